What follows belongs to an exercise in optimizing a design on an open flow for small area, a short achievable clock period and few clock cycles; a production flow would make more cautious choices. RTL that was checked went through simulation tests only; none was proved equivalent to the original. Order is by start time. A run may have started before the one above it ended, and the first run may already hold edits. Some runs may be left out. An edit can pass the tests and still lose a function that they never use. For runs 1, 3 to 9, 21, 24, 25, 29, 42, 44, 49 and 50, only the layout was checked, not whether the RTL still works. No activity file was given, so power comes from the tool's default toggle rates.

$ cat flow/design.v
`timescale 1ns / 1ps
module process(
	input clk,				 
	input rst,				 
	input [23:0] in_pix,	 
	output reg [5:0] row, col, 	 
	output reg out_we, 			 
	output reg [23:0] out_pix,	 
	output reg mirror_done,		 
	output reg gray_done,		 
	output reg filter_done);	 
parameter S0 = 5'b00000;  
parameter S1 = 5'b00001;  
parameter S2 = 5'b00010;  
parameter S3 = 5'b00011;  
parameter S4 = 5'b00100;  
parameter S5 = 5'b00101;  
parameter S6 = 5'b00110;  
parameter S7 = 5'b00111;  
parameter S8 = 5'b01000;  
parameter S9 = 5'b01001;  
parameter S10 = 5'b01010; 
parameter S11 = 5'b01011; 
parameter S12 = 5'b01100; 
parameter S13 = 5'b01101; 
parameter S14 = 5'b01110; 
parameter S15 = 5'b01111; 
parameter S16 = 5'b10000; 
parameter S17 = 5'b10001; 
parameter S18 = 5'b10010; 
reg [5:0] state, next_state;
reg [23:0] val1, val2;
reg [7:0] R, G, B, max, min;
reg [8:0] sum_mm;
reg [7:0] memorare_pixeli[0:64];
reg [7:0] element_filtru;
reg signed [12:0] sum_G;
reg [5:0] linie, coloana;
reg [7:0]  termen;
reg        termen_centru;
reg signed [12:0] t_G;
integer i;
wire [7:0] clamp_G = sum_G[12] ? 8'd0 : (|sum_G[11:8]) ? 8'd255 : sum_G[7:0];
always @(*) begin
	termen = 8'd0;
	termen_centru = 1'b0;
	case (state)
		S8:  if (linie != 0 && coloana != 0)  termen = memorare_pixeli[64];
		S9:  if (linie != 0)                  termen = memorare_pixeli[0];
		S10: if (linie != 0 && coloana != 63) termen = in_pix[15:8];
		S11: if (coloana != 0)                termen = memorare_pixeli[63];
		S12: begin termen = element_filtru; termen_centru = 1'b1; end
		S13: if (coloana != 63)               termen = in_pix[15:8];
		S14: if (linie != 63 && coloana != 0) termen = memorare_pixeli[62];
		S15: if (linie != 63)                 termen = in_pix[15:8];
		S16: if (linie != 63 && coloana != 63) termen = in_pix[15:8];
		default: termen = 8'd0;
	endcase
	if (termen_centru)
		t_G = 13'sd9 * $signed({5'b0, termen});
	else
		t_G = -$signed({5'b0, termen});
end
always @(posedge clk) begin
	if (rst) begin
		state <= S0;
	end else begin
		state <= next_state;
		case(state)
			S0: begin
				row <= 6'b000000;
				col <= 6'b000000;
			end
			S1: begin
				val1 <= in_pix;
				row <= 63 - row;
			end
			S2: begin
				val2 <= in_pix;
				row <= 63 - row;
			end
			S3: begin
				if(row == 31) begin
					row <= 0;
					col <= col+1;
				end else begin
					row <= row+1;
				end
			end
			S4: begin
				row <= 6'b000000;
				col <= 6'b000000;
			end
			S5: begin
				if(row == 63) begin
					row <= 0;
					col <= col+1;
				end else begin
					row <= row+1;
				end
			end
			S6: begin
				row <= 6'b000000;
				col <= 6'b000000;
			end
			S7: begin
				element_filtru <= in_pix[15:8];
				linie <= row;
				coloana <= col;
				sum_G <= 0;
				row <= row - 1;
				col <= col - 1;
			end
			S8: begin
				col <= col + 1;
			end
			S9: begin
				col <= col + 1;
			end
			S10: begin
				col <= col - 2;
				row <= row + 1;
			end
			S11: begin
				col <= col + 1;
			end
			S12: begin
				col <= col + 1;
			end
			S13: begin
				row <= row + 1;
				col <= col - 2;
			end
			S14: begin
				col <= col + 1;
			end
			S15: begin
				col <= col + 1;
			end
			S16: begin
				row <= linie;
				col <= coloana;
			end
			S17: begin
				for (i = 64; i > 0; i = i - 1)
					memorare_pixeli[i] <= memorare_pixeli[i-1];
				memorare_pixeli[0] <= element_filtru;
				if(row == 63) begin
					row <= 0;
					col <= col+1;
				end else begin
					row <= row+1;
				end
			end
			default: ;
		endcase
		if (state >= S8 && state <= S16) begin
			sum_G <= sum_G + t_G;
		end
	end
end
always @(*) begin
	mirror_done = 0;
	gray_done = 0;
	filter_done = 0;
	out_we = 0;
	out_pix = 0;
	next_state = state;
	R = in_pix[23:16];
	G = in_pix[15:8];
	B = in_pix[7:0];
	max = 0;
	min = 0;
	sum_mm = 0;
	case(state)
		S0: next_state = S1;
		S1: next_state = S2;
		S2: begin
			out_we = 1;
			out_pix = val1;
			next_state = S3;
		end
		S3: begin
			out_we = 1;
			out_pix = val2;
			if(col == 63 && row == 31)
				next_state = S4;
			else
				next_state = S1;
		end
		S4: begin
			mirror_done = 1;
			next_state = S5;
		end
		S5: begin
			if (R > B && R > G) begin
				max = R;
				if (G < B)
					min = G;
				else
					min = B;
			end else if (G > R && G > B) begin
				max = G;
				if (R < B)
					min = R;
				else
					min = B;
			end else begin
				max = B;
				if (R < G)
					min = R;
				else
					min = G;
			end
			sum_mm = max + min;
			out_we = 1;
			out_pix = {8'b0, sum_mm[8:1], 8'b0};
			if(col == 63 && row == 63)
				next_state = S6;
			else
				next_state = S5;
		end
		S6: begin
			gray_done = 1;
			next_state = S7;
		end
		S7:  next_state = S8;
		S8:  next_state = S9;
		S9:  next_state = S10;
		S10: next_state = S11;
		S11: next_state = S12;
		S12: next_state = S13;
		S13: next_state = S14;
		S14: next_state = S15;
		S15: next_state = S16;
		S16: next_state = S17;
		S17: begin
			out_we = 1;
			out_pix = {8'b0, clamp_G, 8'b0};
			if(col == 63 && row == 63)
				next_state = S18;
			else
				next_state = S7;
		end
		S18: begin
			filter_done = 1;
			next_state = S0;
		end
		default: next_state = S0;
	endcase
end
endmodule
$ cat flow/run.sh
#!/bin/bash
# synth_recipe.tcl (not shown) runs the flow's synth.tcl, then flattens the netlist and writes it again
# the make line also repeats each setting of config.mk as NAME=value (left out here)
make -C /OpenROAD-flow-scripts/flow DESIGN_CONFIG=/design/flow/config.mk WORK_HOME=/design/flow/orfs CLKGATE_MAP_FILE= SYNTH_SCRIPT=/design/flow/synth_recipe.tcl finish
$ cat flow/config.mk
export PLATFORM = sky130hd
export DESIGN_NAME = process
export DESIGN_NICKNAME = process
export VERILOG_FILES = /design/flow/design.v
export SDC_FILE = /design/flow/constraint.sdc
export NUM_CORES = 4
export LEC_CHECK = 0
export CAP_MARGIN = 20
export CORE_MARGIN = 2
export CORE_UTILIZATION = 45
export PLACE_DENSITY = 0.6
export SLEW_MARGIN = 20
$ cat flow/constraint.sdc
create_clock -name core_clock -period 7.0 [get_ports {clk}]
set_input_delay 1.4000 -clock core_clock [delete_from_list [all_inputs] [get_ports {clk}]]
set_output_delay 1.4000 -clock core_clock [all_outputs]
set_load 0.01 [all_outputs]
==> impl_metrics.toml, run 1 <==
[timing]
tightest_slew_ns = 1.086
finalClockSkew_ns = 0.03573
period_share_pct = 97.24
slew_violations = 0
hold_slack_ns = 0.3988
grt_setup_unrepaired = "yes"
fmax_mhz = 146.9
hold_viol_final = 0
period_needed_ns = 6.807
slew_headroom_pct = 27.44
setup_viol = 0

[worst_setup_path]
crit_path_end_kind = "primary output"
cp_cell_sequence = "clkdlybuf4s50_1 > inv_1 > ha_1 > a21oi_2 > a21oi_1 > or3_4 > nor3_4 > buf_6 > mux2i_1 > o21ai_0 > ha_1 > buf_4 > nand2_1 > o41a_1 > and4_1 > or3_4 > dlygate4sd2_1"
worstRegToRegCells = 18
cpMaxStageDelayCell = "clkdlybuf4s50_1"
cp-start-kind = "input port"
critPathRequiredTime_ns = 5.60
crit_buf_inv = 5
cp_max_fo = 5
critPathKind = "input port to primary output"
cp_data_arrival_time_ns = 5.41
critPathMaxStageDelay_ns = 0.51
crit_cells = 17
critPathTopFamily = "simple AND/OR/NAND/NOR gates"

[global_routing]
gr-usage-met2_pct = 20.42
overflow = 0
antenna_found_initial = 0
grt_pass1_wl_mm = 60.92
grt_use_total_pct = 14.74
met1_usage_pct = 23.51
grt_pass1_vias = 10810
grt_max_degree = 158
grt.busiest_layer = "met1"
grt_util_met3_pct = 3.137

[place]
place_hpwl_mm = 23.11
io_buffer_count = 65
detailed_place.area_um2 = 24890
gp_congestion = 0.8318

[power]
max-vdd-ir-drop_mv = 0.2076
p_clk_share_pct = 40.3
power.switching_w = 0.001583
powerDensity_nw_per_um2 = 282.1
power_frac_comb_pct = 6.1
seqPwrFrac_pct = 53.6
leakagePower_nw = 9.117
power_w = 0.007585
internal_power_w = 0.006002
swShare_pct = 20.87

[synthesis]
synth_top_family_by_area = "compound AO/OA/AOI/OAI gates"
yosysSeqAreaShare_pct = 81.19
syn_inst = 1239
synth_area_um2 = 22790
yosysWarnings = 2
synth_fa_ha_area_share_pct = 3.700
ys.flop_type = "edfxtp_1"
synth.largest_area_cell = "edfxtp_1"
yosys-mux-area-fraction_pct = 0.4391
yosysUniqueCellTypes = 81
synth_top_cells_by_area = "edfxtp_1 81%, ha_1 3.3%, a21oi_1 1.0%"
syn_nets = 1330
synthArstFlopShare_pct = 0
synthSimpleGateAreaFrac_pct = 4.962
synth_top_area_share_pct = 80.76
synth-seq-cells = 618
synth_compound_area_share_pct = 6.911
syn_area_per_cell_um2 = 18.40
synth_enable_flop_cells = 613
synth_xor_xnor_area_share_pct = 1.608

[clock_tree]
clock_latency_ns = 0.62
cts_buffers = 59
ctsLongestPathBuffers = 3
cts_root_buf = "clkbuf_16"
clk_pin_slew_ns = 0.06
htree_levels = 2
clock_sink_count = 618
tritoncts = "built"

[route]
wl_mm = 38.52
wl_per_cell_um = 17.89
via_per_inst = 5.143
drc = 0
detail-route-antenna-nets = 0
first_pass_iters = 6
drt-initial-drc-count = 885
vias = 11070

[die]
initial_core_util_pct = 45.53
die_y_um = 229.1
die_w_um = 229.1
coreArea_um2 = 50070
ios = 66
die_area_um2 = 52470
num_rows = 82

[run]
max-cap-violations = 0

[cells_and_area]
area_delta_synth_final_pct = 17.94
n_antenna_cell = 0
final_cell_area_um2 = 26880
layout-drive-gt1-share_pct = 15.40
final_net_count = 1524
fillers = 4001

[status]
outcome = "finished clean"

[hold_path]
hp-class = "register to register"
hold_path_depth = 0
Yosys cell counts (6+ instances only):
cell and instances:
nor2b_1 11, a222oi_1 7, o22ai_1 8, a22oi_1 11
o21ai_0 41, inv_1 39, a21o_1 13, a21oi_1 46
mux2i_1 10, clkbuf_1 18, xnor2_1 21, nand4_1 10
or3_1 6, nor2_1 60, o221ai_1 6, xor2_1 19
a22o_1 22, nand3_1 19, edfxtp_1 613, nor3_1 21
a31oi_1 6, nand2_1 61, ha_1 61
worst paths after layout:
| kind | startpoint | endpoint | slack [ns] |
|---|---|---|---|
| hold reg to reg | memorare_pixeli[29][2]$_DFFE_PP_ | memorare_pixeli[30][2]$_DFFE_PP_ | 0.40 |
| hold / removal | memorare_pixeli[29][2]$_DFFE_PP_ | memorare_pixeli[30][2]$_DFFE_PP_ | 0.40 |
| setup reg to reg | state[3]$_SDFF_PP0_ | sum_G[12]$_SDFFCE_PN0P_ | 0.71 |
| setup / recovery | in_pix[11] | out_pix[12] | 0.19 |
timing repair:
action,4_1_cts,5_1_grt
gates resized for setup,14,19
endpoints found under the setup margin,6,5
hold buffers,0,0
setup buffers,1,4
pin swaps,5,6
logic make-up (layout without fill, tap and decap cells):
| family | count (synthesis) | count (layout) |
|---|---|---|
| AOI/OAI and AO/OA | 218 | 218 |
| xor gates and xnor gates | 41 | 41 |
| adders and majority gates | 65 | 65 |
| buffers and inverters | 66 | 308 |
| DFF | 618 | 618 |
| muxes | 10 | 10 |
| and+or+nand+nor | 221 | 221 |
final cells by class:
| cell class | count | area [um2] | share of cell area (%) |
|---|---|---|---|
| flip-flops and latches | 618 | 18510 | 68.84 |
| clock inverters | 44 | 384.1 | 1.429 |
| repair buffers | 158 | 1385 | 5.152 |
| well taps | 672 | 840.8 | 3.128 |
| inverters | 41 | 153.9 | 0.5725 |
| multi-input cells | 555 | 4113 | 15.30 |
| clock buffers | 65 | 1499 | 5.576 |
routing by layer:
layer	part of all wire, %	wire length [um]
met1	52	19980
met2	42	16250
met3	4.2	1630
met4	1.7	657
met5	0	0
flip-flops by register name, summed over array words and instances (netlist names):
signal and count:
memorare_pixeli 520, val1 24, val2 24, sum_G 13, element_filtru 8, col 6
coloana 6, linie 6, row 6, state 5
power by group through the flow:
stage / Combinational, W / Clock [W] / Sequential (W)
after global placement: 0.000437 / 0 / 0.00414
after detailed placement: 0.000439 / 0 / 0.00414
after floorplan: 0.000236 / 0 / 0.00413
final: 0.000464 / 0.00306 / 0.00406
after CTS: 0.000447 / 0.00317 / 0.00406
after global routing: 0.000510 / 0.00331 / 0.00407
cell usage in the layout (no fill, tap or decap), drive strengths merged, types with 22 or more instances in the layout:
master,count
a21oi,48
a22o,22
buf,95
clkbuf,65
clkdlybuf4s50,58
clkinv,37
edfxtp,613
ha,61
inv,40
nand2,61
nor2,62
nor3,22
o21ai,45
xnor2,22
per-stage QoR:
stage	worst slack [ns]	std cells	util, %	setup TNS [ns]
after detailed placement	-0.3642	2039	49.72	-1.420
after CTS	0.03683	2149	53.52	0
after floorplan	-2.631	1239	-	-1368.26
after global routing	-0.04600	2153	53.69	-0.09269
after global placement	-0.3871	2039	49.72	-1.488
final	0.1933	2153	53.69	0
==> run 2: changes to the inputs <==
==> flow/design.v (replaced) <==
`timescale 1ns / 1ps
module process(
	input clk,
	input rst,
	input [23:0] in_pix,
	output reg [5:0] row, col,
	output reg out_we,
	output reg [23:0] out_pix,
	output reg mirror_done,
	output reg gray_done,
	output reg filter_done);
localparam PM = 2'd0, PG = 2'd1, PF = 2'd2;
reg [1:0]  phase, nphase;
reg [1:0]  sub, nsub;
reg [12:0] cnt, ncnt;
reg [23:0] P;
reg signed [12:0] T1, Tpre;
reg [9:0]  Hreg;
reg [7:0]  G1, G2;
wire [6:0] s = cnt[12:6];
wire [5:0] i = cnt[5:0];
always @(*) begin
	nphase = phase; nsub = sub; ncnt = cnt;
	case (phase)
	PM: begin
		if (sub == 2'd2) begin
			nsub = 2'd0;
			ncnt = cnt + 13'd1;
			if (cnt[10:0] == 11'd2047) begin nphase = PG; ncnt = 13'd0; end
		end else
			nsub = sub + 2'd1;
	end
	PG: begin
		nsub = sub + 2'd1;
		if (sub == 2'd3) begin
			ncnt = cnt + 13'd1;
			if (cnt[10:0] == 11'd2047) begin nphase = PF; ncnt = 13'd0; end
		end
	end
	default: begin
		if (sub == 2'd0)
			nsub = 2'd1;
		else if (sub == 2'd1) begin
			if (s == 7'd65 && i == 6'd1) begin
				nphase = PM; nsub = 2'd0; ncnt = 13'd0;
			end else if (i == 6'd1 && s != 7'd0) begin
				nsub = 2'd2;
			end else begin
				nsub = 2'd0; ncnt = cnt + 13'd1;
			end
		end else begin
			nsub = 2'd0; ncnt = cnt + 13'd1;
		end
	end
	endcase
end
reg [5:0] nrow, ncol;
reg nwe, nmd, ngd, nfd;
wire [6:0]  nsw = ncnt[12:6];
wire [5:0]  ni  = ncnt[5:0];
wire [12:0] wpos = ncnt - 13'd66;
always @(*) begin
	nrow = 6'd0; ncol = 6'd0; nwe = 1'b0; nmd = 1'b0; ngd = 1'b0; nfd = 1'b0;
	case (nphase)
	PM: begin
		nrow = (nsub == 2'd1) ? ~{1'b0, ncnt[10:6]} : {1'b0, ncnt[10:6]};
		ncol = ncnt[5:0];
		nwe = (nsub != 2'd0);
		nmd = (nsub == 2'd2) && (ncnt[10:0] == 11'd2047);
	end
	PG: begin
		nrow = ncnt[10:5];
		ncol = {ncnt[4:0], nsub[0]};
		nwe = nsub[1];
		ngd = (nsub == 2'd3) && (ncnt[10:0] == 11'd2047);
	end
	default: begin
		case (nsub)
		2'd0: begin
			if (nsw <= 7'd63) begin
				nrow = nsw[5:0];
				ncol = nsw[0] ? ~ni : ni;
				nwe = 1'b1;
			end else if (nsw == 7'd64 && ni == 6'd0) begin
				nrow = 6'd63; ncol = 6'd63; nwe = 1'b1;
			end
		end
		2'd1: begin
			nrow = wpos[11:6];
			ncol = wpos[6] ? wpos[5:0] : ~wpos[5:0];
			nwe = (ncnt >= 13'd66) && (ncnt <= 13'd4161);
			nfd = (nsw == 7'd65) && (ni == 6'd1);
		end
		default: begin
			if (nsw == 7'd64) begin nrow = 6'd63; ncol = 6'd63; end
			else begin nrow = nsw[5:0]; ncol = nsw[0] ? 6'd63 : 6'd0; end
		end
		endcase
	end
	endcase
end
always @(posedge clk) begin
	if (rst) begin
		phase <= PM; sub <= 2'd0; cnt <= 13'd0;
		row <= 6'd0; col <= 6'd0; out_we <= 1'b0;
		mirror_done <= 1'b0; gray_done <= 1'b0; filter_done <= 1'b0;
	end else begin
		phase <= nphase; sub <= nsub; cnt <= ncnt;
		row <= nrow; col <= ncol; out_we <= nwe;
		mirror_done <= nmd; gray_done <= ngd; filter_done <= nfd;
	end
end
wire [7:0] pr = P[23:16], pg = P[15:8], pb = P[7:0];
wire [7:0] mx1 = (pr > pg) ? pr : pg;
wire [7:0] mn1 = (pr > pg) ? pg : pr;
wire [7:0] mx  = (pb > mx1) ? pb : mx1;
wire [7:0] mn  = (pb < mn1) ? pb : mn1;
wire [8:0] gsum = {1'b0, mx} + {1'b0, mn};
wire signed [12:0] pT = P[22:10];
wire [9:0] pH = P[9:0];
wire signed [12:0] tpre_n = $signed({1'b0, G1, 3'b000}) + $signed({5'b0, G1})
                          - $signed({5'b0, G2}) - $signed({3'b0, pH});
wire [7:0] gm = (i == 6'd0) ? 8'd0 : pg;
wire signed [12:0] Tn = Tpre - $signed({5'b0, gm});
wire [9:0] Hn = {2'b0, G1} + {2'b0, G2} + {2'b0, gm};
wire signed [12:0] fd = T1 - $signed({3'b0, Hreg});
wire [7:0] fcl = fd[12] ? 8'd0 : (|fd[11:8]) ? 8'd255 : fd[7:0];
always @(posedge clk) begin
	case (phase)
	PM: out_pix <= in_pix;
	PG: begin
		P <= in_pix;
		if (sub == 2'd1 || sub == 2'd2) out_pix <= {8'd0, gsum[8:1], 8'd0};
	end
	default: begin
		case (sub)
		2'd0: begin
			out_pix <= {8'd0, fcl, 8'd0};
			T1 <= pT;
			Tpre <= tpre_n;
			P <= (s <= 7'd63) ? in_pix : 24'd0;
		end
		2'd1: begin
			out_pix <= {1'b0, Tn, Hn};
			Hreg <= Hn;
			G2 <= (i == 6'd0) ? 8'd0 : G1;
			G1 <= pg;
			P <= (s == 7'd0) ? 24'd0 : (i == 6'd0) ? {1'b0, Tn, Hn} : in_pix;
		end
		default: P <= in_pix;
		endcase
	end
	endcase
end
endmodule
==> run 2 against run 1 <==
Critical endpoint is now out_pix[13]$_DFFE_PP_. Power decreased by 74%. Global-route usage increased by 11 points. Sequential power decreased by 79%. Setup slack improved by 0.65 ns. Via count decreased by 25%. Count of clock-buffer cells in the layout decreased by 42. Die area decreased by 55%. Clock skew decreased by 0.028 ns. Synthesized area decreased by 56%. Clock power decreased by about 70%.
==> impl_metrics.toml, run 2 <==
[synthesis]
synth_xor_xnor_area_share_pct = 5.251
synth_enable_flop_cells = 100
synth_compound_area_share_pct = 21.09
yosysSeqAreaShare_pct = 36.52
ys.flop_type = "edfxtp_1"
synth_top_cells_by_area = "edfxtp_1 30%, ha_1 10%, dfxtp_1 6.6%"
yosysMostFrequentCell = "edfxtp_1"
synth_top_family_by_area = "compound AO/OA/AOI/OAI gates"
synth_common_cells = "100 x edfxtp_1, 94 x inv_1, 86 x nand2_1, 84 x nor2_1, 83 x ha_1"
synth-seq-cells = 133
syn_area_per_cell_um2 = 9.562
synth.largest_area_cell = "edfxtp_1"
yosysUniqueCellTypes = 81
yosys-mux-area-fraction_pct = 1.534
syn_inst = 1049
yosysWarnings = 1
synth_fa_ha_area_share_pct = 15.74
synthArstFlopShare_pct = 0
synth_area_um2 = 10030
syn_nets = 1185
synth_top_area_share_pct = 29.94
synthSimpleGateAreaFrac_pct = 14.16

[clock_tree]
clock_sink_count = 133
ctsLongestPathBuffers = 2
cts_hold_buf = 0
ctsResizeCount = 0
tritoncts = "built"
cts_buffers = 17
post_cts_buffers = 0
cts_root_buf = "clkbuf_16"
clk_pin_slew_ns = 0.06
clock_latency_ns = 0.43
htree_levels = 4

[run]
max-cap-violations = 0

[die]
num_rows = 54
coreArea_um2 = 21820
die_area_um2 = 23500
initial_core_util_pct = 45.96
die_y_um = 153.3
ios = 66
die_w_um = 153.3

[global_routing]
grt_max_degree = 42
overflow = 0
grt_use_total_pct = 26.24
antenna_found_initial = 0
grt_pass1_vias = 7891
grt_pass1_wl_mm = 46.79

[cells_and_area]
final_common_cell = "edfxtp_1"
final_core_util_pct = 53.18
final_net_count = 1244
layout-drive-gt1-share_pct = 7.583
n_antenna_cell = 0
area_delta_synth_final_pct = 15.70
reg_top3 = "P x24, out_pix x24"
layout_common_cells = "100 x edfxtp_1, 94 x inv_1, 86 x nand2_1"

[power]
powerDensity_nw_per_um2 = 173.1
max-vdd-ir-drop_mv = 0.1670
leakagePower_nw = 4.676

[place]
io_buffer_count = 65
gp_congestion = 0.9580
place_hpwl_mm = 22.59
dp_slack_ns = 0.9614

[timing]
slew_headroom_pct = 43.88
period_needed_ns = 6.154
fin_ws_ns = 0.8464
hold_viol_final = 0
fmax_mhz = 162.5
tightest_slew_ns = 0.8354
slew_violations = 0
finalClockSkew_ns = 0.007261
setup_viol = 0
grt_setup_unrepaired = "no"
finalSetupTns_ns = 0
period_share_pct = 87.91

[worst_setup_path]
cpMaxStageDelayCell = "a21o_1"
critPathKind = "register to register"
cp-start-kind = "register"
crit_path_end_kind = "register"
critPathMaxStageDelay_ns = 0.57
cp_max_fo = 18
cp_data_arrival_time_ns = 6.32
critPathRequiredTime_ns = 7.17
crit_buf_inv = 2
critPathTopFamily = "compound AO/OA/AOI/OAI gates"
critPathMostFrequentCell = "a21oi_1"

[route]
via_per_inst = 5.941
first_pass_iters = 5
vias = 8324
detail-route-antenna-nets = 0
drc = 0
wl_per_cell_um = 21.50
drt-initial-drc-count = 937
wl_mm = 30.12

[hold_path]
hp-class = "register to register"

[status]
outcome = "finished clean"
run 2: changes by cell type in the layout (fill, tap and decap cells not counted), moves of 22 or more:
cell,previous run,this run
fa_1,3,27
ha_1,61,83
nand2_1,61,86
buf_4,90,18
nor2_1,58,83
dfxtp_1,5,33
inv_1,39,94
edfxtp_1,613,100
clkbuf_16,59,19
a21oi_1,41,75
run 2: cell type report:
cell class              count  area, um2
clock buffers              23      520.5
fillers                  2043      10220
well taps                 280      350.3
inverters                  95      356.6
multi-input cells         777       5814
clock inverters             9      87.58
repair buffers             84      813.3
flip-flops and latches    133       3664
run 2: path summary, 6_finish.rpt:
kind	startpoint	to	slack (ns)	depth (start not counted)
hold / removal	P[21]$_DFFE_PN_	T1[11]$_DFFE_PP_	0.53	0
hold reg to reg	P[21]$_DFFE_PN_	T1[11]$_DFFE_PP_	0.53	0
setup / recovery	P[13]$_DFFE_PN_	out_pix[13]$_DFFE_PP_	0.85	26
setup reg to reg	P[13]$_DFFE_PN_	out_pix[13]$_DFFE_PP_	0.85	26
run 2: power by group:
| part | switching [W] | internal [W] | total [W] | leakage [nW] |
|---|---|---|---|---|
| clock network | 0.000369 | 0.000562 | 0.000931 | 0.305 |
| logic | 0.000124 | 0.0000890 | 0.000213 | 3.16 |
| registers | 0.00000479 | 0.000860 | 0.000864 | 1.21 |
run 2: metrics by stage:
stage	power, W	hold WS (ns)	instances	cell area, um2
floorplan	0.001001	0.4739	1049	10030
global placement	0.001090	0.5007	1368	10970
detailed placement	0.001089	0.5120	1368	10970
CTS	0.002012	0.5264	1400	11580
global route	0.002068	0.5384	1401	11610
finish	0.002009	0.5290	1401	11610
run 2: cell families after synthesis:
| family | Yosys count |
|---|---|
| AO/OA/AOI/OAI | 304 |
| buffers and inverters | 139 |
| flip-flops | 133 |
| XOR/XNOR | 58 |
| adder cells (fa/ha/maj) | 110 |
| AND/OR/NAND/NOR | 290 |
| multiplexers | 15 |
run 2: per-layer routing:
metal / vias up / share of wire, % / global-route usage [%]
met1: 3985 / 48 / 40.60
met2: 358 / 41 / 35.95
met4: 0 / 1.8 / 7.099
li1: 3942 / - / -
met5: - / 0 / 0
met3: 39 / 9.6 / 6.691
Testbench counts for the RTL of run 2, summed over its fixed seeds: cycles 363,584.
==> run 3: changes to the inputs <==
--- a/flow/design.v
+++ b/flow/design.v
@@ -16,5 +16,3 @@
 reg [23:0] P;
-reg signed [12:0] T1, Tpre;
-reg [9:0]  Hreg;
-reg [7:0]  G1, G2;
+reg [7:0]  G0, G1, G2, D;
 wire [6:0] s = cnt[12:6];
@@ -120,9 +118,8 @@
 wire [9:0] pH = P[9:0];
-wire signed [12:0] tpre_n = $signed({1'b0, G1, 3'b000}) + $signed({5'b0, G1})
-                          - $signed({5'b0, G2}) - $signed({3'b0, pH});
-wire [7:0] gm = (i == 6'd0) ? 8'd0 : pg;
-wire signed [12:0] Tn = Tpre - $signed({5'b0, gm});
-wire [9:0] Hn = {2'b0, G1} + {2'b0, G2} + {2'b0, gm};
-wire signed [12:0] fd = T1 - $signed({3'b0, Hreg});
-wire [7:0] fcl = fd[12] ? 8'd0 : (|fd[11:8]) ? 8'd255 : fd[7:0];
+wire [7:0] g0m = (i == 6'd0) ? 8'd0 : G0;
+wire [9:0] Hn = {2'b0, g0m} + {2'b0, G1} + {2'b0, G2};
+wire signed [12:0] Tn = $signed({1'b0, G1, 3'b000}) + $signed({4'b0, G1, 1'b0})
+                      - $signed({3'b0, Hn}) - $signed({3'b0, pH});
+wire signed [12:0] Dn = pT - $signed({3'b0, Hn});
+wire [7:0] Dcl = Dn[12] ? 8'd0 : (|Dn[11:8]) ? 8'd255 : Dn[7:0];
 always @(posedge clk) begin
@@ -137,6 +134,6 @@
 		2'd0: begin
-			out_pix <= {8'd0, fcl, 8'd0};
-			T1 <= pT;
-			Tpre <= tpre_n;
-			P <= (s <= 7'd63) ? in_pix : 24'd0;
+			out_pix <= {8'd0, D, 8'd0};
+			G0 <= (s <= 7'd63) ? in_pix[15:8] : 8'd0;
+			G1 <= G0;
+			G2 <= (i == 6'd1) ? 8'd0 : G1;
 		end
@@ -144,5 +141,3 @@
 			out_pix <= {1'b0, Tn, Hn};
-			Hreg <= Hn;
-			G2 <= (i == 6'd0) ? 8'd0 : G1;
-			G1 <= pg;
+			D <= Dcl;
 			P <= (s == 7'd0) ? 24'd0 : (i == 6'd0) ? {1'b0, Tn, Hn} : in_pix;
==> run 3 against run 2 <==
Clock skew is 0.00089 ns higher. Maximum frequency down 1.5%. Final cell count is 3.4% higher. Non-clock buffer count decreased by 3.
==> impl_metrics.toml, run 3 <==
[route]
via_per_inst = 5.981
wl_met3_mm = 1.742
detail-route-antenna-nets = 0
drt-initial-drc-count = 766
routed.top_layer = "met4"
first_pass_iters = 5
vias = 8661
wl_per_cell_um = 21.35
wl_mm = 30.91
wirelength_met1_mm = 13.13
drc = 0
wl_met2_mm = 14.75

[global_routing]
overflow = 0
grt_max_degree = 35
grt_use_total_pct = 27.80
grt_pass1_wl_mm = 47.30
grt_pass1_vias = 8201
antenna_found_initial = 0

[hold_path]
min_from = "G0[2]$_SDFFCE_PN0P_"
hp-class = "register to register"
hold_end = "G1[2]$_DFFE_PP_"
hold_path_depth = 0

[die]
die_y_um = 151.2
die_area_um2 = 22850
coreArea_um2 = 21150
ios = 66
initial_core_util_pct = 46.07
die_w_um = 151.2
num_rows = 53

[synthesis]
yosysSeqAreaShare_pct = 31.43
yosysWarnings = 1
synth_common_cells = "105 x inv_1, 105 x nand2_1, 98 x a21oi_1, 98 x nor2_1, 80 x edfxtp_1"
synth_enable_flop_cells = 80
yosysUniqueCellTypes = 95
syn_area_per_cell_um2 = 8.804
synth_area_um2 = 9746
syn_inst = 1107
synth-seq-cells = 113
synthArstFlopShare_pct = 0
ys.flop_type = "edfxtp_1"
synth_top_cells_by_area = "edfxtp_1 25%, ha_1 9.5%, dfxtp_1 6.8%"
synth.largest_area_cell = "edfxtp_1"
synth_top_area_share_pct = 24.65
syn_nets = 1234

[worst_setup_path]
critPathMostFrequentCell = "fa_1"
crit_path_end_kind = "register"
r2r-start = "cnt[5]$_SDFF_PP0_"
critPathKind = "register to register"
rrSetupSlack_ns = 0.75
cp_max_fo = 13
worstRegToRegCells = 24
critPathRequiredTime_ns = 7.14
cp-start-kind = "register"
cp_data_arrival_time_ns = 6.38
cpMaxStageDelayCell = "fa_1"
cp_cell_sequence = "nor4_2 > buf_4 > nand2_1 > and2_1 > fa_1 > ha_1 > fa_1 > a21o_1 > a21oi_1 > xnor2_1 > inv_1 > fa_1 > inv_1 > fa_1 > inv_1 > ha_1 > o21ai_0 > a21boi_0 > o21ai_0 > nand2b_1 > a21o_1 > a21oi_1 > o31ai_1 > o21ai_0"
critPathTopFamily = "adder cells"
critPathMaxStageDelay_ns = 0.51
crit_buf_inv = 4
r2r_end = "P[22]$_DFFE_PP_"

[cells_and_area]
layout-drive-gt1-share_pct = 7.758
final_cell_area_um2 = 11260
final_net_count = 1287
layout_common_cells = "105 x inv_1, 105 x nand2_1, 98 x a21oi_1"
n_antenna_cell = 0
instances_no_fill = 1448
final_core_util_pct = 53.21
area_delta_synth_final_pct = 15.51
reg_top3 = "P x24, out_pix x24, cnt x13"

[clock_tree]
ctsResizeCount = 0
post_cts_buffers = 0
clock_sink_count = 113
cts_root_buf = "clkbuf_16"
htree_levels = 4
clock_latency_ns = 0.43
tritoncts = "built"
clk_pin_slew_ns = 0.06
cts_buffers = 17
cts_hold_buf = 0
ctsLongestPathBuffers = 2

[power]
powerDensity_nw_per_um2 = 182.0
max-vdd-ir-drop_mv = 0.1730
leakagePower_nw = 4.666

[timing]
finalClockSkew_ns = 0.008149
setup_viol = 0
slew_violations = 0
tightest_slew_ns = 1.063
fin_ws_ns = 0.7545
slew_headroom_pct = 28.62
finalSetupTns_ns = 0
grt_setup_unrepaired = "no"
fmax_mhz = 160.1
period_needed_ns = 6.246
hold_viol_final = 0
period_share_pct = 89.22

[place]
place_hpwl_mm = 23.91
io_buffer_count = 65
dp.cells = 1416
gp_congestion = 0.9606
detailed_place.area_um2 = 10660
dp_slack_ns = 0.7206

[run]
max-cap-violations = 0

[status]
outcome = "finished clean"
run 3: metrics by stage:
step,total power (W),hold WS [ns]
2_1_floorplan,0.001025,0.4174
3_3_place_gp,0.001160,0.4294
4_1_cts,0.002052,0.4406
3_5_place_dp,0.001160,0.4265
6_report,0.002049,0.4402
5_1_grt,0.002121,0.4655
run 3: how the worst max path moves through the flow:
stage / from / to / slack, ns / cells after the start
after floorplan: cnt[5]$_SDFF_PP0_ / P[20]$_DFFE_PP_ / 1.25 / 25
after global placement: cnt[5]$_SDFF_PP0_ / P[22]$_DFFE_PP_ / 0.77 / 24
after detailed placement: cnt[5]$_SDFF_PP0_ / P[22]$_DFFE_PP_ / 0.72 / 24
after CTS: cnt[5]$_SDFF_PP0_ / P[22]$_DFFE_PP_ / 0.68 / 24
after global routing: cnt[5]$_SDFF_PP0_ / P[22]$_DFFE_PP_ / 0.31 / 24
final: cnt[5]$_SDFF_PP0_ / P[22]$_DFFE_PP_ / 0.75 / 24
run 3: cells by family (layout without fill, tap and decap cells):
family,after synthesis,in the layout,share of synthesized area (%)
xor+xnor,45,45,4.686
flops,113,113,31.43
simple gates,351,351,17.76
mux,28,28,2.953
fa+ha+maj,102,102,15.15
buf+inv,152,218,6.111
compound gates,316,316,21.92
run 3: cell type report:
class	count	area, um2
Fill cell	1976	9897
Inverter	105	394.1
Tap cell	275	344.1
Sequential cell	113	3063
Timing Repair Buffer	81	770.7
Clock buffer	17	425.4
Multi-Input combinational cell	842	6090
Clock inverter	15	170.2
run 3: where the power goes:
part	total [W]	leakage (nW)	internal [W]	switching, W
Sequential	0.000740	1.03	0.000733	0.00000712
Combinational	0.000411	3.35	0.000169	0.000242
Clock	0.000897	0.291	0.000534	0.000363
Total	0.00205	4.67	0.00144	0.000612
run 3: worst reg2reg max path, delay by kind of cell, from the launching register on:
kind / cells / cell delay [ns]
adders and majority gates: 6 / 2.31
DFF: 1 / 0.40
AOI/OAI and AO/OA: 9 / 1.62
buffers and inverters: 4 / 0.51
xor gates and xnor gates: 1 / 0.22
and+or+nand+nor: 4 / 0.88
run 3: per-layer routing:
metal  up-vias  GRT usage (%)
met5         -              0
met4         0          11.40
met3        70          3.494
met2       331          47.25
met1      4131          35.89
li1       4129              -
==> run 4: changes to the inputs <==
--- a/flow/config.mk
+++ b/flow/config.mk
@@ -7,2 +7,3 @@
 export LEC_CHECK = 0
+export ABC_CLOCK_PERIOD_IN_PS = 2500
 export CAP_MARGIN = 20
@@ -11,2 +12,3 @@
 export PLACE_DENSITY = 0.6
+export SETUP_SLACK_MARGIN = 4.3
 export SLEW_MARGIN = 20
==> run 4 against run 3 <==
Sequential share of layout area decreased by 6.7 points. Highest routed layer unchanged. Critical endpoint is now D[3]$_SDFFCE_PP0P_. Power up 16%. Die area is the same.
==> impl_metrics.toml, run 4 <==
[synthesis]
syn_area_per_cell_um2 = 8.804
synthArstFlopShare_pct = 0
synth_top_area_share_pct = 24.65
synth_top_cells_by_area = "edfxtp_1 25%, ha_1 9.5%, dfxtp_1 6.8%"
yosysWarnings = 1
synth.largest_area_cell = "edfxtp_1"
syn_inst = 1107
ys.flop_type = "edfxtp_1"
yosysUniqueCellTypes = 95
synth-seq-cells = 113
synth_common_cells = "105 x inv_1, 105 x nand2_1, 98 x a21oi_1, 98 x nor2_1, 80 x edfxtp_1"
syn_nets = 1234
synth_area_um2 = 9746
synth_enable_flop_cells = 80
yosysSeqAreaShare_pct = 31.43

[worst_setup_path]
critPathKind = "register to register"
crit_path_end_kind = "register"
critPathTopFamily = "buffers and inverters"
cp-start-kind = "register"
cp_data_arrival_time_ns = 5.57
critPathMaxStageDelay_ns = 0.58
cpMaxStageDelayCell = "fa_2"
rrSetupSlack_ns = 1.59
crit_buf_inv = 15
cp_max_fo = 8
critPathRequiredTime_ns = 7.16
critPathMostFrequentCell = "buf_6"

[global_routing]
grt_max_degree = 35
grt_pass1_wl_mm = 55.98
overflow = 0
grt_use_total_pct = 32.65
grt_pass1_vias = 9685
antenna_found_initial = 0

[route]
drt-initial-drc-count = 1010
drc = 0
vias = 10180
detail-route-antenna-nets = 0
wl_per_cell_um = 23.83
wl_mm = 38.97
via_per_inst = 6.223
first_pass_iters = 5

[timing]
grt_setup_unrepaired = "yes"
period_share_pct = 77.34
period_needed_ns = 5.414
finalSetupTns_ns = 0
setup_viol = 0
hold_viol_final = 0
finalClockSkew_ns = 0.01078
slew_violations = 0
slew_headroom_pct = 34.52
fmax_mhz = 184.7
tightest_slew_ns = 0.9811

[status]
outcome = "finished clean"

[die]
ios = 66
num_rows = 53
die_w_um = 151.2
coreArea_um2 = 21150
initial_core_util_pct = 46.07
die_y_um = 151.2
die_area_um2 = 22850

[clock_tree]
htree_levels = 4
cts_root_buf = "clkbuf_16"
clock_latency_ns = 0.43
cts_hold_buf = 0
ctsLongestPathBuffers = 2
clk_pin_slew_ns = 0.06
clock_sink_count = 113
cts_buffers = 17
tritoncts = "built"

[power]
leakagePower_nw = 6.314
max-vdd-ir-drop_mv = 0.1727
powerDensity_nw_per_um2 = 156.4

[cells_and_area]
final_core_util_pct = 71.54
reg_top3 = "P x24, out_pix x24, cnt x13"
final_common_cell = "buf_4"
final_net_count = 1474
area_delta_synth_final_pct = 55.28
layout-drive-gt1-share_pct = 41.10
n_antenna_cell = 0
layout_common_cells = "137 x buf_4, 89 x nand2_1, 83 x nor2_1"

[place]
io_buffer_count = 65
gp_congestion = 0.9351
place_hpwl_mm = 24.62

[hold_path]
hp-class = "register to register"

[run]
max-cap-violations = 0
-- run 4: area by class of cell --
class                      instances  area [um2]
multi-input combinational        842        8078
fill                            1452        6021
sequential                       113        3098
timing repair buffer             268        2571
clock buffer                      27       600.6
inverter                         105       411.6
tap                              275       344.1
clock inverter                     5       30.03
-- run 4: cells by family after synthesis --
group / count (synthesis) / synth area share (%)
AOI/OAI and AO/OA: 316 / 21.92
and+or+nand+nor: 351 / 17.76
muxes: 28 / 2.953
buffers and inverters: 152 / 6.111
xor gates and xnor gates: 45 / 4.686
DFF: 113 / 31.43
adders and majority gates: 102 / 15.15
-- run 4: worst register-to-register path: cells and delay by family, from the launching register on --
family | cells | cell delay, ns
xor+xnor | 1 | 0.17
buf+inv | 15 | 1.73
simple gates | 3 | 0.49
fa+ha+maj | 3 | 1.05
compound gates | 8 | 1.34
flops | 1 | 0.35
-- run 4: final timing paths --
check / from / depth (start not counted) / to
min: G0[3]$_SDFFCE_PN0P_ / 0 / G1[3]$_DFFE_PP_
max reg2reg: cnt[4]$_SDFF_PP0_ / 30 / D[3]$_SDFFCE_PP0P_
max: cnt[4]$_SDFF_PP0_ / 30 / D[3]$_SDFFCE_PP0P_
min reg2reg: G0[3]$_SDFFCE_PN0P_ / 0 / G1[3]$_DFFE_PP_
-- run 4: power by group --
group          switching, W  leakage (nW)  total [W]  internal [W]
sequential       0.00000703          1.04   0.000739      0.000731
clock              0.000334         0.308   0.000923      0.000588
combinational      0.000371          4.97   0.000706      0.000336
total              0.000712          6.31    0.00237       0.00166
-- run 4: metal layers --
metal / routed length, um / global-route usage (%)
met2: 18500 / 53.84
met3: 3022 / 5.361
met1: 14630 / 40.26
met4: 2823 / 19.49
met5: 0 / 0
-- run 4: metrics by stage --
step / instance area, um2 / hold WS, ns / instances / total power [W] / worst slack, ns
6_report: 15130 / 0.4341 / 1635 / 0.002367 / 1.586
5_1_grt: 15130 / 0.4553 / 1635 / 0.002436 / 1.367
4_1_cts: 13860 / 0.4362 / 1575 / 0.002266 / 1.701
3_5_place_dp: 11010 / 0.4251 / 1409 / 0.001192 / 1.177
3_3_place_gp: 11010 / 0.4225 / 1409 / 0.001193 / 1.204
2_1_floorplan: 10220 / 0.4174 / 1107 / 0.001057 / 1.926
-- run 4: repair_timing --
action / 4_1_cts / 5_1_grt
pin swaps: 111 / 117
resized for setup: 264 / 181
endpoints found under the setup margin: 106 / 111
buffers inserted: 133 / 60
cloned: 1 / 0
==> run 5: changes to the inputs <==
--- a/flow/config.mk
+++ b/flow/config.mk
@@ -12,3 +12,2 @@
 export PLACE_DENSITY = 0.6
-export SETUP_SLACK_MARGIN = 4.3
 export SLEW_MARGIN = 20
==> run 5 against run 4 <==
Die area unchanged. Sequential share of layout area up 6.7 points. Largest cell class unchanged. Critical endpoint is now P[22]$_DFFE_PP_. Cell area down 26%. Routed wire length down 21%. Synthesized cell count unchanged. Worst hold slack better by 0.0061 ns.
==> impl_metrics.toml, run 5 <==
[synthesis]
synth_area_um2 = 9746
yosysUniqueCellTypes = 95
ys.flop_type = "edfxtp_1"
synth-seq-cells = 113
yosysWarnings = 1
synth.largest_area_cell = "edfxtp_1"
synth_common_cells = "105 x inv_1, 105 x nand2_1, 98 x a21oi_1, 98 x nor2_1, 80 x edfxtp_1"
syn_inst = 1107
syn_area_per_cell_um2 = 8.804
yosysSeqAreaShare_pct = 31.43
synth_enable_flop_cells = 80
synth_top_area_share_pct = 24.65
synth_top_cells_by_area = "edfxtp_1 25%, ha_1 9.5%, dfxtp_1 6.8%"
synthArstFlopShare_pct = 0
syn_nets = 1234

[clock_tree]
post_cts_buffers = 0
tritoncts = "built"
ctsResizeCount = 0
clock_latency_ns = 0.43
clock_sink_count = 113
clk_pin_slew_ns = 0.06
cts_hold_buf = 0
cts_root_buf = "clkbuf_16"
htree_levels = 4
ctsLongestPathBuffers = 2
cts_buffers = 17

[worst_setup_path]
cp_data_arrival_time_ns = 6.38
cpMaxStageDelayCell = "fa_1"
crit_buf_inv = 4
critPathMostFrequentCell = "fa_1"
critPathKind = "register to register"
critPathTopFamily = "adder cells"
critPathRequiredTime_ns = 7.14
cp-start-kind = "register"
critPathMaxStageDelay_ns = 0.51
r2r-start = "cnt[5]$_SDFF_PP0_"
cp_cell_sequence = "nor4_2 > buf_4 > nand2_1 > and2_1 > fa_1 > ha_1 > fa_1 > a21o_1 > a21oi_1 > xnor2_1 > inv_1 > fa_1 > inv_1 > fa_1 > inv_1 > ha_1 > o21ai_0 > a21boi_0 > o21ai_0 > nand2b_1 > a21o_1 > a21oi_1 > o31ai_1 > o21ai_0"
cp_max_fo = 13
critPathLaunch = "cnt[5]$_SDFF_PP0_"
crit_path_end_kind = "register"

[route]
via_per_inst = 5.981
detail-route-antenna-nets = 0
wl_mm = 30.91
wl_per_cell_um = 21.35
drc = 0
vias = 8661
drt-initial-drc-count = 766
first_pass_iters = 5

[cells_and_area]
n_antenna_cell = 0
layout-drive-gt1-share_pct = 7.758
layout_common_cells = "105 x inv_1, 105 x nand2_1, 98 x a21oi_1"
area_delta_synth_final_pct = 15.51
final_net_count = 1287
reg_top3 = "P x24, out_pix x24, cnt x13"

[die]
die_area_um2 = 22850
num_rows = 53
coreArea_um2 = 21150
die_y_um = 151.2
initial_core_util_pct = 46.07
die_w_um = 151.2
ios = 66

[timing]
tightest_slew_ns = 1.063
grt_setup_unrepaired = "no"
finalSetupTns_ns = 0
period_needed_ns = 6.246
slew_violations = 0
setup_viol = 0
hold_viol_final = 0
period_share_pct = 89.22
slew_headroom_pct = 28.62
finalClockSkew_ns = 0.008149
hold_slack_ns = 0.4402
fmax_mhz = 160.1

[place]
place_hpwl_mm = 23.91
gp_congestion = 0.9606
io_buffer_count = 65

[global_routing]
antenna_found_initial = 0
grt_use_total_pct = 27.80
overflow = 0
grt_pass1_vias = 8201
grt_pass1_wl_mm = 47.30
grt_max_degree = 35

[hold_path]
hp-class = "register to register"
min_from = "G0[2]$_SDFFCE_PN0P_"

[power]
powerDensity_nw_per_um2 = 182.0
max-vdd-ir-drop_mv = 0.1730
leakagePower_nw = 4.666

[status]
outcome = "finished clean"

[run]
max-cap-violations = 0
-- run 5: cell counts after synthesis --
No cell type changed its count.
-- run 5: path summary, 6_finish.rpt --
| check | slack, ns | cells after the start | end |
|---|---|---|---|
| setup / recovery | 0.75 | 24 | P[22]$_DFFE_PP_ |
| hold / removal | 0.44 | 0 | G1[2]$_DFFE_PP_ |
| setup reg to reg | 0.75 | 24 | P[22]$_DFFE_PP_ |
| hold reg to reg | 0.44 | 0 | G1[2]$_DFFE_PP_ |
-- run 5: layout make-up --
type,count,area (um2)
fill,1976,9897
multi-input combinational,842,6090
sequential,113,3063
timing repair buffer,81,770.7
clock buffer,17,425.4
inverter,105,394.1
tap,275,344.1
clock inverter,15,170.2
-- run 5: layer usage --
metal  vias up  track usage, %  routed length (um)
met3        70           3.494                1742
li1       4129               -                   -
met1      4131           35.89               13130
met4         0           11.40                1291
met2       331           47.25               14750
met5         -               0                   0
-- run 5: logic make-up after synthesis --
kind of cell / Yosys count / share of synthesized area [%]
fa+ha+maj: 102 / 15.15
compound gates: 316 / 21.92
simple gates: 351 / 17.76
mux: 28 / 2.953
xor+xnor: 45 / 4.686
buf+inv: 152 / 6.111
flops: 113 / 31.43
-- run 5: metrics by stage --
| step | utilization (%) | setup WS (ns) | instances | cell area [um2] | power, W |
|---|---|---|---|---|---|
| 3_5_place_dp | 50.40 | 0.7206 | 1416 | 10660 | 0.001160 |
| 2_1_floorplan | - | 1.246 | 1107 | 9746 | 0.001025 |
| 3_3_place_gp | 50.40 | 0.7689 | 1416 | 10660 | 0.001160 |
| 6_report | 53.21 | 0.7545 | 1448 | 11260 | 0.002049 |
| 4_1_cts | 53.21 | 0.6827 | 1448 | 11260 | 0.002052 |
| 5_1_grt | 53.21 | 0.3093 | 1448 | 11260 | 0.002121 |
-- run 5: power breakdown --
part | switching [W] | total, W | internal [W]
registers | 0.00000712 | 0.000740 | 0.000733
clock network | 0.000363 | 0.000897 | 0.000534
logic | 0.000242 | 0.000411 | 0.000169
total | 0.000612 | 0.00205 | 0.00144
-- run 5: worst reg2reg max path: stages (launching register included) --
cell      delay, ns
dfxtp_1        0.40
nor4_2         0.26
buf_4          0.23
nand2_1        0.24
and2_1         0.26
fa_1           0.37
ha_1           0.22
fa_1           0.41
a21o_1         0.18
a21oi_1        0.23
xnor2_1        0.22
inv_1          0.18
fa_1           0.51
inv_1          0.06
fa_1           0.49
inv_1          0.04
ha_1           0.31
o21ai_0        0.13
a21boi_0       0.25
o21ai_0        0.11
nand2b_1       0.12
a21o_1         0.12
a21oi_1        0.09
o31ai_1        0.30
o21ai_0        0.21
==> run 6: changes to the inputs <==
==> flow/design.v (replaced) <==
`timescale 1ns / 1ps
module process(
	input clk,
	input rst,
	input [23:0] in_pix,
	output reg [5:0] row, col,
	output reg out_we,
	output reg [23:0] out_pix,
	output reg mirror_done,
	output reg gray_done,
	output reg filter_done);
localparam PM = 2'd0, PG = 2'd1, PF = 2'd2;
reg [1:0]  phase, nphase;
reg [1:0]  sub, nsub;
reg [12:0] cnt, ncnt;
wire [6:0]  s = cnt[12:6];
wire [5:0]  i = cnt[5:0];
wire [12:0] cinc = cnt + 13'd1;
wire [6:0]  s1 = cinc[12:6];
wire [5:0]  i1 = cinc[5:0];
wire [12:0] wpos = cnt - 13'd66;
wire        last11 = (cnt[10:0] == 11'd2047);
reg [5:0] nrow, ncol;
reg nwe, nmd, ngd, nfd;
reg f_i0, f_i1, f_s0, f_ra;
always @(*) begin
	nphase = phase; nsub = sub; ncnt = cnt;
	nrow = row; ncol = col;
	nwe = 1'b0; nmd = 1'b0; ngd = 1'b0; nfd = 1'b0;
	case (phase)
	PM: begin
		case (sub)
		2'd0: begin
			nsub = 2'd1; nrow = ~{1'b0, cnt[10:6]}; ncol = cnt[5:0]; nwe = 1'b1;
		end
		2'd1: begin
			nsub = 2'd2; nrow = {1'b0, cnt[10:6]}; ncol = cnt[5:0]; nwe = 1'b1;
			nmd = last11;
		end
		default: begin
			nsub = 2'd0;
			if (last11) begin
				nphase = PG; ncnt = 13'd0; nrow = 6'd0; ncol = 6'd0;
			end else begin
				ncnt = cinc; nrow = {1'b0, cinc[10:6]}; ncol = cinc[5:0];
			end
		end
		endcase
	end
	PG: begin
		nsub = sub + 2'd1;
		case (sub)
		2'd0: begin nrow = cnt[10:5]; ncol = {cnt[4:0], 1'b1}; end
		2'd1: begin ncol = {cnt[4:0], 1'b0}; nwe = 1'b1; end
		2'd2: begin ncol = {cnt[4:0], 1'b1}; nwe = 1'b1; ngd = last11; end
		default: begin
			if (last11) begin
				nphase = PF; ncnt = 13'd0; nrow = 6'd0; ncol = 6'd0; nwe = 1'b1;
			end else begin
				ncnt = cinc; nrow = cinc[10:5]; ncol = {cinc[4:0], 1'b0};
			end
		end
		endcase
	end
	default: begin
		case (sub)
		2'd0: begin
			nsub = 2'd1;
			nrow = wpos[11:6];
			ncol = wpos[6] ? wpos[5:0] : ~wpos[5:0];
			nwe = (cnt >= 13'd66) && (cnt <= 13'd4161);
			nfd = (cnt == 13'd4161);
		end
		2'd1: begin
			if (cnt == 13'd4161) begin
				nphase = PM; nsub = 2'd0; ncnt = 13'd0; nrow = 6'd0; ncol = 6'd0;
			end else if (i == 6'd1 && s != 7'd0 && s <= 7'd64) begin
				nsub = 2'd2;
				if (s == 7'd64) begin nrow = 6'd63; ncol = 6'd63; end
				else begin nrow = s[5:0]; ncol = {6{s[0]}}; end
			end else begin
				nsub = 2'd0; ncnt = cinc;
				if (s1 <= 7'd63) begin
					nrow = s1[5:0]; ncol = s1[0] ? ~i1 : i1; nwe = 1'b1;
				end else if (s1 == 7'd64 && i1 == 6'd0) begin
					nrow = 6'd63; ncol = 6'd63; nwe = 1'b1;
				end
			end
		end
		default: begin
			nsub = 2'd0; ncnt = cinc;
			nrow = s[5:0]; ncol = s[0] ? 6'd61 : 6'd2;
			nwe = (s <= 7'd63);
		end
		endcase
	end
	endcase
end
always @(posedge clk) begin
	if (rst) begin
		phase <= PM; sub <= 2'd0; cnt <= 13'd0;
		f_i0 <= 1'b1; f_i1 <= 1'b0; f_s0 <= 1'b1; f_ra <= 1'b1;
		row <= 6'd0; col <= 6'd0; out_we <= 1'b0;
		mirror_done <= 1'b0; gray_done <= 1'b0; filter_done <= 1'b0;
	end else begin
		phase <= nphase; sub <= nsub; cnt <= ncnt;
		f_i0 <= (ncnt[5:0] == 6'd0); f_i1 <= (ncnt[5:0] == 6'd1);
		f_s0 <= (ncnt[12:6] == 7'd0); f_ra <= ~ncnt[12];
		row <= nrow; col <= ncol; out_we <= nwe;
		mirror_done <= nmd; gray_done <= ngd; filter_done <= nfd;
	end
end
reg [23:0] P;
reg [7:0]  G0, G1;
reg [8:0]  E;
reg signed [12:0] K, J;
wire [7:0] ir = in_pix[23:16], ig = in_pix[15:8], ib = in_pix[7:0];
wire rg = ir > ig, rb = ir > ib, gb = ig > ib;
wire [7:0] imax = rg ? (rb ? ir : ib) : (gb ? ig : ib);
wire [7:0] imin = rg ? (gb ? ib : ig) : (rb ? ib : ir);
wire [8:0] gsum = {1'b0, P[15:8]} + {1'b0, P[7:0]};
wire signed [12:0] pT = P[22:10];
wire [9:0] pH = P[9:0];
wire first = f_i0;
wire [7:0] g0a = f_i1 ? 8'd0 : G0;
wire signed [12:0] Dn = J - $signed({5'b0, g0a});
wire [7:0] Dcl = Dn[12] ? 8'd0 : (|Dn[11:8]) ? 8'd255 : Dn[7:0];
wire [7:0] g0b = first ? 8'd0 : G0;
wire [7:0] g1b = first ? 8'd0 : G1;
wire [9:0] Hn = {1'b0, E} + {2'b0, g0b};
wire signed [12:0] Tn = K - $signed({5'b0, g0b});
always @(posedge clk) begin
	case (phase)
	PM: begin
		out_pix <= in_pix;
	end
	PG: begin
		P <= {8'd0, imax, imin};
		out_pix <= {8'd0, gsum[8:1], 8'd0};
	end
	default: begin
		case (sub)
		2'd0: begin
			out_pix <= {8'd0, Dcl, 8'd0};
			K <= K - $signed({3'b0, pH});
			J <= pT - $signed({4'b0, E});
			G1 <= G0;
			G0 <= f_ra ? in_pix[15:8] : 8'd0;
		end
		2'd1: begin
			out_pix <= {1'b0, Tn, Hn};
			E <= {1'b0, G0} + {1'b0, g1b};
			K <= $signed({2'b0, G0, 3'b000}) + $signed({5'b0, G0}) - $signed({5'b0, g1b});
			P <= f_s0 ? 24'd0 : first ? {1'b0, Tn, Hn} : in_pix;
		end
		default: P <= in_pix;
		endcase
	end
	endcase
end
endmodule
--- a/flow/config.mk
+++ b/flow/config.mk
@@ -7,3 +7,2 @@
 export LEC_CHECK = 0
-export ABC_CLOCK_PERIOD_IN_PS = 2500
 export CAP_MARGIN = 20
==> run 6 against run 5 <==
Still clean. Clock power is 5.6% higher. Critical endpoint is now P[15]$_DFFE_PP_. Worst hold slack better by 0.032 ns. Combinational power is 17% higher. Sequential share of layout area grew 0.62 points. Critical path type is now input port to register. Routed wire length increased by 22%. Cell area rose by 18%. Largest power group unchanged. Non-clock buffer count decreased by 2.
==> impl_metrics.toml, run 6 <==
[synthesis]
yosysWarnings = 1
synth.largest_area_cell = "edfxtp_1"
synth-seq-cells = 135
synth_area_um2 = 11710
ys.flop_type = "edfxtp_1"
syn_area_per_cell_um2 = 8.538
synth_enable_flop_cells = 98
synth_top_cells_by_area = "edfxtp_1 25%, ha_1 12%, dfxtp_1 6.3%"
synth_common_cells = "141 x nor2_1, 109 x ha_1, 106 x inv_1, 104 x nand2_1, 98 x edfxtp_1"
synth_top_area_share_pct = 25.14
yosysMostFrequentCell = "nor2_1"
synthArstFlopShare_pct = 0
yosysSeqAreaShare_pct = 31.47
yosysUniqueCellTypes = 86
syn_inst = 1371
syn_nets = 1519

[hold_path]
hp-class = "register to register"

[worst_setup_path]
crit_buf_inv = 2
cp-start-kind = "input port"
cp_cell_sequence = "clkdlybuf4s50_1 > inv_1 > ha_1 > a21o_1 > a21oi_1 > a21oi_1 > a211oi_1 > or3_1 > nand2_1 > o21ai_0 > a21oi_1"
critPathTopFamily = "compound AO/OA/AOI/OAI gates"
critPathMaxStageDelay_ns = 0.71
crit_path_end_kind = "register"
critPathMostFrequentCell = "a21oi_1"
cp_max_fo = 9
cpMaxStageDelayCell = "clkdlybuf4s50_1"
critPathRequiredTime_ns = 7.16
critPathKind = "input port to register"
cp_data_arrival_time_ns = 4.34

[timing]
finalSetupTns_ns = 0
finalClockSkew_ns = 0.01053
grt_setup_unrepaired = "no"
hold_slack_ns = 0.4724
tightest_slew_ns = 1.071
period_needed_ns = 4.185
period_share_pct = 59.78
slew_violations = 0
fmax_mhz = 239.0
setup_viol = 0
fin_ws_ns = 2.815
hold_viol_final = 0
slew_headroom_pct = 28.45

[route]
wl_mm = 37.84
vias = 10610
first_pass_iters = 6
detail-route-antenna-nets = 0
drt-initial-drc-count = 1143
drc = 0
via_per_inst = 6.055
wl_per_cell_um = 21.60

[power]
powerDensity_nw_per_um2 = 175.0
leakagePower_nw = 5.112
seqPwrFrac_pct = 38.4
max-vdd-ir-drop_mv = 0.1360
p_clk_share_pct = 40.9
swShare_pct = 29.58
internal_power_w = 0.001631
power.switching_w = 0.0006852
power_frac_comb_pct = 20.7

[die]
die_w_um = 165.3
die_area_um2 = 27320
initial_core_util_pct = 45.44
ios = 66
die_y_um = 165.3
num_rows = 59
coreArea_um2 = 25760

[global_routing]
grt_max_degree = 45
antenna_found_initial = 0
overflow = 0
grt_use_total_pct = 28.25
grt_pass1_vias = 10140
grt_pass1_wl_mm = 58.59

[cells_and_area]
final_common_cell = "nor2_1"
final_net_count = 1552
seq_area_um2 = 3684
largest_register = "out_pix"
layout-drive-gt1-share_pct = 5.434
largest_reg_flops = 24
area_delta_synth_final_pct = 13.06
instances_no_fill = 1752
multi_input_area_um2 = 7371
reg_top3 = "out_pix x24, P x23"
n_antenna_cell = 0
layout_common_cells = "140 x nor2_1, 109 x ha_1, 106 x inv_1"
fillers = 2423
final_core_util_pct = 51.37

[place]
dp_slack_ns = 2.496
gp_congestion = 0.9280
dp.cells = 1720
io_buffer_count = 65
place_hpwl_mm = 27.96

[clock_tree]
cts_hold_buf = 0
tritoncts = "built"
post_cts_buffers = 0
ctsResizeCount = 0
clock_latency_ns = 0.43
clock_sink_count = 135
cts_buffers = 17
cts_root_buf = "clkbuf_16"
ctsLongestPathBuffers = 2
htree_levels = 4
clk_pin_slew_ns = 0.06

[run]
max-cap-violations = 0

[status]
outcome = "finished clean"
==> run 6: cell types whose count changed after synthesis, sizes merged, moves of 16 or more <==
cell    delta
clkbuf    +24
o21ai     +39
xnor2     +26
edfxtp    +18
nor2      +43
nand2b    +25
xor2      +16
o22ai     +28
ha        +35
==> run 6: area by class of cell <==
class                           instances  area share [%]
Multi-Input combinational cell       1063           55.69
Sequential cell                       135           27.83
Timing Repair Buffer                   79           5.710
Clock buffer                           17           3.214
Tap cell                              335           3.167
Inverter                              108           3.063
Clock inverter                         15           1.324
==> run 6: worst reg2reg max path: cells and delay by family (launching register included) <==
family	cells	cell delay (ns)
XOR/XNOR	1	0.53
flip-flops	1	0.30
AO/OA/AOI/OAI	5	1.13
AND/OR/NAND/NOR	3	0.55
adder cells (fa/ha/maj)	2	0.61
buffers and inverters	2	0.26
==> run 6: kinds of logic (layout without fill, tap and decap cells) <==
group           after synthesis  in the layout  share of synthesized area [%]
xor+xnor                     83             83                          6.274
simple gates                440            440                          18.49
buf+inv                     173            219                          5.697
compound gates              399            399                          22.44
fa+ha+maj                   122            122                          13.87
flops                       135            135                          31.47
mux                          19             19                          1.764
==> run 6: metal layers <==
metal	share of wire [%]	global-route usage (%)
met2	47	46.53
met3	6.4	4.171
met1	42	36.74
met4	4.8	12.81
met5	0	0
==> run 6: power by group through the flow <==
| stage | registers (W) | logic (W) | clock network [W] |
|---|---|---|---|
| 2_1_floorplan | 0.000910 | 0.000310 | 0 |
| 3_3_place_gp | 0.000908 | 0.000467 | 0 |
| 3_5_place_dp | 0.000908 | 0.000471 | 0 |
| 6_report | 0.000891 | 0.000479 | 0.000947 |
| 5_1_grt | 0.000893 | 0.000526 | 0.000995 |
| 4_1_cts | 0.000891 | 0.000474 | 0.000956 |
==> run 6: final timing paths <==
check,start,to,slack (ns),depth (start not counted)
max,in_pix[11],P[15]$_DFFE_PP_,2.82,11
min,col[1]$_SDFFE_PP0P_,col[1]$_SDFFE_PP0P_,0.47,2
max reg2reg,f_i0$_SDFF_PP1_,P[22]$_SDFFCE_PP0P_,3.34,13
min reg2reg,col[1]$_SDFFE_PP0P_,col[1]$_SDFFE_PP0P_,0.47,2
==> run 6: stage by stage <==
stage               total power [W]  area, um2
global placement           0.001375      12630
global route               0.002413      13240
detailed placement         0.001379      12630
finish                     0.002317      13240
CTS                        0.002321      13240
floorplan                  0.001220      11710
==> run 7: changes to the inputs <==
--- a/flow/design.v
+++ b/flow/design.v
@@ -116,7 +116,7 @@
 reg signed [12:0] K, J;
-wire [7:0] ir = in_pix[23:16], ig = in_pix[15:8], ib = in_pix[7:0];
-wire rg = ir > ig, rb = ir > ib, gb = ig > ib;
-wire [7:0] imax = rg ? (rb ? ir : ib) : (gb ? ig : ib);
-wire [7:0] imin = rg ? (gb ? ib : ig) : (rb ? ib : ir);
-wire [8:0] gsum = {1'b0, P[15:8]} + {1'b0, P[7:0]};
+reg rg, rb, gb;
+wire [7:0] pr = P[23:16], pg = P[15:8], pb = P[7:0];
+wire [7:0] pmax = rg ? (rb ? pr : pb) : (gb ? pg : pb);
+wire [7:0] pmin = rg ? (gb ? pb : pg) : (rb ? pb : pr);
+wire [8:0] gsum = {1'b0, pmax} + {1'b0, pmin};
 wire signed [12:0] pT = P[22:10];
@@ -124,7 +124,5 @@
 wire first = f_i0;
-wire [7:0] g0a = f_i1 ? 8'd0 : G0;
-wire signed [12:0] Dn = J - $signed({5'b0, g0a});
+wire signed [12:0] Dn = J - $signed({3'b0, out_pix[9:0]});
 wire [7:0] Dcl = Dn[12] ? 8'd0 : (|Dn[11:8]) ? 8'd255 : Dn[7:0];
 wire [7:0] g0b = first ? 8'd0 : G0;
-wire [7:0] g1b = first ? 8'd0 : G1;
 wire [9:0] Hn = {1'b0, E} + {2'b0, g0b};
@@ -137,3 +135,6 @@
 	PG: begin
-		P <= {8'd0, imax, imin};
+		P <= in_pix;
+		rg <= in_pix[23:16] > in_pix[15:8];
+		rb <= in_pix[23:16] > in_pix[7:0];
+		gb <= in_pix[15:8] > in_pix[7:0];
 		out_pix <= {8'd0, gsum[8:1], 8'd0};
@@ -145,4 +146,4 @@
 			K <= K - $signed({3'b0, pH});
-			J <= pT - $signed({4'b0, E});
-			G1 <= G0;
+			J <= pT;
+			G1 <= first ? 8'd0 : G0;
 			G0 <= f_ra ? in_pix[15:8] : 8'd0;
@@ -151,4 +152,4 @@
 			out_pix <= {1'b0, Tn, Hn};
-			E <= {1'b0, G0} + {1'b0, g1b};
-			K <= $signed({2'b0, G0, 3'b000}) + $signed({5'b0, G0}) - $signed({5'b0, g1b});
+			E <= {1'b0, G0} + {1'b0, G1};
+			K <= $signed({2'b0, G0, 3'b000}) + $signed({5'b0, G0}) - $signed({5'b0, G1});
 			P <= f_s0 ? 24'd0 : first ? {1'b0, Tn, Hn} : in_pix;
==> run 7 against run 6 <==
Sequential share of layout area rose by 0.68 points. Routed wire length shrank 0.66%. Global-route usage down 0.061 points. Sequential power is 3.3% higher. Maximum frequency grew 6.7%. Cell area increased by 0.26%. Sequential cell count is 3 higher.
==> impl_metrics.toml, run 7 <==
[status]
outcome = "finished clean"

[worst_setup_path]
cp_data_arrival_time_ns = 4.25
cp-start-kind = "register"
cp_cell_sequence = "ha_1 > nand4_1 > o31ai_1 > nand4_1 > a2111oi_4 > o21ai_1 > and3_1 > a41o_1"
critPathLaunch = "cnt[0]$_SDFF_PP0_"
cpMaxStageDelayCell = "a2111oi_4"
critPathMaxStageDelay_ns = 0.81
r2r-start = "cnt[0]$_SDFF_PP0_"
critPathMostFrequentCell = "nand4_1"
crit_path_end_kind = "register"
critPathTopFamily = "compound AO/OA/AOI/OAI gates"
critPathRequiredTime_ns = 7.33
cp_max_fo = 15
crit_buf_inv = 0
critPathKind = "register to register"

[timing]
period_share_pct = 56.01
finalSetupTns_ns = 0
slew_headroom_pct = 36.76
tightest_slew_ns = 0.9486
finalClockSkew_ns = 0.01859
period_needed_ns = 3.921
hold_viol_final = 0
grt_setup_unrepaired = "no"
slew_violations = 0
fmax_mhz = 255.1
setup_viol = 0

[cells_and_area]
final_net_count = 1525
layout-drive-gt1-share_pct = 5.575
reg_top3 = "P x24, out_pix x24"
final_common_cell = "inv_1"
fillers = 2480
layout_common_cells = "109 x inv_1, 108 x a21oi_1, 107 x nand2_1"
area_delta_synth_final_pct = 12.93
n_antenna_cell = 0
final_cell_area_um2 = 13270

[clock_tree]
tritoncts = "built"
clock_sink_count = 138
cts_hold_buf = 0
clk_pin_slew_ns = 0.08
clock_latency_ns = 0.44
ctsResizeCount = 0
cts_buffers = 17
post_cts_buffers = 0
cts_root_buf = "clkbuf_16"
ctsLongestPathBuffers = 2
htree_levels = 4

[die]
ios = 66
die_w_um = 165.6
die_y_um = 165.6
coreArea_um2 = 25840
initial_core_util_pct = 45.48
die_area_um2 = 27420
num_rows = 59

[place]
io_buffer_count = 65
place_hpwl_mm = 27.93
detailed_place.area_um2 = 12670
gp_congestion = 0.9500

[synthesis]
yosysUniqueCellTypes = 84
synth.largest_area_cell = "edfxtp_1"
synth_common_cells = "109 x inv_1, 108 x a21oi_1, 107 x nand2_1, 102 x edfxtp_1, 102 x nor2_1"
synth_top_cells_by_area = "edfxtp_1 26%, ha_1 11%, dfxtp_1 6.1%"
yosysWarnings = 1
synth-seq-cells = 138
yosysSeqAreaShare_pct = 32.20
synth_area_um2 = 11750
syn_area_per_cell_um2 = 8.652
synth_enable_flop_cells = 102
ys.flop_type = "edfxtp_1"
synth_top_area_share_pct = 26.07
synthArstFlopShare_pct = 0
syn_nets = 1497
yosysMostFrequentCell = "inv_1"
syn_inst = 1358

[power]
leakagePower_nw = 5.329
powerDensity_nw_per_um2 = 171.7
max-vdd-ir-drop_mv = 0.1286

[hold_path]
hp-class = "register to register"
min_from = "row[5]$_SDFFE_PP0P_"

[route]
first_pass_iters = 7
drt-initial-drc-count = 1170
detail-route-antenna-nets = 0
vias = 10590
drc = 0
wl_mm = 37.59
via_per_inst = 6.104
wl_per_cell_um = 21.68

[global_routing]
grt_max_degree = 41
grt_pass1_wl_mm = 58.08
grt_use_total_pct = 28.19
overflow = 0
antenna_found_initial = 1
grt_pass1_vias = 10120

[run]
max-cap-violations = 0
## run 7: area by class of cell
type	count	area, um2	share of cell area, %
clock buffer	18	429.2	3.234
clock inverter	14	172.7	1.301
multi-input combinational	1032	7243	54.59
sequential	138	3784	28.51
tap	335	419.2	3.159
inverter	114	427.9	3.225
timing repair buffer	83	793.3	5.978
## run 7: worst reg2reg max path: stages, from the launching register on
cell and delay [ns]:
dfxtp_1 0.68, ha_1 0.46, nand4_1 0.48, o31ai_1 0.53
nand4_1 0.21, a2111oi_4 0.81, o21ai_1 0.22, and3_1 0.23
a41o_1 0.20
## run 7: layer usage
layer / track usage (%) / up-vias / part of all wire (%)
met5: 0 / - / 0
met4: 8.268 / 0 / 2.3
met3: 6.643 / 72 / 8.3
met2: 44.25 / 441 / 45
met1: 38.68 / 5015 / 44
li1: - / 5057 / -
## run 7: final timing paths
path	to	slack [ns]	cells after the start
hold reg to reg	row[5]$_SDFFE_PP0P_	0.46	2
setup / recovery	row[4]$_SDFFE_PP0P_	3.08	8
setup reg to reg	row[4]$_SDFFE_PP0P_	3.08	8
hold / removal	row[5]$_SDFFE_PP0P_	0.46	2
## run 7: cell families (layout without fill, tap and decap cells)
| group | count (synthesis) | count (layout) | share of synthesized area (%) |
|---|---|---|---|
| compound gates | 427 | 427 | 24.79 |
| simple gates | 395 | 395 | 16.51 |
| buf+inv | 188 | 229 | 6.197 |
| flops | 138 | 138 | 32.20 |
| fa+ha+maj | 113 | 113 | 12.80 |
| xor+xnor | 72 | 72 | 5.367 |
| mux | 25 | 25 | 2.140 |
## run 7: through the flow
step	instances	total power, W	utilization (%)	setup slack [ns]	hold slack, ns
floorplan	1358	0.001180	-	3.954	0.4414
global placement	1700	0.001322	48.94	3.333	0.4694
detailed placement	1702	0.001324	49.03	3.225	0.4536
CTS	1734	0.002276	51.36	3.206	0.4741
global route	1734	0.002357	51.36	2.855	0.4907
finish	1734	0.002278	51.36	3.079	0.4646
## run 7: where the power goes
| group | total (W) | internal [W] | leakage (nW) | switching (W) |
|---|---|---|---|---|
| Sequential | 0.000920 | 0.000898 | 1.25 | 0.0000223 |
| Combinational | 0.000398 | 0.000158 | 3.80 | 0.000240 |
| Clock | 0.000961 | 0.000562 | 0.281 | 0.000398 |
==> run 8: changes to the inputs <==
--- a/flow/config.mk
+++ b/flow/config.mk
@@ -9,4 +9,4 @@
 export CORE_MARGIN = 2
-export CORE_UTILIZATION = 45
-export PLACE_DENSITY = 0.6
+export CORE_UTILIZATION = 65
+export PLACE_DENSITY = 0.75
 export SLEW_MARGIN = 20
==> run 8 against run 7 <==
Sequential cell count is the same. Sequential power is essentially flat. Count of clock-buffer cells in the layout is the same. First-iteration DRC count grew 15%. Final cell count shrank 6.5%. Highest routed layer unchanged. Critical endpoint unchanged. Synthesized area is the same. Setup slack gained 0.060 ns. Critical path type unchanged.
==> impl_metrics.toml, run 8 <==
[status]
outcome = "finished clean"

[cells_and_area]
area_delta_synth_final_pct = 11.32
instances_no_fill = 1621
final_net_count = 1518
layout-drive-gt1-share_pct = 5.172
final_core_util_pct = 73.32
reg_top3 = "P x24, out_pix x24"
n_antenna_cell = 0
layout_common_cells = "108 x inv_1, 108 x a21oi_1, 107 x nand2_1"

[power]
powerDensity_nw_per_um2 = 171.8
leakagePower_nw = 5.301
max-vdd-ir-drop_mv = 0.1789

[global_routing]
met1_usage_pct = 51.93
grt_util_met3_pct = 8.001
grt_pass1_wl_mm = 56.44
gr-usage-met2_pct = 57.03
antenna_found_initial = 0
grt_max_degree = 41
grt.busiest_layer = "met2"
overflow = 0
grt_pass1_vias = 10110
grt_use_total_pct = 38.05

[timing]
fmax_mhz = 259.0
period_needed_ns = 3.861
grt_setup_unrepaired = "no"
setup_viol = 0
tightest_slew_ns = 1.075
finalClockSkew_ns = 0.007648
slew_violations = 0
period_share_pct = 55.16
hold_viol_final = 0
slew_headroom_pct = 28.00
finalSetupTns_ns = 0

[worst_setup_path]
critPathKind = "register to register"
cp_max_fo = 15
rrSetupSlack_ns = 3.14
cp-start-kind = "register"
cp_data_arrival_time_ns = 4.18
critPathRequiredTime_ns = 7.32
crit_path_end_kind = "register"

[clock_tree]
ctsLongestPathBuffers = 2
clk_pin_slew_ns = 0.06
clock_latency_ns = 0.42
ctsResizeCount = 0
cts_hold_buf = 0
cts_buffers = 17
clock_sink_count = 138
post_cts_buffers = 0
htree_levels = 4
cts_root_buf = "clkbuf_16"
tritoncts = "built"

[synthesis]
syn_inst = 1358
synth_enable_flop_cells = 102
synth_top_area_share_pct = 26.07
synth_area_um2 = 11750
ys.flop_type = "edfxtp_1"
yosysMostFrequentCell = "inv_1"
synth_common_cells = "109 x inv_1, 108 x a21oi_1, 107 x nand2_1, 102 x edfxtp_1, 102 x nor2_1"
synth_top_cells_by_area = "edfxtp_1 26%, ha_1 11%, dfxtp_1 6.1%"
synthArstFlopShare_pct = 0
synth.largest_area_cell = "edfxtp_1"
yosysUniqueCellTypes = 84
yosysSeqAreaShare_pct = 32.20
synth-seq-cells = 138
syn_nets = 1497
syn_area_per_cell_um2 = 8.652
yosysWarnings = 1

[die]
die_y_um = 138.5
ios = 66
die_w_um = 138.5
num_rows = 49
initial_core_util_pct = 65.86
die_area_um2 = 19170
coreArea_um2 = 17840

[place]
dp.cells = 1589
io_buffer_count = 65
place_hpwl_mm = 27.26
gp_congestion = 0.9732

[route]
wl_per_cell_um = 22.93
drc = 0
detail-route-antenna-nets = 0
wl_mm = 37.17
via_per_inst = 6.780
vias = 10990
drt-initial-drc-count = 1346
first_pass_iters = 8

[hold_path]
hp-class = "register to register"

[run]
max-cap-violations = 0
[run 8: power breakdown]
part	internal (W)	leakage, nW	switching (W)
Sequential	0.000898	1.25	0.0000238
Clock	0.000563	0.289	0.000369
Combinational	0.000157	3.76	0.000238
[run 8: cells by family after synthesis]
group / share of synthesized area, %
flops: 32.20
buf+inv: 6.197
mux: 2.140
fa+ha+maj: 12.80
simple gates: 16.51
xor+xnor: 5.367
compound gates: 24.79
[run 8: path summary, 6_finish.rpt]
path | end | cells past startpoint | start
max | row[4]$_SDFFE_PP0P_ | 8 | cnt[0]$_SDFF_PP0_
min | row[5]$_SDFFE_PP0P_ | 2 | row[5]$_SDFFE_PP0P_
max reg2reg | row[4]$_SDFFE_PP0P_ | 8 | cnt[0]$_SDFF_PP0_
min reg2reg | row[5]$_SDFFE_PP0P_ | 2 | row[5]$_SDFFE_PP0P_
[run 8: cell type report]
| cell class | count | area, um2 |
|---|---|---|
| multi-input cells | 1032 | 7248 |
| fillers | 1357 | 4761 |
| flip-flops and latches | 138 | 3784 |
| repair buffers | 76 | 733.2 |
| clock buffers | 18 | 429.2 |
| inverters | 114 | 427.9 |
| well taps | 229 | 286.5 |
| clock inverters | 14 | 171.4 |
[run 8: worst max-delay path: stages, from the launching register on]
cell and delay, ns:
dfxtp_1 0.66, ha_1 0.45, nand4_1 0.45, o31ai_1 0.54
nand4_1 0.21, a2111oi_4 0.77, o21ai_1 0.24, and3_1 0.23
a41o_1 0.20
[run 8: stage by stage]
stage	total power (W)	cell area (um2)	hold slack [ns]	setup slack, ns
after floorplan	0.001180	11750	0.4414	3.954
after global placement	0.001308	12470	0.4827	3.492
after detailed placement	0.001314	12470	0.4866	3.325
after CTS	0.002229	13080	0.4958	3.315
after global routing	0.002313	13080	0.5150	2.985
final	0.002248	13080	0.4841	3.139
[run 8: routing by layer]
metal / part of all wire (%) / vias to the layer above
met5: 0 / -
met4: 5.5 / 0
met3: 11 / 149
met2: 43 / 707
met1: 40 / 5110
li1: - / 5025
==> run 9: changes to the inputs <==
--- a/flow/design.v
+++ b/flow/design.v
@@ -18,4 +18,2 @@
 wire [12:0] cinc = cnt + 13'd1;
-wire [6:0]  s1 = cinc[12:6];
-wire [5:0]  i1 = cinc[5:0];
 wire [12:0] wpos = cnt - 13'd66;
@@ -24,3 +22,4 @@
 reg nwe, nmd, ngd, nfd;
-reg f_i0, f_i1, f_s0, f_ra;
+reg f_i0, f_s0, f_ra;
+reg nf_i0, nf_s0, nf_ra;
 always @(*) begin
@@ -29,2 +28,3 @@
 	nwe = 1'b0; nmd = 1'b0; ngd = 1'b0; nfd = 1'b0;
+	nf_i0 = f_i0; nf_s0 = f_s0; nf_ra = f_ra;
 	case (phase)
@@ -37,3 +37,3 @@
 			nsub = 2'd2; nrow = {1'b0, cnt[10:6]}; ncol = cnt[5:0]; nwe = 1'b1;
-			nmd = last11;
+			nmd = last11; ncnt = cinc;
 		end
@@ -41,6 +41,6 @@
 			nsub = 2'd0;
-			if (last11) begin
+			if (cnt[11]) begin
 				nphase = PG; ncnt = 13'd0; nrow = 6'd0; ncol = 6'd0;
 			end else begin
-				ncnt = cinc; nrow = {1'b0, cinc[10:6]}; ncol = cinc[5:0];
+				nrow = {1'b0, cnt[10:6]}; ncol = cnt[5:0];
 			end
@@ -54,8 +54,9 @@
 		2'd1: begin ncol = {cnt[4:0], 1'b0}; nwe = 1'b1; end
-		2'd2: begin ncol = {cnt[4:0], 1'b1}; nwe = 1'b1; ngd = last11; end
+		2'd2: begin ncol = {cnt[4:0], 1'b1}; nwe = 1'b1; ngd = last11; ncnt = cinc; end
 		default: begin
-			if (last11) begin
+			if (cnt[11]) begin
 				nphase = PF; ncnt = 13'd0; nrow = 6'd0; ncol = 6'd0; nwe = 1'b1;
+				nf_i0 = 1'b1; nf_s0 = 1'b1; nf_ra = 1'b1;
 			end else begin
-				ncnt = cinc; nrow = cinc[10:5]; ncol = {cinc[4:0], 1'b0};
+				nrow = cnt[10:5]; ncol = {cnt[4:0], 1'b0};
 			end
@@ -67,3 +68,3 @@
 		2'd0: begin
-			nsub = 2'd1;
+			nsub = 2'd1; ncnt = cinc;
 			nrow = wpos[11:6];
@@ -74,5 +75,5 @@
 		2'd1: begin
-			if (cnt == 13'd4161) begin
+			if (cnt == 13'd4162) begin
 				nphase = PM; nsub = 2'd0; ncnt = 13'd0; nrow = 6'd0; ncol = 6'd0;
-			end else if (i == 6'd1 && s != 7'd0 && s <= 7'd64) begin
+			end else if (i == 6'd2 && s != 7'd0 && s <= 7'd64) begin
 				nsub = 2'd2;
@@ -81,8 +82,9 @@
 			end else begin
-				nsub = 2'd0; ncnt = cinc;
-				if (s1 <= 7'd63) begin
-					nrow = s1[5:0]; ncol = s1[0] ? ~i1 : i1; nwe = 1'b1;
-				end else if (s1 == 7'd64 && i1 == 6'd0) begin
+				nsub = 2'd0;
+				if (s <= 7'd63) begin
+					nrow = s[5:0]; ncol = s[0] ? ~i : i; nwe = 1'b1;
+				end else if (s == 7'd64 && i == 6'd0) begin
 					nrow = 6'd63; ncol = 6'd63; nwe = 1'b1;
 				end
+				nf_i0 = (i == 6'd0); nf_s0 = (s == 7'd0); nf_ra = ~cnt[12];
 			end
@@ -90,5 +92,6 @@
 		default: begin
-			nsub = 2'd0; ncnt = cinc;
-			nrow = s[5:0]; ncol = s[0] ? 6'd61 : 6'd2;
+			nsub = 2'd0;
+			nrow = s[5:0]; ncol = s[0] ? ~i : i;
 			nwe = (s <= 7'd63);
+			nf_i0 = 1'b0; nf_s0 = 1'b0; nf_ra = ~cnt[12];
 		end
@@ -101,3 +104,3 @@
 		phase <= PM; sub <= 2'd0; cnt <= 13'd0;
-		f_i0 <= 1'b1; f_i1 <= 1'b0; f_s0 <= 1'b1; f_ra <= 1'b1;
+		f_i0 <= 1'b1; f_s0 <= 1'b1; f_ra <= 1'b1;
 		row <= 6'd0; col <= 6'd0; out_we <= 1'b0;
@@ -106,4 +109,3 @@
 		phase <= nphase; sub <= nsub; cnt <= ncnt;
-		f_i0 <= (ncnt[5:0] == 6'd0); f_i1 <= (ncnt[5:0] == 6'd1);
-		f_s0 <= (ncnt[12:6] == 7'd0); f_ra <= ~ncnt[12];
+		f_i0 <= nf_i0; f_s0 <= nf_s0; f_ra <= nf_ra;
 		row <= nrow; col <= ncol; out_we <= nwe;
@@ -129,14 +131,17 @@
 wire signed [12:0] Tn = K - $signed({5'b0, g0b});
+wire fA = (phase == PF) && (sub == 2'd0);
+wire fB = (phase == PF) && (sub == 2'd1);
+always @(posedge clk) begin
+	P <= !fB ? in_pix : f_s0 ? 24'd0 : first ? {1'b0, Tn, Hn} : in_pix;
+	rg <= in_pix[23:16] > in_pix[15:8];
+	rb <= in_pix[23:16] > in_pix[7:0];
+	gb <= in_pix[15:8] > in_pix[7:0];
+	E <= {1'b0, G0} + {1'b0, G1};
+	K <= fA ? K - $signed({3'b0, pH})
+	        : $signed({2'b0, G0, 3'b000}) + $signed({5'b0, G0}) - $signed({5'b0, G1});
+end
 always @(posedge clk) begin
 	case (phase)
-	PM: begin
-		out_pix <= in_pix;
-	end
-	PG: begin
-		P <= in_pix;
-		rg <= in_pix[23:16] > in_pix[15:8];
-		rb <= in_pix[23:16] > in_pix[7:0];
-		gb <= in_pix[15:8] > in_pix[7:0];
-		out_pix <= {8'd0, gsum[8:1], 8'd0};
-	end
+	PM: out_pix <= in_pix;
+	PG: out_pix <= {8'd0, gsum[8:1], 8'd0};
 	default: begin
@@ -145,3 +150,2 @@
 			out_pix <= {8'd0, Dcl, 8'd0};
-			K <= K - $signed({3'b0, pH});
 			J <= pT;
@@ -150,9 +154,4 @@
 		end
-		2'd1: begin
-			out_pix <= {1'b0, Tn, Hn};
-			E <= {1'b0, G0} + {1'b0, G1};
-			K <= $signed({2'b0, G0, 3'b000}) + $signed({5'b0, G0}) - $signed({5'b0, G1});
-			P <= f_s0 ? 24'd0 : first ? {1'b0, Tn, Hn} : in_pix;
-		end
-		default: P <= in_pix;
+		2'd1: out_pix <= {1'b0, Tn, Hn};
+		default: ;
 		endcase
--- a/flow/config.mk
+++ b/flow/config.mk
@@ -9,4 +9,4 @@
 export CORE_MARGIN = 2
-export CORE_UTILIZATION = 65
-export PLACE_DENSITY = 0.75
+export CORE_UTILIZATION = 45
+export PLACE_DENSITY = 0.6
 export SLEW_MARGIN = 20
==> run 9 against run 8 <==
Still clean on timing, DRC and antenna. Sequential cell count is the same. Global-route usage shrank 11 points. Non-clock buffer count shrank 2. Critical path depth grew 3. Critical path type unchanged. Critical endpoint is now out_pix[15]$_DFFE_PP_. Largest power group unchanged. Highest routed layer unchanged.
==> impl_metrics.toml, run 9 <==
[status]
outcome = "finished clean"

[cells_and_area]
layout_common_cells = "103 x inv_1, 103 x ha_1, 100 x o21ai_0"
layout-drive-gt1-share_pct = 4.514
area_delta_synth_final_pct = 14.12
instances_no_fill = 1571
final_cell_area_um2 = 11930
reg_top3 = "P x24, out_pix x24"
final_net_count = 1413
final_core_util_pct = 52.53

[route]
first_pass_iters = 5
vias = 9445
via_per_inst = 6.012
wl_per_cell_um = 20.42
drc = 0
wl_mm = 32.08
drt-initial-drc-count = 1025
detail-route-antenna-nets = 0

[synthesis]
syn_area_per_cell_um2 = 8.457
synth-seq-cells = 138
synthArstFlopShare_pct = 0
yosysSeqAreaShare_pct = 31.51
synth_enable_flop_cells = 53
synth_top_area_share_pct = 16.28
synth_common_cells = "103 x ha_1, 103 x inv_1, 100 x o21ai_0, 95 x nand2_1, 93 x nor2_1"
synth_area_um2 = 10450
syn_nets = 1377
syn_inst = 1236
synth_top_cells_by_area = "dfxtp_1 16%, edfxtp_1 15%, ha_1 12%"
yosysWarnings = 1
yosysUniqueCellTypes = 75
ys.flop_type = "dfxtp_1"
synth.largest_area_cell = "dfxtp_1"

[worst_setup_path]
critPathLaunch = "rg$_DFF_P_"
critPathRequiredTime_ns = 7.17
cpMaxStageDelayCell = "dfxtp_1"
critPathKind = "register to register"
r2r_end = "out_pix[15]$_DFFE_PP_"
cp-start-kind = "register"
cp_max_fo = 25
crit_buf_inv = 1
critPathMostFrequentCell = "a21oi_1"
cp_cell_sequence = "inv_1 > o22ai_1 > a211oi_1 > fa_1 > a21o_1 > a31o_2 > a21oi_1 > nand2b_1 > a21oi_1 > a221oi_1 > o21ai_0"
critPathTopFamily = "compound AO/OA/AOI/OAI gates"
rrSetupSlack_ns = 3.52
worstRegToRegCells = 11
critPathMaxStageDelay_ns = 0.90
cp_data_arrival_time_ns = 3.65
crit_cells = 11
r2r-start = "rg$_DFF_P_"
crit_path_end_kind = "register"
worstSetupEndpoint = "out_pix[15]$_DFFE_PP_"

[place]
dp.cells = 1538
detailed_place.area_um2 = 11310
place_hpwl_mm = 24.21
io_buffer_count = 65
dp_slack_ns = 3.569
gp_congestion = 0.9633

[timing]
finalClockSkew_ns = 0.01334
grt_setup_unrepaired = "no"
tightest_slew_ns = 1.020
finalSetupTns_ns = 0
fin_ws_ns = 3.520
slew_violations = 0
slew_headroom_pct = 31.89
period_needed_ns = 3.480
setup_viol = 0
hold_viol_final = 0
period_share_pct = 49.72
hold_slack_ns = 0.4970
fmax_mhz = 287.3

[global_routing]
grt_max_degree = 36
grt_pass1_vias = 8982
overflow = 0
antenna_found_initial = 0
grt_use_total_pct = 26.61
grt_pass1_wl_mm = 50.07

[power]
internal_power_w = 0.001611
power_w = 0.002265
p_clk_share_pct = 43.1
max-vdd-ir-drop_mv = 0.1500
power.switching_w = 0.0006539
swShare_pct = 28.87
leakagePower_nw = 4.957
seqPwrFrac_pct = 39.5
powerDensity_nw_per_um2 = 189.9
power_frac_comb_pct = 17.4

[clock_tree]
cts_buffers = 17
cts_hold_buf = 0
clock_sink_count = 138
ctsResizeCount = 0
post_cts_buffers = 0
clk_pin_slew_ns = 0.06
tritoncts = "built"
htree_levels = 4
clock_latency_ns = 0.44
cts_root_buf = "clkbuf_16"
ctsLongestPathBuffers = 2

[die]
coreArea_um2 = 22710
ios = 66
initial_core_util_pct = 46.03
num_rows = 55
die_area_um2 = 24460
die_y_um = 156.4
die_w_um = 156.4

[hold_path]
hp-class = "register to register"

[run]
max-cap-violations = 0
[run 9: cell types whose count changed after synthesis, sizes merged, moves of 9 or more]
cell and change:
o31ai -22, nor2 -10, dfxtp +49, nand2 -12
xnor2 -19, a21o -11, nor2b +9, edfxtp -49
clkbuf -13, a21oi -17, nor3 -9, o21ai +17
[run 9: cell type report]
cell class / count / area [um2]
Fill cell: 2145 / 10780
Clock buffer: 18 / 439.2
Clock inverter: 14 / 181.4
Antenna cell: 1 / 2.502
Timing Repair Buffer: 74 / 718.2
Inverter: 104 / 390.4
Sequential cell: 138 / 3293
Tap cell: 285 / 356.6
Multi-Input combinational cell: 937 / 6548
[run 9: kinds of logic (layout without fill, tap and decap cells)]
| family | count (synthesis) | after routing | share of synthesized area [%] |
|---|---|---|---|
| AND/OR/NAND/NOR | 349 | 349 | 16.29 |
| adder cells (fa/ha/maj) | 115 | 115 | 14.63 |
| buffers and inverters | 161 | 210 | 5.877 |
| other | 0 | 1 | 0 |
| AO/OA/AOI/OAI | 391 | 391 | 24.47 |
| multiplexers | 27 | 27 | 2.621 |
| flip-flops | 138 | 138 | 31.51 |
| XOR/XNOR | 55 | 55 | 4.609 |
[run 9: metal layers]
metal	vias up	wire length (um)	GRT usage (%)
met5	-	0	0
met3	58	2439	4.985
li1	4570	-	-
met4	0	931	10.40
met2	370	14330	41.58
met1	4447	14370	36.44
[run 9: power groups by stage]
stage          registers, W  clock network (W)  logic, W
6_report           0.000894           0.000976  0.000394
5_1_grt            0.000898            0.00102  0.000432
4_1_cts            0.000894           0.000983  0.000390
3_5_place_dp       0.000911                  0  0.000386
3_3_place_gp       0.000911                  0  0.000385
2_1_floorplan      0.000895                  0  0.000272
[run 9: worst reg2reg max path, cell delays in order (launching register included)]
cell	delay [ns]
dfxtp_1	0.90
inv_1	0.34
o22ai_1	0.20
a211oi_1	0.15
fa_1	0.47
a21o_1	0.21
a31o_2	0.23
a21oi_1	0.17
nand2b_1	0.15
a21oi_1	0.07
a221oi_1	0.21
o21ai_0	0.12
[run 9: how the worst min path moves through the flow]
stage / startpoint / depth (start not counted) / to
global route: P[12]$_DFF_P_ / 0 / J[2]$_DFFE_PP_
CTS: row[5]$_SDFFE_PP0P_ / 2 / row[5]$_SDFFE_PP0P_
finish: row[5]$_SDFFE_PP0P_ / 2 / row[5]$_SDFFE_PP0P_
global placement: P[15]$_DFF_P_ / 0 / J[5]$_DFFE_PP_
detailed placement: P[15]$_DFF_P_ / 0 / J[5]$_DFFE_PP_
floorplan: P[20]$_DFF_P_ / 0 / J[10]$_DFFE_PP_
==> run 10: changes to the inputs <==
--- a/flow/design.v
+++ b/flow/design.v
@@ -24,2 +24,3 @@
 reg nf_i0, nf_s0, nf_ra;
+reg f_byp, nf_byp;
 always @(*) begin
@@ -28,3 +29,3 @@
 	nwe = 1'b0; nmd = 1'b0; ngd = 1'b0; nfd = 1'b0;
-	nf_i0 = f_i0; nf_s0 = f_s0; nf_ra = f_ra;
+	nf_i0 = f_i0; nf_s0 = f_s0; nf_ra = f_ra; nf_byp = 1'b0;
 	case (phase)
@@ -68,3 +69,3 @@
 		2'd0: begin
-			nsub = 2'd1; ncnt = cinc;
+			nsub = 2'd1; ncnt = cinc; nf_byp = f_i0;
 			nrow = wpos[11:6];
@@ -88,3 +89,3 @@
 				end
-				nf_i0 = (i == 6'd0); nf_s0 = (s == 7'd0); nf_ra = ~cnt[12];
+				nf_i0 = (i == 6'd0); nf_s0 = (cnt <= 13'd64); nf_ra = ~cnt[12];
 			end
@@ -104,3 +105,3 @@
 		phase <= PM; sub <= 2'd0; cnt <= 13'd0;
-		f_i0 <= 1'b1; f_s0 <= 1'b1; f_ra <= 1'b1;
+		f_i0 <= 1'b1; f_s0 <= 1'b1; f_ra <= 1'b1; f_byp <= 1'b0;
 		row <= 6'd0; col <= 6'd0; out_we <= 1'b0;
@@ -109,3 +110,3 @@
 		phase <= nphase; sub <= nsub; cnt <= ncnt;
-		f_i0 <= nf_i0; f_s0 <= nf_s0; f_ra <= nf_ra;
+		f_i0 <= nf_i0; f_s0 <= nf_s0; f_ra <= nf_ra; f_byp <= nf_byp;
 		row <= nrow; col <= ncol; out_we <= nwe;
@@ -128,5 +129,6 @@
 wire [7:0] Dcl = Dn[12] ? 8'd0 : (|Dn[11:8]) ? 8'd255 : Dn[7:0];
-wire [7:0] g0b = first ? 8'd0 : G0;
-wire [9:0] Hn = {1'b0, E} + {2'b0, g0b};
-wire signed [12:0] Tn = K - $signed({5'b0, g0b});
+wire [9:0] Hs = {1'b0, E} + {2'b0, G0};
+wire signed [12:0] Ts = K - $signed({5'b0, G0});
+wire [9:0] Hn = first ? {1'b0, E} : Hs;
+wire signed [12:0] Tn = first ? K : Ts;
 wire fA = (phase == PF) && (sub == 2'd0);
@@ -134,3 +136,3 @@
 always @(posedge clk) begin
-	P <= !fB ? in_pix : f_s0 ? 24'd0 : first ? {1'b0, Tn, Hn} : in_pix;
+	P <= f_byp ? {1'b0, Tn, Hn} : in_pix;
 	rg <= in_pix[23:16] > in_pix[15:8];
@@ -139,3 +141,3 @@
 	E <= {1'b0, G0} + {1'b0, G1};
-	K <= fA ? K - $signed({3'b0, pH})
+	K <= fA ? K - $signed({3'b0, f_s0 ? 10'd0 : pH})
 	        : $signed({2'b0, G0, 3'b000}) + $signed({5'b0, G0}) - $signed({5'b0, G1});
--- a/flow/config.mk
+++ b/flow/config.mk
@@ -11,2 +11,3 @@
 export PLACE_DENSITY = 0.6
+export SETUP_SLACK_MARGIN = 3.9
 export SLEW_MARGIN = 20
==> run 10 against run 9 <==
Synthesized area down 1.3%. Count of clock-buffer cells in the layout down 1. Maximum frequency up 17%. Critical endpoint is now out_pix[8]$_DFFE_PP_. Critical path depth unchanged. Highest routed layer unchanged. Combinational power down 6.6%. Largest cell class unchanged. First-iteration DRC count down 27%. Routed wire length down 5.2%. Final cell count down 1.2%.
==> impl_metrics.toml, run 10 <==
[global_routing]
grt_max_degree = 45
antenna_found_initial = 0
grt_pass1_wl_mm = 47.02
grt_pass1_vias = 8281
grt_use_total_pct = 25.25
overflow = 0

[cells_and_area]
reg_top3 = "P x24, out_pix x24"
layout-drive-gt1-share_pct = 6.788
multi_input_area_um2 = 6451
layout_common_cells = "113 x a21oi_1, 104 x nor2_1, 101 x ha_1"
final_common_cell = "a21oi_1"
fillers = 2125
seq_area_um2 = 3324
area_delta_synth_final_pct = 15.11
instances_no_fill = 1552
n_antenna_cell = 0
final_net_count = 1394

[worst_setup_path]
cpMaxStageDelayCell = "or4b_1"
worstRegToRegCells = 11
cp_cell_sequence = "inv_1 > ha_2 > fa_2 > nor2b_1 > o31ai_2 > a2bb2oi_2 > or4b_1 > a31oi_4 > o211ai_4 > o21ai_1 > o221ai_1"
critPathTopFamily = "compound AO/OA/AOI/OAI gates"
crit_buf_inv = 1
crit_path_end_kind = "register"
cp-start-kind = "register"
critPathKind = "register to register"
cp_data_arrival_time_ns = 3.11
critPathRequiredTime_ns = 7.14
crit_cells = 11
cp_max_fo = 8
critPathMaxStageDelay_ns = 0.54

[status]
outcome = "finished clean"

[timing]
fmax_mhz = 335.9
hold_viol_final = 0
slew_violations = 0
tightest_slew_ns = 0.9269
grt_setup_unrepaired = "yes"
hold_slack_ns = 0.4903
period_share_pct = 42.53
period_needed_ns = 2.977
setup_viol = 0
finalSetupTns_ns = 0
finalClockSkew_ns = 0.01105
slew_headroom_pct = 37.92

[synthesis]
synth_area_um2 = 10320
synthSimpleGateAreaFrac_pct = 16.09
synth_top_cells_by_area = "dfxtp_1 17%, edfxtp_1 15%, ha_1 12%"
syn_inst = 1212
synth_top_area_share_pct = 16.68
yosysWarnings = 1
synth_compound_area_share_pct = 23.78
synth.largest_area_cell = "dfxtp_1"
synthArstFlopShare_pct = 0
synth_common_cells = "113 x a21oi_1, 105 x nor2_1, 102 x ha_1, 96 x inv_1, 86 x dfxtp_1"
synth_enable_flop_cells = 53
yosysMostFrequentCell = "a21oi_1"
syn_nets = 1352
yosysSeqAreaShare_pct = 32.10
yosys-mux-area-fraction_pct = 2.655
synth_fa_ha_area_share_pct = 14.69
yosysUniqueCellTypes = 79
syn_area_per_cell_um2 = 8.515
ys.flop_type = "dfxtp_1"
synth_xor_xnor_area_share_pct = 4.753
synth_top_family_by_area = "compound AO/OA/AOI/OAI gates"
synth-seq-cells = 139

[route]
wl_mm = 30.42
vias = 9124
wl_met3_mm = 1.579
detail-route-antenna-nets = 0
wirelength_met1_mm = 14.40
routed.top_layer = "met4"
wl_per_cell_um = 19.60
first_pass_iters = 5
wl_met2_mm = 13.79
drt-initial-drc-count = 746
drc = 0
via_per_inst = 5.879

[place]
dp.cells = 1510
io_buffer_count = 65
place_hpwl_mm = 22.80
gp_congestion = 0.8910

[clock_tree]
htree_levels = 4
ctsLongestPathBuffers = 2
clock_latency_ns = 0.43
clk_pin_slew_ns = 0.07
tritoncts = "built"
cts_root_buf = "clkbuf_16"
cts_hold_buf = 0
cts_buffers = 17
clock_sink_count = 139

[hold_path]
hp-class = "register to register"
hold_path_depth = 2

[power]
power.switching_w = 0.0006460
powerDensity_nw_per_um2 = 183.3
internal_power_w = 0.001532
swShare_pct = 29.67
max-vdd-ir-drop_mv = 0.1043
p_clk_share_pct = 42.0
seqPwrFrac_pct = 41.1
power_frac_comb_pct = 16.9
leakagePower_nw = 4.871

[run]
max-cap-violations = 0

[die]
die_w_um = 155.4
num_rows = 55
ios = 66
coreArea_um2 = 22570
die_area_um2 = 24160
initial_core_util_pct = 45.72
die_y_um = 155.4
run 10: cell types whose count changed after synthesis, sizes merged, moves of 8 or more:
| cell | before | now |
|---|---|---|
| a21oi | 91 | 114 |
| nand2 | 95 | 77 |
| nand2b | 24 | 32 |
| nor2b | 27 | 36 |
| nor2 | 93 | 105 |
| o211a | 8 | 0 |
| o21ai | 100 | 86 |
run 10: through the flow:
stage          instance area [um2]  worst slack (ns)  util (%)  total power (W)
2_1_floorplan                10320             4.002         -         0.001151
3_3_place_gp                 11160             3.599     49.43         0.001266
3_5_place_dp                 11160             3.540     49.43         0.001267
4_1_cts                      11750             3.874     52.07         0.002176
5_1_grt                      11880             3.761     52.63         0.002261
6_report                     11880             4.023     52.63         0.002178
run 10: logic make-up (layout without fill, tap and decap cells):
kind of cell,Yosys count,after routing
AOI/OAI and AO/OA,377,377
and+or+nand+nor,340,340
buffers and inverters,159,214
DFF,139,139
adders and majority gates,114,114
xor gates and xnor gates,56,56
muxes,27,27
run 10: worst reg2reg max path: stages, from the launching register on:
cell	delay, ns
edfxtp_1	0.37
inv_1	0.10
ha_2	0.22
fa_2	0.23
nor2b_1	0.07
o31ai_2	0.32
a2bb2oi_2	0.15
or4b_1	0.54
a31oi_4	0.22
o211ai_4	0.15
o21ai_1	0.17
o221ai_1	0.16
run 10: final timing paths:
| path | start | end | slack [ns] |
|---|---|---|---|
| setup / recovery | J[0]$_DFFE_PP_ | out_pix[8]$_DFFE_PP_ | 4.02 |
| hold / removal | col[3]$_SDFFE_PP0N_ | col[3]$_SDFFE_PP0N_ | 0.49 |
| hold reg to reg | col[3]$_SDFFE_PP0N_ | col[3]$_SDFFE_PP0N_ | 0.49 |
| setup reg to reg | J[0]$_DFFE_PP_ | out_pix[8]$_DFFE_PP_ | 4.02 |
run 10: cell type report:
cell class	instances	share of cell area (%)
multi-input cells	914	54.31
clock buffers	17	3.581
inverters	97	3.065
repair buffers	85	6.762
well taps	285	3.002
clock inverters	15	1.296
flip-flops and latches	139	27.99
run 10: what timing repair did:
action	CTS	global route
setup endpoints to repair	11	14
resized for setup	5	13
pin swaps	0	3
setup buffers	0	10
gates cloned	0	0
run 10: metal layers:
layer / GRT usage, % / vias up
met5: 0 / -
met4: 7.208 / 0
met3: 3.900 / 39
met2: 39.59 / 285
met1: 36.12 / 4343
li1: - / 4457
run 10: power groups by stage:
stage	sequential, W	combinational, W	clock [W]
floorplan	0.000898	0.000253	0
global placement	0.000917	0.000350	0
detailed placement	0.000917	0.000350	0
CTS	0.000900	0.000352	0.000924
global route	0.000898	0.000406	0.000956
finish	0.000896	0.000368	0.000914
Testbench counts for the RTL of run 10, summed over its fixed seeds: cycles 363,584.
==> run 11: changes to the inputs <==
--- a/flow/config.mk
+++ b/flow/config.mk
@@ -11,3 +11,2 @@
 export PLACE_DENSITY = 0.6
-export SETUP_SLACK_MARGIN = 3.9
 export SLEW_MARGIN = 20
==> run 11 against run 10 <==
Count of clock-buffer cells in the layout unchanged. Clock power about the same. Combinational power decreased by 3%. Die area unchanged. Via count decreased by 1.3%. Cell area decreased by 1.2%.
==> impl_metrics.toml, run 11 <==
[synthesis]
synth-seq-cells = 139
synth_enable_flop_cells = 53
synthArstFlopShare_pct = 0
synth_area_um2 = 10320
synth_top_area_share_pct = 16.68
yosysSeqAreaShare_pct = 32.10
yosysMostFrequentCell = "a21oi_1"
yosysWarnings = 1
synth.largest_area_cell = "dfxtp_1"
syn_inst = 1212
syn_nets = 1352
synth_top_cells_by_area = "dfxtp_1 17%, edfxtp_1 15%, ha_1 12%"
syn_area_per_cell_um2 = 8.515
synth_common_cells = "113 x a21oi_1, 105 x nor2_1, 102 x ha_1, 96 x inv_1, 86 x dfxtp_1"
yosysUniqueCellTypes = 79
ys.flop_type = "dfxtp_1"

[cells_and_area]
final_common_cell = "a21oi_1"
layout_common_cells = "113 x a21oi_1, 104 x nor2_1, 102 x ha_1"
instances_no_fill = 1542
reg_top3 = "P x24, out_pix x24"
layout-drive-gt1-share_pct = 5.171
fillers = 2135
final_net_count = 1384
n_antenna_cell = 0
final_core_util_pct = 52.00
area_delta_synth_final_pct = 13.72

[route]
first_pass_iters = 6
drc = 0
vias = 9003
wl_per_cell_um = 19.58
drt-initial-drc-count = 729
detail-route-antenna-nets = 0
wl_mm = 30.20
via_per_inst = 5.839

[global_routing]
antenna_found_initial = 0
grt_pass1_vias = 8267
grt_pass1_wl_mm = 46.99
overflow = 0
gr-usage-met2_pct = 39.53
grt.busiest_layer = "met2"
grt_max_degree = 45
grt_use_total_pct = 25.24
met1_usage_pct = 36.14
grt_util_met3_pct = 3.900

[clock_tree]
ctsResizeCount = 0
htree_levels = 4
tritoncts = "built"
cts_buffers = 17
clock_sink_count = 139
cts_root_buf = "clkbuf_16"
post_cts_buffers = 0
ctsLongestPathBuffers = 2
cts_hold_buf = 0
clock_latency_ns = 0.43
clk_pin_slew_ns = 0.07

[power]
powerDensity_nw_per_um2 = 184.9
max-vdd-ir-drop_mv = 0.1049
leakagePower_nw = 4.805

[timing]
fmax_mhz = 285.6
hold_viol_final = 0
finalSetupTns_ns = 0
tightest_slew_ns = 1.005
setup_viol = 0
finalClockSkew_ns = 0.01098
slew_headroom_pct = 32.93
grt_setup_unrepaired = "no"
period_share_pct = 50.02
slew_violations = 0
period_needed_ns = 3.501
fin_ws_ns = 3.499

[worst_setup_path]
cp-start-kind = "register"
cp_max_fo = 31
critPathRequiredTime_ns = 7.16
crit_path_end_kind = "register"
rrSetupSlack_ns = 3.50
critPathKind = "register to register"
cp_data_arrival_time_ns = 3.66

[place]
dp.cells = 1510
dp_slack_ns = 3.540
io_buffer_count = 65
gp_congestion = 0.8910
place_hpwl_mm = 22.80

[die]
die_w_um = 155.4
die_y_um = 155.4
num_rows = 55
initial_core_util_pct = 45.72
coreArea_um2 = 22570
ios = 66
die_area_um2 = 24160

[status]
outcome = "finished clean"

[hold_path]
hp-class = "register to register"

[run]
max-cap-violations = 0
run 11: cell counts after synthesis:
Identical to the previous run, type by type.
run 11: final cells by class:
type | instances | area [um2] | area share (%)
timing repair buffer | 75 | 725.7 | 6.183
multi-input combinational | 914 | 6397 | 54.51
clock buffer | 17 | 425.4 | 3.625
sequential | 139 | 3313 | 28.23
inverter | 97 | 364.1 | 3.102
clock inverter | 15 | 153.9 | 1.311
tap | 285 | 356.6 | 3.038
run 11: final timing paths:
| path | from | to | cells past startpoint |
|---|---|---|---|
| max reg2reg | rg$_DFF_P_ | out_pix[15]$_DFFE_PP_ | 12 |
| max | rg$_DFF_P_ | out_pix[15]$_DFFE_PP_ | 12 |
| min | col[3]$_SDFFE_PP0N_ | col[3]$_SDFFE_PP0N_ | 2 |
| min reg2reg | col[3]$_SDFFE_PP0N_ | col[3]$_SDFFE_PP0N_ | 2 |
run 11: kinds of logic after synthesis:
| group | synth area share [%] |
|---|---|
| buf+inv | 5.929 |
| compound gates | 23.78 |
| flops | 32.10 |
| mux | 2.655 |
| xor+xnor | 4.753 |
| simple gates | 16.09 |
| fa+ha+maj | 14.69 |
run 11: critical path: stages, from the launching register on:
cell,delay [ns]
dfxtp_1,0.98
xor2_1,0.24
mux2i_1,0.21
a211oi_1,0.09
fa_1,0.46
a21o_1,0.18
a21oi_1,0.21
nor2b_1,0.08
o21a_1,0.19
o21a_1,0.16
o21ai_0,0.16
a311o_1,0.19
o211ai_1,0.08
run 11: power by group:
| part | total, W | switching [W] | internal [W] |
|---|---|---|---|
| Combinational | 0.000356 | 0.000191 | 0.000164 |
| Clock | 0.000915 | 0.000413 | 0.000502 |
| Sequential | 0.000900 | 0.0000386 | 0.000861 |
| Total | 0.00217 | 0.000643 | 0.00153 |
run 11: per-layer routing:
layer | vias up | wire, um | share of wire (%)
met1 | 4274 | 14320 | 47
met4 | 0 | 519 | 1.7
met3 | 35 | 1631 | 5.4
met2 | 261 | 13730 | 45
li1 | 4433 | - | -
met5 | - | 0 | 0
run 11: stage by stage:
stage / hold WS, ns / total power (W) / area (um2)
3_3_place_gp: 0.4819 / 0.001266 / 11160
5_1_grt: 0.5082 / 0.002253 / 11740
2_1_floorplan: 0.4222 / 0.001151 / 10320
4_1_cts: 0.4933 / 0.002175 / 11740
6_report: 0.4897 / 0.002170 / 11740
3_5_place_dp: 0.4844 / 0.001267 / 11160
==> run 12: changes to the inputs <==
--- a/flow/design.v
+++ b/flow/design.v
@@ -119,7 +119,10 @@
 reg signed [12:0] K, J;
-reg rg, rb, gb;
+reg mxr, mxg, mxb, mnr, mng, mnb;
 wire [7:0] pr = P[23:16], pg = P[15:8], pb = P[7:0];
-wire [7:0] pmax = rg ? (rb ? pr : pb) : (gb ? pg : pb);
-wire [7:0] pmin = rg ? (gb ? pb : pg) : (rb ? pb : pr);
+wire [7:0] pmax = ({8{mxr}} & pr) | ({8{mxg}} & pg) | ({8{mxb}} & pb);
+wire [7:0] pmin = ({8{mnr}} & pr) | ({8{mng}} & pg) | ({8{mnb}} & pb);
 wire [8:0] gsum = {1'b0, pmax} + {1'b0, pmin};
+wire irg = in_pix[23:16] > in_pix[15:8];
+wire irb = in_pix[23:16] > in_pix[7:0];
+wire igb = in_pix[15:8] > in_pix[7:0];
 wire signed [12:0] pT = P[22:10];
@@ -137,5 +140,8 @@
 	P <= f_byp ? {1'b0, Tn, Hn} : in_pix;
-	rg <= in_pix[23:16] > in_pix[15:8];
-	rb <= in_pix[23:16] > in_pix[7:0];
-	gb <= in_pix[15:8] > in_pix[7:0];
+	mxr <= irg & irb;
+	mxg <= ~(irg & irb) & igb;
+	mxb <= ~(irg & irb) & ~igb;
+	mnb <= irb & igb;
+	mng <= ~(irb & igb) & irg;
+	mnr <= ~(irb & igb) & ~irg;
 	E <= {1'b0, G0} + {1'b0, G1};
--- a/flow/config.mk
+++ b/flow/config.mk
@@ -11,2 +11,3 @@
 export PLACE_DENSITY = 0.6
+export SETUP_SLACK_MARGIN = 4.4
 export SLEW_MARGIN = 20
==> run 12 against run 11 <==
Still clean. First-iteration DRC count grew 15%. Sequential share of layout area decreased by 1.1 points. Via count up 1.7%. Final cell count is 2.4% higher. Synthesized cell count rose by 0.25%. Sequential power grew 2%. Maximum frequency is 22% higher. Cell area is 6.3% higher.
==> impl_metrics.toml, run 12 <==
[die]
coreArea_um2 = 22500
ios = 66
num_rows = 55
die_area_um2 = 24020
initial_core_util_pct = 45.59
die_w_um = 155.0
die_y_um = 155.0

[route]
vias = 9152
wl_per_cell_um = 19.87
detail-route-antenna-nets = 0
wl_mm = 31.38
drc = 0
via_per_inst = 5.796
drt-initial-drc-count = 839
first_pass_iters = 5

[global_routing]
grt_use_total_pct = 26.06
grt_util_met3_pct = 3.872
antenna_found_initial = 0
met1_usage_pct = 35.60
grt.busiest_layer = "met2"
gr-usage-met2_pct = 41.14
grt_max_degree = 46
grt_pass1_vias = 8741
overflow = 0
grt_pass1_wl_mm = 48.40

[worst_setup_path]
critPathMaxStageDelay_ns = 0.44
cp-start-kind = "register"
cp_data_arrival_time_ns = 3.05
critPathTopFamily = "simple AND/OR/NAND/NOR gates"
critPathKind = "register to register"
cp_max_fo = 8
crit_buf_inv = 0
crit_path_end_kind = "register"
cpMaxStageDelayCell = "or4b_1"
cp_cell_sequence = "ha_4 > fa_2 > nor2b_4 > o2111ai_2 > nand4b_1 > nand3_1 > a21oi_2 > a21bo_4 > o21ai_4 > or4b_1"
critPathRequiredTime_ns = 7.17

[place]
io_buffer_count = 65
dp_slack_ns = 3.540
place_hpwl_mm = 22.87
detailed_place.area_um2 = 11140
gp_congestion = 0.8937

[cells_and_area]
n_antenna_cell = 0
fillers = 2067
layout-drive-gt1-share_pct = 17.54
area_delta_synth_final_pct = 21.62
layout_common_cells = "111 x nor2_1, 90 x inv_1, 86 x ha_1"
final_net_count = 1421
reg_top3 = "P x24, out_pix x24"
final_cell_area_um2 = 12480
final_common_cell = "nor2_1"

[timing]
setup_viol = 0
tightest_slew_ns = 0.6902
slew_violations = 0
fmax_mhz = 347.1
slew_headroom_pct = 53.94
grt_setup_unrepaired = "yes"
period_needed_ns = 2.881
period_share_pct = 41.16
hold_slack_ns = 0.4911
hold_viol_final = 0
finalSetupTns_ns = 0
fin_ws_ns = 4.119
finalClockSkew_ns = 0.01306

[power]
p_clk_share_pct = 43.6
max-vdd-ir-drop_mv = 0.1475
powerDensity_nw_per_um2 = 177.4
leakagePower_nw = 5.297
internal_power_w = 0.001595
swShare_pct = 27.93
power.switching_w = 0.0006181
seqPwrFrac_pct = 41.3
power_frac_comb_pct = 15.1

[synthesis]
synth_top_area_share_pct = 17.37
syn_nets = 1355
synthArstFlopShare_pct = 0
yosysMostFrequentCell = "nor2_1"
syn_area_per_cell_um2 = 8.444
synth.largest_area_cell = "dfxtp_1"
synth_area_um2 = 10260
synth_common_cells = "117 x nor2_1, 105 x inv_1, 102 x ha_1, 101 x o21ai_0, 97 x a21oi_1"
yosysUniqueCellTypes = 82
synth_enable_flop_cells = 53
yosysSeqAreaShare_pct = 32.88
ys.flop_type = "dfxtp_1"
syn_inst = 1215
synth-seq-cells = 142
synth_top_cells_by_area = "dfxtp_1 17%, edfxtp_1 16%, ha_1 12%"
yosysWarnings = 1

[clock_tree]
cts_buffers = 17
htree_levels = 4
cts_root_buf = "clkbuf_16"
tritoncts = "built"
clock_sink_count = 142
clock_latency_ns = 0.44
clk_pin_slew_ns = 0.06
ctsLongestPathBuffers = 2

[status]
outcome = "finished clean"

[run]
max-cap-violations = 0

[hold_path]
hp-class = "register to register"
run 12: cell count changes after synthesis, sizes merged, moves of 8 or more:
| cell | change |
|---|---|
| nor2 | +12 |
| nor2b | -15 |
| inv | +9 |
| a222oi | +14 |
| buf | -8 |
| o21ai | +22 |
| a211oi | -21 |
| mux2i | -14 |
| a21oi | -16 |
| nand2 | +11 |
run 12: metrics by stage:
step,util [%],instances,total power (W)
floorplan,-,1215,0.001143
global placement,49.52,1512,0.001250
detailed placement,49.52,1512,0.001253
CTS,53.52,1560,0.002211
global route,55.45,1579,0.002299
finish,55.45,1579,0.002213
run 12: power by group through the flow:
| stage | combinational [W] | sequential (W) | clock (W) |
|---|---|---|---|
| after global placement | 0.000317 | 0.000933 | 0 |
| final | 0.000335 | 0.000914 | 0.000965 |
| after CTS | 0.000322 | 0.000914 | 0.000975 |
| after global routing | 0.000370 | 0.000917 | 0.00101 |
| after floorplan | 0.000227 | 0.000916 | 0 |
| after detailed placement | 0.000320 | 0.000933 | 0 |
run 12: metal layers:
metal  share of wire, %  vias to the layer above
li1                   -                     4473
met1                 45                     4300
met2                 45                      321
met3                6.3                       58
met4                3.8                        0
met5                  0                        -
run 12: layout make-up:
class / instances / area [um2] / area share (%)
Inverter: 105 / 421.7 / 3.379
Clock buffer: 18 / 429.2 / 3.439
Multi-Input combinational cell: 907 / 6820 / 54.66
Clock inverter: 14 / 183.9 / 1.474
Sequential cell: 142 / 3385 / 27.12
Tap cell: 285 / 356.6 / 2.858
Timing Repair Buffer: 108 / 882.1 / 7.069
run 12: what timing repair did:
action | in CTS | in global routing
resized for setup | 152 | 112
pin swaps | 22 | 45
hold buffers | 0 | 0
gates cloned | 0 | 0
endpoints found under the setup margin | 156 | 76
buffers inserted | 16 | 19
run 12: path summary, 6_finish.rpt:
| check | slack, ns | from | to | depth (start not counted) |
|---|---|---|---|---|
| worst max-delay path | 4.12 | out_pix[0]$_DFFE_PN_ | out_pix[14]$_DFFE_PN_ | 10 |
| worst min-delay path | 0.49 | P[22]$_DFF_P_ | J[12]$_DFFE_PP_ | 0 |
| worst max register to register | 4.12 | out_pix[0]$_DFFE_PN_ | out_pix[14]$_DFFE_PN_ | 10 |
| worst min register to register | 0.49 | P[22]$_DFF_P_ | J[12]$_DFFE_PP_ | 0 |
run 12: logic make-up (layout without fill, tap and decap cells):
group	after synthesis	after routing	synth area share, %
mux	14	14	1.415
compound gates	359	359	22.57
buf+inv	166	245	6.305
flops	142	142	32.88
xor+xnor	55	55	4.695
simple gates	365	365	17.35
fa+ha+maj	114	114	14.78
Testbench counts for the RTL of run 12, summed over its fixed seeds: cycles 363,584.
==> run 13: changes to the inputs <==
--- a/flow/config.mk
+++ b/flow/config.mk
@@ -11,3 +11,3 @@
 export PLACE_DENSITY = 0.6
-export SETUP_SLACK_MARGIN = 4.4
+export SETUP_SLACK_MARGIN = 4.1
 export SLEW_MARGIN = 20
==> run 13 against run 12 <==
Setup slack lost 0.062 ns. Still clean. Die area is the same. Final cell count down 1.8%. Count of clock-buffer cells in the layout unchanged. Critical path type unchanged. Largest power group is now registers. Synthesized area unchanged.
==> impl_metrics.toml, run 13 <==
[synthesis]
synth_common_cells = "117 x nor2_1, 105 x inv_1, 102 x ha_1, 101 x o21ai_0, 97 x a21oi_1"
yosysWarnings = 1
yosys-mux-area-fraction_pct = 1.415
yosysUniqueCellTypes = 82
yosysMostFrequentCell = "nor2_1"
syn_inst = 1215
ys.flop_type = "dfxtp_1"
synth_enable_flop_cells = 53
synthArstFlopShare_pct = 0
synth_top_cells_by_area = "dfxtp_1 17%, edfxtp_1 16%, ha_1 12%"
yosysSeqAreaShare_pct = 32.88
syn_nets = 1355
synth_fa_ha_area_share_pct = 14.78
syn_area_per_cell_um2 = 8.444
synth_top_area_share_pct = 17.37
synth-seq-cells = 142
synth.largest_area_cell = "dfxtp_1"
synth_top_family_by_area = "compound AO/OA/AOI/OAI gates"
synthSimpleGateAreaFrac_pct = 17.35
synth_area_um2 = 10260
synth_xor_xnor_area_share_pct = 4.695
synth_compound_area_share_pct = 22.57

[cells_and_area]
final_net_count = 1393
fillers = 2105
layout_common_cells = "116 x nor2_1, 101 x inv_1, 98 x ha_1"
final_common_cell = "nor2_1"
area_delta_synth_final_pct = 15.34
multi_input_area_um2 = 6381
seq_area_um2 = 3382
layout-drive-gt1-share_pct = 8.610
final_core_util_pct = 52.59
reg_top3 = "P x24, out_pix x24"
n_antenna_cell = 0

[global_routing]
grt_util_met3_pct = 3.788
met1_usage_pct = 35.21
grt_pass1_wl_mm = 47.32
antenna_found_initial = 0
grt_pass1_vias = 8478
grt.busiest_layer = "met2"
grt_use_total_pct = 25.48
grt_max_degree = 46
overflow = 0
gr-usage-met2_pct = 40.11

[timing]
finalSetupTns_ns = 0
period_needed_ns = 2.943
hold_viol_final = 0
period_share_pct = 42.04
slew_violations = 0
grt_setup_unrepaired = "yes"
finalClockSkew_ns = 0.01215
slew_headroom_pct = 35.10
fmax_mhz = 339.8
setup_viol = 0
tightest_slew_ns = 0.9722

[route]
wl_per_cell_um = 19.58
drt-initial-drc-count = 850
vias = 9065
detail-route-antenna-nets = 0
via_per_inst = 5.845
first_pass_iters = 9
wl_mm = 30.37
drc = 0

[worst_setup_path]
crit_path_end_kind = "register"
r2r-start = "out_pix[2]$_DFFE_PN_"
cp_data_arrival_time_ns = 3.11
cp-start-kind = "register"
cp_max_fo = 8
critPathKind = "register to register"
rrSetupSlack_ns = 4.06
r2r_end = "out_pix[14]$_DFFE_PN_"
critPathRequiredTime_ns = 7.17
worstRegToRegCells = 10

[hold_path]
hold_end = "J[5]$_DFFE_PP_"
min_from = "P[15]$_DFF_P_"
hp-class = "register to register"
hold_path_depth = 0

[clock_tree]
clk_pin_slew_ns = 0.06
cts_hold_buf = 0
clock_latency_ns = 0.43
cts_buffers = 17
ctsLongestPathBuffers = 2
cts_root_buf = "clkbuf_16"
clock_sink_count = 142
htree_levels = 4
tritoncts = "built"

[run]
max-cap-violations = 0

[status]
outcome = "finished clean"

[die]
coreArea_um2 = 22500
ios = 66
initial_core_util_pct = 45.59
die_y_um = 155.0
num_rows = 55
die_w_um = 155.0
die_area_um2 = 24020

[place]
place_hpwl_mm = 22.83
io_buffer_count = 65
gp_congestion = 0.9047

[power]
max-vdd-ir-drop_mv = 0.1534
powerDensity_nw_per_um2 = 178.7
power_w = 0.002115
leakagePower_nw = 5.057
[run 13: cell count changes in the layout (fill, tap and decap cells not counted), moves of 7 or more]
cell             before  now
a21oi_1              80   92
a21oi_2              15    6
buf_4                39   15
buf_6                 7    0
clkbuf_2             11    3
clkdlybuf4s50_1       1   49
dlygate4sd2_1        40    2
dlymetal6s2s_1        1   10
ha_1                 86   98
ha_4                 14    2
inv_1                90  101
inv_2                11    4
o21ai_0              82   93
o21ai_2              11    4
[run 13: layer usage]
layer	wire length, um	share of wire (%)
met3	1739	5.7
met5	0	0
met4	940	3.1
met1	14070	46
met2	13620	45
[run 13: critical path: stages (launching register included)]
cell	delay (ns)
edfxtp_1	0.42
inv_1	0.08
ha_1	0.25
nor2b_2	0.18
o2111ai_2	0.19
nand4b_1	0.20
a211o_1	0.30
a21oi_1	0.16
a21bo_4	0.28
o21ai_2	0.18
or4b_1	0.45
[run 13: through the flow]
step / instances / setup slack [ns] / cell area, um2 / hold WS, ns
3_5_place_dp: 1513 / 3.434 / 11080 / 0.4551
5_1_grt: 1551 / 3.945 / 11830 / 0.4922
2_1_floorplan: 1215 / 4.224 / 10260 / 0.4287
3_3_place_gp: 1513 / 3.495 / 11080 / 0.4510
6_report: 1551 / 4.057 / 11830 / 0.4718
4_1_cts: 1548 / 4.096 / 11690 / 0.4729
[run 13: worst max path at each step]
| stage | slack (ns) | startpoint | endpoint |
|---|---|---|---|
| after global placement | 3.50 | in_pix[9] | mxr$_DFF_P_ |
| final | 4.06 | out_pix[2]$_DFFE_PN_ | out_pix[14]$_DFFE_PN_ |
| after global routing | 3.95 | out_pix[4]$_DFFE_PN_ | out_pix[14]$_DFFE_PN_ |
| after floorplan | 4.22 | in_pix[9] | mxr$_DFF_P_ |
| after CTS | 4.10 | sub[1]$_SDFF_PP0_ | out_pix[3]$_DFFE_PN_ |
| after detailed placement | 3.43 | in_pix[9] | mxr$_DFF_P_ |
[run 13: repair_timing]
| item | CTS | global route |
|---|---|---|
| pin swaps | 5 | 5 |
| setup endpoints to repair | 17 | 30 |
| endpoints found under the hold margin | 0 | 0 |
| cloned | 0 | 0 |
| gates resized for setup | 20 | 51 |
| setup buffers | 3 | 3 |
[run 13: final cells by class]
| cell class | instances | area share [%] |
|---|---|---|
| clock inverters | 14 | 1.015 |
| clock buffers | 18 | 3.627 |
| inverters | 105 | 3.331 |
| multi-input cells | 907 | 53.92 |
| repair buffers | 80 | 6.513 |
| well taps | 285 | 3.013 |
| flip-flops and latches | 142 | 28.58 |
[run 13: power breakdown]
group	internal [W]	switching, W
Clock	0.000488	0.000374
Combinational	0.000150	0.000186
Sequential	0.000882	0.0000346
==> run 14: changes to the inputs <==
--- a/flow/design.v
+++ b/flow/design.v
@@ -18,4 +18,10 @@
 wire [12:0] cinc = cnt + 13'd1;
-wire [12:0] wpos = cnt - 13'd66;
 wire        last11 = (cnt[10:0] == 11'd2047);
+wire        dirA  = cnt[6] ^ cnt[12];
+wire [5:0]  a_row = cnt[11:6] ^ {6{cnt[12]}};
+wire [5:0]  a_col = cnt[5:0] ^ {6{dirA}};
+wire [13:0] wpx   = {1'b0, cnt} - 14'd66;
+wire [5:0]  w_row = wpx[11:6];
+wire [5:0]  w_col = wpx[5:0] ^ {6{~wpx[6]}};
+wire        w_ok  = (wpx[13:12] == 2'b00);
 reg [5:0] nrow, ncol;
@@ -27,3 +33,3 @@
 	nphase = phase; nsub = sub; ncnt = cnt;
-	nrow = row; ncol = col;
+	nrow = a_row; ncol = a_col;
 	nwe = 1'b0; nmd = 1'b0; ngd = 1'b0; nfd = 1'b0;
@@ -32,35 +38,19 @@
 	PM: begin
-		case (sub)
-		2'd0: begin
-			nsub = 2'd1; nrow = ~{1'b0, cnt[10:6]}; ncol = cnt[5:0]; nwe = 1'b1;
-		end
-		2'd1: begin
-			nsub = 2'd2; nrow = {1'b0, cnt[10:6]}; ncol = cnt[5:0]; nwe = 1'b1;
-			nmd = last11; ncnt = cinc;
-		end
-		default: begin
-			nsub = 2'd0;
-			if (cnt[11]) begin
-				nphase = PG; ncnt = 13'd0; nrow = 6'd0; ncol = 6'd0;
-			end else begin
-				nrow = {1'b0, cnt[10:6]}; ncol = cnt[5:0];
-			end
-		end
-		endcase
+		nrow = {sub == 2'd0, cnt[10:6] ^ {5{sub == 2'd0}}};
+		ncol = cnt[5:0];
+		nwe = (sub != 2'd2);
+		nsub = (sub == 2'd2) ? 2'd0 : sub + 2'd1;
+		if (sub == 2'd1) begin nmd = last11; ncnt = cinc; end
+		if (sub == 2'd2 && cnt[11]) begin nphase = PG; ncnt = 13'd0; end
 	end
 	PG: begin
+		nrow = cnt[10:5];
+		ncol = {cnt[4:0], ~sub[0]};
+		nwe = sub[0] ^ sub[1];
 		nsub = sub + 2'd1;
-		case (sub)
-		2'd0: begin nrow = cnt[10:5]; ncol = {cnt[4:0], 1'b1}; end
-		2'd1: begin ncol = {cnt[4:0], 1'b0}; nwe = 1'b1; end
-		2'd2: begin ncol = {cnt[4:0], 1'b1}; nwe = 1'b1; ngd = last11; ncnt = cinc; end
-		default: begin
-			if (cnt[11]) begin
-				nphase = PF; ncnt = 13'd0; nrow = 6'd0; ncol = 6'd0; nwe = 1'b1;
-				nf_i0 = 1'b1; nf_s0 = 1'b1; nf_ra = 1'b1;
-			end else begin
-				nrow = cnt[10:5]; ncol = {cnt[4:0], 1'b0};
-			end
+		if (sub == 2'd2) begin ngd = last11; ncnt = cinc; end
+		if (sub == 2'd3 && cnt[11]) begin
+			nphase = PF; ncnt = 13'd0;
+			nf_i0 = 1'b1; nf_s0 = 1'b1; nf_ra = 1'b1;
 		end
-		endcase
 	end
@@ -70,5 +60,3 @@
 			nsub = 2'd1; ncnt = cinc; nf_byp = f_i0;
-			nrow = wpos[11:6];
-			ncol = wpos[6] ? wpos[5:0] : ~wpos[5:0];
-			nwe = (cnt >= 13'd66) && (cnt <= 13'd4161);
+			nrow = w_row; ncol = w_col; nwe = w_ok;
 			nfd = (cnt == 13'd4161);
@@ -78,13 +66,7 @@
 				nphase = PM; nsub = 2'd0; ncnt = 13'd0; nrow = 6'd0; ncol = 6'd0;
-			end else if (i == 6'd2 && s != 7'd0 && s <= 7'd64) begin
-				nsub = 2'd2;
-				if (s == 7'd64) begin nrow = 6'd63; ncol = 6'd63; end
-				else begin nrow = s[5:0]; ncol = {6{s[0]}}; end
+			end else if (i == 6'd2 && s != 7'd0 && !(cnt[12] && cnt[11:6] != 6'd0)) begin
+				nsub = 2'd2; ncol = {6{dirA}};
 			end else begin
 				nsub = 2'd0;
-				if (s <= 7'd63) begin
-					nrow = s[5:0]; ncol = s[0] ? ~i : i; nwe = 1'b1;
-				end else if (s == 7'd64 && i == 6'd0) begin
-					nrow = 6'd63; ncol = 6'd63; nwe = 1'b1;
-				end
+				nwe = ~cnt[12] | (cnt == 13'd4096);
 				nf_i0 = (i == 6'd0); nf_s0 = (cnt <= 13'd64); nf_ra = ~cnt[12];
@@ -94,4 +76,3 @@
 			nsub = 2'd0;
-			nrow = s[5:0]; ncol = s[0] ? ~i : i;
-			nwe = (s <= 7'd63);
+			nwe = ~cnt[12];
 			nf_i0 = 1'b0; nf_s0 = 1'b0; nf_ra = ~cnt[12];
==> run 14 against run 13 <==
Count of clock-buffer cells in the layout is 1 higher. Final cell count is 3.3% lower. Global-route usage decreased by 0.85 points. Via count down 6.7%. Routed wire length is 5.5% lower. Setup slack worse by 0.10 ns.
==> impl_metrics.toml, run 14 <==
[power]
internal_power_w = 0.001526
p_clk_share_pct = 41.9
seqPwrFrac_pct = 43.5
power.switching_w = 0.0005791
leakagePower_nw = 4.980
max-vdd-ir-drop_mv = 0.1730
power_frac_comb_pct = 14.6
swShare_pct = 27.51
powerDensity_nw_per_um2 = 179.3

[clock_tree]
htree_levels = 4
tritoncts = "built"
clock_sink_count = 142
ctsLongestPathBuffers = 2
cts_root_buf = "clkbuf_16"
clock_latency_ns = 0.44
clk_pin_slew_ns = 0.06
cts_buffers = 17
cts_hold_buf = 0

[cells_and_area]
fillers = 2108
final_common_cell = "nor2_1"
multi_input_area_um2 = 6255
reg_top3 = "P x24, out_pix x24"
layout-drive-gt1-share_pct = 9.426
seq_area_um2 = 3376
area_delta_synth_final_pct = 16.85
n_antenna_cell = 0
final_net_count = 1349
layout_common_cells = "104 x nor2_1, 100 x ha_1, 97 x a21oi_1"

[route]
drt-initial-drc-count = 615
vias = 8460
drc = 0
first_pass_iters = 8
wl_mm = 28.69
wl_per_cell_um = 19.13
detail-route-antenna-nets = 0
via_per_inst = 5.640

[timing]
hold_viol_final = 0
finalClockSkew_ns = 0.009990
fmax_mhz = 328.4
hold_slack_ns = 0.4892
finalSetupTns_ns = 0
slew_headroom_pct = 28.92
period_share_pct = 43.50
setup_viol = 0
tightest_slew_ns = 1.066
slew_violations = 0
grt_setup_unrepaired = "yes"
period_needed_ns = 3.045

[global_routing]
grt_use_total_pct = 24.63
grt_pass1_vias = 8034
antenna_found_initial = 0
overflow = 0
grt_max_degree = 47
grt_pass1_wl_mm = 45.17

[hold_path]
hp-class = "register to register"

[synthesis]
synth-seq-cells = 142
syn_nets = 1296
synth_enable_flop_cells = 53
synth_area_um2 = 10050
yosysUniqueCellTypes = 71
yosys-mux-area-fraction_pct = 2.565
synth_common_cells = "104 x ha_1, 104 x nor2_1, 100 x a21oi_1, 100 x inv_1, 89 x dfxtp_1"
synthArstFlopShare_pct = 0
synthSimpleGateAreaFrac_pct = 16.43
syn_inst = 1154
ys.flop_type = "dfxtp_1"
synth_top_cells_by_area = "dfxtp_1 18%, edfxtp_1 16%, ha_1 13%"
yosysSeqAreaShare_pct = 33.57
synth_top_family_by_area = "compound AO/OA/AOI/OAI gates"
synth.largest_area_cell = "dfxtp_1"
syn_area_per_cell_um2 = 8.709
synth_xor_xnor_area_share_pct = 6.101
synth_top_area_share_pct = 17.73
synth_fa_ha_area_share_pct = 15.34
yosysWarnings = 1
synth_compound_area_share_pct = 20.03

[worst_setup_path]
cpMaxStageDelayCell = "or4b_4"
cp_data_arrival_time_ns = 3.33
critPathRequiredTime_ns = 7.29
crit_path_end_kind = "register"
critPathMaxStageDelay_ns = 0.59
crit_buf_inv = 0
cp_cell_sequence = "ha_4 > fa_2 > nor2b_2 > o31a_1 > o31ai_4 > a211oi_2 > nor3_1 > or4b_4 > a31oi_1 > a221o_1"
cp-start-kind = "register"
critPathKind = "register to register"
cp_max_fo = 8
critPathTopFamily = "compound AO/OA/AOI/OAI gates"

[die]
die_w_um = 153.4
die_y_um = 153.4
ios = 66
num_rows = 54
initial_core_util_pct = 45.91
coreArea_um2 = 21890
die_area_um2 = 23540

[place]
gp_congestion = 0.8870
place_hpwl_mm = 21.61
io_buffer_count = 65

[status]
outcome = "finished clean"

[run]
max-cap-violations = 0
-- run 14: cell types whose count changed after synthesis, sizes merged, moves of 5 or more --
cell / before / now
nand2: 88 / 73
or3: 6 / 12
a31oi: 14 / 9
clkbuf: 49 / 42
o21ai: 108 / 77
nor2: 117 / 104
inv: 105 / 100
and3: 16 / 8
nor2b: 21 / 26
mux2i: 10 / 19
xnor2: 37 / 44
xor2: 18 / 26
-- run 14: routing by layer --
metal / vias up / track usage (%) / wire, um
met1: 3988 / 34.80 / 13670
met3: 40 / 3.771 / 1374
met2: 234 / 38.86 / 12940
met4: 0 / 7.689 / 710
met5: - / 0 / 0
li1: 4198 / - / -
-- run 14: final cells by class --
cell class | instances | area share (%)
clock buffers | 19 | 3.772
clock inverters | 13 | 0.9590
inverters | 101 | 3.229
well taps | 280 | 2.983
flip-flops and latches | 142 | 28.75
repair buffers | 90 | 7.043
multi-input cells | 855 | 53.27
-- run 14: repair_timing --
| item | in CTS | in global routing |
|---|---|---|
| endpoints found under the setup margin | 23 | 44 |
| resized for setup | 26 | 46 |
| setup buffers | 5 | 12 |
| pin swaps | 11 | 16 |
-- run 14: path summary, 6_finish.rpt --
| check | end | slack (ns) | start | cells past startpoint |
|---|---|---|---|---|
| max | out_pix[9]$_DFFE_PN_ | 3.95 | out_pix[0]$_DFFE_PN_ | 10 |
| min | J[0]$_DFFE_PP_ | 0.49 | P[10]$_DFF_P_ | 0 |
| max reg2reg | out_pix[9]$_DFFE_PN_ | 3.95 | out_pix[0]$_DFFE_PN_ | 10 |
| min reg2reg | J[0]$_DFFE_PP_ | 0.49 | P[10]$_DFF_P_ | 0 |
-- run 14: logic make-up after synthesis --
group,count (synthesis)
compound gates,309
simple gates,335
buf+inv,157
flops,142
fa+ha+maj,116
mux,25
xor+xnor,70
-- run 14: power by group through the flow --
| stage | sequential, W | clock, W | combinational (W) |
|---|---|---|---|
| global route | 0.000918 | 0.000932 | 0.000343 |
| CTS | 0.000915 | 0.000899 | 0.000298 |
| finish | 0.000915 | 0.000882 | 0.000308 |
| floorplan | 0.000918 | 0 | 0.000203 |
| detailed placement | 0.000933 | 0 | 0.000293 |
| global placement | 0.000933 | 0 | 0.000294 |
-- run 14: through the flow --
step                std cells  instance area (um2)  power (W)  util (%)  setup WS, ns
floorplan                1154                10060   0.001122         -         4.029
global placement         1451                10900   0.001226     49.77         3.336
detailed placement       1451                10900   0.001225     49.77         3.334
CTS                      1488                11530   0.002111     52.67         3.934
global route             1500                11740   0.002192     53.64         3.859
finish                   1500                11740   0.002105     53.64         3.955
Testbench counts for the RTL of run 14, summed over its fixed seeds: cycles 363,584.
==> run 15: changes to the inputs <==
--- a/flow/config.mk
+++ b/flow/config.mk
@@ -10,2 +10,3 @@
 export CORE_UTILIZATION = 45
+export CTS_BUF_LIST = sky130_fd_sc_hd__clkbuf_8
 export PLACE_DENSITY = 0.6
==> run 15 against run 14 <==
Sequential share of layout area hardly changed. Largest power group unchanged. Clock skew is 0.0051 ns higher. Sequential cell count stayed put. Synthesized area stayed put. Non-clock buffer count is 12 higher. Highest routed layer unchanged. Via count hardly changed. Setup slack worse by 0.0028 ns. Worst hold slack worse by 0.0064 ns.
==> impl_metrics.toml, run 15 <==
[status]
outcome = "finished clean"

[place]
gp_congestion = 0.8870
place_hpwl_mm = 21.61
io_buffer_count = 65
dp_slack_ns = 3.334
detailed_place.area_um2 = 10900

[die]
die_area_um2 = 23540
die_w_um = 153.4
die_y_um = 153.4
initial_core_util_pct = 45.91
num_rows = 54
coreArea_um2 = 21890
ios = 66

[worst_setup_path]
critPathKind = "register to register"
cp_max_fo = 7
cp-start-kind = "register"
critPathRequiredTime_ns = 7.32
critPathMaxStageDelay_ns = 0.56
rrSetupSlack_ns = 3.95
worstRegToRegCells = 11
cp_cell_sequence = "ha_4 > fa_2 > nor2b_2 > o31a_1 > o31ai_4 > a211oi_2 > nor3_1 > or4b_4 > buf_4 > a31oi_4 > a221o_1"
r2r_end = "out_pix[9]$_DFFE_PN_"
cp_data_arrival_time_ns = 3.36
crit_path_end_kind = "register"
cpMaxStageDelayCell = "or4b_4"
r2r-start = "out_pix[0]$_DFFE_PN_"

[synthesis]
synth_enable_flop_cells = 53
syn_nets = 1296
synthArstFlopShare_pct = 0
syn_inst = 1154
synth_common_cells = "104 x ha_1, 104 x nor2_1, 100 x a21oi_1, 100 x inv_1, 89 x dfxtp_1"
ys.flop_type = "dfxtp_1"
synth_top_area_share_pct = 17.73
synth_area_um2 = 10050
yosysWarnings = 1
yosysUniqueCellTypes = 71
synth-seq-cells = 142
synth.largest_area_cell = "dfxtp_1"
yosysSeqAreaShare_pct = 33.57
syn_area_per_cell_um2 = 8.709
synth_top_cells_by_area = "dfxtp_1 18%, edfxtp_1 16%, ha_1 13%"

[power]
max-vdd-ir-drop_mv = 0.1187
leakagePower_nw = 4.981
power_w = 0.001869
powerDensity_nw_per_um2 = 159.0

[timing]
fmax_mhz = 328.1
hold_slack_ns = 0.4828
grt_setup_unrepaired = "yes"
tightest_slew_ns = 1.066
setup_viol = 0
finalClockSkew_ns = 0.01511
finalSetupTns_ns = 0
fin_ws_ns = 3.952
hold_viol_final = 0
slew_violations = 0
period_needed_ns = 3.048
period_share_pct = 43.54
slew_headroom_pct = 28.93

[global_routing]
grt_pass1_vias = 8009
gr-usage-met2_pct = 39.07
grt_max_degree = 47
overflow = 0
met1_usage_pct = 34.91
grt_util_met3_pct = 3.969
grt.busiest_layer = "met2"
grt_pass1_wl_mm = 45.31
grt_use_total_pct = 24.61
antenna_found_initial = 0

[cells_and_area]
reg_top3 = "P x24, out_pix x24"
layout_common_cells = "103 x nor2_1, 101 x ha_1, 97 x a21oi_1"
final_common_cell = "nor2_1"
fillers = 2110
final_net_count = 1361
layout-drive-gt1-share_pct = 10.80
area_delta_synth_final_pct = 16.96
n_antenna_cell = 0
final_cell_area_um2 = 11750

[run]
max-cap-violations = 0

[route]
via_per_inst = 5.592
first_pass_iters = 6
detail-route-antenna-nets = 0
wl_mm = 28.76
drc = 0
drt-initial-drc-count = 660
wl_per_cell_um = 19.02
vias = 8455

[clock_tree]
clk_pin_slew_ns = 0.09
tritoncts = "built"
clock_latency_ns = 0.47
ctsLongestPathBuffers = 2
cts_root_buf = "clkbuf_8"
clock_sink_count = 142
htree_levels = 4
cts_buffers = 17

[hold_path]
hp-class = "register to register"
hold_end = "J[0]$_DFFE_PP_"
min_from = "P[10]$_DFF_P_"
hold_path_depth = 0
run 15: changes by cell type in the layout (fill, tap and decap cells not counted), sizes merged:
cell,change
inv,+1
buf,+12
dlymetal6s2s,+1
dlygate4sd2,+1
clkbuf,-3
run 15: repair_timing:
item	4_1_cts	5_1_grt
setup endpoints to repair	24	45
cloned	0	0
hold buffers	0	0
pin swaps	15	23
buffers inserted	6	23
gates resized for setup	32	53
run 15: where the power goes:
| group | switching [W] | internal (W) | leakage, nW |
|---|---|---|---|
| Clock | 0.000351 | 0.000290 | 0.191 |
| Combinational | 0.000167 | 0.000148 | 3.54 |
| Sequential | 0.0000327 | 0.000881 | 1.25 |
| Total | 0.000551 | 0.00132 | 4.98 |
run 15: layer usage:
metal  wire length [um]  vias up
met5                  0        -
met4                590        0
met3               1362       31
met2              13100      216
met1              13710     3990
li1                   -     4218
run 15: metrics by stage:
stage	utilization [%]	std cells
after floorplan	-	1154
after global placement	49.77	1451
after detailed placement	49.77	1451
after CTS	51.98	1489
after global routing	53.69	1512
final	53.69	1512
run 15: logic make-up (layout without fill, tap and decap cells):
group | after synthesis | count (layout) | synth area share (%)
AOI/OAI and AO/OA | 309 | 309 | 20.03
xor gates and xnor gates | 70 | 70 | 6.101
adders and majority gates | 116 | 116 | 15.34
buffers and inverters | 157 | 235 | 5.964
DFF | 142 | 142 | 33.57
muxes | 25 | 25 | 2.565
and+or+nand+nor | 335 | 335 | 16.43
run 15: how the worst max path moves through the flow:
stage          slack (ns)                  from                     to  cells after the start
4_1_cts              3.93        J[0]$_DFFE_PP_  out_pix[14]$_DFFE_PN_                     11
2_1_floorplan        4.03  out_pix[0]$_DFFE_PN_  out_pix[14]$_DFFE_PN_                     11
6_report             3.95  out_pix[0]$_DFFE_PN_   out_pix[9]$_DFFE_PN_                     11
5_1_grt              3.85  out_pix[1]$_DFFE_PN_  out_pix[14]$_DFFE_PN_                     10
3_5_place_dp         3.33             in_pix[1]            mxb$_DFF_P_                     11
3_3_place_gp         3.34             in_pix[1]            mxb$_DFF_P_                     11
run 15: critical path, delay by kind of cell (launching register included):
family                     cells  cell delay, ns
DFF                            1            0.45
buffers and inverters          1            0.18
AOI/OAI and AO/OA              5            0.90
adders and majority gates      2            0.59
and+or+nand+nor                3            0.77
run 15: final cells by class:
class	instances	area [um2]	share of cell area, %
inverter	101	379.1	3.225
timing repair buffer	102	935.9	7.963
multi-input combinational	855	6349	54.01
sequential	142	3376	28.72
clock buffer	18	247.7	2.108
clock inverter	14	116.4	0.9900
tap	280	350.3	2.981
==> run 16: changes to the inputs <==
==> flow/flow/run.sh (new file) <==
#!/bin/bash
# The standard layout (standard.sh, standard synthesis unchanged),
# except that the port buffers are sky130_fd_sc_hd__buf_1 cells.
# make's full output goes to make.log in the work folder; ORFS keeps each
# step's own log under orfs/logs.
set -euo pipefail
bash standard.sh "BUFFER_PORTS_ARGS=-buffer_cell sky130_fd_sc_hd__buf_1" finish > make.log 2>&1
==> flow/standard.sh (new file) <==
#!/bin/bash
# synth_recipe.tcl (not shown) runs the flow's synth.tcl, then flattens the netlist and writes it again
# the make line also repeats each setting of config.mk as NAME=value (left out here)
make -C /OpenROAD-flow-scripts/flow DESIGN_CONFIG=/design/flow/config.mk WORK_HOME=/design/flow/orfs CLKGATE_MAP_FILE= SYNTH_SCRIPT=/design/flow/synth_recipe.tcl "${@:-finish}"
--- a/flow/config.mk
+++ b/flow/config.mk
@@ -10,3 +10,2 @@
 export CORE_UTILIZATION = 45
-export CTS_BUF_LIST = sky130_fd_sc_hd__clkbuf_8
 export PLACE_DENSITY = 0.6
removed: flow/run.sh
==> run 16 against run 15 <==
Synthesized area unchanged. Maximum frequency increased by 1.1%. Worst hold slack got worse by 0.0037 ns. Critical path depth unchanged. Setup slack improved by 0.032 ns. Cell area decreased by 3.4%. Die area unchanged. Critical path type unchanged. Critical endpoint is now out_pix[14]$_DFFE_PN_.
==> impl_metrics.toml, run 16 <==
[die]
num_rows = 54
coreArea_um2 = 21890
die_y_um = 153.4
die_w_um = 153.4
ios = 66
die_area_um2 = 23540
initial_core_util_pct = 45.91

[timing]
hold_slack_ns = 0.4791
period_needed_ns = 3.016
finalClockSkew_ns = 0.01045
fmax_mhz = 331.6
slew_violations = 0
period_share_pct = 43.08
hold_viol_final = 0
grt_setup_unrepaired = "yes"
setup_viol = 0
slew_headroom_pct = 42.44
tightest_slew_ns = 0.8634
finalSetupTns_ns = 0

[synthesis]
yosysUniqueCellTypes = 71
syn_inst = 1154
synth_enable_flop_cells = 53
synthArstFlopShare_pct = 0
synth_common_cells = "104 x ha_1, 104 x nor2_1, 100 x a21oi_1, 100 x inv_1, 89 x dfxtp_1"
synth_area_um2 = 10050
synth_top_cells_by_area = "dfxtp_1 18%, edfxtp_1 16%, ha_1 13%"
ys.flop_type = "dfxtp_1"
yosysWarnings = 1
syn_nets = 1296
synth.largest_area_cell = "dfxtp_1"
synth-seq-cells = 142
syn_area_per_cell_um2 = 8.709
synth_top_area_share_pct = 17.73
yosysSeqAreaShare_pct = 33.57

[worst_setup_path]
critPathMaxStageDelay_ns = 0.53
cp_data_arrival_time_ns = 3.19
cpMaxStageDelayCell = "or4_1"
worstSetupEndpoint = "out_pix[14]$_DFFE_PN_"
critPathKind = "register to register"
cp_max_fo = 4
crit_path_end_kind = "register"
critPathLaunch = "J[0]$_DFFE_PP_"
worstRegToRegCells = 11
cp_cell_sequence = "inv_1 > ha_2 > fa_2 > nor2b_2 > o31a_1 > o31ai_4 > a21oi_1 > or2_1 > a221oi_4 > a31oi_1 > or4_1"
rrSetupSlack_ns = 3.98
critPathRequiredTime_ns = 7.17
crit_cells = 11
r2r_end = "out_pix[14]$_DFFE_PN_"
r2r-start = "J[0]$_DFFE_PP_"
cp-start-kind = "register"
crit_buf_inv = 1
critPathTopFamily = "compound AO/OA/AOI/OAI gates"

[route]
wl_per_cell_um = 19.22
via_per_inst = 5.697
routed.top_layer = "met4"
wl_met2_mm = 13.09
wl_mm = 28.72
first_pass_iters = 5
wirelength_met1_mm = 13.70
detail-route-antenna-nets = 0
drt-initial-drc-count = 767
drc = 0
wl_met3_mm = 1.269
vias = 8511

[global_routing]
grt_pass1_wl_mm = 45.26
grt_pass1_vias = 8127
grt_max_degree = 47
grt_use_total_pct = 24.53
antenna_found_initial = 0
overflow = 0

[cells_and_area]
multi_input_area_um2 = 6231
final_common_cell = "nor2_1"
reg_top3 = "P x24, out_pix x24"
final_net_count = 1343
seq_area_um2 = 3373
n_antenna_cell = 0
area_delta_synth_final_pct = 13.03
fillers = 2081
layout-drive-gt1-share_pct = 8.567
layout_common_cells = "104 x nor2_1, 102 x ha_1, 96 x inv_1, 96 x a21oi_1, 89 x dfxtp_1"

[clock_tree]
clk_pin_slew_ns = 0.07
clock_sink_count = 142
cts_buffers = 17
cts_hold_buf = 0
cts_root_buf = "clkbuf_16"
ctsLongestPathBuffers = 2
clock_latency_ns = 0.43
tritoncts = "built"
htree_levels = 4

[power]
seqPwrFrac_pct = 41.6
leakagePower_nw = 4.766
power_frac_comb_pct = 12.9
power.switching_w = 0.0005835
internal_power_w = 0.001618
power_w = 0.002201
max-vdd-ir-drop_mv = 0.1600
p_clk_share_pct = 45.6
powerDensity_nw_per_um2 = 193.8
swShare_pct = 26.51

[status]
outcome = "finished clean"

[run]
max-cap-violations = 0

[place]
place_hpwl_mm = 21.61
gp_congestion = 0.9179
io_buffer_count = 65

[hold_path]
hp-class = "register to register"
## run 16: how the worst min path moves through the flow
stage / startpoint / endpoint / cells after the start
CTS: P[10]$_DFF_P_ / J[0]$_DFFE_PP_ / 0
global route: P[10]$_DFF_P_ / J[0]$_DFFE_PP_ / 0
floorplan: P[20]$_DFF_P_ / J[10]$_DFFE_PP_ / 0
finish: P[10]$_DFF_P_ / J[0]$_DFFE_PP_ / 0
detailed placement: P[10]$_DFF_P_ / J[0]$_DFFE_PP_ / 0
global placement: P[10]$_DFF_P_ / J[0]$_DFFE_PP_ / 0
## run 16: stage by stage
step	worst slack (ns)	utilization, %	std cells	area (um2)
4_1_cts	4.031	51.23	1488	11220
2_1_floorplan	4.029	-	1154	10060
3_3_place_gp	3.759	47.95	1452	10500
6_report	3.984	51.89	1494	11360
5_1_grt	3.849	51.89	1494	11360
3_5_place_dp	3.700	47.95	1452	10500
## run 16: cells by family (layout without fill, tap and decap cells)
| group | Yosys count | in the layout | synth area share (%) |
|---|---|---|---|
| simple gates | 335 | 335 | 16.43 |
| compound gates | 309 | 309 | 20.03 |
| buf+inv | 157 | 217 | 5.964 |
| flops | 142 | 142 | 33.57 |
| fa+ha+maj | 116 | 116 | 15.34 |
| xor+xnor | 70 | 70 | 6.101 |
| mux | 25 | 25 | 2.565 |
## run 16: power by group through the flow
stage	registers [W]	clock network, W	logic (W)
2_1_floorplan	0.000918	0	0.000203
3_3_place_gp	0.000931	0	0.000270
4_1_cts	0.000913	0.00101	0.000276
3_5_place_dp	0.000931	0	0.000270
6_report	0.000915	0.00100	0.000283
5_1_grt	0.000916	0.00105	0.000318
## run 16: layer usage
metal / vias to the layer above / GRT usage (%)
met5: - / 0
li1: 4190 / -
met1: 4045 / 34.37
met2: 233 / 39.48
met3: 43 / 3.005
met4: 0 / 8.038
## run 16: repair_timing
action                     in CTS  in global routing
resized for setup              12                 34
setup endpoints to repair      15                 40
pin swaps                       3                  6
setup buffers                   4                  6
## run 16: area by class of cell
cell class	instances	area share, %
clock buffers	18	3.965
multi-input cells	855	54.85
inverters	101	3.337
well taps	280	3.084
clock inverters	14	1.652
repair buffers	84	3.414
flip-flops and latches	142	29.70
==> run 17: changes to the inputs <==
==> flow/flow/run.sh (replaced) <==
#!/bin/bash
# The standard layout (standard.sh, standard synthesis unchanged),
# except that the port buffers are sky130_fd_sc_hd__buf_2 cells.
# make's full output goes to make.log in the work folder; ORFS keeps each
# step's own log under orfs/logs.
set -euo pipefail
bash standard.sh "BUFFER_PORTS_ARGS=-buffer_cell sky130_fd_sc_hd__buf_2" finish > make.log 2>&1
==> run 17 against run 16 <==
Count of clock-buffer cells in the layout increased by 6. Sequential share of layout area grew 0.14 points. Highest routed layer unchanged. Synthesized area stayed put. Critical path depth unchanged. Utilization down 0.23 points. Worst hold slack lost 0.012 ns. First-iteration DRC count shrank 6.4%. Register-to-register slack gained 0.02 ns. Still clean. Global-route usage decreased by 0.28 points. Cell area is 0.44% lower. Sequential power hardly changed. Maximum frequency up 0.78%.
==> impl_metrics.toml, run 17 <==
[cells_and_area]
fillers = 2111
layout_common_cells = "104 x nor2_1, 102 x ha_1, 99 x a21oi_1"
reg_top3 = "P x24, out_pix x24"
area_delta_synth_final_pct = 12.54
final_core_util_pct = 51.66
final_net_count = 1339
layout-drive-gt1-share_pct = 12.23
n_antenna_cell = 0
final_common_cell = "nor2_1"

[global_routing]
gr-usage-met2_pct = 38.67
antenna_found_initial = 0
grt_util_met3_pct = 4.225
met1_usage_pct = 33.52
grt_pass1_wl_mm = 44.80
grt_pass1_vias = 8146
grt.busiest_layer = "met2"
grt_max_degree = 47
overflow = 0
grt_use_total_pct = 24.25

[route]
vias = 8579
via_per_inst = 5.758
detail-route-antenna-nets = 0
first_pass_iters = 6
wl_per_cell_um = 19.15
drt-initial-drc-count = 718
wl_mm = 28.53
drc = 0

[timing]
slew_violations = 0
period_share_pct = 42.75
slew_headroom_pct = 44.20
tightest_slew_ns = 0.8349
hold_viol_final = 0
grt_setup_unrepaired = "yes"
setup_viol = 0
period_needed_ns = 2.993
finalClockSkew_ns = 0.01076
finalSetupTns_ns = 0
fmax_mhz = 334.2

[power]
p_comb_w = 0.000288
internal_power_w = 0.001594
power_leader = "the clock network"
max-vdd-ir-drop_mv = 0.1535
power.switching_w = 0.0005637
power_sequential_w = 0.000915
powerDensity_nw_per_um2 = 190.8
p_clk_share_pct = 44.3
power_frac_comb_pct = 13.3
leakagePower_nw = 4.914
swShare_pct = 26.13
clock_power_w = 0.000955
seqPwrFrac_pct = 42.4

[run]
max-cap-violations = 0

[clock_tree]
tritoncts = "built"
clock_latency_ns = 0.43
cts_buffers = 17
clock_sink_count = 142
htree_levels = 4
cts_root_buf = "clkbuf_16"
clk_pin_slew_ns = 0.06
ctsLongestPathBuffers = 2

[synthesis]
yosysSeqAreaShare_pct = 33.57
synth_enable_flop_cells = 53
synth_top_area_share_pct = 17.73
synth_area_um2 = 10050
syn_area_per_cell_um2 = 8.709
synth_top_cells_by_area = "dfxtp_1 18%, edfxtp_1 16%, ha_1 13%"
synth-seq-cells = 142
synthArstFlopShare_pct = 0
synth.largest_area_cell = "dfxtp_1"
synth_common_cells = "104 x ha_1, 104 x nor2_1, 100 x a21oi_1, 100 x inv_1, 89 x dfxtp_1"
yosysWarnings = 1
syn_nets = 1296
ys.flop_type = "dfxtp_1"
yosysUniqueCellTypes = 71
syn_inst = 1154

[worst_setup_path]
crit_buf_inv = 1
rrSetupSlack_ns = 4.01
cp-start-kind = "register"
critPathTopFamily = "compound AO/OA/AOI/OAI gates"
cp_data_arrival_time_ns = 3.15
cp_max_fo = 3
worstSetupEndpoint = "out_pix[14]$_DFFE_PN_"
crit_path_end_kind = "register"
cpMaxStageDelayCell = "or4_1"
crit_cells = 11
critPathLaunch = "J[0]$_DFFE_PP_"
critPathKind = "register to register"
r2r_end = "out_pix[14]$_DFFE_PN_"
worstRegToRegCells = 11
critPathMaxStageDelay_ns = 0.50
critPathRequiredTime_ns = 7.16
r2r-start = "J[0]$_DFFE_PP_"
cp_cell_sequence = "inv_1 > ha_2 > fa_2 > nor2b_1 > o31a_1 > o31ai_4 > a21oi_1 > or2_1 > a221oi_4 > a31oi_1 > or4_1"

[die]
ios = 66
coreArea_um2 = 21890
num_rows = 54
die_area_um2 = 23540
die_w_um = 153.4
initial_core_util_pct = 45.91
die_y_um = 153.4

[place]
gp_congestion = 0.9197
place_hpwl_mm = 21.54
io_buffer_count = 65

[hold_path]
hp-class = "register to register"

[status]
outcome = "finished clean"
-- run 17: cell counts after synthesis --
No cell type changed its count.
-- run 17: layout make-up --
type	count	area, um2	share of cell area, %
Inverter	101	379.1	3.352
Clock buffer	24	514.2	4.547
Timing Repair Buffer	80	437.9	3.872
Tap cell	280	350.3	3.098
Sequential cell	142	3374	29.84
Multi-Input combinational cell	855	6153	54.41
Clock inverter	8	100.1	0.8851
-- run 17: timing repair --
action                                 in CTS  in global routing
setup buffers                               3                  5
endpoints found under the hold margin       0                  0
gates resized for setup                     5                 22
setup endpoints to repair                  11                 36
hold buffers                                0                  0
pin swaps                                   5                 13
-- run 17: metrics by stage --
| step | setup WS (ns) | std cells | power, W | hold WS, ns | instance area, um2 |
|---|---|---|---|---|---|
| 2_1_floorplan | 4.029 | 1154 | 0.001122 | 0.4293 | 10060 |
| 3_3_place_gp | 3.839 | 1450 | 0.001206 | 0.4507 | 10560 |
| 3_5_place_dp | 3.825 | 1450 | 0.001206 | 0.4537 | 10560 |
| 4_1_cts | 3.965 | 1485 | 0.002161 | 0.4600 | 11210 |
| 5_1_grt | 3.857 | 1490 | 0.002239 | 0.4893 | 11310 |
| 6_report | 4.007 | 1490 | 0.002157 | 0.4675 | 11310 |
-- run 17: cell families (layout without fill, tap and decap cells) --
group,after synthesis,count (layout),share of synthesized area (%)
xor gates and xnor gates,70,70,6.101
AOI/OAI and AO/OA,309,309,20.03
DFF,142,142,33.57
adders and majority gates,116,116,15.34
muxes,25,25,2.565
buffers and inverters,157,213,5.964
and+or+nand+nor,335,335,16.43
-- run 17: layer usage --
layer | vias up | share of wire [%]
met2 | 269 | 45
li1 | 4186 | -
met4 | 0 | 2.6
met3 | 46 | 6.0
met5 | - | 0
met1 | 4078 | 46
-- run 17: worst min path at each step --
stage	from	end	cells past startpoint
2_1_floorplan	P[20]$_DFF_P_	J[10]$_DFFE_PP_	0
3_3_place_gp	P[10]$_DFF_P_	J[0]$_DFFE_PP_	0
3_5_place_dp	P[10]$_DFF_P_	J[0]$_DFFE_PP_	0
4_1_cts	P[10]$_DFF_P_	J[0]$_DFFE_PP_	0
5_1_grt	P[10]$_DFF_P_	J[0]$_DFFE_PP_	0
6_report	P[10]$_DFF_P_	J[0]$_DFFE_PP_	0
-- run 17: worst register-to-register path, stage by stage (launching register included) --
cell and delay, ns:
edfxtp_1 0.36, inv_1 0.07, ha_2 0.19, fa_2 0.21, nor2b_1 0.06, o31a_1 0.28
o31ai_4 0.27, a21oi_1 0.10, or2_1 0.27, a221oi_4 0.29, a31oi_1 0.13, or4_1 0.50
==> run 18: changes to the inputs <==
--- a/flow/config.mk
+++ b/flow/config.mk
@@ -11,3 +11,3 @@
 export PLACE_DENSITY = 0.6
-export SETUP_SLACK_MARGIN = 4.1
+export SETUP_SLACK_MARGIN = 4.3
 export SLEW_MARGIN = 20
==> run 18 against run 17 <==
Count of clock-buffer cells in the layout increased by 1. Largest power group unchanged. Sequential share of layout area decreased by 1.2 points. Worst hold slack improved by 0.029 ns. Highest routed layer unchanged. Clock skew increased by 0.0019 ns. First-iteration DRC count increased by 5.7%. Maximum frequency increased by 0.43%. Setup slack improved by 0.013 ns.
==> impl_metrics.toml, run 18 <==
[route]
first_pass_iters = 6
wl_mm = 29.31
detail-route-antenna-nets = 0
drc = 0
drt-initial-drc-count = 759
vias = 8639
wl_per_cell_um = 19.47
via_per_inst = 5.740

[worst_setup_path]
crit_path_end_kind = "register"
cp_cell_sequence = "inv_1 > ha_2 > fa_2 > nor2b_2 > o31a_1 > o31ai_4 > a21oi_1 > or2_1 > a221oi_4 > buf_4 > buf_6 > a31oi_2 > a221o_1"
cp-start-kind = "register"
critPathKind = "register to register"
critPathRequiredTime_ns = 7.17
cpMaxStageDelayCell = "edfxtp_1"
cp_data_arrival_time_ns = 3.15
cp_max_fo = 6
critPathMaxStageDelay_ns = 0.35
rrSetupSlack_ns = 4.02

[die]
coreArea_um2 = 21890
initial_core_util_pct = 45.91
num_rows = 54
ios = 66
die_area_um2 = 23540
die_w_um = 153.4
die_y_um = 153.4

[synthesis]
synth-seq-cells = 142
synth.largest_area_cell = "dfxtp_1"
synth_compound_area_share_pct = 20.03
synth_xor_xnor_area_share_pct = 6.101
synth_top_family_by_area = "compound AO/OA/AOI/OAI gates"
syn_nets = 1296
synth_top_cells_by_area = "dfxtp_1 18%, edfxtp_1 16%, ha_1 13%"
yosysWarnings = 1
synthSimpleGateAreaFrac_pct = 16.43
synth_fa_ha_area_share_pct = 15.34
synth_common_cells = "104 x ha_1, 104 x nor2_1, 100 x a21oi_1, 100 x inv_1, 89 x dfxtp_1"
synth_enable_flop_cells = 53
synthArstFlopShare_pct = 0
synth_area_um2 = 10050
synth_top_area_share_pct = 17.73
yosysSeqAreaShare_pct = 33.57
yosys-mux-area-fraction_pct = 2.565
syn_area_per_cell_um2 = 8.709
syn_inst = 1154
yosysUniqueCellTypes = 71
ys.flop_type = "dfxtp_1"

[cells_and_area]
final_common_cell = "nor2_1"
layout_common_cells = "102 x nor2_1, 95 x ha_1, 94 x inv_1"
layout-drive-gt1-share_pct = 17.96
n_antenna_cell = 0
area_delta_synth_final_pct = 17.55
reg_top3 = "P x24, out_pix x24"
final_net_count = 1354
final_core_util_pct = 53.97

[global_routing]
grt_pass1_vias = 8096
antenna_found_initial = 0
grt_use_total_pct = 24.56
grt_pass1_wl_mm = 45.25
grt_max_degree = 47
overflow = 0

[timing]
finalClockSkew_ns = 0.01271
setup_viol = 0
grt_setup_unrepaired = "yes"
finalSetupTns_ns = 0
fmax_mhz = 335.6
slew_violations = 0
slew_headroom_pct = 42.51
tightest_slew_ns = 0.8594
period_needed_ns = 2.980
period_share_pct = 42.57
hold_viol_final = 0

[clock_tree]
htree_levels = 4
clock_latency_ns = 0.43
clk_pin_slew_ns = 0.06
cts_root_buf = "clkbuf_16"
ctsLongestPathBuffers = 2
cts_buffers = 17
clock_sink_count = 142
tritoncts = "built"

[hold_path]
hp-class = "register to register"

[place]
place_hpwl_mm = 21.57
io_buffer_count = 65
gp_congestion = 0.9205

[run]
max-cap-violations = 0

[status]
outcome = "finished clean"

[power]
powerDensity_nw_per_um2 = 183.6
leakagePower_nw = 5.065
max-vdd-ir-drop_mv = 0.1723
[run 18: changes by cell type in the layout (fill, tap and decap cells not counted), moves of 6 or more]
cell and delta:
a21oi_1 -8, o21ai_2 +6, buf_4 +12, o21ai_0 -9
ha_1 -7, a21oi_2 +8
[run 18: worst paths after layout]
| kind | from | endpoint | cells after the start |
|---|---|---|---|
| max | J[0]$_DFFE_PP_ | out_pix[9]$_DFFE_PN_ | 13 |
| min | P[15]$_DFF_P_ | J[5]$_DFFE_PP_ | 0 |
| max reg2reg | J[0]$_DFFE_PP_ | out_pix[9]$_DFFE_PN_ | 13 |
| min reg2reg | P[15]$_DFF_P_ | J[5]$_DFFE_PP_ | 0 |
[run 18: cell families after synthesis]
group                      count (synthesis)
muxes                                     25
AOI/OAI and AO/OA                        309
adders and majority gates                116
buffers and inverters                    157
xor gates and xnor gates                  70
and+or+nand+nor                          335
DFF                                      142
[run 18: final cells by class]
cell class / instances / area [um2]
Sequential cell: 142 / 3381
Tap cell: 280 / 350.3
Multi-Input combinational cell: 855 / 6492
Clock inverter: 7 / 68.82
Clock buffer: 25 / 538.0
Inverter: 101 / 394.1
Fill cell: 2094 / 10080
Timing Repair Buffer: 95 / 589.3
[run 18: layer usage]
| layer | routed length, um | global-route usage [%] | vias up |
|---|---|---|---|
| li1 | - | - | 4224 |
| met1 | 13720 | 34.55 | 4137 |
| met2 | 13740 | 39.75 | 251 |
| met3 | 1410 | 4.054 | 27 |
| met4 | 436 | 5.636 | 0 |
| met5 | 0 | 0 | - |
[run 18: report_power, final]
group          leakage (nW)  total, W  switching, W  internal (W)
registers              1.26  0.000915     0.0000326      0.000882
logic                  3.51  0.000312      0.000176      0.000136
clock network         0.301  0.000942      0.000372      0.000571
[run 18: stage by stage]
stage	setup slack, ns	cells	cell area [um2]	power [W]	hold slack [ns]
6_report	4.020	1505	11810	0.002169	0.4963
3_5_place_dp	3.865	1450	10630	0.001211	0.4700
3_3_place_gp	3.940	1450	10630	0.001211	0.4769
4_1_cts	4.012	1491	11430	0.002158	0.4816
2_1_floorplan	4.051	1154	10130	0.001125	0.4293
5_1_grt	3.915	1505	11810	0.002246	0.5006
[run 18: what timing repair did]
action / CTS / global route
gates resized for setup: 39 / 73
hold buffers: 0 / 0
endpoints found under the hold margin: 0 / 0
buffers inserted: 9 / 14
endpoints found under the setup margin: 40 / 54
cloned: 0 / 0
pin swaps: 13 / 36
[run 18: worst max-delay path: cells and delay by family (launching register included)]
kind	cells	cell delay, ns
compound gates	6	1.32
flops	1	0.35
simple gates	2	0.31
buf+inv	3	0.34
fa+ha+maj	2	0.40
==> run 19: changes to the inputs <==
==> flow/design.v: back to that of run 12 <==
--- a/flow/config.mk
+++ b/flow/config.mk
@@ -11,3 +11,3 @@
 export PLACE_DENSITY = 0.6
-export SETUP_SLACK_MARGIN = 4.3
+export SETUP_SLACK_MARGIN = 4.1
 export SLEW_MARGIN = 20
==> run 19 against run 18 <==
First-iteration DRC count increased by 11%. Count of clock-buffer cells in the layout decreased by 7. Sequential cell count unchanged. Global-route usage increased by 0.88 points. Final cell count increased by 3.1%. Largest power group is now registers. Setup slack improved by 0.12 ns. Synthesized area increased by 2.1%. Clock skew decreased by 0.0014 ns.
==> impl_metrics.toml, run 19 <==
[status]
outcome = "finished clean"

[worst_setup_path]
r2r-start = "out_pix[0]$_DFFE_PN_"
cpMaxStageDelayCell = "or4b_4"
critPathKind = "register to register"
cp_cell_sequence = "ha_2 > fa_2 > nor2b_4 > o2111ai_2 > nand4b_1 > nand3_1 > a21oi_2 > a21bo_4 > o21ai_2 > or4b_4"
rrSetupSlack_ns = 4.14
crit_cells = 10
crit_buf_inv = 0
cp_data_arrival_time_ns = 3.03
critPathTopFamily = "simple AND/OR/NAND/NOR gates"
critPathMaxStageDelay_ns = 0.46
worstRegToRegCells = 10
critPathRequiredTime_ns = 7.16
r2r_end = "out_pix[14]$_DFFE_PN_"
crit_path_end_kind = "register"
cp_max_fo = 6
cp-start-kind = "register"

[die]
ios = 66
die_w_um = 155.0
coreArea_um2 = 22500
die_area_um2 = 24020
num_rows = 55
die_y_um = 155.0
initial_core_util_pct = 45.59

[clock_tree]
ctsLongestPathBuffers = 2
clock_latency_ns = 0.43
cts_buffers = 17
cts_hold_buf = 0
htree_levels = 4
cts_root_buf = "clkbuf_16"
tritoncts = "built"
clock_sink_count = 142
clk_pin_slew_ns = 0.06

[global_routing]
grt_pass1_vias = 8520
grt_pass1_wl_mm = 47.56
grt_use_total_pct = 25.44
grt_max_degree = 46
antenna_found_initial = 0
overflow = 0

[timing]
slew_violations = 0
fmax_mhz = 349.1
hold_viol_final = 0
finalClockSkew_ns = 0.01129
period_share_pct = 40.92
hold_slack_ns = 0.4903
period_needed_ns = 2.864
finalSetupTns_ns = 0
grt_setup_unrepaired = "yes"
slew_headroom_pct = 28.55
setup_viol = 0
tightest_slew_ns = 1.070

[synthesis]
synth_common_cells = "117 x nor2_1, 105 x inv_1, 102 x ha_1, 101 x o21ai_0, 97 x a21oi_1"
ys.flop_type = "dfxtp_1"
synth_enable_flop_cells = 53
synth_top_cells_by_area = "dfxtp_1 17%, edfxtp_1 16%, ha_1 12%"
synthArstFlopShare_pct = 0
syn_nets = 1355
yosysUniqueCellTypes = 82
yosysSeqAreaShare_pct = 32.88
synth-seq-cells = 142
yosysMostFrequentCell = "nor2_1"
syn_inst = 1215
syn_area_per_cell_um2 = 8.444
synth.largest_area_cell = "dfxtp_1"
synth_top_area_share_pct = 17.37
synth_area_um2 = 10260
yosysWarnings = 1

[cells_and_area]
final_common_cell = "nor2_1"
n_antenna_cell = 0
fillers = 2130
final_cell_area_um2 = 11520
reg_top3 = "P x24, out_pix x24"
layout-drive-gt1-share_pct = 13.10
area_delta_synth_final_pct = 12.26
layout_common_cells = "116 x nor2_1, 101 x inv_1, 97 x o21ai_0"
final_core_util_pct = 51.18
instances_no_fill = 1552
final_net_count = 1394

[run]
max-cap-violations = 0

[power]
powerDensity_nw_per_um2 = 181.8
max-vdd-ir-drop_mv = 0.1426
leakagePower_nw = 4.979

[route]
drc = 0
via_per_inst = 5.805
detail-route-antenna-nets = 0
first_pass_iters = 6
drt-initial-drc-count = 845
wl_per_cell_um = 19.57
vias = 9009
wl_mm = 30.38

[place]
place_hpwl_mm = 22.77
detailed_place.area_um2 = 10740
dp.cells = 1511
gp_congestion = 0.9258
io_buffer_count = 65

[hold_path]
min_from = "P[15]$_DFF_P_"
hp-class = "register to register"
hold_end = "J[5]$_DFFE_PP_"
hold_path_depth = 0
run 19: worst max path at each step:
stage	start	endpoint	slack (ns)
2_1_floorplan	in_pix[9]	mxr$_DFF_P_	4.22
3_3_place_gp	in_pix[9]	mxr$_DFF_P_	3.97
3_5_place_dp	in_pix[1]	mng$_DFF_P_	3.93
4_1_cts	G0[0]$_SDFFCE_PN0P_	out_pix[14]$_DFFE_PN_	4.08
5_1_grt	out_pix[0]$_DFFE_PN_	out_pix[14]$_DFFE_PN_	4.02
6_report	out_pix[0]$_DFFE_PN_	out_pix[14]$_DFFE_PN_	4.14
run 19: area by class of cell:
cell class | instances | area, um2 | area share [%]
Clock buffer | 18 | 429.2 | 3.726
Clock inverter | 14 | 117.6 | 1.021
Inverter | 105 | 394.1 | 3.422
Multi-Input combinational cell | 907 | 6392 | 55.50
Sequential cell | 142 | 3374 | 29.30
Tap cell | 285 | 356.6 | 3.096
Timing Repair Buffer | 81 | 452.9 | 3.933
run 19: worst register-to-register path: stages (launching register included):
cell,delay (ns)
edfxtp_1,0.40
ha_2,0.21
fa_2,0.41
nor2b_4,0.15
o2111ai_2,0.15
nand4b_1,0.18
nand3_1,0.11
a21oi_2,0.15
a21bo_4,0.26
o21ai_2,0.12
or4b_4,0.46
run 19: power by group:
part / internal, W / switching (W)
Clock: 0.000487 / 0.000375
Sequential: 0.000881 / 0.0000344
Combinational: 0.000133 / 0.000183
Total: 0.00150 / 0.000593
run 19: what timing repair did:
| item | in CTS | in global routing |
|---|---|---|
| resized for setup | 2 | 35 |
| pin swaps | 1 | 11 |
| buffers inserted | 0 | 8 |
| endpoints found under the setup margin | 26 | 25 |
run 19: metal layers:
metal / vias up / wire length [um] / GRT usage [%]
met5: - / 0 / 0
met4: 0 / 1041 / 10.63
met3: 49 / 2000 / 4.401
met2: 315 / 13530 / 39.62
met1: 4214 / 13810 / 35.00
li1: 4431 / - / -
run 19: cell families (layout without fill, tap and decap cells):
kind of cell,after synthesis,in the layout,share of synthesized area (%)
buffers and inverters,166,218,6.305
xor gates and xnor gates,55,55,4.695
AOI/OAI and AO/OA,359,359,22.57
muxes,14,14,1.415
DFF,142,142,32.88
and+or+nand+nor,365,365,17.35
adders and majority gates,114,114,14.78
run 19: per-stage QoR:
step / worst slack [ns] / power (W)
floorplan: 4.224 / 0.001135
global placement: 3.973 / 0.001223
detailed placement: 3.932 / 0.001223
CTS: 4.083 / 0.002083
global route: 4.018 / 0.002174
finish: 4.136 / 0.002094
Testbench counts for the RTL of run 19, summed over its fixed seeds: cycles 363,584.
==> run 20: changes to the inputs <==
--- a/flow/config.mk
+++ b/flow/config.mk
@@ -11,3 +11,3 @@
 export PLACE_DENSITY = 0.6
-export SETUP_SLACK_MARGIN = 4.1
+export SETUP_SLACK_MARGIN = 4.3
 export SLEW_MARGIN = 20
==> run 20 against run 19 <==
Final cell count is 1.8% higher. Largest power group is now the clock network. Utilization is 2.6 points higher. Clock skew is 0.00084 ns lower. Critical path type unchanged. Power is 5.0% higher. Clock power is 13% higher.
==> impl_metrics.toml, run 20 <==
[worst_setup_path]
rrSetupSlack_ns = 4.13
critPathRequiredTime_ns = 7.17
critPathKind = "register to register"
worstRegToRegCells = 9
r2r-start = "P[17]$_DFF_P_"
r2r_end = "out_pix[14]$_DFFE_PN_"
crit_path_end_kind = "register"
cp_data_arrival_time_ns = 3.03
cp-start-kind = "register"
cp_max_fo = 3

[die]
die_y_um = 155.0
ios = 66
coreArea_um2 = 22500
die_w_um = 155.0
num_rows = 55
initial_core_util_pct = 45.59
die_area_um2 = 24020

[synthesis]
syn_nets = 1355
synth_area_um2 = 10260
syn_area_per_cell_um2 = 8.444
yosysMostFrequentCell = "nor2_1"
synth-seq-cells = 142
synth_top_cells_by_area = "dfxtp_1 17%, edfxtp_1 16%, ha_1 12%"
yosysWarnings = 1
synth.largest_area_cell = "dfxtp_1"
synthArstFlopShare_pct = 0
synth_enable_flop_cells = 53
syn_inst = 1215
ys.flop_type = "dfxtp_1"
synth_top_area_share_pct = 17.37
yosysSeqAreaShare_pct = 32.88
yosysUniqueCellTypes = 82
synth_common_cells = "117 x nor2_1, 105 x inv_1, 102 x ha_1, 101 x o21ai_0, 97 x a21oi_1"

[route]
wl_met3_mm = 1.730
wl_mm = 31.06
wl_per_cell_um = 19.66
routed.top_layer = "met4"
first_pass_iters = 6
vias = 9186
drt-initial-drc-count = 785
via_per_inst = 5.814
drc = 0
detail-route-antenna-nets = 0
wirelength_met1_mm = 14.17
wl_met2_mm = 14.43

[cells_and_area]
seq_area_um2 = 3386
reg_top3 = "P x24, out_pix x24"
n_antenna_cell = 0
final_common_cell = "nor2_1"
final_net_count = 1422
fillers = 2082
layout_common_cells = "113 x nor2_1, 92 x inv_1, 91 x ha_1"
area_delta_synth_final_pct = 17.94
layout-drive-gt1-share_pct = 19.61
multi_input_area_um2 = 6676

[global_routing]
grt_pass1_vias = 8505
gr-usage-met2_pct = 41.71
grt.busiest_layer = "met2"
grt_pass1_wl_mm = 47.29
grt_max_degree = 46
grt_use_total_pct = 25.50
overflow = 0
grt_util_met3_pct = 3.816
antenna_found_initial = 0
met1_usage_pct = 35.30

[timing]
period_needed_ns = 2.869
slew_violations = 0
tightest_slew_ns = 0.6909
fmax_mhz = 348.6
grt_setup_unrepaired = "yes"
hold_slack_ns = 0.4752
finalSetupTns_ns = 0
finalClockSkew_ns = 0.01044
slew_headroom_pct = 53.94
hold_viol_final = 0
setup_viol = 0
period_share_pct = 40.98

[status]
outcome = "finished clean"

[place]
gp_congestion = 0.9203
place_hpwl_mm = 22.85
io_buffer_count = 65

[power]
leakagePower_nw = 5.201
p_clk_share_pct = 44.2
swShare_pct = 28.01
power.switching_w = 0.0006161
powerDensity_nw_per_um2 = 181.8
seqPwrFrac_pct = 41.7
power_frac_comb_pct = 14.2
max-vdd-ir-drop_mv = 0.1444
internal_power_w = 0.001583

[clock_tree]
tritoncts = "built"
ctsLongestPathBuffers = 2
clk_pin_slew_ns = 0.07
cts_buffers = 17
clock_sink_count = 142
cts_root_buf = "clkbuf_16"
clock_latency_ns = 0.43
htree_levels = 4
cts_hold_buf = 0

[hold_path]
hp-class = "register to register"
min_from = "P[12]$_DFF_P_"
hold_path_depth = 0
hold_end = "J[2]$_DFFE_PP_"

[run]
max-cap-violations = 0
[run 20: cell counts after synthesis]
No cell type changed its count.
[run 20: per-stage QoR]
step	instance area [um2]	worst slack [ns]	total power, W	utilization [%]	instances
2_1_floorplan	10290	4.302	0.001138	-	1215
3_3_place_gp	10790	3.632	0.001224	47.93	1513
3_5_place_dp	10790	3.775	0.001227	47.93	1513
4_1_cts	11610	4.125	0.002198	51.58	1557
5_1_grt	12100	4.013	0.002290	53.77	1580
6_report	12100	4.131	0.002199	53.77	1580
[run 20: power groups by stage]
| stage | clock (W) | sequential [W] | combinational (W) |
|---|---|---|---|
| after detailed placement | 0 | 0.000933 | 0.000294 |
| after global placement | 0 | 0.000933 | 0.000291 |
| final | 0.000971 | 0.000917 | 0.000312 |
| after global routing | 0.00102 | 0.000919 | 0.000347 |
| after floorplan | 0 | 0.000916 | 0.000222 |
| after CTS | 0.000982 | 0.000915 | 0.000301 |
[run 20: critical path, cell delays in order, from the launching register on]
cell and delay (ns):
dfxtp_1 0.38, a222oi_1 0.54, inv_1 0.11, ha_1 0.32, nand3_1 0.07, o22a_1 0.20, a21oi_2 0.16, a21oi_1 0.11
and4b_1 0.20, or4b_1 0.51
[run 20: repair_timing]
item                                   in CTS  in global routing
setup endpoints to repair                  24                 43
resized for setup                          37                 78
pin swaps                                   8                 30
endpoints found under the hold margin       0                  0
buffers inserted                           12                 23
[run 20: cells by family (layout without fill, tap and decap cells)]
kind of cell | Yosys count | after routing | share of synthesized area (%)
xor gates and xnor gates | 55 | 55 | 4.695
buffers and inverters | 166 | 246 | 6.305
adders and majority gates | 114 | 114 | 14.78
AOI/OAI and AO/OA | 359 | 359 | 22.57
DFF | 142 | 142 | 32.88
muxes | 14 | 14 | 1.415
and+or+nand+nor | 365 | 365 | 17.35
[run 20: worst max path at each step]
| stage | from | to | cells after the start |
|---|---|---|---|
| floorplan | out_pix[0]$_DFFE_PN_ | out_pix[14]$_DFFE_PN_ | 10 |
| global placement | out_pix[0]$_DFFE_PN_ | out_pix[15]$_DFFE_PN_ | 10 |
| detailed placement | out_pix[0]$_DFFE_PN_ | out_pix[15]$_DFFE_PN_ | 10 |
| CTS | mnr$_DFF_P_ | out_pix[15]$_DFFE_PN_ | 10 |
| global route | P[17]$_DFF_P_ | out_pix[14]$_DFFE_PN_ | 9 |
| finish | P[17]$_DFF_P_ | out_pix[14]$_DFFE_PN_ | 9 |
[run 20: layout make-up]
cell class	instances	share of cell area, %
multi-input combinational	907	55.18
sequential	142	27.98
timing repair buffer	109	5.480
clock buffer	19	3.578
inverter	105	3.361
tap	285	2.947
clock inverter	13	1.479
==> run 21: changes to the inputs <==
--- a/flow/design.v
+++ b/flow/design.v
@@ -130,4 +130,4 @@
 wire first = f_i0;
-wire signed [12:0] Dn = J - $signed({3'b0, out_pix[9:0]});
-wire [7:0] Dcl = Dn[12] ? 8'd0 : (|Dn[11:8]) ? 8'd255 : Dn[7:0];
+wire [7:0] Dcl = J[12] ? 8'd0 : (|J[11:8]) ? 8'd255 : J[7:0];
+wire [7:0] g0b = first ? 8'd0 : G0;
 wire [9:0] Hs = {1'b0, E} + {2'b0, G0};
@@ -162,3 +162,6 @@
 		end
-		2'd1: out_pix <= {1'b0, Tn, Hn};
+		2'd1: begin
+			out_pix <= {1'b0, Tn, Hn};
+			J <= J - $signed({4'b0, E}) - $signed({5'b0, g0b});
+		end
 		default: ;
--- a/flow/config.mk
+++ b/flow/config.mk
@@ -11,3 +11,3 @@
 export PLACE_DENSITY = 0.6
-export SETUP_SLACK_MARGIN = 4.3
+export SETUP_SLACK_MARGIN = 4.1
 export SLEW_MARGIN = 20
==> run 21 against run 20 <==
Sequential power barely moved. Sequential share of layout area is 0.99 points lower. Highest routed layer unchanged. Die area is 5.7% higher.
==> impl_metrics.toml, run 21 <==
[clock_tree]
clk_pin_slew_ns = 0.07
ctsLongestPathBuffers = 2
clock_latency_ns = 0.44
htree_levels = 4
cts_root_buf = "clkbuf_16"
tritoncts = "built"
cts_buffers = 17
clock_sink_count = 142

[global_routing]
grt_max_degree = 49
grt_use_total_pct = 27.12
grt_pass1_vias = 9187
antenna_found_initial = 1
overflow = 0
grt_pass1_wl_mm = 53.59

[timing]
slew_violations = 0
grt_setup_unrepaired = "yes"
tightest_slew_ns = 0.9334
hold_viol_final = 0
fmax_mhz = 337.8
slew_headroom_pct = 37.69
period_needed_ns = 2.960
finalClockSkew_ns = 0.01710
hold_slack_ns = 0.4642
period_share_pct = 42.29
setup_viol = 0
finalSetupTns_ns = 0

[route]
drt-initial-drc-count = 1112
via_per_inst = 5.977
wl_mm = 34.91
wl_per_cell_um = 21.03
vias = 9921
drc = 0
first_pass_iters = 7
detail-route-antenna-nets = 0

[synthesis]
synth_top_area_share_pct = 16.40
synthArstFlopShare_pct = 0
synth.largest_area_cell = "dfxtp_1"
synth-seq-cells = 142
yosysWarnings = 1
synth_common_cells = "108 x nor2_1, 107 x inv_1, 106 x ha_1, 98 x o21ai_0, 96 x nand2_1"
yosysMostFrequentCell = "nor2_1"
yosysUniqueCellTypes = 83
synth_top_cells_by_area = "dfxtp_1 16%, edfxtp_1 15%, ha_1 12%"
syn_inst = 1269
synth_enable_flop_cells = 53
syn_nets = 1420
synth_area_um2 = 10860
syn_area_per_cell_um2 = 8.560
ys.flop_type = "dfxtp_1"
yosysSeqAreaShare_pct = 31.05

[worst_setup_path]
cp_data_arrival_time_ns = 3.26
r2r_end = "K[10]$_DFF_P_"
worstRegToRegCells = 12
crit_path_end_kind = "register"
cp-start-kind = "register"
critPathLaunch = "G0[1]$_SDFFCE_PN0P_"
critPathKind = "register to register"
worstSetupEndpoint = "K[10]$_DFF_P_"
r2r-start = "G0[1]$_SDFFCE_PN0P_"
critPathRequiredTime_ns = 7.30
cp_max_fo = 5
rrSetupSlack_ns = 4.04

[die]
coreArea_um2 = 23610
num_rows = 56
ios = 66
die_w_um = 159.4
initial_core_util_pct = 46.00
die_area_um2 = 25400
die_y_um = 159.4

[power]
power_frac_comb_pct = 15.9
power_sequential_w = 0.000918
swShare_pct = 30.98
p_comb_w = 0.000345
powerDensity_nw_per_um2 = 173.2
power.switching_w = 0.0006725
seqPwrFrac_pct = 42.3
clock_power_w = 0.000908
leakagePower_nw = 5.374
max-vdd-ir-drop_mv = 0.1347
p_clk_share_pct = 41.8
power_leader = "registers"
internal_power_w = 0.001498

[hold_path]
hp-class = "register to register"
min_from = "f_byp$_SDFF_PP0_"

[cells_and_area]
fillers = 2260
layout_common_cells = "106 x nor2_1, 101 x inv_1, 93 x o21ai_0, 93 x ha_1, 91 x nand2_1"
final_net_count = 1479
reg_top3 = "P x24, out_pix x24"
n_antenna_cell = 0
layout-drive-gt1-share_pct = 17.15
area_delta_synth_final_pct = 15.34
final_common_cell = "nor2_1"

[run]
max-cap-violations = 0

[status]
outcome = "finished clean"

[place]
gp_congestion = 0.9417
place_hpwl_mm = 25.33
io_buffer_count = 65
-- run 21: cell types whose count changed after synthesis, moves of 5 or more --
cell,delta
nor2_1,-9
a31oi_1,+8
nand2_1,+8
o211ai_1,+8
a21oi_1,-7
fa_1,+7
a311oi_1,+6
mux2_2,+6
buf_2,-5
nand2b_1,-5
o21ai_1,+5
-- run 21: worst max-delay path: stages (launching register included) --
cell      delay, ns
edfxtp_1       0.40
buf_4          0.13
inv_2          0.05
fa_1           0.53
inv_1          0.07
ha_4           0.26
nand2_1        0.05
o21ai_1        0.10
or4_4          0.45
a31oi_4        0.24
o21ai_1        0.13
xnor2_1        0.29
mux2i_1        0.12
-- run 21: logic make-up after synthesis --
family | after synthesis | share of synthesized area, %
fa+ha+maj | 125 | 15.71
buf+inv | 172 | 6.243
flops | 142 | 31.05
compound gates | 386 | 23.72
mux | 23 | 2.258
simple gates | 364 | 16.42
xor+xnor | 57 | 4.596
-- run 21: worst min-delay path by stage --
| stage | endpoint | slack [ns] | cells past startpoint |
|---|---|---|---|
| floorplan | sub[0]$_SDFF_PP0_ | 0.47 | 1 |
| global placement | P[13]$_DFF_P_ | 0.44 | 1 |
| detailed placement | P[13]$_DFF_P_ | 0.45 | 1 |
| CTS | P[13]$_DFF_P_ | 0.46 | 1 |
| global route | P[13]$_DFF_P_ | 0.49 | 1 |
| finish | P[13]$_DFF_P_ | 0.46 | 1 |
-- run 21: area by class of cell --
cell class,instances,area (um2),share of cell area (%)
clock buffers,17,425.4,3.395
well taps,319,399.1,3.186
inverters,110,416.7,3.325
flip-flops and latches,142,3382,26.99
repair buffers,101,618.1,4.933
clock inverters,15,140.1,1.118
repair inverters,1,5.005,0.03994
multi-input cells,955,7143,57.01
-- run 21: through the flow --
stage	utilization [%]	area, um2	worst slack [ns]	cells	power (W)
floorplan	-	10870	4.106	1269	0.001156
global placement	48.28	11400	3.677	1601	0.001254
detailed placement	48.32	11410	3.623	1602	0.001256
CTS	51.65	12200	4.025	1650	0.002157
global route	53.06	12530	3.933	1660	0.002251
finish	53.06	12530	4.040	1660	0.002171
-- run 21: timing repair --
item,CTS,global route
cloned,1,0
setup buffers,15,10
pin swaps,6,26
gates resized for setup,26,53
setup endpoints to repair,44,40
hold buffers,0,0
-- run 21: per-layer routing --
metal	vias up	routed length (um)	GRT usage, %	part of all wire, %
met4	0	580	6.777	1.7
met5	-	0	0	0
met2	421	14750	39.33	42
met1	4757	16440	41.10	47
li1	4705	-	-	-
met3	38	3136	5.288	9.0
==> run 22: changes to the inputs <==
--- a/flow/design.v
+++ b/flow/design.v
@@ -130,4 +130,4 @@
 wire first = f_i0;
-wire [7:0] Dcl = J[12] ? 8'd0 : (|J[11:8]) ? 8'd255 : J[7:0];
-wire [7:0] g0b = first ? 8'd0 : G0;
+wire signed [12:0] Dn = J - $signed({3'b0, out_pix[9:0]});
+wire [7:0] Dcl = Dn[12] ? 8'd0 : (|Dn[11:8]) ? 8'd255 : Dn[7:0];
 wire [9:0] Hs = {1'b0, E} + {2'b0, G0};
@@ -162,6 +162,3 @@
 		end
-		2'd1: begin
-			out_pix <= {1'b0, Tn, Hn};
-			J <= J - $signed({4'b0, E}) - $signed({5'b0, g0b});
-		end
+		2'd1: out_pix <= {1'b0, Tn, Hn};
 		default: ;
--- a/flow/config.mk
+++ b/flow/config.mk
@@ -9,4 +9,4 @@
 export CORE_MARGIN = 2
-export CORE_UTILIZATION = 45
-export PLACE_DENSITY = 0.6
+export CORE_UTILIZATION = 50
+export PLACE_DENSITY = 0.75
 export SETUP_SLACK_MARGIN = 4.1
==> run 22 against run 21 <==
Still clean. Count of clock-buffer cells in the layout grew 2. Cell area shrank 7.6%. Sequential cell count is the same. Critical endpoint is now out_pix[14]$_DFFE_PN_. Largest power group is now the clock network. Highest routed layer unchanged.
==> impl_metrics.toml, run 22 <==
[status]
outcome = "finished clean"

[synthesis]
synth_enable_flop_cells = 53
synth_area_um2 = 10260
yosysUniqueCellTypes = 82
ys.flop_type = "dfxtp_1"
synth-seq-cells = 142
syn_inst = 1215
synth_common_cells = "117 x nor2_1, 105 x inv_1, 102 x ha_1, 101 x o21ai_0, 97 x a21oi_1"
yosysWarnings = 1
yosysSeqAreaShare_pct = 32.88
synth.largest_area_cell = "dfxtp_1"
syn_nets = 1355
syn_area_per_cell_um2 = 8.444
yosysMostFrequentCell = "nor2_1"
synth_top_cells_by_area = "dfxtp_1 17%, edfxtp_1 16%, ha_1 12%"
synthArstFlopShare_pct = 0
synth_top_area_share_pct = 17.37

[run]
max-cap-violations = 0

[clock_tree]
clk_pin_slew_ns = 0.06
htree_levels = 4
clock_latency_ns = 0.43
tritoncts = "built"
ctsLongestPathBuffers = 2
clock_sink_count = 142
cts_root_buf = "clkbuf_16"
cts_buffers = 17

[die]
num_rows = 52
ios = 66
coreArea_um2 = 20170
die_y_um = 147.2
die_area_um2 = 21680
initial_core_util_pct = 50.87
die_w_um = 147.2

[worst_setup_path]
cp-start-kind = "register"
critPathKind = "register to register"
critPathRequiredTime_ns = 7.17
crit_path_end_kind = "register"
cpMaxStageDelayCell = "or4b_4"
critPathMaxStageDelay_ns = 0.48
cp_data_arrival_time_ns = 3.10
cp_cell_sequence = "ha_4 > fa_2 > nor2b_4 > o2111ai_2 > nand4b_1 > buf_4 > a21oi_1 > xor2_1 > nor3_4 > o21ai_2 > or4b_4"
cp_max_fo = 8

[route]
first_pass_iters = 8
wl_mm = 29.81
drt-initial-drc-count = 1268
drc = 0
wl_per_cell_um = 19.39
vias = 9326
via_per_inst = 6.068
detail-route-antenna-nets = 0

[timing]
fin_ws_ns = 4.065
period_share_pct = 41.93
hold_slack_ns = 0.4811
setup_viol = 0
slew_violations = 0
finalSetupTns_ns = 0
grt_setup_unrepaired = "yes"
tightest_slew_ns = 1.052
fmax_mhz = 340.7
finalClockSkew_ns = 0.009218
period_needed_ns = 2.935
hold_viol_final = 0
slew_headroom_pct = 29.78

[place]
detailed_place.area_um2 = 10720
gp_congestion = 0.9242
io_buffer_count = 65
place_hpwl_mm = 21.94
dp_slack_ns = 3.926

[cells_and_area]
layout-drive-gt1-share_pct = 13.34
layout_common_cells = "116 x nor2_1, 100 x inv_1, 97 x ha_1"
reg_top3 = "P x24, out_pix x24"
final_core_util_pct = 57.41
final_common_cell = "nor2_1"
fillers = 1790
area_delta_synth_final_pct = 12.87
final_cell_area_um2 = 11580
n_antenna_cell = 0
final_net_count = 1394

[power]
leakagePower_nw = 5.015
powerDensity_nw_per_um2 = 190.2
max-vdd-ir-drop_mv = 0.1444

[global_routing]
grt_pass1_wl_mm = 47.07
grt_max_degree = 46
overflow = 0
antenna_found_initial = 0
grt_pass1_vias = 8574
grt_use_total_pct = 27.71

[hold_path]
hp-class = "register to register"
## run 22: cell count changes in the layout (fill, tap and decap cells not counted), moves of 6 or more
cell	previous run	this run
buf_4	31	15
nor2_1	106	116
o211ai_1	13	5
a211oi_2	7	0
a21oi_1	85	92
ha_4	10	4
mux2_2	10	4
o21ai_1	12	6
## run 22: metal layers
layer | wire length (um) | GRT usage (%)
met2 | 13350 | 43.06
met5 | 0 | 0
met1 | 12710 | 37.89
met4 | 1160 | 11.59
met3 | 2590 | 5.404
## run 22: metrics by stage
step,total power (W),instances
4_1_cts,0.002187,1531
3_5_place_dp,0.001220,1495
2_1_floorplan,0.001135,1215
6_report,0.002202,1537
3_3_place_gp,0.001215,1495
5_1_grt,0.002276,1537
## run 22: worst paths after layout
path | slack, ns | cells after the start | startpoint | endpoint
setup / recovery | 4.06 | 11 | out_pix[0]$_DFFE_PN_ | out_pix[14]$_DFFE_PN_
hold / removal | 0.48 | 0 | P[12]$_DFF_P_ | J[2]$_DFFE_PP_
setup reg to reg | 4.06 | 11 | out_pix[0]$_DFFE_PN_ | out_pix[14]$_DFFE_PN_
hold reg to reg | 0.48 | 0 | P[12]$_DFF_P_ | J[2]$_DFFE_PP_
## run 22: cell type report
class / count / area, um2 / area share [%]
Clock buffer: 19 / 432.9 / 3.739
Clock inverter: 13 / 188.9 / 1.632
Inverter: 105 / 397.9 / 3.436
Multi-Input combinational cell: 907 / 6389 / 55.17
Sequential cell: 142 / 3381 / 29.19
Tap cell: 270 / 337.8 / 2.917
Timing Repair Buffer: 81 / 452.9 / 3.911
## run 22: worst max-delay path, delay by kind of cell, from the launching register on
family	cells	cell delay, ns
adder cells (fa/ha/maj)	2	0.62
AND/OR/NAND/NOR	4	0.90
buffers and inverters	1	0.13
XOR/XNOR	1	0.25
flip-flops	1	0.44
AO/OA/AOI/OAI	3	0.34
## run 22: power breakdown
part	total [W]	switching (W)	internal, W
combinational	0.000318	0.000185	0.000133
sequential	0.000917	0.0000351	0.000882
clock	0.000967	0.000370	0.000597
## run 22: timing repair
item / CTS / global route
endpoints found under the setup margin: 33 / 20
hold buffers: 0 / 0
setup buffers: 4 / 5
gates resized for setup: 17 / 28
cloned: 0 / 0
pin swaps: 6 / 6
## run 22: kinds of logic after synthesis
logic type / count (synthesis) / synth area share [%]
simple gates: 365 / 17.35
mux: 14 / 1.415
xor+xnor: 55 / 4.695
buf+inv: 166 / 6.305
flops: 142 / 32.88
compound gates: 359 / 22.57
fa+ha+maj: 114 / 14.78
Testbench counts for the RTL of run 22, summed over its fixed seeds: cycles 363,584.
==> run 23: changes to the inputs <==
--- a/flow/config.mk
+++ b/flow/config.mk
@@ -9,4 +9,6 @@
 export CORE_MARGIN = 2
-export CORE_UTILIZATION = 50
-export PLACE_DENSITY = 0.75
+export CORE_UTILIZATION = 45
+export CTS_CLUSTER_DIAMETER = 150
+export CTS_CLUSTER_SIZE = 36
+export PLACE_DENSITY = 0.6
 export SETUP_SLACK_MARGIN = 4.1
==> run 23 against run 22 <==
Clock power shrank 11%. Still clean on timing, DRC and antenna. Critical path type unchanged. Largest power group is now registers. Non-clock buffer count is the same. Critical endpoint unchanged. Register-to-register slack gained 0.07 ns. Routed wire length grew 1.9%. Sequential cell count is the same. Largest cell class unchanged. Critical path depth shrank 1. Die area grew 11%. Sequential share of layout area grew 0.10 points. First-iteration DRC count shrank 33%. Maximum frequency grew 2.5%.
==> impl_metrics.toml, run 23 <==
[synthesis]
ys.flop_type = "dfxtp_1"
synth_xor_xnor_area_share_pct = 4.695
synth_top_area_share_pct = 17.37
yosysSeqAreaShare_pct = 32.88
synthSimpleGateAreaFrac_pct = 17.35
synth_top_family_by_area = "compound AO/OA/AOI/OAI gates"
synth-seq-cells = 142
syn_area_per_cell_um2 = 8.444
yosysUniqueCellTypes = 82
synth_common_cells = "117 x nor2_1, 105 x inv_1, 102 x ha_1, 101 x o21ai_0, 97 x a21oi_1"
yosysWarnings = 1
synth_top_cells_by_area = "dfxtp_1 17%, edfxtp_1 16%, ha_1 12%"
syn_nets = 1355
yosysMostFrequentCell = "nor2_1"
synth_fa_ha_area_share_pct = 14.78
synth.largest_area_cell = "dfxtp_1"
synthArstFlopShare_pct = 0
yosys-mux-area-fraction_pct = 1.415
syn_inst = 1215
synth_compound_area_share_pct = 22.57
synth_area_um2 = 10260
synth_enable_flop_cells = 53

[die]
die_w_um = 155.0
die_y_um = 155.0
num_rows = 55
die_area_um2 = 24020
initial_core_util_pct = 45.59
coreArea_um2 = 22500
ios = 66

[run]
max-cap-violations = 0

[place]
place_hpwl_mm = 22.77
io_buffer_count = 65
dp_slack_ns = 3.932
gp_congestion = 0.9258
detailed_place.area_um2 = 10740

[cells_and_area]
area_delta_synth_final_pct = 12.26
final_common_cell = "nor2_1"
final_net_count = 1394
layout-drive-gt1-share_pct = 13.10
final_cell_area_um2 = 11520
layout_common_cells = "116 x nor2_1, 101 x inv_1, 97 x o21ai_0"
reg_top3 = "P x24, out_pix x24"
n_antenna_cell = 0
final_core_util_pct = 51.18

[global_routing]
grt_pass1_vias = 8520
grt_use_total_pct = 25.44
grt_max_degree = 46
antenna_found_initial = 0
grt_pass1_wl_mm = 47.56
overflow = 0

[route]
wl_mm = 30.38
detail-route-antenna-nets = 0
vias = 9009
wl_per_cell_um = 19.57
drt-initial-drc-count = 845
drc = 0
first_pass_iters = 6
via_per_inst = 5.805

[worst_setup_path]
critPathRequiredTime_ns = 7.16
critPathKind = "register to register"
cp_max_fo = 6
cp-start-kind = "register"
cp_data_arrival_time_ns = 3.03
crit_path_end_kind = "register"

[timing]
tightest_slew_ns = 1.070
finalClockSkew_ns = 0.01129
setup_viol = 0
fmax_mhz = 349.1
period_share_pct = 40.92
fin_ws_ns = 4.136
slew_violations = 0
grt_setup_unrepaired = "yes"
hold_viol_final = 0
slew_headroom_pct = 28.55
finalSetupTns_ns = 0
period_needed_ns = 2.864

[power]
powerDensity_nw_per_um2 = 181.8
power_w = 0.002094
leakagePower_nw = 4.979
max-vdd-ir-drop_mv = 0.1426

[clock_tree]
clock_sink_count = 142
tritoncts = "built"
cts_hold_buf = 0
htree_levels = 4
ctsLongestPathBuffers = 2
clock_latency_ns = 0.43
cts_buffers = 17
clk_pin_slew_ns = 0.06
cts_root_buf = "clkbuf_16"

[status]
outcome = "finished clean"

[hold_path]
hp-class = "register to register"
[run 23: per-layer routing]
| layer | GRT usage (%) | share of wire, % | routed length, um |
|---|---|---|---|
| met5 | 0 | 0 | 0 |
| met4 | 10.63 | 3.4 | 1041 |
| met3 | 4.401 | 6.6 | 2000 |
| met2 | 39.62 | 45 | 13530 |
| met1 | 35.00 | 45 | 13810 |
[run 23: final cells by class]
type / instances / area [um2]
Fill cell: 2130 / 10990
Inverter: 105 / 394.1
Clock buffer: 18 / 429.2
Sequential cell: 142 / 3374
Timing Repair Buffer: 81 / 452.9
Multi-Input combinational cell: 907 / 6392
Tap cell: 285 / 356.6
Clock inverter: 14 / 117.6
[run 23: repair_timing]
item	CTS	global route
resized for setup	2	35
pin swaps	1	11
gates cloned	0	0
buffers inserted	0	8
endpoints found under the setup margin	26	25
[run 23: cell families after synthesis]
family          Yosys count
compound gates          359
simple gates            365
buf+inv                 166
flops                   142
fa+ha+maj               114
mux                      14
xor+xnor                 55
[run 23: stage by stage]
stage               std cells  hold slack [ns]
detailed placement       1511           0.4639
finish                   1552           0.4903
CTS                      1543           0.4775
floorplan                1215           0.4287
global route             1552           0.4943
global placement         1511           0.4597
[run 23: where the power goes]
part | switching, W | internal [W]
sequential | 0.0000344 | 0.000881
combinational | 0.000183 | 0.000133
clock | 0.000375 | 0.000487
total | 0.000593 | 0.00150
[run 23: worst max-delay path, stage by stage (launching register included)]
cell and delay [ns]:
edfxtp_1 0.40, ha_2 0.21, fa_2 0.41, nor2b_4 0.15
o2111ai_2 0.15, nand4b_1 0.18, nand3_1 0.11, a21oi_2 0.15
a21bo_4 0.26, o21ai_2 0.12, or4b_4 0.46
[run 23: path summary, 6_finish.rpt]
check	start	cells after the start	endpoint	slack, ns
max	out_pix[0]$_DFFE_PN_	10	out_pix[14]$_DFFE_PN_	4.14
max reg2reg	out_pix[0]$_DFFE_PN_	10	out_pix[14]$_DFFE_PN_	4.14
min	P[15]$_DFF_P_	0	J[5]$_DFFE_PP_	0.49
min reg2reg	P[15]$_DFF_P_	0	J[5]$_DFFE_PP_	0.49
==> run 24: changes to the inputs <==
--- a/flow/design.v
+++ b/flow/design.v
@@ -136,3 +136,2 @@
 wire signed [12:0] Tn = first ? K : Ts;
-wire fA = (phase == PF) && (sub == 2'd0);
 wire fB = (phase == PF) && (sub == 2'd1);
@@ -147,4 +146,4 @@
 	E <= {1'b0, G0} + {1'b0, G1};
-	K <= fA ? K - $signed({3'b0, f_s0 ? 10'd0 : pH})
-	        : $signed({2'b0, G0, 3'b000}) + $signed({5'b0, G0}) - $signed({5'b0, G1});
+	K <= $signed({2'b0, G0, 3'b000}) + $signed({5'b0, G0}) - $signed({5'b0, G1})
+	     - $signed({3'b0, f_s0 ? 10'd0 : pH});
 end
--- a/flow/config.mk
+++ b/flow/config.mk
@@ -10,4 +10,2 @@
 export CORE_UTILIZATION = 45
-export CTS_CLUSTER_DIAMETER = 150
-export CTS_CLUSTER_SIZE = 36
 export PLACE_DENSITY = 0.6
==> run 24 against run 23 <==
Highest routed layer unchanged. Sequential cell count unchanged. Synthesized cell count shrank 7.1%. Routed wire length shrank 4.1%. Clock skew decreased by 0.00085 ns. Worst hold slack got worse by 0.014 ns. Combinational power fell by 3%. Global-route usage is 0.50 points lower. Synthesized area shrank 3.9%. First-iteration DRC count fell by 13%. Critical endpoint is now K[11]$_DFF_P_. Clock power up 11%. Die area is 3.8% lower. Cell area decreased by 0.83%.
==> impl_metrics.toml, run 24 <==
[die]
initial_core_util_pct = 45.47
coreArea_um2 = 21690
die_area_um2 = 23120
ios = 66
die_y_um = 152.0
die_w_um = 152.0
num_rows = 54

[synthesis]
yosysWarnings = 1
synth.largest_area_cell = "dfxtp_1"
synth_common_cells = "104 x inv_1, 100 x a21oi_1, 97 x nor2_1, 94 x ha_1, 89 x dfxtp_1"
synth_top_area_share_pct = 18.07
yosysUniqueCellTypes = 76
ys.flop_type = "dfxtp_1"
synthArstFlopShare_pct = 0
synth_enable_flop_cells = 53
yosysMostFrequentCell = "inv_1"
synth_top_cells_by_area = "dfxtp_1 18%, edfxtp_1 16%, ha_1 12%"
synth-seq-cells = 142
syn_area_per_cell_um2 = 8.735
yosysSeqAreaShare_pct = 34.20
syn_inst = 1129
synth_area_um2 = 9862
syn_nets = 1269

[timing]
slew_headroom_pct = 44.43
slew_violations = 0
setup_viol = 0
period_needed_ns = 2.956
finalSetupTns_ns = 0
hold_viol_final = 0
finalClockSkew_ns = 0.01043
grt_setup_unrepaired = "yes"
period_share_pct = 42.22
tightest_slew_ns = 0.8324
fmax_mhz = 338.3
fin_ws_ns = 4.044

[clock_tree]
tritoncts = "built"
clk_pin_slew_ns = 0.07
cts_root_buf = "clkbuf_16"
cts_hold_buf = 0
ctsLongestPathBuffers = 2
cts_buffers = 17
htree_levels = 4
clock_sink_count = 142
clock_latency_ns = 0.43

[route]
drt-initial-drc-count = 739
detail-route-antenna-nets = 0
vias = 8528
wl_per_cell_um = 19.66
drc = 0
wl_mm = 29.14
via_per_inst = 5.754
first_pass_iters = 8

[hold_path]
hp-class = "register to register"

[global_routing]
overflow = 0
grt_pass1_wl_mm = 45.48
antenna_found_initial = 0
grt_max_degree = 46
grt_use_total_pct = 24.94
grt_pass1_vias = 8034

[cells_and_area]
reg_top3 = "P x24, out_pix x24"
area_delta_synth_final_pct = 15.82
final_net_count = 1329
layout-drive-gt1-share_pct = 16.39
layout_common_cells = "102 x inv_1, 96 x nor2_1, 93 x ha_1"
final_core_util_pct = 52.67
final_cell_area_um2 = 11420
final_common_cell = "inv_1"
n_antenna_cell = 0

[worst_setup_path]
critPathKind = "register to register"
crit_path_end_kind = "register"
critPathTopFamily = "adder cells"
cpMaxStageDelayCell = "fa_1"
cp_cell_sequence = "inv_2 > fa_1 > inv_1 > fa_1 > ha_1 > a21o_1 > a21oi_2 > o21bai_1 > a21oi_2 > o21ai_2 > a21oi_2 > o21bai_1 > xnor2_1"
cp_data_arrival_time_ns = 3.27
critPathMaxStageDelay_ns = 0.54
cp-start-kind = "register"
critPathRequiredTime_ns = 7.32
cp_max_fo = 2
crit_buf_inv = 2
critPathMostFrequentCell = "a21oi_2"

[run]
max-cap-violations = 0

[place]
detailed_place.area_um2 = 10390
io_buffer_count = 65
place_hpwl_mm = 21.40
gp_congestion = 0.8749
dp_slack_ns = 3.728

[power]
powerDensity_nw_per_um2 = 191.1
max-vdd-ir-drop_mv = 0.1758
leakagePower_nw = 4.973
power_w = 0.002183

[status]
outcome = "finished clean"
-- run 24: where the power goes --
group	total [W]	switching (W)	internal, W
sequential	0.000918	0.0000355	0.000882
combinational	0.000306	0.000178	0.000128
clock	0.000959	0.000411	0.000547
-- run 24: cell type report --
cell class | count | area (um2)
Multi-Input combinational cell | 822 | 6030
Tap cell | 280 | 350.3
Fill cell | 2014 | 10270
Timing Repair Buffer | 102 | 630.6
Clock inverter | 15 | 195.2
Sequential cell | 142 | 3401
Inverter | 104 | 390.4
Clock buffer | 17 | 425.4
-- run 24: layer usage --
| layer | global-route usage [%] | vias up | share of wire [%] |
|---|---|---|---|
| li1 | - | 4168 | - |
| met1 | 35.35 | 4034 | 46 |
| met2 | 40.03 | 292 | 46 |
| met3 | 3.537 | 34 | 5.7 |
| met4 | 6.809 | 0 | 1.6 |
| met5 | 0 | - | 0 |
-- run 24: metrics by stage --
step	std cells	hold slack [ns]
floorplan	1129	0.4087
global placement	1425	0.4500
detailed placement	1425	0.4605
CTS	1474	0.4759
global route	1482	0.4953
finish	1482	0.4763
-- run 24: worst register-to-register path, cell delays in order, from the launching register on --
cell and delay, ns:
edfxtp_1 0.38, inv_2 0.07, fa_1 0.54, inv_1 0.05
fa_1 0.49, ha_1 0.31, a21o_1 0.17, a21oi_2 0.14
o21bai_1 0.08, a21oi_2 0.17, o21ai_2 0.10, a21oi_2 0.13
o21bai_1 0.08, xnor2_1 0.13
-- run 24: final timing paths --
kind | startpoint | endpoint | slack [ns] | cells past startpoint
worst min register to register | P[10]$_DFF_P_ | J[0]$_DFFE_PP_ | 0.48 | 0
worst max-delay path | G0[0]$_SDFFCE_PN0P_ | K[11]$_DFF_P_ | 4.04 | 13
worst max register to register | G0[0]$_SDFFCE_PN0P_ | K[11]$_DFF_P_ | 4.04 | 13
worst min-delay path | P[10]$_DFF_P_ | J[0]$_DFFE_PP_ | 0.48 | 0
-- run 24: repair_timing --
action,4_1_cts,5_1_grt
setup buffers,17,8
setup endpoints to repair,30,43
pin swaps,17,22
gates cloned,0,0
gates resized for setup,25,41
-- run 24: kinds of logic (layout without fill, tap and decap cells) --
kind of cell | Yosys count | in the layout | synth area share (%)
AO/OA/AOI/OAI | 328 | 328 | 21.92
XOR/XNOR | 45 | 45 | 3.996
adder cells (fa/ha/maj) | 114 | 114 | 15.99
buffers and inverters | 165 | 238 | 6.534
flip-flops | 142 | 142 | 34.20
multiplexers | 15 | 15 | 1.535
AND/OR/NAND/NOR | 320 | 320 | 15.82
==> run 25: changes to the inputs <==
--- a/flow/design.v
+++ b/flow/design.v
@@ -18,4 +18,10 @@
 wire [12:0] cinc = cnt + 13'd1;
-wire [12:0] wpos = cnt - 13'd66;
 wire        last11 = (cnt[10:0] == 11'd2047);
+wire        dirA  = cnt[6] ^ cnt[12];
+wire [5:0]  a_row = cnt[11:6] ^ {6{cnt[12]}};
+wire [5:0]  a_col = cnt[5:0] ^ {6{dirA}};
+wire [13:0] wpx   = {1'b0, cnt} - 14'd66;
+wire [5:0]  w_row = wpx[11:6];
+wire [5:0]  w_col = wpx[5:0] ^ {6{~wpx[6]}};
+wire        w_ok  = (wpx[13:12] == 2'b00);
 reg [5:0] nrow, ncol;
@@ -27,3 +33,3 @@
 	nphase = phase; nsub = sub; ncnt = cnt;
-	nrow = row; ncol = col;
+	nrow = a_row; ncol = a_col;
 	nwe = 1'b0; nmd = 1'b0; ngd = 1'b0; nfd = 1'b0;
@@ -32,35 +38,19 @@
 	PM: begin
-		case (sub)
-		2'd0: begin
-			nsub = 2'd1; nrow = ~{1'b0, cnt[10:6]}; ncol = cnt[5:0]; nwe = 1'b1;
-		end
-		2'd1: begin
-			nsub = 2'd2; nrow = {1'b0, cnt[10:6]}; ncol = cnt[5:0]; nwe = 1'b1;
-			nmd = last11; ncnt = cinc;
-		end
-		default: begin
-			nsub = 2'd0;
-			if (cnt[11]) begin
-				nphase = PG; ncnt = 13'd0; nrow = 6'd0; ncol = 6'd0;
-			end else begin
-				nrow = {1'b0, cnt[10:6]}; ncol = cnt[5:0];
-			end
-		end
-		endcase
+		nrow = {sub == 2'd0, cnt[10:6] ^ {5{sub == 2'd0}}};
+		ncol = cnt[5:0];
+		nwe = (sub != 2'd2);
+		nsub = (sub == 2'd2) ? 2'd0 : sub + 2'd1;
+		if (sub == 2'd1) begin nmd = last11; ncnt = cinc; end
+		if (sub == 2'd2 && cnt[11]) begin nphase = PG; ncnt = 13'd0; end
 	end
 	PG: begin
+		nrow = cnt[10:5];
+		ncol = {cnt[4:0], ~sub[0]};
+		nwe = sub[0] ^ sub[1];
 		nsub = sub + 2'd1;
-		case (sub)
-		2'd0: begin nrow = cnt[10:5]; ncol = {cnt[4:0], 1'b1}; end
-		2'd1: begin ncol = {cnt[4:0], 1'b0}; nwe = 1'b1; end
-		2'd2: begin ncol = {cnt[4:0], 1'b1}; nwe = 1'b1; ngd = last11; ncnt = cinc; end
-		default: begin
-			if (cnt[11]) begin
-				nphase = PF; ncnt = 13'd0; nrow = 6'd0; ncol = 6'd0; nwe = 1'b1;
-				nf_i0 = 1'b1; nf_s0 = 1'b1; nf_ra = 1'b1;
-			end else begin
-				nrow = cnt[10:5]; ncol = {cnt[4:0], 1'b0};
-			end
+		if (sub == 2'd2) begin ngd = last11; ncnt = cinc; end
+		if (sub == 2'd3 && cnt[11]) begin
+			nphase = PF; ncnt = 13'd0;
+			nf_i0 = 1'b1; nf_s0 = 1'b1; nf_ra = 1'b1;
 		end
-		endcase
 	end
@@ -70,5 +60,3 @@
 			nsub = 2'd1; ncnt = cinc; nf_byp = f_i0;
-			nrow = wpos[11:6];
-			ncol = wpos[6] ? wpos[5:0] : ~wpos[5:0];
-			nwe = (cnt >= 13'd66) && (cnt <= 13'd4161);
+			nrow = w_row; ncol = w_col; nwe = w_ok;
 			nfd = (cnt == 13'd4161);
@@ -78,13 +66,7 @@
 				nphase = PM; nsub = 2'd0; ncnt = 13'd0; nrow = 6'd0; ncol = 6'd0;
-			end else if (i == 6'd2 && s != 7'd0 && s <= 7'd64) begin
-				nsub = 2'd2;
-				if (s == 7'd64) begin nrow = 6'd63; ncol = 6'd63; end
-				else begin nrow = s[5:0]; ncol = {6{s[0]}}; end
+			end else if (i == 6'd2 && s != 7'd0 && !(cnt[12] && cnt[11:6] != 6'd0)) begin
+				nsub = 2'd2; ncol = {6{dirA}};
 			end else begin
 				nsub = 2'd0;
-				if (s <= 7'd63) begin
-					nrow = s[5:0]; ncol = s[0] ? ~i : i; nwe = 1'b1;
-				end else if (s == 7'd64 && i == 6'd0) begin
-					nrow = 6'd63; ncol = 6'd63; nwe = 1'b1;
-				end
+				nwe = ~cnt[12] | (cnt == 13'd4096);
 				nf_i0 = (i == 6'd0); nf_s0 = (cnt <= 13'd64); nf_ra = ~cnt[12];
@@ -94,4 +76,3 @@
 			nsub = 2'd0;
-			nrow = s[5:0]; ncol = s[0] ? ~i : i;
-			nwe = (s <= 7'd63);
+			nwe = ~cnt[12];
 			nf_i0 = 1'b0; nf_s0 = 1'b0; nf_ra = ~cnt[12];
@@ -136,3 +117,2 @@
 wire signed [12:0] Tn = first ? K : Ts;
-wire fB = (phase == PF) && (sub == 2'd1);
 always @(posedge clk) begin
==> run 25 against run 24 <==
Utilization grew 0.43 points. Synthesized area decreased by 2.0%. Routed wire length is 7.5% lower. Register-to-register slack worse by 0.13 ns. Combinational power increased by 4%. Largest power group unchanged. Highest routed layer unchanged.
==> impl_metrics.toml, run 25 <==
[timing]
period_needed_ns = 3.083
slew_headroom_pct = 36.62
period_share_pct = 44.05
setup_viol = 0
hold_slack_ns = 0.4639
fmax_mhz = 324.3
slew_violations = 0
finalClockSkew_ns = 0.008687
tightest_slew_ns = 0.9495
finalSetupTns_ns = 0
grt_setup_unrepaired = "yes"
hold_viol_final = 0

[synthesis]
synthArstFlopShare_pct = 0
syn_nets = 1211
syn_area_per_cell_um2 = 9.033
yosysUniqueCellTypes = 67
synth_top_area_share_pct = 18.43
yosysWarnings = 1
synth_area_um2 = 9666
synth_common_cells = "103 x inv_1, 95 x ha_1, 90 x nor2_1, 89 x dfxtp_1, 73 x nand2_1"
synth_top_cells_by_area = "dfxtp_1 18%, edfxtp_1 16%, ha_1 12%"
synth.largest_area_cell = "dfxtp_1"
synth-seq-cells = 142
synth_enable_flop_cells = 53
ys.flop_type = "dfxtp_1"
yosysSeqAreaShare_pct = 34.90
yosysMostFrequentCell = "inv_1"
syn_inst = 1070

[die]
ios = 66
coreArea_um2 = 21020
num_rows = 53
die_w_um = 150.6
die_y_um = 150.6
die_area_um2 = 22670
initial_core_util_pct = 45.98

[worst_setup_path]
cpMaxStageDelayCell = "fa_1"
cp_cell_sequence = "inv_2 > fa_1 > inv_1 > fa_1 > ha_1 > a21o_1 > a21oi_2 > o21bai_1 > a2111o_1 > a31oi_1 > o21bai_1 > xnor2_1"
worstRegToRegCells = 12
r2r-start = "G0[0]$_SDFFCE_PN0P_"
critPathMaxStageDelay_ns = 0.55
cp_max_fo = 2
rrSetupSlack_ns = 3.92
r2r_end = "K[11]$_DFF_P_"
critPathRequiredTime_ns = 7.31
cp-start-kind = "register"
crit_path_end_kind = "register"
critPathKind = "register to register"
cp_data_arrival_time_ns = 3.39

[cells_and_area]
final_core_util_pct = 53.10
final_common_cell = "inv_1"
instances_no_fill = 1421
final_net_count = 1274
n_antenna_cell = 0
reg_top3 = "P x24, out_pix x24"
area_delta_synth_final_pct = 15.48
layout_common_cells = "100 x inv_1, 92 x ha_1, 90 x nor2_1"
final_cell_area_um2 = 11160
layout-drive-gt1-share_pct = 15.97

[power]
max-vdd-ir-drop_mv = 0.1605
leakagePower_nw = 4.902
powerDensity_nw_per_um2 = 195.4

[route]
first_pass_iters = 7
drt-initial-drc-count = 607
vias = 8027
drc = 0
via_per_inst = 5.649
detail-route-antenna-nets = 0
wl_per_cell_um = 18.96
wl_mm = 26.94

[clock_tree]
clock_latency_ns = 0.42
ctsLongestPathBuffers = 2
clock_sink_count = 142
tritoncts = "built"
clk_pin_slew_ns = 0.06
cts_buffers = 17
htree_levels = 4
cts_root_buf = "clkbuf_16"
cts_hold_buf = 0

[place]
place_hpwl_mm = 20.19
io_buffer_count = 65
gp_congestion = 0.8733
dp.cells = 1370
detailed_place.area_um2 = 10210

[hold_path]
hp-class = "register to register"
min_from = "P[13]$_DFF_P_"
hold_end = "J[3]$_DFFE_PP_"
hold_path_depth = 0

[global_routing]
grt_pass1_wl_mm = 42.03
grt_pass1_vias = 7636
grt_max_degree = 45
antenna_found_initial = 0
grt_use_total_pct = 24.39
overflow = 0

[status]
outcome = "finished clean"

[run]
max-cap-violations = 0
## run 25: worst max path at each step
stage / depth (start not counted) / to / start / slack (ns)
4_1_cts: 12 / K[11]$_DFF_P_ / G0[0]$_SDFFCE_PN0P_ / 3.92
3_5_place_dp: 12 / K[11]$_DFF_P_ / f_s0$_SDFFE_PP1P_ / 3.77
2_1_floorplan: 12 / K[11]$_DFF_P_ / G0[0]$_SDFFCE_PN0P_ / 4.01
6_report: 12 / K[11]$_DFF_P_ / G0[0]$_SDFFCE_PN0P_ / 3.92
3_3_place_gp: 12 / K[11]$_DFF_P_ / f_s0$_SDFFE_PP1P_ / 3.81
5_1_grt: 12 / K[11]$_DFF_P_ / G0[0]$_SDFFCE_PN0P_ / 3.78
## run 25: stage by stage
step	power, W	setup WS [ns]
final	0.002181	3.917
after CTS	0.002180	3.919
after global placement	0.001234	3.806
after detailed placement	0.001238	3.768
after global routing	0.002262	3.779
after floorplan	0.001144	4.010
## run 25: final cells by class
class / instances / area [um2]
clock buffer: 18 / 429.2
clock inverter: 14 / 182.7
fill: 1926 / 9859
inverter: 103 / 386.6
multi-input combinational: 779 / 5909
sequential: 142 / 3386
tap: 275 / 344.1
timing repair buffer: 90 / 524.3
## run 25: critical path, delay by kind of cell, from the launching register on
family | cells | cell delay (ns)
fa+ha+maj | 3 | 1.30
xor+xnor | 1 | 0.12
compound gates | 6 | 1.05
buf+inv | 2 | 0.12
flops | 1 | 0.38
## run 25: timing repair
| action | 4_1_cts | 5_1_grt |
|---|---|---|
| pin swaps | 5 | 20 |
| resized for setup | 22 | 34 |
| hold endpoints to repair | 0 | 0 |
| buffers inserted | 10 | 9 |
| setup endpoints to repair | 34 | 37 |
## run 25: logic make-up (layout without fill, tap and decap cells)
family                   after synthesis  after routing  synth area share [%]
flip-flops                           142            142                 34.90
multiplexers                          24             24                 2.524
buffers and inverters                149            225                 5.968
AO/OA/AOI/OAI                        264            264                 18.24
XOR/XNOR                              65             65                 5.890
AND/OR/NAND/NOR                      311            311                 16.04
adder cells (fa/ha/maj)              115            115                 16.44
## run 25: report_power, final
part / switching (W) / internal, W / leakage (nW) / total (W)
combinational: 0.000181 / 0.000138 / 3.35 / 0.000319
clock: 0.000373 / 0.000568 / 0.295 / 0.000941
sequential: 0.0000380 / 0.000883 / 1.26 / 0.000921
## run 25: layer usage
layer	global-route usage [%]	routed length [um]
met1	34.22	12490
met2	38.68	12070
met3	4.242	1706
met4	6.792	676
met5	0	0
==> run 26: changes to the inputs <==
==> flow/design.v: back to that of run 12 <==
--- a/flow/config.mk
+++ b/flow/config.mk
@@ -13 +13,2 @@
 export SLEW_MARGIN = 20
+export TNS_END_PERCENT = 5
==> run 26 against run 25 <==
Critical path depth is 2 lower. Sequential share of layout area down 0.93 points. Largest power group is now registers. Synthesized cell count grew 14%. Critical endpoint is now out_pix[14]$_DFFE_PN_.
==> impl_metrics.toml, run 26 <==
[route]
first_pass_iters = 7
vias = 8959
via_per_inst = 5.773
wl_per_cell_um = 19.55
wl_mm = 30.34
detail-route-antenna-nets = 0
drt-initial-drc-count = 829
drc = 0

[clock_tree]
clock_latency_ns = 0.43
tritoncts = "built"
cts_hold_buf = 0
ctsLongestPathBuffers = 2
cts_buffers = 17
clock_sink_count = 142
clk_pin_slew_ns = 0.06
cts_root_buf = "clkbuf_16"
htree_levels = 4

[worst_setup_path]
critPathMaxStageDelay_ns = 0.46
cp-start-kind = "register"
cp_cell_sequence = "ha_2 > fa_2 > nor2b_4 > o2111ai_2 > nand4b_1 > nand3_1 > a21oi_2 > a21bo_4 > o21ai_2 > or4b_4"
cp_data_arrival_time_ns = 3.04
r2r-start = "out_pix[0]$_DFFE_PN_"
cp_max_fo = 6
crit_path_end_kind = "register"
critPathRequiredTime_ns = 7.16
cpMaxStageDelayCell = "or4b_4"
critPathLaunch = "out_pix[0]$_DFFE_PN_"
critPathKind = "register to register"

[synthesis]
yosysSeqAreaShare_pct = 32.88
yosysWarnings = 1
synth_enable_flop_cells = 53
synth.largest_area_cell = "dfxtp_1"
synth_common_cells = "117 x nor2_1, 105 x inv_1, 102 x ha_1, 101 x o21ai_0, 97 x a21oi_1"
yosysMostFrequentCell = "nor2_1"
synth_area_um2 = 10260
synth_top_area_share_pct = 17.37
synth-seq-cells = 142
synth_top_cells_by_area = "dfxtp_1 17%, edfxtp_1 16%, ha_1 12%"
syn_inst = 1215
ys.flop_type = "dfxtp_1"
syn_nets = 1355
yosysUniqueCellTypes = 82
syn_area_per_cell_um2 = 8.444
synthArstFlopShare_pct = 0

[cells_and_area]
final_cell_area_um2 = 11480
layout_common_cells = "116 x nor2_1, 102 x inv_1, 98 x ha_1"
final_net_count = 1394
n_antenna_cell = 0
fillers = 2137
area_delta_synth_final_pct = 11.88
layout-drive-gt1-share_pct = 12.63
final_common_cell = "nor2_1"
reg_top3 = "P x24, out_pix x24"
final_core_util_pct = 51.01

[timing]
finalSetupTns_ns = 0
hold_viol_final = 0
finalClockSkew_ns = 0.01185
slew_violations = 0
fmax_mhz = 347.3
period_needed_ns = 2.879
setup_viol = 0
tightest_slew_ns = 1.078
hold_slack_ns = 0.4860
slew_headroom_pct = 28.03
period_share_pct = 41.13
grt_setup_unrepaired = "yes"

[hold_path]
hp-class = "register to register"
min_from = "P[15]$_DFF_P_"

[die]
ios = 66
die_w_um = 155.0
die_y_um = 155.0
die_area_um2 = 24020
coreArea_um2 = 22500
initial_core_util_pct = 45.59
num_rows = 55

[run]
max-cap-violations = 0

[place]
detailed_place.area_um2 = 10740
io_buffer_count = 65
place_hpwl_mm = 22.77
gp_congestion = 0.9258

[power]
leakagePower_nw = 4.979
powerDensity_nw_per_um2 = 181.8
max-vdd-ir-drop_mv = 0.1418

[global_routing]
antenna_found_initial = 0
grt_pass1_vias = 8520
grt_pass1_wl_mm = 47.56
overflow = 0
grt_max_degree = 46
grt_use_total_pct = 25.44

[status]
outcome = "finished clean"
## run 26: changes by cell type in the layout (fill, tap and decap cells not counted), moves of 7 or more
| cell | change |
|---|---|
| nand3_1 | +8 |
| mux2i_1 | -9 |
| nor2_1 | +26 |
| nand4_1 | -8 |
| nand2b_1 | +9 |
| buf_4 | -7 |
| nand2_1 | +17 |
| a21oi_1 | +35 |
| dfxtp_1 | +7 |
| o21ai_0 | +41 |
## run 26: cells by family after synthesis
group / count (synthesis) / share of synthesized area (%)
adders and majority gates: 114 / 14.78
and+or+nand+nor: 365 / 17.35
buffers and inverters: 166 / 6.305
DFF: 142 / 32.88
muxes: 14 / 1.415
xor gates and xnor gates: 55 / 4.695
AOI/OAI and AO/OA: 359 / 22.57
## run 26: metal layers
metal,vias to the layer above,GRT usage [%],routed length [um]
li1,4426,-,-
met1,4187,35.00,13880
met2,298,39.62,13640
met3,48,4.401,1822
met4,0,10.63,1004
met5,-,0,0
## run 26: report_power, final
group          total (W)  internal, W  switching (W)
clock network   0.000862     0.000487       0.000375
logic           0.000310     0.000130       0.000180
registers       0.000916     0.000881      0.0000343
## run 26: worst paths after layout
kind | end | slack [ns] | cells after the start
setup / recovery | out_pix[14]$_DFFE_PN_ | 4.12 | 10
hold / removal | J[5]$_DFFE_PP_ | 0.49 | 0
setup reg to reg | out_pix[14]$_DFFE_PN_ | 4.12 | 10
hold reg to reg | J[5]$_DFFE_PP_ | 0.49 | 0
## run 26: repair_timing
action,4_1_cts,5_1_grt
endpoints found under the setup margin,26,25
pin swaps,1,8
buffers inserted,0,8
resized for setup,2,29
## run 26: metrics by stage
| step | cells | power [W] | setup WS, ns |
|---|---|---|---|
| floorplan | 1215 | 0.001135 | 4.224 |
| detailed placement | 1511 | 0.001223 | 3.932 |
| global placement | 1511 | 0.001223 | 3.973 |
| CTS | 1543 | 0.002083 | 4.083 |
| global route | 1552 | 0.002169 | 3.929 |
| finish | 1552 | 0.002087 | 4.121 |
## run 26: layout make-up
| type | count | area [um2] | area share [%] |
|---|---|---|---|
| multi-input cells | 907 | 6354 | 55.35 |
| flip-flops and latches | 142 | 3374 | 29.40 |
| repair buffers | 81 | 452.9 | 3.946 |
| clock buffers | 18 | 429.2 | 3.739 |
| inverters | 105 | 394.1 | 3.434 |
| well taps | 285 | 356.6 | 3.107 |
| clock inverters | 14 | 117.6 | 1.025 |
## run 26: critical path: cells and delay by family, from the launching register on
family,cells,cell delay [ns]
AO/OA/AOI/OAI,4,0.70
adder cells (fa/ha/maj),2,0.62
AND/OR/NAND/NOR,4,0.90
flip-flops,1,0.40
Testbench counts for the RTL of run 26, summed over its fixed seeds: cycles 363,584.
==> run 27: changes to the inputs <==
--- a/flow/config.mk
+++ b/flow/config.mk
@@ -7,3 +7,3 @@
 export LEC_CHECK = 0
-export CAP_MARGIN = 20
+export CAP_MARGIN = 0
 export CORE_MARGIN = 2
@@ -12,3 +12,2 @@
 export SETUP_SLACK_MARGIN = 4.1
-export SLEW_MARGIN = 20
-export TNS_END_PERCENT = 5
+export SLEW_MARGIN = 0
==> run 27 against run 26 <==
Cell area grew 0.48%. Sequential power hardly changed. Synthesized area did not move. Clock skew is essentially flat. Register-to-register slack improved by 0.03 ns. Still clean. Critical path depth did not move. Combinational power grew 2%. Routed wire length about the same. Sequential cell count is the same. Utilization rose by 0.24 points. Synthesized cell count is the same.
==> impl_metrics.toml, run 27 <==
[clock_tree]
tritoncts = "built"
clock_sink_count = 142
ctsLongestPathBuffers = 2
cts_root_buf = "clkbuf_16"
cts_buffers = 17
clk_pin_slew_ns = 0.06
clock_latency_ns = 0.43
htree_levels = 4

[die]
coreArea_um2 = 22500
initial_core_util_pct = 45.59
die_y_um = 155.0
die_w_um = 155.0
ios = 66
die_area_um2 = 24020
num_rows = 55

[global_routing]
grt.busiest_layer = "met2"
grt_use_total_pct = 25.44
gr-usage-met2_pct = 39.62
antenna_found_initial = 0
grt_max_degree = 46
grt_util_met3_pct = 4.401
met1_usage_pct = 35.00
grt_pass1_vias = 8520
grt_pass1_wl_mm = 47.56
overflow = 0

[cells_and_area]
layout-drive-gt1-share_pct = 13.26
seq_area_um2 = 3374
reg_top3 = "P x24, out_pix x24"
final_net_count = 1394
n_antenna_cell = 0
area_delta_synth_final_pct = 12.42
final_common_cell = "nor2_1"
multi_input_area_um2 = 6416
final_core_util_pct = 51.25
layout_common_cells = "116 x nor2_1, 101 x inv_1, 97 x o21ai_0"
fillers = 2131

[route]
wl_per_cell_um = 19.56
wl_mm = 30.36
detail-route-antenna-nets = 0
drt-initial-drc-count = 791
via_per_inst = 5.762
first_pass_iters = 8
vias = 8943
drc = 0

[synthesis]
yosysSeqAreaShare_pct = 32.88
synth-seq-cells = 142
syn_inst = 1215
yosysUniqueCellTypes = 82
ys.flop_type = "dfxtp_1"
syn_area_per_cell_um2 = 8.444
synth.largest_area_cell = "dfxtp_1"
synthArstFlopShare_pct = 0
yosysMostFrequentCell = "nor2_1"
yosysWarnings = 1
synth_enable_flop_cells = 53
synth_top_area_share_pct = 17.37
syn_nets = 1355
synth_common_cells = "117 x nor2_1, 105 x inv_1, 102 x ha_1, 101 x o21ai_0, 97 x a21oi_1"
synth_area_um2 = 10260
synth_top_cells_by_area = "dfxtp_1 17%, edfxtp_1 16%, ha_1 12%"

[timing]
fmax_mhz = 350.5
grt_setup_unrepaired = "yes"
hold_viol_final = 0
slew_violations = 0
period_needed_ns = 2.853
finalClockSkew_ns = 0.01158
tightest_slew_ns = 1.070
period_share_pct = 40.75
hold_slack_ns = 0.4874
finalSetupTns_ns = 0
setup_viol = 0
slew_headroom_pct = 28.48

[worst_setup_path]
cpMaxStageDelayCell = "or4b_4"
cp_max_fo = 6
crit_path_end_kind = "register"
cp-start-kind = "register"
cp_cell_sequence = "ha_2 > fa_2 > nor2b_4 > o2111ai_2 > nand4b_1 > nand3_1 > a21oi_2 > a21bo_4 > o21ai_2 > or4b_4"
cp_data_arrival_time_ns = 3.02
critPathKind = "register to register"
critPathTopFamily = "simple AND/OR/NAND/NOR gates"
critPathMaxStageDelay_ns = 0.46
crit_buf_inv = 0
critPathRequiredTime_ns = 7.17

[place]
place_hpwl_mm = 22.77
io_buffer_count = 65
gp_congestion = 0.9258

[power]
leakagePower_nw = 4.981
powerDensity_nw_per_um2 = 181.8
max-vdd-ir-drop_mv = 0.1441

[hold_path]
hp-class = "register to register"

[status]
outcome = "finished clean"

[run]
max-cap-violations = 0
==> run 27: path summary, 6_finish.rpt <==
kind / cells past startpoint / endpoint / from / slack [ns]
max: 10 / out_pix[14]$_DFFE_PN_ / out_pix[0]$_DFFE_PN_ / 4.15
min: 0 / J[5]$_DFFE_PP_ / P[15]$_DFF_P_ / 0.49
max reg2reg: 10 / out_pix[14]$_DFFE_PN_ / out_pix[0]$_DFFE_PN_ / 4.15
min reg2reg: 0 / J[5]$_DFFE_PP_ / P[15]$_DFF_P_ / 0.49
==> run 27: logic make-up (layout without fill, tap and decap cells) <==
logic type      count (synthesis)  count (layout)  synth area share, %
flops                         142             142                32.88
mux                            14              14                1.415
simple gates                  365             365                17.35
compound gates                359             359                22.57
xor+xnor                       55              55                4.695
fa+ha+maj                     114             114                14.78
buf+inv                       166             218                6.305
==> run 27: where the power goes <==
group	switching (W)	total, W	internal (W)
Clock	0.000378	0.000865	0.000486
Sequential	0.0000343	0.000916	0.000881
Combinational	0.000183	0.000316	0.000133
Total	0.000595	0.00210	0.00150
==> run 27: final cells by class <==
cell class / count / share of cell area [%]
multi-input cells: 907 / 55.63
clock inverters: 14 / 1.020
inverters: 105 / 3.417
well taps: 285 / 3.092
clock buffers: 18 / 3.721
flip-flops and latches: 142 / 29.26
repair buffers: 81 / 3.862
==> run 27: metal layers <==
layer  vias up  routed length (um)
li1       4427                   -
met1      4180               13890
met2       286               13480
met3        50                1902
met4         0                1088
met5         -                   0
==> run 27: what timing repair did <==
item                       CTS  global route
buffers inserted             0             9
pin swaps                    1             9
setup endpoints to repair   26            49
hold buffers                 0             0
resized for setup            2            39
==> run 27: worst register-to-register path, stage by stage (launching register included) <==
cell,delay [ns]
edfxtp_1,0.40
ha_2,0.21
fa_2,0.41
nor2b_4,0.15
o2111ai_2,0.13
nand4b_1,0.17
nand3_1,0.11
a21oi_2,0.14
a21bo_4,0.25
o21ai_2,0.15
or4b_4,0.47
==> run 27: through the flow <==
step	worst slack, ns	std cells	instance area [um2]	total power (W)
global placement	3.973	1511	10740	0.001223
floorplan	4.224	1215	10260	0.001135
CTS	4.083	1543	11290	0.002083
detailed placement	3.932	1511	10740	0.001223
finish	4.147	1552	11530	0.002097
global route	4.037	1552	11530	0.002175
==> run 28: changes to the inputs <==
--- a/flow/config.mk
+++ b/flow/config.mk
@@ -7,3 +7,3 @@
 export LEC_CHECK = 0
-export CAP_MARGIN = 0
+export CAP_MARGIN = 20
 export CORE_MARGIN = 2
@@ -11,3 +11,3 @@
 export PLACE_DENSITY = 0.6
-export SETUP_SLACK_MARGIN = 4.1
-export SLEW_MARGIN = 0
+export SETUP_SLACK_MARGIN = 4.0
+export SLEW_MARGIN = 20
==> run 28 against run 27 <==
Synthesized area unchanged. First-iteration DRC count up 9.7%. Final cell count down 0.26%. Utilization down 0.65 points. Combinational power down 4%. Setup slack worse by 0.024 ns. Clock skew up 0.00071 ns. Sequential power about the same. Critical path type unchanged. Global-route usage unchanged. Count of clock-buffer cells in the layout unchanged. Still clean on timing, DRC and antenna.
==> impl_metrics.toml, run 28 <==
[die]
coreArea_um2 = 22500
die_y_um = 155.0
die_w_um = 155.0
num_rows = 55
initial_core_util_pct = 45.59
ios = 66
die_area_um2 = 24020

[cells_and_area]
layout-drive-gt1-share_pct = 11.72
instances_no_fill = 1548
final_cell_area_um2 = 11390
layout_common_cells = "116 x nor2_1, 102 x inv_1, 101 x ha_1"
final_net_count = 1390
n_antenna_cell = 0
fillers = 2143
area_delta_synth_final_pct = 10.99
final_common_cell = "nor2_1"
reg_top3 = "P x24, out_pix x24"

[worst_setup_path]
cp-start-kind = "register"
crit_path_end_kind = "register"
cp_max_fo = 8
critPathRequiredTime_ns = 7.16
critPathKind = "register to register"
cp_data_arrival_time_ns = 3.04

[synthesis]
synth_compound_area_share_pct = 22.57
synth_top_family_by_area = "compound AO/OA/AOI/OAI gates"
synth_enable_flop_cells = 53
syn_nets = 1355
synthSimpleGateAreaFrac_pct = 17.35
synth.largest_area_cell = "dfxtp_1"
ys.flop_type = "dfxtp_1"
syn_area_per_cell_um2 = 8.444
yosys-mux-area-fraction_pct = 1.415
yosysWarnings = 1
synth_fa_ha_area_share_pct = 14.78
yosysUniqueCellTypes = 82
synth_area_um2 = 10260
synth_common_cells = "117 x nor2_1, 105 x inv_1, 102 x ha_1, 101 x o21ai_0, 97 x a21oi_1"
yosysMostFrequentCell = "nor2_1"
synth_top_area_share_pct = 17.37
synthArstFlopShare_pct = 0
syn_inst = 1215
synth_xor_xnor_area_share_pct = 4.695
yosysSeqAreaShare_pct = 32.88
synth-seq-cells = 142
synth_top_cells_by_area = "dfxtp_1 17%, edfxtp_1 16%, ha_1 12%"

[clock_tree]
ctsLongestPathBuffers = 2
clock_sink_count = 142
htree_levels = 4
cts_root_buf = "clkbuf_16"
clk_pin_slew_ns = 0.06
cts_hold_buf = 0
cts_buffers = 17
tritoncts = "built"
clock_latency_ns = 0.43

[global_routing]
grt_use_total_pct = 25.44
antenna_found_initial = 0
grt_max_degree = 46
grt_pass1_wl_mm = 47.55
overflow = 0
grt_pass1_vias = 8521

[route]
drt-initial-drc-count = 868
wl_per_cell_um = 19.58
via_per_inst = 5.782
wl_mm = 30.31
drc = 0
first_pass_iters = 7
detail-route-antenna-nets = 0
vias = 8950

[status]
outcome = "finished clean"

[place]
place_hpwl_mm = 22.77
io_buffer_count = 65
dp.cells = 1511
gp_congestion = 0.9258
detailed_place.area_um2 = 10740

[timing]
hold_slack_ns = 0.4843
slew_violations = 0
slew_headroom_pct = 27.61
grt_setup_unrepaired = "no"
finalClockSkew_ns = 0.01229
period_needed_ns = 2.877
hold_viol_final = 0
period_share_pct = 41.10
finalSetupTns_ns = 0
tightest_slew_ns = 1.084
setup_viol = 0
fmax_mhz = 347.6

[power]
powerDensity_nw_per_um2 = 182.9
power_w = 0.002082
leakagePower_nw = 4.955
max-vdd-ir-drop_mv = 0.1434

[run]
max-cap-violations = 0

[hold_path]
hp-class = "register to register"
run 28: cell count changes in the layout (fill, tap and decap cells not counted), sizes merged:
cell | before | now
buf | 81 | 77
run 28: logic make-up (layout without fill, tap and decap cells):
| kind of cell | after synthesis | count (layout) |
|---|---|---|
| simple gates | 365 | 365 |
| compound gates | 359 | 359 |
| buf+inv | 166 | 214 |
| flops | 142 | 142 |
| fa+ha+maj | 114 | 114 |
| xor+xnor | 55 | 55 |
| mux | 14 | 14 |
run 28: per-layer routing:
layer	GRT usage [%]	routed length [um]	up-vias
met2	39.60	13510	300
li1	-	-	4418
met4	10.63	1054	0
met1	35.02	13940	4182
met3	4.401	1802	50
met5	0	0	-
run 28: layout make-up:
cell class	instances	area, um2	area share, %
multi-input cells	907	6292	55.26
repair buffers	77	422.9	3.714
flip-flops and latches	142	3374	29.63
clock buffers	18	429.2	3.769
well taps	285	356.6	3.132
clock inverters	14	117.6	1.033
inverters	105	394.1	3.461
run 28: final timing paths:
path	from	endpoint	slack, ns	cells past startpoint
max	out_pix[0]$_DFFE_PN_	out_pix[14]$_DFFE_PN_	4.12	10
min	P[15]$_DFF_P_	J[5]$_DFFE_PP_	0.48	0
max reg2reg	out_pix[0]$_DFFE_PN_	out_pix[14]$_DFFE_PN_	4.12	10
min reg2reg	P[15]$_DFF_P_	J[5]$_DFFE_PP_	0.48	0
run 28: power by group:
part           switching, W  internal (W)
sequential        0.0000341      0.000881
combinational      0.000177      0.000127
clock              0.000377      0.000486
run 28: critical path, stage by stage, from the launching register on:
cell and delay, ns:
edfxtp_1 0.39, ha_1 0.23, fa_2 0.36, nor2b_2 0.18, o2111ai_2 0.14, nand4b_1 0.18, nand3_1 0.10, a21oi_1 0.14
a21bo_2 0.28, o21ai_1 0.17, or4b_1 0.46
run 28: per-stage QoR:
step | setup WS, ns | utilization (%)
after detailed placement | 3.932 | 47.75
after global placement | 3.973 | 47.75
final | 4.123 | 50.60
after CTS | 4.065 | 50.18
after global routing | 3.931 | 50.60
after floorplan | 4.224 | -
run 28: what timing repair did:
| item | 4_1_cts | 5_1_grt |
|---|---|---|
| hold endpoints to repair | 0 | 0 |
| setup buffers | 0 | 4 |
| gates resized for setup | 0 | 19 |
| setup endpoints to repair | 0 | 19 |
==> run 29: changes to the inputs <==
--- a/flow/design.v
+++ b/flow/design.v
@@ -118,3 +118,4 @@
 reg [8:0]  E;
-reg signed [12:0] K, J;
+reg signed [12:0] K;
+reg [9:0]  J;
 reg mxr, mxg, mxb, mnr, mng, mnb;
@@ -130,4 +131,5 @@
 wire first = f_i0;
-wire signed [12:0] Dn = J - $signed({3'b0, out_pix[9:0]});
-wire [7:0] Dcl = Dn[12] ? 8'd0 : (|Dn[11:8]) ? 8'd255 : Dn[7:0];
+wire [9:0] Jn = pT[12] ? 10'd0 : (|pT[11:10]) ? 10'h3ff : pT[9:0];
+wire [10:0] Dn = {1'b0, J} - {1'b0, out_pix[9:0]};
+wire [7:0] Dcl = Dn[10] ? 8'd0 : (|Dn[9:8]) ? 8'd255 : Dn[7:0];
 wire [9:0] Hs = {1'b0, E} + {2'b0, G0};
@@ -158,3 +160,3 @@
 			out_pix <= {8'd0, Dcl, 8'd0};
-			J <= pT;
+			J <= Jn;
 			G1 <= first ? 8'd0 : G0;
--- a/flow/config.mk
+++ b/flow/config.mk
@@ -11,3 +11,3 @@
 export PLACE_DENSITY = 0.6
-export SETUP_SLACK_MARGIN = 4.0
+export SETUP_SLACK_MARGIN = 4.1
 export SLEW_MARGIN = 20
==> run 29 against run 28 <==
Largest cell class unchanged. Highest routed layer unchanged. Cell area up 3.3%. Global-route usage up 1.1 points. Final cell count up 1.3%. Critical endpoint is now out_pix[22]$_DFFE_PN_.
==> impl_metrics.toml, run 29 <==
[synthesis]
synth.largest_area_cell = "dfxtp_1"
yosys-mux-area-fraction_pct = 2.268
syn_inst = 1224
synth_top_family_by_area = "compound AO/OA/AOI/OAI gates"
synth_top_area_share_pct = 17.18
synthSimpleGateAreaFrac_pct = 17.62
synth_top_cells_by_area = "dfxtp_1 17%, edfxtp_1 14%, ha_1 12%"
synthArstFlopShare_pct = 0
yosysUniqueCellTypes = 78
synth_compound_area_share_pct = 23.18
synth_common_cells = "143 x nor2_1, 102 x ha_1, 102 x inv_1, 89 x dfxtp_1, 84 x a21oi_1"
yosysWarnings = 1
synth_area_um2 = 10370
syn_nets = 1364
synth_xor_xnor_area_share_pct = 4.223
synth_fa_ha_area_share_pct = 14.62
ys.flop_type = "dfxtp_1"
yosysSeqAreaShare_pct = 31.66
yosysMostFrequentCell = "nor2_1"
syn_area_per_cell_um2 = 8.472
synth_enable_flop_cells = 50
synth-seq-cells = 139

[clock_tree]
htree_levels = 4
tritoncts = "built"
clock_latency_ns = 0.43
ctsLongestPathBuffers = 2
cts_hold_buf = 0
clock_sink_count = 139
cts_root_buf = "clkbuf_16"
cts_buffers = 17
clk_pin_slew_ns = 0.07

[global_routing]
grt_pass1_vias = 8939
grt_pass1_wl_mm = 49.74
overflow = 0
grt_max_degree = 46
grt_use_total_pct = 26.50
antenna_found_initial = 0

[worst_setup_path]
critPathRequiredTime_ns = 7.16
critPathKind = "register to register"
crit_path_end_kind = "register"
cp-start-kind = "register"
cp_data_arrival_time_ns = 2.98
cp_max_fo = 6
rrSetupSlack_ns = 4.18

[timing]
period_needed_ns = 2.816
slew_violations = 0
grt_setup_unrepaired = "yes"
slew_headroom_pct = 49.50
fmax_mhz = 355.1
finalClockSkew_ns = 0.009477
hold_viol_final = 0
tightest_slew_ns = 0.7575
finalSetupTns_ns = 0
period_share_pct = 40.23
setup_viol = 0

[power]
max-vdd-ir-drop_mv = 0.1421
power.switching_w = 0.0006321
seqPwrFrac_pct = 40.8
internal_power_w = 0.001561
swShare_pct = 28.82
powerDensity_nw_per_um2 = 186.5
leakagePower_nw = 5.170
p_clk_share_pct = 44.3
power_frac_comb_pct = 14.9

[hold_path]
hp-class = "register to register"

[place]
io_buffer_count = 65
detailed_place.area_um2 = 10870
dp.cells = 1520
place_hpwl_mm = 23.29
gp_congestion = 0.9061

[cells_and_area]
instances_no_fill = 1568
final_cell_area_um2 = 11760
area_delta_synth_final_pct = 13.38
layout-drive-gt1-share_pct = 14.42
fillers = 2152
layout_common_cells = "141 x nor2_1, 99 x ha_1, 96 x inv_1"
final_common_cell = "nor2_1"
n_antenna_cell = 0
final_net_count = 1410
reg_top3 = "P x24, out_pix x24"

[die]
die_area_um2 = 24280
num_rows = 55
die_w_um = 155.8
ios = 66
die_y_um = 155.8
coreArea_um2 = 22640
initial_core_util_pct = 45.80

[route]
first_pass_iters = 8
wl_per_cell_um = 20.25
via_per_inst = 5.923
drt-initial-drc-count = 1002
vias = 9287
detail-route-antenna-nets = 0
wl_mm = 31.75
drc = 0

[run]
max-cap-violations = 0

[status]
outcome = "finished clean"
run 29: cell families (layout without fill, tap and decap cells):
family                   count (synthesis)  count (layout)
XOR/XNOR                                50              50
flip-flops                             139             139
AO/OA/AOI/OAI                          352             352
buffers and inverters                  170             229
AND/OR/NAND/NOR                        376             376
multiplexers                            23              23
adder cells (fa/ha/maj)                114             114
run 29: what timing repair did:
| item | CTS | global route |
|---|---|---|
| buffers inserted | 5 | 11 |
| gates resized for setup | 10 | 24 |
| setup endpoints to repair | 21 | 21 |
| pin swaps | 2 | 4 |
run 29: power by group through the flow:
| stage | Combinational (W) | Sequential [W] | Clock [W] |
|---|---|---|---|
| 2_1_floorplan | 0.000238 | 0.000896 | 0 |
| 4_1_cts | 0.000322 | 0.000893 | 0.000978 |
| 6_report | 0.000328 | 0.000895 | 0.000971 |
| 3_5_place_dp | 0.000317 | 0.000911 | 0 |
| 5_1_grt | 0.000365 | 0.000896 | 0.00101 |
| 3_3_place_gp | 0.000313 | 0.000911 | 0 |
run 29: per-stage QoR:
step	hold WS [ns]	worst slack [ns]	util [%]	power (W)
after floorplan	0.4725	4.134	-	0.001134
after global placement	0.4789	3.885	48.03	0.001224
after detailed placement	0.4846	3.825	48.03	0.001227
after CTS	0.4967	4.045	51.11	0.002193
after global routing	0.5284	4.072	51.93	0.002274
final	0.4941	4.184	51.93	0.002193
run 29: final timing paths:
kind / start / cells after the start / to
worst min-delay path: col[0]$_SDFFE_PP0N_ / 2 / col[0]$_SDFFE_PP0N_
worst min register to register: col[0]$_SDFFE_PP0N_ / 2 / col[0]$_SDFFE_PP0N_
worst max-delay path: G0[6]$_SDFFCE_PN0P_ / 8 / out_pix[22]$_DFFE_PN_
worst max register to register: G0[6]$_SDFFCE_PN0P_ / 8 / out_pix[22]$_DFFE_PN_
run 29: metal layers:
layer,share of wire (%),wire length (um),track usage [%]
met1,46,14450,36.51
met2,45,14310,42.01
met3,6.1,1939,4.000
met4,3.3,1044,10.18
met5,0,0,0
run 29: critical path: stages (launching register included):
cell and delay [ns]:
edfxtp_1 0.54, inv_2 0.16, ha_1 0.35, or2_2 0.28, a211oi_1 0.40, a21oi_2 0.10, buf_4 0.19, and3_1 0.17
or3_1 0.36
run 29: final cells by class:
type | instances | area, um2 | area share, %
Multi-Input combinational cell | 915 | 6564 | 55.83
Sequential cell | 139 | 3284 | 27.93
Timing Repair Buffer | 94 | 543.0 | 4.619
Clock buffer | 18 | 450.4 | 3.831
Inverter | 103 | 386.6 | 3.288
Tap cell | 285 | 356.6 | 3.033
Clock inverter | 14 | 172.7 | 1.469
==> run 30: changes to the inputs <==
--- a/flow/design.v
+++ b/flow/design.v
@@ -18,4 +18,10 @@
 wire [12:0] cinc = cnt + 13'd1;
-wire [12:0] wpos = cnt - 13'd66;
 wire        last11 = (cnt[10:0] == 11'd2047);
+wire        dirA  = cnt[6] ^ cnt[12];
+wire [5:0]  a_row = cnt[11:6] ^ {6{cnt[12]}};
+wire [5:0]  a_col = cnt[5:0] ^ {6{dirA}};
+wire [13:0] wpx   = {1'b0, cnt} - 14'd66;
+wire [5:0]  w_row = wpx[11:6];
+wire [5:0]  w_col = wpx[5:0] ^ {6{~wpx[6]}};
+wire        w_ok  = (wpx[13:12] == 2'b00);
 reg [5:0] nrow, ncol;
@@ -27,3 +33,3 @@
 	nphase = phase; nsub = sub; ncnt = cnt;
-	nrow = row; ncol = col;
+	nrow = a_row; ncol = a_col;
 	nwe = 1'b0; nmd = 1'b0; ngd = 1'b0; nfd = 1'b0;
@@ -32,35 +38,19 @@
 	PM: begin
-		case (sub)
-		2'd0: begin
-			nsub = 2'd1; nrow = ~{1'b0, cnt[10:6]}; ncol = cnt[5:0]; nwe = 1'b1;
-		end
-		2'd1: begin
-			nsub = 2'd2; nrow = {1'b0, cnt[10:6]}; ncol = cnt[5:0]; nwe = 1'b1;
-			nmd = last11; ncnt = cinc;
-		end
-		default: begin
-			nsub = 2'd0;
-			if (cnt[11]) begin
-				nphase = PG; ncnt = 13'd0; nrow = 6'd0; ncol = 6'd0;
-			end else begin
-				nrow = {1'b0, cnt[10:6]}; ncol = cnt[5:0];
-			end
-		end
-		endcase
+		nrow = {sub == 2'd0, cnt[10:6] ^ {5{sub == 2'd0}}};
+		ncol = cnt[5:0];
+		nwe = (sub != 2'd2);
+		nsub = (sub == 2'd2) ? 2'd0 : sub + 2'd1;
+		if (sub == 2'd1) begin nmd = last11; ncnt = cinc; end
+		if (sub == 2'd2 && cnt[11]) begin nphase = PG; ncnt = 13'd0; end
 	end
 	PG: begin
+		nrow = cnt[10:5];
+		ncol = {cnt[4:0], ~sub[0]};
+		nwe = sub[0] ^ sub[1];
 		nsub = sub + 2'd1;
-		case (sub)
-		2'd0: begin nrow = cnt[10:5]; ncol = {cnt[4:0], 1'b1}; end
-		2'd1: begin ncol = {cnt[4:0], 1'b0}; nwe = 1'b1; end
-		2'd2: begin ncol = {cnt[4:0], 1'b1}; nwe = 1'b1; ngd = last11; ncnt = cinc; end
-		default: begin
-			if (cnt[11]) begin
-				nphase = PF; ncnt = 13'd0; nrow = 6'd0; ncol = 6'd0; nwe = 1'b1;
-				nf_i0 = 1'b1; nf_s0 = 1'b1; nf_ra = 1'b1;
-			end else begin
-				nrow = cnt[10:5]; ncol = {cnt[4:0], 1'b0};
-			end
+		if (sub == 2'd2) begin ngd = last11; ncnt = cinc; end
+		if (sub == 2'd3 && cnt[11]) begin
+			nphase = PF; ncnt = 13'd0;
+			nf_i0 = 1'b1; nf_s0 = 1'b1; nf_ra = 1'b1;
 		end
-		endcase
 	end
@@ -70,5 +60,3 @@
 			nsub = 2'd1; ncnt = cinc; nf_byp = f_i0;
-			nrow = wpos[11:6];
-			ncol = wpos[6] ? wpos[5:0] : ~wpos[5:0];
-			nwe = (cnt >= 13'd66) && (cnt <= 13'd4161);
+			nrow = w_row; ncol = w_col; nwe = w_ok;
 			nfd = (cnt == 13'd4161);
@@ -78,13 +66,7 @@
 				nphase = PM; nsub = 2'd0; ncnt = 13'd0; nrow = 6'd0; ncol = 6'd0;
-			end else if (i == 6'd2 && s != 7'd0 && s <= 7'd64) begin
-				nsub = 2'd2;
-				if (s == 7'd64) begin nrow = 6'd63; ncol = 6'd63; end
-				else begin nrow = s[5:0]; ncol = {6{s[0]}}; end
+			end else if (i == 6'd2 && s != 7'd0 && !(cnt[12] && cnt[11:6] != 6'd0)) begin
+				nsub = 2'd2; ncol = {6{dirA}};
 			end else begin
 				nsub = 2'd0;
-				if (s <= 7'd63) begin
-					nrow = s[5:0]; ncol = s[0] ? ~i : i; nwe = 1'b1;
-				end else if (s == 7'd64 && i == 6'd0) begin
-					nrow = 6'd63; ncol = 6'd63; nwe = 1'b1;
-				end
+				nwe = ~cnt[12] | (cnt == 13'd4096);
 				nf_i0 = (i == 6'd0); nf_s0 = (cnt <= 13'd64); nf_ra = ~cnt[12];
@@ -94,4 +76,3 @@
 			nsub = 2'd0;
-			nrow = s[5:0]; ncol = s[0] ? ~i : i;
-			nwe = (s <= 7'd63);
+			nwe = ~cnt[12];
 			nf_i0 = 1'b0; nf_s0 = 1'b0; nf_ra = ~cnt[12];
@@ -139,3 +120,2 @@
 wire fA = (phase == PF) && (sub == 2'd0);
-wire fB = (phase == PF) && (sub == 2'd1);
 always @(posedge clk) begin
==> run 30 against run 29 <==
Maximum frequency is 4.0% lower. Synthesized area is 1.6% lower. Register-to-register slack worse by 0.12 ns. First-iteration DRC count is 10% lower. Combinational power is 5% lower. Die area is 1.6% lower. Sequential power hardly changed. Routed wire length is 4.7% lower. Power is 5.5% lower. Clock skew is 0.0019 ns lower. Worst hold slack better by 0.087 ns. Clock power is 11% lower. Critical endpoint is now out_pix[6]$_DFFE_PN_. Highest routed layer unchanged.
==> impl_metrics.toml, run 30 <==
[status]
outcome = "finished clean"

[timing]
finalSetupTns_ns = 0
slew_violations = 0
finalClockSkew_ns = 0.007613
period_share_pct = 41.89
hold_viol_final = 0
period_needed_ns = 2.932
slew_headroom_pct = 42.58
fmax_mhz = 341.0
grt_setup_unrepaired = "yes"
setup_viol = 0
tightest_slew_ns = 0.8551

[synthesis]
syn_area_per_cell_um2 = 8.714
yosysSeqAreaShare_pct = 32.18
synth_xor_xnor_area_share_pct = 6.254
synthSimpleGateAreaFrac_pct = 16.28
synth_compound_area_share_pct = 21.26
syn_nets = 1313
synth-seq-cells = 139
synth_area_um2 = 10200
synth_top_area_share_pct = 17.46
synth_top_family_by_area = "compound AO/OA/AOI/OAI gates"
synth_fa_ha_area_share_pct = 15.11
yosys-mux-area-fraction_pct = 2.085
synth_top_cells_by_area = "dfxtp_1 17%, edfxtp_1 15%, ha_1 13%"
syn_inst = 1171
yosysWarnings = 1
yosysMostFrequentCell = "nor2_1"
yosysUniqueCellTypes = 77
synth_enable_flop_cells = 50
synthArstFlopShare_pct = 0
ys.flop_type = "dfxtp_1"
synth_common_cells = "126 x nor2_1, 104 x ha_1, 98 x inv_1, 89 x dfxtp_1, 85 x a21oi_1"
synth.largest_area_cell = "dfxtp_1"

[worst_setup_path]
worstRegToRegCells = 10
rrSetupSlack_ns = 4.07
crit_path_end_kind = "register"
worstSetupEndpoint = "out_pix[6]$_DFFE_PN_"
cp-start-kind = "register"
cp_max_fo = 4
cp_data_arrival_time_ns = 3.04
r2r_end = "out_pix[6]$_DFFE_PN_"
critPathRequiredTime_ns = 7.11
r2r-start = "G0[0]$_SDFFCE_PN0P_"
critPathKind = "register to register"
critPathLaunch = "G0[0]$_SDFFCE_PN0P_"

[place]
place_hpwl_mm = 22.74
io_buffer_count = 65
gp_congestion = 0.9132
detailed_place.area_um2 = 10640

[cells_and_area]
fillers = 2179
final_core_util_pct = 50.72
layout_common_cells = "125 x nor2_1, 103 x ha_1, 90 x inv_1"
final_net_count = 1364
area_delta_synth_final_pct = 11.51
final_common_cell = "nor2_1"
reg_top3 = "P x24, out_pix x24"
layout-drive-gt1-share_pct = 13.60
final_cell_area_um2 = 11380
n_antenna_cell = 0

[route]
detail-route-antenna-nets = 0
drt-initial-drc-count = 902
drc = 0
via_per_inst = 5.843
wl_mm = 30.26
wl_per_cell_um = 19.91
vias = 8881
first_pass_iters = 5

[global_routing]
overflow = 0
grt_max_degree = 39
grt_pass1_wl_mm = 46.66
antenna_found_initial = 0
grt_use_total_pct = 25.33
grt_pass1_vias = 8257

[run]
max-cap-violations = 0

[hold_path]
hp-class = "register to register"
hold_path_depth = 2

[clock_tree]
cts_root_buf = "clkbuf_16"
tritoncts = "built"
clk_pin_slew_ns = 0.06
clock_sink_count = 139
cts_hold_buf = 0
post_cts_buffers = 6
htree_levels = 4
cts_buffers = 17
ctsLongestPathBuffers = 2
clock_latency_ns = 0.43
ctsResizeCount = 10

[power]
max-vdd-ir-drop_mv = 0.1472
leakagePower_nw = 4.900
powerDensity_nw_per_um2 = 182.2

[die]
num_rows = 55
initial_core_util_pct = 45.48
coreArea_um2 = 22430
die_y_um = 154.6
ios = 66
die_area_um2 = 23900
die_w_um = 154.6
[run 30: cell types whose count changed after synthesis, moves of 8 or more]
| cell | delta |
|---|---|
| xnor2_1 | +21 |
| nor2_1 | -17 |
| clkbuf_1 | -14 |
| o21ai_0 | -12 |
| a221oi_1 | -8 |
| nand2_1 | +8 |
[run 30: worst min path at each step]
stage                             start  slack [ns]       endpoint
finish              G1[0]$_SDFFCE_PP0P_        0.58   E[0]$_DFF_P_
global route              K[12]$_DFF_P_        0.63  K[12]$_DFF_P_
CTS                 G1[0]$_SDFFCE_PP0P_        0.58   E[0]$_DFF_P_
detailed placement  G1[0]$_SDFFCE_PP0P_        0.57   E[0]$_DFF_P_
global placement          K[12]$_DFF_P_        0.57  K[12]$_DFF_P_
floorplan                  E[8]$_DFF_P_        0.50   P[9]$_DFF_P_
[run 30: cell type report]
class / instances / area (um2) / share of cell area [%]
Inverter: 101 / 382.9 / 3.365
Timing Repair Buffer: 86 / 483.0 / 4.245
Tap cell: 285 / 356.6 / 3.134
Sequential cell: 139 / 3287 / 28.89
Multi-Input combinational cell: 876 / 6312 / 55.48
Timing Repair inverter: 1 / 7.507 / 0.06598
Clock inverter: 15 / 123.9 / 1.089
Clock buffer: 17 / 425.4 / 3.739
[run 30: report_power, final]
group	switching [W]	leakage [nW]	internal [W]	total [W]
logic	0.000178	3.41	0.000134	0.000312
clock network	0.000375	0.272	0.000488	0.000863
registers	0.0000353	1.22	0.000863	0.000898
[run 30: stage by stage]
step | std cells | worst slack (ns) | power, W | hold WS [ns]
floorplan | 1171 | 4.285 | 0.001126 | 0.4989
global placement | 1475 | 3.544 | 0.001210 | 0.5665
detailed placement | 1475 | 3.479 | 0.001214 | 0.5682
CTS | 1514 | 4.109 | 0.002076 | 0.5794
global route | 1520 | 3.993 | 0.002155 | 0.6324
finish | 1520 | 4.068 | 0.002073 | 0.5812
[run 30: worst max-delay path, stage by stage, from the launching register on]
cell	delay [ns]
edfxtp_1	0.44
buf_4	0.14
ha_1	0.15
inv_1	0.06
fa_1	0.39
nor2b_1	0.17
o21ai_0	0.12
a21boi_1	0.25
o311ai_1	0.17
a31oi_1	0.46
o22ai_1	0.28
[run 30: kinds of logic after synthesis]
family	count (synthesis)
xor+xnor	72
simple gates	344
fa+ha+maj	116
compound gates	326
flops	139
buf+inv	156
mux	18
[run 30: layer usage]
metal / global-route usage, % / vias up / part of all wire [%]
met4: 9.303 / 0 / 2.9
met2: 40.52 / 314 / 45
met5: 0 / - / 0
met1: 34.74 / 4223 / 46
li1: - / 4298 / -
met3: 3.951 / 46 / 6.3
Testbench counts for the RTL of run 30, summed over its fixed seeds: cycles 363,584.
==> run 31: changes to the inputs <==
--- a/flow/config.mk
+++ b/flow/config.mk
@@ -11,3 +11,3 @@
 export PLACE_DENSITY = 0.6
-export SETUP_SLACK_MARGIN = 4.1
+export SETUP_SLACK_MARGIN = 4.2
 export SLEW_MARGIN = 20
==> run 31 against run 30 <==
Still clean. Power is 0.45% higher. Synthesized cell count did not move. Clock power up 0.6%. Sequential cell count did not move. Utilization increased by 0.51 points. Routed wire length is 1.1% higher. Cell area grew 1.0%. Clock skew up 0.0026 ns. Register-to-register slack gained 0.15 ns. Synthesized area unchanged. Worst hold slack about the same. Final cell count increased by 0.33%.
==> impl_metrics.toml, run 31 <==
[cells_and_area]
instances_no_fill = 1525
final_common_cell = "nor2_1"
area_delta_synth_final_pct = 12.63
final_net_count = 1369
layout_common_cells = "125 x nor2_1, 101 x ha_1, 88 x inv_1"
reg_top3 = "P x24, out_pix x24"
layout-drive-gt1-share_pct = 15.40
fillers = 2171
n_antenna_cell = 0

[timing]
hold_viol_final = 0
fmax_mhz = 359.4
finalSetupTns_ns = 0
fin_ws_ns = 4.217
slew_violations = 0
finalClockSkew_ns = 0.01023
setup_viol = 0
grt_setup_unrepaired = "yes"
slew_headroom_pct = 42.50
tightest_slew_ns = 0.8563
period_needed_ns = 2.783
period_share_pct = 39.75

[synthesis]
synthArstFlopShare_pct = 0
syn_inst = 1171
synth_area_um2 = 10200
yosysSeqAreaShare_pct = 32.18
synth_enable_flop_cells = 50
synth_common_cells = "126 x nor2_1, 104 x ha_1, 98 x inv_1, 89 x dfxtp_1, 85 x a21oi_1"
yosysUniqueCellTypes = 77
ys.flop_type = "dfxtp_1"
synth.largest_area_cell = "dfxtp_1"
yosysMostFrequentCell = "nor2_1"
synth_top_area_share_pct = 17.46
synth-seq-cells = 139
syn_nets = 1313
yosysWarnings = 1
syn_area_per_cell_um2 = 8.714
synth_top_cells_by_area = "dfxtp_1 17%, edfxtp_1 15%, ha_1 13%"

[worst_setup_path]
critPathRequiredTime_ns = 7.31
critPathKind = "register to register"
crit_path_end_kind = "register"
cp_max_fo = 3
cp-start-kind = "register"
critPathLaunch = "G0[1]$_SDFFCE_PN0P_"
cp_data_arrival_time_ns = 3.09
r2r-start = "G0[1]$_SDFFCE_PN0P_"

[global_routing]
overflow = 0
grt_pass1_vias = 8225
grt_pass1_wl_mm = 46.69
grt_max_degree = 39
grt_use_total_pct = 25.35
antenna_found_initial = 0

[clock_tree]
clock_latency_ns = 0.44
cts_root_buf = "clkbuf_16"
htree_levels = 4
clock_sink_count = 139
cts_hold_buf = 0
cts_buffers = 17
clk_pin_slew_ns = 0.07
tritoncts = "built"
ctsLongestPathBuffers = 2

[place]
dp_slack_ns = 3.479
gp_congestion = 0.9132
io_buffer_count = 65
place_hpwl_mm = 22.74
dp.cells = 1475

[route]
detail-route-antenna-nets = 0
first_pass_iters = 7
via_per_inst = 5.919
vias = 9027
drc = 0
drt-initial-drc-count = 842
wl_mm = 30.61
wl_per_cell_um = 20.07

[power]
leakagePower_nw = 4.942
powerDensity_nw_per_um2 = 181.2
max-vdd-ir-drop_mv = 0.1502

[die]
die_y_um = 154.6
die_w_um = 154.6
num_rows = 55
initial_core_util_pct = 45.48
die_area_um2 = 23900
ios = 66
coreArea_um2 = 22430

[status]
outcome = "finished clean"

[run]
max-cap-violations = 0

[hold_path]
hp-class = "register to register"
min_from = "G1[0]$_SDFFCE_PP0P_"
-- run 31: cell counts after synthesis --
No cell type changed its count.
-- run 31: worst paths after layout --
check / depth (start not counted) / end / slack [ns]
worst max-delay path: 11 / K[11]$_DFF_P_ / 4.22
worst min-delay path: 2 / E[0]$_DFF_P_ / 0.58
worst min register to register: 2 / E[0]$_DFF_P_ / 0.58
worst max register to register: 11 / K[11]$_DFF_P_ / 4.22
-- run 31: worst max-delay path: stages, from the launching register on --
cell and delay (ns):
edfxtp_1 0.46, buf_4 0.18, ha_1 0.29, ha_2 0.20
fa_2 0.42, a211oi_4 0.30, o21ai_2 0.09, a21o_1 0.16
a21o_1 0.18, a31oi_2 0.18, xnor2_1 0.13, mux2i_1 0.08
-- run 31: cell families (layout without fill, tap and decap cells) --
group,count (synthesis),in the layout,share of synthesized area [%]
AO/OA/AOI/OAI,326,326,21.26
XOR/XNOR,72,72,6.254
adder cells (fa/ha/maj),116,116,15.11
buffers and inverters,156,225,6.830
flip-flops,139,139,32.18
multiplexers,18,18,2.085
AND/OR/NAND/NOR,344,344,16.28
-- run 31: cell type report --
type | instances | area, um2 | share of cell area [%]
multi-input combinational | 876 | 6374 | 55.46
timing repair buffer | 91 | 524.3 | 4.562
timing repair inverter | 1 | 7.507 | 0.06532
tap | 285 | 356.6 | 3.103
inverter | 101 | 387.9 | 3.375
clock inverter | 15 | 123.9 | 1.078
sequential | 139 | 3293 | 28.66
clock buffer | 17 | 425.4 | 3.702
-- run 31: power by group --
group          internal, W  total [W]  switching (W)
registers         0.000864   0.000900      0.0000356
logic             0.000135   0.000314       0.000179
clock network     0.000488   0.000868       0.000381
total              0.00149    0.00208       0.000596
-- run 31: metal layers --
metal  up-vias  wire length (um)  part of all wire (%)  track usage, %
met4         0               877                   2.9           9.039
met1      4296             13810                    45           35.09
met2       359             13880                    45           40.39
met5         -                 0                     0               0
met3        54              2037                   6.7           3.811
li1       4318                 -                     -               -
-- run 31: timing repair --
action,CTS,global route
setup endpoints to repair,27,40
hold endpoints to repair,0,0
gates cloned,1,0
buffers inserted,8,9
resized for setup,17,46
pin swaps,4,15
-- run 31: metrics by stage --
stage	total power [W]	hold slack (ns)	area (um2)	utilization, %
floorplan	0.001126	0.4989	10200	-
detailed placement	0.001214	0.5682	10640	47.41
CTS	0.002076	0.5794	11290	50.31
global route	0.002157	0.6324	11490	51.23
finish	0.002082	0.5811	11490	51.23
global placement	0.001210	0.5665	10640	47.41
==> run 32: changes to the inputs <==
--- a/flow/config.mk
+++ b/flow/config.mk
@@ -11,3 +11,3 @@
 export PLACE_DENSITY = 0.6
-export SETUP_SLACK_MARGIN = 4.2
+export SETUP_SLACK_MARGIN = 4.3
 export SLEW_MARGIN = 20
==> run 32 against run 31 <==
Combinational power grew 4%. Critical path type unchanged. Sequential power is essentially flat. Routed wire length grew 0.85%. Critical path depth grew 2. Clock power grew 5.3%. Power grew 2.7%. Largest cell class unchanged. Via count shrank 0.17%. Count of clock-buffer cells in the layout is the same. Maximum frequency grew 1.8%.
==> impl_metrics.toml, run 32 <==
[clock_tree]
ctsLongestPathBuffers = 2
cts_buffers = 17
tritoncts = "built"
clock_latency_ns = 0.43
clk_pin_slew_ns = 0.07
cts_hold_buf = 0
cts_root_buf = "clkbuf_16"
clock_sink_count = 139
htree_levels = 4

[worst_setup_path]
cpMaxStageDelayCell = "fa_1"
cp_max_fo = 5
critPathRequiredTime_ns = 7.30
critPathKind = "register to register"
crit_path_end_kind = "register"
critPathTopFamily = "compound AO/OA/AOI/OAI gates"
crit_buf_inv = 4
rrSetupSlack_ns = 4.27
cp_cell_sequence = "buf_6 > clkinvlp_4 > buf_12 > fa_1 > inv_2 > ha_4 > a211oi_4 > o21ai_2 > a21o_1 > a21o_1 > a31oi_2 > xnor2_1 > mux2i_1"
cp-start-kind = "register"
critPathMaxStageDelay_ns = 0.53
cp_data_arrival_time_ns = 3.03
critPathMostFrequentCell = "a21o_1"

[power]
power_w = 0.002138
powerDensity_nw_per_um2 = 179.0
max-vdd-ir-drop_mv = 0.1484
leakagePower_nw = 5.055

[timing]
fmax_mhz = 365.9
hold_viol_final = 0
tightest_slew_ns = 0.8878
slew_headroom_pct = 40.39
slew_violations = 0
period_share_pct = 39.04
finalSetupTns_ns = 0
grt_setup_unrepaired = "yes"
period_needed_ns = 2.733
setup_viol = 0
fin_ws_ns = 4.267
finalClockSkew_ns = 0.01292

[die]
num_rows = 55
die_w_um = 154.6
coreArea_um2 = 22430
die_area_um2 = 23900
die_y_um = 154.6
initial_core_util_pct = 45.48
ios = 66

[route]
wl_mm = 30.87
detail-route-antenna-nets = 0
via_per_inst = 5.852
first_pass_iters = 5
wl_per_cell_um = 20.04
vias = 9012
drt-initial-drc-count = 846
drc = 0

[cells_and_area]
instances_no_fill = 1540
final_common_cell = "nor2_1"
area_delta_synth_final_pct = 17.07
n_antenna_cell = 0
reg_top3 = "P x24, out_pix x24"
layout_common_cells = "124 x nor2_1, 93 x ha_1, 86 x inv_1"
fillers = 2029
layout-drive-gt1-share_pct = 19.92
final_net_count = 1384

[synthesis]
synthArstFlopShare_pct = 0
yosysMostFrequentCell = "nor2_1"
yosysUniqueCellTypes = 77
syn_nets = 1313
yosysSeqAreaShare_pct = 32.18
synth_enable_flop_cells = 50
synth_compound_area_share_pct = 21.26
synth_xor_xnor_area_share_pct = 6.254
synth_top_cells_by_area = "dfxtp_1 17%, edfxtp_1 15%, ha_1 13%"
synth_area_um2 = 10200
syn_inst = 1171
synth.largest_area_cell = "dfxtp_1"
syn_area_per_cell_um2 = 8.714
synth-seq-cells = 139
synth_top_area_share_pct = 17.46
ys.flop_type = "dfxtp_1"
yosys-mux-area-fraction_pct = 2.085
yosysWarnings = 1
synth_common_cells = "126 x nor2_1, 104 x ha_1, 98 x inv_1, 89 x dfxtp_1, 85 x a21oi_1"
synthSimpleGateAreaFrac_pct = 16.28
synth_fa_ha_area_share_pct = 15.11
synth_top_family_by_area = "compound AO/OA/AOI/OAI gates"

[global_routing]
antenna_found_initial = 0
overflow = 0
grt_pass1_vias = 8298
grt_max_degree = 46
grt_pass1_wl_mm = 47.18
grt_use_total_pct = 25.58

[place]
place_hpwl_mm = 22.47
gp_congestion = 0.8944
dp.cells = 1475
io_buffer_count = 65
dp_slack_ns = 3.449

[hold_path]
hp-class = "register to register"

[run]
max-cap-violations = 0

[status]
outcome = "finished clean"
==> run 32: path summary, 6_finish.rpt <==
| kind | start | depth (start not counted) | to |
|---|---|---|---|
| max | G0[1]$_SDFFCE_PN0P_ | 13 | K[11]$_DFF_P_ |
| min reg2reg | phase[0]$_SDFFE_PP0P_ | 2 | phase[0]$_SDFFE_PP0P_ |
| min | phase[0]$_SDFFE_PP0P_ | 2 | phase[0]$_SDFFE_PP0P_ |
| max reg2reg | G0[1]$_SDFFCE_PN0P_ | 13 | K[11]$_DFF_P_ |
==> run 32: cell families after synthesis <==
| kind of cell | Yosys count |
|---|---|
| AND/OR/NAND/NOR | 344 |
| buffers and inverters | 156 |
| flip-flops | 139 |
| adder cells (fa/ha/maj) | 116 |
| AO/OA/AOI/OAI | 326 |
| XOR/XNOR | 72 |
| multiplexers | 18 |
==> run 32: area by class of cell <==
class / instances / area (um2) / share of cell area, %
repair inverters: 1 / 7.507 / 0.06285
clock buffers: 17 / 425.4 / 3.561
multi-input cells: 876 / 6646 / 55.64
clock inverters: 15 / 155.1 / 1.299
flip-flops and latches: 139 / 3301 / 27.63
inverters: 101 / 389.1 / 3.258
repair buffers: 106 / 664.4 / 5.562
well taps: 285 / 356.6 / 2.985
==> run 32: stage by stage <==
| step | utilization [%] | hold WS, ns | cell area (um2) |
|---|---|---|---|
| after floorplan | - | 0.4989 | 10210 |
| after detailed placement | 47.43 | 0.5338 | 10640 |
| after CTS | 51.41 | 0.5428 | 11530 |
| final | 53.25 | 0.5460 | 11950 |
| after global routing | 53.25 | 0.6003 | 11950 |
| after global placement | 47.43 | 0.5267 | 10640 |
==> run 32: power breakdown <==
part	total [W]	switching, W	internal (W)
registers	0.000899	0.0000352	0.000864
clock network	0.000914	0.000411	0.000503
logic	0.000325	0.000183	0.000142
total	0.00214	0.000629	0.00151
==> run 32: worst reg2reg max path, stage by stage (launching register included) <==
cell and delay, ns:
edfxtp_1 0.38, buf_6 0.12, clkinvlp_4 0.11, buf_12 0.15, fa_1 0.53, inv_2 0.05
ha_4 0.18, a211oi_4 0.20, o21ai_2 0.10, a21o_1 0.18, a21o_1 0.18, a31oi_2 0.19
xnor2_1 0.13, mux2i_1 0.08
==> run 32: routing by layer <==
layer | share of wire (%) | GRT usage [%] | wire length (um)
met2 | 45 | 40.54 | 13950
met5 | 0 | 0 | 0
met1 | 47 | 36.21 | 14380
met3 | 5.6 | 2.998 | 1730
met4 | 2.6 | 8.907 | 811
==> run 32: repair_timing <==
action / in CTS / in global routing
endpoints found under the setup margin: 52 / 55
gates resized for setup: 44 / 84
pin swaps: 12 / 38
cloned: 1 / 0
buffers inserted: 20 / 12
==> run 33: changes to the inputs <==
--- a/flow/design.v
+++ b/flow/design.v
@@ -106,5 +106,24 @@
 wire [8:0] gsum = {1'b0, pmax} + {1'b0, pmin};
-wire irg = in_pix[23:16] > in_pix[15:8];
-wire irb = in_pix[23:16] > in_pix[7:0];
-wire igb = in_pix[15:8] > in_pix[7:0];
+function gt8(input [7:0] x, input [7:0] y);
+	reg [7:0] gg, ee;
+	reg [3:0] g1, e1;
+	reg [1:0] g2, e2;
+	integer k;
+	begin
+		gg = x & ~y;
+		ee = ~(x ^ y);
+		for (k = 0; k < 4; k = k + 1) begin
+			g1[k] = gg[2*k+1] | (ee[2*k+1] & gg[2*k]);
+			e1[k] = ee[2*k+1] & ee[2*k];
+		end
+		for (k = 0; k < 2; k = k + 1) begin
+			g2[k] = g1[2*k+1] | (e1[2*k+1] & g1[2*k]);
+			e2[k] = e1[2*k+1] & e1[2*k];
+		end
+		gt8 = g2[1] | (e2[1] & g2[0]);
+	end
+endfunction
+wire irg = gt8(in_pix[23:16], in_pix[15:8]);
+wire irb = gt8(in_pix[23:16], in_pix[7:0]);
+wire igb = gt8(in_pix[15:8], in_pix[7:0]);
 wire signed [12:0] pT = P[22:10];
--- a/flow/config.mk
+++ b/flow/config.mk
@@ -11,3 +11,3 @@
 export PLACE_DENSITY = 0.6
-export SETUP_SLACK_MARGIN = 4.3
+export SETUP_SLACK_MARGIN = 4.2
 export SLEW_MARGIN = 20
==> run 33 against run 32 <==
Global-route usage grew 0.85 points. Worst hold slack gained 0.063 ns. Power grew 0.64%. Setup slack lost 0.088 ns. Sequential share of layout area grew 0.16 points. Sequential cell count is the same. Clock skew shrank 0.00062 ns. Die area grew 2.2%. Maximum frequency shrank 3.1%. Critical endpoint is now out_pix[8]$_DFFE_PP_.
==> impl_metrics.toml, run 33 <==
[cells_and_area]
fillers = 2141
final_net_count = 1417
instances_no_fill = 1576
final_cell_area_um2 = 11830
n_antenna_cell = 0
reg_top3 = "P x24, out_pix x24"
final_common_cell = "nor2_1"
area_delta_synth_final_pct = 13.37
layout-drive-gt1-share_pct = 14.72
layout_common_cells = "128 x nor2_1, 95 x ha_1, 86 x dfxtp_1"

[place]
io_buffer_count = 65
place_hpwl_mm = 23.33
dp.cells = 1520
gp_congestion = 0.9128
detailed_place.area_um2 = 10920

[worst_setup_path]
crit_path_end_kind = "register"
cp-start-kind = "register"
cp_max_fo = 4
critPathKind = "register to register"
critPathRequiredTime_ns = 7.15
worstRegToRegCells = 9
cp_data_arrival_time_ns = 2.97

[timing]
period_share_pct = 40.29
grt_setup_unrepaired = "yes"
slew_violations = 0
hold_slack_ns = 0.6087
slew_headroom_pct = 31.70
tightest_slew_ns = 1.021
finalClockSkew_ns = 0.01230
hold_viol_final = 0
setup_viol = 0
fmax_mhz = 354.6
finalSetupTns_ns = 0
period_needed_ns = 2.820

[clock_tree]
cts_root_buf = "clkbuf_16"
clock_sink_count = 139
cts_buffers = 17
htree_levels = 4
ctsLongestPathBuffers = 2
tritoncts = "built"
clk_pin_slew_ns = 0.07
clock_latency_ns = 0.44
cts_hold_buf = 0

[route]
drt-initial-drc-count = 930
drc = 0
detail-route-antenna-nets = 0
vias = 9351
first_pass_iters = 6
via_per_inst = 5.933
wl_mm = 31.89
wl_per_cell_um = 20.23

[hold_path]
hold_path_depth = 2
hp-class = "register to register"

[status]
outcome = "finished clean"

[die]
die_y_um = 156.3
ios = 66
num_rows = 55
die_w_um = 156.3
die_area_um2 = 24410
coreArea_um2 = 22710
initial_core_util_pct = 45.93

[synthesis]
syn_inst = 1225
yosysSeqAreaShare_pct = 31.47
synth_area_um2 = 10430
syn_nets = 1364
synth.largest_area_cell = "dfxtp_1"
synth_enable_flop_cells = 50
synth_top_cells_by_area = "dfxtp_1 17%, edfxtp_1 14%, ha_1 12%"
synth_common_cells = "130 x nor2_1, 101 x ha_1, 93 x inv_1, 89 x dfxtp_1"
syn_area_per_cell_um2 = 8.515
ys.flop_type = "dfxtp_1"
synth-seq-cells = 139
yosysWarnings = 1
synth_top_area_share_pct = 17.08
synthArstFlopShare_pct = 0
yosysUniqueCellTypes = 83
yosysMostFrequentCell = "nor2_1"

[global_routing]
grt_pass1_vias = 8672
grt_max_degree = 45
overflow = 0
antenna_found_initial = 0
grt_pass1_wl_mm = 49.18
grt_use_total_pct = 26.43

[power]
leakagePower_nw = 4.989
powerDensity_nw_per_um2 = 181.9
max-vdd-ir-drop_mv = 0.1273
power_w = 0.002152

[run]
max-cap-violations = 0
[run 33: final cells by class]
cell class	count	area (um2)	area share, %
clock buffer	17	425.4	3.597
clock inverter	15	175.2	1.481
inverter	93	361.6	3.058
multi-input combinational	929	6650	56.23
sequential	139	3287	27.79
tap	285	356.6	3.015
timing repair buffer	97	565.5	4.782
timing repair inverter	1	5.005	0.04232
[run 33: timing repair]
| action | CTS | global route |
|---|---|---|
| resized for setup | 14 | 30 |
| setup endpoints to repair | 47 | 21 |
| pin swaps | 0 | 12 |
| buffers inserted | 7 | 16 |
| gates cloned | 1 | 0 |
[run 33: path summary, 6_finish.rpt]
kind              slack (ns)                    to           startpoint
setup reg to reg        4.18  out_pix[8]$_DFFE_PP_  G0[0]$_SDFFCE_PN0P_
hold reg to reg         0.61          E[0]$_DFF_P_  G1[0]$_SDFFCE_PP0P_
setup / recovery        4.18  out_pix[8]$_DFFE_PP_  G0[0]$_SDFFCE_PN0P_
hold / removal          0.61          E[0]$_DFF_P_  G1[0]$_SDFFCE_PP0P_
[run 33: per-stage QoR]
stage / utilization, % / setup WS (ns)
2_1_floorplan: - / 4.209
3_3_place_gp: 48.06 / 3.766
3_5_place_dp: 48.08 / 3.583
4_1_cts: 51.12 / 4.211
5_1_grt: 52.08 / 4.117
6_report: 52.08 / 4.180
[run 33: cells by family after synthesis]
| kind of cell | Yosys count | synth area share (%) |
|---|---|---|
| adder cells (fa/ha/maj) | 113 | 14.42 |
| AO/OA/AOI/OAI | 341 | 22.08 |
| flip-flops | 139 | 31.47 |
| AND/OR/NAND/NOR | 383 | 17.97 |
| buffers and inverters | 157 | 5.925 |
| multiplexers | 29 | 2.843 |
| XOR/XNOR | 63 | 5.290 |
[run 33: power by group]
part	internal, W	switching (W)	total (W)	leakage (nW)
Clock	0.000510	0.000420	0.000930	0.288
Sequential	0.000863	0.0000406	0.000904	1.23
Combinational	0.000137	0.000181	0.000318	3.47
[run 33: worst max-delay path: stages (launching register included)]
cell and delay [ns]:
edfxtp_1 0.50, ha_2 0.25, inv_2 0.06, fa_2 0.20
nor2b_2 0.06, o31a_1 0.25, o21a_1 0.21, o41a_1 0.52
mux2i_2 0.30, o2111ai_2 0.20
[run 33: routing by layer]
| metal | global-route usage (%) | wire length, um | part of all wire, % |
|---|---|---|---|
| met1 | 39.06 | 15440 | 48 |
| met2 | 39.29 | 13400 | 42 |
| met3 | 3.489 | 2041 | 6.4 |
| met4 | 9.611 | 1009 | 3.2 |
| met5 | 0 | 0 | 0 |
Testbench counts for the RTL of run 33, summed over its fixed seeds: cycles 363,584.
==> run 34: changes to the inputs <==
--- a/flow/design.v
+++ b/flow/design.v
@@ -106,24 +106,5 @@
 wire [8:0] gsum = {1'b0, pmax} + {1'b0, pmin};
-function gt8(input [7:0] x, input [7:0] y);
-	reg [7:0] gg, ee;
-	reg [3:0] g1, e1;
-	reg [1:0] g2, e2;
-	integer k;
-	begin
-		gg = x & ~y;
-		ee = ~(x ^ y);
-		for (k = 0; k < 4; k = k + 1) begin
-			g1[k] = gg[2*k+1] | (ee[2*k+1] & gg[2*k]);
-			e1[k] = ee[2*k+1] & ee[2*k];
-		end
-		for (k = 0; k < 2; k = k + 1) begin
-			g2[k] = g1[2*k+1] | (e1[2*k+1] & g1[2*k]);
-			e2[k] = e1[2*k+1] & e1[2*k];
-		end
-		gt8 = g2[1] | (e2[1] & g2[0]);
-	end
-endfunction
-wire irg = gt8(in_pix[23:16], in_pix[15:8]);
-wire irb = gt8(in_pix[23:16], in_pix[7:0]);
-wire igb = gt8(in_pix[15:8], in_pix[7:0]);
+wire irg = in_pix[23:16] > in_pix[15:8];
+wire irb = in_pix[23:16] > in_pix[7:0];
+wire igb = in_pix[15:8] > in_pix[7:0];
 wire signed [12:0] pT = P[22:10];
--- a/flow/config.mk
+++ b/flow/config.mk
@@ -7,2 +7,3 @@
 export LEC_CHECK = 0
+export ABC_AREA = 1
 export CAP_MARGIN = 20
==> run 34 against run 33 <==
Still clean on timing, DRC and antenna. Maximum frequency grew 9.6%. Synthesized cell count grew 23%. Routed wire length grew 3.7%. Via count grew 8.4%. Critical path depth grew 1. Setup slack gained 0.25 ns. Sequential share of layout area shrank 0.18 points. Worst hold slack lost 0.015 ns. Combinational power grew 81%.
==> impl_metrics.toml, run 34 <==
[status]
outcome = "finished clean"

[power]
internal_power_w = 0.001698
p_clk_share_pct = 39.3
power.switching_w = 0.0007921
leakagePower_nw = 5.726
powerDensity_nw_per_um2 = 209.4
power_w = 0.002491
max-vdd-ir-drop_mv = 0.1236
power_frac_comb_pct = 23.1
swShare_pct = 31.80
seqPwrFrac_pct = 37.6

[die]
coreArea_um2 = 23400
die_y_um = 158.1
ios = 66
num_rows = 56
initial_core_util_pct = 45.68
die_area_um2 = 25010
die_w_um = 158.1

[synthesis]
synth-seq-cells = 139
yosysWarnings = 1
synth_common_cells = "391 x nand2_1, 192 x inv_1, 131 x nand3_1, 104 x ha_1, 101 x a21oi_1"
syn_nets = 1646
ys.flop_type = "dfxtp_1"
synthArstFlopShare_pct = 0
syn_area_per_cell_um2 = 7.108
yosysMostFrequentCell = "nand2_1"
synth_top_area_share_pct = 16.67
yosysSeqAreaShare_pct = 30.71
synth_top_cells_by_area = "dfxtp_1 17%, edfxtp_1 14%, nand2_1 14%"
synth.largest_area_cell = "dfxtp_1"
synth_enable_flop_cells = 50
yosysUniqueCellTypes = 53
synth_area_um2 = 10690
syn_inst = 1504

[place]
detailed_place.area_um2 = 11200
io_buffer_count = 65
dp_slack_ns = 3.819
dp.cells = 1848
gp_congestion = 0.9696
place_hpwl_mm = 25.98

[route]
wl_mm = 33.06
drt-initial-drc-count = 868
via_per_inst = 5.374
vias = 10140
drc = 0
first_pass_iters = 5
detail-route-antenna-nets = 0
wl_per_cell_um = 17.53

[hold_path]
hp-class = "register to register"

[global_routing]
grt_util_met3_pct = 3.942
grt_pass1_wl_mm = 50.79
grt.busiest_layer = "met2"
grt_pass1_vias = 9216
grt_max_degree = 34
overflow = 0
antenna_found_initial = 0
gr-usage-met2_pct = 41.93
grt_use_total_pct = 26.79
met1_usage_pct = 38.21

[worst_setup_path]
critPathKind = "register to register"
crit_path_end_kind = "register"
cp-start-kind = "register"
cp_data_arrival_time_ns = 2.82
cp_max_fo = 4
critPathRequiredTime_ns = 7.25

[clock_tree]
cts_root_buf = "clkbuf_16"
clock_sink_count = 139
clk_pin_slew_ns = 0.07
tritoncts = "built"
htree_levels = 4
ctsLongestPathBuffers = 2
cts_buffers = 17
clock_latency_ns = 0.44

[timing]
hold_slack_ns = 0.5940
fin_ws_ns = 4.427
slew_headroom_pct = 49.67
slew_violations = 0
hold_viol_final = 0
fmax_mhz = 388.7
period_share_pct = 36.75
finalSetupTns_ns = 0
tightest_slew_ns = 0.7541
finalClockSkew_ns = 0.01263
setup_viol = 0
period_needed_ns = 2.573
grt_setup_unrepaired = "no"

[cells_and_area]
fillers = 2371
reg_top3 = "P x24, out_pix x24"
area_delta_synth_final_pct = 11.28
layout_common_cells = "391 x nand2_1, 190 x inv_1, 131 x nand3_1"
layout-drive-gt1-share_pct = 10.21
instances_no_fill = 1886
final_net_count = 1696
final_common_cell = "nand2_1"
n_antenna_cell = 0
final_core_util_pct = 50.83
final_cell_area_um2 = 11900

[run]
max-cap-violations = 0
## run 34: power by group through the flow
| stage | sequential (W) | combinational, W | clock, W |
|---|---|---|---|
| 2_1_floorplan | 0.000938 | 0.000413 | 0 |
| 3_3_place_gp | 0.000954 | 0.000563 | 0 |
| 3_5_place_dp | 0.000954 | 0.000564 | 0 |
| 4_1_cts | 0.000937 | 0.000569 | 0.000988 |
| 5_1_grt | 0.000945 | 0.000644 | 0.00103 |
| 6_report | 0.000937 | 0.000575 | 0.000978 |
## run 34: kinds of logic (layout without fill, tap and decap cells)
family	Yosys count	in the layout	synth area share, %
and+or+nand+nor	709	709	29.11
xor gates and xnor gates	41	41	3.359
muxes	1	1	0.09364
buffers and inverters	249	312	9.422
adders and majority gates	116	116	14.42
AOI/OAI and AO/OA	249	249	12.89
DFF	139	139	30.71
## run 34: final cells by class
cell class | instances | area (um2) | area share [%]
sequential | 139 | 3284 | 27.61
clock inverter | 12 | 170.2 | 1.430
tap | 319 | 399.1 | 3.355
clock buffer | 20 | 456.7 | 3.839
timing repair buffer | 73 | 385.4 | 3.239
timing repair inverter | 1 | 7.507 | 0.06310
multi-input combinational | 1116 | 6412 | 53.90
inverter | 206 | 780.7 | 6.563
## run 34: layer usage
layer / wire length, um / share of wire, % / up-vias
met3: 2267 / 6.9 / 42
met1: 15300 / 46 / 4663
met4: 673 / 2.0 / 0
li1: - / - / 5071
met2: 14820 / 45 / 360
met5: 0 / 0 / -
## run 34: repair_timing
| action | CTS | global route |
|---|---|---|
| pin swaps | 0 | 0 |
| resized for setup | 4 | 6 |
| gates cloned | 1 | 0 |
| setup buffers | 1 | 4 |
| endpoints found under the hold margin | 0 | 0 |
| hold buffers | 0 | 0 |
| endpoints found under the setup margin | 34 | 36 |
## run 34: worst max-delay path: stages, from the launching register on
cell	delay (ns)
edfxtp_1	0.51
ha_1	0.27
fa_1	0.41
inv_1	0.08
nand3_1	0.06
nand2_1	0.14
nand4_1	0.17
nand2_1	0.13
xor2_1	0.23
inv_1	0.13
o21ai_0	0.26
## run 34: worst paths after layout
| path | start | to | slack (ns) | depth (start not counted) |
|---|---|---|---|---|
| worst min-delay path | P[18]$_DFF_P_ | J[8]$_SDFFCE_PP0P_ | 0.59 | 2 |
| worst max register to register | G0[0]$_SDFFCE_PN0P_ | out_pix[18]$_DFFE_PN_ | 4.43 | 10 |
| worst min register to register | P[18]$_DFF_P_ | J[8]$_SDFFCE_PP0P_ | 0.59 | 2 |
| worst max-delay path | G0[0]$_SDFFCE_PN0P_ | out_pix[18]$_DFFE_PN_ | 4.43 | 10 |
Testbench counts for the RTL of run 34, summed over its fixed seeds: cycles 363,584.
==> run 35: changes to the inputs <==
--- a/flow/config.mk
+++ b/flow/config.mk
@@ -12,3 +12,3 @@
 export PLACE_DENSITY = 0.6
-export SETUP_SLACK_MARGIN = 4.2
+export SETUP_SLACK_MARGIN = 4.0
 export SLEW_MARGIN = 20
==> run 35 against run 34 <==
Die area stayed put. Critical path depth shrank 4. Synthesized area is the same. Critical endpoint is now out_pix[0]$_DFFE_PN_. Critical path type unchanged. Count of clock-buffer cells in the layout did not move. Via count unchanged.
==> impl_metrics.toml, run 35 <==
[cells_and_area]
n_antenna_cell = 0
layout-drive-gt1-share_pct = 9.725
fillers = 2373
instances_no_fill = 1882
final_net_count = 1692
reg_top3 = "P x24, out_pix x24"
area_delta_synth_final_pct = 10.91
layout_common_cells = "391 x nand2_1, 191 x inv_1, 131 x nand3_1"
final_common_cell = "nand2_1"

[timing]
period_share_pct = 39.99
finalClockSkew_ns = 0.01011
fmax_mhz = 357.2
setup_viol = 0
grt_setup_unrepaired = "no"
hold_viol_final = 0
period_needed_ns = 2.799
finalSetupTns_ns = 0
tightest_slew_ns = 0.7751
slew_violations = 0
slew_headroom_pct = 48.27

[die]
die_y_um = 158.1
die_area_um2 = 25010
coreArea_um2 = 23400
ios = 66
die_w_um = 158.1
num_rows = 56
initial_core_util_pct = 45.68

[synthesis]
yosysWarnings = 1
ys.flop_type = "dfxtp_1"
synth_common_cells = "391 x nand2_1, 192 x inv_1, 131 x nand3_1, 104 x ha_1, 101 x a21oi_1"
yosysMostFrequentCell = "nand2_1"
yosysUniqueCellTypes = 53
syn_inst = 1504
synth_top_area_share_pct = 16.67
synth.largest_area_cell = "dfxtp_1"
synth-seq-cells = 139
syn_nets = 1646
yosysSeqAreaShare_pct = 30.71
syn_area_per_cell_um2 = 7.108
synthArstFlopShare_pct = 0
synth_enable_flop_cells = 50
synth_top_cells_by_area = "dfxtp_1 17%, edfxtp_1 14%, nand2_1 14%"
synth_area_um2 = 10690

[route]
via_per_inst = 5.386
wl_mm = 33.20
drt-initial-drc-count = 862
vias = 10140
first_pass_iters = 5
wl_per_cell_um = 17.64
detail-route-antenna-nets = 0
drc = 0

[clock_tree]
clock_sink_count = 139
ctsLongestPathBuffers = 2
cts_root_buf = "clkbuf_16"
clk_pin_slew_ns = 0.06
htree_levels = 4
clock_latency_ns = 0.44
tritoncts = "built"
cts_buffers = 17

[global_routing]
grt_pass1_vias = 9216
overflow = 0
grt_pass1_wl_mm = 50.70
antenna_found_initial = 0
grt_max_degree = 34
grt_use_total_pct = 26.74

[power]
power_leader = "the clock network"
max-vdd-ir-drop_mv = 0.1233
seqPwrFrac_pct = 37.6
powerDensity_nw_per_um2 = 210.3
power_sequential_w = 0.000938
p_comb_w = 0.000576
clock_power_w = 0.000980
swShare_pct = 31.91
power.switching_w = 0.0007957
p_clk_share_pct = 39.3
power_frac_comb_pct = 23.1
leakagePower_nw = 5.718
internal_power_w = 0.001698

[worst_setup_path]
crit_path_end_kind = "register"
rrSetupSlack_ns = 4.20
cpMaxStageDelayCell = "nor2_1"
critPathRequiredTime_ns = 7.09
cp-start-kind = "register"
crit_buf_inv = 3
critPathMaxStageDelay_ns = 0.55
cp_data_arrival_time_ns = 2.89
critPathKind = "register to register"
cp_max_fo = 14
critPathTopFamily = "buffers and inverters"
cp_cell_sequence = "inv_1 > ha_1 > inv_2 > nand2_1 > nor2_1 > clkinvlp_4"

[place]
dp.cells = 1848
place_hpwl_mm = 25.98
gp_congestion = 0.9696
io_buffer_count = 65

[status]
outcome = "finished clean"

[run]
max-cap-violations = 0

[hold_path]
hp-class = "register to register"
## run 35: cell count changes in the layout (fill, tap and decap cells not counted)
cell,before,now
inv_1,190,191
nor2_1,96,97
o21ai_1,8,6
ha_1,103,104
buf_4,8,4
dfxtp_2,1,0
ha_2,1,0
o21ai_0,88,90
nor2_2,6,5
clkinvlp_4,6,5
dfxtp_1,88,89
## run 35: kinds of logic (layout without fill, tap and decap cells)
group | count (synthesis) | count (layout) | synth area share [%]
XOR/XNOR | 41 | 41 | 3.359
AO/OA/AOI/OAI | 249 | 249 | 12.89
adder cells (fa/ha/maj) | 116 | 116 | 14.42
multiplexers | 1 | 1 | 0.09364
buffers and inverters | 249 | 308 | 9.422
AND/OR/NAND/NOR | 709 | 709 | 29.11
flip-flops | 139 | 139 | 30.71
## run 35: per-layer routing
layer | track usage, % | routed length (um) | vias up
met2 | 41.80 | 14800 | 353
met3 | 4.106 | 2211 | 40
met5 | 0 | 0 | -
li1 | - | - | 5060
met4 | 7.894 | 676 | 0
met1 | 38.09 | 15510 | 4683
## run 35: timing repair
item | 4_1_cts | 5_1_grt
resized for setup | 2 | 2
buffers inserted | 0 | 1
cloned | 0 | 1
endpoints found under the setup margin | 10 | 26
hold buffers | 0 | 0
## run 35: area by class of cell
cell class / instances / area, um2 / share of cell area, %
Multi-Input combinational cell: 1116 / 6407 / 54.04
Sequential cell: 139 / 3283 / 27.69
Inverter: 206 / 777.0 / 6.553
Clock buffer: 20 / 456.7 / 3.852
Tap cell: 319 / 399.1 / 3.366
Timing Repair Buffer: 69 / 355.3 / 2.997
Clock inverter: 12 / 170.2 / 1.435
Timing Repair inverter: 1 / 7.507 / 0.06332
## run 35: through the flow
step	instance area (um2)	worst slack, ns	hold WS [ns]	util (%)	power [W]
after floorplan	10690	4.485	0.4740	-	0.001351
after global placement	11200	4.002	0.5797	47.87	0.001517
after detailed placement	11200	3.819	0.5961	47.87	0.001518
after CTS	11840	3.978	0.5944	50.58	0.002494
after global routing	11860	4.004	0.6105	50.66	0.002616
final	11860	4.201	0.6007	50.66	0.002493
## run 35: worst min-delay path, delay by kind of cell, from the launching register on
family | cells | cell delay [ns]
AOI/OAI and AO/OA | 1 | 0.06
DFF | 1 | 0.33
buffers and inverters | 1 | 0.06
## run 35: worst paths after layout
check / cells after the start / start / to
min: 2 / P[18]$_DFF_P_ / J[8]$_SDFFCE_PP0P_
max: 6 / sub[0]$_SDFF_PP0_ / out_pix[0]$_DFFE_PN_
min reg2reg: 2 / P[18]$_DFF_P_ / J[8]$_SDFFCE_PP0P_
max reg2reg: 6 / sub[0]$_SDFF_PP0_ / out_pix[0]$_DFFE_PN_
==> run 36: changes to the inputs <==
--- a/flow/design.v
+++ b/flow/design.v
@@ -106,5 +106,24 @@
 wire [8:0] gsum = {1'b0, pmax} + {1'b0, pmin};
-wire irg = in_pix[23:16] > in_pix[15:8];
-wire irb = in_pix[23:16] > in_pix[7:0];
-wire igb = in_pix[15:8] > in_pix[7:0];
+function gt8(input [7:0] x, input [7:0] y);
+	reg [7:0] gg, ee;
+	reg [3:0] g1, e1;
+	reg [1:0] g2, e2;
+	integer k;
+	begin
+		gg = x & ~y;
+		ee = ~(x ^ y);
+		for (k = 0; k < 4; k = k + 1) begin
+			g1[k] = gg[2*k+1] | (ee[2*k+1] & gg[2*k]);
+			e1[k] = ee[2*k+1] & ee[2*k];
+		end
+		for (k = 0; k < 2; k = k + 1) begin
+			g2[k] = g1[2*k+1] | (e1[2*k+1] & g1[2*k]);
+			e2[k] = e1[2*k+1] & e1[2*k];
+		end
+		gt8 = g2[1] | (e2[1] & g2[0]);
+	end
+endfunction
+wire irg = gt8(in_pix[23:16], in_pix[15:8]);
+wire irb = gt8(in_pix[23:16], in_pix[7:0]);
+wire igb = gt8(in_pix[15:8], in_pix[7:0]);
 wire signed [12:0] pT = P[22:10];
--- a/flow/config.mk
+++ b/flow/config.mk
@@ -12,3 +12,3 @@
 export PLACE_DENSITY = 0.6
-export SETUP_SLACK_MARGIN = 4.0
+export SETUP_SLACK_MARGIN = 4.2
 export SLEW_MARGIN = 20
==> run 36 against run 35 <==
Die area decreased by 1.6%. Count of clock-buffer cells in the layout is 2 lower. Worst hold slack got worse by 0.038 ns. Cell area down 1.5%. Critical path type unchanged. Critical endpoint is now K[9]$_DFF_P_. Largest cell class unchanged. Largest power group unchanged.
==> impl_metrics.toml, run 36 <==
[die]
die_w_um = 156.9
num_rows = 55
die_area_um2 = 24610
ios = 66
die_y_um = 156.9
initial_core_util_pct = 46.17
coreArea_um2 = 22780

[global_routing]
antenna_found_initial = 0
grt_pass1_vias = 9110
overflow = 0
grt_use_total_pct = 26.84
grt_pass1_wl_mm = 50.13
grt_max_degree = 34

[timing]
setup_viol = 0
fmax_mhz = 381.3
hold_viol_final = 0
finalSetupTns_ns = 0
grt_setup_unrepaired = "no"
period_share_pct = 37.46
tightest_slew_ns = 0.9087
hold_slack_ns = 0.5626
period_needed_ns = 2.622
slew_violations = 0
slew_headroom_pct = 39.34
finalClockSkew_ns = 0.01337

[cells_and_area]
layout_common_cells = "398 x nand2_1, 188 x inv_1, 131 x nand3_1"
n_antenna_cell = 0
reg_top3 = "P x24, out_pix x24"
final_cell_area_um2 = 11670
final_common_cell = "nand2_1"
layout-drive-gt1-share_pct = 9.929
final_net_count = 1668
area_delta_synth_final_pct = 11.01
final_core_util_pct = 51.25

[power]
powerDensity_nw_per_um2 = 181.5
leakagePower_nw = 5.744
p_clk_share_pct = 43.0
power_frac_comb_pct = 14.8
internal_power_w = 0.001494
power.switching_w = 0.0006253
max-vdd-ir-drop_mv = 0.1433
swShare_pct = 29.51
seqPwrFrac_pct = 42.2

[synthesis]
synth_area_um2 = 10520
synth-seq-cells = 139
yosysUniqueCellTypes = 54
syn_inst = 1478
ys.flop_type = "dfxtp_1"
syn_nets = 1617
synth_top_cells_by_area = "dfxtp_1 17%, edfxtp_1 14%, nand2_1 14%"
synthArstFlopShare_pct = 0
yosysSeqAreaShare_pct = 31.22
yosysMostFrequentCell = "nand2_1"
synth_common_cells = "399 x nand2_1, 189 x inv_1, 131 x nand3_1, 101 x ha_1, 99 x a21oi_1"
synth.largest_area_cell = "dfxtp_1"
synth_enable_flop_cells = 50
syn_area_per_cell_um2 = 7.115
yosysWarnings = 1
synth_top_area_share_pct = 16.94

[clock_tree]
cts_buffers = 17
ctsLongestPathBuffers = 2
cts_hold_buf = 0
htree_levels = 4
clock_latency_ns = 0.43
clock_sink_count = 139
clk_pin_slew_ns = 0.06
tritoncts = "built"
cts_root_buf = "clkbuf_16"

[place]
gp_congestion = 0.9759
place_hpwl_mm = 25.84
detailed_place.area_um2 = 11080
io_buffer_count = 65

[run]
max-cap-violations = 0

[route]
wl_per_cell_um = 17.57
wl_mm = 32.57
drc = 0
vias = 9816
detail-route-antenna-nets = 0
via_per_inst = 5.294
drt-initial-drc-count = 940
first_pass_iters = 5

[worst_setup_path]
rrSetupSlack_ns = 4.38
cp_max_fo = 6
critPathKind = "register to register"
crit_path_end_kind = "register"
cp_data_arrival_time_ns = 2.94
critPathRequiredTime_ns = 7.31
cp-start-kind = "register"

[hold_path]
hp-class = "register to register"

[status]
outcome = "finished clean"
-- run 36: layer usage --
layer | vias up | track usage [%] | wire (um)
li1 | 4947 | - | -
met1 | 4504 | 36.91 | 15170
met2 | 311 | 42.86 | 14540
met3 | 54 | 4.237 | 1910
met4 | 0 | 9.174 | 947
met5 | - | 0 | 0
-- run 36: cells by family after synthesis --
group / Yosys count / share of synthesized area [%]
AOI/OAI and AO/OA: 235 / 12.47
xor gates and xnor gates: 40 / 3.331
adders and majority gates: 113 / 14.30
buffers and inverters: 241 / 9.018
DFF: 139 / 31.22
and+or+nand+nor: 710 / 29.66
-- run 36: stage by stage --
step                instances  power, W  setup WS, ns
finish                   1854  0.002119         4.378
global route             1854  0.002205         4.202
CTS                      1854  0.002126         4.220
detailed placement       1823  0.001220         4.232
global placement         1823  0.001222         4.281
floorplan                1478  0.001115         4.606
-- run 36: cell type report --
cell class | count | area [um2]
Tap cell | 313 | 391.6
Timing Repair Buffer | 70 | 362.8
Fill cell | 2268 | 11100
Sequential cell | 139 | 3283
Multi-Input combinational cell | 1098 | 6287
Clock inverter | 13 | 132.6
Clock buffer | 18 | 450.4
Inverter | 203 | 765.7
-- run 36: repair_timing --
action,4_1_cts,5_1_grt
hold endpoints to repair,0,0
buffers inserted,0,0
resized for setup,0,3
setup endpoints to repair,0,17
-- run 36: path summary, 6_finish.rpt --
check | depth (start not counted) | start | to
setup reg to reg | 10 | G0[1]$_SDFFCE_PN0P_ | K[9]$_DFF_P_
setup / recovery | 10 | G0[1]$_SDFFCE_PN0P_ | K[9]$_DFF_P_
hold / removal | 2 | f_s0$_SDFFE_PP1P_ | f_s0$_SDFFE_PP1P_
hold reg to reg | 2 | f_s0$_SDFFE_PP1P_ | f_s0$_SDFFE_PP1P_
-- run 36: power groups by stage --
| stage | clock network [W] | logic, W | registers (W) |
|---|---|---|---|
| global route | 0.000955 | 0.000352 | 0.000897 |
| detailed placement | 0 | 0.000307 | 0.000912 |
| floorplan | 0 | 0.000218 | 0.000897 |
| global placement | 0 | 0.000310 | 0.000912 |
| finish | 0.000911 | 0.000314 | 0.000895 |
| CTS | 0.000922 | 0.000310 | 0.000894 |
-- run 36: worst max-delay path, cell delays in order (launching register included) --
cell	delay, ns
edfxtp_1	0.48
inv_1	0.23
fa_1	0.58
inv_1	0.04
ha_1	0.35
a21oi_1	0.20
nand2_1	0.12
a21oi_1	0.23
o21bai_1	0.12
nor2_1	0.10
o22ai_1	0.08
Testbench counts for the RTL of run 36, summed over its fixed seeds: cycles 363,584.
==> run 37: changes to the inputs <==
--- a/flow/design.v
+++ b/flow/design.v
@@ -106,24 +106,5 @@
 wire [8:0] gsum = {1'b0, pmax} + {1'b0, pmin};
-function gt8(input [7:0] x, input [7:0] y);
-	reg [7:0] gg, ee;
-	reg [3:0] g1, e1;
-	reg [1:0] g2, e2;
-	integer k;
-	begin
-		gg = x & ~y;
-		ee = ~(x ^ y);
-		for (k = 0; k < 4; k = k + 1) begin
-			g1[k] = gg[2*k+1] | (ee[2*k+1] & gg[2*k]);
-			e1[k] = ee[2*k+1] & ee[2*k];
-		end
-		for (k = 0; k < 2; k = k + 1) begin
-			g2[k] = g1[2*k+1] | (e1[2*k+1] & g1[2*k]);
-			e2[k] = e1[2*k+1] & e1[2*k];
-		end
-		gt8 = g2[1] | (e2[1] & g2[0]);
-	end
-endfunction
-wire irg = gt8(in_pix[23:16], in_pix[15:8]);
-wire irb = gt8(in_pix[23:16], in_pix[7:0]);
-wire igb = gt8(in_pix[15:8], in_pix[7:0]);
+wire irg = in_pix[23:16] > in_pix[15:8];
+wire irb = in_pix[23:16] > in_pix[7:0];
+wire igb = in_pix[15:8] > in_pix[7:0];
 wire signed [12:0] pT = P[22:10];
--- a/flow/config.mk
+++ b/flow/config.mk
@@ -12,3 +12,3 @@
 export PLACE_DENSITY = 0.6
-export SETUP_SLACK_MARGIN = 4.2
+export SETUP_SLACK_MARGIN = 4.4
 export SLEW_MARGIN = 20
==> run 37 against run 36 <==
Routed wire length grew 2.2%. Worst hold slack better by 0.035 ns. Critical path depth up 1. Synthesized area increased by 1.7%. Critical endpoint is now out_pix[6]$_DFFE_PN_.
==> impl_metrics.toml, run 37 <==
[status]
outcome = "finished clean"

[timing]
tightest_slew_ns = 0.7553
fmax_mhz = 395.4
slew_headroom_pct = 49.59
grt_setup_unrepaired = "yes"
hold_viol_final = 0
period_needed_ns = 2.529
period_share_pct = 36.13
finalSetupTns_ns = 0
slew_violations = 0
finalClockSkew_ns = 0.01065
setup_viol = 0

[worst_setup_path]
r2r_end = "out_pix[6]$_DFFE_PN_"
critPathRequiredTime_ns = 7.17
critPathKind = "register to register"
critPathLaunch = "G0[0]$_SDFFCE_PN0P_"
cp_data_arrival_time_ns = 2.69
worstSetupEndpoint = "out_pix[6]$_DFFE_PN_"
r2r-start = "G0[0]$_SDFFCE_PN0P_"
cp-start-kind = "register"
cp_max_fo = 4
crit_path_end_kind = "register"
worstRegToRegCells = 11
rrSetupSlack_ns = 4.47

[route]
drt-initial-drc-count = 791
via_per_inst = 5.349
vias = 10150
first_pass_iters = 8
drc = 0
detail-route-antenna-nets = 0
wl_per_cell_um = 17.54
wl_mm = 33.29

[cells_and_area]
layout_common_cells = "390 x nand2_1, 183 x inv_1, 130 x nand3_1"
reg_top3 = "P x24, out_pix x24"
layout-drive-gt1-share_pct = 12.03
final_common_cell = "nand2_1"
instances_no_fill = 1898
n_antenna_cell = 0
area_delta_synth_final_pct = 12.58
final_net_count = 1708

[synthesis]
yosysMostFrequentCell = "nand2_1"
synth_enable_flop_cells = 50
syn_inst = 1504
synth.largest_area_cell = "dfxtp_1"
ys.flop_type = "dfxtp_1"
synth-seq-cells = 139
syn_area_per_cell_um2 = 7.108
yosysSeqAreaShare_pct = 30.71
synth_top_area_share_pct = 16.67
synthArstFlopShare_pct = 0
synth_common_cells = "391 x nand2_1, 192 x inv_1, 131 x nand3_1, 104 x ha_1, 101 x a21oi_1"
synth_top_cells_by_area = "dfxtp_1 17%, edfxtp_1 14%, nand2_1 14%"
syn_nets = 1646
synth_area_um2 = 10690
yosysUniqueCellTypes = 53
yosysWarnings = 1

[clock_tree]
ctsLongestPathBuffers = 2
cts_hold_buf = 0
tritoncts = "built"
cts_buffers = 17
clock_latency_ns = 0.44
cts_root_buf = "clkbuf_16"
htree_levels = 4
clock_sink_count = 139
clk_pin_slew_ns = 0.06

[global_routing]
met1_usage_pct = 38.31
grt.busiest_layer = "met2"
overflow = 0
grt_max_degree = 34
gr-usage-met2_pct = 42.05
grt_pass1_wl_mm = 50.85
grt_util_met3_pct = 3.942
grt_use_total_pct = 26.83
grt_pass1_vias = 9215
antenna_found_initial = 0

[power]
powerDensity_nw_per_um2 = 207.7
power_w = 0.002500
max-vdd-ir-drop_mv = 0.1234
leakagePower_nw = 5.772

[run]
max-cap-violations = 0

[die]
die_area_um2 = 25010
initial_core_util_pct = 45.68
coreArea_um2 = 23400
die_w_um = 158.1
die_y_um = 158.1
num_rows = 56
ios = 66

[place]
io_buffer_count = 65
place_hpwl_mm = 25.98
gp_congestion = 0.9696
dp.cells = 1848

[hold_path]
hp-class = "register to register"
## run 37: layer usage
metal	part of all wire, %	wire length [um]
met5	0	0
met4	2.2	719
met3	6.0	1984
met2	45	14890
met1	47	15690
## run 37: kinds of logic after synthesis
kind of cell	Yosys count	share of synthesized area [%]
compound gates	249	12.89
xor+xnor	41	3.359
fa+ha+maj	116	14.42
buf+inv	249	9.422
flops	139	30.71
mux	1	0.09364
simple gates	709	29.11
## run 37: stage by stage
step	utilization [%]	worst slack, ns	hold WS [ns]	cell area, um2
6_report	51.43	4.471	0.5976	12040
4_1_cts	50.80	4.429	0.5944	11890
3_3_place_gp	47.87	4.002	0.5797	11200
3_5_place_dp	47.87	3.819	0.5961	11200
2_1_floorplan	-	4.485	0.4740	10690
5_1_grt	51.43	4.314	0.6118	12040
## run 37: power by group
part / leakage (nW) / internal [W] / switching, W
sequential: 1.23 / 0.000888 / 0.0000501
clock: 0.299 / 0.000612 / 0.000366
combinational: 4.24 / 0.000204 / 0.000380
total: 5.77 / 0.00170 / 0.000796
## run 37: repair_timing
| item | 4_1_cts | 5_1_grt |
|---|---|---|
| pin swaps | 0 | 5 |
| endpoints found under the hold margin | 0 | 0 |
| endpoints found under the setup margin | 68 | 29 |
| setup buffers | 4 | 13 |
| cloned | 1 | 0 |
| gates resized for setup | 10 | 25 |
## run 37: worst min-delay path by stage
stage	startpoint	to	slack [ns]	cells past startpoint
CTS	P[18]$_DFF_P_	J[8]$_SDFFCE_PP0P_	0.59	2
global placement	G1[0]$_SDFFCE_PP0P_	E[0]$_DFF_P_	0.58	2
floorplan	f_s0$_SDFFE_PP1P_	f_s0$_SDFFE_PP1P_	0.47	2
finish	P[18]$_DFF_P_	J[8]$_SDFFCE_PP0P_	0.60	2
detailed placement	P[18]$_DFF_P_	J[8]$_SDFFCE_PP0P_	0.60	2
global route	P[18]$_DFF_P_	J[8]$_SDFFCE_PP0P_	0.61	2
## run 37: critical path, stage by stage (launching register included)
cell and delay [ns]:
edfxtp_1 0.44, buf_4 0.14, ha_1 0.18, inv_1 0.06
fa_1 0.40, nand3b_1 0.17, nand2_1 0.11, nand3_1 0.13
a21oi_1 0.15, nand3b_1 0.14, nand3_1 0.09, o21ai_0 0.23
## run 37: layout make-up
type	instances	area [um2]
Sequential cell	139	3284
Fill cell	2379	11370
Inverter	206	787.0
Multi-Input combinational cell	1116	6455
Clock inverter	12	170.2
Clock buffer	20	456.7
Timing Repair inverter	1	7.507
Tap cell	319	399.1
Timing Repair Buffer	85	475.5
Testbench counts for the RTL of run 37, summed over its fixed seeds: cycles 363,584.
==> run 38: changes to the inputs <==
--- a/flow/config.mk
+++ b/flow/config.mk
@@ -12,3 +12,3 @@
 export PLACE_DENSITY = 0.6
-export SETUP_SLACK_MARGIN = 4.4
+export SETUP_SLACK_MARGIN = 4.8
 export SLEW_MARGIN = 20
==> run 38 against run 37 <==
Clock power grew 1%. Utilization grew 8.1 points. Power grew 5.8%. Via count grew 5.1%. Register-to-register slack gained 0.14 ns. Critical path depth shrank 10. Sequential share of layout area shrank 3.4 points. Non-clock buffer count grew 53. Die area is the same. Combinational power grew 21%. Largest cell class unchanged. Highest routed layer unchanged.
==> impl_metrics.toml, run 38 <==
[status]
outcome = "finished clean"

[synthesis]
synth-seq-cells = 139
synthArstFlopShare_pct = 0
syn_nets = 1646
yosysUniqueCellTypes = 53
syn_area_per_cell_um2 = 7.108
syn_inst = 1504
yosysWarnings = 1
synth_area_um2 = 10690
synth.largest_area_cell = "dfxtp_1"
synth_enable_flop_cells = 50
synth_top_cells_by_area = "dfxtp_1 17%, edfxtp_1 14%, nand2_1 14%"
yosysSeqAreaShare_pct = 30.71
ys.flop_type = "dfxtp_1"
synth_top_area_share_pct = 16.67
synth_common_cells = "391 x nand2_1, 192 x inv_1, 131 x nand3_1, 104 x ha_1, 101 x a21oi_1"
yosysMostFrequentCell = "nand2_1"

[die]
initial_core_util_pct = 45.68
num_rows = 56
ios = 66
coreArea_um2 = 23400
die_w_um = 158.1
die_y_um = 158.1
die_area_um2 = 25010

[route]
wl_per_cell_um = 18.40
vias = 10670
drc = 0
wl_mm = 35.89
via_per_inst = 5.471
drt-initial-drc-count = 973
first_pass_iters = 6
detail-route-antenna-nets = 0

[clock_tree]
ctsLongestPathBuffers = 2
cts_buffers = 17
htree_levels = 4
clock_latency_ns = 0.44
cts_root_buf = "clkbuf_16"
cts_hold_buf = 0
tritoncts = "built"
clk_pin_slew_ns = 0.06
clock_sink_count = 139

[worst_setup_path]
critPathMaxStageDelay_ns = 0.42
cp_data_arrival_time_ns = 1.02
r2r_end = "P[12]$_DFF_P_"
critPathRequiredTime_ns = 5.60
critPathKind = "register to primary output"
cp-start-kind = "register"
crit_buf_inv = 1
cpMaxStageDelayCell = "edfxtp_1"
critPathTopFamily = "flip-flops"
cp_max_fo = 2
cp_cell_sequence = "buf_2"
worstRegToRegCells = 12
crit_path_end_kind = "primary output"
rrSetupSlack_ns = 4.61
r2r-start = "G0[0]$_SDFFCE_PN0P_"

[hold_path]
hold_end = "cnt[1]$_SDFFE_PP0P_"
hold_path_depth = 2
hp-class = "register to register"
min_from = "cnt[1]$_SDFFE_PP0P_"

[global_routing]
grt_max_degree = 34
antenna_found_initial = 0
grt_use_total_pct = 28.42
overflow = 0
grt_pass1_wl_mm = 53.70
grt_pass1_vias = 9850

[cells_and_area]
reg_top3 = "P x24, out_pix x24"
layout_common_cells = "353 x nand2_1, 152 x inv_1, 105 x nand3_1"
layout-drive-gt1-share_pct = 27.57
final_common_cell = "nand2_1"
final_net_count = 1761
area_delta_synth_final_pct = 30.35
n_antenna_cell = 0

[timing]
slew_violations = 0
setup_viol = 0
finalSetupTns_ns = 0
period_share_pct = 34.61
tightest_slew_ns = 0.9795
fmax_mhz = 412.7
period_needed_ns = 2.423
fin_ws_ns = 4.577
finalClockSkew_ns = 0.01143
grt_setup_unrepaired = "yes"
slew_headroom_pct = 34.63
hold_viol_final = 0

[run]
max-cap-violations = 0

[place]
dp_slack_ns = 4.064
gp_congestion = 0.9918
place_hpwl_mm = 26.38
io_buffer_count = 65

[power]
power_w = 0.002645
max-vdd-ir-drop_mv = 0.1648
powerDensity_nw_per_um2 = 189.8
leakagePower_nw = 6.234
-- run 38: cell counts after synthesis --
Identical to the previous run, type by type.
-- run 38: worst max-delay path by stage --
stage | startpoint | end | slack [ns] | cells after the start
6_report | out_pix[9]$_DFFE_PN_ | out_pix[9] | 4.58 | 1
5_1_grt | G0[0]$_SDFFCE_PN0P_ | P[12]$_DFF_P_ | 4.56 | 12
4_1_cts | out_pix[1]$_DFFE_PN_ | out_pix[1] | 4.54 | 1
3_5_place_dp | sub[0]$_SDFF_PP0_ | col[4]$_SDFF_PP0_ | 4.06 | 9
3_3_place_gp | sub[0]$_SDFF_PP0_ | col[4]$_SDFF_PP0_ | 4.16 | 9
2_1_floorplan | in_pix[1] | mnr$_DFF_P_ | 4.61 | 10
-- run 38: layout make-up --
cell class	count	area [um2]
clock buffer	19	432.9
multi-input combinational	1116	7541
tap	319	399.1
sequential	139	3326
fill	2170	9468
timing repair inverter	1	7.507
timing repair buffer	138	1160
inverter	206	877.1
clock inverter	13	191.4
-- run 38: metrics by stage --
| stage | utilization (%) | std cells | hold slack [ns] | cell area (um2) |
|---|---|---|---|---|
| final | 59.54 | 1951 | 0.5639 | 13930 |
| after global routing | 59.54 | 1951 | 0.5987 | 13930 |
| after CTS | 55.12 | 1926 | 0.5785 | 12900 |
| after detailed placement | 49.08 | 1849 | 0.5645 | 11480 |
| after global placement | 49.08 | 1849 | 0.5610 | 11480 |
| after floorplan | - | 1504 | 0.4740 | 10960 |
-- run 38: metal layers --
layer	GRT usage (%)	wire (um)	vias up
li1	-	-	5217
met3	4.407	2177	65
met1	39.16	16040	5016
met5	0	0	-
met4	11.11	1174	0
met2	44.74	16490	375
-- run 38: what timing repair did --
action / in CTS / in global routing
cloned: 1 / 0
pin swaps: 41 / 81
setup buffers: 44 / 25
gates resized for setup: 131 / 227
setup endpoints to repair: 154 / 124
-- run 38: cell families after synthesis --
logic type | count (synthesis) | synth area share, %
buffers and inverters | 249 | 9.422
xor gates and xnor gates | 41 | 3.359
muxes | 1 | 0.09364
DFF | 139 | 30.71
and+or+nand+nor | 709 | 29.11
AOI/OAI and AO/OA | 249 | 12.89
adders and majority gates | 116 | 14.42
-- run 38: power by group --
part / switching (W) / total (W) / internal (W)
clock: 0.000391 / 0.000991 / 0.000600
combinational: 0.000429 / 0.000708 / 0.000279
sequential: 0.0000550 / 0.000946 / 0.000891
==> run 39: changes to the inputs <==
--- a/flow/design.v
+++ b/flow/design.v
@@ -106,5 +106,24 @@
 wire [8:0] gsum = {1'b0, pmax} + {1'b0, pmin};
-wire irg = in_pix[23:16] > in_pix[15:8];
-wire irb = in_pix[23:16] > in_pix[7:0];
-wire igb = in_pix[15:8] > in_pix[7:0];
+function gt8(input [7:0] x, input [7:0] y);
+	reg [7:0] gg, ee;
+	reg [3:0] g1, e1;
+	reg [1:0] g2, e2;
+	integer k;
+	begin
+		gg = x & ~y;
+		ee = ~(x ^ y);
+		for (k = 0; k < 4; k = k + 1) begin
+			g1[k] = gg[2*k+1] | (ee[2*k+1] & gg[2*k]);
+			e1[k] = ee[2*k+1] & ee[2*k];
+		end
+		for (k = 0; k < 2; k = k + 1) begin
+			g2[k] = g1[2*k+1] | (e1[2*k+1] & g1[2*k]);
+			e2[k] = e1[2*k+1] & e1[2*k];
+		end
+		gt8 = g2[1] | (e2[1] & g2[0]);
+	end
+endfunction
+wire irg = gt8(in_pix[23:16], in_pix[15:8]);
+wire irb = gt8(in_pix[23:16], in_pix[7:0]);
+wire igb = gt8(in_pix[15:8], in_pix[7:0]);
 wire signed [12:0] pT = P[22:10];
--- a/flow/config.mk
+++ b/flow/config.mk
@@ -12,3 +12,3 @@
 export PLACE_DENSITY = 0.6
-export SETUP_SLACK_MARGIN = 4.8
+export SETUP_SLACK_MARGIN = 4.6
 export SLEW_MARGIN = 20
==> run 39 against run 38 <==
Still clean on timing, DRC and antenna. Count of clock-buffer cells in the layout shrank 1. Die area shrank 1.6%. Global-route usage shrank 1.1 points. Critical endpoint is now out_pix[1].
==> impl_metrics.toml, run 39 <==
[status]
outcome = "finished clean"

[timing]
finalSetupTns_ns = 0
grt_setup_unrepaired = "yes"
finalClockSkew_ns = 0.009284
hold_viol_final = 0
tightest_slew_ns = 0.8849
period_needed_ns = 2.451
slew_violations = 0
slew_headroom_pct = 40.94
fmax_mhz = 408.0
period_share_pct = 35.02
fin_ws_ns = 4.549
setup_viol = 0

[clock_tree]
clock_latency_ns = 0.43
htree_levels = 4
cts_buffers = 17
ctsLongestPathBuffers = 2
clock_sink_count = 139
cts_root_buf = "clkbuf_16"
clk_pin_slew_ns = 0.06
tritoncts = "built"

[synthesis]
syn_area_per_cell_um2 = 7.115
yosys-mux-area-fraction_pct = 0
ys.flop_type = "dfxtp_1"
yosysUniqueCellTypes = 54
synth_common_cells = "399 x nand2_1, 189 x inv_1, 131 x nand3_1, 101 x ha_1, 99 x a21oi_1"
yosysMostFrequentCell = "nand2_1"
synth_area_um2 = 10520
synth_enable_flop_cells = 50
synthSimpleGateAreaFrac_pct = 29.66
synth_compound_area_share_pct = 12.47
synth_xor_xnor_area_share_pct = 3.331
synthArstFlopShare_pct = 0
synth_top_cells_by_area = "dfxtp_1 17%, edfxtp_1 14%, nand2_1 14%"
synth-seq-cells = 139
yosysSeqAreaShare_pct = 31.22
syn_inst = 1478
synth_top_family_by_area = "simple AND/OR/NAND/NOR gates"
synth_top_area_share_pct = 16.94
synth_fa_ha_area_share_pct = 14.30
synth.largest_area_cell = "dfxtp_1"
yosysWarnings = 1
syn_nets = 1617

[worst_setup_path]
crit_cells = 1
critPathKind = "register to primary output"
rrSetupSlack_ns = 4.63
critPathRequiredTime_ns = 5.60
r2r-start = "G0[0]$_SDFFCE_PN0P_"
critPathMaxStageDelay_ns = 0.45
cpMaxStageDelayCell = "edfxtp_1"
cp_cell_sequence = "buf_2"
cp-start-kind = "register"
crit_buf_inv = 1
r2r_end = "out_pix[14]$_DFFE_PP_"
critPathTopFamily = "flip-flops"
worstSetupEndpoint = "out_pix[1]"
worstRegToRegCells = 8
crit_path_end_kind = "primary output"
cp_max_fo = 2
critPathLaunch = "out_pix[1]$_DFFE_PP_"
cp_data_arrival_time_ns = 1.05

[die]
die_y_um = 156.9
coreArea_um2 = 22780
initial_core_util_pct = 46.17
die_area_um2 = 24610
num_rows = 55
die_w_um = 156.9
ios = 66

[global_routing]
grt_use_total_pct = 27.30
grt_pass1_wl_mm = 50.85
grt_max_degree = 34
antenna_found_initial = 0
grt_pass1_vias = 9163
overflow = 0

[place]
io_buffer_count = 65
dp_slack_ns = 4.232
place_hpwl_mm = 25.84
detailed_place.area_um2 = 11080
gp_congestion = 0.9759

[power]
max-vdd-ir-drop_mv = 0.1433
leakagePower_nw = 5.864
powerDensity_nw_per_um2 = 176.2
power_w = 0.002126

[cells_and_area]
final_net_count = 1693
multi_input_area_um2 = 6474
final_common_cell = "nand2_1"
seq_area_um2 = 3286
reg_top3 = "P x24, out_pix x24"
fillers = 2239
final_cell_area_um2 = 12070
area_delta_synth_final_pct = 14.73
n_antenna_cell = 0
layout-drive-gt1-share_pct = 14.18
layout_common_cells = "392 x nand2_1, 180 x inv_1, 128 x nand3_1"

[route]
drt-initial-drc-count = 988
wl_mm = 33.33
vias = 10020
drc = 0
wl_per_cell_um = 17.74
first_pass_iters = 6
detail-route-antenna-nets = 0
via_per_inst = 5.331

[run]
max-cap-violations = 0

[hold_path]
hp-class = "register to register"
[run 39: cell count changes in the layout (fill, tap and decap cells not counted), sizes merged, moves of 5 or more]
cell,before,now
a21oi,106,101
nand2,401,409
clkinvlp,9,3
nand4,33,20
xnor2,15,10
buf,137,94
o21ai,97,85
[run 39: how the worst min path moves through the flow]
| stage | from | to | slack (ns) | cells after the start |
|---|---|---|---|---|
| 6_report | f_s0$_SDFFE_PP1P_ | f_s0$_SDFFE_PP1P_ | 0.56 | 2 |
| 5_1_grt | f_s0$_SDFFE_PP1P_ | f_s0$_SDFFE_PP1P_ | 0.59 | 2 |
| 4_1_cts | f_s0$_SDFFE_PP1P_ | f_s0$_SDFFE_PP1P_ | 0.57 | 2 |
| 3_5_place_dp | f_s0$_SDFFE_PP1P_ | f_s0$_SDFFE_PP1P_ | 0.55 | 2 |
| 3_3_place_gp | f_s0$_SDFFE_PP1P_ | f_s0$_SDFFE_PP1P_ | 0.55 | 2 |
| 2_1_floorplan | f_s0$_SDFFE_PP1P_ | f_s0$_SDFFE_PP1P_ | 0.48 | 2 |
[run 39: kinds of logic (layout without fill, tap and decap cells)]
kind of cell             Yosys count  in the layout
adder cells (fa/ha/maj)          113            113
AO/OA/AOI/OAI                    235            235
flip-flops                       139            139
XOR/XNOR                          40             40
AND/OR/NAND/NOR                  710            710
buffers and inverters            241            329
[run 39: stage by stage]
stage | cells | hold WS, ns | util [%]
2_1_floorplan | 1478 | 0.4802 | -
3_3_place_gp | 1823 | 0.5487 | 48.66
3_5_place_dp | 1823 | 0.5520 | 48.66
4_1_cts | 1866 | 0.5669 | 51.91
5_1_grt | 1879 | 0.5855 | 52.97
6_report | 1879 | 0.5593 | 52.97
[run 39: cell type report]
cell class                 count  share of cell area (%)
clock inverter                13                   1.099
timing repair inverter         1                 0.04148
tap                          313                   3.246
multi-input combinational   1098                   53.66
sequential                   139                   27.23
clock buffer                  18                   3.733
timing repair buffer          94                   4.604
inverter                     203                   6.388
[run 39: power by group]
part	leakage, nW	internal [W]	switching (W)
combinational	4.37	0.000117	0.000202
clock	0.287	0.000519	0.000393
sequential	1.21	0.000862	0.0000328
total	5.86	0.00150	0.000628
[run 39: repair_timing]
action / CTS / global route
gates resized for setup: 28 / 37
setup buffers: 11 / 13
endpoints found under the setup margin: 48 / 48
cloned: 1 / 0
pin swaps: 5 / 14
hold buffers: 0 / 0
hold endpoints to repair: 0 / 0
[run 39: metal layers]
metal  track usage (%)  part of all wire, %  up-vias
li1                  -                    -     5007
met1             37.65                   46     4580
met2             43.78                   45      359
met3             4.154                  6.1       71
met4             8.869                  3.2        0
met5                 0                    0        -
Testbench counts for the RTL of run 39, summed over its fixed seeds: cycles 363,584.
==> run 40: changes to the inputs <==
--- a/flow/design.v
+++ b/flow/design.v
@@ -106,24 +106,5 @@
 wire [8:0] gsum = {1'b0, pmax} + {1'b0, pmin};
-function gt8(input [7:0] x, input [7:0] y);
-	reg [7:0] gg, ee;
-	reg [3:0] g1, e1;
-	reg [1:0] g2, e2;
-	integer k;
-	begin
-		gg = x & ~y;
-		ee = ~(x ^ y);
-		for (k = 0; k < 4; k = k + 1) begin
-			g1[k] = gg[2*k+1] | (ee[2*k+1] & gg[2*k]);
-			e1[k] = ee[2*k+1] & ee[2*k];
-		end
-		for (k = 0; k < 2; k = k + 1) begin
-			g2[k] = g1[2*k+1] | (e1[2*k+1] & g1[2*k]);
-			e2[k] = e1[2*k+1] & e1[2*k];
-		end
-		gt8 = g2[1] | (e2[1] & g2[0]);
-	end
-endfunction
-wire irg = gt8(in_pix[23:16], in_pix[15:8]);
-wire irb = gt8(in_pix[23:16], in_pix[7:0]);
-wire igb = gt8(in_pix[15:8], in_pix[7:0]);
+wire irg = in_pix[23:16] > in_pix[15:8];
+wire irb = in_pix[23:16] > in_pix[7:0];
+wire igb = in_pix[15:8] > in_pix[7:0];
 wire signed [12:0] pT = P[22:10];
==> run 40 against run 39 <==
Power increased by 17%. Cell area is 2.9% higher. Highest routed layer unchanged. Setup slack improved by 0.020 ns. Clock power is 3.1% higher. Sequential power up 5.1%. Critical path depth unchanged. Die area is 1.6% higher. Final cell count rose by 1.4%. Count of clock-buffer cells in the layout is 2 higher. Clock skew barely moved.
==> impl_metrics.toml, run 40 <==
[status]
outcome = "finished clean"

[route]
wl_per_cell_um = 17.38
drc = 0
vias = 10360
drt-initial-drc-count = 934
detail-route-antenna-nets = 0
first_pass_iters = 5
via_per_inst = 5.440
wl_mm = 33.12

[worst_setup_path]
cp_max_fo = 2
critPathRequiredTime_ns = 5.60
critPathMaxStageDelay_ns = 0.44
cp_data_arrival_time_ns = 1.03
cpMaxStageDelayCell = "edfxtp_1"
r2r_end = "K[8]$_DFF_P_"
cp_cell_sequence = "buf_2"
critPathKind = "register to primary output"
worstRegToRegCells = 11
rrSetupSlack_ns = 4.64
cp-start-kind = "register"
crit_buf_inv = 1
r2r-start = "G0[0]$_SDFFCE_PN0P_"
critPathTopFamily = "flip-flops"
crit_path_end_kind = "primary output"

[global_routing]
grt_max_degree = 34
antenna_found_initial = 0
overflow = 0
grt_use_total_pct = 27.25
grt_pass1_wl_mm = 51.95
grt_pass1_vias = 9712

[synthesis]
synth-seq-cells = 139
synthArstFlopShare_pct = 0
yosysMostFrequentCell = "nand2_1"
synth_top_cells_by_area = "dfxtp_1 17%, edfxtp_1 14%, nand2_1 14%"
synth_common_cells = "391 x nand2_1, 192 x inv_1, 131 x nand3_1, 104 x ha_1, 101 x a21oi_1"
yosysUniqueCellTypes = 53
synth_top_area_share_pct = 16.67
synth_area_um2 = 10690
synth.largest_area_cell = "dfxtp_1"
yosysSeqAreaShare_pct = 30.71
syn_nets = 1646
yosysWarnings = 1
ys.flop_type = "dfxtp_1"
syn_inst = 1504
synth_enable_flop_cells = 50
syn_area_per_cell_um2 = 7.108

[hold_path]
hold_path_depth = 3
min_from = "K[11]$_DFF_P_"
hold_end = "K[11]$_DFF_P_"
hp-class = "register to register"

[timing]
finalClockSkew_ns = 0.009613
finalSetupTns_ns = 0
hold_viol_final = 0
slew_headroom_pct = 48.63
slew_violations = 0
hold_slack_ns = 0.6026
setup_viol = 0
fin_ws_ns = 4.569
fmax_mhz = 411.4
period_share_pct = 34.72
period_needed_ns = 2.431
tightest_slew_ns = 0.7697
grt_setup_unrepaired = "yes"

[clock_tree]
ctsLongestPathBuffers = 2
cts_buffers = 17
tritoncts = "built"
clk_pin_slew_ns = 0.06
cts_root_buf = "clkbuf_16"
clock_latency_ns = 0.43
htree_levels = 4
clock_sink_count = 139

[die]
num_rows = 56
coreArea_um2 = 23400
ios = 66
die_area_um2 = 25010
die_y_um = 158.1
die_w_um = 158.1
initial_core_util_pct = 45.68

[cells_and_area]
n_antenna_cell = 0
layout_common_cells = "388 x nand2_1, 166 x inv_1, 129 x nand3_1"
final_core_util_pct = 53.03
area_delta_synth_final_pct = 16.08
final_common_cell = "nand2_1"
reg_top3 = "P x24, out_pix x24"
final_net_count = 1715
layout-drive-gt1-share_pct = 16.08

[run]
max-cap-violations = 0

[place]
place_hpwl_mm = 25.91
dp_slack_ns = 4.000
io_buffer_count = 65
gp_congestion = 0.9551

[power]
max-vdd-ir-drop_mv = 0.1479
powerDensity_nw_per_um2 = 200.2
leakagePower_nw = 5.800
==> run 40: cell families after synthesis <==
family / share of synthesized area (%)
simple gates: 29.11
mux: 0.09364
fa+ha+maj: 14.42
compound gates: 12.89
xor+xnor: 3.359
buf+inv: 9.422
flops: 30.71
==> run 40: power by group <==
group	internal [W]	switching [W]	leakage, nW
Clock	0.000565	0.000375	0.286
Sequential	0.000889	0.0000518	1.23
Combinational	0.000218	0.000386	4.28
Total	0.00167	0.000813	5.80
==> run 40: metal layers <==
metal	share of wire (%)	up-vias	global-route usage (%)	wire length [um]
met5	0	-	0	0
met2	46	395	44.97	15270
li1	-	5115	-	-
met1	45	4819	37.42	14820
met4	1.6	0	6.221	546
met3	7.5	35	4.517	2476
==> run 40: how the worst max path moves through the flow <==
stage | endpoint | slack, ns | from | cells after the start
5_1_grt | K[8]$_DFF_P_ | 4.52 | G0[0]$_SDFFCE_PN0P_ | 11
6_report | out_pix[6] | 4.57 | out_pix[6]$_DFFE_PN_ | 1
3_5_place_dp | K[4]$_DFF_P_ | 4.00 | sub[0]$_SDFF_PP0_ | 8
3_3_place_gp | K[4]$_DFF_P_ | 4.12 | sub[0]$_SDFF_PP0_ | 8
4_1_cts | out_pix[6] | 4.57 | out_pix[6]$_DFFE_PN_ | 1
2_1_floorplan | mxb$_DFF_P_ | 4.60 | in_pix[3] | 9
==> run 40: area by class of cell <==
type	count	area (um2)
Tap cell	319	399.1
Timing Repair Buffer	92	548.0
Multi-Input combinational cell	1116	6761
Timing Repair inverter	1	7.507
Clock buffer	20	436.7
Sequential cell	139	3293
Inverter	206	800.8
Fill cell	2304	10990
Clock inverter	12	162.7
==> run 40: worst register-to-register path: stages, from the launching register on <==
cell,delay (ns)
edfxtp_1,0.41
buf_4,0.16
inv_2,0.05
fa_1,0.52
inv_1,0.06
ha_4,0.24
a21oi_2,0.16
nand2_1,0.11
a211o_1,0.31
nand2_1,0.08
nand2_1,0.05
o21ai_0,0.14
==> run 40: through the flow <==
stage          power (W)  cell area (um2)  instances
3_3_place_gp    0.001523            11320       1848
4_1_cts         0.002466            12070       1892
5_1_grt         0.002611            12410       1905
2_1_floorplan   0.001357            10810       1504
6_report        0.002484            12410       1905
3_5_place_dp    0.001526            11320       1848
==> run 40: what timing repair did <==
item | in CTS | in global routing
gates resized for setup | 25 | 61
pin swaps | 4 | 8
hold buffers | 0 | 0
gates cloned | 1 | 0
endpoints found under the setup margin | 85 | 50
setup buffers | 11 | 13
Testbench counts for the RTL of run 40, summed over its fixed seeds: cycles 363,584.
==> run 41: changes to the inputs <==
--- a/flow/design.v
+++ b/flow/design.v
@@ -106,5 +106,24 @@
 wire [8:0] gsum = {1'b0, pmax} + {1'b0, pmin};
-wire irg = in_pix[23:16] > in_pix[15:8];
-wire irb = in_pix[23:16] > in_pix[7:0];
-wire igb = in_pix[15:8] > in_pix[7:0];
+function gt8(input [7:0] x, input [7:0] y);
+	reg [7:0] gg, ee;
+	reg [3:0] g1, e1;
+	reg [1:0] g2, e2;
+	integer k;
+	begin
+		gg = x & ~y;
+		ee = ~(x ^ y);
+		for (k = 0; k < 4; k = k + 1) begin
+			g1[k] = gg[2*k+1] | (ee[2*k+1] & gg[2*k]);
+			e1[k] = ee[2*k+1] & ee[2*k];
+		end
+		for (k = 0; k < 2; k = k + 1) begin
+			g2[k] = g1[2*k+1] | (e1[2*k+1] & g1[2*k]);
+			e2[k] = e1[2*k+1] & e1[2*k];
+		end
+		gt8 = g2[1] | (e2[1] & g2[0]);
+	end
+endfunction
+wire irg = gt8(in_pix[23:16], in_pix[15:8]);
+wire irb = gt8(in_pix[23:16], in_pix[7:0]);
+wire igb = gt8(in_pix[15:8], in_pix[7:0]);
 wire signed [12:0] pT = P[22:10];
--- a/flow/config.mk
+++ b/flow/config.mk
@@ -12,3 +12,3 @@
 export PLACE_DENSITY = 0.6
-export SETUP_SLACK_MARGIN = 4.6
+export SETUP_SLACK_MARGIN = 4.7
 export SLEW_MARGIN = 20
==> run 41 against run 40 <==
Non-clock buffer count increased by 23. Die area down 1.6%. Synthesized area decreased by 1.6%. First-iteration DRC count decreased by 21%. Power fell by 14%. Worst hold slack lost 0.061 ns. Critical path type unchanged. Largest cell class unchanged. Largest power group is now the clock network.
==> impl_metrics.toml, run 41 <==
[worst_setup_path]
critPathTopFamily = "flip-flops"
crit_buf_inv = 1
critPathMaxStageDelay_ns = 0.43
cp_data_arrival_time_ns = 1.03
cp-start-kind = "register"
critPathKind = "register to primary output"
cp_max_fo = 2
cpMaxStageDelayCell = "edfxtp_1"
cp_cell_sequence = "buf_2"
rrSetupSlack_ns = 4.71
critPathRequiredTime_ns = 5.60
crit_path_end_kind = "primary output"

[clock_tree]
cts_hold_buf = 0
clk_pin_slew_ns = 0.07
htree_levels = 4
clock_latency_ns = 0.43
clock_sink_count = 139
cts_buffers = 17
tritoncts = "built"
ctsLongestPathBuffers = 2
cts_root_buf = "clkbuf_16"

[die]
die_area_um2 = 24610
die_y_um = 156.9
coreArea_um2 = 22780
ios = 66
initial_core_util_pct = 46.17
die_w_um = 156.9
num_rows = 55

[synthesis]
yosysWarnings = 1
synth_enable_flop_cells = 50
ys.flop_type = "dfxtp_1"
synth-seq-cells = 139
synthArstFlopShare_pct = 0
yosysMostFrequentCell = "nand2_1"
synth_common_cells = "399 x nand2_1, 189 x inv_1, 131 x nand3_1, 101 x ha_1, 99 x a21oi_1"
syn_nets = 1617
syn_inst = 1478
yosysUniqueCellTypes = 54
synth_area_um2 = 10520
syn_area_per_cell_um2 = 7.115
synth.largest_area_cell = "dfxtp_1"
yosysSeqAreaShare_pct = 31.22
synth_top_area_share_pct = 16.94
synth_top_cells_by_area = "dfxtp_1 17%, edfxtp_1 14%, nand2_1 14%"

[timing]
finalSetupTns_ns = 0
grt_setup_unrepaired = "yes"
tightest_slew_ns = 0.6953
fin_ws_ns = 4.569
period_share_pct = 34.72
setup_viol = 0
period_needed_ns = 2.431
fmax_mhz = 411.4
slew_headroom_pct = 53.47
slew_violations = 0
hold_viol_final = 0
finalClockSkew_ns = 0.009409

[power]
leakagePower_nw = 5.988
max-vdd-ir-drop_mv = 0.1273
powerDensity_nw_per_um2 = 171.3

[cells_and_area]
fillers = 2261
reg_top3 = "P x24, out_pix x24"
final_net_count = 1714
seq_area_um2 = 3299
layout-drive-gt1-share_pct = 17.95
final_core_util_pct = 54.98
multi_input_area_um2 = 6703
final_common_cell = "nand2_1"
layout_common_cells = "390 x nand2_1, 174 x inv_1, 124 x nand3_1"
final_cell_area_um2 = 12520
area_delta_synth_final_pct = 19.08

[place]
place_hpwl_mm = 25.07
detailed_place.area_um2 = 11150
gp_congestion = 0.9763
io_buffer_count = 65
dp_slack_ns = 4.249

[route]
drc = 0
via_per_inst = 5.301
drt-initial-drc-count = 737
vias = 10080
first_pass_iters = 6
detail-route-antenna-nets = 0
wl_mm = 33.15
wl_per_cell_um = 17.43

[global_routing]
grt_pass1_wl_mm = 50.84
antenna_found_initial = 1
grt_pass1_vias = 9449
met1_usage_pct = 37.23
grt.busiest_layer = "met2"
overflow = 0
grt_use_total_pct = 27.17
grt_util_met3_pct = 3.462
gr-usage-met2_pct = 44.05
grt_max_degree = 34

[hold_path]
hp-class = "register to register"

[run]
max-cap-violations = 0

[status]
outcome = "finished clean"
[run 41: cell types whose count changed after synthesis, moves of 4 or more]
cell      before  now
nand4_1       33   20
o21ai_0       90   75
nand2_1      391  399
xnor2_1       15   10
clkbuf_2       4    0
xor2_1        26   30
buf_4          8    3
[run 41: layout make-up]
type	instances	area share, %
repair buffers	115	5.935
multi-input cells	1098	53.52
clock inverters	14	1.219
well taps	313	3.127
clock buffers	18	3.427
diodes	1	0.01998
flip-flops and latches	139	26.35
inverters	203	6.364
repair inverters	1	0.03996
[run 41: final timing paths]
kind                             start                 to  cells after the start
setup reg to reg   G0[0]$_SDFFCE_PN0P_       K[8]$_DFF_P_                     11
hold reg to reg      f_s0$_SDFFE_PP1P_  f_s0$_SDFFE_PP1P_                      2
hold / removal       f_s0$_SDFFE_PP1P_  f_s0$_SDFFE_PP1P_                      2
setup / recovery  out_pix[5]$_DFFE_PP_         out_pix[5]                      1
[run 41: per-layer routing]
metal / vias up / share of wire, % / routed length, um
met5: - / 0 / 0
li1: 5060 / - / -
met4: 0 / 2.3 / 758
met1: 4670 / 45 / 14990
met2: 306 / 46 / 15400
met3: 46 / 6.0 / 1999
[run 41: timing repair]
| item | CTS | global route |
|---|---|---|
| gates resized for setup | 50 | 71 |
| endpoints found under the setup margin | 109 | 69 |
| setup buffers | 20 | 24 |
| gates cloned | 1 | 0 |
| pin swaps | 12 | 22 |
[run 41: logic make-up after synthesis]
family          share of synthesized area [%]
simple gates                            29.66
xor+xnor                                3.331
buf+inv                                 9.018
fa+ha+maj                               14.30
compound gates                          12.47
flops                                   31.22
[run 41: stage by stage]
step / total power, W / std cells / hold WS [ns]
2_1_floorplan: 0.001118 / 1478 / 0.4802
3_3_place_gp: 0.001223 / 1824 / 0.5516
3_5_place_dp: 0.001222 / 1824 / 0.5466
4_1_cts: 0.002142 / 1877 / 0.5619
5_1_grt: 0.002228 / 1902 / 0.5742
6_report: 0.002145 / 1902 / 0.5415
[run 41: power breakdown]
group          internal (W)  switching (W)
logic              0.000126       0.000206
clock network      0.000506       0.000413
registers          0.000863      0.0000317
total               0.00150       0.000650
Testbench counts for the RTL of run 41, summed over its fixed seeds: cycles 363,584.
==> run 42: changes to the inputs <==
==> flow/design.v: back to that of run 29 <==
--- a/flow/config.mk
+++ b/flow/config.mk
@@ -12,3 +12,3 @@
 export PLACE_DENSITY = 0.6
-export SETUP_SLACK_MARGIN = 4.7
+export SETUP_SLACK_MARGIN = 4.6
 export SLEW_MARGIN = 20
==> run 42 against run 41 <==
Routed wire length rose by 9.9%. Synthesized area rose by 5.5%. Clock power rose by 1%. Highest routed layer unchanged. Still clean. Critical endpoint is now out_pix[21]. Combinational power rose by 28%. Utilization fell by 1.5 points.
==> impl_metrics.toml, run 42 <==
[worst_setup_path]
worstRegToRegCells = 12
critPathMaxStageDelay_ns = 0.46
r2r-start = "G0[6]$_SDFFCE_PN0P_"
cp-start-kind = "register"
cp_data_arrival_time_ns = 1.05
cpMaxStageDelayCell = "edfxtp_1"
r2r_end = "K[11]$_DFF_P_"
cp_cell_sequence = "buf_6"
critPathRequiredTime_ns = 5.60
crit_path_end_kind = "primary output"
cp_max_fo = 1
critPathKind = "register to primary output"
crit_buf_inv = 1
rrSetupSlack_ns = 4.70
critPathTopFamily = "flip-flops"

[clock_tree]
cts_buffers = 17
clock_sink_count = 139
clk_pin_slew_ns = 0.07
tritoncts = "built"
clock_latency_ns = 0.44
cts_root_buf = "clkbuf_16"
htree_levels = 4
cts_hold_buf = 0
ctsLongestPathBuffers = 2

[synthesis]
syn_area_per_cell_um2 = 6.753
synth_area_um2 = 11090
syn_inst = 1643
synth_top_cells_by_area = "dfxtp_1 16%, nand2_1 16%, edfxtp_1 14%"
yosysMostFrequentCell = "nand2_1"
yosysSeqAreaShare_pct = 29.59
yosysWarnings = 1
yosysUniqueCellTypes = 46
synth-seq-cells = 139
synth_top_area_share_pct = 16.06
synth.largest_area_cell = "dfxtp_1"
synth_enable_flop_cells = 50
synthArstFlopShare_pct = 0
synth_common_cells = "462 x nand2_1, 215 x inv_1, 143 x nor2_1, 139 x nand3_1, 109 x o21ai_0"
syn_nets = 1783
ys.flop_type = "dfxtp_1"

[cells_and_area]
area_delta_synth_final_pct = 16.98
layout_common_cells = "458 x nand2_1, 195 x inv_1, 134 x nor2_1"
final_common_cell = "nand2_1"
fillers = 2425
reg_top3 = "P x24, out_pix x24"
n_antenna_cell = 0
multi_input_area_um2 = 7107
layout-drive-gt1-share_pct = 15.15
final_net_count = 1856
seq_area_um2 = 3288

[timing]
period_needed_ns = 2.448
hold_viol_final = 0
finalSetupTns_ns = 0
fin_ws_ns = 4.552
hold_slack_ns = 0.5142
slew_headroom_pct = 29.38
finalClockSkew_ns = 0.01555
tightest_slew_ns = 1.058
fmax_mhz = 408.6
grt_setup_unrepaired = "yes"
slew_violations = 0
setup_viol = 0
period_share_pct = 34.97

[route]
drc = 0
detail-route-antenna-nets = 0
wl_per_cell_um = 17.74
via_per_inst = 5.434
first_pass_iters = 6
wl_mm = 36.42
drt-initial-drc-count = 1156
vias = 11160

[die]
num_rows = 57
die_w_um = 161.0
die_y_um = 161.0
ios = 66
coreArea_um2 = 24250
initial_core_util_pct = 45.75
die_area_um2 = 25930

[place]
io_buffer_count = 65
dp_slack_ns = 3.933
place_hpwl_mm = 27.09
gp_congestion = 0.9498

[global_routing]
antenna_found_initial = 0
grt_use_total_pct = 28.11
overflow = 0
grt_pass1_wl_mm = 56.88
grt_max_degree = 32
grt_pass1_vias = 10480

[hold_path]
hold_path_depth = 4
min_from = "row[1]$_SDFFE_PP0P_"
hp-class = "register to register"
hold_end = "row[1]$_SDFFE_PP0P_"

[status]
outcome = "finished clean"

[power]
powerDensity_nw_per_um2 = 174.1
max-vdd-ir-drop_mv = 0.1557
leakagePower_nw = 6.272

[run]
max-cap-violations = 0
## run 42: cell types whose count changed in the layout (fill, tap and decap cells not counted), moves of 7 or more
cell,previous run,this run
o21ai_0,65,86
dfxtp_2,13,4
nand3b_1,12,3
dfxtp_1,76,85
xor2_1,30,18
nand3_1,124,133
nor2_1,93,134
inv_1,174,195
buf_4,46,35
o211ai_1,4,11
nand2_1,390,458
o21ai_1,13,22
nand4_1,20,27
## run 42: cells by family after synthesis
| group | count (synthesis) | synth area share [%] |
|---|---|---|
| buffers and inverters | 278 | 10.13 |
| xor gates and xnor gates | 32 | 2.526 |
| DFF | 139 | 29.59 |
| and+or+nand+nor | 813 | 30.90 |
| AOI/OAI and AO/OA | 267 | 13.18 |
| adders and majority gates | 114 | 13.67 |
## run 42: repair_timing
item | 4_1_cts | 5_1_grt
resized for setup | 34 | 96
pin swaps | 3 | 24
endpoints found under the setup margin | 89 | 65
gates cloned | 2 | 0
setup buffers | 16 | 15
## run 42: layer usage
layer	track usage, %	wire length, um
met1	39.36	16690
met4	10.67	1259
met3	3.826	2352
met2	44.25	16120
met5	0	0
## run 42: worst max path at each step
stage | start | endpoint | slack, ns | cells after the start
floorplan | in_pix[9] | mxb$_DFF_P_ | 4.53 | 11
global placement | sub[0]$_SDFF_PP0_ | f_s0$_SDFFE_PP1P_ | 4.00 | 10
detailed placement | sub[1]$_SDFF_PP0_ | f_s0$_SDFFE_PP1P_ | 3.93 | 11
CTS | out_pix[21]$_DFFE_PN_ | out_pix[21] | 4.54 | 1
global route | out_pix[21]$_DFFE_PN_ | out_pix[21] | 4.51 | 1
finish | out_pix[21]$_DFFE_PN_ | out_pix[21] | 4.55 | 1
## run 42: where the power goes
| group | switching [W] | internal (W) | leakage, nW |
|---|---|---|---|
| Combinational | 0.000265 | 0.000161 | 4.75 |
| Sequential | 0.0000387 | 0.000865 | 1.22 |
| Clock | 0.000443 | 0.000488 | 0.300 |
## run 42: layout make-up
type                    instances  share of cell area [%]
clock inverters                15                   1.494
flip-flops and latches        139                   25.33
repair inverters                2                 0.09640
well taps                     324                   3.123
repair buffers                101                   4.897
inverters                     229                   7.018
clock buffers                  17                   3.278
multi-input cells            1226                   54.76
## run 42: per-stage QoR
step                utilization, %  area, um2  total power, W  std cells
CTS                          51.62      12520        0.002247       2038
finish                       53.52      12980        0.002259       2053
global placement             48.14      11670        0.001310       1988
floorplan                        -      11170        0.001196       1643
detailed placement           48.14      11670        0.001312       1988
global route                 53.52      12980        0.002357       2053
==> run 43: changes to the inputs <==
==> flow/design.v: back to that of run 33 <==
--- a/flow/config.mk
+++ b/flow/config.mk
@@ -12,3 +12,3 @@
 export PLACE_DENSITY = 0.6
-export SETUP_SLACK_MARGIN = 4.6
+export SETUP_SLACK_MARGIN = 4.5
 export SLEW_MARGIN = 20
==> run 43 against run 42 <==
Clock skew is 0.0056 ns lower. Largest power group unchanged. Global-route usage shrank 0.97 points. Final cell count shrank 9.1%. Count of clock-buffer cells in the layout is 1 higher. Critical endpoint is now out_pix[1]. Non-clock buffer count is 20 lower. Routed wire length fell by 9.3%. Highest routed layer unchanged. Synthesized area down 5.2%. Sequential share of layout area rose by 2.4 points. Register-to-register slack lost 0.10 ns. Utilization shrank 1.4 points. First-iteration DRC count decreased by 19%. Die area decreased by 5.1%.
==> impl_metrics.toml, run 43 <==
[synthesis]
synth_top_area_share_pct = 16.94
yosysWarnings = 1
synth_common_cells = "399 x nand2_1, 189 x inv_1, 131 x nand3_1, 101 x ha_1, 99 x a21oi_1"
yosysUniqueCellTypes = 54
synth-seq-cells = 139
syn_inst = 1478
synth_area_um2 = 10520
ys.flop_type = "dfxtp_1"
yosysMostFrequentCell = "nand2_1"
synthArstFlopShare_pct = 0
syn_nets = 1617
synth_enable_flop_cells = 50
syn_area_per_cell_um2 = 7.115
synth_top_cells_by_area = "dfxtp_1 17%, edfxtp_1 14%, nand2_1 14%"
yosysSeqAreaShare_pct = 31.22
synth.largest_area_cell = "dfxtp_1"

[die]
initial_core_util_pct = 46.17
coreArea_um2 = 22780
die_w_um = 156.9
ios = 66
die_y_um = 156.9
die_area_um2 = 24610
num_rows = 55

[clock_tree]
clk_pin_slew_ns = 0.06
cts_root_buf = "clkbuf_16"
cts_buffers = 17
htree_levels = 4
clock_sink_count = 139
tritoncts = "built"
ctsLongestPathBuffers = 2
clock_latency_ns = 0.43
cts_hold_buf = 0

[worst_setup_path]
cp_max_fo = 2
crit_cells = 1
crit_buf_inv = 1
worstRegToRegCells = 8
critPathMaxStageDelay_ns = 0.45
critPathRequiredTime_ns = 5.60
crit_path_end_kind = "primary output"
cp-start-kind = "register"
cpMaxStageDelayCell = "edfxtp_1"
critPathTopFamily = "flip-flops"
cp_data_arrival_time_ns = 1.04
critPathKind = "register to primary output"
cp_cell_sequence = "buf_2"

[cells_and_area]
final_core_util_pct = 52.09
area_delta_synth_final_pct = 12.83
multi_input_area_um2 = 6389
seq_area_um2 = 3286
layout_common_cells = "396 x nand2_1, 181 x inv_1, 129 x nand3_1"
layout-drive-gt1-share_pct = 12.62
n_antenna_cell = 0
fillers = 2252
reg_top3 = "P x24, out_pix x24"
final_net_count = 1680
final_common_cell = "nand2_1"

[route]
vias = 9957
via_per_inst = 5.336
detail-route-antenna-nets = 0
wl_per_cell_um = 17.70
first_pass_iters = 7
drt-initial-drc-count = 942
drc = 0
wl_mm = 33.02

[timing]
finalSetupTns_ns = 0
slew_headroom_pct = 43.36
hold_slack_ns = 0.5604
hold_viol_final = 0
grt_setup_unrepaired = "yes"
slew_violations = 0
setup_viol = 0
tightest_slew_ns = 0.8486
period_share_pct = 34.90
period_needed_ns = 2.443
finalClockSkew_ns = 0.009989
fmax_mhz = 409.3

[global_routing]
grt_use_total_pct = 27.15
grt_pass1_vias = 9146
grt_max_degree = 34
overflow = 0
grt_pass1_wl_mm = 50.56
antenna_found_initial = 0

[status]
outcome = "finished clean"

[place]
io_buffer_count = 65
gp_congestion = 0.9759
place_hpwl_mm = 25.84

[run]
max-cap-violations = 0

[power]
max-vdd-ir-drop_mv = 0.1427
powerDensity_nw_per_um2 = 178.9
leakagePower_nw = 5.797

[hold_path]
hold_path_depth = 2
hp-class = "register to register"
## run 43: final cells by class
class                   count  area share (%)
multi-input cells        1098           53.84
flip-flops and latches    139           27.69
inverters                 203           6.454
clock buffers              18           3.796
repair buffers             81           3.754
well taps                 313           3.301
clock inverters            13           1.118
repair inverters            1         0.04218
## run 43: kinds of logic after synthesis
family,count (synthesis),synth area share [%]
flops,139,31.22
buf+inv,241,9.018
xor+xnor,40,3.331
compound gates,235,12.47
fa+ha+maj,113,14.30
simple gates,710,29.66
## run 43: path summary, 6_finish.rpt
kind                             start                     to  slack [ns]
hold reg to reg      f_s0$_SDFFE_PP1P_      f_s0$_SDFFE_PP1P_        0.56
setup reg to reg   G0[0]$_SDFFCE_PN0P_  out_pix[14]$_DFFE_PP_        4.60
setup / recovery  out_pix[1]$_DFFE_PP_             out_pix[1]        4.56
hold / removal       f_s0$_SDFFE_PP1P_      f_s0$_SDFFE_PP1P_        0.56
## run 43: where the power goes
group	leakage, nW	switching, W	internal [W]
sequential	1.21	0.0000327	0.000862
clock	0.287	0.000394	0.000519
combinational	4.30	0.000202	0.000115
total	5.80	0.000628	0.00149
## run 43: metrics by stage
stage               cells  setup slack (ns)  power (W)  area, um2
global placement     1823             4.281   0.001222      11080
CTS                  1859             4.505   0.002127      11720
global route         1866             4.484   0.002207      11870
detailed placement   1823             4.232   0.001220      11080
finish               1866             4.557   0.002123      11870
floorplan            1478             4.606   0.001115      10520
## run 43: worst reg2reg max path, delay by kind of cell (launching register included)
kind | cells | cell delay [ns]
AOI/OAI and AO/OA | 2 | 0.42
xor gates and xnor gates | 1 | 0.13
adders and majority gates | 2 | 0.68
DFF | 1 | 0.53
and+or+nand+nor | 3 | 0.41
## run 43: metal layers
layer | vias up | part of all wire [%] | global-route usage, %
li1 | 4977 | - | -
met1 | 4556 | 46 | 37.43
met2 | 366 | 45 | 43.48
met3 | 58 | 6.4 | 4.154
met4 | 0 | 2.9 | 8.956
met5 | - | 0 | 0
## run 43: timing repair
item,4_1_cts,5_1_grt
pin swaps,1,4
gates cloned,1,0
resized for setup,9,32
setup endpoints to repair,33,36
setup buffers,4,7
Testbench counts for the RTL of run 43, summed over its fixed seeds: cycles 363,584.
==> run 44: changes to the inputs <==
--- a/flow/design.v
+++ b/flow/design.v
@@ -138,3 +138,2 @@
 wire signed [12:0] Tn = first ? K : Ts;
-wire fA = (phase == PF) && (sub == 2'd0);
 always @(posedge clk) begin
@@ -148,4 +147,4 @@
 	E <= {1'b0, G0} + {1'b0, G1};
-	K <= fA ? K - $signed({3'b0, f_s0 ? 10'd0 : pH})
-	        : $signed({2'b0, G0, 3'b000}) + $signed({5'b0, G0}) - $signed({5'b0, G1});
+	K <= $signed({2'b0, G0, 3'b000}) + $signed({5'b0, G0}) - $signed({5'b0, G1})
+	     - $signed({3'b0, f_s0 ? 10'd0 : pH});
 end
==> run 44 against run 43 <==
Power up 0.76%. Synthesized area down 2.2%. Sequential power about the same. Clock power is 3.0% higher. Combinational power decreased by 3%. Global-route usage is 0.23 points lower. Highest routed layer unchanged. Cell area fell by 0.39%. Synthesized cell count decreased by 2.9%. Sequential share of layout area is 0.18 points higher. Worst hold slack better by 0.0063 ns. Largest cell class unchanged. Critical path depth up 9.
==> impl_metrics.toml, run 44 <==
[place]
gp_congestion = 0.8843
place_hpwl_mm = 23.51
dp.cells = 1745
io_buffer_count = 65
dp_slack_ns = 3.989

[cells_and_area]
layout-drive-gt1-share_pct = 14.88
final_net_count = 1644
n_antenna_cell = 0
reg_top3 = "P x24, out_pix x24"
instances_no_fill = 1804
fillers = 2201
area_delta_synth_final_pct = 14.93
layout_common_cells = "370 x nand2_1, 188 x inv_1, 127 x nand3_1"
final_common_cell = "nand2_1"

[synthesis]
yosys-mux-area-fraction_pct = 0
synthSimpleGateAreaFrac_pct = 28.95
synth_common_cells = "374 x nand2_1, 200 x inv_1, 130 x nand3_1, 101 x nor2_1, 92 x ha_1"
synth-seq-cells = 139
yosysSeqAreaShare_pct = 31.93
yosysMostFrequentCell = "nand2_1"
synth.largest_area_cell = "dfxtp_1"
synth_top_cells_by_area = "dfxtp_1 17%, edfxtp_1 15%, nand2_1 14%"
synth_top_area_share_pct = 17.33
yosysWarnings = 1
synth_compound_area_share_pct = 10.77
synth_enable_flop_cells = 50
synth_fa_ha_area_share_pct = 15.09
syn_inst = 1435
syn_nets = 1573
syn_area_per_cell_um2 = 7.166
synth_xor_xnor_area_share_pct = 3.322
synth_top_family_by_area = "simple AND/OR/NAND/NOR gates"
synth_area_um2 = 10280
ys.flop_type = "dfxtp_1"
synthArstFlopShare_pct = 0
yosysUniqueCellTypes = 47

[route]
first_pass_iters = 5
wl_mm = 31.71
wl_met3_mm = 2.117
wl_met2_mm = 14.41
vias = 9765
via_per_inst = 5.413
drt-initial-drc-count = 769
wirelength_met1_mm = 14.08
routed.top_layer = "met4"
drc = 0
wl_per_cell_um = 17.58
detail-route-antenna-nets = 0

[clock_tree]
tritoncts = "built"
cts_root_buf = "clkbuf_16"
clk_pin_slew_ns = 0.06
htree_levels = 4
clock_sink_count = 139
cts_buffers = 17
ctsLongestPathBuffers = 2
clock_latency_ns = 0.44

[worst_setup_path]
cp_data_arrival_time_ns = 3.02
cpMaxStageDelayCell = "fa_1"
r2r_end = "K[10]$_DFF_P_"
worstRegToRegCells = 10
rrSetupSlack_ns = 4.34
cp_max_fo = 3
cp_cell_sequence = "inv_2 > fa_1 > inv_1 > fa_1 > inv_1 > fa_2 > o21ai_2 > nand4_1 > o211ai_1 > xor2_1"
crit_buf_inv = 3
critPathKind = "register to register"
critPathMaxStageDelay_ns = 0.53
r2r-start = "G0[0]$_SDFFCE_PN0P_"
critPathRequiredTime_ns = 7.37
cp-start-kind = "register"
crit_path_end_kind = "register"
critPathTopFamily = "adder cells"

[die]
die_y_um = 155.2
die_area_um2 = 24080
die_w_um = 155.2
initial_core_util_pct = 45.70
coreArea_um2 = 22500
num_rows = 55
ios = 66

[global_routing]
grt_util_met3_pct = 3.593
gr-usage-met2_pct = 43.83
grt.busiest_layer = "met2"
antenna_found_initial = 0
met1_usage_pct = 36.45
overflow = 0
grt_pass1_vias = 9310
grt_pass1_wl_mm = 49.99
grt_use_total_pct = 26.92
grt_max_degree = 39

[timing]
setup_viol = 0
hold_viol_final = 0
grt_setup_unrepaired = "yes"
period_needed_ns = 2.655
tightest_slew_ns = 0.7378
slew_headroom_pct = 50.75
slew_violations = 0
period_share_pct = 37.93
finalSetupTns_ns = 0
finalClockSkew_ns = 0.01049
hold_slack_ns = 0.5667
fmax_mhz = 376.6
fin_ws_ns = 4.345

[power]
swShare_pct = 28.26
internal_power_w = 0.001535
p_clk_share_pct = 43.9
leakagePower_nw = 5.761
powerDensity_nw_per_um2 = 181.0
seqPwrFrac_pct = 41.8
power_frac_comb_pct = 14.3
power.switching_w = 0.0006045
max-vdd-ir-drop_mv = 0.1531

[hold_path]
hold_end = "P[13]$_DFF_P_"
hp-class = "register to register"
min_from = "K[3]$_DFF_P_"
hold_path_depth = 2

[run]
max-cap-violations = 0

[status]
outcome = "finished clean"
run 44: how the worst max path moves through the flow:
stage / start / depth (start not counted) / endpoint / slack (ns)
floorplan: G0[1]$_SDFFCE_PN0P_ / 11 / K[9]$_DFF_P_ / 4.42
detailed placement: f_s0$_SDFFE_PP1P_ / 11 / K[12]$_DFF_P_ / 3.99
global placement: f_s0$_SDFFE_PP1P_ / 11 / K[12]$_DFF_P_ / 4.03
finish: G0[0]$_SDFFCE_PN0P_ / 10 / K[10]$_DFF_P_ / 4.34
CTS: G0[0]$_SDFFCE_PN0P_ / 10 / K[10]$_DFF_P_ / 4.35
global route: G0[1]$_SDFFCE_PN0P_ / 11 / K[9]$_DFF_P_ / 4.24
run 44: layout make-up:
type	instances	area, um2	area share, %
Sequential cell	139	3294	27.87
Clock inverter	14	171.4	1.450
Inverter	215	817.0	6.913
Clock buffer	18	429.2	3.631
Tap cell	285	356.6	3.017
Timing Repair inverter	2	12.51	0.1059
Timing Repair Buffer	95	554.3	4.690
Multi-Input combinational cell	1036	6183	52.32
run 44: power groups by stage:
| stage | Sequential [W] | Combinational, W | Clock [W] |
|---|---|---|---|
| 4_1_cts | 0.000894 | 0.000300 | 0.000942 |
| 5_1_grt | 0.000897 | 0.000347 | 0.000981 |
| 6_report | 0.000894 | 0.000305 | 0.000939 |
| 2_1_floorplan | 0.000897 | 0.000220 | 0 |
| 3_5_place_dp | 0.000911 | 0.000297 | 0 |
| 3_3_place_gp | 0.000911 | 0.000296 | 0 |
run 44: through the flow:
step	power (W)	area [um2]	utilization, %
3_5_place_dp	0.001208	10860	48.27
6_report	0.002139	11820	52.52
5_1_grt	0.002225	11820	52.52
2_1_floorplan	0.001117	10370	-
3_3_place_gp	0.001207	10860	48.27
4_1_cts	0.002136	11660	51.84
run 44: cell families (layout without fill, tap and decap cells):
group                      count (synthesis)  after routing
and+or+nand+nor                          685            685
buffers and inverters                    260            344
AOI/OAI and AO/OA                        200            200
DFF                                      139            139
adders and majority gates                112            112
xor gates and xnor gates                  39             39
run 44: what timing repair did:
action                     4_1_cts  5_1_grt
gates cloned                     2        0
hold buffers                     0        0
buffers inserted                16        9
setup endpoints to repair       42       49
gates resized for setup         28       32
pin swaps                       14       10
run 44: worst reg2reg max path, delay by kind of cell, from the launching register on:
kind                     cells  cell delay (ns)
adder cells (fa/ha/maj)      3             1.42
buffers and inverters        3             0.19
flip-flops                   1             0.39
AO/OA/AOI/OAI                2             0.31
XOR/XNOR                     1             0.18
AND/OR/NAND/NOR              1             0.10
==> run 45: changes to the inputs <==
--- a/flow/design.v
+++ b/flow/design.v
@@ -138,2 +138,3 @@
 wire signed [12:0] Tn = first ? K : Ts;
+wire fA = (phase == PF) && (sub == 2'd0);
 always @(posedge clk) begin
@@ -147,4 +148,4 @@
 	E <= {1'b0, G0} + {1'b0, G1};
-	K <= $signed({2'b0, G0, 3'b000}) + $signed({5'b0, G0}) - $signed({5'b0, G1})
-	     - $signed({3'b0, f_s0 ? 10'd0 : pH});
+	K <= fA ? K - $signed({3'b0, f_s0 ? 10'd0 : pH})
+	        : $signed({2'b0, G0, 3'b000}) + $signed({5'b0, G0}) - $signed({5'b0, G1});
 end
--- a/flow/config.mk
+++ b/flow/config.mk
@@ -10,3 +10,3 @@
 export CORE_MARGIN = 2
-export CORE_UTILIZATION = 45
+export CORE_UTILIZATION = 35
 export PLACE_DENSITY = 0.6
==> run 45 against run 44 <==
Still clean on timing, DRC and antenna. Final cell count up 7.9%. Via count grew 2.5%. Power is 4.8% higher. Worst hold slack better by 0.021 ns. Global-route usage decreased by 5.7 points. Count of clock-buffer cells in the layout down 1. Sequential cell count unchanged. Critical path depth fell by 9. Maximum frequency up 8.5%. Routed wire length increased by 3.5%. Synthesized area grew 2.3%. Sequential share of layout area decreased by 0.70 points. Critical endpoint is now out_pix[0].
==> impl_metrics.toml, run 45 <==
[status]
outcome = "finished clean"

[clock_tree]
clock_sink_count = 139
clock_latency_ns = 0.44
clk_pin_slew_ns = 0.06
cts_hold_buf = 0
ctsLongestPathBuffers = 2
cts_buffers = 17
cts_root_buf = "clkbuf_16"
tritoncts = "built"
htree_levels = 4

[timing]
grt_setup_unrepaired = "yes"
finalSetupTns_ns = 0
hold_slack_ns = 0.5873
tightest_slew_ns = 0.8213
slew_headroom_pct = 45.19
slew_violations = 0
fmax_mhz = 408.6
period_needed_ns = 2.447
period_share_pct = 34.96
finalClockSkew_ns = 0.009053
setup_viol = 0
hold_viol_final = 0

[synthesis]
synth_common_cells = "399 x nand2_1, 189 x inv_1, 131 x nand3_1, 101 x ha_1, 99 x a21oi_1"
synth_enable_flop_cells = 50
synth-seq-cells = 139
synth.largest_area_cell = "dfxtp_1"
synthArstFlopShare_pct = 0
syn_inst = 1478
yosysSeqAreaShare_pct = 31.22
syn_area_per_cell_um2 = 7.115
ys.flop_type = "dfxtp_1"
synth_area_um2 = 10520
syn_nets = 1617
synth_top_cells_by_area = "dfxtp_1 17%, edfxtp_1 14%, nand2_1 14%"
yosysUniqueCellTypes = 54
yosysMostFrequentCell = "nand2_1"
synth_top_area_share_pct = 16.94
yosysWarnings = 1

[cells_and_area]
layout_common_cells = "397 x nand2_1, 180 x inv_1, 128 x nand3_1"
n_antenna_cell = 0
fillers = 3165
area_delta_synth_final_pct = 14.93
final_net_count = 1682
reg_top3 = "P x24, out_pix x24"
final_core_util_pct = 40.78
layout-drive-gt1-share_pct = 12.60
final_common_cell = "nand2_1"

[power]
powerDensity_nw_per_um2 = 185.4
leakagePower_nw = 5.832
power_w = 0.002241
max-vdd-ir-drop_mv = 0.1845

[worst_setup_path]
cp_cell_sequence = "buf_2"
critPathTopFamily = "flip-flops"
crit_buf_inv = 1
critPathMaxStageDelay_ns = 0.44
cp_max_fo = 2
cpMaxStageDelayCell = "edfxtp_1"
crit_path_end_kind = "primary output"
cp-start-kind = "register"
cp_data_arrival_time_ns = 1.05
critPathKind = "register to primary output"
critPathRequiredTime_ns = 5.60

[route]
drt-initial-drc-count = 851
vias = 10010
wl_per_cell_um = 16.86
via_per_inst = 5.142
drc = 0
wl_mm = 32.81
first_pass_iters = 6
detail-route-antenna-nets = 0

[global_routing]
antenna_found_initial = 0
grt_pass1_wl_mm = 50.98
grt_pass1_vias = 9373
grt_max_degree = 33
grt_use_total_pct = 21.17
overflow = 0

[place]
gp_congestion = 0.9232
place_hpwl_mm = 25.81
io_buffer_count = 65

[die]
die_area_um2 = 31450
ios = 66
coreArea_um2 = 29640
die_y_um = 177.3
initial_core_util_pct = 35.48
num_rows = 63
die_w_um = 177.3

[hold_path]
hp-class = "register to register"

[run]
max-cap-violations = 0
run 45: changes by cell type after synthesis, sizes merged, moves of 5 or more:
cell,before,now
inv,210,199
nor3,7,13
nand4,35,20
a21oi,88,101
nand2,382,409
a21o,0,5
ha,92,101
buf,22,17
fa,20,12
o21ai,67,85
run 45: repair_timing:
item                                    4_1_cts  5_1_grt
gates resized for setup                       7       35
cloned                                        0        1
pin swaps                                     0        4
endpoints found under the setup margin       36       28
setup buffers                                 4        8
run 45: worst min-delay path, delay by kind of cell, from the launching register on:
family         cells  cell delay [ns]
AO/OA/AOI/OAI      2             0.15
flip-flops         1             0.40
run 45: worst paths after layout:
path                            slack, ns                 start  cells after the start                 to
worst min register to register       0.59     f_s0$_SDFFE_PP1P_                      2  f_s0$_SDFFE_PP1P_
worst max register to register       4.63   G0[1]$_SDFFCE_PN0P_                     10       K[9]$_DFF_P_
worst max-delay path                 4.55  out_pix[0]$_DFFE_PP_                      1         out_pix[0]
worst min-delay path                 0.59     f_s0$_SDFFE_PP1P_                      2  f_s0$_SDFFE_PP1P_
run 45: logic make-up after synthesis:
| kind of cell | Yosys count | synth area share (%) |
|---|---|---|
| flops | 139 | 31.22 |
| compound gates | 235 | 12.47 |
| buf+inv | 241 | 9.018 |
| fa+ha+maj | 113 | 14.30 |
| xor+xnor | 40 | 3.331 |
| simple gates | 710 | 29.66 |
run 45: power by group:
| part | total, W | switching, W | internal (W) |
|---|---|---|---|
| registers | 0.000895 | 0.0000329 | 0.000862 |
| clock network | 0.00103 | 0.000389 | 0.000640 |
| logic | 0.000317 | 0.000201 | 0.000117 |
run 45: cell type report:
class                   count  area [um2]  area share (%)
repair inverters            1       5.005         0.04141
multi-input cells        1098        6411           53.04
repair buffers             83       464.2           3.841
clock buffers              17       425.4           3.520
inverters                 203       769.5           6.366
clock inverters            15       239.0           1.977
well taps                 390       488.0           4.037
flip-flops and latches    139        3284           27.17
run 45: metal layers:
metal	vias to the layer above	global-route usage, %	part of all wire (%)
met5	-	0	0
met4	0	8.811	3.3
met3	57	2.935	4.6
met2	310	33.69	46
met1	4645	28.81	47
li1	4995	-	-
run 45: through the flow:
step,setup WS [ns],cell area (um2),cells
2_1_floorplan,4.606,10520,1478
3_3_place_gp,4.291,11190,1901
3_5_place_dp,4.268,11190,1901
4_1_cts,4.508,11900,1937
5_1_grt,4.471,12090,1946
6_report,4.553,12090,1946
Testbench counts for the RTL of run 45, summed over its fixed seeds: cycles 363,584.
==> run 46: changes to the inputs <==
--- a/flow/config.mk
+++ b/flow/config.mk
@@ -10,4 +10,4 @@
 export CORE_MARGIN = 2
-export CORE_UTILIZATION = 35
-export PLACE_DENSITY = 0.6
+export CORE_UTILIZATION = 45
+export PLACE_DENSITY = 0.7
 export SETUP_SLACK_MARGIN = 4.5
==> run 46 against run 45 <==
Critical path depth up 8. Synthesized area unchanged. Combinational power fell by 3%. Count of clock-buffer cells in the layout grew 1. Power down 3.3%. Synthesized cell count did not move. Utilization grew 11 points. First-iteration DRC count decreased by 0.24%. Register-to-register slack worse by 0.14 ns. Worst hold slack worse by 0.028 ns.
==> impl_metrics.toml, run 46 <==
[status]
outcome = "finished clean"

[route]
first_pass_iters = 8
vias = 10090
via_per_inst = 5.407
drt-initial-drc-count = 849
drc = 0
wl_per_cell_um = 16.62
wl_mm = 31.04
detail-route-antenna-nets = 0

[cells_and_area]
reg_top3 = "P x24, out_pix x24"
final_cell_area_um2 = 11900
final_net_count = 1680
area_delta_synth_final_pct = 13.18
layout_common_cells = "396 x nand2_1, 180 x inv_1, 131 x nand3_1"
n_antenna_cell = 0
final_common_cell = "nand2_1"
layout-drive-gt1-share_pct = 12.36

[die]
ios = 66
initial_core_util_pct = 46.17
die_y_um = 156.9
die_area_um2 = 24610
num_rows = 55
coreArea_um2 = 22780
die_w_um = 156.9

[synthesis]
yosysMostFrequentCell = "nand2_1"
yosysWarnings = 1
yosysUniqueCellTypes = 54
synth-seq-cells = 139
synth_area_um2 = 10520
synth_top_area_share_pct = 16.94
synth_common_cells = "399 x nand2_1, 189 x inv_1, 131 x nand3_1, 101 x ha_1, 99 x a21oi_1"
synth_top_cells_by_area = "dfxtp_1 17%, edfxtp_1 14%, nand2_1 14%"
synth_enable_flop_cells = 50
ys.flop_type = "dfxtp_1"
yosysSeqAreaShare_pct = 31.22
syn_inst = 1478
syn_area_per_cell_um2 = 7.115
synthArstFlopShare_pct = 0
syn_nets = 1617
synth.largest_area_cell = "dfxtp_1"

[worst_setup_path]
worstSetupEndpoint = "out_pix[14]$_DFFE_PP_"
critPathKind = "register to register"
r2r_end = "out_pix[14]$_DFFE_PP_"
rrSetupSlack_ns = 4.49
cp-start-kind = "register"
critPathLaunch = "G0[0]$_SDFFCE_PN0P_"
crit_path_end_kind = "register"
worstRegToRegCells = 9
cp_data_arrival_time_ns = 2.67
cp_max_fo = 4
r2r-start = "G0[0]$_SDFFCE_PN0P_"
critPathRequiredTime_ns = 7.16

[timing]
hold_viol_final = 0
period_needed_ns = 2.512
period_share_pct = 35.89
slew_headroom_pct = 41.42
fmax_mhz = 398.1
finalSetupTns_ns = 0
grt_setup_unrepaired = "yes"
setup_viol = 0
tightest_slew_ns = 0.8778
finalClockSkew_ns = 0.006448
slew_violations = 0

[place]
detailed_place.area_um2 = 11080
io_buffer_count = 65
place_hpwl_mm = 24.05
gp_congestion = 0.9509

[power]
swShare_pct = 27.42
max-vdd-ir-drop_mv = 0.1461
power_frac_comb_pct = 14.3
power_w = 0.002167
leakagePower_nw = 5.783
power.switching_w = 0.0005942
p_clk_share_pct = 44.4
powerDensity_nw_per_um2 = 182.0
seqPwrFrac_pct = 41.3
internal_power_w = 0.001573

[clock_tree]
clock_sink_count = 139
clock_latency_ns = 0.42
tritoncts = "built"
cts_buffers = 17
ctsLongestPathBuffers = 2
htree_levels = 4
cts_root_buf = "clkbuf_16"
cts_hold_buf = 0
clk_pin_slew_ns = 0.06

[global_routing]
grt_pass1_wl_mm = 48.61
grt_max_degree = 33
antenna_found_initial = 0
overflow = 0
grt_pass1_vias = 9264
grt_use_total_pct = 25.48

[run]
max-cap-violations = 0

[hold_path]
hp-class = "register to register"
min_from = "E[8]$_DFF_P_"
-- run 46: cell types whose count changed in the layout (fill, tap and decap cells not counted), moves of 3 or more --
| cell | previous run | this run |
|---|---|---|
| nand3_1 | 128 | 131 |
| o21ai_0 | 69 | 72 |
| o21ai_1 | 13 | 9 |
| ha_4 | 4 | 1 |
-- run 46: final cells by class --
cell class,instances,area [um2]
timing repair buffer,81,445.4
multi-input combinational,1098,6381
clock buffer,18,429.2
sequential,139,3284
inverter,203,769.5
timing repair inverter,1,5.005
tap,313,391.6
fill,2174,10880
clock inverter,14,196.4
-- run 46: how the worst min path moves through the flow --
stage | to | slack, ns | cells after the start
3_3_place_gp | P[9]$_DFF_P_ | 0.52 | 2
3_5_place_dp | P[9]$_DFF_P_ | 0.54 | 2
2_1_floorplan | f_s0$_SDFFE_PP1P_ | 0.48 | 2
4_1_cts | P[9]$_DFF_P_ | 0.55 | 2
5_1_grt | P[9]$_DFF_P_ | 0.57 | 2
6_report | P[9]$_DFF_P_ | 0.56 | 2
-- run 46: cell families after synthesis --
| group | synth area share (%) |
|---|---|
| fa+ha+maj | 14.30 |
| compound gates | 12.47 |
| buf+inv | 9.018 |
| xor+xnor | 3.331 |
| simple gates | 29.66 |
| flops | 31.22 |
-- run 46: what timing repair did --
item	CTS	global route
endpoints found under the hold margin	0	0
gates resized for setup	13	23
pin swaps	0	1
buffers inserted	7	4
gates cloned	0	1
setup endpoints to repair	75	24
-- run 46: through the flow --
stage	util, %	worst slack, ns	hold WS [ns]	cells
CTS	51.76	4.460	0.5544	1862
floorplan	-	4.606	0.4802	1478
global route	52.25	4.428	0.5720	1867
detailed placement	48.66	3.843	0.5440	1823
global placement	48.66	3.952	0.5178	1823
finish	52.25	4.488	0.5589	1867
-- run 46: power groups by stage --
stage	clock, W	combinational, W	sequential (W)
after floorplan	0	0.000218	0.000897
after global placement	0	0.000297	0.000911
after detailed placement	0	0.000299	0.000912
after CTS	0.000968	0.000302	0.000894
after global routing	0.000999	0.000351	0.000898
final	0.000963	0.000309	0.000895
-- run 46: routing by layer --
metal / global-route usage (%) / part of all wire (%) / vias to the layer above
li1: - / - / 4992
met1: 35.03 / 45 / 4612
met2: 40.31 / 45 / 422
met3: 3.711 / 7.2 / 68
met4: 10.05 / 3.3 / 0
met5: 0 / 0 / -
-- run 46: worst max-delay path, cell delays in order, from the launching register on --
cell and delay [ns]:
edfxtp_1 0.46, buf_4 0.17, ha_1 0.22, fa_2 0.40, nand3b_1 0.17, nand2_1 0.12
xnor2_1 0.13, o21ai_1 0.16, a21oi_1 0.27, nand3_1 0.14
==> run 47: changes to the inputs <==
--- a/flow/config.mk
+++ b/flow/config.mk
@@ -11,4 +11,5 @@
 export CORE_UTILIZATION = 45
-export PLACE_DENSITY = 0.7
+export PLACE_DENSITY = 0.6
 export SETUP_SLACK_MARGIN = 4.5
 export SLEW_MARGIN = 20
+export TNS_END_PERCENT = 30
==> run 47 against run 46 <==
Via count is 1.1% lower. Non-clock buffer count is 1 higher. Count of clock-buffer cells in the layout stayed put. Global-route usage is 1.5 points higher. Clock skew is 0.0045 ns higher. Power is 2.0% lower. Largest cell class unchanged. Critical endpoint is now out_pix[1].
==> impl_metrics.toml, run 47 <==
[synthesis]
syn_inst = 1478
synthSimpleGateAreaFrac_pct = 29.66
ys.flop_type = "dfxtp_1"
synth_enable_flop_cells = 50
synth_top_area_share_pct = 16.94
synth_common_cells = "399 x nand2_1, 189 x inv_1, 131 x nand3_1, 101 x ha_1, 99 x a21oi_1"
synth-seq-cells = 139
synth_top_cells_by_area = "dfxtp_1 17%, edfxtp_1 14%, nand2_1 14%"
synth_compound_area_share_pct = 12.47
yosysWarnings = 1
yosysMostFrequentCell = "nand2_1"
synthArstFlopShare_pct = 0
synth.largest_area_cell = "dfxtp_1"
synth_fa_ha_area_share_pct = 14.30
syn_nets = 1617
yosys-mux-area-fraction_pct = 0
synth_xor_xnor_area_share_pct = 3.331
yosysSeqAreaShare_pct = 31.22
synth_area_um2 = 10520
synth_top_family_by_area = "simple AND/OR/NAND/NOR gates"
syn_area_per_cell_um2 = 7.115
yosysUniqueCellTypes = 54

[power]
power.switching_w = 0.0006293
seqPwrFrac_pct = 42.1
internal_power_w = 0.001495
power_frac_comb_pct = 14.9
powerDensity_nw_per_um2 = 178.8
max-vdd-ir-drop_mv = 0.1436
leakagePower_nw = 5.800
p_clk_share_pct = 43.0
swShare_pct = 29.63

[cells_and_area]
final_core_util_pct = 52.13
layout-drive-gt1-share_pct = 12.61
final_common_cell = "nand2_1"
area_delta_synth_final_pct = 12.92
reg_top3 = "P x24, out_pix x24"
final_net_count = 1681
layout_common_cells = "396 x nand2_1, 180 x inv_1, 131 x nand3_1"
n_antenna_cell = 0
fillers = 2247

[timing]
fmax_mhz = 400.5
finalClockSkew_ns = 0.01092
setup_viol = 0
grt_setup_unrepaired = "yes"
slew_headroom_pct = 42.22
period_share_pct = 35.67
slew_violations = 0
finalSetupTns_ns = 0
hold_viol_final = 0
tightest_slew_ns = 0.8657
period_needed_ns = 2.497

[die]
initial_core_util_pct = 46.17
die_y_um = 156.9
ios = 66
die_area_um2 = 24610
coreArea_um2 = 22780
num_rows = 55
die_w_um = 156.9

[worst_setup_path]
critPathMaxStageDelay_ns = 0.48
cpMaxStageDelayCell = "edfxtp_1"
critPathRequiredTime_ns = 5.60
cp_cell_sequence = "buf_2"
crit_buf_inv = 1
critPathTopFamily = "flip-flops"
cp_max_fo = 3
worstRegToRegCells = 10
cp-start-kind = "register"
critPathKind = "register to primary output"
crit_cells = 1
cp_data_arrival_time_ns = 1.10
crit_path_end_kind = "primary output"

[route]
wl_per_cell_um = 17.64
drt-initial-drc-count = 983
vias = 9981
wl_mm = 32.94
detail-route-antenna-nets = 0
via_per_inst = 5.346
first_pass_iters = 5
drc = 0

[clock_tree]
clock_sink_count = 139
htree_levels = 4
ctsLongestPathBuffers = 2
cts_hold_buf = 0
cts_buffers = 17
clk_pin_slew_ns = 0.06
clock_latency_ns = 0.43
cts_root_buf = "clkbuf_16"
tritoncts = "built"

[global_routing]
grt_pass1_wl_mm = 50.29
antenna_found_initial = 0
overflow = 0
grt_pass1_vias = 9125
grt_use_total_pct = 26.95
grt_max_degree = 34

[status]
outcome = "finished clean"

[place]
io_buffer_count = 65
place_hpwl_mm = 25.84
gp_congestion = 0.9759

[hold_path]
hp-class = "register to register"
hold_path_depth = 2

[run]
max-cap-violations = 0
run 47: worst paths after layout:
check,startpoint,endpoint,slack (ns)
min reg2reg,f_s0$_SDFFE_PP1P_,f_s0$_SDFFE_PP1P_,0.57
max,out_pix[1]$_DFFE_PP_,out_pix[1],4.50
min,f_s0$_SDFFE_PP1P_,f_s0$_SDFFE_PP1P_,0.57
max reg2reg,G0[0]$_SDFFCE_PN0P_,out_pix[8]$_DFFE_PP_,4.62
run 47: cells by family (layout without fill, tap and decap cells):
group                      count (synthesis)  after routing
xor gates and xnor gates                  40             40
buffers and inverters                    241            317
and+or+nand+nor                          710            710
DFF                                      139            139
adders and majority gates                113            113
AOI/OAI and AO/OA                        235            235
run 47: per-layer routing:
metal	GRT usage (%)	vias up	wire [um]
met5	0	-	0
met4	9.000	0	936
met3	4.265	57	2006
met2	43.13	356	14860
met1	37.07	4582	15140
li1	-	4986	-
run 47: stage by stage:
step / setup WS [ns] / hold WS, ns / std cells / power (W) / area, um2
3_5_place_dp: 4.232 / 0.5520 / 1823 / 0.001220 / 11080
3_3_place_gp: 4.281 / 0.5487 / 1823 / 0.001222 / 11080
5_1_grt: 4.464 / 0.5855 / 1867 / 0.002207 / 11880
6_report: 4.503 / 0.5662 / 1867 / 0.002124 / 11880
4_1_cts: 4.388 / 0.5669 / 1855 / 0.002126 / 11680
2_1_floorplan: 4.606 / 0.4802 / 1478 / 0.001115 / 10520
run 47: power groups by stage:
| stage | Clock [W] | Sequential [W] | Combinational (W) |
|---|---|---|---|
| floorplan | 0 | 0.000897 | 0.000218 |
| CTS | 0.000922 | 0.000894 | 0.000310 |
| detailed placement | 0 | 0.000912 | 0.000307 |
| global route | 0.000955 | 0.000897 | 0.000354 |
| global placement | 0 | 0.000912 | 0.000310 |
| finish | 0.000913 | 0.000895 | 0.000316 |
run 47: final cells by class:
cell class / count / area, um2 / area share [%]
clock buffer: 18 / 450.4 / 3.793
clock inverter: 13 / 132.6 / 1.117
inverter: 203 / 768.2 / 6.469
multi-input combinational: 1098 / 6389 / 53.80
sequential: 139 / 3286 / 27.67
tap: 313 / 391.6 / 3.298
timing repair buffer: 82 / 452.9 / 3.814
timing repair inverter: 1 / 5.005 / 0.04215
run 47: repair_timing:
action | CTS | global route
pin swaps | 0 | 4
setup endpoints to repair | 33 | 45
setup buffers | 0 | 12
cloned | 1 | 0
resized for setup | 2 | 39
==> run 48: changes to the inputs <==
--- a/flow/config.mk
+++ b/flow/config.mk
@@ -14,2 +14,2 @@
 export SLEW_MARGIN = 20
-export TNS_END_PERCENT = 30
+export TNS_END_PERCENT = 60
==> run 48 against run 47 <==
Via count fell by 0.26%. Final cell count shrank 0.16%. Die area unchanged. Largest power group unchanged. Still clean on timing, DRC and antenna. Count of clock-buffer cells in the layout did not move. Power about the same.
==> impl_metrics.toml, run 48 <==
[status]
outcome = "finished clean"

[run]
max-cap-violations = 0

[cells_and_area]
layout-drive-gt1-share_pct = 12.38
layout_common_cells = "396 x nand2_1, 181 x inv_1, 131 x nand3_1"
seq_area_um2 = 3286
multi_input_area_um2 = 6379
final_cell_area_um2 = 11840
reg_top3 = "P x24, out_pix x24"
area_delta_synth_final_pct = 12.61
fillers = 2256
instances_no_fill = 1864
n_antenna_cell = 0
final_common_cell = "nand2_1"
final_net_count = 1678

[synthesis]
synthArstFlopShare_pct = 0
yosysWarnings = 1
synth_area_um2 = 10520
synth_enable_flop_cells = 50
synth_fa_ha_area_share_pct = 14.30
ys.flop_type = "dfxtp_1"
synth_common_cells = "399 x nand2_1, 189 x inv_1, 131 x nand3_1, 101 x ha_1, 99 x a21oi_1"
yosysSeqAreaShare_pct = 31.22
synth_top_family_by_area = "simple AND/OR/NAND/NOR gates"
synth-seq-cells = 139
syn_area_per_cell_um2 = 7.115
synth_compound_area_share_pct = 12.47
yosysUniqueCellTypes = 54
synthSimpleGateAreaFrac_pct = 29.66
synth.largest_area_cell = "dfxtp_1"
yosysMostFrequentCell = "nand2_1"
synth_xor_xnor_area_share_pct = 3.331
yosys-mux-area-fraction_pct = 0
syn_nets = 1617
syn_inst = 1478
synth_top_area_share_pct = 16.94
synth_top_cells_by_area = "dfxtp_1 17%, edfxtp_1 14%, nand2_1 14%"

[die]
ios = 66
num_rows = 55
die_area_um2 = 24610
coreArea_um2 = 22780
die_w_um = 156.9
initial_core_util_pct = 46.17
die_y_um = 156.9

[power]
max-vdd-ir-drop_mv = 0.1425
powerDensity_nw_per_um2 = 179.3
leakagePower_nw = 5.786
power_w = 0.002124

[worst_setup_path]
cp_data_arrival_time_ns = 1.10
critPathMaxStageDelay_ns = 0.49
cpMaxStageDelayCell = "edfxtp_1"
r2r_end = "out_pix[8]$_DFFE_PP_"
worstRegToRegCells = 10
rrSetupSlack_ns = 4.53
crit_path_end_kind = "primary output"
critPathTopFamily = "flip-flops"
critPathRequiredTime_ns = 5.60
crit_buf_inv = 1
critPathKind = "register to primary output"
cp-start-kind = "register"
cp_max_fo = 3
critPathLaunch = "out_pix[1]$_DFFE_PP_"
r2r-start = "G0[0]$_SDFFCE_PN0P_"
cp_cell_sequence = "buf_2"

[hold_path]
min_from = "f_s0$_SDFFE_PP1P_"
hold_path_depth = 2
hp-class = "register to register"
hold_end = "f_s0$_SDFFE_PP1P_"

[timing]
hold_viol_final = 0
grt_setup_unrepaired = "yes"
setup_viol = 0
fmax_mhz = 399.3
finalClockSkew_ns = 0.01055
period_share_pct = 35.78
period_needed_ns = 2.505
slew_violations = 0
hold_slack_ns = 0.5602
slew_headroom_pct = 42.73
finalSetupTns_ns = 0
tightest_slew_ns = 0.8581

[clock_tree]
clock_latency_ns = 0.43
htree_levels = 4
cts_hold_buf = 0
cts_buffers = 17
clock_sink_count = 139
ctsLongestPathBuffers = 2
tritoncts = "built"
cts_root_buf = "clkbuf_16"
clk_pin_slew_ns = 0.07

[route]
vias = 9955
drc = 0
via_per_inst = 5.341
drt-initial-drc-count = 993
wl_per_cell_um = 17.71
wl_mm = 33.02
detail-route-antenna-nets = 0
first_pass_iters = 6

[place]
io_buffer_count = 65
place_hpwl_mm = 25.84
detailed_place.area_um2 = 11080
gp_congestion = 0.9759
dp.cells = 1823

[global_routing]
antenna_found_initial = 0
gr-usage-met2_pct = 43.38
met1_usage_pct = 37.26
grt_use_total_pct = 27.09
grt_max_degree = 34
overflow = 0
grt_util_met3_pct = 4.182
grt_pass1_wl_mm = 50.47
grt_pass1_vias = 9142
grt.busiest_layer = "met2"
[run 48: cell counts after synthesis]
Identical to the previous run, type by type.
[run 48: cell type report]
type                            instances  share of cell area [%]
Sequential cell                       139                   27.74
Timing Repair inverter                  1                 0.04226
Clock inverter                         13                   1.120
Multi-Input combinational cell       1098                   53.86
Clock buffer                           18                   3.803
Tap cell                              313                   3.307
Timing Repair Buffer                   79                   3.634
Inverter                              203                   6.487
[run 48: report_power, final]
group / leakage, nW / internal [W] / switching (W)
Clock: 0.287 / 0.000519 / 0.000395
Sequential: 1.21 / 0.000862 / 0.0000327
Combinational: 4.29 / 0.000114 / 0.000202
Total: 5.79 / 0.00149 / 0.000629
[run 48: what timing repair did]
action	CTS	global route
setup endpoints to repair	33	40
resized for setup	4	36
buffers inserted	3	6
gates cloned	1	0
pin swaps	0	2
[run 48: through the flow]
step / util, % / worst slack [ns]
2_1_floorplan: - / 4.606
6_report: 51.99 / 4.495
3_3_place_gp: 48.66 / 4.281
5_1_grt: 51.99 / 4.454
4_1_cts: 51.38 / 4.458
3_5_place_dp: 48.66 / 4.232
[run 48: worst max-delay path by stage]
| stage | to | slack, ns | depth (start not counted) |
|---|---|---|---|
| 2_1_floorplan | mnr$_DFF_P_ | 4.61 | 10 |
| 3_3_place_gp | cnt[12]$_SDFFE_PP0P_ | 4.28 | 11 |
| 3_5_place_dp | cnt[7]$_SDFFE_PP0P_ | 4.23 | 10 |
| 4_1_cts | out_pix[8]$_DFFE_PP_ | 4.46 | 10 |
| 5_1_grt | out_pix[8]$_DFFE_PP_ | 4.45 | 10 |
| 6_report | out_pix[1] | 4.50 | 1 |
[run 48: cell families after synthesis]
group | count (synthesis)
xor gates and xnor gates | 40
buffers and inverters | 241
DFF | 139
and+or+nand+nor | 710
AOI/OAI and AO/OA | 235
adders and majority gates | 113
[run 48: metal layers]
| metal | part of all wire (%) | wire, um |
|---|---|---|
| met1 | 46 | 15130 |
| met4 | 3.0 | 1001 |
| met3 | 6.1 | 1998 |
| met2 | 45 | 14890 |
| met5 | 0 | 0 |
[run 48: worst min-delay path: stages, from the launching register on]
cell     delay, ns
dfxtp_1       0.38
a21oi_1       0.08
o21ai_1       0.06
==> run 49: changes to the inputs <==
--- a/flow/design.v
+++ b/flow/design.v
@@ -101,6 +101,6 @@
 reg [9:0]  J;
-reg mxr, mxg, mxb, mnr, mng, mnb;
+reg rg, rb, gb;
 wire [7:0] pr = P[23:16], pg = P[15:8], pb = P[7:0];
-wire [7:0] pmax = ({8{mxr}} & pr) | ({8{mxg}} & pg) | ({8{mxb}} & pb);
-wire [7:0] pmin = ({8{mnr}} & pr) | ({8{mng}} & pg) | ({8{mnb}} & pb);
+wire [7:0] pmax = (rg & rb) ? pr : gb ? pg : pb;
+wire [7:0] pmin = (rb & gb) ? pb : rg ? pg : pr;
 wire [8:0] gsum = {1'b0, pmax} + {1'b0, pmin};
@@ -141,8 +141,5 @@
 	P <= f_byp ? {1'b0, Tn, Hn} : in_pix;
-	mxr <= irg & irb;
-	mxg <= ~(irg & irb) & igb;
-	mxb <= ~(irg & irb) & ~igb;
-	mnb <= irb & igb;
-	mng <= ~(irb & igb) & irg;
-	mnr <= ~(irb & igb) & ~irg;
+	rg <= irg;
+	rb <= irb;
+	gb <= igb;
 	E <= {1'b0, G0} + {1'b0, G1};
--- a/flow/config.mk
+++ b/flow/config.mk
@@ -14,2 +14 @@
 export SLEW_MARGIN = 20
-export TNS_END_PERCENT = 60
==> run 49 against run 48 <==
Still clean on timing, DRC and antenna. Routed wire length shrank 0.69%. Cell area up 0.99%. Maximum frequency rose by 2.9%. Count of clock-buffer cells in the layout unchanged. First-iteration DRC count down 5.4%. Worst hold slack lost 0.0062 ns. Clock power decreased by 2%. Register-to-register slack improved by 0.05 ns. Synthesized area rose by 0.75%. Critical path depth did not move. Clock skew up 0.0039 ns. Non-clock buffer count unchanged. Largest cell class unchanged.
==> impl_metrics.toml, run 49 <==
[status]
outcome = "finished clean"

[timing]
slew_headroom_pct = 43.74
slew_violations = 0
finalClockSkew_ns = 0.01449
fin_ws_ns = 4.565
fmax_mhz = 410.7
hold_viol_final = 0
grt_setup_unrepaired = "yes"
period_needed_ns = 2.435
setup_viol = 0
period_share_pct = 34.78
tightest_slew_ns = 0.8430
finalSetupTns_ns = 0

[place]
io_buffer_count = 65
place_hpwl_mm = 25.73
dp_slack_ns = 4.274
gp_congestion = 0.9392

[route]
first_pass_iters = 6
drc = 0
drt-initial-drc-count = 939
detail-route-antenna-nets = 0
wl_mm = 32.79
via_per_inst = 5.340
vias = 10050
wl_per_cell_um = 17.42

[synthesis]
syn_area_per_cell_um2 = 7.111
ys.flop_type = "dfxtp_1"
yosysUniqueCellTypes = 54
synth_area_um2 = 10600
yosysMostFrequentCell = "nand2_1"
synth.largest_area_cell = "dfxtp_1"
synth_top_cells_by_area = "dfxtp_1 16%, edfxtp_1 14%, nand2_1 14%"
yosysSeqAreaShare_pct = 30.42
synth_enable_flop_cells = 50
syn_inst = 1490
synth-seq-cells = 136
synth_top_area_share_pct = 16.25
synth_common_cells = "387 x nand2_1, 201 x inv_1, 123 x nand3_1, 103 x a21oi_1, 101 x ha_1"
syn_nets = 1629
yosysWarnings = 1
synthArstFlopShare_pct = 0

[hold_path]
hp-class = "register to register"

[clock_tree]
tritoncts = "built"
cts_hold_buf = 0
clock_sink_count = 136
ctsLongestPathBuffers = 2
clock_latency_ns = 0.43
cts_root_buf = "clkbuf_16"
clk_pin_slew_ns = 0.06
htree_levels = 4
cts_buffers = 17

[worst_setup_path]
cp_max_fo = 3
critPathRequiredTime_ns = 5.60
cp-start-kind = "register"
rrSetupSlack_ns = 4.58
critPathKind = "register to primary output"
cpMaxStageDelayCell = "edfxtp_1"
crit_buf_inv = 1
critPathTopFamily = "flip-flops"
crit_path_end_kind = "primary output"
cp_data_arrival_time_ns = 1.03
critPathMaxStageDelay_ns = 0.44
cp_cell_sequence = "buf_2"

[die]
coreArea_um2 = 23260
num_rows = 56
die_w_um = 157.4
die_y_um = 157.4
initial_core_util_pct = 45.55
die_area_um2 = 24790
ios = 66

[global_routing]
overflow = 0
grt_pass1_vias = 9322
grt_max_degree = 35
antenna_found_initial = 1
grt_pass1_wl_mm = 51.03
grt_use_total_pct = 26.86

[cells_and_area]
area_delta_synth_final_pct = 12.88
reg_top3 = "P x24, out_pix x24"
layout_common_cells = "384 x nand2_1, 191 x inv_1, 120 x nand3_1"
layout-drive-gt1-share_pct = 13.00
multi_input_area_um2 = 6497
final_common_cell = "nand2_1"
final_net_count = 1688
seq_area_um2 = 3232
fillers = 2377

[power]
leakagePower_nw = 5.826
powerDensity_nw_per_um2 = 175.6
max-vdd-ir-drop_mv = 0.1692

[run]
max-cap-violations = 0
==> run 49: repair_timing <==
| item | 4_1_cts | 5_1_grt |
|---|---|---|
| cloned | 0 | 1 |
| endpoints found under the setup margin | 31 | 31 |
| resized for setup | 12 | 41 |
| pin swaps | 1 | 4 |
| setup buffers | 2 | 8 |
==> run 49: stage by stage <==
| step | util, % | area, um2 | std cells | total power [W] | hold slack, ns |
|---|---|---|---|---|---|
| floorplan | - | 10600 | 1490 | 0.001110 | 0.4891 |
| global placement | 47.88 | 11140 | 1838 | 0.001208 | 0.5468 |
| detailed placement | 47.88 | 11140 | 1838 | 0.001208 | 0.5437 |
| CTS | 50.53 | 11750 | 1872 | 0.002106 | 0.5557 |
| global route | 51.41 | 11960 | 1882 | 0.002192 | 0.6027 |
| finish | 51.41 | 11960 | 1882 | 0.002100 | 0.5540 |
==> run 49: per-layer routing <==
metal | part of all wire (%) | track usage (%) | wire length (um)
met5 | 0 | 0 | 0
met4 | 2.3 | 7.922 | 750
met3 | 5.5 | 3.387 | 1805
met2 | 46 | 44.02 | 15070
met1 | 46 | 37.03 | 15160
==> run 49: final cells by class <==
class / instances / area share [%]
multi-input combinational: 1101 / 54.33
clock buffer: 18 / 3.588
sequential: 136 / 27.02
tap: 319 / 3.337
clock inverter: 14 / 1.276
antenna: 1 / 0.02092
inverter: 214 / 6.831
timing repair buffer: 79 / 3.599
==> run 49: kinds of logic after synthesis <==
kind of cell / count (synthesis) / share of synthesized area [%]
AOI/OAI and AO/OA: 260 / 13.66
xor gates and xnor gates: 30 / 2.480
buffers and inverters: 254 / 9.636
DFF: 136 / 30.42
adders and majority gates: 113 / 14.19
muxes: 1 / 0.09448
and+or+nand+nor: 696 / 29.51
==> run 49: power by group <==
group,internal [W],switching (W),leakage (nW)
Combinational,0.000120,0.000212,4.35
Sequential,0.000843,0.0000249,1.20
Clock,0.000526,0.000373,0.274
==> run 49: path summary, 6_finish.rpt <==
path,start,cells after the start,endpoint
setup / recovery,out_pix[1]$_DFFE_PP_,1,out_pix[1]
setup reg to reg,G0[0]$_SDFFCE_PN0P_,8,out_pix[12]$_DFFE_PP_
hold / removal,E[8]$_DFF_P_,2,P[9]$_DFF_P_
hold reg to reg,E[8]$_DFF_P_,2,P[9]$_DFF_P_
==> run 50: changes to the inputs <==
--- a/flow/design.v
+++ b/flow/design.v
@@ -101,6 +101,6 @@
 reg [9:0]  J;
-reg rg, rb, gb;
+reg mxr, mxg, mxb, mnr, mng, mnb;
 wire [7:0] pr = P[23:16], pg = P[15:8], pb = P[7:0];
-wire [7:0] pmax = (rg & rb) ? pr : gb ? pg : pb;
-wire [7:0] pmin = (rb & gb) ? pb : rg ? pg : pr;
+wire [7:0] pmax = ({8{mxr}} & pr) | ({8{mxg}} & pg) | ({8{mxb}} & pb);
+wire [7:0] pmin = ({8{mnr}} & pr) | ({8{mng}} & pg) | ({8{mnb}} & pb);
 wire [8:0] gsum = {1'b0, pmax} + {1'b0, pmin};
@@ -134,6 +134,5 @@
 wire [7:0] Dcl = Dn[10] ? 8'd0 : (|Dn[9:8]) ? 8'd255 : Dn[7:0];
-wire [9:0] Hs = {1'b0, E} + {2'b0, G0};
-wire signed [12:0] Ts = K - $signed({5'b0, G0});
-wire [9:0] Hn = first ? {1'b0, E} : Hs;
-wire signed [12:0] Tn = first ? K : Ts;
+wire [7:0] g0b = first ? 8'd0 : G0;
+wire [9:0] Hn = {1'b0, E} + {2'b0, g0b};
+wire signed [12:0] Tn = K - $signed({5'b0, g0b});
 wire fA = (phase == PF) && (sub == 2'd0);
@@ -141,5 +140,8 @@
 	P <= f_byp ? {1'b0, Tn, Hn} : in_pix;
-	rg <= irg;
-	rb <= irb;
-	gb <= igb;
+	mxr <= irg & irb;
+	mxg <= ~(irg & irb) & igb;
+	mxb <= ~(irg & irb) & ~igb;
+	mnb <= irb & igb;
+	mng <= ~(irb & igb) & irg;
+	mnr <= ~(irb & igb) & ~irg;
 	E <= {1'b0, G0} + {1'b0, G1};
==> run 50 against run 49 <==
Sequential share of layout area increased by 0.66 points. Clock skew down 0.0015 ns. Synthesized area shrank 1.6%. Synthesized cell count decreased by 2.7%. Non-clock buffer count is 3 higher. Count of clock-buffer cells in the layout up 2. Power up 3.2%. First-iteration DRC count is 10% lower. Critical path depth unchanged. Routed wire length down 2.1%. Via count is 3.4% lower.
==> impl_metrics.toml, run 50 <==
[place]
gp_congestion = 0.9223
place_hpwl_mm = 25.49
io_buffer_count = 65

[die]
num_rows = 55
initial_core_util_pct = 45.92
coreArea_um2 = 22710
ios = 66
die_area_um2 = 24410
die_y_um = 156.2
die_w_um = 156.2

[run]
max-cap-violations = 0

[hold_path]
hp-class = "register to register"

[route]
wl_per_cell_um = 17.73
first_pass_iters = 5
wl_mm = 32.12
drt-initial-drc-count = 842
via_per_inst = 5.360
detail-route-antenna-nets = 0
vias = 9707
drc = 0

[synthesis]
synth_xor_xnor_area_share_pct = 3.192
yosysMostFrequentCell = "nand2_1"
synth_compound_area_share_pct = 12.90
yosysSeqAreaShare_pct = 31.49
synth_top_cells_by_area = "dfxtp_1 17%, edfxtp_1 14%, nand2_1 13%"
synthArstFlopShare_pct = 0
ys.flop_type = "dfxtp_1"
yosys-mux-area-fraction_pct = 0
syn_nets = 1589
synth_top_area_share_pct = 17.09
synth_fa_ha_area_share_pct = 14.42
synthSimpleGateAreaFrac_pct = 28.57
synth_common_cells = "355 x nand2_1, 206 x inv_1, 127 x nand3_1, 108 x nor2_1, 101 x ha_1"
synth_enable_flop_cells = 50
syn_inst = 1450
synth.largest_area_cell = "dfxtp_1"
synth_top_family_by_area = "simple AND/OR/NAND/NOR gates"
synth_area_um2 = 10430
yosysUniqueCellTypes = 55
synth-seq-cells = 139
syn_area_per_cell_um2 = 7.191
yosysWarnings = 1

[cells_and_area]
final_common_cell = "nand2_1"
final_net_count = 1652
area_delta_synth_final_pct = 13.94
layout_common_cells = "350 x nand2_1, 200 x inv_1, 127 x nand3_1"
fillers = 2287
n_antenna_cell = 0
reg_top3 = "P x24, out_pix x24"
layout-drive-gt1-share_pct = 13.83

[clock_tree]
cts_buffers = 17
tritoncts = "built"
ctsLongestPathBuffers = 2
cts_root_buf = "clkbuf_16"
htree_levels = 4
clock_sink_count = 139
clock_latency_ns = 0.43
clk_pin_slew_ns = 0.06
cts_hold_buf = 0

[worst_setup_path]
critPathMaxStageDelay_ns = 0.45
cp_max_fo = 2
crit_path_end_kind = "primary output"
cp_cell_sequence = "buf_2"
cp-start-kind = "register"
critPathTopFamily = "flip-flops"
crit_buf_inv = 1
critPathKind = "register to primary output"
cpMaxStageDelayCell = "edfxtp_1"
critPathRequiredTime_ns = 5.60
cp_data_arrival_time_ns = 1.06

[global_routing]
grt_max_degree = 32
antenna_found_initial = 0
overflow = 0
grt_pass1_wl_mm = 50.70
grt_use_total_pct = 27.16
grt_pass1_vias = 9272

[timing]
finalSetupTns_ns = 0
grt_setup_unrepaired = "yes"
hold_slack_ns = 0.5596
tightest_slew_ns = 0.8491
fmax_mhz = 406.1
slew_headroom_pct = 43.31
hold_viol_final = 0
finalClockSkew_ns = 0.01294
setup_viol = 0
period_share_pct = 35.18
slew_violations = 0
period_needed_ns = 2.463

[power]
max-vdd-ir-drop_mv = 0.1431
powerDensity_nw_per_um2 = 182.4
leakagePower_nw = 5.763
power_w = 0.002167

[status]
outcome = "finished clean"
## run 50: stage by stage
| step | area [um2] | util [%] | setup WS, ns | std cells |
|---|---|---|---|---|
| after global routing | 11880 | 52.32 | 4.424 | 1811 |
| final | 11880 | 52.32 | 4.537 | 1811 |
| after CTS | 11630 | 51.23 | 4.351 | 1798 |
| after global placement | 10960 | 48.26 | 4.044 | 1765 |
| after detailed placement | 10960 | 48.26 | 3.903 | 1765 |
| after floorplan | 10430 | - | 4.605 | 1450 |
## run 50: power by group
part | leakage (nW) | switching, W | total, W | internal, W
combinational | 4.24 | 0.000210 | 0.000334 | 0.000125
clock | 0.292 | 0.000379 | 0.000937 | 0.000558
sequential | 1.23 | 0.0000332 | 0.000896 | 0.000862
total | 5.76 | 0.000621 | 0.00217 | 0.00155
## run 50: what timing repair did
action / 4_1_cts / 5_1_grt
pin swaps: 0 / 8
endpoints found under the hold margin: 0 / 0
gates resized for setup: 23 / 44
setup endpoints to repair: 48 / 38
buffers inserted: 1 / 13
## run 50: final timing paths
path	start	end	slack (ns)	cells after the start
worst min-delay path	f_s0$_SDFFE_PP1P_	f_s0$_SDFFE_PP1P_	0.56	2
worst max-delay path	out_pix[6]$_DFFE_PP_	out_pix[6]	4.54	1
worst min register to register	f_s0$_SDFFE_PP1P_	f_s0$_SDFFE_PP1P_	0.56	2
worst max register to register	G0[2]$_SDFFCE_PN0P_	out_pix[15]$_DFFE_PP_	4.57	12
## run 50: layer usage
metal / up-vias / wire (um) / track usage, %
met4: 0 / 1040 / 11.01
li1: 4895 / - / -
met5: - / 0 / 0
met2: 316 / 13920 / 41.85
met3: 56 / 1824 / 4.126
met1: 4440 / 15330 / 38.19
## run 50: cells by family after synthesis
group | after synthesis
AO/OA/AOI/OAI | 238
XOR/XNOR | 38
adder cells (fa/ha/maj) | 113
buffers and inverters | 253
flip-flops | 139
AND/OR/NAND/NOR | 669
## run 50: area by class of cell
class,count,area (um2),share of cell area (%)
multi-input combinational,1058,6357,53.51
sequential,139,3289,27.69
clock buffer,20,467.9,3.939
tap,285,356.6,3.001
timing repair buffer,82,452.9,3.812
clock inverter,12,137.6,1.158
inverter,215,819.5,6.898

## static timing again, ports no longer ideal
In the flow no input, the clock included, has a driving cell. The finished layouts below were timed again as built, in two steps. Step 1, drivers: a clkbuf_16 drives clk and a buf_2 each remaining input, both assumed. Step 2 moves the port delays by t, midway between the first and last clock arrival at a register: inputs arrive t later, outputs are due t later. That takes back most of the time a late clock gives input paths. Slacks: ideal ports / drivers / drivers and shift; pairs: ideal ports / drivers.
run	shift t [ns]	slack for setup (ns)	hold slack, ns	latest minus earliest clock arrival (ns)	worst data-port slew with drivers (ns)
run 1	0.665	0.193 / 0.169 / 0.169	0.399 / 0.399 / 0.399	0.038 / 0.037	0.06
run 2	0.472	0.846 / 0.846 / 0.846	0.529 / 0.529 / 0.529	0.007 / 0.007	0.05
run 3	0.471	0.754 / 0.754 / 0.754	0.440 / 0.440 / 0.440	0.008 / 0.008	0.05
run 4	0.474	1.586 / 1.586 / 1.586	0.434 / 0.434 / 0.434	0.010 / 0.011	0.06
run 5	0.471	0.754 / 0.754 / 0.754	0.440 / 0.440 / 0.440	0.008 / 0.008	0.05
run 6	0.476	2.815 / 2.824 / 2.348	0.472 / 0.472 / 0.472	0.011 / 0.011	0.05
run 7	0.483	3.079 / 3.079 / 3.079	0.465 / 0.465 / 0.465	0.019 / 0.019	0.04
run 8	0.465	3.139 / 3.139 / 3.139	0.484 / 0.484 / 0.484	0.009 / 0.009	0.04
run 9	0.479	3.520 / 3.520 / 3.520	0.497 / 0.497 / 0.497	0.014 / 0.014	0.04
run 10	0.476	4.023 / 4.023 / 3.622	0.490 / 0.490 / 0.490	0.011 / 0.011	0.04
run 11	0.476	3.499 / 3.499 / 3.499	0.490 / 0.490 / 0.490	0.011 / 0.011	0.04
run 12	0.477	4.119 / 4.119 / 4.002	0.491 / 0.491 / 0.491	0.013 / 0.013	0.05
run 13	0.476	4.057 / 4.057 / 3.718	0.472 / 0.472 / 0.472	0.016 / 0.016	0.04
run 14	0.476	3.955 / 3.955 / 3.739	0.489 / 0.489 / 0.489	0.010 / 0.010	0.05
run 15	0.500	3.952 / 3.952 / 3.722	0.483 / 0.483 / 0.483	0.015 / 0.015	0.05
run 16	0.476	3.984 / 3.984 / 3.798	0.479 / 0.479 / 0.479	0.011 / 0.010	0.06
run 17	0.473	4.007 / 4.007 / 3.801	0.467 / 0.467 / 0.467	0.011 / 0.011	0.04
run 18	0.467	4.020 / 4.020 / 3.892	0.496 / 0.496 / 0.496	0.014 / 0.015	0.06
run 19	0.472	4.136 / 4.136 / 3.874	0.490 / 0.490 / 0.490	0.012 / 0.012	0.04
run 20	0.474	4.131 / 4.131 / 3.978	0.475 / 0.475 / 0.475	0.011 / 0.011	0.04
run 21	0.485	4.040 / 4.040 / 3.944	0.464 / 0.464 / 0.464	0.018 / 0.017	0.03
run 22	0.473	4.065 / 4.065 / 3.833	0.481 / 0.481 / 0.481	0.010 / 0.009	0.04
run 23	0.472	4.136 / 4.136 / 3.874	0.490 / 0.490 / 0.490	0.012 / 0.012	0.04
run 24	0.469	4.044 / 4.044 / 3.893	0.476 / 0.476 / 0.476	0.011 / 0.010	0.04
run 25	0.461	3.917 / 3.917 / 3.917	0.464 / 0.464 / 0.464	0.008 / 0.009	0.05
run 26	0.471	4.121 / 4.121 / 3.879	0.486 / 0.486 / 0.486	0.012 / 0.012	0.04
run 27	0.474	4.147 / 4.147 / 3.873	0.487 / 0.487 / 0.487	0.012 / 0.011	0.04
run 28	0.474	4.123 / 4.123 / 3.871	0.484 / 0.484 / 0.484	0.012 / 0.012	0.05
run 29	0.469	4.184 / 4.184 / 3.938	0.494 / 0.494 / 0.494	0.009 / 0.010	0.04
run 30	0.469	4.068 / 4.068 / 3.894	0.581 / 0.581 / 0.581	0.010 / 0.010	0.04
run 31	0.474	4.217 / 4.217 / 3.890	0.581 / 0.581 / 0.581	0.011 / 0.011	0.04
run 32	0.478	4.267 / 4.267 / 3.937	0.546 / 0.546 / 0.546	0.013 / 0.014	0.03
run 33	0.478	4.180 / 4.180 / 3.884	0.609 / 0.609 / 0.609	0.013 / 0.012	0.04
run 34	0.479	4.427 / 4.427 / 4.077	0.594 / 0.594 / 0.594	0.013 / 0.013	0.04
run 35	0.483	4.201 / 4.201 / 4.074	0.601 / 0.601 / 0.601	0.013 / 0.012	0.04
run 36	0.474	4.378 / 4.378 / 4.199	0.563 / 0.563 / 0.563	0.014 / 0.014	0.06
run 37	0.480	4.471 / 4.471 / 4.122	0.598 / 0.598 / 0.598	0.013 / 0.013	0.04
run 38	0.481	4.577 / 4.530 / 4.304	0.564 / 0.564 / 0.564	0.013 / 0.013	0.07
run 39	0.472	4.549 / 4.501 / 4.255	0.559 / 0.559 / 0.559	0.010 / 0.010	0.06
run 40	0.472	4.569 / 4.521 / 4.202	0.603 / 0.603 / 0.603	0.010 / 0.010	0.06
run 41	0.474	4.569 / 4.520 / 4.306	0.542 / 0.542 / 0.542	0.009 / 0.009	0.07
run 42	0.482	4.552 / 4.503 / 4.187	0.514 / 0.514 / 0.514	0.016 / 0.016	0.05
run 43	0.470	4.557 / 4.509 / 4.218	0.560 / 0.560 / 0.560	0.010 / 0.010	0.06
run 44	0.480	4.345 / 4.345 / 4.243	0.567 / 0.567 / 0.567	0.013 / 0.013	0.04
run 45	0.483	4.553 / 4.502 / 4.233	0.587 / 0.587 / 0.587	0.010 / 0.010	0.03
run 46	0.469	4.488 / 4.488 / 4.239	0.559 / 0.559 / 0.559	0.007 / 0.007	0.06
run 47	0.474	4.503 / 4.455 / 4.215	0.566 / 0.566 / 0.566	0.011 / 0.011	0.06
run 48	0.472	4.495 / 4.447 / 4.211	0.560 / 0.560 / 0.560	0.011 / 0.011	0.06
run 49	0.472	4.565 / 4.519 / 4.358	0.554 / 0.554 / 0.554	0.016 / 0.016	0.08
run 50	0.474	4.537 / 4.489 / 4.251	0.560 / 0.560 / 0.560	0.013 / 0.013	0.04
After both steps setup and hold are still met in every run listed. For run 6, which loses most, drivers alone change the setup slack by +0.009 ns; drivers and shift together by -0.467 ns.
